From an optimization exercise on the open Yosys and OpenROAD flow, aimed at small area, a short achievable clock period and few clock cycles; shortcuts taken in it are not production practice. RTL that was checked went through simulation tests only; none was proved equivalent to the original. Runs are listed by start time; runs that overlapped did not see each other's results, and the first one shown may already differ from the original design. Some runs may be left out. An edit can pass the tests and still lose a function that they never use. The RTL of runs 7 to 9 was laid out without a check of its function.

File: design/flow/run.sh
#!/bin/bash
# synth_recipe.tcl (not shown) runs the flow's synth.tcl, then flattens the netlist and writes it again
# the make line also repeats each setting of config.mk as NAME=value (left out here)
make -C /OpenROAD-flow-scripts/flow DESIGN_CONFIG=/design/flow/config.mk WORK_HOME=/design/flow/orfs CLKGATE_MAP_FILE= SYNTH_SCRIPT=/design/flow/synth_recipe.tcl finish
File: design/flow/config.mk
export PLATFORM = sky130hd
export DESIGN_NAME = LinearRegressor
export DESIGN_NICKNAME = LinearRegressor
export VERILOG_FILES = /design/flow/design.v
export SDC_FILE = /design/flow/constraint.sdc
export NUM_CORES = 8
export LEC_CHECK = 0
export CAP_MARGIN = 20
export CORE_MARGIN = 2
export CORE_UTILIZATION = 45
export PLACE_DENSITY = 0.6
export SLEW_MARGIN = 20
File: design/flow/constraint.sdc
create_clock -name core_clock -period 360.0 [get_ports {clk}]
set_input_delay 72.0000 -clock core_clock [delete_from_list [all_inputs] [get_ports {clk}]]
set_output_delay 72.0000 -clock core_clock [all_outputs]
set_load 0.01 [all_outputs]
File: design/flow/design.v
module Controller(input clk, rst, Start, Cout1, Cout2, output reg [15:0] m, output reg Ready, en_x2, en_xx, en_xy, en_x, en_y, en_x_y, en_b0, en_b1, en_err, ld_1, ld_2, cnt1, cnt2);
	reg [3:0] nstate, pstate;
	parameter [3:0] idle = 0, read = 1, cal = 2, mult1 = 3, div1 = 4, sub1 = 5, div2 = 6, mult2 = 7, sub2 = 8, div3 = 9, err_init = 10, err = 11, final_err = 12, finish = 13;
	always @(pstate, Start, Cout1, Cout2) begin
		nstate = 0;
		m = 16'b0; Ready = 1'b0; en_x2 = 1'b0; en_xx = 1'b0; en_xy = 1'b0; en_x = 1'b0; en_y = 1'b0; en_x_y = 1'b0; en_b0 = 1'b0; en_b1 = 1'b0; en_err = 1'b0; ld_1 = 1'b0; ld_2 = 1'b0; cnt1 = 1'b0; cnt2 = 1'b0;
		case(pstate)
			idle: begin nstate = Start ? read : idle; Ready = 1'b1; end
			read: begin nstate = cal; ld_1 = 1'b1; ld_2 = 1'b1; end
			cal: begin nstate = Cout1 ? mult1 : cal; cnt1 = 1'b1; en_x = 1'b1; en_y = 1'b1; en_xy = 1'b1; en_xx = 1'b1; m[10] = 1'b1; m[8] = 1'd1; m[4] = 1'b1; m[2] = 1'b1; end
			mult1: begin nstate = div1; cnt2 = 1'b1; en_x2 = 1'b1; en_x_y = 1'b1; m[3] = 1'b1; m[7] = 1'b1; m[9] = 1'b1; ld_1 = 1'b1; end
			div1: begin nstate = sub1; cnt2 = 1'b1; en_x2 = 1'b1; en_x_y = 1'b1; m[15] = 1'b1; m[5] = 1'b1; end
			sub1: begin nstate = div2; cnt2 = 1'b1; en_xx = 1'b1; en_xy = 1'b1; m[13] = 1'b1; m[12] = 1'b1; end
			div2: begin nstate = mult2; cnt2 =1'b1; en_b1 = 1'b1; m[14] = 1'b1; end
			mult2: begin nstate = sub2; cnt2 = 1'b1; en_b0 = 1'b1; m[1] = 1'b1; m[3] = 1'b1; m[6] = 1'b1; m[11] = 1'b1; end
			sub2: begin nstate = div3; cnt2 = 1'b1; en_b0 = 1'b1; end
			div3: begin nstate = err_init; cnt2 = 1'b1; en_b0 = 1'b1; m[11] = 1'b1; ld_1 = 1'b1; end
			err_init: begin nstate = Cout2 ? err : err_init; cnt2 = 1'b1; end
			err: begin nstate = Cout1 ? final_err : err; cnt1 = 1'b1; en_err = 1'b1; end
			final_err: begin nstate = idle; en_err = 1'b1; end
			default: nstate = idle;
		endcase
	end
	always @(posedge clk, posedge rst) begin
		if(rst)
			pstate <= idle;
		else
			pstate <= nstate;
	end
endmodule		 
module DataLoader(input clk, rst, cnt1, cnt2, ld_1, ld_2, input [19:0] x_in, y_in, output [7:0] addr, output [19:0] xi, yi, output Cout1, Cout2);
	reg [7:0] PO1;
	reg [2:0] PO2;
	always @(posedge clk, posedge rst) begin
		if (rst)
			PO1 <= 8'b0;
		else begin
			if(ld_1)
				PO1 <= 8'd106;
			else if (cnt1) PO1 <= PO1 + 1;
		end
	end
	assign Cout1 = (cnt1) ? &{PO1, 1'b1} : 1'b0;
	always @(posedge clk, posedge rst) begin
		if (rst)
			PO2 <= 3'b0;
		else begin
			if(ld_2)
				PO2 <= 3'b0;
			else if (cnt2) PO2 <= PO2 + 1;
		end	
	end
	assign Cout2 = (cnt2) ? &{PO2, 1'b1} : 1'b0;
	assign addr = PO1 - 8'b01101010;
	assign xi = x_in;
	assign yi = y_in;
endmodule
module CoCalculator(input clk, rst, clr, en_x, en_y, en_xx, en_xy, en_x2, en_x_y, en_b0, en_b1, input [19:0] xi, yi, input [15:0] m, output [83:0] b0, output [55:0] b1);
	reg [27:0] reg_x;
	reg [27:0] reg_y;
	reg [55:0] reg_xx;
	reg [55:0] reg_x2;
	reg [55:0] reg_x_y;
	reg [55:0] reg_xy;
	reg [55:0] reg_b1;
	reg [83:0] reg_b0;
	always @(posedge clk, posedge rst) begin
		if(rst) begin
			reg_x <= 28'b0;
			reg_y <= 28'b0;
			reg_xx <= 56'b0;
			reg_x2 <= 56'b0;
			reg_x_y <= 56'b0;
			reg_xy <= 56'b0;
			reg_b1 <= 56'b0;
			reg_b0 <= 84'b0;
		end
		else if(clr) begin
			reg_x <= 28'b0;
			reg_y <= 28'b0;
			reg_xx <= 56'b0;
			reg_xy <= 56'b0;
		end
		else begin
			if(en_x)
				reg_x <= reg_x + {8'b0,xi};
			if(en_y)
				reg_y <= reg_y + {8'b0,yi};
			if(en_xx) begin
				if(m[10]) begin
					if(m[4])
						reg_xx <= reg_xx + (xi * xi);
					else 
						reg_xx <= reg_xx + (reg_x * reg_x);
				end
				else
					reg_xx <= reg_xx - reg_x2;
			end
			if(en_xy) begin
				if(m[8]) begin
					if(m[2] && m[3] == 1'b0)
						reg_xy <= reg_xy + (xi * yi);
				end
				else
					reg_xy <= reg_xy - reg_x_y;
			end
			if(en_x2) begin
				if(m[9])
					reg_x2 <= reg_x * reg_x;
				else
					reg_x2 <= reg_x2 / 8'b10010110;
			end
			if(en_x_y) begin
				if(m[7])
					reg_x_y <= reg_x * reg_y;
				else
					reg_x_y <= reg_x_y / 8'b10010110;
			end
			if(en_b1)
				reg_b1 <= (reg_xy << 10) / reg_xx;
			if(en_b0) begin
				if(m[11]) begin
					if(m[6])
						reg_b0 <= reg_b1 * reg_x;
					else
						reg_b0 <= reg_b0 / 8'b10010110;
				end
				else
					reg_b0 <= reg_y - (reg_b0 >> 10);
			end
		end
	end
	assign b0 = reg_b0;
	assign b1 = reg_b1;
endmodule
module ErrorChecker(input clk, rst, en_err, cnt1, input [19:0] xi, yi, input [19:0] b0, b1, output [19:0] err, output reg err_valid);
	reg [83:0] reg_err;
	always @(posedge clk, posedge rst) begin
		if(rst) begin
			reg_err <= 84'b0;
			err_valid <= 1'b0;
		end
		else begin
			err_valid <= en_err & cnt1;
			if(en_err)
				reg_err <= yi - b0 - ((b1 * xi) >> 10);
		end
	end
	assign err = reg_err[19:0];
endmodule
module LinearRegressor(input clk, rst, start, input [19:0] x_in, y_in, output [7:0] addr, output [19:0] Vect_E, output err_valid, output ready);
	wire [19:0] Xi, Yi, B0, B1;
	wire [15:0] M;
	wire En_x2, En_xx, En_xy, En_x, En_y, En_x_y, En_b0, En_b1, En_err, Ld_1, Ld_2, cnt_1, cnt_2, Co1, Co2;
	Controller CTRL(.clk(clk), .rst(rst), .Start(start), .Cout1(Co1), .Cout2(Co2), .m(M), .Ready(ready), .en_x2(En_x2), .en_xx(En_xx), .en_xy(En_xy), .en_x(En_x), .en_y(En_y), .en_x_y(En_x_y), .en_b0(En_b0), .en_b1(En_b1), .en_err(En_err), .ld_1(Ld_1), .ld_2(Ld_2), .cnt1(cnt_1), .cnt2(cnt_2));
	DataLoader DL(.clk(clk), .rst(rst), .cnt1(cnt_1), .cnt2(cnt_2), .ld_1(Ld_1), .ld_2(Ld_2), .x_in(x_in), .y_in(y_in), .addr(addr), .xi(Xi), .yi(Yi), .Cout1(Co1), .Cout2(Co2));
	CoCalculator CC(.clk(clk), .rst(rst), .clr(Ld_2), .en_x2(En_x2), .en_xx(En_xx), .en_xy(En_xy), .en_x(En_x), .en_y(En_y), .en_x_y(En_x_y), .en_b0(En_b0), .en_b1(En_b1), .xi(Xi), .yi(Yi), .m(M), .b0(B0), .b1(B1));
	ErrorChecker ECH(.clk(clk), .rst(rst), .en_err(En_err), .cnt1(cnt_1), .xi(Xi), .yi(Yi), .b1(B1), .b0(B0), .err(Vect_E), .err_valid(err_valid));
endmodule
==> results.txt, run 1 <==
status=timing/DRC/antenna clean; final setup violation count=0; Max-Cap Viols=0; most numerous cell in the Yosys netlist=nand2_1; syn avg cell area=7.924 um^2; Worst Hold Depth=2; clk latency of the worst-skew pair=between 800 and 900 ps; area delta synth->final=3.543%; Rows=about 290; CP delay by family, top=compound AO/OA/AOI/OAI gates; design area=between 200000 and 300000 um^2; largest net degree at the start of global routing=100; drt first pass iters=7; chip height=789.0 um; fraction of registers with async set/reset=between 90% and 100%; Initial Utilization=45.14%; Post-CTS Hold Buffers=0; Synth Net Count=around 41000; WHS Endpoint=ECH.reg_err[13]$_DFFE_PP0N_; Tcrit/Tclk final=about 93%; Clock Path Buffers=4; library cells used by synthesis=approximately 230; total track usage=between 20 and 30%; Min-Delay Startpoint=ECH.reg_err[13]$_DFFE_PP0N_; gpl congestion=about 0.93; share of the synthesized area in the top cell type=25.83%; dominant cells by area after synthesis=fa_1 26%, ha_1 13%, nand2_1 6.5%, inv_1 6.0%, o21a_1 4.0%; Die Span X=a little under 800 um; wire per inst=about 22 um; Crit Path Category=flip-flop to flip-flop; post-synth top area cell=fa_1; Fmax=~3.0 MHz; Critical Path Stages=slightly below 700; clock transition at the registers of the reported paths=around 60 ps; num ports=73; CTS buffer count=79; fin nets=just over 40000; DR DRC count=0; buffer and inverter count on the worst path=37; max incr delay on CP=between 500 and 600 ps; WP data required=~360000 ps; Cell Area, Synth=between 200000 and 300000 um^2; vias per inst=5.925; initial antenna violation count=72; clock sinks=between 400 and 500; global-route wire length before repair=~1400000 um; Max H-tree Level=3; crit path to=CC.reg_b1[0]$_DFFE_PP0P_; initial drt markers=between 15000 and 20000; vias=roughly 250k; Tmin final=335820 ps; Final Hold Vio Count=0; critical-path maximum fanout=65; worst path arrival time=336500 ps; CTS root buf=clkbuf_16; port bufs=72; Post-synth EDFFs=0; Critical Path Most Common Cell=o21a_1; Gate Count Post-Synth=35000; Yosys warning total=6; startpoint type of the worst setup path=flip-flop; Post-DRT Antenna Nets=0; vias in the first global route=243800; relative slew slack=between 15 and 20%; Main synth FF type=dfrtp_1; DP HPWL=about 730000 um; FF+latch count, synth=approximately 450; layout cell share with drive strength beyond 1=under 10%; Final Max Slew Viols=0; sequential area share after synthesis=between 4 and 5%; DIE AREA=approximately 620000 um^2; Routed Wire Length=slightly above 900000 um; CP Capture Type=flip-flop; CTS tree=done; Crit. Startpoint=CC.reg_xx[55]$_DFFE_PP0P_; GRT overflow=0; clk_skew=around 65 ps; placed cell area=around 280000 um^2; core area=614400 um^2; most frequent cells after synthesis=4822 x nand2_1, 4427 x inv_1, 3578 x fa_1; worst hold path class=flip-flop to flip-flop; crit path max-delay cell type=dfrtp_1
==> metrics by stage <==
step	hold WS, ps	setup slack (ps)	TNS (ps)	util [%]	instances
3_5_place_dp	474.5	13900	0	46.07	41810
2_1_floorplan	471.4	34200	0	-	35000
4_1_cts	488.3	12710	0	46.50	41950
6_report	479.0	24180	0	46.74	42100
3_3_place_gp	465.9	18900	0	46.07	41810
5_1_grt	520.6	-381.6	-381.6	46.73	42090
==> sequential cells by signal, summed over array words and instances, names as in the netlist <==
| signal | count |
|---|---|
| CC.reg_b0 | 84 |
| CC.reg_b1 | 56 |
| CC.reg_x2 | 56 |
| CC.reg_x_y | 56 |
| CC.reg_xx | 56 |
| CC.reg_xy | 46 |
| CC.reg_x | 28 |
| CC.reg_y | 28 |
| ECH.reg_err | 20 |
| DL.PO1 | 8 |
| CTRL.pstate | 4 |
| DL.PO2 | 3 |
| ECH.err_valid | 1 |
==> repair_timing <==
item / 4_1_cts / 5_1_grt
endpoints found under the setup margin: 0 / 3
resized for setup: 0 / 142
buffers inserted: 0 / 45
==> kinds of logic after synthesis <==
| logic type | count (synthesis) | synth area share, % |
|---|---|---|
| AND/OR/NAND/NOR | 11560 | 19.69 |
| AO/OA/AOI/OAI | 8171 | 21.02 |
| adder cells (fa/ha/maj) | 6506 | 38.96 |
| buffers and inverters | 6319 | 9.431 |
| XOR/XNOR | 1489 | 4.855 |
| multiplexers | 509 | 2.018 |
| flip-flops | 446 | 4.024 |
==> placed cells by master (no fill, tap or decap), types with 120 or more instances in the layout <==
cell      count
buf_4       451
mux2i_1     271
xor2_1      324
nor3_1     1640
o31ai_1    1077
o21bai_1    236
o21a_1     1494
and3_1      124
nor4_1      120
or3_1       168
and2_1     1043
a31oi_1     171
a211oi_1    169
nand2b_1    276
ha_1       2843
o211ai_1    128
nor2b_1     176
a21oi_1    1491
nand2_1    4813
nand3_1     364
fa_1       3578
nand4_1     201
a21o_1      434
nor2_1     1765
mux2_2      171
dfrtp_1     388
o21ai_0    1122
inv_1      4400
xnor2_1    1106
or2_2       218
==> routing by layer <==
layer	vias to the layer above	share of wire [%]	routed length [um]	track usage [%]
met5	-	0.016	147	0
met4	22	4.5	41590	11.05
met3	1441	7.3	67230	4.710
met2	7707	45	414700	46.69
met1	123500	43	401700	39.39
li1	116800	-	-	-
==> area by class of cell <==
type | instances | area (um^2)
diodes | 89 | 222.7
clock buffers | 99 | 2152
clock inverters | 40 | 488.0
fillers | 60580 | 327200
inverters | 4496 | 16960
multi-input cells | 28250 | 241100
flip-flops and latches | 446 | 11300
well taps | 8120 | 10160
repair buffers | 567 | 4792
Testbench counts, summed over its fixed seeds: cycles 24,872.
Power of run 1 is not shown: the default activity estimate is doubtful for this run.
## Run 2: large edit since run 1, in outline
design/flow/design.v: 159 -> 4240 lines; modules unchanged: 0
  lr_sq: new, 955 lines, not shown
  lr_mxy: new, 1791 lines, shown in part
  lr_q1: new, 275 lines, not shown
  lr_q2: new, 347 lines, not shown
  lr_dstage: new, 200 lines, not shown
  lr_tw: new, 43 lines
  lr_tu: new, 67 lines
  lr_ta: new, 123 lines
  lr_add28: new, 116 lines
  lr_add20: new, 84 lines
  lr_add10: new, 44 lines
  lr_add9: new, 40 lines
  LinearRegressor: edited, 9 -> 126 lines
  lr_tstep: new, 16 lines
  lr_b0: new, 13 lines
  removed: Controller, DataLoader, CoCalculator, ErrorChecker
==> module lr_mxy as of run 2, first 131 of 1791 lines <==
module lr_mxy(input [19:0] u, w, input [47:0] ra, input [19:0] rb, output [47:0] z);
  wire n_1;
  wire n_2;
  wire n_3;
  wire n_4;
  wire n_5;
  wire n_6;
  wire n_7;
  wire n_8;
  wire n_9;
  wire n_10;
  wire n_11;
  wire n_12;
  wire n_13;
  wire n_14;
  wire n_15;
  wire n_16;
  wire n_17;
  wire n_18;
  wire n_19;
  wire n_20;
  wire n_21;
  wire n_22;
  wire n_23;
  wire n_24;
  wire n_25;
  wire n_26;
  wire n_27;
  wire n_28;
  wire n_29;
  wire n_30;
  wire n_31;
  wire n_32;
  wire n_33;
  wire n_34;
  wire n_35;
  wire n_36;
  wire n_37;
  wire n_38;
  wire n_39;
  wire n_40;
  wire n_41;
  wire n_42;
  wire n_43;
  wire n_44;
  wire n_45;
  wire n_46;
  wire n_47;
  wire n_48;
  wire n_49;
  wire n_50;
  wire n_51;
  wire n_52;
  wire n_53;
  wire n_54;
  wire n_55;
  wire n_56;
  wire n_57;
  wire n_58;
  wire n_59;
  wire n_60;
  wire n_61;
  wire n_62;
  wire n_63;
  wire n_64;
  wire n_65;
  wire n_66;
  wire n_67;
  wire n_68;
  wire n_69;
  wire n_70;
  wire n_71;
  wire n_72;
  wire n_73;
  wire n_74;
  wire n_75;
  wire n_76;
  wire n_77;
  wire n_78;
  wire n_79;
  wire n_80;
  wire n_81;
  wire n_82;
  wire n_83;
  wire n_84;
  wire n_85;
  wire n_86;
  wire n_87;
  wire n_88;
  wire n_89;
  wire n_90;
  wire n_91;
  wire n_92;
  wire n_93;
  wire n_94;
  wire n_95;
  wire n_96;
  wire n_97;
  wire n_98;
  wire n_99;
  wire n_100;
  wire n_101;
  wire n_102;
  wire n_103;
  wire n_104;
  wire n_105;
  wire n_106;
  wire n_107;
  wire n_108;
  wire n_109;
  wire n_110;
  wire n_111;
  wire n_112;
  wire n_113;
  wire n_114;
  wire n_115;
  wire n_116;
  wire n_117;
  wire n_118;
  wire n_119;
  wire n_120;
  wire n_121;
  wire n_122;
  wire n_123;
  wire n_124;
  wire n_125;
  wire n_126;
  wire n_127;
  wire n_128;
  wire n_129;
  wire n_130;
==> module lr_tw as of run 2 <==
module lr_tw(input q, input [9:0] L, Sl, output [11:0] W);
  wire n_1;
  wire n_2;
  wire n_3;
  wire n_4;
  wire n_5;
  wire n_6;
  wire n_7;
  wire n_8;
  wire n_9;
  wire n_10;
  wire n_11;
  wire n_12;
  wire n_13;
  wire n_14;
  wire n_15;
  wire n_16;
  wire n_17;
  wire n_18;
  wire n_19;
  wire n_20;
  assign n_1 = L[0] ^ (q & Sl[1]);
  assign n_2 = L[0] & (q & Sl[1]);
  assign n_3 = L[1] ^ (q & Sl[2]) ^ n_2;
  assign n_4 = (L[1] & (q & Sl[2])) | (L[1] & n_2) | ((q & Sl[2]) & n_2);
  assign n_5 = L[2] ^ (q & Sl[3]) ^ n_4;
  assign n_6 = (L[2] & (q & Sl[3])) | (L[2] & n_4) | ((q & Sl[3]) & n_4);
  assign n_7 = L[3] ^ (q & Sl[4]) ^ n_6;
  assign n_8 = (L[3] & (q & Sl[4])) | (L[3] & n_6) | ((q & Sl[4]) & n_6);
  assign n_9 = L[4] ^ (q & Sl[5]) ^ n_8;
  assign n_10 = (L[4] & (q & Sl[5])) | (L[4] & n_8) | ((q & Sl[5]) & n_8);
  assign n_11 = L[5] ^ (q & Sl[6]) ^ n_10;
  assign n_12 = (L[5] & (q & Sl[6])) | (L[5] & n_10) | ((q & Sl[6]) & n_10);
  assign n_13 = L[6] ^ (q & Sl[7]) ^ n_12;
  assign n_14 = (L[6] & (q & Sl[7])) | (L[6] & n_12) | ((q & Sl[7]) & n_12);
  assign n_15 = L[7] ^ (q & Sl[8]) ^ n_14;
  assign n_16 = (L[7] & (q & Sl[8])) | (L[7] & n_14) | ((q & Sl[8]) & n_14);
  assign n_17 = L[8] ^ (q & Sl[9]) ^ n_16;
  assign n_18 = (L[8] & (q & Sl[9])) | (L[8] & n_16) | ((q & Sl[9]) & n_16);
  assign n_19 = L[9] ^ n_18;
  assign n_20 = L[9] & n_18;
  assign W = {n_20, n_19, n_17, n_15, n_13, n_11, n_9, n_7, n_5, n_3, n_1, (q & Sl[0])};
endmodule
==> module lr_tu as of run 2 <==
module lr_tu(input q, input [7:0] B, h, input [1:0] f, output [9:0] U);
  wire n_1;
  wire n_2;
  wire n_3;
  wire n_4;
  wire n_5;
  wire n_6;
  wire n_7;
  wire n_8;
  wire n_9;
  wire n_10;
  wire n_11;
  wire n_12;
  wire n_13;
  wire n_14;
  wire n_15;
  wire n_16;
  wire n_17;
  wire n_18;
  wire n_19;
  wire n_20;
  wire n_21;
  wire n_22;
  wire n_23;
  wire n_24;
  wire n_25;
  wire n_26;
  wire n_27;
  wire n_28;
  wire n_29;
  wire n_30;
  wire n_31;
  wire n_32;
  assign n_1 = B[0] ^ (q & h[1]) ^ f[1];
  assign n_2 = (B[0] & (q & h[1])) | (B[0] & f[1]) | ((q & h[1]) & f[1]);
  assign n_3 = n_2 ^ B[1] ^ (q & h[2]);
  assign n_4 = (n_2 & B[1]) | (n_2 & (q & h[2])) | (B[1] & (q & h[2]));
  assign n_5 = n_4 ^ B[2] ^ (q & h[3]);
  assign n_6 = (n_4 & B[2]) | (n_4 & (q & h[3])) | (B[2] & (q & h[3]));
  assign n_7 = n_6 ^ B[3] ^ (q & h[4]);
  assign n_8 = (n_6 & B[3]) | (n_6 & (q & h[4])) | (B[3] & (q & h[4]));
  assign n_9 = n_8 ^ B[4] ^ (q & h[5]);
  assign n_10 = (n_8 & B[4]) | (n_8 & (q & h[5])) | (B[4] & (q & h[5]));
  assign n_11 = n_10 ^ B[5] ^ (q & h[6]);
  assign n_12 = (n_10 & B[5]) | (n_10 & (q & h[6])) | (B[5] & (q & h[6]));
  assign n_13 = n_12 ^ B[6] ^ (q & h[7]);
  assign n_14 = (n_12 & B[6]) | (n_12 & (q & h[7])) | (B[6] & (q & h[7]));
  assign n_15 = (q & h[0]) ^ f[0];
  assign n_16 = (q & h[0]) & f[0];
  assign n_17 = n_1 ^ n_16;
  assign n_18 = n_1 & n_16;
  assign n_19 = n_3 ^ n_18;
  assign n_20 = n_3 & n_18;
  assign n_21 = n_5 ^ n_20;
  assign n_22 = n_5 & n_20;
  assign n_23 = n_7 ^ n_22;
  assign n_24 = n_7 & n_22;
  assign n_25 = n_9 ^ n_24;
  assign n_26 = n_9 & n_24;
  assign n_27 = n_11 ^ n_26;
  assign n_28 = n_11 & n_26;
  assign n_29 = n_13 ^ n_28;
  assign n_30 = n_13 & n_28;
  assign n_31 = n_14 ^ B[7] ^ n_30;
  assign n_32 = (n_14 & B[7]) | (n_14 & n_30) | (B[7] & n_30);
  assign U = {n_32, n_31, n_29, n_27, n_25, n_23, n_21, n_19, n_17, n_15};
endmodule
==> module lr_ta as of run 2 <==
module lr_ta(input q, input [19:0] A, input [9:0] g, input [1:0] e, output [20:0] An);
  wire n_1;
  wire n_2;
  wire n_3;
  wire n_4;
  wire n_5;
  wire n_6;
  wire n_7;
  wire n_8;
  wire n_9;
  wire n_10;
  wire n_11;
  wire n_12;
  wire n_13;
  wire n_14;
  wire n_15;
  wire n_16;
  wire n_17;
  wire n_18;
  wire n_19;
  wire n_20;
  wire n_21;
  wire n_22;
  wire n_23;
  wire n_24;
  wire n_25;
  wire n_26;
  wire n_27;
  wire n_28;
  wire n_29;
  wire n_30;
  wire n_31;
  wire n_32;
  wire n_33;
  wire n_34;
  wire n_35;
  wire n_36;
  wire n_37;
  wire n_38;
  wire n_39;
  wire n_40;
  wire n_41;
  wire n_42;
  wire n_43;
  wire n_44;
  wire n_45;
  wire n_46;
  wire n_47;
  wire n_48;
  wire n_49;
  wire n_50;
  wire n_51;
  wire n_52;
  wire n_53;
  wire n_54;
  wire n_55;
  wire n_56;
  wire n_57;
  wire n_58;
  wire n_59;
  wire n_60;
  assign n_1 = A[0] ^ (q & g[1]) ^ e[1];
  assign n_2 = (A[0] & (q & g[1])) | (A[0] & e[1]) | ((q & g[1]) & e[1]);
  assign n_3 = n_2 ^ A[1] ^ (q & g[2]);
  assign n_4 = (n_2 & A[1]) | (n_2 & (q & g[2])) | (A[1] & (q & g[2]));
  assign n_5 = n_4 ^ A[2] ^ (q & g[3]);
  assign n_6 = (n_4 & A[2]) | (n_4 & (q & g[3])) | (A[2] & (q & g[3]));
  assign n_7 = n_6 ^ A[3] ^ (q & g[4]);
  assign n_8 = (n_6 & A[3]) | (n_6 & (q & g[4])) | (A[3] & (q & g[4]));
  assign n_9 = n_8 ^ A[4] ^ (q & g[5]);
  assign n_10 = (n_8 & A[4]) | (n_8 & (q & g[5])) | (A[4] & (q & g[5]));
  assign n_11 = n_10 ^ A[5] ^ (q & g[6]);
  assign n_12 = (n_10 & A[5]) | (n_10 & (q & g[6])) | (A[5] & (q & g[6]));
  assign n_13 = n_12 ^ A[6] ^ (q & g[7]);
  assign n_14 = (n_12 & A[6]) | (n_12 & (q & g[7])) | (A[6] & (q & g[7]));
  assign n_15 = n_14 ^ A[7] ^ (q & g[8]);
  assign n_16 = (n_14 & A[7]) | (n_14 & (q & g[8])) | (A[7] & (q & g[8]));
  assign n_17 = n_16 ^ A[8] ^ (q & g[9]);
  assign n_18 = (n_16 & A[8]) | (n_16 & (q & g[9])) | (A[8] & (q & g[9]));
  assign n_19 = (q & g[0]) ^ e[0];
  assign n_20 = (q & g[0]) & e[0];
  assign n_21 = n_1 ^ n_20;
  assign n_22 = n_1 & n_20;
  assign n_23 = n_3 ^ n_22;
  assign n_24 = n_3 & n_22;
  assign n_25 = n_5 ^ n_24;
  assign n_26 = n_5 & n_24;
  assign n_27 = n_7 ^ n_26;
  assign n_28 = n_7 & n_26;
  assign n_29 = n_9 ^ n_28;
  assign n_30 = n_9 & n_28;
  assign n_31 = n_11 ^ n_30;
  assign n_32 = n_11 & n_30;
  assign n_33 = n_13 ^ n_32;
  assign n_34 = n_13 & n_32;
  assign n_35 = n_15 ^ n_34;
  assign n_36 = n_15 & n_34;
  assign n_37 = n_17 ^ n_36;
  assign n_38 = n_17 & n_36;
  assign n_39 = n_18 ^ A[9] ^ n_38;
  assign n_40 = (n_18 & A[9]) | (n_18 & n_38) | (A[9] & n_38);
  assign n_41 = A[10] ^ n_40;
  assign n_42 = A[10] & n_40;
  assign n_43 = A[11] ^ n_42;
  assign n_44 = A[11] & n_42;
  assign n_45 = A[12] ^ n_44;
  assign n_46 = A[12] & n_44;
  assign n_47 = A[13] ^ n_46;
  assign n_48 = A[13] & n_46;
  assign n_49 = A[14] ^ n_48;
  assign n_50 = A[14] & n_48;
  assign n_51 = A[15] ^ n_50;
  assign n_52 = A[15] & n_50;
  assign n_53 = A[16] ^ n_52;
  assign n_54 = A[16] & n_52;
  assign n_55 = A[17] ^ n_54;
  assign n_56 = A[17] & n_54;
  assign n_57 = A[18] ^ n_56;
  assign n_58 = A[18] & n_56;
  assign n_59 = A[19] ^ n_58;
  assign n_60 = A[19] & n_58;
  assign An = {n_59, n_57, n_55, n_53, n_51, n_49, n_47, n_45, n_43, n_41, n_39, n_37, n_35, n_33, n_31, n_29, n_27, n_25, n_23, n_21, n_19};
endmodule
==> module lr_add28 as of run 2 <==
module lr_add28(input [27:0] a, b, input ci, output [27:0] s, output co);
  wire n_1;
  wire n_2;
  wire n_3;
  wire n_4;
  wire n_5;
  wire n_6;
  wire n_7;
  wire n_8;
  wire n_9;
  wire n_10;
  wire n_11;
  wire n_12;
  wire n_13;
  wire n_14;
  wire n_15;
  wire n_16;
  wire n_17;
  wire n_18;
  wire n_19;
  wire n_20;
  wire n_21;
  wire n_22;
  wire n_23;
  wire n_24;
  wire n_25;
  wire n_26;
  wire n_27;
  wire n_28;
  wire n_29;
  wire n_30;
  wire n_31;
  wire n_32;
  wire n_33;
  wire n_34;
  wire n_35;
  wire n_36;
  wire n_37;
  wire n_38;
  wire n_39;
  wire n_40;
  wire n_41;
  wire n_42;
  wire n_43;
  wire n_44;
  wire n_45;
  wire n_46;
  wire n_47;
  wire n_48;
  wire n_49;
  wire n_50;
  wire n_51;
  wire n_52;
  wire n_53;
  wire n_54;
  wire n_55;
  wire n_56;
  assign n_1 = a[0] ^ b[0] ^ ci;
  assign n_2 = (a[0] & b[0]) | (a[0] & ci) | (b[0] & ci);
  assign n_3 = n_2 ^ a[1] ^ b[1];
  assign n_4 = (n_2 & a[1]) | (n_2 & b[1]) | (a[1] & b[1]);
  assign n_5 = n_4 ^ a[2] ^ b[2];
  assign n_6 = (n_4 & a[2]) | (n_4 & b[2]) | (a[2] & b[2]);
  assign n_7 = n_6 ^ a[3] ^ b[3];
  assign n_8 = (n_6 & a[3]) | (n_6 & b[3]) | (a[3] & b[3]);
  assign n_9 = n_8 ^ a[4] ^ b[4];
  assign n_10 = (n_8 & a[4]) | (n_8 & b[4]) | (a[4] & b[4]);
  assign n_11 = n_10 ^ a[5] ^ b[5];
  assign n_12 = (n_10 & a[5]) | (n_10 & b[5]) | (a[5] & b[5]);
  assign n_13 = n_12 ^ a[6] ^ b[6];
  assign n_14 = (n_12 & a[6]) | (n_12 & b[6]) | (a[6] & b[6]);
  assign n_15 = n_14 ^ a[7] ^ b[7];
  assign n_16 = (n_14 & a[7]) | (n_14 & b[7]) | (a[7] & b[7]);
  assign n_17 = n_16 ^ a[8] ^ b[8];
  assign n_18 = (n_16 & a[8]) | (n_16 & b[8]) | (a[8] & b[8]);
  assign n_19 = n_18 ^ a[9] ^ b[9];
  assign n_20 = (n_18 & a[9]) | (n_18 & b[9]) | (a[9] & b[9]);
  assign n_21 = n_20 ^ a[10] ^ b[10];
  assign n_22 = (n_20 & a[10]) | (n_20 & b[10]) | (a[10] & b[10]);
  assign n_23 = n_22 ^ a[11] ^ b[11];
  assign n_24 = (n_22 & a[11]) | (n_22 & b[11]) | (a[11] & b[11]);
  assign n_25 = n_24 ^ a[12] ^ b[12];
  assign n_26 = (n_24 & a[12]) | (n_24 & b[12]) | (a[12] & b[12]);
  assign n_27 = n_26 ^ a[13] ^ b[13];
  assign n_28 = (n_26 & a[13]) | (n_26 & b[13]) | (a[13] & b[13]);
  assign n_29 = n_28 ^ a[14] ^ b[14];
  assign n_30 = (n_28 & a[14]) | (n_28 & b[14]) | (a[14] & b[14]);
  assign n_31 = n_30 ^ a[15] ^ b[15];
  assign n_32 = (n_30 & a[15]) | (n_30 & b[15]) | (a[15] & b[15]);
  assign n_33 = n_32 ^ a[16] ^ b[16];
  assign n_34 = (n_32 & a[16]) | (n_32 & b[16]) | (a[16] & b[16]);
  assign n_35 = n_34 ^ a[17] ^ b[17];
  assign n_36 = (n_34 & a[17]) | (n_34 & b[17]) | (a[17] & b[17]);
  assign n_37 = n_36 ^ a[18] ^ b[18];
  assign n_38 = (n_36 & a[18]) | (n_36 & b[18]) | (a[18] & b[18]);
  assign n_39 = n_38 ^ a[19] ^ b[19];
  assign n_40 = (n_38 & a[19]) | (n_38 & b[19]) | (a[19] & b[19]);
  assign n_41 = n_40 ^ a[20] ^ b[20];
  assign n_42 = (n_40 & a[20]) | (n_40 & b[20]) | (a[20] & b[20]);
  assign n_43 = n_42 ^ a[21] ^ b[21];
  assign n_44 = (n_42 & a[21]) | (n_42 & b[21]) | (a[21] & b[21]);
  assign n_45 = n_44 ^ a[22] ^ b[22];
  assign n_46 = (n_44 & a[22]) | (n_44 & b[22]) | (a[22] & b[22]);
  assign n_47 = n_46 ^ a[23] ^ b[23];
  assign n_48 = (n_46 & a[23]) | (n_46 & b[23]) | (a[23] & b[23]);
  assign n_49 = n_48 ^ a[24] ^ b[24];
  assign n_50 = (n_48 & a[24]) | (n_48 & b[24]) | (a[24] & b[24]);
  assign n_51 = n_50 ^ a[25] ^ b[25];
  assign n_52 = (n_50 & a[25]) | (n_50 & b[25]) | (a[25] & b[25]);
  assign n_53 = n_52 ^ a[26] ^ b[26];
  assign n_54 = (n_52 & a[26]) | (n_52 & b[26]) | (a[26] & b[26]);
  assign n_55 = n_54 ^ a[27] ^ b[27];
  assign n_56 = (n_54 & a[27]) | (n_54 & b[27]) | (a[27] & b[27]);
  assign s = {n_55, n_53, n_51, n_49, n_47, n_45, n_43, n_41, n_39, n_37, n_35, n_33, n_31, n_29, n_27, n_25, n_23, n_21, n_19, n_17, n_15, n_13, n_11, n_9, n_7, n_5, n_3, n_1};
  assign co = n_56;
endmodule
==> module lr_add20 as of run 2 <==
module lr_add20(input [19:0] a, b, input ci, output [19:0] s, output co);
  wire n_1;
  wire n_2;
  wire n_3;
  wire n_4;
  wire n_5;
  wire n_6;
  wire n_7;
  wire n_8;
  wire n_9;
  wire n_10;
  wire n_11;
  wire n_12;
  wire n_13;
  wire n_14;
  wire n_15;
  wire n_16;
  wire n_17;
  wire n_18;
  wire n_19;
  wire n_20;
  wire n_21;
  wire n_22;
  wire n_23;
  wire n_24;
  wire n_25;
  wire n_26;
  wire n_27;
  wire n_28;
  wire n_29;
  wire n_30;
  wire n_31;
  wire n_32;
  wire n_33;
  wire n_34;
  wire n_35;
  wire n_36;
  wire n_37;
  wire n_38;
  wire n_39;
  wire n_40;
  assign n_1 = a[0] ^ b[0] ^ ci;
  assign n_2 = (a[0] & b[0]) | (a[0] & ci) | (b[0] & ci);
  assign n_3 = n_2 ^ a[1] ^ b[1];
  assign n_4 = (n_2 & a[1]) | (n_2 & b[1]) | (a[1] & b[1]);
  assign n_5 = n_4 ^ a[2] ^ b[2];
  assign n_6 = (n_4 & a[2]) | (n_4 & b[2]) | (a[2] & b[2]);
  assign n_7 = n_6 ^ a[3] ^ b[3];
  assign n_8 = (n_6 & a[3]) | (n_6 & b[3]) | (a[3] & b[3]);
  assign n_9 = n_8 ^ a[4] ^ b[4];
  assign n_10 = (n_8 & a[4]) | (n_8 & b[4]) | (a[4] & b[4]);
  assign n_11 = n_10 ^ a[5] ^ b[5];
  assign n_12 = (n_10 & a[5]) | (n_10 & b[5]) | (a[5] & b[5]);
  assign n_13 = n_12 ^ a[6] ^ b[6];
  assign n_14 = (n_12 & a[6]) | (n_12 & b[6]) | (a[6] & b[6]);
  assign n_15 = n_14 ^ a[7] ^ b[7];
  assign n_16 = (n_14 & a[7]) | (n_14 & b[7]) | (a[7] & b[7]);
  assign n_17 = n_16 ^ a[8] ^ b[8];
  assign n_18 = (n_16 & a[8]) | (n_16 & b[8]) | (a[8] & b[8]);
  assign n_19 = n_18 ^ a[9] ^ b[9];
  assign n_20 = (n_18 & a[9]) | (n_18 & b[9]) | (a[9] & b[9]);
  assign n_21 = n_20 ^ a[10] ^ b[10];
  assign n_22 = (n_20 & a[10]) | (n_20 & b[10]) | (a[10] & b[10]);
  assign n_23 = n_22 ^ a[11] ^ b[11];
  assign n_24 = (n_22 & a[11]) | (n_22 & b[11]) | (a[11] & b[11]);
  assign n_25 = n_24 ^ a[12] ^ b[12];
  assign n_26 = (n_24 & a[12]) | (n_24 & b[12]) | (a[12] & b[12]);
  assign n_27 = n_26 ^ a[13] ^ b[13];
  assign n_28 = (n_26 & a[13]) | (n_26 & b[13]) | (a[13] & b[13]);
  assign n_29 = n_28 ^ a[14] ^ b[14];
  assign n_30 = (n_28 & a[14]) | (n_28 & b[14]) | (a[14] & b[14]);
  assign n_31 = n_30 ^ a[15] ^ b[15];
  assign n_32 = (n_30 & a[15]) | (n_30 & b[15]) | (a[15] & b[15]);
  assign n_33 = n_32 ^ a[16] ^ b[16];
  assign n_34 = (n_32 & a[16]) | (n_32 & b[16]) | (a[16] & b[16]);
  assign n_35 = n_34 ^ a[17] ^ b[17];
  assign n_36 = (n_34 & a[17]) | (n_34 & b[17]) | (a[17] & b[17]);
  assign n_37 = n_36 ^ a[18] ^ b[18];
  assign n_38 = (n_36 & a[18]) | (n_36 & b[18]) | (a[18] & b[18]);
  assign n_39 = n_38 ^ a[19] ^ b[19];
  assign n_40 = (n_38 & a[19]) | (n_38 & b[19]) | (a[19] & b[19]);
  assign s = {n_39, n_37, n_35, n_33, n_31, n_29, n_27, n_25, n_23, n_21, n_19, n_17, n_15, n_13, n_11, n_9, n_7, n_5, n_3, n_1};
  assign co = n_40;
endmodule
==> module lr_add10 as of run 2 <==
module lr_add10(input [9:0] a, b, input ci, output [9:0] s, output co);
  wire n_1;
  wire n_2;
  wire n_3;
  wire n_4;
  wire n_5;
  wire n_6;
  wire n_7;
  wire n_8;
  wire n_9;
  wire n_10;
  wire n_11;
  wire n_12;
  wire n_13;
  wire n_14;
  wire n_15;
  wire n_16;
  wire n_17;
  wire n_18;
  wire n_19;
  wire n_20;
  assign n_1 = a[0] ^ b[0] ^ ci;
  assign n_2 = (a[0] & b[0]) | (a[0] & ci) | (b[0] & ci);
  assign n_3 = n_2 ^ a[1] ^ b[1];
  assign n_4 = (n_2 & a[1]) | (n_2 & b[1]) | (a[1] & b[1]);
  assign n_5 = n_4 ^ a[2] ^ b[2];
  assign n_6 = (n_4 & a[2]) | (n_4 & b[2]) | (a[2] & b[2]);
  assign n_7 = n_6 ^ a[3] ^ b[3];
  assign n_8 = (n_6 & a[3]) | (n_6 & b[3]) | (a[3] & b[3]);
  assign n_9 = n_8 ^ a[4] ^ b[4];
  assign n_10 = (n_8 & a[4]) | (n_8 & b[4]) | (a[4] & b[4]);
  assign n_11 = n_10 ^ a[5] ^ b[5];
  assign n_12 = (n_10 & a[5]) | (n_10 & b[5]) | (a[5] & b[5]);
  assign n_13 = n_12 ^ a[6] ^ b[6];
  assign n_14 = (n_12 & a[6]) | (n_12 & b[6]) | (a[6] & b[6]);
  assign n_15 = n_14 ^ a[7] ^ b[7];
  assign n_16 = (n_14 & a[7]) | (n_14 & b[7]) | (a[7] & b[7]);
  assign n_17 = n_16 ^ a[8] ^ b[8];
  assign n_18 = (n_16 & a[8]) | (n_16 & b[8]) | (a[8] & b[8]);
  assign n_19 = n_18 ^ a[9] ^ b[9];
  assign n_20 = (n_18 & a[9]) | (n_18 & b[9]) | (a[9] & b[9]);
  assign s = {n_19, n_17, n_15, n_13, n_11, n_9, n_7, n_5, n_3, n_1};
  assign co = n_20;
endmodule
==> module lr_add9 as of run 2 <==
module lr_add9(input [8:0] a, b, input ci, output [8:0] s, output co);
  wire n_1;
  wire n_2;
  wire n_3;
  wire n_4;
  wire n_5;
  wire n_6;
  wire n_7;
  wire n_8;
  wire n_9;
  wire n_10;
  wire n_11;
  wire n_12;
  wire n_13;
  wire n_14;
  wire n_15;
  wire n_16;
  wire n_17;
  wire n_18;
  assign n_1 = a[0] ^ b[0] ^ ci;
  assign n_2 = (a[0] & b[0]) | (a[0] & ci) | (b[0] & ci);
  assign n_3 = n_2 ^ a[1] ^ b[1];
  assign n_4 = (n_2 & a[1]) | (n_2 & b[1]) | (a[1] & b[1]);
  assign n_5 = n_4 ^ a[2] ^ b[2];
  assign n_6 = (n_4 & a[2]) | (n_4 & b[2]) | (a[2] & b[2]);
  assign n_7 = n_6 ^ a[3] ^ b[3];
  assign n_8 = (n_6 & a[3]) | (n_6 & b[3]) | (a[3] & b[3]);
  assign n_9 = n_8 ^ a[4] ^ b[4];
  assign n_10 = (n_8 & a[4]) | (n_8 & b[4]) | (a[4] & b[4]);
  assign n_11 = n_10 ^ a[5] ^ b[5];
  assign n_12 = (n_10 & a[5]) | (n_10 & b[5]) | (a[5] & b[5]);
  assign n_13 = n_12 ^ a[6] ^ b[6];
  assign n_14 = (n_12 & a[6]) | (n_12 & b[6]) | (a[6] & b[6]);
  assign n_15 = n_14 ^ a[7] ^ b[7];
  assign n_16 = (n_14 & a[7]) | (n_14 & b[7]) | (a[7] & b[7]);
  assign n_17 = n_16 ^ a[8] ^ b[8];
  assign n_18 = (n_16 & a[8]) | (n_16 & b[8]) | (a[8] & b[8]);
  assign s = {n_17, n_15, n_13, n_11, n_9, n_7, n_5, n_3, n_1};
  assign co = n_18;
endmodule
==> module LinearRegressor as of run 2 <==
module LinearRegressor(input clk, rst, start, input [19:0] x_in, y_in, output [7:0] addr, output [19:0] Vect_E, output err_valid, output ready);
	reg p_idle, p_sum, p_joint, p_div, p_res;
	reg [7:0] cnt;
	reg ev;
	wire c150 = (cnt == 8'd150);
	wire c27 = (cnt == 8'd27);
	wire last_sum = p_sum & c150;
	wire last_joint = p_joint & c27;
	wire last_div = p_div & c27;
	wire last_res = p_res & c150;
	wire first = p_sum & (cnt == 8'd1);
	wire keep = ~first;
	wire jlow = cnt < 8'd4;             
	wire dlive = cnt < 8'd23;           
	always @(posedge clk, posedge rst) begin
		if (rst) begin
			p_idle <= 1'b1; p_sum <= 1'b0; p_joint <= 1'b0; p_div <= 1'b0; p_res <= 1'b0;
			cnt <= 8'd0; ev <= 1'b0;
		end else begin
			p_idle <= (p_idle & ~start) | last_res;
			p_sum <= (p_idle & start) | (p_sum & ~c150);
			p_joint <= last_sum | (p_joint & ~c27);
			p_div <= last_joint | (p_div & ~c27);
			p_res <= last_div | (p_res & ~c150);
			cnt <= (p_idle | last_sum | last_joint | last_div | last_res) ? 8'd0 : cnt + 8'd1;
			ev <= p_res & (cnt != 8'd0);
		end
	end
	assign addr = cnt;
	assign ready = p_idle;
	assign err_valid = ev;
	reg [19:0] xr, yr;
	reg [27:0] SX, SY;
	reg [47:0] SXX, SXY;
	reg [47:0] Q1;                      
	reg [45:0] QN;                      
	reg [7:0] rb, rd, R1h, R2h, h;
	reg [19:0] A;
	reg [7:0] B;
	reg [9:0] L;
	reg ovf;
	reg [19:0] VE;
	assign Vect_E = VE;
	wire load = ~(p_joint | p_div);
	wire s = SX[27];
	wire t = SY[27];
	wire [8:0] ra9 = {rb, s};
	wire qa = ra9 >= 9'd150;
	wire [7:0] rb_n = qa ? ra9 - 9'd150 : ra9[7:0];
	wire [8:0] rc9 = {rd, t};
	wire qc = rc9 >= 9'd150;
	wire [7:0] rd_n = qc ? rc9 - 9'd150 : rc9[7:0];
	wire [10:0] U1 = {1'b0, R1h, 2'b00} + (s ? {1'b0, rb, 2'b01} : 11'd0);
	wire u1a = U1 >= 11'd600;
	wire [10:0] U1a = u1a ? U1 - 11'd600 : U1;
	wire u1b = U1a >= 11'd300;
	wire [10:0] U1b = u1b ? U1a - 11'd300 : U1a;
	wire u1c = U1b >= 11'd150;
	wire [10:0] U1c = u1c ? U1b - 11'd150 : U1b;
	wire [2:0] e1 = {u1a, u1b, u1c};
	wire [47:0] q1_n;
	lr_q1 HQ1(.q({Q1[45:0], ~SXX[47:46]}), .xa(s ? xr : 20'd0), .e(e1), .s(q1_n));
	wire [10:0] U2 = {1'b0, R2h, 2'b00} + (s ? {2'b0, rd, 1'b0} : 11'd0) + (t ? {2'b0, rb, 1'b0} : 11'd0) + {10'd0, s & t};
	wire u2a = U2 >= 11'd600;
	wire [10:0] U2a = u2a ? U2 - 11'd600 : U2;
	wire u2b = U2a >= 11'd300;
	wire [10:0] U2b = u2b ? U2a - 11'd300 : U2a;
	wire u2c = U2b >= 11'd150;
	wire [10:0] U2c = u2c ? U2b - 11'd150 : U2b;
	wire [2:0] e2 = {u2a, u2b, u2c};
	wire [45:0] q2_n;
	lr_q2 HQ2(.q({QN[43:0], ~SXY[47:46]}), .ya(s ? yr : 20'd0), .xb(t ? xr : 20'd0), .e(e2), .s(q2_n));
	wire n1 = ~QN[45] & dlive & p_div;
	wire n2 = ~QN[44] & dlive & p_div;
	wire [47:0] d1, d2;
	wire co1, co2;
	lr_dstage DS1(.rn({SXX, n1}), .nv(Q1), .d(d1), .co(co1));
	wire q1 = co1 & p_div;
	wire [47:0] r1 = q1 ? d1 : {SXX[46:0], n1};
	lr_dstage DS2(.rn({r1, n2}), .nv(Q1), .d(d2), .co(co2));
	wire q2 = co2 & p_div;
	wire [47:0] r2 = q2 ? d2 : {r1[46:0], n2};
	wire [9:0] Sl = SX[9:0];
	wire [9:0] g = xr[19:10];
	wire [9:0] L1, L2;
	wire [7:0] B1, B2;
	wire [19:0] A1, A2;
	wire o1, o2;
	lr_tstep TS1(.q(q1), .A(A), .B(B), .L(L), .Sl(Sl), .h(h), .g(g), .An(A1), .Bn(B1), .Ln(L1), .ov(o1));
	lr_tstep TS2(.q(q2), .A(A1), .B(B1), .L(L1), .Sl(Sl), .h(h), .g(g), .An(A2), .Bn(B2), .Ln(L2), .ov(o2));
	wire [19:0] c = {yr[7:0], yr[19:8]};    
	wire [19:0] b0;
	lr_b0 FB0(.c(c), .d(rd), .A(A), .B(B), .ovf(ovf), .b0(b0));
	wire [47:0] sq_o;
	lr_sq SQ(.x(xr), .acc(SXX & {48{keep}}), .s(sq_o));
	wire [47:0] mx_o;
	wire [47:0] ra = p_res ? {18'd0, ~yr, 10'd0} : (SXY & {48{keep}});
	lr_mxy MXY(.u(xr), .w(p_res ? QN[19:0] : yr), .ra(ra), .rb(p_res ? Q1[19:0] : 20'd0), .z(mx_o));
	wire [27:0] sx_o, sy_o;
	wire sx_c, sy_c;
	lr_add28 ASX(.a(SX & {28{keep}}), .b({8'd0, xr & {20{p_sum}}}), .ci(1'b0), .s(sx_o), .co(sx_c));
	lr_add28 ASY(.a(SY & {28{keep}}), .b({8'd0, yr}), .ci(1'b0), .s(sy_o), .co(sy_c));
	always @(posedge clk) begin
		xr[19:10] <= load ? x_in[19:10] : (p_joint ? xr[18:9] : xr[19:10]);
		xr[9:0] <= load ? x_in[9:0] : {xr[8:0], qa};
		yr <= load ? y_in : {yr[18:0], p_joint ? qc : yr[19]};
		SX <= p_joint ? {SX[26:0], SX[27]} : sx_o;
		SY <= p_joint ? {SY[26:0], SY[27]} : sy_o;
		SXX <= (p_sum | (p_joint & jlow)) ? sq_o : r2;
		SXY <= (p_joint & ~jlow) ? {SXY[45:0], 2'b00} : mx_o;
		rb <= p_joint ? rb_n : 8'd0;
		rd <= p_sum ? 8'd0 : (p_joint ? rd_n : rd);
		R1h <= p_joint ? U1c[7:0] : 8'd0;
		R2h <= p_joint ? U2c[7:0] : 8'd0;
		if (p_joint && cnt == 8'd17) h <= rb_n;
		if (p_joint) Q1 <= q1_n;
		else if (p_res && cnt == 8'd0) Q1[19:0] <= b0;
		if (p_joint) QN <= q2_n;
		else if (p_div) QN <= {QN[43:0], q1, q2};
		A <= p_div ? A2 : 20'd0;
		B <= p_div ? B2 : 8'd0;
		L <= p_div ? L2 : 10'd0;
		ovf <= p_div & (ovf | o1 | o2);
		VE <= ~mx_o[29:10];
	end
endmodule
==> module lr_tstep as of run 2 <==
module lr_tstep(input q, input [19:0] A, input [7:0] B, input [9:0] L, Sl, input [7:0] h, input [9:0] g, output [19:0] An, output [7:0] Bn, output [9:0] Ln, output ov);
	wire [11:0] W;
	lr_tw TW(.q(q), .L(L), .Sl(Sl), .W(W));
	assign Ln = W[9:0];
	wire [9:0] U;
	lr_tu TU(.q(q), .B(B), .h(h), .f(W[11:10]), .U(U));
	wire ua = U >= 10'd300;
	wire [9:0] Ua = ua ? U - 10'd300 : U;
	wire ub = Ua >= 10'd150;
	wire [9:0] Ub = ub ? Ua - 10'd150 : Ua;
	assign Bn = Ub[7:0];
	wire [20:0] As;
	lr_ta TA(.q(q), .A(A), .g(g), .e({ua, ub}), .An(As));
	assign An = As[19:0];
	assign ov = A[19] | As[20];
endmodule
==> module lr_b0 as of run 2 <==
module lr_b0(input [19:0] c, input [7:0] d, input [19:0] A, input [7:0] B, input ovf, output [19:0] b0);
	localparam [19:0] K = 20'h1b4e8;     
	wire [19:0] D;
	wire nb;
	lr_add20 AD(.a(c), .b(~A), .ci(1'b1), .s(D), .co(nb));
	wire bgt = B > d;
	wire wrap = ovf | ~nb | ((D == 20'd0) & bgt);
	wire zneg = {1'b0, B} > {1'b0, d} + 9'd16;
	wire zbig = {1'b0, d} >= {1'b0, B} + 9'd134;
	wire [19:0] corr = wrap ? (zneg ? K - 20'd1 : (zbig ? K + 20'd1 : K)) : (bgt ? 20'hFFFFF : 20'd0);
	wire bc;
	lr_add20 AB(.a(D), .b(corr), .ci(1'b0), .s(b0), .co(bc));
endmodule
==> run 2 against run 1 <==
Net effect:
- critical path depth is 691 lower
- core utilization is 2.4 points higher
- cell count is 85% lower
- highest routed layer unchanged
- die area is 82% lower
- worst hold slack worse by 32 ps
- wire length is 86% lower
- first-iteration DRC count is 92% lower
- via count is 87% lower
- area after synthesis is 82% lower
==> results.txt, run 2 <==
Tmin final=approximately 74000 ps; GRT overflow=0; r2r setup slk=~300000 ps; fin nets=6226; commonest non-fill, non-tap cell in the layout=inv_1; initial drt markers=between 1500 and 2000; DP HPWL=95170 um; Final Max Slew Viols=0; wire per inst=20.11 um; startpoint type of the worst setup path=flip-flop; vias per inst=slightly above 5; RSZ-0062 raised after global routing=no; Synth Net Count=~6300; clock transition at the registers of the reported paths=60 ps; M1 WL=~57000 um; library cells used by synthesis=97; DR DRC count=0; met2 wire length=59830 um; clk latency of the worst-skew pair=around 690 ps; CP delay by family, top=buffers and inverters; most numerous cell in the Yosys netlist=inv_1; total track usage=between 20% and 30%; Max-Cap Viols=0; core area=107400 um^2; share of the synthesized area in the top cell type=approximately 37%; setup TNS=0 ps; dominant cells by area after synthesis=fa_1 37%, dfxtp_1 11%, ha_1 7.4%, inv_1 7.2%, edfxtp_1 6.9%; Final Hold Vio Count=0; largest net degree at the start of global routing=76; Crit. Startpoint=cnt[7]$_DFF_PP0_; num ports=73; FF-to-FF Start=cnt[0]$_DFF_PP0_; DIE AREA=approximately 110000 um^2; Initial Utilization=45.44%; vias in the first global route=~36000; Main synth FF type=dfxtp_1; met3 wire len=approximately 7600 um; most frequent cells in the layout=934 x inv_1, 911 x fa_1, 647 x nand2_1; Post-CTS Hold Buffers=0; status=timing/DRC/antenna clean; Post-synth EDFFs=between 100 and 150; Clock Path Buffers=3; FF+latch count, synth=just under 400; WP data required=around 290000 ps; fraction of registers with async set/reset=between 3 and 4%; initial antenna violation count=3; Rows=120; # Post-CTS Setup Buffers=0; Cell Area, Synth=48780 um^2; crit path to=addr[7]; Die Span X=333.3 um; Fmax=around 14 MHz; Gate Count Post-Synth=just over 5000; global-route wire length before repair=208700 um; Worst R2R End=ovf$_DFF_P_; port bufs=72; Max H-tree Level=2; clock sinks=~400; Yosys warning total=1; max incr delay on CP=approximately 740 ps; Top Registers=Q1 (48), SXX (48), SXY (48); worst hold path class=flip-flop to flip-flop; critical-path maximum fanout=5; relative slew slack=between 30% and 40%; layout cell share with drive strength beyond 1=7.397%; CP Capture Type=output port; Post-DRT Antenna Nets=0; drt first pass iters=5; Routed Wire Length=129400 um; chip height=about 330 um; syn avg cell area=approximately 9.7 um^2; CTS root buf=clkbuf_16; buffer and inverter count on the worst path=1; DR top layer=met5; area delta synth->final=8.133%; Critical Path Stages=1; post-synth top area cell=fa_1; crit path cell chain=clkdlybuf4s50_1; Slew @ Worst Pin=between 1000 and 1500 ps; vias=between 30000 and 40000; gpl congestion=0.8787; most frequent cells after synthesis=936 x inv_1, 911 x fa_1, 648 x nand2_1; clk_skew=55.61 ps; sequential area share after synthesis=between 10% and 20%; worst r2r path cells=approximately 160; CTS tree=done; PostCTS Resize Cnt=0; Crit Path Category=flip-flop to output port; Tcrit/Tclk final=a little over 20%; final setup violation count=0; worst path arrival time=around 1800 ps; crit path max-delay cell type=clkdlybuf4s50_1; CTS buffer count=between 50 and 60
[run 2: changes by cell type after synthesis, sizes merged, moves of 1140 or more]
cell,change
nor3,-1677
fa,-2667
nand2,-4205
ha,-2556
o21a,-1501
inv,-3505
clkbuf,-1282
a21oi,-1489
o21ai,-1140
nor2,-1699
[run 2: per-stage QoR]
| stage | util, % | worst slack [ps] | hold WS (ps) | cell area, um^2 | instances |
|---|---|---|---|---|---|
| final | 49.14 | 286180 | 447.1 | 52750 | 6433 |
| after global routing | 49.14 | 286050 | 460.6 | 52750 | 6432 |
| after CTS | 49.13 | 286090 | 455.4 | 52740 | 6432 |
| after detailed placement | 47.51 | 286800 | 440.7 | 51010 | 6334 |
| after global placement | 47.51 | 286810 | 431.0 | 51010 | 6334 |
| after floorplan | - | 287460 | 420.1 | 48780 | 5028 |
[run 2: kinds of logic (layout without fill, tap and decap cells)]
| logic type | Yosys count | in the layout | synth area share [%] |
|---|---|---|---|
| muxes | 197 | 197 | 4.424 |
| xor gates and xnor gates | 80 | 80 | 1.482 |
| adders and majority gates | 1198 | 1198 | 44.75 |
| other | 0 | 1 | 0 |
| AOI/OAI and AO/OA | 429 | 429 | 5.699 |
| DFF | 398 | 398 | 18.78 |
| and+or+nand+nor | 1529 | 1529 | 15.60 |
| buffers and inverters | 1197 | 1198 | 9.272 |
[run 2: layout make-up]
cell class / count / area (um^2)
diodes: 1 / 2.502
repair buffers: 161 / 1389
well taps: 1403 / 1755
clock buffers: 59 / 1338
flip-flops and latches: 398 / 9179
inverters: 939 / 3530
multi-input cells: 3433 / 35160
fillers: 10020 / 54600
clock inverters: 39 / 400.4
[run 2: how the worst min path moves through the flow]
stage	from	end	slack [ps]	cells after the start
final	SX[17]$_DFF_P_	SX[18]$_DFF_P_	450	2
after global routing	SX[17]$_DFF_P_	SX[18]$_DFF_P_	460	2
after CTS	SX[26]$_DFF_P_	SX[27]$_DFF_P_	460	2
after detailed placement	SX[26]$_DFF_P_	SX[27]$_DFF_P_	440	2
after global placement	SY[1]$_DFF_P_	SY[2]$_DFF_P_	430	2
after floorplan	SX[26]$_DFF_P_	SX[27]$_DFF_P_	420	2
[run 2: layer usage]
| metal | vias to the layer above | global-route usage (%) |
|---|---|---|
| met5 | - | 0 |
| met4 | 2 | 8.915 |
| met3 | 236 | 3.797 |
| met2 | 816 | 39.56 |
| met1 | 17120 | 33.05 |
| li1 | 15280 | - |
[run 2: tightest hold or removal path, cell delays in order, from the launching register on]
cell and delay, ps:
dfxtp_1 330, nand2_1 50, o21ai_0 50
Testbench counts for the RTL of run 2, summed over its fixed seeds: cycles 28,712.
Power of run 2 is not shown: the default activity estimate is doubtful for this run.
## Run 3: large edit since run 2, in outline
design/flow/design.v: 4240 -> 4070 lines; modules unchanged: 7
  lr_sq: edited, 955 -> 947 lines
  lr_mxy: edited, 1791 -> 1683 lines, shown in part
  lr_q1: edited, 275 -> 267 lines
  lr_dstage: edited, 200 -> 192 lines
  lr_tm: new, 75 lines
  LinearRegressor: edited, 126 -> 125 lines
  lr_tstep: edited, 16 -> 14 lines
  removed: lr_tw, lr_tu
==> module lr_sq, changes in run 3 <==
@@ -1,3 +1,3 @@
-module lr_sq(input [19:0] x, input [47:0] acc, output [47:0] s);
+module lr_sq(input [19:0] x, input [45:0] acc, output [45:0] s);
   wire n_1;
   wire n_2;
@@ -472,8 +472,4 @@
   wire n_471;
   wire n_472;
-  wire n_473;
-  wire n_474;
-  wire n_475;
-  wire n_476;
   assign n_1 = acc[2] ^ (x[0] & x[1]) ^ x[1];
   assign n_2 = (acc[2] & (x[0] & x[1])) | (acc[2] & x[1]) | ((x[0] & x[1]) & x[1]);
@@ -948,8 +944,4 @@
   assign n_471 = acc[45] ^ n_470;
   assign n_472 = acc[45] & n_470;
-  assign n_473 = acc[46] ^ n_472;
-  assign n_474 = acc[46] & n_472;
-  assign n_475 = acc[47] ^ n_474;
-  assign n_476 = acc[47] & n_474;
-  assign s = {n_475, n_473, n_471, n_469, n_467, n_465, n_463, n_461, n_459, n_457, n_455, n_453, n_451, n_449, n_447, n_445, n_443, n_441, n_439, n_437, n_435, n_433, n_431, n_429, n_427, n_425, n_423, n_421, n_419, n_417, n_415, n_413, n_411, n_409, n_407, n_405, n_403, n_401, n_399, n_397, n_395, n_393, n_391, n_389, n_387, n_385, n_383, n_381};
+  assign s = {n_471, n_469, n_467, n_465, n_463, n_461, n_459, n_457, n_455, n_453, n_451, n_449, n_447, n_445, n_443, n_441, n_439, n_437, n_435, n_433, n_431, n_429, n_427, n_425, n_423, n_421, n_419, n_417, n_415, n_413, n_411, n_409, n_407, n_405, n_403, n_401, n_399, n_397, n_395, n_393, n_391, n_389, n_387, n_385, n_383, n_381};
 endmodule
==> module lr_mxy as of run 3, first 131 of 1683 lines <==
module lr_mxy(input [19:0] u, w, input [45:0] ra, input [19:0] rb, output [45:0] z);
  wire n_1;
  wire n_2;
  wire n_3;
  wire n_4;
  wire n_5;
  wire n_6;
  wire n_7;
  wire n_8;
  wire n_9;
  wire n_10;
  wire n_11;
  wire n_12;
  wire n_13;
  wire n_14;
  wire n_15;
  wire n_16;
  wire n_17;
  wire n_18;
  wire n_19;
  wire n_20;
  wire n_21;
  wire n_22;
  wire n_23;
  wire n_24;
  wire n_25;
  wire n_26;
  wire n_27;
  wire n_28;
  wire n_29;
  wire n_30;
  wire n_31;
  wire n_32;
  wire n_33;
  wire n_34;
  wire n_35;
  wire n_36;
  wire n_37;
  wire n_38;
  wire n_39;
  wire n_40;
  wire n_41;
  wire n_42;
  wire n_43;
  wire n_44;
  wire n_45;
  wire n_46;
  wire n_47;
  wire n_48;
  wire n_49;
  wire n_50;
  wire n_51;
  wire n_52;
  wire n_53;
  wire n_54;
  wire n_55;
  wire n_56;
  wire n_57;
  wire n_58;
  wire n_59;
  wire n_60;
  wire n_61;
  wire n_62;
  wire n_63;
  wire n_64;
  wire n_65;
  wire n_66;
  wire n_67;
  wire n_68;
  wire n_69;
  wire n_70;
  wire n_71;
  wire n_72;
  wire n_73;
  wire n_74;
  wire n_75;
  wire n_76;
  wire n_77;
  wire n_78;
  wire n_79;
  wire n_80;
  wire n_81;
  wire n_82;
  wire n_83;
  wire n_84;
  wire n_85;
  wire n_86;
  wire n_87;
  wire n_88;
  wire n_89;
  wire n_90;
  wire n_91;
  wire n_92;
  wire n_93;
  wire n_94;
  wire n_95;
  wire n_96;
  wire n_97;
  wire n_98;
  wire n_99;
  wire n_100;
  wire n_101;
  wire n_102;
  wire n_103;
  wire n_104;
  wire n_105;
  wire n_106;
  wire n_107;
  wire n_108;
  wire n_109;
  wire n_110;
  wire n_111;
  wire n_112;
  wire n_113;
  wire n_114;
  wire n_115;
  wire n_116;
  wire n_117;
  wire n_118;
  wire n_119;
  wire n_120;
  wire n_121;
  wire n_122;
  wire n_123;
  wire n_124;
  wire n_125;
  wire n_126;
  wire n_127;
  wire n_128;
  wire n_129;
  wire n_130;
==> module lr_q1, changes in run 3 <==
@@ -1,3 +1,3 @@
-module lr_q1(input [47:0] q, input [19:0] xa, input [2:0] e, output [47:0] s);
+module lr_q1(input [45:0] q, input [19:0] xa, input [2:0] e, output [45:0] s);
   wire n_1;
   wire n_2;
@@ -132,8 +132,4 @@
   wire n_131;
   wire n_132;
-  wire n_133;
-  wire n_134;
-  wire n_135;
-  wire n_136;
   assign n_1 = q[2] ^ xa[0] ^ e[2];
   assign n_2 = (q[2] & xa[0]) | (q[2] & e[2]) | (xa[0] & e[2]);
@@ -268,8 +264,4 @@
   assign n_131 = q[45] ^ n_130;
   assign n_132 = q[45] & n_130;
-  assign n_133 = q[46] ^ n_132;
-  assign n_134 = q[46] & n_132;
-  assign n_135 = q[47] ^ n_134;
-  assign n_136 = q[47] & n_134;
-  assign s = {n_135, n_133, n_131, n_129, n_127, n_125, n_123, n_121, n_119, n_117, n_115, n_113, n_111, n_109, n_107, n_105, n_103, n_101, n_99, n_97, n_95, n_93, n_91, n_89, n_87, n_85, n_83, n_81, n_79, n_77, n_75, n_73, n_71, n_69, n_67, n_65, n_63, n_61, n_59, n_57, n_55, n_53, n_51, n_49, n_47, n_45, n_43, n_41};
+  assign s = {n_131, n_129, n_127, n_125, n_123, n_121, n_119, n_117, n_115, n_113, n_111, n_109, n_107, n_105, n_103, n_101, n_99, n_97, n_95, n_93, n_91, n_89, n_87, n_85, n_83, n_81, n_79, n_77, n_75, n_73, n_71, n_69, n_67, n_65, n_63, n_61, n_59, n_57, n_55, n_53, n_51, n_49, n_47, n_45, n_43, n_41};
 endmodule
==> module lr_dstage, changes in run 3 <==
@@ -1,3 +1,3 @@
-module lr_dstage(input [48:0] rn, input [47:0] nv, output [47:0] d, output co);
+module lr_dstage(input [46:0] rn, input [45:0] nv, output [45:0] d, output co);
   wire n_1;
   wire n_2;
@@ -94,8 +94,4 @@
   wire n_93;
   wire n_94;
-  wire n_95;
-  wire n_96;
-  wire n_97;
-  wire n_98;
   assign n_1 = rn[0] ^ nv[0] ^ 1'b1;
   assign n_2 = (rn[0] & nv[0]) | (rn[0] & 1'b1) | (nv[0] & 1'b1);
@@ -190,11 +186,7 @@
   assign n_91 = n_90 ^ rn[45] ^ nv[45];
   assign n_92 = (n_90 & rn[45]) | (n_90 & nv[45]) | (rn[45] & nv[45]);
-  assign n_93 = n_92 ^ rn[46] ^ nv[46];
-  assign n_94 = (n_92 & rn[46]) | (n_92 & nv[46]) | (rn[46] & nv[46]);
-  assign n_95 = n_94 ^ rn[47] ^ nv[47];
-  assign n_96 = (n_94 & rn[47]) | (n_94 & nv[47]) | (rn[47] & nv[47]);
-  assign n_97 = n_96 ^ rn[48] ^ 1'b1;
-  assign n_98 = (n_96 & rn[48]) | (n_96 & 1'b1) | (rn[48] & 1'b1);
-  assign d = {n_95, n_93, n_91, n_89, n_87, n_85, n_83, n_81, n_79, n_77, n_75, n_73, n_71, n_69, n_67, n_65, n_63, n_61, n_59, n_57, n_55, n_53, n_51, n_49, n_47, n_45, n_43, n_41, n_39, n_37, n_35, n_33, n_31, n_29, n_27, n_25, n_23, n_21, n_19, n_17, n_15, n_13, n_11, n_9, n_7, n_5, n_3, n_1};
-  assign co = n_98;
+  assign n_93 = n_92 ^ rn[46] ^ 1'b1;
+  assign n_94 = (n_92 & rn[46]) | (n_92 & 1'b1) | (rn[46] & 1'b1);
+  assign d = {n_91, n_89, n_87, n_85, n_83, n_81, n_79, n_77, n_75, n_73, n_71, n_69, n_67, n_65, n_63, n_61, n_59, n_57, n_55, n_53, n_51, n_49, n_47, n_45, n_43, n_41, n_39, n_37, n_35, n_33, n_31, n_29, n_27, n_25, n_23, n_21, n_19, n_17, n_15, n_13, n_11, n_9, n_7, n_5, n_3, n_1};
+  assign co = n_94;
 endmodule
==> module lr_tm as of run 3 <==
module lr_tm(input q, input [17:0] M, m, output [18:0] S);
  wire n_1;
  wire n_2;
  wire n_3;
  wire n_4;
  wire n_5;
  wire n_6;
  wire n_7;
  wire n_8;
  wire n_9;
  wire n_10;
  wire n_11;
  wire n_12;
  wire n_13;
  wire n_14;
  wire n_15;
  wire n_16;
  wire n_17;
  wire n_18;
  wire n_19;
  wire n_20;
  wire n_21;
  wire n_22;
  wire n_23;
  wire n_24;
  wire n_25;
  wire n_26;
  wire n_27;
  wire n_28;
  wire n_29;
  wire n_30;
  wire n_31;
  wire n_32;
  wire n_33;
  wire n_34;
  wire n_35;
  wire n_36;
  assign n_1 = M[0] ^ (q & m[1]);
  assign n_2 = M[0] & (q & m[1]);
  assign n_3 = M[1] ^ (q & m[2]) ^ n_2;
  assign n_4 = (M[1] & (q & m[2])) | (M[1] & n_2) | ((q & m[2]) & n_2);
  assign n_5 = M[2] ^ (q & m[3]) ^ n_4;
  assign n_6 = (M[2] & (q & m[3])) | (M[2] & n_4) | ((q & m[3]) & n_4);
  assign n_7 = M[3] ^ (q & m[4]) ^ n_6;
  assign n_8 = (M[3] & (q & m[4])) | (M[3] & n_6) | ((q & m[4]) & n_6);
  assign n_9 = M[4] ^ (q & m[5]) ^ n_8;
  assign n_10 = (M[4] & (q & m[5])) | (M[4] & n_8) | ((q & m[5]) & n_8);
  assign n_11 = M[5] ^ (q & m[6]) ^ n_10;
  assign n_12 = (M[5] & (q & m[6])) | (M[5] & n_10) | ((q & m[6]) & n_10);
  assign n_13 = M[6] ^ (q & m[7]) ^ n_12;
  assign n_14 = (M[6] & (q & m[7])) | (M[6] & n_12) | ((q & m[7]) & n_12);
  assign n_15 = M[7] ^ (q & m[8]) ^ n_14;
  assign n_16 = (M[7] & (q & m[8])) | (M[7] & n_14) | ((q & m[8]) & n_14);
  assign n_17 = M[8] ^ (q & m[9]) ^ n_16;
  assign n_18 = (M[8] & (q & m[9])) | (M[8] & n_16) | ((q & m[9]) & n_16);
  assign n_19 = M[9] ^ (q & m[10]) ^ n_18;
  assign n_20 = (M[9] & (q & m[10])) | (M[9] & n_18) | ((q & m[10]) & n_18);
  assign n_21 = M[10] ^ (q & m[11]) ^ n_20;
  assign n_22 = (M[10] & (q & m[11])) | (M[10] & n_20) | ((q & m[11]) & n_20);
  assign n_23 = M[11] ^ (q & m[12]) ^ n_22;
  assign n_24 = (M[11] & (q & m[12])) | (M[11] & n_22) | ((q & m[12]) & n_22);
  assign n_25 = M[12] ^ (q & m[13]) ^ n_24;
  assign n_26 = (M[12] & (q & m[13])) | (M[12] & n_24) | ((q & m[13]) & n_24);
  assign n_27 = M[13] ^ (q & m[14]) ^ n_26;
  assign n_28 = (M[13] & (q & m[14])) | (M[13] & n_26) | ((q & m[14]) & n_26);
  assign n_29 = M[14] ^ (q & m[15]) ^ n_28;
  assign n_30 = (M[14] & (q & m[15])) | (M[14] & n_28) | ((q & m[15]) & n_28);
  assign n_31 = M[15] ^ (q & m[16]) ^ n_30;
  assign n_32 = (M[15] & (q & m[16])) | (M[15] & n_30) | ((q & m[16]) & n_30);
  assign n_33 = M[16] ^ (q & m[17]) ^ n_32;
  assign n_34 = (M[16] & (q & m[17])) | (M[16] & n_32) | ((q & m[17]) & n_32);
  assign n_35 = M[17] ^ n_34;
  assign n_36 = M[17] & n_34;
  assign S = {n_35, n_33, n_31, n_29, n_27, n_25, n_23, n_21, n_19, n_17, n_15, n_13, n_11, n_9, n_7, n_5, n_3, n_1, (q & m[0])};
endmodule
==> module LinearRegressor as of run 3 <==
module LinearRegressor(input clk, rst, start, input [19:0] x_in, y_in, output [7:0] addr, output [19:0] Vect_E, output err_valid, output ready);
	reg p_idle, p_sum, p_joint, p_div, p_res;
	reg [7:0] cnt;
	reg ev;
	wire c150 = (cnt == 8'd150);
	wire c27 = (cnt == 8'd27);
	wire last_sum = p_sum & c150;
	wire last_joint = p_joint & c27;
	wire last_div = p_div & c27;
	wire last_res = p_res & c150;
	wire first = p_sum & (cnt == 8'd1);
	wire keep = ~first;
	wire jlow = cnt < 8'd5;             
	wire dlive = cnt < 8'd23;           
	always @(posedge clk, posedge rst) begin
		if (rst) begin
			p_idle <= 1'b1; p_sum <= 1'b0; p_joint <= 1'b0; p_div <= 1'b0; p_res <= 1'b0;
			cnt <= 8'd0; ev <= 1'b0;
		end else begin
			p_idle <= (p_idle & ~start) | last_res;
			p_sum <= (p_idle & start) | (p_sum & ~c150);
			p_joint <= last_sum | (p_joint & ~c27);
			p_div <= last_joint | (p_div & ~c27);
			p_res <= last_div | (p_res & ~c150);
			cnt <= (p_idle | last_sum | last_joint | last_div | last_res) ? 8'd0 : (sk0 ? 8'd12 : cnt + 8'd1);
			ev <= p_res & (cnt != 8'd0);
		end
	end
	assign addr = cnt;
	assign ready = p_idle;
	assign err_valid = ev;
	reg [19:0] xr, yr;
	reg [27:0] SX, SY;
	reg [45:0] SXX, SXY;                
	reg [45:0] Q1;                      
	reg [45:0] QN;                      
	reg [7:0] rb, rd, R1h, R2h, h;
	reg [19:0] A;
	reg [17:0] M;                       
	reg skip;                           
	reg ovf;
	assign Vect_E = ~SXY[29:10];
	wire load = ~(p_joint | p_div);
	wire s = SX[27];
	wire t = SY[27];
	wire [8:0] ra9 = {rb, s};
	wire qa = ra9 >= 9'd150;
	wire [7:0] rb_n = qa ? ra9 - 9'd150 : ra9[7:0];
	wire [8:0] rc9 = {rd, t};
	wire qc = rc9 >= 9'd150;
	wire [7:0] rd_n = qc ? rc9 - 9'd150 : rc9[7:0];
	wire [10:0] U1 = {1'b0, R1h, 2'b00} + (s ? {1'b0, rb, 2'b01} : 11'd0);
	wire u1a = U1 >= 11'd600;
	wire [10:0] U1a = u1a ? U1 - 11'd600 : U1;
	wire u1b = U1a >= 11'd300;
	wire [10:0] U1b = u1b ? U1a - 11'd300 : U1a;
	wire u1c = U1b >= 11'd150;
	wire [10:0] U1c = u1c ? U1b - 11'd150 : U1b;
	wire [2:0] e1 = {u1a, u1b, u1c};
	wire [45:0] q1_n;
	lr_q1 HQ1(.q({Q1[43:0], ~SXX[45:44]}), .xa(s ? xr : 20'd0), .e(e1), .s(q1_n));
	wire [10:0] U2 = {1'b0, R2h, 2'b00} + (s ? {2'b0, rd, 1'b0} : 11'd0) + (t ? {2'b0, rb, 1'b0} : 11'd0) + {10'd0, s & t};
	wire u2a = U2 >= 11'd600;
	wire [10:0] U2a = u2a ? U2 - 11'd600 : U2;
	wire u2b = U2a >= 11'd300;
	wire [10:0] U2b = u2b ? U2a - 11'd300 : U2a;
	wire u2c = U2b >= 11'd150;
	wire [10:0] U2c = u2c ? U2b - 11'd150 : U2b;
	wire [2:0] e2 = {u2a, u2b, u2c};
	wire [45:0] q2_n;
	lr_q2 HQ2(.q({QN[43:0], ~SXY[45:44]}), .ya(s ? yr : 20'd0), .xb(t ? xr : 20'd0), .e(e2), .s(q2_n));
	wire big = ~&Q1[45:24];
	wire sk0 = p_div & (cnt == 8'd0) & big;
	wire n1 = (skip ? ~QN[23] : ~QN[45]) & dlive & p_div;
	wire n2 = (skip ? ~QN[22] : ~QN[44]) & dlive & p_div;
	wire [45:0] d1, d2;
	wire co1, co2;
	lr_dstage DS1(.rn({SXX, n1}), .nv(Q1), .d(d1), .co(co1));
	wire q1 = co1 & p_div & ~sk0;
	wire [45:0] r1 = q1 ? d1 : {SXX[44:0], n1};
	lr_dstage DS2(.rn({r1, n2}), .nv(Q1), .d(d2), .co(co2));
	wire q2 = co2 & p_div & ~sk0;
	wire [45:0] r2 = q2 ? d2 : {r1[44:0], n2};
	wire [17:0] m = {h, SX[9:0]};        
	wire [9:0] g = xr[19:10];            
	wire [17:0] M1, M2;
	wire [19:0] A1, A2;
	wire o1, o2;
	lr_tstep TS1(.q(q1), .A(A), .M(M), .m(m), .g(g), .An(A1), .Mn(M1), .ov(o1));
	lr_tstep TS2(.q(q2), .A(A1), .M(M1), .m(m), .g(g), .An(A2), .Mn(M2), .ov(o2));
	wire [19:0] c = yr;
	wire [19:0] b0;
	lr_b0 FB0(.c(c), .d(rd), .A(A), .B(M[17:10]), .ovf(ovf), .b0(b0));
	wire [45:0] sq_o;
	lr_sq SQ(.x(xr), .acc(SXX & {46{keep}}), .s(sq_o));
	wire [45:0] mx_o;
	wire [45:0] ra = p_res ? {16'd0, ~yr, 10'd0} : (SXY & {46{keep}});
	lr_mxy MXY(.u(xr), .w(p_res ? QN[19:0] : yr), .ra(ra), .rb(p_res ? Q1[19:0] : 20'd0), .z(mx_o));
	wire [27:0] sx_o, sy_o;
	wire sx_c, sy_c;
	lr_add28 ASX(.a(SX & {28{keep}}), .b({8'd0, xr & {20{p_sum}}}), .ci(1'b0), .s(sx_o), .co(sx_c));
	lr_add28 ASY(.a(SY & {28{keep}}), .b({8'd0, yr}), .ci(1'b0), .s(sy_o), .co(sy_c));
	always @(posedge clk) begin
		xr[19:10] <= load ? x_in[19:10] : (p_joint ? xr[18:9] : xr[19:10]);
		xr[9:0] <= load ? x_in[9:0] : {xr[8:0], qa};
		if (!p_div) yr <= load ? y_in : {yr[18:0], qc};
		SX <= p_joint ? {SX[26:0], SX[27]} : sx_o;
		SY <= p_joint ? {SY[26:0], SY[27]} : sy_o;
		SXX <= (p_sum | (p_joint & jlow)) ? sq_o : (sk0 ? {22'd0, ~QN[45:22]} : r2);
		SXY <= (p_joint & ~jlow) ? {SXY[43:0], 2'b00} : mx_o;
		rb <= p_joint ? rb_n : 8'd0;
		rd <= p_sum ? 8'd0 : (p_joint ? rd_n : rd);
		R1h <= p_joint ? U1c[7:0] : 8'd0;
		R2h <= p_joint ? U2c[7:0] : 8'd0;
		if (p_joint && cnt == 8'd17) h <= rb_n;
		if (p_joint) Q1 <= q1_n;
		else if (p_res && cnt == 8'd0) Q1[19:0] <= b0;
		if (p_joint) QN <= q2_n;
		else if (p_div) QN <= {QN[43:0], q1, q2};
		A <= p_div ? A2 : 20'd0;
		M <= p_div ? M2 : 18'd0;
		skip <= p_div & (skip | sk0);
		ovf <= p_div & (ovf | o1 | o2);
	end
endmodule
==> module lr_tstep as of run 3 <==
module lr_tstep(input q, input [19:0] A, input [17:0] M, m, input [9:0] g, output [19:0] An, output [17:0] Mn, output ov);
	wire [18:0] S;
	lr_tm TM(.q(q), .M(M), .m(m), .S(S));
	wire [8:0] U = S[18:10];
	wire ua = U >= 9'd300;
	wire [8:0] Ua = ua ? U - 9'd300 : U;
	wire ub = Ua >= 9'd150;
	wire [8:0] Ub = ub ? Ua - 9'd150 : Ua;
	assign Mn = {Ub[7:0], S[9:0]};
	wire [20:0] As;
	lr_ta TA(.q(q), .A(A), .g(g), .e({ua, ub}), .An(As));
	assign An = As[19:0];
	assign ov = A[19] | As[20];
endmodule
--- a/design/flow/config.mk
+++ b/design/flow/config.mk
@@ -6,4 +6,5 @@
 export NUM_CORES = 8
 export LEC_CHECK = 0
+export ABC_AREA = 1
 export CAP_MARGIN = 20
 export CORE_MARGIN = 2
==> run 3 against run 2 <==
Net effect:
- still clean
- via count grew 5.9%
- core utilization down 0.054 points
- cell area decreased by 5.5%
- non-clock buffer count is 11 higher
==> results.txt, run 3 <==
Die Span X=~320 um; adder-cell share of the synthesized area=between 40% and 50%; dominant cells by area after synthesis=fa_1 33%, dfxtp_1 10%, nand2_1 9.9%, inv_1 9.7%, edfxtp_1 8.5%; largest net degree at the start of global routing=just over 200; port bufs=a little over 70; worst hold path class=flip-flop to flip-flop; Crit Path Category=flip-flop to output port; DIE AREA=roughly 100000 um^2; initial antenna violation count=5; Main synth FF type=dfxtp_1; main combinational cell family by area after synthesis=adder cells; most frequent cells in the layout=1214 x nand2_1, 1188 x inv_1, 751 x fa_1; syn avg cell area=~8.4 um^2; Clock Path Buffers=3; initial drt markers=roughly 3000; vias=35410; r2r setup slk=about 300000 ps; relative slew slack=about 27%; post-synthesis compound-gate area fraction=8.354%; post-synth top area cell=fa_1; clock sinks=roughly 370; worst r2r path cells=between 150 and 200; crit path to=ready; crit path cell chain=clkdlybuf4s50_1; crit path max-delay cell type=dfstp_2; area delta synth->final=8.520%; Post-CTS Hold Buffers=0; Max-Cap Viols=0; post-synthesis mux area share=0%; wire per inst=roughly 20 um; Initial Utilization=between 40% and 50%; gpl congestion=between 0.9 and 1; Routed Wire Length=about 130000 um; GRT overflow=0; global-route wire length before repair=around 210000 um; fraction of registers with async set/reset=3.753%; fin nets=~6500; Fmax=between 10 and 15 MHz; buffer and inverter count on the worst path=1; most numerous cell in the Yosys netlist=nand2_1; startpoint type of the worst setup path=flip-flop; Critical Path Stages=1; vias in the first global route=roughly 36000; layout cell share with drive strength beyond 1=roughly 5.9%; DP HPWL=slightly below 100000 um; WP data required=around 290000 ps; most frequent cells after synthesis=1215 x nand2_1, 1192 x inv_1, 751 x fa_1; CTS buffer count=50; Yosys warning total=1; RSZ-0062 raised after global routing=no; DR DRC count=0; PostCTS Resize Cnt=0; Cell Area, Synth=roughly 46000 um^2; sequential area share after synthesis=~19%; core area=between 100000 and 150000 um^2; num ports=73; vias per inst=5.183; Max H-tree Level=2; Final Max Slew Viols=0; Synth Net Count=approximately 6500; status=timing/DRC/antenna clean; final setup violation count=0; CTS tree=done; Rows=between 100 and 150; setup TNS=0 ps; Final Hold Vio Count=0; # Post-CTS Setup Buffers=0; Post-synth EDFFs=130; FF-to-FF Start=cnt[5]$_DFF_PP0_; Worst R2R End=ovf$_DFF_P_; Slew @ Worst Pin=approximately 1100 ps; library cells used by synthesis=63; Synth Area in XOR/XNOR=under 10%; CTS root buf=clkbuf_16; FF+latch count, synth=around 370; clk latency of the worst-skew pair=660 ps; max incr delay on CP=roughly 540 ps; clock transition at the registers of the reported paths=60 ps; Post-DRT Antenna Nets=0; clk_skew=~35 ps; commonest non-fill, non-tap cell in the layout=nand2_1; Gate Count Post-Synth=5474; Tmin final=between 70000 and 80000 ps; worst path arrival time=around 1700 ps; CP Capture Type=output port; critical-path maximum fanout=3; chip height=between 300 and 400 um; Post-Synth Simple-Gate Area=between 10 and 15%; Tcrit/Tclk final=between 20 and 25%; Crit. Startpoint=p_idle$_DFF_PP1_; drt first pass iters=7; share of the synthesized area in the top cell type=between 30% and 40%; total track usage=26.55%; CP delay by family, top=flip-flops
-- run 3: worst reg2reg max path: cells and delay by family, from the launching register on --
family                   cells  cell delay [ps]
adder cells (fa/ha/maj)    128            48130
AO/OA/AOI/OAI                4              770
flip-flops                   1              400
buffers and inverters       13              800
AND/OR/NAND/NOR             11             1740
-- run 3: per-stage QoR --
stage	std cells	hold WS, ps	area, um^2	setup slack [ps]	utilization, %
CTS	6832	445.4	49860	286260	49.07
detailed placement	6738	439.4	48150	286950	47.39
finish	6833	444.5	49870	286310	49.08
floorplan	5474	409.5	45950	287460	-
global placement	6738	434.8	48150	286950	47.39
global route	6832	475.1	49860	286250	49.08
-- run 3: cell families (layout without fill, tap and decap cells) --
logic type,after synthesis,count (layout)
adder cells (fa/ha/maj),1020,1020
other,0,1
AND/OR/NAND/NOR,1668,1668
flip-flops,373,373
AO/OA/AOI/OAI,658,658
XOR/XNOR,267,267
buffers and inverters,1488,1478
-- run 3: worst min path at each step --
| stage | from | to | slack [ps] | cells past startpoint |
|---|---|---|---|---|
| floorplan | SX[27]$_DFF_P_ | h[0]$_DFFE_PP_ | 410 | 0 |
| global placement | SXY[34]$_DFF_P_ | SXY[36]$_DFF_P_ | 430 | 2 |
| detailed placement | SXY[42]$_DFF_P_ | SXY[44]$_DFF_P_ | 440 | 2 |
| CTS | SXY[41]$_DFF_P_ | SXY[43]$_DFF_P_ | 450 | 2 |
| global route | SXY[42]$_DFF_P_ | SXY[44]$_DFF_P_ | 480 | 2 |
| finish | SXY[39]$_DFF_P_ | SXY[41]$_DFF_P_ | 440 | 2 |
-- run 3: final cells by class --
| cell class | count | area, um^2 |
|---|---|---|
| well taps | 1368 | 1712 |
| diodes | 1 | 2.502 |
| fillers | 9914 | 51730 |
| inverters | 1212 | 4554 |
| flip-flops and latches | 373 | 8846 |
| clock inverters | 28 | 264.0 |
| clock buffers | 66 | 1445 |
| repair buffers | 172 | 1484 |
| multi-input cells | 3613 | 31560 |
-- run 3: metal layers --
layer | track usage [%] | vias up | wire (um)
met5 | 0 | - | 12
met4 | 8.014 | 2 | 3971
met3 | 4.177 | 197 | 10220
met2 | 42.43 | 1171 | 61080
met1 | 37.24 | 17530 | 58980
li1 | - | 16510 | -
Testbench counts for the RTL of run 3, summed over its fixed seeds: cycles 27,843.
Power of run 3 is left out: the tool's default activity adds up to more than one toggle a clock period on the data nets, which glitch-free logic cannot reach.
==> run 4: changes to the inputs <==
--- a/design/flow/design.v
+++ b/design/flow/design.v
@@ -3941,5 +3941,5 @@
 			p_div <= last_joint | (p_div & ~c27);
 			p_res <= last_div | (p_res & ~c150);
-			cnt <= (p_idle | last_sum | last_joint | last_div | last_res) ? 8'd0 : (sk0 ? 8'd12 : cnt + 8'd1);
+			cnt <= (p_idle | last_joint | last_div | last_res) ? 8'd0 : (last_sum ? {5'd0, k0} : (sk0 ? 8'd12 : cnt + 8'd1));
 			ev <= p_res & (cnt != 8'd0);
 		end
@@ -3954,12 +3954,13 @@
 	reg [45:0] QN;                      
 	reg [7:0] rb, rd, R1h, R2h, h;
-	reg [19:0] A;
-	reg [17:0] M;                       
+	wire [19:0] A = SXY[19:0];
+	wire [17:0] M = SXY[37:20];          
 	reg skip;                           
 	reg ovf;
 	assign Vect_E = ~SXY[29:10];
 	wire load = ~(p_joint | p_div);
-	wire s = SX[27];
-	wire t = SY[27];
+	wire [4:0] bi = 5'd27 - cnt[4:0];      
+	wire s = SX[bi];
+	wire t = SY[bi];
 	wire [8:0] ra9 = {rb, s};
 	wire qa = ra9 >= 9'd150;
@@ -4018,13 +4019,16 @@
 	wire sx_c, sy_c;
 	lr_add28 ASX(.a(SX & {28{keep}}), .b({8'd0, xr & {20{p_sum}}}), .ci(1'b0), .s(sx_o), .co(sx_c));
-	lr_add28 ASY(.a(SY & {28{keep}}), .b({8'd0, yr}), .ci(1'b0), .s(sy_o), .co(sy_c));
+	lr_add28 ASY(.a(SY & {28{keep}}), .b({8'd0, yr & {20{p_sum}}}), .ci(1'b0), .s(sy_o), .co(sy_c));
+	wire [4:0] lz = sx_o[27:23] | sy_o[27:23];
+	wire [2:0] k0 = lz[4] ? 3'd0 : lz[3] ? 3'd1 : lz[2] ? 3'd2 : lz[1] ? 3'd3 : lz[0] ? 3'd4 : 3'd5;
 	always @(posedge clk) begin
 		xr[19:10] <= load ? x_in[19:10] : (p_joint ? xr[18:9] : xr[19:10]);
 		xr[9:0] <= load ? x_in[9:0] : {xr[8:0], qa};
 		if (!p_div) yr <= load ? y_in : {yr[18:0], qc};
-		SX <= p_joint ? {SX[26:0], SX[27]} : sx_o;
-		SY <= p_joint ? {SY[26:0], SY[27]} : sy_o;
+		SX <= sx_o;
+		SY <= sy_o;
 		SXX <= (p_sum | (p_joint & jlow)) ? sq_o : (sk0 ? {22'd0, ~QN[45:22]} : r2);
-		SXY <= (p_joint & ~jlow) ? {SXY[43:0], 2'b00} : mx_o;
+		SXY[45:38] <= (p_joint & ~jlow) ? SXY[43:36] : mx_o[45:38];
+		SXY[37:0] <= p_div ? {M2, A2} : ((p_joint & ~jlow) ? {SXY[35:0], 2'b00} : mx_o[37:0]);
 		rb <= p_joint ? rb_n : 8'd0;
 		rd <= p_sum ? 8'd0 : (p_joint ? rd_n : rd);
@@ -4036,6 +4040,4 @@
 		if (p_joint) QN <= q2_n;
 		else if (p_div) QN <= {QN[43:0], q1, q2};
-		A <= p_div ? A2 : 20'd0;
-		M <= p_div ? M2 : 18'd0;
 		skip <= p_div & (skip | sk0);
 		ovf <= p_div & (ovf | o1 | o2);
==> run 4 against run 3 <==
Net effect:
- still clean
- synthesized cell count down 1.9%
- area after synthesis down 2.1%
- register-to-register slack worse by 1600 ps
- first-iteration DRC count up 1.5%
- wire length up 8.9%
- sequential share of layout area down 1.1 points
- cell area down 2.6%
- global-route usage up 2.6 points
- count of clock-buffer cells in the layout down 14
- critical endpoint is now addr[0]
- largest cell class unchanged
==> results.txt, run 4 <==
post-synth top area cell=fa_1; CP Capture Type=output port; Crit Path Category=flip-flop to output port; most numerous cell in the Yosys netlist=inv_1; fin nets=6400; worst hold path class=flip-flop to flip-flop; buffer and inverter count on the worst path=1; most frequent cells after synthesis=1131 x inv_1, 1033 x nand2_1, 751 x fa_1; Post-synth EDFFs=130; Yosys warning total=1; Final Hold Vio Count=0; Fmax=about 13 MHz; global-route wire length before repair=225000 um; DR DRC count=0; Slew @ Worst Pin=1087 ps; crit path max-delay cell type=dfrtp_1; CTS root buf=clkbuf_16; num ports=73; critical-path maximum fanout=32; worst path arrival time=between 2000 and 2500 ps; chip height=320.2 um; GRT overflow=0; sequential area share after synthesis=between 15 and 20%; clk latency of the worst-skew pair=around 600 ps; dominant cells by area after synthesis=fa_1 33%, inv_1 9.4%, edfxtp_1 8.7%, nand2_1 8.6%, dfxtp_1 8.5%; vias=approximately 36000; Initial Utilization=45.57%; Main synth FF type=dfxtp_1; drt first pass iters=7; final setup violation count=0; relative slew slack=between 20% and 30%; vias in the first global route=approximately 37000; clock transition at the registers of the reported paths=60 ps; PostCTS Resize Cnt=0; fraction of registers with async set/reset=under 10%; DP HPWL=109500 um; CP delay by family, top=flip-flops; DIE AREA=approximately 100000 um^2; Clock Path Buffers=3; Final Max Slew Viols=0; share of the synthesized area in the top cell type=between 30% and 40%; WP data required=288000 ps; Max-Cap Viols=0; Routed Wire Length=around 150000 um; clk_skew=21.78 ps; gpl congestion=between 0.9 and 1; startpoint type of the worst setup path=flip-flop; Non-Filler Instances=6654; status=timing/DRC/antenna clean; vias per inst=approximately 5.4; Gate Count Post-Synth=approximately 5400; Synth Net Count=roughly 6400; Tcrit/Tclk final=around a fifth; Cell Area, Synth=44990 um^2; max incr delay on CP=roughly 1000 ps; commonest non-fill, non-tap cell in the layout=inv_1; Post-CTS Hold Buffers=0; CTS buffer count=42; Post-DRT Antenna Nets=0; library cells used by synthesis=64; FF+latch count, synth=~340; total track usage=29.11%; area delta synth->final=7.957%; most frequent cells in the layout=1129 x inv_1, 1032 x nand2_1, 751 x fa_1; largest net degree at the start of global routing=79; crit path cell chain=clkdlybuf4s50_1; placed cell count=6575; setup TNS=0 ps; # Post-CTS Setup Buffers=0; core area=~99000 um^2; initial antenna violation count=3; syn avg cell area=approximately 8.4 um^2; Tmin final=about 74000 ps; Rows=about 120; RSZ-0062 raised after global routing=no; Max H-tree Level=2; layout cell share with drive strength beyond 1=5.499%; initial drt markers=between 3000 and 4000; port bufs=between 70 and 80; Die Span X=between 300 and 400 um; CTS tree=done; wire per inst=21.97 um; clock sinks=335
[run 4: cell count changes in the layout (fill, tap and decap cells not counted), moves of 14 or more]
cell and change:
nand2_2 -25, dfxtp_1 -37, inv_1 -59, a21oi_1 +28, nand3_1 +62, nand2_1 -182, buf_4 +14, nor2_1 +92
o311ai_0 -21, o211ai_1 +14, o21ai_1 +15
[run 4: final timing paths]
check                                     to  depth (start not counted)  slack [ps]              from
setup / recovery                     addr[0]                          1      285670  cnt[0]$_DFF_PP0_
hold / removal               SXY[43]$_DFF_P_                          2         460   SXY[41]$_DFF_P_
setup reg to reg             SXY[19]$_DFF_P_                        158      306490  cnt[0]$_DFF_PP0_
hold reg to reg              SXY[43]$_DFF_P_                          2         460   SXY[41]$_DFF_P_
max in group asynchronous  p_joint$_DFF_PP0_                          2      287760               rst
min in group asynchronous   cnt[5]$_DFF_PP0_                          2       71780               rst
[run 4: cell type report]
type	count	area, um^2
Tap cell	1287	1610
Clock buffer	52	1109
Inverter	1170	4394
Antenna cell	2	5.005
Multi-Input combinational cell	3598	31510
Timing Repair Buffer	186	1597
Sequential cell	335	8085
Clock inverter	24	256.5
Fill cell	9508	50140
[run 4: per-layer routing]
metal,GRT usage [%],share of wire [%],vias up,routed length [um]
met5,0,0,-,0
met4,11.62,4.8,0,6986
met3,5.872,8.7,350,12660
met2,47.38,46,1448,67320
met1,38.12,41,17750,59220
li1,-,-,16330,-
[run 4: stage by stage]
stage	utilization [%]	setup WS, ps	hold WS [ps]	area [um^2]
6_report	49.20	285670	462.6	48570
3_5_place_dp	47.78	286270	453.0	47160
2_1_floorplan	-	287460	426.2	44990
3_3_place_gp	47.78	286290	445.0	47160
5_1_grt	49.20	285580	482.3	48560
4_1_cts	49.16	285640	465.2	48530
[run 4: kinds of logic after synthesis]
logic type                 Yosys count  share of synthesized area (%)
AOI/OAI and AO/OA                  696                          8.836
xor gates and xnor gates           273                          5.332
adders and majority gates         1024                          41.01
buffers and inverters             1437                          12.15
DFF                                335                          17.96
muxes                                1                        0.02503
and+or+nand+nor                   1604                          14.69
Testbench counts for the RTL of run 4, summed over its fixed seeds: cycles 27,506.
Power of run 4 is left out for the same reason.
==> run 5: changes to the inputs <==
--- a/design/flow/config.mk
+++ b/design/flow/config.mk
@@ -7,7 +7,8 @@
 export LEC_CHECK = 0
 export ABC_AREA = 1
-export CAP_MARGIN = 20
+export CAP_MARGIN = 5
 export CORE_MARGIN = 2
 export CORE_UTILIZATION = 45
+export CTS_BUF_LIST = sky130_fd_sc_hd__clkbuf_4
 export PLACE_DENSITY = 0.6
-export SLEW_MARGIN = 20
+export SLEW_MARGIN = 5
==> run 5 against run 4 <==
Net effect:
- count of clock-buffer cells in the layout is 82 higher
- worst hold slack worse by 3.5 ps
- cell area is 0.19% lower
- synthesized cell count stayed put
- clock skew is 87 ps higher
- die area stayed put
- largest cell class unchanged
==> results.txt, run 5 <==
Gate Count Post-Synth=5370; gpl congestion=around 0.98; Post-DRT Antenna Nets=0; drt first pass iters=7; sequential area share after synthesis=roughly 18%; worst hold path class=flip-flop to flip-flop; clk_skew=108.9 ps; buffer and inverter count on the worst path=1; WP data required=between 200000 and 300000 ps; startpoint type of the worst setup path=flip-flop; area delta synth->final=7.757%; critical-path maximum fanout=32; Cell Area, Synth=between 40000 and 50000 um^2; Routed Wire Length=roughly 150000 um; setup TNS=0 ps; port bufs=72; PostCTS Resize Cnt=0; status=timing/DRC/antenna clean; chip height=about 320 um; Post-Synth Simple-Gate Area=between 10 and 15%; Initial Utilization=between 40% and 50%; most frequent cells after synthesis=1131 x inv_1, 1033 x nand2_1, 751 x fa_1; most frequent cells in the layout=1129 x inv_1, 1032 x nand2_1, 751 x fa_1; worst r2r path cells=approximately 160; total track usage=between 20% and 30%; global-route wire length before repair=around 230000 um; wire per inst=between 20 and 25 um; FF-to-FF Start=cnt[0]$_DFF_PP0_; Tcrit/Tclk final=slightly above 20%; CP delay by family, top=flip-flops; Fmax=13.40 MHz; Post-CTS Hold Buffers=0; Synth Area in XOR/XNOR=5.332%; vias in the first global route=37630; Fillers=~9600; DR DRC count=0; Worst R2R End=SXY[19]$_DFF_P_; Worst Hold Depth=2; post-synthesis mux area share=less than 1%; crit path max-delay cell type=dfrtp_1; WHS Endpoint=SXY[43]$_DFF_P_; Max H-tree Level=3; Main synth FF type=dfxtp_1; Yosys warning total=1; Final Max Slew Viols=0; relative slew slack=approximately 16%; Crit Path Category=flip-flop to output port; post-synthesis compound-gate area fraction=8.836%; Min-Delay Startpoint=SXY[41]$_DFF_P_; dominant cells by area after synthesis=fa_1 33%, inv_1 9.4%, edfxtp_1 8.7%, nand2_1 8.6%, dfxtp_1 8.5%; GRT overflow=0; CTS tree=done; Final Hold Vio Count=0; Rows=between 100 and 150; num ports=73; initial antenna violation count=7; Clock Path Buffers=3; crit path cell chain=clkdlybuf4s50_1; placed cell area=between 40000 and 50000 um^2; Tmin final=around 75000 ps; syn avg cell area=around 8.4 um^2; share of the synthesized area in the top cell type=roughly a third; max incr delay on CP=roughly 1000 ps; FF+latch count, synth=between 300 and 400; worst path arrival time=around 2600 ps; CTS buffer count=98; post-synth top area cell=fa_1; final setup violation count=0; clk latency of the worst-skew pair=around 950 ps; multi-input gate area in the final layout=~31000 um^2; most numerous cell in the Yosys netlist=inv_1; layout cell share with drive strength beyond 1=6.909%; FF+latch area=a little over 8000 um^2; fraction of registers with async set/reset=4.179%; core area=around 100000 um^2; Max-Cap Viols=0; CP Capture Type=output port; DIE AREA=102500 um^2; fin nets=about 6500; vias per inst=around 5.4; CTS root buf=clkbuf_4; library cells used by synthesis=64; Die Span X=roughly 320 um; main combinational cell family by area after synthesis=adder cells; largest net degree at the start of global routing=a little under 80; adder-cell share of the synthesized area=41.01%; Slew @ Worst Pin=1258 ps; DP HPWL=between 100000 and 150000 um; clock transition at the registers of the reported paths=about 70 ps; Synth Net Count=6437; r2r setup slk=306520 ps; # Post-CTS Setup Buffers=0; Post-synth EDFFs=between 100 and 150; initial drt markers=between 2000 and 3000; Crit. Startpoint=cnt[0]$_DFF_PP0_; commonest non-fill, non-tap cell in the layout=inv_1; vias=approximately 36000; design area=48480 um^2; RSZ-0062 raised after global routing=no; clock sinks=335
-- run 5: kinds of logic (layout without fill, tap and decap cells) --
logic type               after synthesis  count (layout)
AND/OR/NAND/NOR                     1604            1604
buffers and inverters               1437            1538
adder cells (fa/ha/maj)             1024            1024
AO/OA/AOI/OAI                        696             696
flip-flops                           335             335
XOR/XNOR                             273             273
multiplexers                           1               1
other                                  0               7
-- run 5: worst max path at each step --
stage / end / slack (ps) / depth (start not counted)
after global placement: addr[0] / 286290 / 1
after CTS: addr[0] / 285300 / 1
after floorplan: ready / 287460 / 0
after detailed placement: addr[0] / 286270 / 1
final: addr[0] / 285360 / 1
after global routing: addr[0] / 285250 / 1
-- run 5: metrics by stage --
| stage | utilization [%] | cells | hold WS, ps | worst slack [ps] |
|---|---|---|---|---|
| CTS | 49.09 | 6758 | 463.0 | 285300 |
| finish | 49.11 | 6765 | 459.1 | 285360 |
| global placement | 47.78 | 6575 | 445.0 | 286290 |
| global route | 49.10 | 6761 | 488.4 | 285250 |
| detailed placement | 47.78 | 6575 | 449.1 | 286270 |
| floorplan | - | 5370 | 426.2 | 287460 |
-- run 5: area by class of cell --
| cell class | instances | share of cell area, % |
|---|---|---|
| multi-input cells | 3598 | 64.98 |
| flip-flops and latches | 335 | 16.68 |
| inverters | 1170 | 9.065 |
| well taps | 1287 | 3.322 |
| repair buffers | 185 | 3.237 |
| clock buffers | 134 | 2.075 |
| clock inverters | 49 | 0.6066 |
| diodes | 7 | 0.03614 |
-- run 5: layer usage --
layer / GRT usage [%] / vias up / share of wire [%] / wire, um
li1: - / 16530 / - / -
met1: 37.48 / 17780 / 40 / 58360
met2: 47.04 / 1547 / 45 / 66510
met3: 7.078 / 438 / 9.4 / 13770
met4: 13.09 / 6 / 5.4 / 7920
met5: 0 / - / 0.026 / 38
Power of run 5 is left out for the same reason.
==> run 6: changes to the inputs <==
==> design/flow/flow/run.sh (new file) <==
#!/bin/bash
# Layout flow: the standard synthesis, then flow/invopt.py re-chooses the inverters
# around the full adders (flip-flops, ports and cell names kept), then the standard
# layout from that netlist.  Each tool's output goes to its own log in this folder.
set -euo pipefail
R=orfs/results/${FLOW_PLATFORM}/LinearRegressor/base
bash standard.sh synth > synth.log 2>&1
cp "$R/1_2_yosys.v" "$R/1_2_yosys.std.v"
python3 flow/invopt.py "$R/1_2_yosys.std.v" "$R/1_2_yosys.v" 300 > invopt.log 2>&1
bash standard.sh > layout.log 2>&1
==> design/flow/flow/invopt.py (new file) <==
#!/usr/bin/env python3
"""Inverter clean-up on the synthesized netlist.

Yosys maps full adders onto fixed fa cells after ABC has chosen signal polarities, so the
netlist carries many inverters between adders.  This pass removes every inverter and puts
back as few as it can, choosing for each full adder whether it works on inverted signals
(FA(~a,~b,~c) = (~s,~co)) and for some gates whether to use their inverting or
non-inverting form (nand2 <-> and2, ...).  Flip-flops, ports and all other cells are kept
as they are, with the same names.
usage: invopt.py in.v out.v"""
import re, sys, collections

src = open(sys.argv[1]).read()
m = re.search(r'module\s+(\w+)\s*\((.*?)\);(.*)endmodule', src, re.S)
mod_name, portlist, body = m.group(1), m.group(2), m.group(3)
item_re = re.compile(r'(\s*(?:input|output|wire|inout)\b[^;]*;)|(\s*(sky130_fd_sc_hd__\w+)\s+(\\\S+|\S+)\s*\((.*?)\);)', re.S)
pin_re = re.compile(r'\.(\w+)\(\s*(\\\S+\s|[^()\s]+)\s*\)')
decls, cells = [], []
for im in item_re.finditer(body):
    if im.group(1):
        decls.append(im.group(1).strip())
    else:
        cells.append([im.group(3), im.group(4), {p: n.strip() for p, n in pin_re.findall(im.group(5))}])
assert item_re.sub('', body).strip() == ''

ports = set()
for d in decls:
    dm = re.match(r'(input|output|inout)\s*(\[(\d+):(\d+)\])?\s*(\S+)\s*;', d)
    if dm:
        if dm.group(2):
            a, b = int(dm.group(3)), int(dm.group(4))
            ports.update(f"{dm.group(5)}[{i}]" for i in range(min(a, b), max(a, b) + 1))
        else:
            ports.add(dm.group(5))

P = 'sky130_fd_sc_hd__'
INV_AREA = 3.7536
# inverting form (output Y) <-> non-inverting form (output X), with areas
SIB = {}
for a, b, aa, ba in [
        ('nand2_1', 'and2_1', 3.7536, 6.256), ('nor2_1', 'or2_1', 3.7536, 6.256),
        ('nand3_1', 'and3_1', 5.0048, 6.256), ('nor3_1', 'or3_1', 5.0048, 6.256),
        ('nand4_1', 'and4_1', 6.256, 8.7584), ('nor4_1', 'or4_1', 6.256, 7.5072),
        ('a21oi_1', 'a21o_1', 5.0048, 7.5072), ('o21ai_0', 'o21a_1', 5.0048, 7.5072),
        ('o21ai_1', 'o21a_1', 5.0048, 7.5072), ('a22oi_1', 'a22o_1', 7.5072, 8.7584),
        ('o22ai_1', 'o22a_1', 6.256, 8.7584), ('a211oi_1', 'a211o_1', 7.5072, 8.7584),
        ('o211ai_1', 'o211a_1', 7.5072, 10.0096), ('a31oi_1', 'a31o_1', 6.256, 8.7584),
        ('o31ai_1', 'o31a_1', 7.5072, 8.7584), ('nand2b_1', 'and2b_1', 6.256, 7.5072),
        ('nor2b_1', 'or2b_1', 6.256, 7.5072), ('a32oi_1', 'a32o_1', 8.7584, 10.0096),
        ('o32ai_1', 'o32a_1', 8.7584, 10.0096), ('a221oi_1', 'a221o_1', 8.7584, 10.0096),
        ('o221ai_1', 'o221a_1', 8.7584, 11.2608), ('a2bb2oi_1', 'a2bb2o_1', 8.7584, 10.0096),
        ('o2bb2ai_1', 'o2bb2a_1', 8.7584, 10.0096), ('a21boi_0', 'a21bo_1', 7.5072, 10.0096),
        ('o21bai_1', 'o21ba_1', 7.5072, 10.0096), ('a311oi_1', 'a311o_1', 8.7584, 10.0096),
        ('o311ai_0', 'o311a_1', 8.7584, 10.0096), ('a41oi_1', 'a41o_1', 8.7584, 10.0096),
        ('o41ai_1', 'o41a_1', 8.7584, 11.2608), ('nand3b_1', 'and3b_1', 7.5072, 8.7584),
        ('nor3b_1', 'or3b_1', 7.5072, 8.7584)]:
    SIB[P + a] = (P + b, 'Y', 'X', ba - aa)
    SIB[P + b] = (P + a, 'X', 'Y', aa - ba)
SIB[P + 'xor2_1'] = (P + 'xnor2_1', 'X', 'Y', 0.0)
SIB[P + 'xnor2_1'] = (P + 'xor2_1', 'Y', 'X', 0.0)

OUT = {'X', 'Y', 'Q', 'Q_N', 'COUT', 'SUM', 'HI', 'LO'}
def is_inv(t): return re.match(P + r'(inv|clkinv|clkinvlp)_\d+$', t) is not None
def is_fa(t): return t == P + 'fa_1'

drv = {}
for ci, (t, n, p) in enumerate(cells):
    for pin, net in p.items():
        if pin in OUT: drv[net] = ci

def root(net):
    par = 0
    while net in drv and is_inv(cells[drv[net]][0]):
        net = cells[drv[net]][2]['A']; par ^= 1
    return net, par

keep_inv = {ci for ci, c in enumerate(cells) if is_inv(c[0]) and c[2]['Y'] in ports}
cons = collections.defaultdict(list)   # root -> [(ci, pin, parity)]
for ci, (t, n, p) in enumerate(cells):
    if is_inv(t) and ci not in keep_inv: continue
    for pin, net in p.items():
        if pin in OUT: continue
        r, par = root(net)
        cons[r].append((ci, pin, par))

var = {}          # ci -> 0/1  (FA flip, or gate swap)
frozen = set()
for ci, (t, n, p) in enumerate(cells):
    if is_fa(t) or (t in SIB and ci not in keep_inv):
        var[ci] = 0
        if any(net in ports for pin, net in p.items() if pin in OUT): frozen.add(ci)
def avail(r):
    d = drv.get(r)
    return var.get(d, 0) if d is not None else 0
def need(r):
    a = avail(r)
    for ci, pin, par in cons[r]:
        f = var[ci] if is_fa(cells[ci][0]) else 0
        if par ^ f != a: return 1
    return 0
def affected(ci):
    t, n, p = cells[ci]
    rs = {net for pin, net in p.items() if pin in OUT}
    if is_fa(t): rs |= {root(p[x])[0] for x in ('A', 'B', 'CIN')}
    return rs
def local_cost(ci, rs):
    c = sum(need(r) for r in rs) * INV_AREA
    if cells[ci][0] in SIB and var[ci]: c += SIB[cells[ci][0]][3]
    return c
import random
rng = random.Random(1)
order = [ci for ci in var if ci not in frozen]
aff = {ci: affected(ci) for ci in order}
def total():
    return sum(need(r) for r in cons) * INV_AREA + sum(SIB[cells[ci][0]][3] for ci in var if var[ci] and cells[ci][0] in SIB)
def descend():
    for it in range(100):
        improved = False
        rng.shuffle(order)
        for ci in order:
            rs = aff[ci]
            before = local_cost(ci, rs)
            var[ci] ^= 1
            if local_cost(ci, rs) < before - 1e-9: improved = True
            else: var[ci] ^= 1
        if not improved: break
descend()
best = dict(var); bestc = total()
for restart in range(int(sys.argv[3]) if len(sys.argv) > 3 else 20):
    # perturb: flip a random 5% of the variables, then descend again
    for ci in rng.sample(order, max(1, len(order) // 20)): var[ci] ^= 1
    descend()
    c = total()
    if c < bestc - 1e-9: best = dict(var); bestc = c
    else: var.update(best)
var.update(best)

# rebuild
newcells, newwires, invnet = [], [], {}
def phys(r, want):
    if want == avail(r): return r
    if r not in invnet:
        nm = f"_invopt_{len(invnet)}_"
        invnet[r] = nm
        newwires.append(nm)
        newcells.append([P + 'inv_1', nm + 'i', {'A': r, 'Y': nm}])
    return invnet[r]
nflip = nswap = 0
for ci, (t, n, p) in enumerate(cells):
    if is_inv(t) and ci not in keep_inv: continue
    f = var.get(ci, 0)
    q = {}
    for pin, net in p.items():
        if pin in OUT: q[pin] = net
        else:
            r, par = root(net)
            q[pin] = phys(r, par ^ (f if is_fa(t) else 0))
    if f and t in SIB:
        nt, o_old, o_new, _ = SIB[t]
        q[o_new] = q.pop(o_old); t = nt; nswap += 1
    elif f: nflip += 1
    newcells.append([t, n, q])
def fmt(x): return x + ' ' if x.startswith('\\') else x
out = [f"/* inverters re-chosen by invopt.py */", f"module {mod_name}({portlist});"]
out += ["  " + d for d in decls] + [f"  wire {w};" for w in newwires]
for t, n, p in newcells:
    out.append(f"  {t} {fmt(n)} (" + ", ".join(f".{k}({fmt(v)})" for k, v in p.items()) + ");")
out.append("endmodule")
open(sys.argv[2], 'w').write("\n".join(out) + "\n")
ninv = sum(1 for c in cells if is_inv(c[0]))
print(f"invopt: inverters {ninv} -> {len(invnet) + len(keep_inv)}; "
      f"full adders flipped {nflip}, gates swapped {nswap}", file=sys.stderr)
==> design/flow/standard.sh (new file) <==
#!/bin/bash
# synth_recipe.tcl (not shown) runs the flow's synth.tcl, then flattens the netlist and writes it again
# the make line also repeats each setting of config.mk as NAME=value (left out here)
make -C /OpenROAD-flow-scripts/flow DESIGN_CONFIG=/design/flow/config.mk WORK_HOME=/design/flow/orfs CLKGATE_MAP_FILE= SYNTH_SCRIPT=/design/flow/synth_recipe.tcl "${@:-finish}"
--- a/design/flow/config.mk
+++ b/design/flow/config.mk
@@ -7,8 +7,7 @@
 export LEC_CHECK = 0
 export ABC_AREA = 1
-export CAP_MARGIN = 5
+export CAP_MARGIN = 20
 export CORE_MARGIN = 2
 export CORE_UTILIZATION = 45
-export CTS_BUF_LIST = sky130_fd_sc_hd__clkbuf_4
 export PLACE_DENSITY = 0.6
-export SLEW_MARGIN = 5
+export SLEW_MARGIN = 20
removed: design/flow/run.sh
==> run 6 against run 5 <==
Net effect:
- cell area fell by 3.5%
- die area fell by 4.2%
- maximum frequency rose by 0.94%
- sequential cell count did not move
- worst hold slack got worse by 10 ps
- worst setup slack improved by 700 ps
- cell count fell by 11%
- via count fell by 5.5%
- register-to-register slack improved by 3600 ps
- synthesized cell count fell by 12%
- global-route usage rose by 1.1 points
- non-clock buffer count fell by 5
- critical endpoint is now addr[2]
- critical path type unchanged
==> results.txt, run 6 <==
vias in the first global route=about 35000; num ports=73; largest net degree at the start of global routing=around 100; Synth Net Count=roughly 5800; Tcrit/Tclk final=20.54%; crit path to=addr[2]; vias per inst=approximately 5.7; CP delay by family, top=buffers and inverters; drt first pass iters=6; DP HPWL=110900 um; clock sinks=roughly 340; setup TNS=0 ps; gpl congestion=0.9719; CTS tree=done; Max H-tree Level=2; port bufs=72; Slew @ Worst Pin=~1100 ps; Final Hold Vio Count=0; FF-to-FF Start=cnt[0]$_DFF_PP0_; Yosys warning total=1; RSZ-0062 raised after global routing=no; fin nets=5755; Max-Cap Viols=0; syn avg cell area=between 9 and 10 um^2; Routed Wire Length=~150000 um; DR DRC count=0; layout cell share with drive strength beyond 1=under 10%; startpoint type of the worst setup path=flip-flop; initial drt markers=3795; total track usage=between 30 and 40%; DIE AREA=~100000 um^2; vias=roughly 34000; core area=approximately 95000 um^2; Worst R2R End=SXY[19]$_DFF_P_; most frequent cells in the layout=872 x nand2_1, 751 x fa_1, 518 x inv_1; critical-path maximum fanout=10; clk_skew=a little over 30 ps; Post-DRT Antenna Nets=0; crit path cell chain=clkdlybuf4s50_1; Finished Core Util=49.31%; initial antenna violation count=15; CTS root buf=clkbuf_16; Crit Path Category=flip-flop to output port; global-route wire length before repair=~220000 um; relative slew slack=a little under a quarter; Cell Area, Synth=43080 um^2; CP Capture Type=output port; clk latency of the worst-skew pair=approximately 640 ps; Tmin final=73950 ps; Fmax=~14 MHz; WP data required=~290000 ps; Post-CTS Hold Buffers=0; worst hold path class=flip-flop to flip-flop; Critical Path Stages=1; r2r setup slk=between 300000 and 400000 ps; Clock Path Buffers=3; Crit. Startpoint=cnt[2]$_DFF_PP0_; Rows=around 110; CTS buffer count=45; Gate Count Post-Synth=roughly 4700; final setup violation count=0; GRT overflow=0; Initial Utilization=between 40 and 50%; commonest non-fill, non-tap cell in the layout=nand2_1; Final Max Slew Viols=0; Die Span X=between 300 and 400 um; # Post-CTS Setup Buffers=0; max incr delay on CP=roughly 660 ps; status=timing/DRC/antenna clean; wire per inst=24.49 um; worst r2r path cells=154; buffer and inverter count on the worst path=1; worst path arrival time=1950 ps; PostCTS Resize Cnt=0; area delta synth->final=8.606%; crit path max-delay cell type=clkdlybuf4s50_1; chip height=between 300 and 400 um; clock transition at the registers of the reported paths=60 ps
[run 6: through the flow]
stage	instance area (um^2)	hold WS (ps)	setup WS, ps	instances
after floorplan	43080	426.2	287460	4728
after CTS	46730	450.7	286040	5987
final	46780	448.9	286050	5991
after detailed placement	45170	439.1	286730	5904
after global routing	46780	472.9	286020	5989
after global placement	45170	442.6	286730	5904
[run 6: tightest hold or removal path: stages, from the launching register on]
cell and delay, ps:
dfxtp_1 300, nand2_1 60, nand2_1 40
[run 6: worst min path at each step]
stage,start,end,depth (start not counted)
final,SXY[42]$_DFF_P_,SXY[44]$_DFF_P_,2
after global routing,SXY[42]$_DFF_P_,SXY[44]$_DFF_P_,2
after CTS,SXY[42]$_DFF_P_,SXY[44]$_DFF_P_,2
after detailed placement,SXY[42]$_DFF_P_,SXY[44]$_DFF_P_,2
after global placement,SXY[42]$_DFF_P_,SXY[44]$_DFF_P_,2
after floorplan,SXY[39]$_DFF_P_,SXY[41]$_DFF_P_,2
[run 6: final cells by class]
cell class	instances	area [um^2]
Inverter	528	1982
Clock buffer	61	1267
Fill cell	8927	48080
Multi-Input combinational cell	3598	32020
Tap cell	1265	1583
Timing Repair Buffer	180	1551
Sequential cell	335	8085
Clock inverter	22	294.0
Antenna cell	2	5.005
[run 6: routing by layer]
metal	share of wire, %	track usage [%]	vias to the layer above	wire, um
li1	-	-	15050	-
met1	41	42.60	17110	60190
met2	42	44.71	1798	62330
met3	12	9.295	339	18020
met4	4.2	10.44	8	6153
met5	0.037	0	-	54
Power of run 6 is left out for the same reason.
==> run 7: changes to the inputs <==
--- a/design/flow/design.v
+++ b/design/flow/design.v
@@ -3917,8 +3917,62 @@
   assign co = n_18;
 endmodule
+module lr_add8(input [7:0] a, b, input ci, output [7:0] s, output co);
+  wire n_1;
+  wire n_2;
+  wire n_3;
+  wire n_4;
+  wire n_5;
+  wire n_6;
+  wire n_7;
+  wire n_8;
+  wire n_9;
+  wire n_10;
+  wire n_11;
+  wire n_12;
+  wire n_13;
+  wire n_14;
+  wire n_15;
+  wire n_16;
+  assign n_1 = a[0] ^ b[0] ^ ci;
+  assign n_2 = (a[0] & b[0]) | (a[0] & ci) | (b[0] & ci);
+  assign n_3 = n_2 ^ a[1] ^ b[1];
+  assign n_4 = (n_2 & a[1]) | (n_2 & b[1]) | (a[1] & b[1]);
+  assign n_5 = n_4 ^ a[2] ^ b[2];
+  assign n_6 = (n_4 & a[2]) | (n_4 & b[2]) | (a[2] & b[2]);
+  assign n_7 = n_6 ^ a[3] ^ b[3];
+  assign n_8 = (n_6 & a[3]) | (n_6 & b[3]) | (a[3] & b[3]);
+  assign n_9 = n_8 ^ a[4] ^ b[4];
+  assign n_10 = (n_8 & a[4]) | (n_8 & b[4]) | (a[4] & b[4]);
+  assign n_11 = n_10 ^ a[5] ^ b[5];
+  assign n_12 = (n_10 & a[5]) | (n_10 & b[5]) | (a[5] & b[5]);
+  assign n_13 = n_12 ^ a[6] ^ b[6];
+  assign n_14 = (n_12 & a[6]) | (n_12 & b[6]) | (a[6] & b[6]);
+  assign n_15 = n_14 ^ a[7] ^ b[7];
+  assign n_16 = (n_14 & a[7]) | (n_14 & b[7]) | (a[7] & b[7]);
+  assign s = {n_15, n_13, n_11, n_9, n_7, n_5, n_3, n_1};
+  assign co = n_16;
+endmodule
 module LinearRegressor(input clk, rst, start, input [19:0] x_in, y_in, output [7:0] addr, output [19:0] Vect_E, output err_valid, output ready);
+	function [7:0] radd8; input [7:0] a, b; integer i; reg c;
+		begin c = 1'b0; for (i = 0; i < 8; i = i + 1) begin radd8[i] = a[i] ^ b[i] ^ c; c = (a[i] & b[i]) | (a[i] & c) | (b[i] & c); end end
+	endfunction
+	function [10:0] radd11; input [10:0] a, b; input ci; integer i; reg c;
+		begin c = ci; for (i = 0; i < 11; i = i + 1) begin radd11[i] = a[i] ^ b[i] ^ c; c = (a[i] & b[i]) | (a[i] & c) | (b[i] & c); end end
+	endfunction
+	function [10:0] red150; input [10:0] U; reg [2:0] e; reg [7:0] c;
+		begin
+			e = (U >= 11'd1050) ? 3'd7 : (U >= 11'd900) ? 3'd6 : (U >= 11'd750) ? 3'd5 : (U >= 11'd600) ? 3'd4 :
+			    (U >= 11'd450) ? 3'd3 : (U >= 11'd300) ? 3'd2 : (U >= 11'd150) ? 3'd1 : 3'd0;
+			case (e)    
+				3'd0: c = 8'd0; 3'd1: c = 8'd106; 3'd2: c = 8'd212; 3'd3: c = 8'd62;
+				3'd4: c = 8'd168; 3'd5: c = 8'd18; 3'd6: c = 8'd124; default: c = 8'd230;
+			endcase
+			red150 = {e, radd8(U[7:0], c)};
+		end
+	endfunction
 	reg p_idle, p_sum, p_joint, p_div, p_res;
 	reg [7:0] cnt;
 	reg ev;
+	reg [7:0] ar;                      
 	wire c150 = (cnt == 8'd150);
 	wire c27 = (cnt == 8'd27);
@@ -3931,8 +3985,9 @@
 	wire jlow = cnt < 8'd5;             
 	wire dlive = cnt < 8'd23;           
+	wire [7:0] cnt_n;
 	always @(posedge clk, posedge rst) begin
 		if (rst) begin
 			p_idle <= 1'b1; p_sum <= 1'b0; p_joint <= 1'b0; p_div <= 1'b0; p_res <= 1'b0;
-			cnt <= 8'd0; ev <= 1'b0;
+			cnt <= 8'd0; ar <= 8'd0; ev <= 1'b0;
 		end else begin
 			p_idle <= (p_idle & ~start) | last_res;
@@ -3941,9 +3996,11 @@
 			p_div <= last_joint | (p_div & ~c27);
 			p_res <= last_div | (p_res & ~c150);
-			cnt <= (p_idle | last_joint | last_div | last_res) ? 8'd0 : (last_sum ? {5'd0, k0} : (sk0 ? 8'd12 : cnt + 8'd1));
+			cnt <= cnt_n;
+			ar <= cnt_n;
 			ev <= p_res & (cnt != 8'd0);
 		end
 	end
-	assign addr = cnt;
+	assign cnt_n = (p_idle | last_joint | last_div | last_res) ? 8'd0 : (last_sum ? {5'd0, k0} : (sk0 ? 8'd12 : radd8(cnt, 8'd1)));
+	assign addr = ar;
 	assign ready = p_idle;
 	assign err_valid = ev;
@@ -3965,26 +4022,16 @@
 	wire [8:0] ra9 = {rb, s};
 	wire qa = ra9 >= 9'd150;
-	wire [7:0] rb_n = qa ? ra9 - 9'd150 : ra9[7:0];
+	wire [7:0] rb_n = radd8(ra9[7:0], qa ? 8'd106 : 8'd0);       
 	wire [8:0] rc9 = {rd, t};
 	wire qc = rc9 >= 9'd150;
-	wire [7:0] rd_n = qc ? rc9 - 9'd150 : rc9[7:0];
-	wire [10:0] U1 = {1'b0, R1h, 2'b00} + (s ? {1'b0, rb, 2'b01} : 11'd0);
-	wire u1a = U1 >= 11'd600;
-	wire [10:0] U1a = u1a ? U1 - 11'd600 : U1;
-	wire u1b = U1a >= 11'd300;
-	wire [10:0] U1b = u1b ? U1a - 11'd300 : U1a;
-	wire u1c = U1b >= 11'd150;
-	wire [10:0] U1c = u1c ? U1b - 11'd150 : U1b;
-	wire [2:0] e1 = {u1a, u1b, u1c};
+	wire [7:0] rd_n = radd8(rc9[7:0], qc ? 8'd106 : 8'd0);
+	wire [10:0] U1 = radd11({1'b0, R1h, 2'b00}, s ? {1'b0, rb, 2'b01} : 11'd0, 1'b0);
+	wire [10:0] V1 = red150(U1);
+	wire [2:0] e1 = V1[10:8];
 	wire [45:0] q1_n;
 	lr_q1 HQ1(.q({Q1[43:0], ~SXX[45:44]}), .xa(s ? xr : 20'd0), .e(e1), .s(q1_n));
-	wire [10:0] U2 = {1'b0, R2h, 2'b00} + (s ? {2'b0, rd, 1'b0} : 11'd0) + (t ? {2'b0, rb, 1'b0} : 11'd0) + {10'd0, s & t};
-	wire u2a = U2 >= 11'd600;
-	wire [10:0] U2a = u2a ? U2 - 11'd600 : U2;
-	wire u2b = U2a >= 11'd300;
-	wire [10:0] U2b = u2b ? U2a - 11'd300 : U2a;
-	wire u2c = U2b >= 11'd150;
-	wire [10:0] U2c = u2c ? U2b - 11'd150 : U2b;
-	wire [2:0] e2 = {u2a, u2b, u2c};
+	wire [10:0] U2 = radd11(radd11({1'b0, R2h, 2'b00}, s ? {2'b0, rd, 1'b0} : 11'd0, s & t), t ? {2'b0, rb, 1'b0} : 11'd0, 1'b0);
+	wire [10:0] V2 = red150(U2);
+	wire [2:0] e2 = V2[10:8];
 	wire [45:0] q2_n;
 	lr_q2 HQ2(.q({QN[43:0], ~SXY[45:44]}), .ya(s ? yr : 20'd0), .xb(t ? xr : 20'd0), .e(e2), .s(q2_n));
@@ -4033,6 +4080,6 @@
 		rb <= p_joint ? rb_n : 8'd0;
 		rd <= p_sum ? 8'd0 : (p_joint ? rd_n : rd);
-		R1h <= p_joint ? U1c[7:0] : 8'd0;
-		R2h <= p_joint ? U2c[7:0] : 8'd0;
+		R1h <= p_joint ? V1[7:0] : 8'd0;
+		R2h <= p_joint ? V2[7:0] : 8'd0;
 		if (p_joint && cnt == 8'd17) h <= rb_n;
 		if (p_joint) Q1 <= q1_n;
@@ -4047,10 +4094,12 @@
 	wire [18:0] S;
 	lr_tm TM(.q(q), .M(M), .m(m), .S(S));
-	wire [8:0] U = S[18:10];
+	wire [8:0] U = S[18:10];            
 	wire ua = U >= 9'd300;
-	wire [8:0] Ua = ua ? U - 9'd300 : U;
-	wire ub = Ua >= 9'd150;
-	wire [8:0] Ub = ub ? Ua - 9'd150 : Ua;
-	assign Mn = {Ub[7:0], S[9:0]};
+	wire ub = ~ua & (U >= 9'd150);
+	wire [7:0] c = ua ? 8'd212 : (ub ? 8'd106 : 8'd0);    
+	wire [7:0] bs;
+	wire bc;
+	lr_add8 AB(.a(U[7:0]), .b(c), .ci(1'b0), .s(bs), .co(bc));
+	assign Mn = {bs, S[9:0]};
 	wire [20:0] As;
 	lr_ta TA(.q(q), .A(A), .g(g), .e({ua, ub}), .An(As));
@@ -4063,8 +4112,12 @@
 	wire nb;
 	lr_add20 AD(.a(c), .b(~A), .ci(1'b1), .s(D), .co(nb));
-	wire bgt = B > d;
+	wire [8:0] z;
+	wire zc;
+	lr_add9 AZ(.a({1'b0, d}), .b({1'b1, ~B}), .ci(1'b1), .s(z), .co(zc));    
+	wire [8:0] z16 = z + 9'd16;
+	wire bgt = z[8];                     
+	wire zneg = z16[8];                  
+	wire zbig = ~z16[8] & (z16[7:0] >= 8'd150);
 	wire wrap = ovf | ~nb | ((D == 20'd0) & bgt);
-	wire zneg = {1'b0, B} > {1'b0, d} + 9'd16;
-	wire zbig = {1'b0, d} >= {1'b0, B} + 9'd134;
 	wire [19:0] corr = wrap ? (zneg ? K - 20'd1 : (zbig ? K + 20'd1 : K)) : (bgt ? 20'hFFFFF : 20'd0);
 	wire bc;
==> run 7 against run 6 <==
Net effect:
- clock skew rose by 3.8 ps
- core utilization is 0.53 points lower
- synthesized cell count is 6.2% lower
- wire length is 5.5% lower
- register-to-register slack worse by 1200 ps
- sequential share of layout area is 0.53 points higher
- cell area down 3.0%
- sequential cell count unchanged
- worst hold slack gained 8.7 ps
- critical path depth unchanged
- first-iteration DRC count fell by 29%
- critical endpoint is now addr[0]
- largest cell class unchanged
- highest routed layer unchanged
==> results.txt, run 7 <==
fin nets=~5500; initial antenna violation count=5; final setup violation count=0; # Post-CTS Setup Buffers=0; CTS buffer count=45; port bufs=72; vias in the first global route=33220; RSZ-0062 raised after global routing=no; Slew @ Worst Pin=1116 ps; vias per inst=5.635; CP delay by family, top=flip-flops; Clock Path Buffers=3; FF+latch area=around 8100 um^2; Final Hold Vio Count=0; PostCTS Resize Cnt=0; layout cell share with drive strength beyond 1=between 5 and 6%; DIE AREA=about 96000 um^2; CTS tree=done; status=timing/DRC/antenna clean; commonest non-fill, non-tap cell in the layout=nand2_1; Post-DRT Antenna Nets=0; total track usage=between 20% and 30%; crit path cell chain=clkdlybuf4s50_1; clk latency of the worst-skew pair=about 620 ps; Tmin final=74280 ps; worst hold path class=flip-flop to flip-flop; clk_skew=between 30 and 40 ps; clock sinks=roughly 340; Gate Count Post-Synth=roughly 4400; Die Span X=310 um; Max-Cap Viols=0; Initial Utilization=45.28%; drt first pass iters=6; CTS root buf=clkbuf_16; multi-input gate area in the final layout=approximately 30000 um^2; startpoint type of the worst setup path=flip-flop; Rows=roughly 110; num ports=between 70 and 80; critical-path maximum fanout=31; Yosys warning total=1; worst path arrival time=~2300 ps; Cell Area, Synth=around 42000 um^2; area delta synth->final=7.723%; WP data required=approximately 290000 ps; largest net degree at the start of global routing=89; clock transition at the registers of the reported paths=around 60 ps; Synth Net Count=roughly 5500; Tcrit/Tclk final=20.63%; chip height=between 300 and 400 um; DP HPWL=around 100000 um; Fmax=approximately 13 MHz; buffer and inverter count on the worst path=1; CP Capture Type=output port; crit path max-delay cell type=dfrtp_1; GRT overflow=0; global-route wire length before repair=211200 um; most frequent cells in the layout=862 x nand2_1, 795 x fa_1, 508 x inv_1; wire per inst=24.46 um; syn avg cell area=about 9.5 um^2; relative slew slack=approximately 26%; Post-CTS Hold Buffers=0; Final Max Slew Viols=0; initial drt markers=2712; vias=about 32000; Max H-tree Level=2; max incr delay on CP=980 ps; Crit Path Category=flip-flop to output port; core area=about 93000 um^2; WHS=457.6 ps; DR DRC count=0; setup TNS=0 ps; gpl congestion=0.9795; Fillers=between 8000 and 9000; Routed Wire Length=between 100000 and 150000 um
## run 7: path summary, 6_finish.rpt
path	start	to	slack (ps)	depth (start not counted)
max	ar[0]$_DFF_PP0_	addr[0]	285720	1
min	SXY[41]$_DFF_P_	SXY[43]$_DFF_P_	460	2
max reg2reg	ar[0]$_DFF_PP0_	SXY[19]$_DFF_P_	308960	156
min reg2reg	SXY[41]$_DFF_P_	SXY[43]$_DFF_P_	460	2
max in group asynchronous	rst	p_joint$_DFF_PP0_	287830	2
min in group asynchronous	rst	ar[4]$_DFF_PP0_	71740	2
## run 7: routing by layer
metal	up-vias	GRT usage, %	wire length [um]
met3	349	6.545	12440
met1	16220	38.74	54870
li1	13920	-	-
met5	-	0	20
met2	1448	47.42	63630
met4	4	14.11	7720
## run 7: per-stage QoR
stage / instance area [um^2] / cells / setup slack [ps] / utilization, %
after floorplan: 42140 / 4437 / 287460 / -
after global placement: 43900 / 5584 / 286340 / 47.18
after detailed placement: 43900 / 5584 / 286320 / 47.18
after CTS: 45380 / 5667 / 285660 / 48.77
after global routing: 45380 / 5667 / 285600 / 48.77
final: 45390 / 5670 / 285720 / 48.78
## run 7: final cells by class
| cell class | instances | area share [%] |
|---|---|---|
| Timing Repair Buffer | 161 | 3.060 |
| Clock buffer | 63 | 2.858 |
| Sequential cell | 335 | 17.81 |
| Clock inverter | 20 | 0.4135 |
| Antenna cell | 3 | 0.01654 |
| Multi-Input combinational cell | 3320 | 68.13 |
| Tap cell | 1254 | 3.457 |
| Inverter | 514 | 4.253 |
Power of run 7 is left out for the same reason.
==> run 8: changes to the inputs <==
--- a/design/flow/design.v
+++ b/design/flow/design.v
@@ -3974,5 +3974,4 @@
 	reg [7:0] cnt;
 	reg ev;
-	reg [7:0] ar;                      
 	wire c150 = (cnt == 8'd150);
 	wire c27 = (cnt == 8'd27);
@@ -3989,5 +3988,5 @@
 		if (rst) begin
 			p_idle <= 1'b1; p_sum <= 1'b0; p_joint <= 1'b0; p_div <= 1'b0; p_res <= 1'b0;
-			cnt <= 8'd0; ar <= 8'd0; ev <= 1'b0;
+			cnt <= 8'd0; ev <= 1'b0;
 		end else begin
 			p_idle <= (p_idle & ~start) | last_res;
@@ -3997,10 +3996,9 @@
 			p_res <= last_div | (p_res & ~c150);
 			cnt <= cnt_n;
-			ar <= cnt_n;
 			ev <= p_res & (cnt != 8'd0);
 		end
 	end
-	assign cnt_n = (p_idle | last_joint | last_div | last_res) ? 8'd0 : (last_sum ? {5'd0, k0} : (sk0 ? 8'd12 : radd8(cnt, 8'd1)));
-	assign addr = ar;
+	assign cnt_n = (p_idle | (last_joint & ~big) | last_div | last_res) ? 8'd0 : (last_sum ? {5'd0, k0} : ((last_joint & big) ? 8'd12 : radd8(cnt, 8'd1)));
+	assign addr = cnt;
 	assign ready = p_idle;
 	assign err_valid = ev;
@@ -4036,15 +4034,14 @@
 	wire [45:0] q2_n;
 	lr_q2 HQ2(.q({QN[43:0], ~SXY[45:44]}), .ya(s ? yr : 20'd0), .xb(t ? xr : 20'd0), .e(e2), .s(q2_n));
-	wire big = ~&Q1[45:24];
-	wire sk0 = p_div & (cnt == 8'd0) & big;
-	wire n1 = (skip ? ~QN[23] : ~QN[45]) & dlive & p_div;
-	wire n2 = (skip ? ~QN[22] : ~QN[44]) & dlive & p_div;
+	wire big = ~&q1_n[45:24];
+	wire n1 = (skip ? ~QN[21] : ~QN[45]) & dlive & p_div;
+	wire n2 = (skip ? ~QN[20] : ~QN[44]) & dlive & p_div;
 	wire [45:0] d1, d2;
 	wire co1, co2;
 	lr_dstage DS1(.rn({SXX, n1}), .nv(Q1), .d(d1), .co(co1));
-	wire q1 = co1 & p_div & ~sk0;
+	wire q1 = co1 & p_div;
 	wire [45:0] r1 = q1 ? d1 : {SXX[44:0], n1};
 	lr_dstage DS2(.rn({r1, n2}), .nv(Q1), .d(d2), .co(co2));
-	wire q2 = co2 & p_div & ~sk0;
+	wire q2 = co2 & p_div;
 	wire [45:0] r2 = q2 ? d2 : {r1[44:0], n2};
 	wire [17:0] m = {h, SX[9:0]};        
@@ -4075,5 +4072,5 @@
 		SX <= sx_o;
 		SY <= sy_o;
-		SXX <= (p_sum | (p_joint & jlow)) ? sq_o : (sk0 ? {22'd0, ~QN[45:22]} : r2);
+		SXX <= (p_sum | (p_joint & jlow)) ? sq_o : ((last_joint & big) ? {22'd0, ~q2_n[45:22]} : r2);
 		SXY[45:38] <= (p_joint & ~jlow) ? SXY[43:36] : mx_o[45:38];
 		SXY[37:0] <= p_div ? {M2, A2} : ((p_joint & ~jlow) ? {SXY[35:0], 2'b00} : mx_o[37:0]);
@@ -4087,5 +4084,5 @@
 		if (p_joint) QN <= q2_n;
 		else if (p_div) QN <= {QN[43:0], q1, q2};
-		skip <= p_div & (skip | sk0);
+		skip <= (last_joint & big) | (p_div & skip);
 		ovf <= p_div & (ovf | o1 | o2);
 	end
==> run 8 against run 7 <==
Net effect:
- global-route usage is 0.11 points lower
- maximum frequency grew 0.33%
- synthesized cell count down 2.0%
- register-to-register slack gained 2800 ps
- area after synthesis barely moved
- core utilization grew 0.30 points
- die area hardly changed
- count of clock-buffer cells in the layout decreased by 4
- largest cell class unchanged
==> results.txt, run 8 <==
Slew @ Worst Pin=~1100 ps; Routed Wire Length=about 140000 um; DR DRC count=0; area delta synth->final=8.287%; Initial Utilization=~45%; Post-CTS Hold Buffers=0; WHS=462.9 ps; r2r setup slk=311770 ps; PostCTS Resize Cnt=0; WP data required=~290000 ps; Tcrit/Tclk final=roughly 21%; CP Capture Type=output port; clk latency of the worst-skew pair=slightly above 600 ps; clk_skew=just under 40 ps; relative slew slack=28.86%; drt first pass iters=8; vias per inst=between 5 and 6; clock sinks=335; DIE AREA=about 96000 um^2; commonest non-fill, non-tap cell in the layout=fa_1; gpl congestion=around 1.0; worst r2r path cells=roughly 150; num ports=between 70 and 80; Min-Delay Startpoint=SXY[43]$_DFF_P_; WHS Endpoint=SXY[45]$_DFF_P_; most frequent cells in the layout=795 x fa_1, 700 x nand2_1, 503 x inv_1; Max-Cap Viols=0; Worst R2R End=SXY[19]$_DFF_P_; critical-path maximum fanout=17; design area=~46000 um^2; Fmax=approximately 14 MHz; Gate Count Post-Synth=about 4400; clock transition at the registers of the reported paths=~60 ps; Rows=about 110; core area=about 93000 um^2; largest net degree at the start of global routing=slightly above 80; setup TNS=0 ps; max incr delay on CP=770 ps; Post-DRT Antenna Nets=0; initial drt markers=around 2800; Max H-tree Level=2; buffer and inverter count on the worst path=1; worst path arrival time=~2000 ps; wire per inst=roughly 25 um; layout cell share with drive strength beyond 1=6.267%; placed cell area=~44000 um^2; chip height=310.1 um; total track usage=slightly below 30%; FF-to-FF Start=cnt[1]$_DFF_PP0_; final setup violation count=0; GRT overflow=0; Yosys warning total=1; Die Span X=a little over 300 um; Clock Path Buffers=3; crit path cell chain=clkdlybuf4s50_1; CTS buffer count=44; DP HPWL=between 100000 and 150000 um; vias in the first global route=approximately 33000; port bufs=72; Final Max Slew Viols=0; Worst Hold Depth=2; initial antenna violation count=6; Tmin final=74040 ps; RSZ-0062 raised after global routing=no; CTS root buf=clkbuf_16; vias=31690; status=timing/DRC/antenna clean; worst hold path class=flip-flop to flip-flop; syn avg cell area=between 9 and 10 um^2; Fillers=8760; # Post-CTS Setup Buffers=0; Cell Area, Synth=roughly 42000 um^2; crit path max-delay cell type=dfrtp_1; startpoint type of the worst setup path=flip-flop; fin nets=roughly 5400; Crit Path Category=flip-flop to output port; global-route wire length before repair=210200 um; Synth Net Count=roughly 5400; CP delay by family, top=flip-flops; CTS tree=done; Final Hold Vio Count=0
[run 8: through the flow]
| stage | std cells | worst slack [ps] | utilization, % |
|---|---|---|---|
| after global placement | 5512 | 286620 | 47.41 |
| final | 5599 | 285960 | 49.08 |
| after CTS | 5594 | 285950 | 49.05 |
| after floorplan | 4350 | 287460 | - |
| after global routing | 5594 | 285920 | 49.06 |
| after detailed placement | 5512 | 286610 | 47.41 |
[run 8: worst max-delay path by stage]
| stage | startpoint | to | slack (ps) | cells after the start |
|---|---|---|---|---|
| 2_1_floorplan | p_idle$_DFF_PP1_ | ready | 287460 | 0 |
| 3_3_place_gp | cnt[1]$_DFF_PP0_ | addr[1] | 286620 | 1 |
| 3_5_place_dp | cnt[1]$_DFF_PP0_ | addr[1] | 286610 | 1 |
| 4_1_cts | cnt[1]$_DFF_PP0_ | addr[1] | 285950 | 1 |
| 5_1_grt | cnt[1]$_DFF_PP0_ | addr[1] | 285920 | 1 |
| 6_report | cnt[1]$_DFF_PP0_ | addr[1] | 285960 | 1 |
[run 8: metal layers]
layer | up-vias | part of all wire [%] | track usage [%]
met4 | 6 | 5.5 | 13.31
met2 | 1512 | 45 | 46.69
met1 | 16000 | 39 | 38.56
li1 | 13750 | - | -
met5 | - | 0.028 | 0
met3 | 420 | 10 | 7.758
[run 8: worst register-to-register path: cells and delay by family, from the launching register on]
| family | cells | cell delay, ps |
|---|---|---|
| fa+ha+maj | 124 | 42200 |
| buf+inv | 12 | 2420 |
| simple gates | 9 | 1800 |
| flops | 1 | 770 |
| compound gates | 5 | 610 |
| xor+xnor | 2 | 270 |
[run 8: cell type report]
class	instances	area, um^2	area share, %
antenna	5	12.51	0.02740
clock buffer	59	1292	2.830
clock inverter	23	240.2	0.5261
inverter	508	1908	4.178
multi-input combinational	3244	31090	68.09
sequential	335	8087	17.71
tap	1254	1569	3.436
timing repair buffer	171	1464	3.206
Power of run 8 is left out for the same reason.
==> run 9: changes to the inputs <==
==> design/flow/flow/run.sh (replaced) <==
#!/bin/bash
# Layout flow: the standard synthesis, then flow/invopt.py re-chooses the inverters
# around the full adders (flip-flops, ports and cell names kept), then the standard
# layout from that netlist, with the port buffers of flow/ports.env.  Each tool's output
# goes to its own log in this folder.
set -euo pipefail
R=orfs/results/${FLOW_PLATFORM}/LinearRegressor/base
bash standard.sh synth > synth.log 2>&1
cp "$R/1_2_yosys.v" "$R/1_2_yosys.std.v"
python3 flow/invopt.py "$R/1_2_yosys.std.v" "$R/1_2_yosys.v" 300 > invopt.log 2>&1
if [[ -f flow/ports.env ]]; then source flow/ports.env; fi
bash standard.sh > layout.log 2>&1
==> design/flow/flow/ports.env (new file) <==
export BUFFER_PORTS_ARGS="-buffer_cell sky130_fd_sc_hd__buf_2"
==> run 9 against run 8 <==
Net effect:
- cell count about the same
- via count decreased by 0.26%
- non-clock buffer count increased by 2
==> results.txt, run 9 <==
status=timing/DRC/antenna clean; most frequent cells in the layout=795 x fa_1, 700 x nand2_1, 503 x inv_1; Crit. Startpoint=cnt[1]$_DFF_PP0_; Final Hold Vio Count=0; Critical Path Stages=1; Max H-tree Level=2; vias per inst=between 5 and 6; Max-Cap Viols=0; Final Max Slew Viols=0; PostCTS Resize Cnt=0; clk latency of the worst-skew pair=around 610 ps; Routed Wire Length=138500 um; Gate Count Post-Synth=roughly 4400; clk_skew=21.55 ps; clock transition at the registers of the reported paths=around 60 ps; clock sinks=between 300 and 400; Rows=~110; core area=93050 um^2; fin nets=between 5000 and 6000; DP HPWL=just over 100000 um; vias=roughly 32000; DIE AREA=96180 um^2; Cell Area, Synth=between 40000 and 50000 um^2; vias in the first global route=between 30000 and 40000; drt first pass iters=5; layout cell share with drive strength beyond 1=under 10%; chip height=approximately 310 um; crit path max-delay cell type=dfrtp_1; area delta synth->final=7.189%; Synth Net Count=approximately 5400; Worst Hold Depth=2; initial antenna violation count=8; global-route wire length before repair=roughly 210000 um; crit path cell chain=buf_2; worst hold path class=flip-flop to flip-flop; buffer and inverter count on the worst path=1; largest net degree at the start of global routing=just over 80; port bufs=72; RSZ-0062 raised after global routing=no; DR DRC count=0; GRT overflow=0; Tcrit/Tclk final=between 20 and 25%; setup TNS=0 ps; wire per inst=roughly 25 um; Post-DRT Antenna Nets=0; worst path arrival time=approximately 1600 ps; critical-path maximum fanout=17; Fmax=around 14 MHz; worst r2r path cells=approximately 160; Clock Path Buffers=3; crit path to=addr[1]; num ports=between 70 and 80; gpl congestion=0.9970; Initial Utilization=a little under half; relative slew slack=roughly 27%; startpoint type of the worst setup path=flip-flop; Fillers=a little under 9000; Slew @ Worst Pin=approximately 1100 ps; Yosys warning total=1; CP delay by family, top=flip-flops; WP data required=288000 ps; # Post-CTS Setup Buffers=0; total track usage=between 20% and 30%; CP Capture Type=output port; CTS buffer count=43; Tmin final=73610 ps; final setup violation count=0; FF-to-FF Start=cnt[1]$_DFF_PP0_; syn avg cell area=slightly below 10 um^2; Post-CTS Hold Buffers=0; Crit Path Category=flip-flop to output port; Min-Delay Startpoint=SXY[43]$_DFF_P_; initial drt markers=approximately 2800; Worst R2R End=SXY[19]$_DFF_P_; r2r setup slk=around 310000 ps; max incr delay on CP=750 ps; commonest non-fill, non-tap cell in the layout=fa_1; CTS tree=done; Die Span X=310.1 um; CTS root buf=clkbuf_16
-- run 9: final cells by class --
type                            instances  area, um^2  share of cell area, %
Antenna cell                            7       17.52                0.03875
Inverter                              508        1908                  4.221
Timing Repair Buffer                  173        1119                  2.475
Tap cell                             1254        1569                  3.471
Sequential cell                       335        8085                  17.89
Multi-Input combinational cell       3244       31090                  68.79
Clock inverter                         22       207.7                 0.4595
Clock buffer                           58        1204                  2.663
-- run 9: stage by stage --
stage	hold slack (ps)	instance area (um^2)	util, %	setup slack, ps	cells
global route	494.5	45190	48.56	286360	5595
CTS	470.8	45180	48.55	286370	5594
floorplan	426.2	42170	-	287460	4350
global placement	448.9	43770	47.04	287030	5514
detailed placement	457.7	43770	47.04	287020	5514
finish	464.9	45200	48.58	286390	5601
-- run 9: tightest hold or removal path, cell delays in order, from the launching register on --
cell and delay [ps]:
dfxtp_1 320, nand2_1 50, o21ai_0 60
-- run 9: worst min-delay path by stage --
stage and to:
5_1_grt SXY[43]$_DFF_P_, 2_1_floorplan SXY[41]$_DFF_P_, 4_1_cts SXY[41]$_DFF_P_, 3_3_place_gp SXY[45]$_DFF_P_, 3_5_place_dp SXY[45]$_DFF_P_, 6_report SXY[45]$_DFF_P_
-- run 9: routing by layer --
metal  GRT usage [%]  up-vias  part of all wire (%)
met1           38.93    15990                    39
met2           46.95     1466                    45
met5               0        -                 0.017
met4           13.96        4                   5.8
li1                -    13770                     -
met3           7.390      382                    10
Power of run 9 is left out for the same reason.
==> run 10: changes to the inputs <==
--- a/design/flow/design.v
+++ b/design/flow/design.v
@@ -3510,5 +3510,5 @@
   assign S = {n_35, n_33, n_31, n_29, n_27, n_25, n_23, n_21, n_19, n_17, n_15, n_13, n_11, n_9, n_7, n_5, n_3, n_1, (q & m[0])};
 endmodule
-module lr_ta(input q, input [19:0] A, input [9:0] g, input [1:0] e, output [20:0] An);
+module lr_ta(input q, inj, input [20:0] A, input [9:0] g, input [1:0] e, output [21:0] An);
   wire n_1;
   wire n_2;
@@ -3571,44 +3571,46 @@
   wire n_59;
   wire n_60;
-  assign n_1 = A[0] ^ (q & g[1]) ^ e[1];
-  assign n_2 = (A[0] & (q & g[1])) | (A[0] & e[1]) | ((q & g[1]) & e[1]);
-  assign n_3 = n_2 ^ A[1] ^ (q & g[2]);
-  assign n_4 = (n_2 & A[1]) | (n_2 & (q & g[2])) | (A[1] & (q & g[2]));
-  assign n_5 = n_4 ^ A[2] ^ (q & g[3]);
-  assign n_6 = (n_4 & A[2]) | (n_4 & (q & g[3])) | (A[2] & (q & g[3]));
-  assign n_7 = n_6 ^ A[3] ^ (q & g[4]);
-  assign n_8 = (n_6 & A[3]) | (n_6 & (q & g[4])) | (A[3] & (q & g[4]));
-  assign n_9 = n_8 ^ A[4] ^ (q & g[5]);
-  assign n_10 = (n_8 & A[4]) | (n_8 & (q & g[5])) | (A[4] & (q & g[5]));
-  assign n_11 = n_10 ^ A[5] ^ (q & g[6]);
-  assign n_12 = (n_10 & A[5]) | (n_10 & (q & g[6])) | (A[5] & (q & g[6]));
-  assign n_13 = n_12 ^ A[6] ^ (q & g[7]);
-  assign n_14 = (n_12 & A[6]) | (n_12 & (q & g[7])) | (A[6] & (q & g[7]));
-  assign n_15 = n_14 ^ A[7] ^ (q & g[8]);
-  assign n_16 = (n_14 & A[7]) | (n_14 & (q & g[8])) | (A[7] & (q & g[8]));
-  assign n_17 = n_16 ^ A[8] ^ (q & g[9]);
-  assign n_18 = (n_16 & A[8]) | (n_16 & (q & g[9])) | (A[8] & (q & g[9]));
-  assign n_19 = (q & g[0]) ^ e[0];
-  assign n_20 = (q & g[0]) & e[0];
-  assign n_21 = n_1 ^ n_20;
-  assign n_22 = n_1 & n_20;
-  assign n_23 = n_3 ^ n_22;
-  assign n_24 = n_3 & n_22;
-  assign n_25 = n_5 ^ n_24;
-  assign n_26 = n_5 & n_24;
-  assign n_27 = n_7 ^ n_26;
-  assign n_28 = n_7 & n_26;
-  assign n_29 = n_9 ^ n_28;
-  assign n_30 = n_9 & n_28;
-  assign n_31 = n_11 ^ n_30;
-  assign n_32 = n_11 & n_30;
-  assign n_33 = n_13 ^ n_32;
-  assign n_34 = n_13 & n_32;
-  assign n_35 = n_15 ^ n_34;
-  assign n_36 = n_15 & n_34;
-  assign n_37 = n_17 ^ n_36;
-  assign n_38 = n_17 & n_36;
-  assign n_39 = n_18 ^ A[9] ^ n_38;
-  assign n_40 = (n_18 & A[9]) | (n_18 & n_38) | (A[9] & n_38);
+  wire n_61;
+  wire n_62;
+  assign n_1 = inj ^ (q & g[0]) ^ e[0];
+  assign n_2 = (inj & (q & g[0])) | (inj & e[0]) | ((q & g[0]) & e[0]);
+  assign n_3 = A[0] ^ (q & g[1]) ^ e[1];
+  assign n_4 = (A[0] & (q & g[1])) | (A[0] & e[1]) | ((q & g[1]) & e[1]);
+  assign n_5 = n_4 ^ A[1] ^ (q & g[2]);
+  assign n_6 = (n_4 & A[1]) | (n_4 & (q & g[2])) | (A[1] & (q & g[2]));
+  assign n_7 = n_6 ^ A[2] ^ (q & g[3]);
+  assign n_8 = (n_6 & A[2]) | (n_6 & (q & g[3])) | (A[2] & (q & g[3]));
+  assign n_9 = n_8 ^ A[3] ^ (q & g[4]);
+  assign n_10 = (n_8 & A[3]) | (n_8 & (q & g[4])) | (A[3] & (q & g[4]));
+  assign n_11 = n_10 ^ A[4] ^ (q & g[5]);
+  assign n_12 = (n_10 & A[4]) | (n_10 & (q & g[5])) | (A[4] & (q & g[5]));
+  assign n_13 = n_12 ^ A[5] ^ (q & g[6]);
+  assign n_14 = (n_12 & A[5]) | (n_12 & (q & g[6])) | (A[5] & (q & g[6]));
+  assign n_15 = n_14 ^ A[6] ^ (q & g[7]);
+  assign n_16 = (n_14 & A[6]) | (n_14 & (q & g[7])) | (A[6] & (q & g[7]));
+  assign n_17 = n_16 ^ A[7] ^ (q & g[8]);
+  assign n_18 = (n_16 & A[7]) | (n_16 & (q & g[8])) | (A[7] & (q & g[8]));
+  assign n_19 = n_18 ^ A[8] ^ (q & g[9]);
+  assign n_20 = (n_18 & A[8]) | (n_18 & (q & g[9])) | (A[8] & (q & g[9]));
+  assign n_21 = n_2 ^ n_3;
+  assign n_22 = n_2 & n_3;
+  assign n_23 = n_5 ^ n_22;
+  assign n_24 = n_5 & n_22;
+  assign n_25 = n_7 ^ n_24;
+  assign n_26 = n_7 & n_24;
+  assign n_27 = n_9 ^ n_26;
+  assign n_28 = n_9 & n_26;
+  assign n_29 = n_11 ^ n_28;
+  assign n_30 = n_11 & n_28;
+  assign n_31 = n_13 ^ n_30;
+  assign n_32 = n_13 & n_30;
+  assign n_33 = n_15 ^ n_32;
+  assign n_34 = n_15 & n_32;
+  assign n_35 = n_17 ^ n_34;
+  assign n_36 = n_17 & n_34;
+  assign n_37 = n_19 ^ n_36;
+  assign n_38 = n_19 & n_36;
+  assign n_39 = n_20 ^ A[9] ^ n_38;
+  assign n_40 = (n_20 & A[9]) | (n_20 & n_38) | (A[9] & n_38);
   assign n_41 = A[10] ^ n_40;
   assign n_42 = A[10] & n_40;
@@ -3631,5 +3633,7 @@
   assign n_59 = A[19] ^ n_58;
   assign n_60 = A[19] & n_58;
-  assign An = {n_59, n_57, n_55, n_53, n_51, n_49, n_47, n_45, n_43, n_41, n_39, n_37, n_35, n_33, n_31, n_29, n_27, n_25, n_23, n_21, n_19};
+  assign n_61 = A[20] ^ n_60;
+  assign n_62 = A[20] & n_60;
+  assign An = {n_61, n_59, n_57, n_55, n_53, n_51, n_49, n_47, n_45, n_43, n_41, n_39, n_37, n_35, n_33, n_31, n_29, n_27, n_25, n_23, n_21, n_1};
 endmodule
 module lr_add28(input [27:0] a, b, input ci, output [27:0] s, output co);
@@ -3957,4 +3961,7 @@
 		begin c = 1'b0; for (i = 0; i < 8; i = i + 1) begin radd8[i] = a[i] ^ b[i] ^ c; c = (a[i] & b[i]) | (a[i] & c) | (b[i] & c); end end
 	endfunction
+	function [3:0] radd4; input [3:0] a, b; integer i; reg c;
+		begin c = 1'b0; for (i = 0; i < 4; i = i + 1) begin radd4[i] = a[i] ^ b[i] ^ c; c = (a[i] & b[i]) | (a[i] & c) | (b[i] & c); end end
+	endfunction
 	function [10:0] radd11; input [10:0] a, b; input ci; integer i; reg c;
 		begin c = ci; for (i = 0; i < 11; i = i + 1) begin radd11[i] = a[i] ^ b[i] ^ c; c = (a[i] & b[i]) | (a[i] & c) | (b[i] & c); end end
@@ -4009,6 +4016,6 @@
 	reg [45:0] QN;                      
 	reg [7:0] rb, rd, R1h, R2h, h;
-	wire [19:0] A = SXY[19:0];
-	wire [17:0] M = SXY[37:20];          
+	wire [20:0] A = SXY[20:0];           
+	wire [17:0] M = SXY[38:21];          
 	reg skip;                           
 	reg ovf;
@@ -4048,11 +4055,14 @@
 	wire [9:0] g = xr[19:10];            
 	wire [17:0] M1, M2;
-	wire [19:0] A1, A2;
+	wire [20:0] A1, A2;
 	wire o1, o2;
-	lr_tstep TS1(.q(q1), .A(A), .M(M), .m(m), .g(g), .An(A1), .Mn(M1), .ov(o1));
-	lr_tstep TS2(.q(q2), .A(A1), .M(M1), .m(m), .g(g), .An(A2), .Mn(M2), .ov(o2));
-	wire [19:0] c = yr;
+	wire late = cnt >= 8'd18;
+	wire [3:0] ci = radd4(cnt[3:0], 4'd14);           
+	wire inj1 = late & ~yr[5'd19 - {ci, 1'b0}];
+	wire inj2 = late & ~yr[5'd18 - {ci, 1'b0}];
+	lr_tstep TS1(.q(q1), .inj(inj1), .A(A), .M(M), .m(m), .g(g), .An(A1), .Mn(M1), .ov(o1));
+	lr_tstep TS2(.q(q2), .inj(inj2), .A(A1), .M(M1), .m(m), .g(g), .An(A2), .Mn(M2), .ov(o2));
 	wire [19:0] b0;
-	lr_b0 FB0(.c(c), .d(rd), .A(A), .B(M[17:10]), .ovf(ovf), .b0(b0));
+	lr_b0 FB0(.F(A), .d(rd), .B(M[17:10]), .ovf(ovf), .b0(b0));
 	wire [45:0] sq_o;
 	lr_sq SQ(.x(xr), .acc(SXX & {46{keep}}), .s(sq_o));
@@ -4073,6 +4083,6 @@
 		SY <= sy_o;
 		SXX <= (p_sum | (p_joint & jlow)) ? sq_o : ((last_joint & big) ? {22'd0, ~q2_n[45:22]} : r2);
-		SXY[45:38] <= (p_joint & ~jlow) ? SXY[43:36] : mx_o[45:38];
-		SXY[37:0] <= p_div ? {M2, A2} : ((p_joint & ~jlow) ? {SXY[35:0], 2'b00} : mx_o[37:0]);
+		SXY[45:39] <= (p_joint & ~jlow) ? SXY[43:37] : mx_o[45:39];
+		SXY[38:0] <= p_div ? {M2, A2} : ((p_joint & ~jlow) ? {SXY[36:0], 2'b00} : mx_o[38:0]);
 		rb <= p_joint ? rb_n : 8'd0;
 		rd <= p_sum ? 8'd0 : (p_joint ? rd_n : rd);
@@ -4082,11 +4092,12 @@
 		if (p_joint) Q1 <= q1_n;
 		else if (p_res && cnt == 8'd0) Q1[19:0] <= b0;
-		if (p_joint) QN <= q2_n;
-		else if (p_div) QN <= {QN[43:0], q1, q2};
+		QN[45:20] <= p_joint ? q2_n[45:20] : QN[43:18];
+		if (p_joint) QN[19:0] <= q2_n[19:0];
+		else if (p_div) QN[19:0] <= {QN[17:0], q1, q2};
 		skip <= (last_joint & big) | (p_div & skip);
 		ovf <= p_div & (ovf | o1 | o2);
 	end
 endmodule
-module lr_tstep(input q, input [19:0] A, input [17:0] M, m, input [9:0] g, output [19:0] An, output [17:0] Mn, output ov);
+module lr_tstep(input q, inj, input [20:0] A, input [17:0] M, m, input [9:0] g, output [20:0] An, output [17:0] Mn, output ov);
 	wire [18:0] S;
 	lr_tm TM(.q(q), .M(M), .m(m), .S(S));
@@ -4099,14 +4110,11 @@
 	lr_add8 AB(.a(U[7:0]), .b(c), .ci(1'b0), .s(bs), .co(bc));
 	assign Mn = {bs, S[9:0]};
-	wire [20:0] As;
-	lr_ta TA(.q(q), .A(A), .g(g), .e({ua, ub}), .An(As));
-	assign An = As[19:0];
-	assign ov = A[19] | As[20];
+	wire [21:0] As;
+	lr_ta TA(.q(q), .inj(inj), .A(A), .g(g), .e({ua, ub}), .An(As));
+	assign An = As[20:0];
+	assign ov = A[20] | As[21];
 endmodule
-module lr_b0(input [19:0] c, input [7:0] d, input [19:0] A, input [7:0] B, input ovf, output [19:0] b0);
+module lr_b0(input [20:0] F, input [7:0] d, input [7:0] B, input ovf, output [19:0] b0);
 	localparam [19:0] K = 20'h1b4e8;     
-	wire [19:0] D;
-	wire nb;
-	lr_add20 AD(.a(c), .b(~A), .ci(1'b1), .s(D), .co(nb));
 	wire [8:0] z;
 	wire zc;
@@ -4116,7 +4124,7 @@
 	wire zneg = z16[8];                  
 	wire zbig = ~z16[8] & (z16[7:0] >= 8'd150);
-	wire wrap = ovf | ~nb | ((D == 20'd0) & bgt);
+	wire wrap = ovf | F[20] | ((&F[19:0]) & bgt);
 	wire [19:0] corr = wrap ? (zneg ? K - 20'd1 : (zbig ? K + 20'd1 : K)) : (bgt ? 20'hFFFFF : 20'd0);
 	wire bc;
-	lr_add20 AB(.a(D), .b(corr), .ci(1'b0), .s(b0), .co(bc));
+	lr_add20 AB(.a(~F[19:0]), .b(corr), .ci(1'b0), .s(b0), .co(bc));
 endmodule
--- a/design/flow/config.mk
+++ b/design/flow/config.mk
@@ -10,4 +10,6 @@
 export CORE_MARGIN = 2
 export CORE_UTILIZATION = 45
+export CTS_CLUSTER_DIAMETER = 100
+export CTS_CLUSTER_SIZE = 20
 export PLACE_DENSITY = 0.6
 export SLEW_MARGIN = 20
==> run 10 against run 9 <==
Net effect:
- critical path type unchanged
- worst hold slack worse by 17 ps
- largest cell class unchanged
- cell area down 2.9%
- highest routed layer unchanged
- maximum frequency up 0.12%
- core utilization down 0.62 points
- sequential share of layout area down 0.061 points
- via count down 0.60%
- wire length down 1.8%
==> results.txt, run 10 <==
relative slew slack=28.00%; Max H-tree Level=1; WP data required=about 290000 ps; WHS Endpoint=QN[35]$_DFF_P_; vias=between 30000 and 40000; initial antenna violation count=6; drt first pass iters=5; CP Capture Type=output port; Fmax=13.60 MHz; RSZ-0062 raised after global routing=no; num ports=73; Crit Path Category=flip-flop to output port; global-route wire length before repair=between 200000 and 250000 um; commonest non-fill, non-tap cell in the layout=nand2_1; vias per inst=5.665; core area=91520 um^2; fin nets=about 5400; placed cell area=between 40000 and 50000 um^2; status=timing/DRC/antenna clean; Clock Path Buffers=3; Worst R2R End=ovf$_DFF_P_; syn avg cell area=9.413 um^2; Gate Count Post-Synth=approximately 4400; Yosys warning total=1; clk_skew=51.35 ps; Final Hold Vio Count=0; CTS buffer count=26; CTS tree=done; most frequent cells in the layout=804 x nand2_1, 778 x fa_1, 496 x inv_1; Tcrit/Tclk final=between 20% and 30%; critical-path maximum fanout=10; GRT overflow=0; Routed Wire Length=between 100000 and 150000 um; Non-Filler Instances=~5500; initial drt markers=roughly 3000; setup TNS=0 ps; DIE AREA=between 90000 and 100000 um^2; clock transition at the registers of the reported paths=90 ps; worst r2r path cells=between 150 and 200; # Post-CTS Setup Buffers=0; PostCTS Resize Cnt=0; placed cell count=roughly 5500; Rows=approximately 110; Final Max Slew Viols=0; area delta synth->final=5.682%; Finished Core Util=about 48%; Post-DRT Antenna Nets=0; startpoint type of the worst setup path=flip-flop; port bufs=72; total track usage=approximately 29%; largest net degree at the start of global routing=81; max incr delay on CP=660 ps; crit path cell chain=buf_2; Worst Hold Depth=2; Initial Utilization=approximately 45%; Die Span X=between 300 and 400 um; wire per inst=approximately 25 um; chip height=between 300 and 400 um; Tmin final=between 70000 and 80000 ps; gpl congestion=around 0.97; crit path max-delay cell type=dfrtp_1; vias in the first global route=about 33000; Post-CTS Hold Buffers=0; worst hold path class=flip-flop to flip-flop; DP HPWL=101600 um; FF-to-FF Start=cnt[0]$_DFF_PP0_; Cell Area, Synth=around 42000 um^2; clk latency of the worst-skew pair=640 ps; buffer and inverter count on the worst path=1; Critical Path Stages=1; CP delay by family, top=flip-flops; Slew @ Worst Pin=~1100 ps; Max-Cap Viols=0; layout cell share with drive strength beyond 1=approximately 6.6%; CTS root buf=clkbuf_16; final setup violation count=0; Synth Net Count=approximately 5500; r2r setup slk=310220 ps; worst path arrival time=around 1500 ps; clock sinks=between 300 and 400; design area=about 44000 um^2; DR DRC count=0; Min-Delay Startpoint=QN[33]$_DFF_P_
run 10: changes by cell type in the layout (fill, tap and decap cells not counted), moves of 17 or more:
cell / change
clkbuf_16: -17
edfxtp_1: -26
fa_1: -17
nor2_1: +30
o22ai_2: -22
nand2_1: +104
o22ai_1: +23
dfxtp_1: +27
mux2i_1: -18
and2_1: -45
run 10: worst max-delay path by stage:
stage | from | to
6_report | cnt[2]$_DFF_PP0_ | addr[2]
5_1_grt | cnt[2]$_DFF_PP0_ | addr[2]
4_1_cts | cnt[2]$_DFF_PP0_ | addr[2]
3_5_place_dp | cnt[2]$_DFF_PP0_ | addr[2]
3_3_place_gp | cnt[2]$_DFF_PP0_ | addr[2]
2_1_floorplan | p_idle$_DFF_PP1_ | ready
run 10: area by class of cell:
cell class	count	area, um^2
fill	8746	47630
multi-input combinational	3309	30740
sequential	335	7824
inverter	501	1881
tap	1186	1484
timing repair buffer	166	1066
clock buffer	32	694.4
clock inverter	16	195.2
antenna	1	2.502
run 10: through the flow:
step	hold WS (ps)	worst slack (ps)
CTS	443.4	286430
global placement	431.5	287140
global route	465.6	286410
detailed placement	436.4	287130
finish	448.1	286480
floorplan	422.8	287460
run 10: metal layers:
metal	wire (um)	up-vias	GRT usage (%)	part of all wire, %
li1	-	13850	-	-
met1	53500	15800	38.57	39
met2	62380	1426	47.68	46
met4	7742	4	13.52	5.7
met3	12380	341	5.333	9.1
met5	23	-	0	0.017
Testbench counts for the RTL of run 10, summed over its fixed seeds: cycles 27,427.
Power of run 10 is left out for the same reason.
==> run 11: changes to the inputs <==
--- a/design/flow/config.mk
+++ b/design/flow/config.mk
@@ -10,6 +10,6 @@
 export CORE_MARGIN = 2
 export CORE_UTILIZATION = 45
-export CTS_CLUSTER_DIAMETER = 100
-export CTS_CLUSTER_SIZE = 20
+export CTS_CLUSTER_DIAMETER = 150
+export CTS_CLUSTER_SIZE = 16
 export PLACE_DENSITY = 0.6
 export SLEW_MARGIN = 20
==> run 11 against run 10 <==
Net effect:
- critical path depth did not move
- sequential share of layout area rose by 0.066 points
- still clean
- cell count barely moved
==> results.txt, run 11 <==
clock transition at the registers of the reported paths=about 80 ps; Max H-tree Level=1; Finished Core Util=a little under half; max incr delay on CP=680 ps; Gate Count Post-Synth=between 4000 and 5000; Tmin final=roughly 74000 ps; layout cell share with drive strength beyond 1=about 6.2%; crit path to=addr[2]; worst r2r path cells=roughly 160; PostCTS Resize Cnt=0; GRT overflow=0; crit path cell chain=buf_2; gpl congestion=slightly below 1; Tcrit/Tclk final=between 20% and 30%; Fillers=around 8700; Worst R2R End=ovf$_DFF_P_; drt first pass iters=6; DP HPWL=approximately 100000 um; design area=~44000 um^2; ant diodes=0; Yosys warning total=1; Crit Path Category=flip-flop to output port; FF-to-FF Start=cnt[0]$_DFF_PP0_; relative slew slack=roughly 29%; worst path arrival time=1530 ps; DR DRC count=0; vias per inst=5.690; placed cell area=42990 um^2; Clock Path Buffers=3; vias=31540; Final Hold Vio Count=0; Die Span X=307.8 um; num ports=73; initial drt markers=about 3000; area delta synth->final=5.290%; Rows=approximately 110; Final Max Slew Viols=0; wire per inst=about 25 um; # Post-CTS Setup Buffers=0; CTS tree=done; worst hold path class=flip-flop to flip-flop; commonest non-fill, non-tap cell in the layout=nand2_1; DIE AREA=approximately 95000 um^2; CTS buffer count=25; buffer and inverter count on the worst path=1; core area=between 90000 and 100000 um^2; critical-path maximum fanout=10; most frequent cells in the layout=804 x nand2_1, 778 x fa_1, 496 x inv_1; startpoint type of the worst setup path=flip-flop; Fmax=13.60 MHz; global-route wire length before repair=approximately 210000 um; syn avg cell area=9.413 um^2; Crit. Startpoint=cnt[2]$_DFF_PP0_; largest net degree at the start of global routing=81; Synth Net Count=roughly 5500; port bufs=72; final setup violation count=0; clk latency of the worst-skew pair=about 620 ps; clock sinks=between 300 and 400; initial antenna violation count=8; setup TNS=0 ps; CP delay by family, top=flip-flops; r2r setup slk=between 300000 and 400000 ps; clk_skew=39.95 ps; Critical Path Stages=1; WP data required=288000 ps; total track usage=~29%; crit path max-delay cell type=dfrtp_1; vias in the first global route=about 33000; Max-Cap Viols=0; Initial Utilization=between 40% and 50%; fin nets=between 5000 and 6000; Post-CTS Hold Buffers=0; Routed Wire Length=approximately 140000 um; chip height=307.8 um; status=timing/DRC/antenna clean; CP Capture Type=output port; RSZ-0062 raised after global routing=no; Slew @ Worst Pin=about 1100 ps; WHS=~450 ps; CTS root buf=clkbuf_16; Cell Area, Synth=around 42000 um^2; Post-DRT Antenna Nets=0
==> run 11: cell type report <==
cell class | count | area, um^2 | share of cell area (%)
Inverter | 501 | 1881 | 4.301
Tap cell | 1186 | 1484 | 3.394
Clock buffer | 42 | 689.4 | 1.577
Timing Repair Buffer | 166 | 1066 | 2.438
Sequential cell | 335 | 7824 | 17.89
Multi-Input combinational cell | 3309 | 30740 | 70.31
Clock inverter | 3 | 40.04 | 0.09156
==> run 11: how the worst min path moves through the flow <==
| stage | from | to | slack [ps] | cells after the start |
|---|---|---|---|---|
| 3_5_place_dp | SXY[41]$_DFF_P_ | SXY[43]$_DFF_P_ | 440 | 2 |
| 2_1_floorplan | QN[22]$_DFF_P_ | QN[24]$_DFF_P_ | 420 | 2 |
| 4_1_cts | SXY[41]$_DFF_P_ | SXY[43]$_DFF_P_ | 450 | 2 |
| 6_report | SXY[41]$_DFF_P_ | SXY[43]$_DFF_P_ | 450 | 2 |
| 5_1_grt | QN[36]$_DFF_P_ | QN[38]$_DFF_P_ | 480 | 2 |
| 3_3_place_gp | QN[34]$_DFF_P_ | QN[36]$_DFF_P_ | 430 | 2 |
==> run 11: metal layers <==
| metal | routed length [um] | vias up | track usage, % |
|---|---|---|---|
| li1 | - | 13830 | - |
| met4 | 7675 | 6 | 13.31 |
| met2 | 62760 | 1436 | 47.75 |
| met3 | 12140 | 323 | 5.643 |
| met1 | 53740 | 15940 | 38.44 |
| met5 | 41 | - | 0 |
==> run 11: through the flow <==
stage          std cells  worst slack (ps)
2_1_floorplan       4412            287460
3_3_place_gp        5497            287140
3_5_place_dp        5497            287130
4_1_cts             5542            286460
5_1_grt             5542            286440
6_report            5542            286470
Power of run 11 is left out for the same reason.
==> run 12: changes to the inputs <==
--- a/design/flow/config.mk
+++ b/design/flow/config.mk
@@ -7,5 +7,5 @@
 export LEC_CHECK = 0
 export ABC_AREA = 1
-export CAP_MARGIN = 20
+export CAP_MARGIN = 0
 export CORE_MARGIN = 2
 export CORE_UTILIZATION = 45
@@ -13,3 +13,3 @@
 export CTS_CLUSTER_SIZE = 16
 export PLACE_DENSITY = 0.6
-export SLEW_MARGIN = 20
+export SLEW_MARGIN = 0
==> run 12 against run 11 <==
Net effect:
- maximum frequency barely moved
- die area is the same
- register-to-register slack barely moved
- largest cell class unchanged
- critical endpoint unchanged
- still clean
==> results.txt, run 12 <==
Routed Wire Length=about 140000 um; DP HPWL=101600 um; worst hold path class=flip-flop to flip-flop; DIE AREA=94740 um^2; PostCTS Resize Cnt=0; Tcrit/Tclk final=just over 20%; CP Capture Type=output port; GRT overflow=0; CTS root buf=clkbuf_16; met3 wire len=around 12000 um; Synth Net Count=5478; crit path max-delay cell type=dfrtp_1; met2 wire length=around 63000 um; Worst R2R End=ovf$_DFF_P_; clock sinks=approximately 340; worst path arrival time=~1600 ps; chip height=307.8 um; multi-input gate area in the final layout=30740 um^2; core area=91520 um^2; clk_skew=slightly below 40 ps; max incr delay on CP=about 700 ps; Gate Count Post-Synth=about 4400; num ports=73; drt first pass iters=6; initial drt markers=between 3000 and 4000; DR DRC count=0; largest net degree at the start of global routing=81; DR top layer=met5; Die Span X=roughly 310 um; Clock Path Buffers=3; Min-Delay Startpoint=SXY[41]$_DFF_P_; Rows=approximately 110; Cell Area, Synth=between 40000 and 50000 um^2; setup TNS=0 ps; final setup violation count=0; CP delay by family, top=flip-flops; CTS buffer count=25; gpl congestion=roughly 0.97; total track usage=29.49%; area delta synth->final=5.272%; clk latency of the worst-skew pair=about 620 ps; WHS Endpoint=SXY[43]$_DFF_P_; Initial Utilization=45.38%; Fillers=between 8000 and 9000; Post-CTS Hold Buffers=0; FF-to-FF Start=cnt[0]$_DFF_PP0_; Slew @ Worst Pin=about 1200 ps; Yosys warning total=1; vias=approximately 31000; startpoint type of the worst setup path=flip-flop; initial antenna violation count=8; # Post-CTS Setup Buffers=0; fin nets=5404; RSZ-0062 raised after global routing=no; ant diodes=0; CTS tree=done; Worst Hold Depth=2; worst r2r path cells=157; most frequent cells in the layout=804 x nand2_1, 778 x fa_1, 496 x inv_1; Max H-tree Level=1; WP data required=288000 ps; vias in the first global route=about 33000; vias per inst=around 5.7; global-route wire length before repair=207900 um; FF+latch area=7824 um^2; layout cell share with drive strength beyond 1=6.244%; M1 WL=~54000 um; Tmin final=73550 ps; port bufs=72; crit path cell chain=buf_2; Fmax=13.60 MHz; clock transition at the registers of the reported paths=80 ps; critical-path maximum fanout=10; commonest non-fill, non-tap cell in the layout=nand2_1; wire per inst=between 20 and 25 um; Crit Path Category=flip-flop to output port; relative slew slack=21.21%; Final Max Slew Viols=0; r2r setup slk=310210 ps; syn avg cell area=9.413 um^2; status=timing/DRC/antenna clean; Final Hold Vio Count=0; Max-Cap Viols=0; buffer and inverter count on the worst path=1; Post-DRT Antenna Nets=0
run 12: per-layer routing:
layer  vias to the layer above  global-route usage, %
met2                      1408                  47.75
met3                       311                  5.643
li1                      13820                      -
met1                     15930                  38.44
met5                         -                      0
met4                         6                  13.31
run 12: per-stage QoR:
step / cell area (um^2) / utilization, % / hold WS [ps] / worst slack (ps) / std cells
after global routing: 43720 / 47.77 / 478.5 / 286440 / 5542
after CTS: 43720 / 47.77 / 450.4 / 286460 / 5542
after floorplan: 41530 / - / 422.8 / 287460 / 4412
after global placement: 42990 / 46.97 / 431.5 / 287140 / 5497
final: 43720 / 47.77 / 448.6 / 286450 / 5542
after detailed placement: 42990 / 46.97 / 436.4 / 287130 / 5497
run 12: layout make-up:
type / instances / share of cell area (%)
inverter: 501 / 4.301
tap: 1186 / 3.394
clock inverter: 3 / 0.09158
timing repair buffer: 166 / 2.438
clock buffer: 42 / 1.577
multi-input combinational: 3309 / 70.30
sequential: 335 / 17.89
run 12: worst max path at each step:
stage	startpoint	endpoint	slack [ps]	cells past startpoint
finish	cnt[2]$_DFF_PP0_	addr[2]	286450	1
global route	cnt[2]$_DFF_PP0_	addr[2]	286440	1
CTS	cnt[2]$_DFF_PP0_	addr[2]	286460	1
detailed placement	cnt[2]$_DFF_PP0_	addr[2]	287130	1
global placement	cnt[2]$_DFF_PP0_	addr[2]	287140	1
floorplan	p_idle$_DFF_PP1_	ready	287460	0
Power of run 12 is left out for the same reason.
==> run 13: changes to the inputs <==
--- a/design/flow/design.v
+++ b/design/flow/design.v
@@ -946,5 +946,5 @@
   assign s = {n_471, n_469, n_467, n_465, n_463, n_461, n_459, n_457, n_455, n_453, n_451, n_449, n_447, n_445, n_443, n_441, n_439, n_437, n_435, n_433, n_431, n_429, n_427, n_425, n_423, n_421, n_419, n_417, n_415, n_413, n_411, n_409, n_407, n_405, n_403, n_401, n_399, n_397, n_395, n_393, n_391, n_389, n_387, n_385, n_383, n_381};
 endmodule
-module lr_mxy(input [19:0] u, w, input [45:0] ra, input [19:0] rb, output [45:0] z);
+module lr_mxy(input [19:0] u, w, input [45:0] ra, output [45:0] z);
   wire n_1;
   wire n_2;
@@ -1747,44 +1747,4 @@
   wire n_799;
   wire n_800;
-  wire n_801;
-  wire n_802;
-  wire n_803;
-  wire n_804;
-  wire n_805;
-  wire n_806;
-  wire n_807;
-  wire n_808;
-  wire n_809;
-  wire n_810;
-  wire n_811;
-  wire n_812;
-  wire n_813;
-  wire n_814;
-  wire n_815;
-  wire n_816;
-  wire n_817;
-  wire n_818;
-  wire n_819;
-  wire n_820;
-  wire n_821;
-  wire n_822;
-  wire n_823;
-  wire n_824;
-  wire n_825;
-  wire n_826;
-  wire n_827;
-  wire n_828;
-  wire n_829;
-  wire n_830;
-  wire n_831;
-  wire n_832;
-  wire n_833;
-  wire n_834;
-  wire n_835;
-  wire n_836;
-  wire n_837;
-  wire n_838;
-  wire n_839;
-  wire n_840;
   assign n_1 = w[0] ^ 1'b0;
   assign n_2 = (w[1] & ~w[0] & ~1'b0) | (~w[1] & w[0] & 1'b0);
@@ -2051,581 +2011,541 @@
   assign n_263 = n_57 ^ n_79 ^ n_101;
   assign n_264 = (n_57 & n_79) | (n_57 & n_101) | (n_79 & n_101);
-  assign n_265 = ra[10] ^ rb[0] ^ n_14;
-  assign n_266 = (ra[10] & rb[0]) | (ra[10] & n_14) | (rb[0] & n_14);
-  assign n_267 = n_36 ^ n_58 ^ n_80;
-  assign n_268 = (n_36 & n_58) | (n_36 & n_80) | (n_58 & n_80);
-  assign n_269 = n_102 ^ n_124 ^ n_123;
-  assign n_270 = (n_102 & n_124) | (n_102 & n_123) | (n_124 & n_123);
-  assign n_271 = ra[11] ^ rb[1] ^ n_15;
-  assign n_272 = (ra[11] & rb[1]) | (ra[11] & n_15) | (rb[1] & n_15);
-  assign n_273 = n_37 ^ n_59 ^ n_81;
-  assign n_274 = (n_37 & n_59) | (n_37 & n_81) | (n_59 & n_81);
-  assign n_275 = ra[12] ^ rb[2] ^ n_16;
-  assign n_276 = (ra[12] & rb[2]) | (ra[12] & n_16) | (rb[2] & n_16);
-  assign n_277 = n_38 ^ n_60 ^ n_82;
-  assign n_278 = (n_38 & n_60) | (n_38 & n_82) | (n_60 & n_82);
-  assign n_279 = n_104 ^ n_126 ^ n_148;
-  assign n_280 = (n_104 & n_126) | (n_104 & n_148) | (n_126 & n_148);
-  assign n_281 = ra[13] ^ rb[3] ^ n_17;
-  assign n_282 = (ra[13] & rb[3]) | (ra[13] & n_17) | (rb[3] & n_17);
-  assign n_283 = n_39 ^ n_61 ^ n_83;
-  assign n_284 = (n_39 & n_61) | (n_39 & n_83) | (n_61 & n_83);
-  assign n_285 = n_105 ^ n_127 ^ n_149;
-  assign n_286 = (n_105 & n_127) | (n_105 & n_149) | (n_127 & n_149);
-  assign n_287 = ra[14] ^ rb[4] ^ n_18;
-  assign n_288 = (ra[14] & rb[4]) | (ra[14] & n_18) | (rb[4] & n_18);
-  assign n_289 = n_40 ^ n_62 ^ n_84;
-  assign n_290 = (n_40 & n_62) | (n_40 & n_84) | (n_62 & n_84);
-  assign n_291 = n_106 ^ n_128 ^ n_150;
-  assign n_292 = (n_106 & n_128) | (n_106 & n_150) | (n_128 & n_150);
-  assign n_293 = ra[15] ^ rb[5] ^ n_19;
-  assign n_294 = (ra[15] & rb[5]) | (ra[15] & n_19) | (rb[5] & n_19);
-  assign n_295 = n_41 ^ n_63 ^ n_85;
-  assign n_296 = (n_41 & n_63) | (n_41 & n_85) | (n_63 & n_85);
-  assign n_297 = n_107 ^ n_129 ^ n_151;
-  assign n_298 = (n_107 & n_129) | (n_107 & n_151) | (n_129 & n_151);
-  assign n_299 = ra[16] ^ rb[6] ^ n_20;
-  assign n_300 = (ra[16] & rb[6]) | (ra[16] & n_20) | (rb[6] & n_20);
-  assign n_301 = n_42 ^ n_64 ^ n_86;
-  assign n_302 = (n_42 & n_64) | (n_42 & n_86) | (n_64 & n_86);
-  assign n_303 = n_108 ^ n_130 ^ n_152;
-  assign n_304 = (n_108 & n_130) | (n_108 & n_152) | (n_130 & n_152);
-  assign n_305 = n_174 ^ n_196 ^ n_195;
-  assign n_306 = (n_174 & n_196) | (n_174 & n_195) | (n_196 & n_195);
-  assign n_307 = ra[17] ^ rb[7] ^ n_21;
-  assign n_308 = (ra[17] & rb[7]) | (ra[17] & n_21) | (rb[7] & n_21);
-  assign n_309 = n_43 ^ n_65 ^ n_87;
-  assign n_310 = (n_43 & n_65) | (n_43 & n_87) | (n_65 & n_87);
-  assign n_311 = n_109 ^ n_131 ^ n_153;
-  assign n_312 = (n_109 & n_131) | (n_109 & n_153) | (n_131 & n_153);
-  assign n_313 = ra[18] ^ rb[8] ^ n_22;
-  assign n_314 = (ra[18] & rb[8]) | (ra[18] & n_22) | (rb[8] & n_22);
-  assign n_315 = n_44 ^ n_66 ^ n_88;
-  assign n_316 = (n_44 & n_66) | (n_44 & n_88) | (n_66 & n_88);
-  assign n_317 = n_110 ^ n_132 ^ n_154;
-  assign n_318 = (n_110 & n_132) | (n_110 & n_154) | (n_132 & n_154);
-  assign n_319 = n_176 ^ n_198 ^ n_220;
-  assign n_320 = (n_176 & n_198) | (n_176 & n_220) | (n_198 & n_220);
-  assign n_321 = ra[19] ^ rb[9] ^ n_23;
-  assign n_322 = (ra[19] & rb[9]) | (ra[19] & n_23) | (rb[9] & n_23);
-  assign n_323 = n_45 ^ n_67 ^ n_89;
-  assign n_324 = (n_45 & n_67) | (n_45 & n_89) | (n_67 & n_89);
-  assign n_325 = n_111 ^ n_133 ^ n_155;
-  assign n_326 = (n_111 & n_133) | (n_111 & n_155) | (n_133 & n_155);
-  assign n_327 = n_177 ^ n_199 ^ n_221;
-  assign n_328 = (n_177 & n_199) | (n_177 & n_221) | (n_199 & n_221);
-  assign n_329 = ra[20] ^ rb[10] ^ n_24;
-  assign n_330 = (ra[20] & rb[10]) | (ra[20] & n_24) | (rb[10] & n_24);
-  assign n_331 = n_46 ^ n_68 ^ n_90;
-  assign n_332 = (n_46 & n_68) | (n_46 & n_90) | (n_68 & n_90);
-  assign n_333 = n_112 ^ n_134 ^ n_156;
-  assign n_334 = (n_112 & n_134) | (n_112 & n_156) | (n_134 & n_156);
-  assign n_335 = n_178 ^ n_200 ^ n_222;
-  assign n_336 = (n_178 & n_200) | (n_178 & n_222) | (n_200 & n_222);
-  assign n_337 = ra[21] ^ rb[11] ^ ~n_3;
-  assign n_338 = (ra[21] & rb[11]) | (ra[21] & ~n_3) | (rb[11] & ~n_3);
-  assign n_339 = n_47 ^ n_69 ^ n_91;
-  assign n_340 = (n_47 & n_69) | (n_47 & n_91) | (n_69 & n_91);
-  assign n_341 = n_113 ^ n_135 ^ n_157;
-  assign n_342 = (n_113 & n_135) | (n_113 & n_157) | (n_135 & n_157);
-  assign n_343 = n_179 ^ n_201 ^ n_223;
-  assign n_344 = (n_179 & n_201) | (n_179 & n_223) | (n_201 & n_223);
-  assign n_345 = ra[22] ^ rb[12] ^ n_48;
-  assign n_346 = (ra[22] & rb[12]) | (ra[22] & n_48) | (rb[12] & n_48);
-  assign n_347 = n_70 ^ n_92 ^ n_114;
-  assign n_348 = (n_70 & n_92) | (n_70 & n_114) | (n_92 & n_114);
-  assign n_349 = n_136 ^ n_158 ^ n_180;
-  assign n_350 = (n_136 & n_158) | (n_136 & n_180) | (n_158 & n_180);
-  assign n_351 = n_202 ^ n_224 ^ (w[19] & u[2]);
-  assign n_352 = (n_202 & n_224) | (n_202 & (w[19] & u[2])) | (n_224 & (w[19] & u[2]));
-  assign n_353 = ra[23] ^ rb[13] ^ ~n_27;
-  assign n_354 = (ra[23] & rb[13]) | (ra[23] & ~n_27) | (rb[13] & ~n_27);
-  assign n_355 = n_71 ^ n_93 ^ n_115;
-  assign n_356 = (n_71 & n_93) | (n_71 & n_115) | (n_93 & n_115);
-  assign n_357 = n_137 ^ n_159 ^ n_181;
-  assign n_358 = (n_137 & n_159) | (n_137 & n_181) | (n_159 & n_181);
-  assign n_359 = n_203 ^ n_225 ^ (w[19] & u[3]);
-  assign n_360 = (n_203 & n_225) | (n_203 & (w[19] & u[3])) | (n_225 & (w[19] & u[3]));
-  assign n_361 = ra[24] ^ rb[14] ^ n_72;
-  assign n_362 = (ra[24] & rb[14]) | (ra[24] & n_72) | (rb[14] & n_72);
-  assign n_363 = n_94 ^ n_116 ^ n_138;
-  assign n_364 = (n_94 & n_116) | (n_94 & n_138) | (n_116 & n_138);
-  assign n_365 = n_160 ^ n_182 ^ n_204;
-  assign n_366 = (n_160 & n_182) | (n_160 & n_204) | (n_182 & n_204);
-  assign n_367 = n_226 ^ (w[19] & u[4]) ^ 1'b1;
-  assign n_368 = (n_226 & (w[19] & u[4])) | (n_226 & 1'b1) | ((w[19] & u[4]) & 1'b1);
-  assign n_369 = ra[25] ^ rb[15] ^ ~n_51;
-  assign n_370 = (ra[25] & rb[15]) | (ra[25] & ~n_51) | (rb[15] & ~n_51);
-  assign n_371 = n_95 ^ n_117 ^ n_139;
-  assign n_372 = (n_95 & n_117) | (n_95 & n_139) | (n_117 & n_139);
-  assign n_373 = n_161 ^ n_183 ^ n_205;
-  assign n_374 = (n_161 & n_183) | (n_161 & n_205) | (n_183 & n_205);
-  assign n_375 = ra[26] ^ rb[16] ^ n_96;
-  assign n_376 = (ra[26] & rb[16]) | (ra[26] & n_96) | (rb[16] & n_96);
-  assign n_377 = n_118 ^ n_140 ^ n_162;
-  assign n_378 = (n_118 & n_140) | (n_118 & n_162) | (n_140 & n_162);
-  assign n_379 = n_184 ^ n_206 ^ n_228;
-  assign n_380 = (n_184 & n_206) | (n_184 & n_228) | (n_206 & n_228);
-  assign n_381 = ra[27] ^ rb[17] ^ ~n_75;
-  assign n_382 = (ra[27] & rb[17]) | (ra[27] & ~n_75) | (rb[17] & ~n_75);
-  assign n_383 = n_119 ^ n_141 ^ n_163;
-  assign n_384 = (n_119 & n_141) | (n_119 & n_163) | (n_141 & n_163);
-  assign n_385 = n_185 ^ n_207 ^ n_229;
-  assign n_386 = (n_185 & n_207) | (n_185 & n_229) | (n_207 & n_229);
-  assign n_387 = ra[28] ^ rb[18] ^ n_120;
-  assign n_388 = (ra[28] & rb[18]) | (ra[28] & n_120) | (rb[18] & n_120);
-  assign n_389 = n_142 ^ n_164 ^ n_186;
-  assign n_390 = (n_142 & n_164) | (n_142 & n_186) | (n_164 & n_186);
-  assign n_391 = n_208 ^ n_230 ^ (w[19] & u[8]);
-  assign n_392 = (n_208 & n_230) | (n_208 & (w[19] & u[8])) | (n_230 & (w[19] & u[8]));
-  assign n_393 = ra[29] ^ rb[19] ^ ~n_99;
-  assign n_394 = (ra[29] & rb[19]) | (ra[29] & ~n_99) | (rb[19] & ~n_99);
-  assign n_395 = n_143 ^ n_165 ^ n_187;
-  assign n_396 = (n_143 & n_165) | (n_143 & n_187) | (n_165 & n_187);
-  assign n_397 = n_209 ^ n_231 ^ (w[19] & u[9]);
-  assign n_398 = (n_209 & n_231) | (n_209 & (w[19] & u[9])) | (n_231 & (w[19] & u[9]));
-  assign n_399 = ra[30] ^ n_144 ^ n_166;
-  assign n_400 = (ra[30] & n_144) | (ra[30] & n_166) | (n_144 & n_166);
-  assign n_401 = n_188 ^ n_210 ^ n_232;
-  assign n_402 = (n_188 & n_210) | (n_188 & n_232) | (n_210 & n_232);
-  assign n_403 = ra[31] ^ ~n_123 ^ n_167;
-  assign n_404 = (ra[31] & ~n_123) | (ra[31] & n_167) | (~n_123 & n_167);
-  assign n_405 = n_189 ^ n_211 ^ n_233;
-  assign n_406 = (n_189 & n_211) | (n_189 & n_233) | (n_211 & n_233);
-  assign n_407 = ra[32] ^ n_168 ^ n_190;
-  assign n_408 = (ra[32] & n_168) | (ra[32] & n_190) | (n_168 & n_190);
-  assign n_409 = n_212 ^ n_234 ^ (w[19] & u[12]);
-  assign n_410 = (n_212 & n_234) | (n_212 & (w[19] & u[12])) | (n_234 & (w[19] & u[12]));
-  assign n_411 = ra[33] ^ ~n_147 ^ n_191;
-  assign n_412 = (ra[33] & ~n_147) | (ra[33] & n_191) | (~n_147 & n_191);
-  assign n_413 = n_213 ^ n_235 ^ (w[19] & u[13]);
-  assign n_414 = (n_213 & n_235) | (n_213 & (w[19] & u[13])) | (n_235 & (w[19] & u[13]));
-  assign n_415 = ra[34] ^ n_192 ^ n_214;
-  assign n_416 = (ra[34] & n_192) | (ra[34] & n_214) | (n_192 & n_214);
-  assign n_417 = n_236 ^ (w[19] & u[14]) ^ 1'b1;
-  assign n_418 = (n_236 & (w[19] & u[14])) | (n_236 & 1'b1) | ((w[19] & u[14]) & 1'b1);
-  assign n_419 = ra[35] ^ ~n_171 ^ n_215;
-  assign n_420 = (ra[35] & ~n_171) | (ra[35] & n_215) | (~n_171 & n_215);
-  assign n_421 = ra[36] ^ n_216 ^ n_238;
-  assign n_422 = (ra[36] & n_216) | (ra[36] & n_238) | (n_216 & n_238);
-  assign n_423 = ra[37] ^ ~n_195 ^ n_239;
-  assign n_424 = (ra[37] & ~n_195) | (ra[37] & n_239) | (~n_195 & n_239);
-  assign n_425 = ra[38] ^ n_240 ^ (w[19] & u[18]);
-  assign n_426 = (ra[38] & n_240) | (ra[38] & (w[19] & u[18])) | (n_240 & (w[19] & u[18]));
-  assign n_427 = ra[39] ^ ~n_219 ^ (w[19] & u[19]);
-  assign n_428 = (ra[39] & ~n_219) | (ra[39] & (w[19] & u[19])) | (~n_219 & (w[19] & u[19]));
-  assign n_429 = n_242 ^ ra[1] ^ n_5;
-  assign n_430 = (n_242 & ra[1]) | (n_242 & n_5) | (ra[1] & n_5);
-  assign n_431 = n_246 ^ n_247 ^ n_52;
-  assign n_432 = (n_246 & n_247) | (n_246 & n_52) | (n_247 & n_52);
-  assign n_433 = n_248 ^ n_249 ^ n_53;
-  assign n_434 = (n_248 & n_249) | (n_248 & n_53) | (n_249 & n_53);
-  assign n_435 = n_250 ^ n_251 ^ n_253;
-  assign n_436 = (n_250 & n_251) | (n_250 & n_253) | (n_251 & n_253);
-  assign n_437 = n_252 ^ n_254 ^ n_255;
-  assign n_438 = (n_252 & n_254) | (n_252 & n_255) | (n_254 & n_255);
-  assign n_439 = n_256 ^ n_257 ^ n_259;
-  assign n_440 = (n_256 & n_257) | (n_256 & n_259) | (n_257 & n_259);
-  assign n_441 = n_258 ^ n_260 ^ n_261;
-  assign n_442 = (n_258 & n_260) | (n_258 & n_261) | (n_260 & n_261);
-  assign n_443 = n_262 ^ n_264 ^ n_265;
-  assign n_444 = (n_262 & n_264) | (n_262 & n_265) | (n_264 & n_265);
-  assign n_445 = n_266 ^ n_268 ^ n_270;
-  assign n_446 = (n_266 & n_268) | (n_266 & n_270) | (n_268 & n_270);
-  assign n_447 = n_271 ^ n_273 ^ n_103;
-  assign n_448 = (n_271 & n_273) | (n_271 & n_103) | (n_273 & n_103);
-  assign n_449 = n_272 ^ n_274 ^ n_275;
-  assign n_450 = (n_272 & n_274) | (n_272 & n_275) | (n_274 & n_275);
-  assign n_451 = n_277 ^ n_279 ^ n_147;
-  assign n_452 = (n_277 & n_279) | (n_277 & n_147) | (n_279 & n_147);
-  assign n_453 = n_276 ^ n_278 ^ n_280;
-  assign n_454 = (n_276 & n_278) | (n_276 & n_280) | (n_278 & n_280);
-  assign n_455 = n_281 ^ n_283 ^ n_285;
-  assign n_456 = (n_281 & n_283) | (n_281 & n_285) | (n_283 & n_285);
-  assign n_457 = n_282 ^ n_284 ^ n_286;
-  assign n_458 = (n_282 & n_284) | (n_282 & n_286) | (n_284 & n_286);
-  assign n_459 = n_287 ^ n_289 ^ n_291;
-  assign n_460 = (n_287 & n_289) | (n_287 & n_291) | (n_289 & n_291);
-  assign n_461 = n_288 ^ n_290 ^ n_292;
-  assign n_462 = (n_288 & n_290) | (n_288 & n_292) | (n_290 & n_292);
-  assign n_463 = n_293 ^ n_295 ^ n_297;
-  assign n_464 = (n_293 & n_295) | (n_293 & n_297) | (n_295 & n_297);
-  assign n_465 = n_294 ^ n_296 ^ n_298;
-  assign n_466 = (n_294 & n_296) | (n_294 & n_298) | (n_296 & n_298);
-  assign n_467 = n_299 ^ n_301 ^ n_303;
-  assign n_468 = (n_299 & n_301) | (n_299 & n_303) | (n_301 & n_303);
-  assign n_469 = n_300 ^ n_302 ^ n_304;
-  assign n_470 = (n_300 & n_302) | (n_300 & n_304) | (n_302 & n_304);
-  assign n_471 = n_306 ^ n_307 ^ n_309;
-  assign n_472 = (n_306 & n_307) | (n_306 & n_309) | (n_307 & n_309);
-  assign n_473 = n_311 ^ n_175 ^ n_197;
-  assign n_474 = (n_311 & n_175) | (n_311 & n_197) | (n_175 & n_197);
-  assign n_475 = n_308 ^ n_310 ^ n_312;
-  assign n_476 = (n_308 & n_310) | (n_308 & n_312) | (n_310 & n_312);
-  assign n_477 = n_313 ^ n_315 ^ n_317;
-  assign n_478 = (n_313 & n_315) | (n_313 & n_317) | (n_315 & n_317);
-  assign n_479 = n_314 ^ n_316 ^ n_318;
-  assign n_480 = (n_314 & n_316) | (n_314 & n_318) | (n_316 & n_318);
-  assign n_481 = n_320 ^ n_321 ^ n_323;
-  assign n_482 = (n_320 & n_321) | (n_320 & n_323) | (n_321 & n_323);
-  assign n_483 = n_322 ^ n_324 ^ n_326;
-  assign n_484 = (n_322 & n_324) | (n_322 & n_326) | (n_324 & n_326);
-  assign n_485 = n_328 ^ n_329 ^ n_331;
-  assign n_486 = (n_328 & n_329) | (n_328 & n_331) | (n_329 & n_331);
-  assign n_487 = n_333 ^ n_335 ^ (w[19] & u[0]);
-  assign n_488 = (n_333 & n_335) | (n_333 & (w[19] & u[0])) | (n_335 & (w[19] & u[0]));
-  assign n_489 = n_330 ^ n_332 ^ n_334;
-  assign n_490 = (n_330 & n_332) | (n_330 & n_334) | (n_332 & n_334);
-  assign n_491 = n_336 ^ n_337 ^ n_339;
-  assign n_492 = (n_336 & n_337) | (n_336 & n_339) | (n_337 & n_339);
-  assign n_493 = n_341 ^ n_343 ^ (w[19] & u[1]);
-  assign n_494 = (n_341 & n_343) | (n_341 & (w[19] & u[1])) | (n_343 & (w[19] & u[1]));
-  assign n_495 = n_338 ^ n_340 ^ n_342;
-  assign n_496 = (n_338 & n_340) | (n_338 & n_342) | (n_340 & n_342);
-  assign n_497 = n_344 ^ n_345 ^ n_347;
-  assign n_498 = (n_344 & n_345) | (n_344 & n_347) | (n_345 & n_347);
-  assign n_499 = n_349 ^ n_351 ^ 1'b1;
-  assign n_500 = (n_349 & n_351) | (n_349 & 1'b1) | (n_351 & 1'b1);
-  assign n_501 = n_346 ^ n_348 ^ n_350;
-  assign n_502 = (n_346 & n_348) | (n_346 & n_350) | (n_348 & n_350);
-  assign n_503 = n_352 ^ n_353 ^ n_355;
-  assign n_504 = (n_352 & n_353) | (n_352 & n_355) | (n_353 & n_355);
-  assign n_505 = n_354 ^ n_356 ^ n_358;
-  assign n_506 = (n_354 & n_356) | (n_354 & n_358) | (n_356 & n_358);
-  assign n_507 = n_360 ^ n_361 ^ n_363;
-  assign n_508 = (n_360 & n_361) | (n_360 & n_363) | (n_361 & n_363);
-  assign n_509 = n_362 ^ n_364 ^ n_366;
-  assign n_510 = (n_362 & n_364) | (n_362 & n_366) | (n_364 & n_366);
-  assign n_511 = n_368 ^ n_369 ^ n_371;
-  assign n_512 = (n_368 & n_369) | (n_368 & n_371) | (n_369 & n_371);
-  assign n_513 = n_373 ^ n_227 ^ (w[19] & u[5]);
-  assign n_514 = (n_373 & n_227) | (n_373 & (w[19] & u[5])) | (n_227 & (w[19] & u[5]));
-  assign n_515 = n_370 ^ n_372 ^ n_374;
-  assign n_516 = (n_370 & n_372) | (n_370 & n_374) | (n_372 & n_374);
-  assign n_517 = n_375 ^ n_377 ^ n_379;
-  assign n_518 = (n_375 & n_377) | (n_375 & n_379) | (n_377 & n_379);
-  assign n_519 = n_376 ^ n_378 ^ n_380;
-  assign n_520 = (n_376 & n_378) | (n_376 & n_380) | (n_378 & n_380);
-  assign n_521 = n_381 ^ n_383 ^ n_385;
-  assign n_522 = (n_381 & n_383) | (n_381 & n_385) | (n_383 & n_385);
-  assign n_523 = n_382 ^ n_384 ^ n_386;
-  assign n_524 = (n_382 & n_384) | (n_382 & n_386) | (n_384 & n_386);
-  assign n_525 = n_387 ^ n_389 ^ n_391;
-  assign n_526 = (n_387 & n_389) | (n_387 & n_391) | (n_389 & n_391);
-  assign n_527 = n_388 ^ n_390 ^ n_392;
-  assign n_528 = (n_388 & n_390) | (n_388 & n_392) | (n_390 & n_392);
-  assign n_529 = n_393 ^ n_395 ^ n_397;
-  assign n_530 = (n_393 & n_395) | (n_393 & n_397) | (n_395 & n_397);
-  assign n_531 = n_394 ^ n_396 ^ n_398;
-  assign n_532 = (n_394 & n_396) | (n_394 & n_398) | (n_396 & n_398);
-  assign n_533 = n_399 ^ n_401 ^ (w[19] & u[10]);
-  assign n_534 = (n_399 & n_401) | (n_399 & (w[19] & u[10])) | (n_401 & (w[19] & u[10]));
-  assign n_535 = n_400 ^ n_402 ^ n_403;
-  assign n_536 = (n_400 & n_402) | (n_400 & n_403) | (n_402 & n_403);
-  assign n_537 = n_404 ^ n_406 ^ n_407;
-  assign n_538 = (n_404 & n_406) | (n_404 & n_407) | (n_406 & n_407);
-  assign n_539 = n_408 ^ n_410 ^ n_411;
-  assign n_540 = (n_408 & n_410) | (n_408 & n_411) | (n_410 & n_411);
-  assign n_541 = n_412 ^ n_414 ^ n_415;
-  assign n_542 = (n_412 & n_414) | (n_412 & n_415) | (n_414 & n_415);
-  assign n_543 = n_416 ^ n_418 ^ n_419;
-  assign n_544 = (n_416 & n_418) | (n_416 & n_419) | (n_418 & n_419);
-  assign n_545 = n_420 ^ n_421 ^ (w[19] & u[16]);
-  assign n_546 = (n_420 & n_421) | (n_420 & (w[19] & u[16])) | (n_421 & (w[19] & u[16]));
-  assign n_547 = n_422 ^ n_423 ^ (w[19] & u[17]);
-  assign n_548 = (n_422 & n_423) | (n_422 & (w[19] & u[17])) | (n_423 & (w[19] & u[17]));
-  assign n_549 = n_424 ^ n_425 ^ 1'b1;
-  assign n_550 = (n_424 & n_425) | (n_424 & 1'b1) | (n_425 & 1'b1);
-  assign n_551 = n_428 ^ ra[40] ^ 1'b1;
-  assign n_552 = (n_428 & ra[40]) | (n_428 & 1'b1) | (ra[40] & 1'b1);
-  assign n_553 = n_430 ^ n_243 ^ n_27;
-  assign n_554 = (n_430 & n_243) | (n_430 & n_27) | (n_243 & n_27);
-  assign n_555 = n_436 ^ n_437 ^ n_55;
-  assign n_556 = (n_436 & n_437) | (n_436 & n_55) | (n_437 & n_55);
-  assign n_557 = n_438 ^ n_439 ^ n_99;
-  assign n_558 = (n_438 & n_439) | (n_438 & n_99) | (n_439 & n_99);
-  assign n_559 = n_440 ^ n_441 ^ n_263;
-  assign n_560 = (n_440 & n_441) | (n_440 & n_263) | (n_441 & n_263);
-  assign n_561 = n_442 ^ n_443 ^ n_267;
-  assign n_562 = (n_442 & n_443) | (n_442 & n_267) | (n_443 & n_267);
-  assign n_563 = n_444 ^ n_445 ^ n_447;
-  assign n_564 = (n_444 & n_445) | (n_444 & n_447) | (n_445 & n_447);
-  assign n_565 = n_446 ^ n_448 ^ n_449;
-  assign n_566 = (n_446 & n_448) | (n_446 & n_449) | (n_448 & n_449);
-  assign n_567 = n_450 ^ n_452 ^ n_453;
-  assign n_568 = (n_450 & n_452) | (n_450 & n_453) | (n_452 & n_453);
-  assign n_569 = n_454 ^ n_456 ^ n_457;
-  assign n_570 = (n_454 & n_456) | (n_454 & n_457) | (n_456 & n_457);
-  assign n_571 = n_459 ^ n_172 ^ n_171;
-  assign n_572 = (n_459 & n_172) | (n_459 & n_171) | (n_172 & n_171);
-  assign n_573 = n_458 ^ n_460 ^ n_461;
-  assign n_574 = (n_458 & n_460) | (n_458 & n_461) | (n_460 & n_461);
-  assign n_575 = n_462 ^ n_464 ^ n_465;
-  assign n_576 = (n_462 & n_464) | (n_462 & n_465) | (n_464 & n_465);
-  assign n_577 = n_466 ^ n_468 ^ n_469;
-  assign n_578 = (n_466 & n_468) | (n_466 & n_469) | (n_468 & n_469);
-  assign n_579 = n_470 ^ n_472 ^ n_474;
-  assign n_580 = (n_470 & n_472) | (n_470 & n_474) | (n_472 & n_474);
-  assign n_581 = n_475 ^ n_477 ^ n_319;
-  assign n_582 = (n_475 & n_477) | (n_475 & n_319) | (n_477 & n_319);
-  assign n_583 = n_476 ^ n_478 ^ n_479;
-  assign n_584 = (n_476 & n_478) | (n_476 & n_479) | (n_478 & n_479);
-  assign n_585 = n_481 ^ n_325 ^ n_327;
-  assign n_586 = (n_481 & n_325) | (n_481 & n_327) | (n_325 & n_327);
-  assign n_587 = n_480 ^ n_482 ^ n_483;
-  assign n_588 = (n_480 & n_482) | (n_480 & n_483) | (n_482 & n_483);
-  assign n_589 = n_484 ^ n_486 ^ n_488;
-  assign n_590 = (n_484 & n_486) | (n_484 & n_488) | (n_486 & n_488);
-  assign n_591 = n_489 ^ n_491 ^ n_493;
-  assign n_592 = (n_489 & n_491) | (n_489 & n_493) | (n_491 & n_493);
-  assign n_593 = n_490 ^ n_492 ^ n_494;
-  assign n_594 = (n_490 & n_492) | (n_490 & n_494) | (n_492 & n_494);
-  assign n_595 = n_495 ^ n_497 ^ n_499;
-  assign n_596 = (n_495 & n_497) | (n_495 & n_499) | (n_497 & n_499);
-  assign n_597 = n_496 ^ n_498 ^ n_500;
-  assign n_598 = (n_496 & n_498) | (n_496 & n_500) | (n_498 & n_500);
-  assign n_599 = n_501 ^ n_503 ^ n_357;
-  assign n_600 = (n_501 & n_503) | (n_501 & n_357) | (n_503 & n_357);
-  assign n_601 = n_502 ^ n_504 ^ n_505;
-  assign n_602 = (n_502 & n_504) | (n_502 & n_505) | (n_504 & n_505);
-  assign n_603 = n_507 ^ n_365 ^ n_367;
-  assign n_604 = (n_507 & n_365) | (n_507 & n_367) | (n_365 & n_367);
-  assign n_605 = n_506 ^ n_508 ^ n_509;
-  assign n_606 = (n_506 & n_508) | (n_506 & n_509) | (n_508 & n_509);
-  assign n_607 = n_510 ^ n_512 ^ n_514;
-  assign n_608 = (n_510 & n_512) | (n_510 & n_514) | (n_512 & n_514);
-  assign n_609 = n_515 ^ n_517 ^ (w[19] & u[6]);
-  assign n_610 = (n_515 & n_517) | (n_515 & (w[19] & u[6])) | (n_517 & (w[19] & u[6]));
-  assign n_611 = n_516 ^ n_518 ^ n_519;
-  assign n_612 = (n_516 & n_518) | (n_516 & n_519) | (n_518 & n_519);
-  assign n_613 = n_520 ^ n_522 ^ n_523;
-  assign n_614 = (n_520 & n_522) | (n_520 & n_523) | (n_522 & n_523);
-  assign n_615 = n_524 ^ n_526 ^ n_527;
-  assign n_616 = (n_524 & n_526) | (n_524 & n_527) | (n_526 & n_527);
-  assign n_617 = n_528 ^ n_530 ^ n_531;
-  assign n_618 = (n_528 & n_530) | (n_528 & n_531) | (n_530 & n_531);
-  assign n_619 = n_532 ^ n_534 ^ n_535;
-  assign n_620 = (n_532 & n_534) | (n_532 & n_535) | (n_534 & n_535);
-  assign n_621 = n_536 ^ n_537 ^ n_409;
-  assign n_622 = (n_536 & n_537) | (n_536 & n_409) | (n_537 & n_409);
-  assign n_623 = n_538 ^ n_539 ^ n_413;
-  assign n_624 = (n_538 & n_539) | (n_538 & n_413) | (n_539 & n_413);
-  assign n_625 = n_540 ^ n_541 ^ n_417;
-  assign n_626 = (n_540 & n_541) | (n_540 & n_417) | (n_541 & n_417);
-  assign n_627 = n_542 ^ n_543 ^ n_237;
-  assign n_628 = (n_542 & n_543) | (n_542 & n_237) | (n_543 & n_237);
-  assign n_629 = n_544 ^ n_545 ^ 1'b1;
-  assign n_630 = (n_544 & n_545) | (n_544 & 1'b1) | (n_545 & 1'b1);
-  assign n_631 = n_550 ^ n_426 ^ n_427;
-  assign n_632 = (n_550 & n_426) | (n_550 & n_427) | (n_426 & n_427);
-  assign n_633 = n_552 ^ ra[41] ^ 1'b1;
-  assign n_634 = (n_552 & ra[41]) | (n_552 & 1'b1) | (ra[41] & 1'b1);
-  assign n_635 = n_554 ^ n_244 ^ n_245;
-  assign n_636 = (n_554 & n_244) | (n_554 & n_245) | (n_244 & n_245);
-  assign n_637 = n_560 ^ n_561 ^ n_269;
-  assign n_638 = (n_560 & n_561) | (n_560 & n_269) | (n_561 & n_269);
-  assign n_639 = n_562 ^ n_563 ^ n_125;
-  assign n_640 = (n_562 & n_563) | (n_562 & n_125) | (n_563 & n_125);
-  assign n_641 = n_564 ^ n_565 ^ n_451;
-  assign n_642 = (n_564 & n_565) | (n_564 & n_451) | (n_565 & n_451);
-  assign n_643 = n_566 ^ n_567 ^ n_455;
-  assign n_644 = (n_566 & n_567) | (n_566 & n_455) | (n_567 & n_455);
-  assign n_645 = n_568 ^ n_569 ^ n_571;
-  assign n_646 = (n_568 & n_569) | (n_568 & n_571) | (n_569 & n_571);
-  assign n_647 = n_570 ^ n_572 ^ n_573;
-  assign n_648 = (n_570 & n_572) | (n_570 & n_573) | (n_572 & n_573);
-  assign n_649 = n_574 ^ n_575 ^ n_467;
-  assign n_650 = (n_574 & n_575) | (n_574 & n_467) | (n_575 & n_467);
-  assign n_651 = n_576 ^ n_577 ^ n_471;
-  assign n_652 = (n_576 & n_577) | (n_576 & n_471) | (n_577 & n_471);
-  assign n_653 = n_578 ^ n_579 ^ n_581;
-  assign n_654 = (n_578 & n_579) | (n_578 & n_581) | (n_579 & n_581);
-  assign n_655 = n_580 ^ n_582 ^ n_583;
-  assign n_656 = (n_580 & n_582) | (n_580 & n_583) | (n_582 & n_583);
-  assign n_657 = n_584 ^ n_586 ^ n_587;
-  assign n_658 = (n_584 & n_586) | (n_584 & n_587) | (n_586 & n_587);
-  assign n_659 = n_588 ^ n_589 ^ n_591;
-  assign n_660 = (n_588 & n_589) | (n_588 & n_591) | (n_589 & n_591);
-  assign n_661 = n_590 ^ n_592 ^ n_593;
-  assign n_662 = (n_590 & n_592) | (n_590 & n_593) | (n_592 & n_593);
-  assign n_663 = n_594 ^ n_596 ^ n_597;
-  assign n_664 = (n_594 & n_596) | (n_594 & n_597) | (n_596 & n_597);
-  assign n_665 = n_598 ^ n_600 ^ n_601;
-  assign n_666 = (n_598 & n_600) | (n_598 & n_601) | (n_600 & n_601);
-  assign n_667 = n_602 ^ n_604 ^ n_605;
-  assign n_668 = (n_602 & n_604) | (n_602 & n_605) | (n_604 & n_605);
-  assign n_669 = n_606 ^ n_607 ^ n_609;
-  assign n_670 = (n_606 & n_607) | (n_606 & n_609) | (n_607 & n_609);
-  assign n_671 = n_608 ^ n_610 ^ n_611;
-  assign n_672 = (n_608 & n_610) | (n_608 & n_611) | (n_610 & n_611);
-  assign n_673 = n_612 ^ n_613 ^ n_525;
-  assign n_674 = (n_612 & n_613) | (n_612 & n_525) | (n_613 & n_525);
-  assign n_675 = n_614 ^ n_615 ^ n_529;
-  assign n_676 = (n_614 & n_615) | (n_614 & n_529) | (n_615 & n_529);
-  assign n_677 = n_616 ^ n_617 ^ n_533;
-  assign n_678 = (n_616 & n_617) | (n_616 & n_533) | (n_617 & n_533);
-  assign n_679 = n_618 ^ n_619 ^ n_405;
-  assign n_680 = (n_618 & n_619) | (n_618 & n_405) | (n_619 & n_405);
-  assign n_681 = n_620 ^ n_621 ^ 1'b1;
-  assign n_682 = (n_620 & n_621) | (n_620 & 1'b1) | (n_621 & 1'b1);
-  assign n_683 = n_626 ^ n_627 ^ (w[19] & u[15]);
-  assign n_684 = (n_626 & n_627) | (n_626 & (w[19] & u[15])) | (n_627 & (w[19] & u[15]));
-  assign n_685 = n_630 ^ n_546 ^ n_547;
-  assign n_686 = (n_630 & n_546) | (n_630 & n_547) | (n_546 & n_547);
-  assign n_687 = n_634 ^ ra[42] ^ 1'b1;
-  assign n_688 = (n_634 & ra[42]) | (n_634 & 1'b1) | (ra[42] & 1'b1);
-  assign n_689 = n_636 ^ n_431 ^ n_51;
-  assign n_690 = (n_636 & n_431) | (n_636 & n_51) | (n_431 & n_51);
-  assign n_691 = n_646 ^ n_647 ^ n_463;
-  assign n_692 = (n_646 & n_647) | (n_646 & n_463) | (n_647 & n_463);
-  assign n_693 = n_648 ^ n_649 ^ n_305;
-  assign n_694 = (n_648 & n_649) | (n_648 & n_305) | (n_649 & n_305);
-  assign n_695 = n_650 ^ n_651 ^ n_473;
-  assign n_696 = (n_650 & n_651) | (n_650 & n_473) | (n_651 & n_473);
-  assign n_697 = n_652 ^ n_653 ^ n_219;
-  assign n_698 = (n_652 & n_653) | (n_652 & n_219) | (n_653 & n_219);
-  assign n_699 = n_654 ^ n_655 ^ n_585;
-  assign n_700 = (n_654 & n_655) | (n_654 & n_585) | (n_655 & n_585);
-  assign n_701 = n_656 ^ n_657 ^ n_485;
-  assign n_702 = (n_656 & n_657) | (n_656 & n_485) | (n_657 & n_485);
-  assign n_703 = n_658 ^ n_659 ^ 1'b1;
-  assign n_704 = (n_658 & n_659) | (n_658 & 1'b1) | (n_659 & 1'b1);
-  assign n_705 = n_660 ^ n_661 ^ n_595;
-  assign n_706 = (n_660 & n_661) | (n_660 & n_595) | (n_661 & n_595);
-  assign n_707 = n_662 ^ n_663 ^ n_599;
-  assign n_708 = (n_662 & n_663) | (n_662 & n_599) | (n_663 & n_599);
-  assign n_709 = n_664 ^ n_665 ^ n_603;
-  assign n_710 = (n_664 & n_665) | (n_664 & n_603) | (n_665 & n_603);
-  assign n_711 = n_666 ^ n_667 ^ n_511;
-  assign n_712 = (n_666 & n_667) | (n_666 & n_511) | (n_667 & n_511);
-  assign n_713 = n_668 ^ n_669 ^ 1'b1;
-  assign n_714 = (n_668 & n_669) | (n_668 & 1'b1) | (n_669 & 1'b1);
-  assign n_715 = n_670 ^ n_671 ^ n_521;
-  assign n_716 = (n_670 & n_671) | (n_670 & n_521) | (n_671 & n_521);
-  assign n_717 = n_672 ^ n_673 ^ 1'b1;
-  assign n_718 = (n_672 & n_673) | (n_672 & 1'b1) | (n_673 & 1'b1);
-  assign n_719 = n_676 ^ n_677 ^ 1'b1;
-  assign n_720 = (n_676 & n_677) | (n_676 & 1'b1) | (n_677 & 1'b1);
-  assign n_721 = n_678 ^ n_679 ^ (w[19] & u[11]);
-  assign n_722 = (n_678 & n_679) | (n_678 & (w[19] & u[11])) | (n_679 & (w[19] & u[11]));
-  assign n_723 = n_682 ^ n_622 ^ n_623;
-  assign n_724 = (n_682 & n_622) | (n_682 & n_623) | (n_622 & n_623);
-  assign n_725 = n_684 ^ n_628 ^ n_629;
-  assign n_726 = (n_684 & n_628) | (n_684 & n_629) | (n_628 & n_629);
-  assign n_727 = n_686 ^ n_548 ^ n_549;
-  assign n_728 = (n_686 & n_548) | (n_686 & n_549) | (n_548 & n_549);
-  assign n_729 = n_688 ^ ra[43] ^ 1'b1;
-  assign n_730 = (n_688 & ra[43]) | (n_688 & 1'b1) | (ra[43] & 1'b1);
-  assign n_731 = n_690 ^ n_432 ^ n_433;
-  assign n_732 = (n_690 & n_432) | (n_690 & n_433) | (n_432 & n_433);
-  assign n_733 = n_700 ^ n_701 ^ n_487;
-  assign n_734 = (n_700 & n_701) | (n_700 & n_487) | (n_701 & n_487);
-  assign n_735 = n_706 ^ n_707 ^ n_359;
-  assign n_736 = (n_706 & n_707) | (n_706 & n_359) | (n_707 & n_359);
-  assign n_737 = n_710 ^ n_711 ^ n_513;
-  assign n_738 = (n_710 & n_711) | (n_710 & n_513) | (n_711 & n_513);
-  assign n_739 = n_714 ^ n_715 ^ (w[19] & u[7]);
-  assign n_740 = (n_714 & n_715) | (n_714 & (w[19] & u[7])) | (n_715 & (w[19] & u[7]));
-  assign n_741 = n_718 ^ n_674 ^ n_675;
-  assign n_742 = (n_718 & n_674) | (n_718 & n_675) | (n_674 & n_675);
-  assign n_743 = n_722 ^ n_680 ^ n_681;
-  assign n_744 = (n_722 & n_680) | (n_722 & n_681) | (n_680 & n_681);
-  assign n_745 = n_724 ^ n_624 ^ n_625;
-  assign n_746 = (n_724 & n_624) | (n_724 & n_625) | (n_624 & n_625);
-  assign n_747 = n_730 ^ ra[44] ^ 1'b1;
-  assign n_748 = (n_730 & ra[44]) | (n_730 & 1'b1) | (ra[44] & 1'b1);
-  assign n_749 = n_732 ^ n_434 ^ n_435;
-  assign n_750 = (n_732 & n_434) | (n_732 & n_435) | (n_434 & n_435);
-  assign n_751 = n_734 ^ n_702 ^ n_703;
-  assign n_752 = (n_734 & n_702) | (n_734 & n_703) | (n_702 & n_703);
-  assign n_753 = n_736 ^ n_708 ^ n_709;
-  assign n_754 = (n_736 & n_708) | (n_736 & n_709) | (n_708 & n_709);
-  assign n_755 = n_738 ^ n_712 ^ n_713;
-  assign n_756 = (n_738 & n_712) | (n_738 & n_713) | (n_712 & n_713);
-  assign n_757 = n_740 ^ n_716 ^ n_717;
-  assign n_758 = (n_740 & n_716) | (n_740 & n_717) | (n_716 & n_717);
-  assign n_759 = n_748 ^ ra[45] ^ 1'b1;
-  assign n_760 = (n_748 & ra[45]) | (n_748 & 1'b1) | (ra[45] & 1'b1);
-  assign n_761 = n_750 ^ n_555 ^ n_77;
-  assign n_762 = (n_750 & n_555) | (n_750 & n_77) | (n_555 & n_77);
-  assign n_763 = n_752 ^ n_704 ^ n_705;
-  assign n_764 = (n_752 & n_704) | (n_752 & n_705) | (n_704 & n_705);
-  assign n_765 = n_762 ^ n_556 ^ n_557;
-  assign n_766 = (n_762 & n_556) | (n_762 & n_557) | (n_556 & n_557);
-  assign n_767 = n_766 ^ n_558 ^ n_559;
-  assign n_768 = (n_766 & n_558) | (n_766 & n_559) | (n_558 & n_559);
-  assign n_769 = n_768 ^ n_637;
-  assign n_770 = n_768 & n_637;
-  assign n_771 = n_638 ^ n_639 ^ n_770;
-  assign n_772 = (n_638 & n_639) | (n_638 & n_770) | (n_639 & n_770);
-  assign n_773 = n_640 ^ n_641 ^ n_772;
-  assign n_774 = (n_640 & n_641) | (n_640 & n_772) | (n_641 & n_772);
-  assign n_775 = n_642 ^ n_643 ^ n_774;
-  assign n_776 = (n_642 & n_643) | (n_642 & n_774) | (n_643 & n_774);
-  assign n_777 = n_644 ^ n_645 ^ n_776;
-  assign n_778 = (n_644 & n_645) | (n_644 & n_776) | (n_645 & n_776);
-  assign n_779 = n_691 ^ n_173 ^ n_778;
-  assign n_780 = (n_691 & n_173) | (n_691 & n_778) | (n_173 & n_778);
-  assign n_781 = n_692 ^ n_693 ^ n_780;
-  assign n_782 = (n_692 & n_693) | (n_692 & n_780) | (n_693 & n_780);
-  assign n_783 = n_694 ^ n_695 ^ n_782;
-  assign n_784 = (n_694 & n_695) | (n_694 & n_782) | (n_695 & n_782);
-  assign n_785 = n_696 ^ n_697 ^ n_784;
-  assign n_786 = (n_696 & n_697) | (n_696 & n_784) | (n_697 & n_784);
-  assign n_787 = n_698 ^ n_699 ^ n_786;
-  assign n_788 = (n_698 & n_699) | (n_698 & n_786) | (n_699 & n_786);
-  assign n_789 = n_733 ^ n_788;
-  assign n_790 = n_733 & n_788;
-  assign n_791 = n_751 ^ n_790;
-  assign n_792 = n_751 & n_790;
-  assign n_793 = n_763 ^ n_792;
-  assign n_794 = n_763 & n_792;
-  assign n_795 = n_764 ^ n_735 ^ n_794;
-  assign n_796 = (n_764 & n_735) | (n_764 & n_794) | (n_735 & n_794);
-  assign n_797 = n_753 ^ n_796;
-  assign n_798 = n_753 & n_796;
-  assign n_799 = n_754 ^ n_737 ^ n_798;
-  assign n_800 = (n_754 & n_737) | (n_754 & n_798) | (n_737 & n_798);
-  assign n_801 = n_755 ^ n_800;
-  assign n_802 = n_755 & n_800;
-  assign n_803 = n_756 ^ n_739 ^ n_802;
-  assign n_804 = (n_756 & n_739) | (n_756 & n_802) | (n_739 & n_802);
-  assign n_805 = n_757 ^ n_804;
-  assign n_806 = n_757 & n_804;
-  assign n_807 = n_758 ^ n_741 ^ n_806;
-  assign n_808 = (n_758 & n_741) | (n_758 & n_806) | (n_741 & n_806);
-  assign n_809 = n_742 ^ n_719 ^ n_808;
-  assign n_810 = (n_742 & n_719) | (n_742 & n_808) | (n_719 & n_808);
-  assign n_811 = n_720 ^ n_721 ^ n_810;
-  assign n_812 = (n_720 & n_721) | (n_720 & n_810) | (n_721 & n_810);
-  assign n_813 = n_743 ^ n_812;
-  assign n_814 = n_743 & n_812;
-  assign n_815 = n_744 ^ n_723 ^ n_814;
-  assign n_816 = (n_744 & n_723) | (n_744 & n_814) | (n_723 & n_814);
-  assign n_817 = n_745 ^ n_816;
-  assign n_818 = n_745 & n_816;
-  assign n_819 = n_746 ^ n_683 ^ n_818;
-  assign n_820 = (n_746 & n_683) | (n_746 & n_818) | (n_683 & n_818);
-  assign n_821 = n_725 ^ n_820;
-  assign n_822 = n_725 & n_820;
-  assign n_823 = n_726 ^ n_685 ^ n_822;
-  assign n_824 = (n_726 & n_685) | (n_726 & n_822) | (n_685 & n_822);
-  assign n_825 = n_727 ^ n_824;
-  assign n_826 = n_727 & n_824;
-  assign n_827 = n_728 ^ n_631 ^ n_826;
-  assign n_828 = (n_728 & n_631) | (n_728 & n_826) | (n_631 & n_826);
-  assign n_829 = n_632 ^ n_551 ^ n_828;
-  assign n_830 = (n_632 & n_551) | (n_632 & n_828) | (n_551 & n_828);
-  assign n_831 = n_633 ^ n_830;
-  assign n_832 = n_633 & n_830;
-  assign n_833 = n_687 ^ n_832;
-  assign n_834 = n_687 & n_832;
-  assign n_835 = n_729 ^ n_834;
-  assign n_836 = n_729 & n_834;
-  assign n_837 = n_747 ^ n_836;
-  assign n_838 = n_747 & n_836;
-  assign n_839 = n_759 ^ n_838;
-  assign n_840 = n_759 & n_838;
-  assign z = {n_839, n_837, n_835, n_833, n_831, n_829, n_827, n_825, n_823, n_821, n_819, n_817, n_815, n_813, n_811, n_809, n_807, n_805, n_803, n_801, n_799, n_797, n_795, n_793, n_791, n_789, n_787, n_785, n_783, n_781, n_779, n_777, n_775, n_773, n_771, n_769, n_767, n_765, n_761, n_749, n_731, n_689, n_635, n_553, n_429, n_241};
+  assign n_265 = ra[10] ^ n_14 ^ n_36;
+  assign n_266 = (ra[10] & n_14) | (ra[10] & n_36) | (n_14 & n_36);
+  assign n_267 = n_58 ^ n_80 ^ n_102;
+  assign n_268 = (n_58 & n_80) | (n_58 & n_102) | (n_80 & n_102);
+  assign n_269 = ra[11] ^ n_15 ^ n_37;
+  assign n_270 = (ra[11] & n_15) | (ra[11] & n_37) | (n_15 & n_37);
+  assign n_271 = n_59 ^ n_81 ^ n_103;
+  assign n_272 = (n_59 & n_81) | (n_59 & n_103) | (n_81 & n_103);
+  assign n_273 = ra[12] ^ n_16 ^ n_38;
+  assign n_274 = (ra[12] & n_16) | (ra[12] & n_38) | (n_16 & n_38);
+  assign n_275 = n_60 ^ n_82 ^ n_104;
+  assign n_276 = (n_60 & n_82) | (n_60 & n_104) | (n_82 & n_104);
+  assign n_277 = n_126 ^ n_148 ^ n_147;
+  assign n_278 = (n_126 & n_148) | (n_126 & n_147) | (n_148 & n_147);
+  assign n_279 = ra[13] ^ n_17 ^ n_39;
+  assign n_280 = (ra[13] & n_17) | (ra[13] & n_39) | (n_17 & n_39);
+  assign n_281 = n_61 ^ n_83 ^ n_105;
+  assign n_282 = (n_61 & n_83) | (n_61 & n_105) | (n_83 & n_105);
+  assign n_283 = ra[14] ^ n_18 ^ n_40;
+  assign n_284 = (ra[14] & n_18) | (ra[14] & n_40) | (n_18 & n_40);
+  assign n_285 = n_62 ^ n_84 ^ n_106;
+  assign n_286 = (n_62 & n_84) | (n_62 & n_106) | (n_84 & n_106);
+  assign n_287 = n_128 ^ n_150 ^ n_172;
+  assign n_288 = (n_128 & n_150) | (n_128 & n_172) | (n_150 & n_172);
+  assign n_289 = ra[15] ^ n_19 ^ n_41;
+  assign n_290 = (ra[15] & n_19) | (ra[15] & n_41) | (n_19 & n_41);
+  assign n_291 = n_63 ^ n_85 ^ n_107;
+  assign n_292 = (n_63 & n_85) | (n_63 & n_107) | (n_85 & n_107);
+  assign n_293 = n_129 ^ n_151 ^ n_173;
+  assign n_294 = (n_129 & n_151) | (n_129 & n_173) | (n_151 & n_173);
+  assign n_295 = ra[16] ^ n_20 ^ n_42;
+  assign n_296 = (ra[16] & n_20) | (ra[16] & n_42) | (n_20 & n_42);
+  assign n_297 = n_64 ^ n_86 ^ n_108;
+  assign n_298 = (n_64 & n_86) | (n_64 & n_108) | (n_86 & n_108);
+  assign n_299 = n_130 ^ n_152 ^ n_174;
+  assign n_300 = (n_130 & n_152) | (n_130 & n_174) | (n_152 & n_174);
+  assign n_301 = ra[17] ^ n_21 ^ n_43;
+  assign n_302 = (ra[17] & n_21) | (ra[17] & n_43) | (n_21 & n_43);
+  assign n_303 = n_65 ^ n_87 ^ n_109;
+  assign n_304 = (n_65 & n_87) | (n_65 & n_109) | (n_87 & n_109);
+  assign n_305 = n_131 ^ n_153 ^ n_175;
+  assign n_306 = (n_131 & n_153) | (n_131 & n_175) | (n_153 & n_175);
+  assign n_307 = ra[18] ^ n_22 ^ n_44;
+  assign n_308 = (ra[18] & n_22) | (ra[18] & n_44) | (n_22 & n_44);
+  assign n_309 = n_66 ^ n_88 ^ n_110;
+  assign n_310 = (n_66 & n_88) | (n_66 & n_110) | (n_88 & n_110);
+  assign n_311 = n_132 ^ n_154 ^ n_176;
+  assign n_312 = (n_132 & n_154) | (n_132 & n_176) | (n_154 & n_176);
+  assign n_313 = n_198 ^ n_220 ^ n_219;
+  assign n_314 = (n_198 & n_220) | (n_198 & n_219) | (n_220 & n_219);
+  assign n_315 = ra[19] ^ n_23 ^ n_45;
+  assign n_316 = (ra[19] & n_23) | (ra[19] & n_45) | (n_23 & n_45);
+  assign n_317 = n_67 ^ n_89 ^ n_111;
+  assign n_318 = (n_67 & n_89) | (n_67 & n_111) | (n_89 & n_111);
+  assign n_319 = n_133 ^ n_155 ^ n_177;
+  assign n_320 = (n_133 & n_155) | (n_133 & n_177) | (n_155 & n_177);
+  assign n_321 = ra[20] ^ n_24 ^ n_46;
+  assign n_322 = (ra[20] & n_24) | (ra[20] & n_46) | (n_24 & n_46);
+  assign n_323 = n_68 ^ n_90 ^ n_112;
+  assign n_324 = (n_68 & n_90) | (n_68 & n_112) | (n_90 & n_112);
+  assign n_325 = n_134 ^ n_156 ^ n_178;
+  assign n_326 = (n_134 & n_156) | (n_134 & n_178) | (n_156 & n_178);
+  assign n_327 = n_200 ^ n_222 ^ (w[19] & u[0]);
+  assign n_328 = (n_200 & n_222) | (n_200 & (w[19] & u[0])) | (n_222 & (w[19] & u[0]));
+  assign n_329 = ra[21] ^ ~n_3 ^ n_47;
+  assign n_330 = (ra[21] & ~n_3) | (ra[21] & n_47) | (~n_3 & n_47);
+  assign n_331 = n_69 ^ n_91 ^ n_113;
+  assign n_332 = (n_69 & n_91) | (n_69 & n_113) | (n_91 & n_113);
+  assign n_333 = n_135 ^ n_157 ^ n_179;
+  assign n_334 = (n_135 & n_157) | (n_135 & n_179) | (n_157 & n_179);
+  assign n_335 = n_201 ^ n_223 ^ (w[19] & u[1]);
+  assign n_336 = (n_201 & n_223) | (n_201 & (w[19] & u[1])) | (n_223 & (w[19] & u[1]));
+  assign n_337 = ra[22] ^ n_48 ^ n_70;
+  assign n_338 = (ra[22] & n_48) | (ra[22] & n_70) | (n_48 & n_70);
+  assign n_339 = n_92 ^ n_114 ^ n_136;
+  assign n_340 = (n_92 & n_114) | (n_92 & n_136) | (n_114 & n_136);
+  assign n_341 = n_158 ^ n_180 ^ n_202;
+  assign n_342 = (n_158 & n_180) | (n_158 & n_202) | (n_180 & n_202);
+  assign n_343 = n_224 ^ (w[19] & u[2]) ^ 1'b1;
+  assign n_344 = (n_224 & (w[19] & u[2])) | (n_224 & 1'b1) | ((w[19] & u[2]) & 1'b1);
+  assign n_345 = ra[23] ^ ~n_27 ^ n_71;
+  assign n_346 = (ra[23] & ~n_27) | (ra[23] & n_71) | (~n_27 & n_71);
+  assign n_347 = n_93 ^ n_115 ^ n_137;
+  assign n_348 = (n_93 & n_115) | (n_93 & n_137) | (n_115 & n_137);
+  assign n_349 = n_159 ^ n_181 ^ n_203;
+  assign n_350 = (n_159 & n_181) | (n_159 & n_203) | (n_181 & n_203);
+  assign n_351 = ra[24] ^ n_72 ^ n_94;
+  assign n_352 = (ra[24] & n_72) | (ra[24] & n_94) | (n_72 & n_94);
+  assign n_353 = n_116 ^ n_138 ^ n_160;
+  assign n_354 = (n_116 & n_138) | (n_116 & n_160) | (n_138 & n_160);
+  assign n_355 = n_182 ^ n_204 ^ n_226;
+  assign n_356 = (n_182 & n_204) | (n_182 & n_226) | (n_204 & n_226);
+  assign n_357 = ra[25] ^ ~n_51 ^ n_95;
+  assign n_358 = (ra[25] & ~n_51) | (ra[25] & n_95) | (~n_51 & n_95);
+  assign n_359 = n_117 ^ n_139 ^ n_161;
+  assign n_360 = (n_117 & n_139) | (n_117 & n_161) | (n_139 & n_161);
+  assign n_361 = n_183 ^ n_205 ^ n_227;
+  assign n_362 = (n_183 & n_205) | (n_183 & n_227) | (n_205 & n_227);
+  assign n_363 = ra[26] ^ n_96 ^ n_118;
+  assign n_364 = (ra[26] & n_96) | (ra[26] & n_118) | (n_96 & n_118);
+  assign n_365 = n_140 ^ n_162 ^ n_184;
+  assign n_366 = (n_140 & n_162) | (n_140 & n_184) | (n_162 & n_184);
+  assign n_367 = n_206 ^ n_228 ^ (w[19] & u[6]);
+  assign n_368 = (n_206 & n_228) | (n_206 & (w[19] & u[6])) | (n_228 & (w[19] & u[6]));
+  assign n_369 = ra[27] ^ ~n_75 ^ n_119;
+  assign n_370 = (ra[27] & ~n_75) | (ra[27] & n_119) | (~n_75 & n_119);
+  assign n_371 = n_141 ^ n_163 ^ n_185;
+  assign n_372 = (n_141 & n_163) | (n_141 & n_185) | (n_163 & n_185);
+  assign n_373 = n_207 ^ n_229 ^ (w[19] & u[7]);
+  assign n_374 = (n_207 & n_229) | (n_207 & (w[19] & u[7])) | (n_229 & (w[19] & u[7]));
+  assign n_375 = ra[28] ^ n_120 ^ n_142;
+  assign n_376 = (ra[28] & n_120) | (ra[28] & n_142) | (n_120 & n_142);
+  assign n_377 = n_164 ^ n_186 ^ n_208;
+  assign n_378 = (n_164 & n_186) | (n_164 & n_208) | (n_186 & n_208);
+  assign n_379 = n_230 ^ (w[19] & u[8]) ^ 1'b1;
+  assign n_380 = (n_230 & (w[19] & u[8])) | (n_230 & 1'b1) | ((w[19] & u[8]) & 1'b1);
+  assign n_381 = ra[29] ^ ~n_99 ^ n_143;
+  assign n_382 = (ra[29] & ~n_99) | (ra[29] & n_143) | (~n_99 & n_143);
+  assign n_383 = n_165 ^ n_187 ^ n_209;
+  assign n_384 = (n_165 & n_187) | (n_165 & n_209) | (n_187 & n_209);
+  assign n_385 = ra[30] ^ n_144 ^ n_166;
+  assign n_386 = (ra[30] & n_144) | (ra[30] & n_166) | (n_144 & n_166);
+  assign n_387 = n_188 ^ n_210 ^ n_232;
+  assign n_388 = (n_188 & n_210) | (n_188 & n_232) | (n_210 & n_232);
+  assign n_389 = ra[31] ^ ~n_123 ^ n_167;
+  assign n_390 = (ra[31] & ~n_123) | (ra[31] & n_167) | (~n_123 & n_167);
+  assign n_391 = n_189 ^ n_211 ^ n_233;
+  assign n_392 = (n_189 & n_211) | (n_189 & n_233) | (n_211 & n_233);
+  assign n_393 = ra[32] ^ n_168 ^ n_190;
+  assign n_394 = (ra[32] & n_168) | (ra[32] & n_190) | (n_168 & n_190);
+  assign n_395 = n_212 ^ n_234 ^ (w[19] & u[12]);
+  assign n_396 = (n_212 & n_234) | (n_212 & (w[19] & u[12])) | (n_234 & (w[19] & u[12]));
+  assign n_397 = ra[33] ^ ~n_147 ^ n_191;
+  assign n_398 = (ra[33] & ~n_147) | (ra[33] & n_191) | (~n_147 & n_191);
+  assign n_399 = n_213 ^ n_235 ^ (w[19] & u[13]);
+  assign n_400 = (n_213 & n_235) | (n_213 & (w[19] & u[13])) | (n_235 & (w[19] & u[13]));
+  assign n_401 = ra[34] ^ n_192 ^ n_214;
+  assign n_402 = (ra[34] & n_192) | (ra[34] & n_214) | (n_192 & n_214);
+  assign n_403 = n_236 ^ (w[19] & u[14]) ^ 1'b1;
+  assign n_404 = (n_236 & (w[19] & u[14])) | (n_236 & 1'b1) | ((w[19] & u[14]) & 1'b1);
+  assign n_405 = ra[35] ^ ~n_171 ^ n_215;
+  assign n_406 = (ra[35] & ~n_171) | (ra[35] & n_215) | (~n_171 & n_215);
+  assign n_407 = ra[36] ^ n_216 ^ n_238;
+  assign n_408 = (ra[36] & n_216) | (ra[36] & n_238) | (n_216 & n_238);
+  assign n_409 = ra[37] ^ ~n_195 ^ n_239;
+  assign n_410 = (ra[37] & ~n_195) | (ra[37] & n_239) | (~n_195 & n_239);
+  assign n_411 = ra[38] ^ n_240 ^ (w[19] & u[18]);
+  assign n_412 = (ra[38] & n_240) | (ra[38] & (w[19] & u[18])) | (n_240 & (w[19] & u[18]));
+  assign n_413 = ra[39] ^ ~n_219 ^ (w[19] & u[19]);
+  assign n_414 = (ra[39] & ~n_219) | (ra[39] & (w[19] & u[19])) | (~n_219 & (w[19] & u[19]));
+  assign n_415 = n_242 ^ ra[1] ^ n_5;
+  assign n_416 = (n_242 & ra[1]) | (n_242 & n_5) | (ra[1] & n_5);
+  assign n_417 = n_246 ^ n_247 ^ n_52;
+  assign n_418 = (n_246 & n_247) | (n_246 & n_52) | (n_247 & n_52);
+  assign n_419 = n_248 ^ n_249 ^ n_53;
+  assign n_420 = (n_248 & n_249) | (n_248 & n_53) | (n_249 & n_53);
+  assign n_421 = n_250 ^ n_251 ^ n_253;
+  assign n_422 = (n_250 & n_251) | (n_250 & n_253) | (n_251 & n_253);
+  assign n_423 = n_252 ^ n_254 ^ n_255;
+  assign n_424 = (n_252 & n_254) | (n_252 & n_255) | (n_254 & n_255);
+  assign n_425 = n_256 ^ n_257 ^ n_259;
+  assign n_426 = (n_256 & n_257) | (n_256 & n_259) | (n_257 & n_259);
+  assign n_427 = n_258 ^ n_260 ^ n_261;
+  assign n_428 = (n_258 & n_260) | (n_258 & n_261) | (n_260 & n_261);
+  assign n_429 = n_262 ^ n_264 ^ n_265;
+  assign n_430 = (n_262 & n_264) | (n_262 & n_265) | (n_264 & n_265);
+  assign n_431 = n_267 ^ n_124 ^ n_123;
+  assign n_432 = (n_267 & n_124) | (n_267 & n_123) | (n_124 & n_123);
+  assign n_433 = n_266 ^ n_268 ^ n_269;
+  assign n_434 = (n_266 & n_268) | (n_266 & n_269) | (n_268 & n_269);
+  assign n_435 = n_270 ^ n_272 ^ n_273;
+  assign n_436 = (n_270 & n_272) | (n_270 & n_273) | (n_272 & n_273);
+  assign n_437 = n_274 ^ n_276 ^ n_278;
+  assign n_438 = (n_274 & n_276) | (n_274 & n_278) | (n_276 & n_278);
+  assign n_439 = n_279 ^ n_281 ^ n_127;
+  assign n_440 = (n_279 & n_281) | (n_279 & n_127) | (n_281 & n_127);
+  assign n_441 = n_280 ^ n_282 ^ n_283;
+  assign n_442 = (n_280 & n_282) | (n_280 & n_283) | (n_282 & n_283);
+  assign n_443 = n_285 ^ n_287 ^ n_171;
+  assign n_444 = (n_285 & n_287) | (n_285 & n_171) | (n_287 & n_171);
+  assign n_445 = n_284 ^ n_286 ^ n_288;
+  assign n_446 = (n_284 & n_286) | (n_284 & n_288) | (n_286 & n_288);
+  assign n_447 = n_289 ^ n_291 ^ n_293;
+  assign n_448 = (n_289 & n_291) | (n_289 & n_293) | (n_291 & n_293);
+  assign n_449 = n_290 ^ n_292 ^ n_294;
+  assign n_450 = (n_290 & n_292) | (n_290 & n_294) | (n_292 & n_294);
+  assign n_451 = n_295 ^ n_297 ^ n_299;
+  assign n_452 = (n_295 & n_297) | (n_295 & n_299) | (n_297 & n_299);
+  assign n_453 = n_296 ^ n_298 ^ n_300;
+  assign n_454 = (n_296 & n_298) | (n_296 & n_300) | (n_298 & n_300);
+  assign n_455 = n_301 ^ n_303 ^ n_305;
+  assign n_456 = (n_301 & n_303) | (n_301 & n_305) | (n_303 & n_305);
+  assign n_457 = n_302 ^ n_304 ^ n_306;
+  assign n_458 = (n_302 & n_304) | (n_302 & n_306) | (n_304 & n_306);
+  assign n_459 = n_307 ^ n_309 ^ n_311;
+  assign n_460 = (n_307 & n_309) | (n_307 & n_311) | (n_309 & n_311);
+  assign n_461 = n_308 ^ n_310 ^ n_312;
+  assign n_462 = (n_308 & n_310) | (n_308 & n_312) | (n_310 & n_312);
+  assign n_463 = n_314 ^ n_315 ^ n_317;
+  assign n_464 = (n_314 & n_315) | (n_314 & n_317) | (n_315 & n_317);
+  assign n_465 = n_319 ^ n_199 ^ n_221;
+  assign n_466 = (n_319 & n_199) | (n_319 & n_221) | (n_199 & n_221);
+  assign n_467 = n_316 ^ n_318 ^ n_320;
+  assign n_468 = (n_316 & n_318) | (n_316 & n_320) | (n_318 & n_320);
+  assign n_469 = n_321 ^ n_323 ^ n_325;
+  assign n_470 = (n_321 & n_323) | (n_321 & n_325) | (n_323 & n_325);
+  assign n_471 = n_322 ^ n_324 ^ n_326;
+  assign n_472 = (n_322 & n_324) | (n_322 & n_326) | (n_324 & n_326);
+  assign n_473 = n_328 ^ n_329 ^ n_331;
+  assign n_474 = (n_328 & n_329) | (n_328 & n_331) | (n_329 & n_331);
+  assign n_475 = n_333 ^ n_335 ^ 1'b1;
+  assign n_476 = (n_333 & n_335) | (n_333 & 1'b1) | (n_335 & 1'b1);
+  assign n_477 = n_330 ^ n_332 ^ n_334;
+  assign n_478 = (n_330 & n_332) | (n_330 & n_334) | (n_332 & n_334);
+  assign n_479 = n_336 ^ n_337 ^ n_339;
+  assign n_480 = (n_336 & n_337) | (n_336 & n_339) | (n_337 & n_339);
+  assign n_481 = n_338 ^ n_340 ^ n_342;
+  assign n_482 = (n_338 & n_340) | (n_338 & n_342) | (n_340 & n_342);
+  assign n_483 = n_344 ^ n_345 ^ n_347;
+  assign n_484 = (n_344 & n_345) | (n_344 & n_347) | (n_345 & n_347);
+  assign n_485 = n_349 ^ n_225 ^ (w[19] & u[3]);
+  assign n_486 = (n_349 & n_225) | (n_349 & (w[19] & u[3])) | (n_225 & (w[19] & u[3]));
+  assign n_487 = n_346 ^ n_348 ^ n_350;
+  assign n_488 = (n_346 & n_348) | (n_346 & n_350) | (n_348 & n_350);
+  assign n_489 = n_351 ^ n_353 ^ n_355;
+  assign n_490 = (n_351 & n_353) | (n_351 & n_355) | (n_353 & n_355);
+  assign n_491 = n_352 ^ n_354 ^ n_356;
+  assign n_492 = (n_352 & n_354) | (n_352 & n_356) | (n_354 & n_356);
+  assign n_493 = n_357 ^ n_359 ^ n_361;
+  assign n_494 = (n_357 & n_359) | (n_357 & n_361) | (n_359 & n_361);
+  assign n_495 = n_358 ^ n_360 ^ n_362;
+  assign n_496 = (n_358 & n_360) | (n_358 & n_362) | (n_360 & n_362);
+  assign n_497 = n_363 ^ n_365 ^ n_367;
+  assign n_498 = (n_363 & n_365) | (n_363 & n_367) | (n_365 & n_367);
+  assign n_499 = n_364 ^ n_366 ^ n_368;
+  assign n_500 = (n_364 & n_366) | (n_364 & n_368) | (n_366 & n_368);
+  assign n_501 = n_369 ^ n_371 ^ n_373;
+  assign n_502 = (n_369 & n_371) | (n_369 & n_373) | (n_371 & n_373);
+  assign n_503 = n_370 ^ n_372 ^ n_374;
+  assign n_504 = (n_370 & n_372) | (n_370 & n_374) | (n_372 & n_374);
+  assign n_505 = n_375 ^ n_377 ^ n_379;
+  assign n_506 = (n_375 & n_377) | (n_375 & n_379) | (n_377 & n_379);
+  assign n_507 = n_376 ^ n_378 ^ n_380;
+  assign n_508 = (n_376 & n_378) | (n_376 & n_380) | (n_378 & n_380);
+  assign n_509 = n_381 ^ n_383 ^ n_231;
+  assign n_510 = (n_381 & n_383) | (n_381 & n_231) | (n_383 & n_231);
+  assign n_511 = n_382 ^ n_384 ^ n_385;
+  assign n_512 = (n_382 & n_384) | (n_382 & n_385) | (n_384 & n_385);
+  assign n_513 = n_387 ^ (w[19] & u[10]) ^ 1'b1;
+  assign n_514 = (n_387 & (w[19] & u[10])) | (n_387 & 1'b1) | ((w[19] & u[10]) & 1'b1);
+  assign n_515 = n_386 ^ n_388 ^ n_389;
+  assign n_516 = (n_386 & n_388) | (n_386 & n_389) | (n_388 & n_389);
+  assign n_517 = n_390 ^ n_392 ^ n_393;
+  assign n_518 = (n_390 & n_392) | (n_390 & n_393) | (n_392 & n_393);
+  assign n_519 = n_394 ^ n_396 ^ n_397;
+  assign n_520 = (n_394 & n_396) | (n_394 & n_397) | (n_396 & n_397);
+  assign n_521 = n_398 ^ n_400 ^ n_401;
+  assign n_522 = (n_398 & n_400) | (n_398 & n_401) | (n_400 & n_401);
+  assign n_523 = n_402 ^ n_404 ^ n_405;
+  assign n_524 = (n_402 & n_404) | (n_402 & n_405) | (n_404 & n_405);
+  assign n_525 = n_406 ^ n_407 ^ (w[19] & u[16]);
+  assign n_526 = (n_406 & n_407) | (n_406 & (w[19] & u[16])) | (n_407 & (w[19] & u[16]));
+  assign n_527 = n_408 ^ n_409 ^ (w[19] & u[17]);
+  assign n_528 = (n_408 & n_409) | (n_408 & (w[19] & u[17])) | (n_409 & (w[19] & u[17]));
+  assign n_529 = n_410 ^ n_411 ^ 1'b1;
+  assign n_530 = (n_410 & n_411) | (n_410 & 1'b1) | (n_411 & 1'b1);
+  assign n_531 = n_414 ^ ra[40] ^ 1'b1;
+  assign n_532 = (n_414 & ra[40]) | (n_414 & 1'b1) | (ra[40] & 1'b1);
+  assign n_533 = n_416 ^ n_243 ^ n_27;
+  assign n_534 = (n_416 & n_243) | (n_416 & n_27) | (n_243 & n_27);
+  assign n_535 = n_422 ^ n_423 ^ n_55;
+  assign n_536 = (n_422 & n_423) | (n_422 & n_55) | (n_423 & n_55);
+  assign n_537 = n_424 ^ n_425 ^ n_99;
+  assign n_538 = (n_424 & n_425) | (n_424 & n_99) | (n_425 & n_99);
+  assign n_539 = n_426 ^ n_427 ^ n_263;
+  assign n_540 = (n_426 & n_427) | (n_426 & n_263) | (n_427 & n_263);
+  assign n_541 = n_428 ^ n_429 ^ n_431;
+  assign n_542 = (n_428 & n_429) | (n_428 & n_431) | (n_429 & n_431);
+  assign n_543 = n_430 ^ n_432 ^ n_433;
+  assign n_544 = (n_430 & n_432) | (n_430 & n_433) | (n_432 & n_433);
+  assign n_545 = n_434 ^ n_435 ^ n_275;
+  assign n_546 = (n_434 & n_435) | (n_434 & n_275) | (n_435 & n_275);
+  assign n_547 = n_436 ^ n_437 ^ n_439;
+  assign n_548 = (n_436 & n_437) | (n_436 & n_439) | (n_437 & n_439);
+  assign n_549 = n_438 ^ n_440 ^ n_441;
+  assign n_550 = (n_438 & n_440) | (n_438 & n_441) | (n_440 & n_441);
+  assign n_551 = n_442 ^ n_444 ^ n_445;
+  assign n_552 = (n_442 & n_444) | (n_442 & n_445) | (n_444 & n_445);
+  assign n_553 = n_446 ^ n_448 ^ n_449;
+  assign n_554 = (n_446 & n_448) | (n_446 & n_449) | (n_448 & n_449);
+  assign n_555 = n_451 ^ n_196 ^ n_195;
+  assign n_556 = (n_451 & n_196) | (n_451 & n_195) | (n_196 & n_195);
+  assign n_557 = n_450 ^ n_452 ^ n_453;
+  assign n_558 = (n_450 & n_452) | (n_450 & n_453) | (n_452 & n_453);
+  assign n_559 = n_454 ^ n_456 ^ n_457;
+  assign n_560 = (n_454 & n_456) | (n_454 & n_457) | (n_456 & n_457);
+  assign n_561 = n_458 ^ n_460 ^ n_461;
+  assign n_562 = (n_458 & n_460) | (n_458 & n_461) | (n_460 & n_461);
+  assign n_563 = n_462 ^ n_464 ^ n_466;
+  assign n_564 = (n_462 & n_464) | (n_462 & n_466) | (n_464 & n_466);
+  assign n_565 = n_467 ^ n_469 ^ n_327;
+  assign n_566 = (n_467 & n_469) | (n_467 & n_327) | (n_469 & n_327);
+  assign n_567 = n_468 ^ n_470 ^ n_471;
+  assign n_568 = (n_468 & n_470) | (n_468 & n_471) | (n_470 & n_471);
+  assign n_569 = n_472 ^ n_474 ^ n_476;
+  assign n_570 = (n_472 & n_474) | (n_472 & n_476) | (n_474 & n_476);
+  assign n_571 = n_477 ^ n_479 ^ n_341;
+  assign n_572 = (n_477 & n_479) | (n_477 & n_341) | (n_479 & n_341);
+  assign n_573 = n_478 ^ n_480 ^ n_481;
+  assign n_574 = (n_478 & n_480) | (n_478 & n_481) | (n_480 & n_481);
+  assign n_575 = n_482 ^ n_484 ^ n_486;
+  assign n_576 = (n_482 & n_484) | (n_482 & n_486) | (n_484 & n_486);
+  assign n_577 = n_487 ^ n_489 ^ (w[19] & u[4]);
+  assign n_578 = (n_487 & n_489) | (n_487 & (w[19] & u[4])) | (n_489 & (w[19] & u[4]));
+  assign n_579 = n_488 ^ n_490 ^ n_491;
+  assign n_580 = (n_488 & n_490) | (n_488 & n_491) | (n_490 & n_491);
+  assign n_581 = n_492 ^ n_494 ^ n_495;
+  assign n_582 = (n_492 & n_494) | (n_492 & n_495) | (n_494 & n_495);
+  assign n_583 = n_496 ^ n_498 ^ n_499;
+  assign n_584 = (n_496 & n_498) | (n_496 & n_499) | (n_498 & n_499);
+  assign n_585 = n_500 ^ n_502 ^ n_503;
+  assign n_586 = (n_500 & n_502) | (n_500 & n_503) | (n_502 & n_503);
+  assign n_587 = n_504 ^ n_506 ^ n_507;
+  assign n_588 = (n_504 & n_506) | (n_504 & n_507) | (n_506 & n_507);
+  assign n_589 = n_508 ^ n_510 ^ n_511;
+  assign n_590 = (n_508 & n_510) | (n_508 & n_511) | (n_510 & n_511);
+  assign n_591 = n_512 ^ n_514 ^ n_515;
+  assign n_592 = (n_512 & n_514) | (n_512 & n_515) | (n_514 & n_515);
+  assign n_593 = n_516 ^ n_517 ^ n_395;
+  assign n_594 = (n_516 & n_517) | (n_516 & n_395) | (n_517 & n_395);
+  assign n_595 = n_518 ^ n_519 ^ n_399;
+  assign n_596 = (n_518 & n_519) | (n_518 & n_399) | (n_519 & n_399);
+  assign n_597 = n_520 ^ n_521 ^ n_403;
+  assign n_598 = (n_520 & n_521) | (n_520 & n_403) | (n_521 & n_403);
+  assign n_599 = n_522 ^ n_523 ^ n_237;
+  assign n_600 = (n_522 & n_523) | (n_522 & n_237) | (n_523 & n_237);
+  assign n_601 = n_524 ^ n_525 ^ 1'b1;
+  assign n_602 = (n_524 & n_525) | (n_524 & 1'b1) | (n_525 & 1'b1);
+  assign n_603 = n_530 ^ n_412 ^ n_413;
+  assign n_604 = (n_530 & n_412) | (n_530 & n_413) | (n_412 & n_413);
+  assign n_605 = n_532 ^ ra[41] ^ 1'b1;
+  assign n_606 = (n_532 & ra[41]) | (n_532 & 1'b1) | (ra[41] & 1'b1);
+  assign n_607 = n_534 ^ n_244 ^ n_245;
+  assign n_608 = (n_534 & n_244) | (n_534 & n_245) | (n_244 & n_245);
+  assign n_609 = n_542 ^ n_543 ^ n_271;
+  assign n_610 = (n_542 & n_543) | (n_542 & n_271) | (n_543 & n_271);
+  assign n_611 = n_544 ^ n_545 ^ n_277;
+  assign n_612 = (n_544 & n_545) | (n_544 & n_277) | (n_545 & n_277);
+  assign n_613 = n_546 ^ n_547 ^ n_149;
+  assign n_614 = (n_546 & n_547) | (n_546 & n_149) | (n_547 & n_149);
+  assign n_615 = n_548 ^ n_549 ^ n_443;
+  assign n_616 = (n_548 & n_549) | (n_548 & n_443) | (n_549 & n_443);
+  assign n_617 = n_550 ^ n_551 ^ n_447;
+  assign n_618 = (n_550 & n_551) | (n_550 & n_447) | (n_551 & n_447);
+  assign n_619 = n_552 ^ n_553 ^ n_555;
+  assign n_620 = (n_552 & n_553) | (n_552 & n_555) | (n_553 & n_555);
+  assign n_621 = n_554 ^ n_556 ^ n_557;
+  assign n_622 = (n_554 & n_556) | (n_554 & n_557) | (n_556 & n_557);
+  assign n_623 = n_558 ^ n_559 ^ n_459;
+  assign n_624 = (n_558 & n_559) | (n_558 & n_459) | (n_559 & n_459);
+  assign n_625 = n_560 ^ n_561 ^ n_463;
+  assign n_626 = (n_560 & n_561) | (n_560 & n_463) | (n_561 & n_463);
+  assign n_627 = n_562 ^ n_563 ^ n_565;
+  assign n_628 = (n_562 & n_563) | (n_562 & n_565) | (n_563 & n_565);
+  assign n_629 = n_564 ^ n_566 ^ n_567;
+  assign n_630 = (n_564 & n_566) | (n_564 & n_567) | (n_566 & n_567);
+  assign n_631 = n_568 ^ n_569 ^ n_571;
+  assign n_632 = (n_568 & n_569) | (n_568 & n_571) | (n_569 & n_571);
+  assign n_633 = n_570 ^ n_572 ^ n_573;
+  assign n_634 = (n_570 & n_572) | (n_570 & n_573) | (n_572 & n_573);
+  assign n_635 = n_574 ^ n_575 ^ n_577;
+  assign n_636 = (n_574 & n_575) | (n_574 & n_577) | (n_575 & n_577);
+  assign n_637 = n_576 ^ n_578 ^ n_579;
+  assign n_638 = (n_576 & n_578) | (n_576 & n_579) | (n_578 & n_579);
+  assign n_639 = n_580 ^ n_581 ^ n_497;
+  assign n_640 = (n_580 & n_581) | (n_580 & n_497) | (n_581 & n_497);
+  assign n_641 = n_582 ^ n_583 ^ n_501;
+  assign n_642 = (n_582 & n_583) | (n_582 & n_501) | (n_583 & n_501);
+  assign n_643 = n_584 ^ n_585 ^ n_505;
+  assign n_644 = (n_584 & n_585) | (n_584 & n_505) | (n_585 & n_505);
+  assign n_645 = n_586 ^ n_587 ^ n_509;
+  assign n_646 = (n_586 & n_587) | (n_586 & n_509) | (n_587 & n_509);
+  assign n_647 = n_588 ^ n_589 ^ n_513;
+  assign n_648 = (n_588 & n_589) | (n_588 & n_513) | (n_589 & n_513);
+  assign n_649 = n_590 ^ n_591 ^ n_391;
+  assign n_650 = (n_590 & n_591) | (n_590 & n_391) | (n_591 & n_391);
+  assign n_651 = n_592 ^ n_593 ^ 1'b1;
+  assign n_652 = (n_592 & n_593) | (n_592 & 1'b1) | (n_593 & 1'b1);
+  assign n_653 = n_598 ^ n_599 ^ (w[19] & u[15]);
+  assign n_654 = (n_598 & n_599) | (n_598 & (w[19] & u[15])) | (n_599 & (w[19] & u[15]));
+  assign n_655 = n_602 ^ n_526 ^ n_527;
+  assign n_656 = (n_602 & n_526) | (n_602 & n_527) | (n_526 & n_527);
+  assign n_657 = n_606 ^ ra[42] ^ 1'b1;
+  assign n_658 = (n_606 & ra[42]) | (n_606 & 1'b1) | (ra[42] & 1'b1);
+  assign n_659 = n_608 ^ n_417 ^ n_51;
+  assign n_660 = (n_608 & n_417) | (n_608 & n_51) | (n_417 & n_51);
+  assign n_661 = n_620 ^ n_621 ^ n_455;
+  assign n_662 = (n_620 & n_621) | (n_620 & n_455) | (n_621 & n_455);
+  assign n_663 = n_622 ^ n_623 ^ n_313;
+  assign n_664 = (n_622 & n_623) | (n_622 & n_313) | (n_623 & n_313);
+  assign n_665 = n_624 ^ n_625 ^ n_465;
+  assign n_666 = (n_624 & n_625) | (n_624 & n_465) | (n_625 & n_465);
+  assign n_667 = n_628 ^ n_629 ^ n_473;
+  assign n_668 = (n_628 & n_629) | (n_628 & n_473) | (n_629 & n_473);
+  assign n_669 = n_630 ^ n_631 ^ n_343;
+  assign n_670 = (n_630 & n_631) | (n_630 & n_343) | (n_631 & n_343);
+  assign n_671 = n_632 ^ n_633 ^ n_483;
+  assign n_672 = (n_632 & n_633) | (n_632 & n_483) | (n_633 & n_483);
+  assign n_673 = n_634 ^ n_635 ^ 1'b1;
+  assign n_674 = (n_634 & n_635) | (n_634 & 1'b1) | (n_635 & 1'b1);
+  assign n_675 = n_636 ^ n_637 ^ n_493;
+  assign n_676 = (n_636 & n_637) | (n_636 & n_493) | (n_637 & n_493);
+  assign n_677 = n_638 ^ n_639 ^ 1'b1;
+  assign n_678 = (n_638 & n_639) | (n_638 & 1'b1) | (n_639 & 1'b1);
+  assign n_679 = n_644 ^ n_645 ^ (w[19] & u[9]);
+  assign n_680 = (n_644 & n_645) | (n_644 & (w[19] & u[9])) | (n_645 & (w[19] & u[9]));
+  assign n_681 = n_648 ^ n_649 ^ (w[19] & u[11]);
+  assign n_682 = (n_648 & n_649) | (n_648 & (w[19] & u[11])) | (n_649 & (w[19] & u[11]));
+  assign n_683 = n_652 ^ n_594 ^ n_595;
+  assign n_684 = (n_652 & n_594) | (n_652 & n_595) | (n_594 & n_595);
+  assign n_685 = n_654 ^ n_600 ^ n_601;
+  assign n_686 = (n_654 & n_600) | (n_654 & n_601) | (n_600 & n_601);
+  assign n_687 = n_656 ^ n_528 ^ n_529;
+  assign n_688 = (n_656 & n_528) | (n_656 & n_529) | (n_528 & n_529);
+  assign n_689 = n_658 ^ ra[43] ^ 1'b1;
+  assign n_690 = (n_658 & ra[43]) | (n_658 & 1'b1) | (ra[43] & 1'b1);
+  assign n_691 = n_660 ^ n_418 ^ n_419;
+  assign n_692 = (n_660 & n_418) | (n_660 & n_419) | (n_418 & n_419);
+  assign n_693 = n_666 ^ n_626 ^ n_627;
+  assign n_694 = (n_666 & n_626) | (n_666 & n_627) | (n_626 & n_627);
+  assign n_695 = n_670 ^ n_671 ^ n_485;
+  assign n_696 = (n_670 & n_671) | (n_670 & n_485) | (n_671 & n_485);
+  assign n_697 = n_674 ^ n_675 ^ (w[19] & u[5]);
+  assign n_698 = (n_674 & n_675) | (n_674 & (w[19] & u[5])) | (n_675 & (w[19] & u[5]));
+  assign n_699 = n_678 ^ n_640 ^ n_641;
+  assign n_700 = (n_678 & n_640) | (n_678 & n_641) | (n_640 & n_641);
+  assign n_701 = n_680 ^ n_646 ^ n_647;
+  assign n_702 = (n_680 & n_646) | (n_680 & n_647) | (n_646 & n_647);
+  assign n_703 = n_682 ^ n_650 ^ n_651;
+  assign n_704 = (n_682 & n_650) | (n_682 & n_651) | (n_650 & n_651);
+  assign n_705 = n_684 ^ n_596 ^ n_597;
+  assign n_706 = (n_684 & n_596) | (n_684 & n_597) | (n_596 & n_597);
+  assign n_707 = n_690 ^ ra[44] ^ 1'b1;
+  assign n_708 = (n_690 & ra[44]) | (n_690 & 1'b1) | (ra[44] & 1'b1);
+  assign n_709 = n_692 ^ n_420 ^ n_421;
+  assign n_710 = (n_692 & n_420) | (n_692 & n_421) | (n_420 & n_421);
+  assign n_711 = n_694 ^ n_667 ^ n_475;
+  assign n_712 = (n_694 & n_667) | (n_694 & n_475) | (n_667 & n_475);
+  assign n_713 = n_696 ^ n_672 ^ n_673;
+  assign n_714 = (n_696 & n_672) | (n_696 & n_673) | (n_672 & n_673);
+  assign n_715 = n_698 ^ n_676 ^ n_677;
+  assign n_716 = (n_698 & n_676) | (n_698 & n_677) | (n_676 & n_677);
+  assign n_717 = n_700 ^ n_642 ^ n_643;
+  assign n_718 = (n_700 & n_642) | (n_700 & n_643) | (n_642 & n_643);
+  assign n_719 = n_708 ^ ra[45] ^ 1'b1;
+  assign n_720 = (n_708 & ra[45]) | (n_708 & 1'b1) | (ra[45] & 1'b1);
+  assign n_721 = n_710 ^ n_535 ^ n_77;
+  assign n_722 = (n_710 & n_535) | (n_710 & n_77) | (n_535 & n_77);
+  assign n_723 = n_712 ^ n_668 ^ n_669;
+  assign n_724 = (n_712 & n_668) | (n_712 & n_669) | (n_668 & n_669);
+  assign n_725 = n_722 ^ n_536 ^ n_537;
+  assign n_726 = (n_722 & n_536) | (n_722 & n_537) | (n_536 & n_537);
+  assign n_727 = n_726 ^ n_538 ^ n_539;
+  assign n_728 = (n_726 & n_538) | (n_726 & n_539) | (n_538 & n_539);
+  assign n_729 = n_728 ^ n_540 ^ n_541;
+  assign n_730 = (n_728 & n_540) | (n_728 & n_541) | (n_540 & n_541);
+  assign n_731 = n_730 ^ n_609 ^ n_125;
+  assign n_732 = (n_730 & n_609) | (n_730 & n_125) | (n_609 & n_125);
+  assign n_733 = n_732 ^ n_610 ^ n_611;
+  assign n_734 = (n_732 & n_610) | (n_732 & n_611) | (n_610 & n_611);
+  assign n_735 = n_734 ^ n_612 ^ n_613;
+  assign n_736 = (n_734 & n_612) | (n_734 & n_613) | (n_612 & n_613);
+  assign n_737 = n_736 ^ n_614 ^ n_615;
+  assign n_738 = (n_736 & n_614) | (n_736 & n_615) | (n_614 & n_615);
+  assign n_739 = n_738 ^ n_616 ^ n_617;
+  assign n_740 = (n_738 & n_616) | (n_738 & n_617) | (n_616 & n_617);
+  assign n_741 = n_740 ^ n_618 ^ n_619;
+  assign n_742 = (n_740 & n_618) | (n_740 & n_619) | (n_618 & n_619);
+  assign n_743 = n_742 ^ n_661 ^ n_197;
+  assign n_744 = (n_742 & n_661) | (n_742 & n_197) | (n_661 & n_197);
+  assign n_745 = n_744 ^ n_662 ^ n_663;
+  assign n_746 = (n_744 & n_662) | (n_744 & n_663) | (n_662 & n_663);
+  assign n_747 = n_746 ^ n_664 ^ n_665;
+  assign n_748 = (n_746 & n_664) | (n_746 & n_665) | (n_664 & n_665);
+  assign n_749 = n_748 ^ n_693;
+  assign n_750 = n_748 & n_693;
+  assign n_751 = n_711 ^ n_750;
+  assign n_752 = n_711 & n_750;
+  assign n_753 = n_723 ^ n_752;
+  assign n_754 = n_723 & n_752;
+  assign n_755 = n_724 ^ n_695 ^ n_754;
+  assign n_756 = (n_724 & n_695) | (n_724 & n_754) | (n_695 & n_754);
+  assign n_757 = n_713 ^ n_756;
+  assign n_758 = n_713 & n_756;
+  assign n_759 = n_714 ^ n_697 ^ n_758;
+  assign n_760 = (n_714 & n_697) | (n_714 & n_758) | (n_697 & n_758);
+  assign n_761 = n_715 ^ n_760;
+  assign n_762 = n_715 & n_760;
+  assign n_763 = n_716 ^ n_699 ^ n_762;
+  assign n_764 = (n_716 & n_699) | (n_716 & n_762) | (n_699 & n_762);
+  assign n_765 = n_717 ^ n_764;
+  assign n_766 = n_717 & n_764;
+  assign n_767 = n_718 ^ n_679 ^ n_766;
+  assign n_768 = (n_718 & n_679) | (n_718 & n_766) | (n_679 & n_766);
+  assign n_769 = n_701 ^ n_768;
+  assign n_770 = n_701 & n_768;
+  assign n_771 = n_702 ^ n_681 ^ n_770;
+  assign n_772 = (n_702 & n_681) | (n_702 & n_770) | (n_681 & n_770);
+  assign n_773 = n_703 ^ n_772;
+  assign n_774 = n_703 & n_772;
+  assign n_775 = n_704 ^ n_683 ^ n_774;
+  assign n_776 = (n_704 & n_683) | (n_704 & n_774) | (n_683 & n_774);
+  assign n_777 = n_705 ^ n_776;
+  assign n_778 = n_705 & n_776;
+  assign n_779 = n_706 ^ n_653 ^ n_778;
+  assign n_780 = (n_706 & n_653) | (n_706 & n_778) | (n_653 & n_778);
+  assign n_781 = n_685 ^ n_780;
+  assign n_782 = n_685 & n_780;
+  assign n_783 = n_686 ^ n_655 ^ n_782;
+  assign n_784 = (n_686 & n_655) | (n_686 & n_782) | (n_655 & n_782);
+  assign n_785 = n_687 ^ n_784;
+  assign n_786 = n_687 & n_784;
+  assign n_787 = n_688 ^ n_603 ^ n_786;
+  assign n_788 = (n_688 & n_603) | (n_688 & n_786) | (n_603 & n_786);
+  assign n_789 = n_604 ^ n_531 ^ n_788;
+  assign n_790 = (n_604 & n_531) | (n_604 & n_788) | (n_531 & n_788);
+  assign n_791 = n_605 ^ n_790;
+  assign n_792 = n_605 & n_790;
+  assign n_793 = n_657 ^ n_792;
+  assign n_794 = n_657 & n_792;
+  assign n_795 = n_689 ^ n_794;
+  assign n_796 = n_689 & n_794;
+  assign n_797 = n_707 ^ n_796;
+  assign n_798 = n_707 & n_796;
+  assign n_799 = n_719 ^ n_798;
+  assign n_800 = n_719 & n_798;
+  assign z = {n_799, n_797, n_795, n_793, n_791, n_789, n_787, n_785, n_783, n_781, n_779, n_777, n_775, n_773, n_771, n_769, n_767, n_765, n_763, n_761, n_759, n_757, n_755, n_753, n_751, n_749, n_747, n_745, n_743, n_741, n_739, n_737, n_735, n_733, n_731, n_729, n_727, n_725, n_721, n_709, n_691, n_659, n_607, n_533, n_415, n_241};
 endmodule
 module lr_q1(input [45:0] q, input [19:0] xa, input [2:0] e, output [45:0] s);
@@ -4063,15 +3983,15 @@
 	lr_tstep TS1(.q(q1), .inj(inj1), .A(A), .M(M), .m(m), .g(g), .An(A1), .Mn(M1), .ov(o1));
 	lr_tstep TS2(.q(q2), .inj(inj2), .A(A1), .M(M1), .m(m), .g(g), .An(A2), .Mn(M2), .ov(o2));
-	wire [19:0] b0;
-	lr_b0 FB0(.F(A), .d(rd), .B(M[17:10]), .ovf(ovf), .b0(b0));
+	wire [19:0] nb0;                     
+	lr_b0 FB0(.F(A), .d(rd), .B(M[17:10]), .ovf(ovf), .nb0(nb0));
 	wire [45:0] sq_o;
 	lr_sq SQ(.x(xr), .acc(SXX & {46{keep}}), .s(sq_o));
 	wire [45:0] mx_o;
-	wire [45:0] ra = p_res ? {16'd0, ~yr, 10'd0} : (SXY & {46{keep}});
-	lr_mxy MXY(.u(xr), .w(p_res ? QN[19:0] : yr), .ra(ra), .rb(p_res ? Q1[19:0] : 20'd0), .z(mx_o));
+	wire [45:0] ra = p_res ? {16'd0, ~sy_o[19:0], 10'd0} : (SXY & {46{keep}});
+	lr_mxy MXY(.u(xr), .w(p_res ? QN[19:0] : yr), .ra(ra), .z(mx_o));
 	wire [27:0] sx_o, sy_o;
 	wire sx_c, sy_c;
 	lr_add28 ASX(.a(SX & {28{keep}}), .b({8'd0, xr & {20{p_sum}}}), .ci(1'b0), .s(sx_o), .co(sx_c));
-	lr_add28 ASY(.a(SY & {28{keep}}), .b({8'd0, yr & {20{p_sum}}}), .ci(1'b0), .s(sy_o), .co(sy_c));
+	lr_add28 ASY(.a(SY & {28{keep}}), .b({8'd0, yr}), .ci(1'b0), .s(sy_o), .co(sy_c));
 	wire [4:0] lz = sx_o[27:23] | sy_o[27:23];
 	wire [2:0] k0 = lz[4] ? 3'd0 : lz[3] ? 3'd1 : lz[2] ? 3'd2 : lz[1] ? 3'd3 : lz[0] ? 3'd4 : 3'd5;
@@ -4081,5 +4001,6 @@
 		if (!p_div) yr <= load ? y_in : {yr[18:0], qc};
 		SX <= sx_o;
-		SY <= sy_o;
+		if (p_sum) SY <= sy_o;
+		else if (p_res && cnt == 8'd0) SY[19:0] <= nb0;
 		SXX <= (p_sum | (p_joint & jlow)) ? sq_o : ((last_joint & big) ? {22'd0, ~q2_n[45:22]} : r2);
 		SXY[45:39] <= (p_joint & ~jlow) ? SXY[43:37] : mx_o[45:39];
@@ -4091,5 +4012,4 @@
 		if (p_joint && cnt == 8'd17) h <= rb_n;
 		if (p_joint) Q1 <= q1_n;
-		else if (p_res && cnt == 8'd0) Q1[19:0] <= b0;
 		QN[45:20] <= p_joint ? q2_n[45:20] : QN[43:18];
 		if (p_joint) QN[19:0] <= q2_n[19:0];
@@ -4115,5 +4035,5 @@
 	assign ov = A[20] | As[21];
 endmodule
-module lr_b0(input [20:0] F, input [7:0] d, input [7:0] B, input ovf, output [19:0] b0);
+module lr_b0(input [20:0] F, input [7:0] d, input [7:0] B, input ovf, output [19:0] nb0);
 	localparam [19:0] K = 20'h1b4e8;     
 	wire [8:0] z;
@@ -4125,6 +4045,6 @@
 	wire zbig = ~z16[8] & (z16[7:0] >= 8'd150);
 	wire wrap = ovf | F[20] | ((&F[19:0]) & bgt);
-	wire [19:0] corr = wrap ? (zneg ? K - 20'd1 : (zbig ? K + 20'd1 : K)) : (bgt ? 20'hFFFFF : 20'd0);
+	wire [19:0] ncorr = wrap ? (zneg ? 20'd1 - K : (zbig ? 20'hFFFFF - K : 20'd0 - K)) : (bgt ? 20'd1 : 20'd0);
 	wire bc;
-	lr_add20 AB(.a(~F[19:0]), .b(corr), .ci(1'b0), .s(b0), .co(bc));
+	lr_add20 AB(.a(F[19:0]), .b(ncorr), .ci(1'b1), .s(nb0), .co(bc));
 endmodule
--- a/design/flow/flow/run.sh
+++ b/design/flow/flow/run.sh
@@ -8,5 +8,5 @@
 bash standard.sh synth > synth.log 2>&1
 cp "$R/1_2_yosys.v" "$R/1_2_yosys.std.v"
-python3 flow/invopt.py "$R/1_2_yosys.std.v" "$R/1_2_yosys.v" 300 > invopt.log 2>&1
+python3 flow/invopt.py "$R/1_2_yosys.std.v" "$R/1_2_yosys.v" 3000000 > invopt.log 2>&1
 if [[ -f flow/ports.env ]]; then source flow/ports.env; fi
 bash standard.sh > layout.log 2>&1
--- a/design/flow/flow/invopt.py
+++ b/design/flow/flow/invopt.py
@@ -108,5 +108,5 @@
     if cells[ci][0] in SIB and var[ci]: c += SIB[cells[ci][0]][3]
     return c
-import random
+import random, math
 rng = random.Random(1)
 order = [ci for ci in var if ci not in frozen]
@@ -114,4 +114,11 @@
 def total():
     return sum(need(r) for r in cons) * INV_AREA + sum(SIB[cells[ci][0]][3] for ci in var if var[ci] and cells[ci][0] in SIB)
+def delta(ci):
+    rs = aff[ci]
+    before = local_cost(ci, rs)
+    var[ci] ^= 1
+    after = local_cost(ci, rs)
+    var[ci] ^= 1
+    return after - before
 def descend():
     for it in range(100):
@@ -119,21 +126,21 @@
         rng.shuffle(order)
         for ci in order:
-            rs = aff[ci]
-            before = local_cost(ci, rs)
-            var[ci] ^= 1
-            if local_cost(ci, rs) < before - 1e-9: improved = True
-            else: var[ci] ^= 1
+            if delta(ci) < -1e-9: var[ci] ^= 1; improved = True
         if not improved: break
 descend()
-best = dict(var); bestc = total()
-for restart in range(int(sys.argv[3]) if len(sys.argv) > 3 else 20):
-    # perturb: flip a random 5% of the variables, then descend again
-    for ci in rng.sample(order, max(1, len(order) // 20)): var[ci] ^= 1
-    descend()
-    c = total()
-    if c < bestc - 1e-9: best = dict(var); bestc = c
-    else: var.update(best)
+moves = int(sys.argv[3]) if len(sys.argv) > 3 else 300000
+cur = total(); best = dict(var); bestc = cur
+T0, T1 = 3.0, 0.1
+n = len(order)
+for k in range(moves):
+    T = T0 * (T1 / T0) ** (k / moves)
+    ci = order[rng.randrange(n)]
+    d = delta(ci)
+    if d <= 0 or rng.random() < math.exp(-d / T):
+        var[ci] ^= 1; cur += d
+        if cur < bestc - 1e-9 and (k & 255) == 0 or cur < bestc - 3:
+            bestc = cur; best = dict(var)
 var.update(best)
-
+descend()
 # rebuild
 newcells, newwires, invnet = [], [], {}
--- a/design/flow/config.mk
+++ b/design/flow/config.mk
@@ -7,5 +7,5 @@
 export LEC_CHECK = 0
 export ABC_AREA = 1
-export CAP_MARGIN = 0
+export CAP_MARGIN = 20
 export CORE_MARGIN = 2
 export CORE_UTILIZATION = 45
@@ -13,3 +13,3 @@
 export CTS_CLUSTER_SIZE = 16
 export PLACE_DENSITY = 0.6
-export SLEW_MARGIN = 0
+export SLEW_MARGIN = 20
==> run 13 against run 12 <==
Net effect:
- maximum frequency is essentially flat
- via count shrank 1.4%
- clock skew shrank 4.4 ps
- critical path type unchanged
==> results.txt, run 13 <==
status=timing/DRC/antenna clean; initial antenna violation count=7; Fmax=roughly 14 MHz; port bufs=72; fin nets=5299; Cell Area, Synth=between 40000 and 50000 um^2; DP HPWL=98310 um; Synth Net Count=around 5400; r2r setup slk=between 300000 and 400000 ps; Setup Slack @ Placement=~290000 ps; CP Capture Type=output port; CTS root buf=clkbuf_16; most frequent cells in the layout=771 x nand2_1, 749 x fa_1, 499 x inv_1; layout cell share with drive strength beyond 1=6.762%; final setup violation count=0; PostCTS Resize Cnt=0; Worst R2R End=SXY[20]$_DFF_P_; CTS buffer count=26; Post-DRT Antenna Nets=0; syn avg cell area=roughly 9.5 um^2; critical-path maximum fanout=45; DR DRC count=0; vias=between 30000 and 40000; commonest non-fill, non-tap cell in the layout=nand2_1; Final Max Slew Viols=0; Final Hold Vio Count=0; worst setup margin=286410 ps; chip height=305.9 um; Rows=110; worst hold path class=flip-flop to flip-flop; WHS Endpoint=QN[35]$_DFF_P_; Min-Delay Startpoint=QN[33]$_DFF_P_; # Post-CTS Setup Buffers=0; largest net degree at the start of global routing=slightly above 80; core area=approximately 90000 um^2; WP data required=~290000 ps; CTS tree=done; Tcrit/Tclk final=about a fifth; design area=43310 um^2; worst r2r path cells=160; clk latency of the worst-skew pair=between 600 and 700 ps; vias per inst=5.693; RSZ-0062 raised after global routing=no; global-route wire length before repair=203500 um; Die Span X=approximately 310 um; FF+latch area=about 8100 um^2; vias in the first global route=around 32000; GRT overflow=0; Fillers=between 8000 and 9000; DIE AREA=between 90000 and 100000 um^2; Post-CTS Hold Buffers=0; wire per inst=about 24 um; Worst Hold Depth=2; num ports=73; placed cell area=42530 um^2; worst path arrival time=approximately 1600 ps; drt first pass iters=6; Max H-tree Level=1; clock transition at the registers of the reported paths=80 ps; gpl congestion=roughly 0.97; Tmin final=roughly 74000 ps; Max-Cap Viols=0; multi-input gate area in the final layout=between 20000 and 30000 um^2; relative slew slack=30.97%; clk_skew=~35 ps; FF-to-FF Start=cnt[0]$_DFF_PP0_; area delta synth->final=5.594%; Initial Utilization=a little under half; Clock Path Buffers=3; Gate Count Post-Synth=around 4300; initial drt markers=around 3600; total track usage=about 29%; startpoint type of the worst setup path=flip-flop; Yosys warning total=1; setup TNS=0 ps; Crit Path Category=flip-flop to output port; Slew @ Worst Pin=~1000 ps; Routed Wire Length=132800 um; clock sinks=335
## run 13: worst max path at each step
stage                   end  cells past startpoint  slack [ps]              from
floorplan             ready                      0      287460  p_idle$_DFF_PP1_
global placement    addr[0]                      2      287060  cnt[0]$_DFF_PP0_
detailed placement  addr[0]                      2      287060  cnt[0]$_DFF_PP0_
CTS                 addr[0]                      2      286390  cnt[0]$_DFF_PP0_
global route        addr[0]                      2      286360  cnt[0]$_DFF_PP0_
finish              addr[0]                      2      286410  cnt[0]$_DFF_PP0_
## run 13: per-layer routing
layer	vias up	share of wire [%]	track usage, %
met3	223	12	7.652
met5	-	0.051	0
li1	13650	-	-
met2	1596	42	42.39
met1	15560	42	42.23
met4	10	3.5	8.489
## run 13: layout make-up
type	instances	area share, %
tap	1176	3.397
clock buffer	43	1.649
clock inverter	5	0.1329
inverter	508	4.402
sequential	335	18.71
multi-input combinational	3214	69.19
timing repair buffer	169	2.513
antenna	1	0.005778
## run 13: through the flow
step / utilization (%) / hold slack (ps) / instances
floorplan: - / 422.8 / 4315
global placement: 47.18 / 436.0 / 5402
finish: 48.05 / 417.7 / 5451
global route: 48.04 / 446.1 / 5450
CTS: 48.03 / 420.0 / 5450
detailed placement: 47.18 / 437.6 / 5402
## run 13: worst max-delay path, stage by stage (launching register included)
cell,delay (ps)
dfrtp_1,330
buf_4,420
buf_2,230
Testbench counts for the RTL of run 13, summed over its fixed seeds: cycles 27,427.
Power of run 13 is left out for the same reason.
==> run 14: changes to the inputs <==
--- a/design/flow/config.mk
+++ b/design/flow/config.mk
@@ -12,4 +12,5 @@
 export CTS_CLUSTER_DIAMETER = 150
 export CTS_CLUSTER_SIZE = 16
+export GPL_TIMING_DRIVEN = 0
 export PLACE_DENSITY = 0.6
 export SLEW_MARGIN = 20
==> run 14 against run 13 <==
Net effect:
- still clean on timing, DRC and antenna
- area after synthesis did not move
- non-clock buffer count increased by 168
- worst setup slack improved by 58 ps
- critical endpoint is now addr[2]
- register-to-register slack got worse by 1600 ps
- critical path depth fell by 1
- via count up 5.5%
- count of clock-buffer cells in the layout up 1
- maximum frequency is essentially flat
- global-route usage grew 5.6 points
==> results.txt, run 14 <==
Slew @ Worst Pin=1301 ps; DP HPWL=130800 um; RSZ-0062 raised after global routing=no; chip height=around 310 um; vias=between 30000 and 40000; fin nets=roughly 5500; Final Max Slew Viols=0; relative slew slack=a little over an eighth; area delta synth->final=6.571%; CTS buffer count=24; gpl congestion=1.038; largest net degree at the start of global routing=32; Initial Utilization=around 46%; Cell Area, Synth=about 41000 um^2; startpoint type of the worst setup path=flip-flop; num ports=between 70 and 80; clk_skew=48.74 ps; FF-to-FF Start=cnt[2]$_DFF_PP0_; multi-input gate area in the final layout=29940 um^2; design area=~44000 um^2; Die Span X=between 300 and 400 um; initial drt markers=~4000; status=timing/DRC/antenna clean; Synth Net Count=~5400; Crit Path Category=flip-flop to output port; CP delay by family, top=flip-flops; Final Hold Vio Count=0; Rows=110; crit path max-delay cell type=dfrtp_1; buffer and inverter count on the worst path=1; clk latency of the worst-skew pair=610 ps; Fillers=~8700; PostCTS Resize Cnt=0; FF+latch area=8100 um^2; core area=between 90000 and 100000 um^2; Crit. Startpoint=cnt[2]$_DFF_PP0_; Max H-tree Level=1; commonest non-fill, non-tap cell in the layout=nand2_1; DIE AREA=approximately 94000 um^2; worst hold path class=flip-flop to flip-flop; vias in the first global route=32790; global-route wire length before repair=231700 um; DR DRC count=0; syn avg cell area=9.506 um^2; worst path arrival time=between 1500 and 2000 ps; Clock Path Buffers=3; placed cell area=between 40000 and 50000 um^2; Post-CTS Hold Buffers=0; Max-Cap Viols=0; initial antenna violation count=9; port bufs=72; Tcrit/Tclk final=a little over 20%; total track usage=roughly a third; clock transition at the registers of the reported paths=around 80 ps; max incr delay on CP=about 700 ps; GRT overflow=0; setup TNS=0 ps; Tmin final=approximately 74000 ps; Fmax=around 14 MHz; Post-DRT Antenna Nets=0; layout cell share with drive strength beyond 1=5.791%; drt first pass iters=6; clock sinks=335; most frequent cells in the layout=772 x nand2_1, 749 x fa_1, 508 x inv_1; CTS root buf=clkbuf_16; crit path cell chain=buf_2; # Post-CTS Setup Buffers=0; vias per inst=approximately 5.8; Min-Delay Startpoint=QN[37]$_DFF_P_; WP data required=~290000 ps; Routed Wire Length=roughly 160000 um; CTS tree=done; Gate Count Post-Synth=~4300; wire per inst=28.57 um; CP Capture Type=output port; critical-path maximum fanout=11; Yosys warning total=1; final setup violation count=0
## run 14: changes by cell type in the layout (fill, tap and decap cells not counted), moves of 3 or more
| cell | delta |
|---|---|
| buf_2 | +51 |
| inv_2 | -7 |
| buf_1 | +27 |
| clkbuf_1 | +154 |
| inv_1 | +9 |
| nor2_1 | +3 |
| clkbuf_2 | +17 |
| buf_8 | +3 |
| buf_6 | +6 |
| diode_2 | +8 |
| buf_4 | -90 |
## run 14: metrics by stage
| step | setup WS, ps | cells | util (%) | hold slack (ps) |
|---|---|---|---|---|
| finish | 286470 | 5623 | 48.49 | 451.6 |
| CTS | 286480 | 5613 | 48.45 | 454.3 |
| global placement | 287120 | 5563 | 47.53 | 437.8 |
| detailed placement | 287120 | 5569 | 47.67 | 439.1 |
| global route | 286460 | 5614 | 48.47 | 477.4 |
| floorplan | 287460 | 4315 | - | 422.8 |
## run 14: area by class of cell
cell class	instances	area share [%]
Clock buffer	44	1.594
Timing Repair Buffer	79	1.056
Inverter	508	4.362
Multi-Input combinational cell	3214	68.49
Antenna cell	9	0.05152
Tap cell	1176	3.366
Sequential cell	335	18.53
Buffer	258	2.553
## run 14: layer usage
metal  wire [um]  GRT usage (%)
met4        6649          11.75
met3       23300          13.12
met5          27              0
met1       67120          50.10
met2       63550          47.05
## run 14: path summary, 6_finish.rpt
check / end / slack, ps / cells after the start
min in group asynchronous: ev$_DFF_PP0_ / 71520 / 2
worst max register to register: SXY[20]$_DFF_P_ / 304750 / 161
worst min register to register: QN[39]$_DFF_P_ / 450 / 2
worst min-delay path: QN[39]$_DFF_P_ / 450 / 2
max in group asynchronous: p_joint$_DFF_PP0_ / 287970 / 2
worst max-delay path: addr[2] / 286470 / 1
Power of run 14 is left out for the same reason.
==> run 15: changes to the inputs <==
--- a/design/flow/config.mk
+++ b/design/flow/config.mk
@@ -9,8 +9,7 @@
 export CAP_MARGIN = 20
 export CORE_MARGIN = 2
-export CORE_UTILIZATION = 45
+export CORE_UTILIZATION = 65
 export CTS_CLUSTER_DIAMETER = 150
 export CTS_CLUSTER_SIZE = 16
-export GPL_TIMING_DRIVEN = 0
-export PLACE_DENSITY = 0.6
+export PLACE_DENSITY = 0.8
 export SLEW_MARGIN = 20
==> run 15 against run 14 <==
Net effect:
- cell area is 2.0% lower
- register-to-register slack better by 860 ps
- global-route usage is 5.9 points higher
- critical path type unchanged
- worst hold slack worse by 4.4 ps
- via count is 1.5% lower
- count of clock-buffer cells in the layout is 1 lower
- sequential share of layout area is 0.39 points higher
- still clean
==> results.txt, run 15 <==
status=timing/DRC/antenna clean; FF+latch area=approximately 8000 um^2; CP delay by family, top=flip-flops; crit path max-delay cell type=dfrtp_1; r2r setup slk=about 310000 ps; vias per inst=approximately 6.3; clock transition at the registers of the reported paths=~80 ps; fin nets=5293; wire per inst=24.80 um; port bufs=72; CTS tree=done; CTS buffer count=25; PostCTS Resize Cnt=0; Fmax=13.61 MHz; worst r2r path cells=160; Cell Area, Synth=a little over 40000 um^2; Crit Path Category=flip-flop to output port; core area=about 63000 um^2; Post-DRT Antenna Nets=0; Fillers=between 4000 and 5000; Max H-tree Level=1; clock sinks=around 340; Die Span X=255.2 um; num ports=between 70 and 80; largest net degree at the start of global routing=around 80; Post-CTS Hold Buffers=0; Clock Path Buffers=3; RSZ-0062 raised after global routing=no; clk_skew=38.34 ps; GRT overflow=0; gpl congestion=just over 1; DP HPWL=93770 um; commonest non-fill, non-tap cell in the layout=nand2_1; Rows=92; Gate Count Post-Synth=4315; Yosys warning total=1; final setup violation count=0; initial antenna violation count=4; Crit. Startpoint=cnt[2]$_DFF_PP0_; area delta synth->final=4.457%; Tcrit/Tclk final=between 20% and 30%; critical-path maximum fanout=11; worst hold path class=flip-flop to flip-flop; DIE AREA=around 65000 um^2; Routed Wire Length=~130000 um; layout cell share with drive strength beyond 1=6.585%; Initial Utilization=about two thirds; Tmin final=about 73000 ps; crit path cell chain=buf_2; vias=32260; vias in the first global route=33370; syn avg cell area=around 9.5 um^2; # Post-CTS Setup Buffers=0; global-route wire length before repair=195600 um; Max-Cap Viols=0; relative slew slack=approximately a quarter; Worst Hold Depth=2; DR DRC count=0; most frequent cells in the layout=771 x nand2_1, 749 x fa_1, 499 x inv_1; drt first pass iters=8; crit path to=addr[2]; WP data required=between 200000 and 300000 ps; multi-input gate area in the final layout=approximately 30000 um^2; Slew @ Worst Pin=between 1000 and 1500 ps; Critical Path Stages=1; setup TNS=0 ps; CP Capture Type=output port; clk latency of the worst-skew pair=roughly 630 ps; total track usage=between 40% and 50%; startpoint type of the worst setup path=flip-flop; initial drt markers=around 3900; worst path arrival time=between 1000 and 1500 ps; Final Max Slew Viols=0; Final Hold Vio Count=0; max incr delay on CP=between 600 and 700 ps; chip height=approximately 260 um; CTS root buf=clkbuf_16; Synth Net Count=5360; buffer and inverter count on the worst path=1; Worst R2R End=SXY[20]$_DFF_P_; FF-to-FF Start=cnt[0]$_DFF_PP0_
run 15: per-layer routing:
layer	global-route usage, %	vias up	wire (um)
li1	-	13630	-
met2	59.41	2388	53990
met3	14.74	440	20130
met1	54.35	15800	45790
met4	17.61	6	6821
met5	1.429	-	150
run 15: worst min-delay path by stage:
| stage | startpoint | endpoint | slack (ps) |
|---|---|---|---|
| finish | QN[29]$_DFF_P_ | QN[31]$_DFF_P_ | 450 |
| detailed placement | QN[32]$_DFF_P_ | QN[34]$_DFF_P_ | 430 |
| global route | QN[29]$_DFF_P_ | QN[31]$_DFF_P_ | 470 |
| global placement | QN[33]$_DFF_P_ | QN[35]$_DFF_P_ | 430 |
| floorplan | QN[22]$_DFF_P_ | QN[24]$_DFF_P_ | 420 |
| CTS | QN[32]$_DFF_P_ | QN[34]$_DFF_P_ | 450 |
run 15: layout make-up:
type	instances	area share, %
Antenna cell	3	0.01752
Clock buffer	43	1.618
Clock inverter	3	0.09637
Inverter	508	4.450
Multi-Input combinational cell	3214	69.98
Sequential cell	335	18.92
Tap cell	846	2.471
Timing Repair Buffer	164	2.453
run 15: metrics by stage:
step           instances  instance area (um^2)  hold slack [ps]  utilization, %  setup slack [ps]
3_3_place_gp        5067                 42100            432.7           67.10            287240
4_1_cts             5113                 42830            450.3           68.27            286560
3_5_place_dp        5067                 42100            432.6           67.10            287200
5_1_grt             5114                 42840            470.0           68.29            286500
2_1_floorplan       4315                 41020            422.8               -            287460
6_report            5116                 42850            447.3           68.30            286540
Power of run 15 is left out for the same reason.
==> run 16: changes to the inputs <==
--- a/design/flow/config.mk
+++ b/design/flow/config.mk
@@ -9,7 +9,7 @@
 export CAP_MARGIN = 20
 export CORE_MARGIN = 2
-export CORE_UTILIZATION = 65
+export CORE_UTILIZATION = 72
 export CTS_CLUSTER_DIAMETER = 150
 export CTS_CLUSTER_SIZE = 16
-export PLACE_DENSITY = 0.8
+export PLACE_DENSITY = 0.86
 export SLEW_MARGIN = 20
==> run 16 against run 15 <==
Net effect:
- first-iteration DRC count grew 20%
- register-to-register slack gained 220 ps
- clock skew shrank 3.4 ps
- critical path type unchanged
- highest routed layer unchanged
- critical endpoint is now addr[0]
==> results.txt, run 16 <==
status=timing/DRC/antenna clean; gpl congestion=around 1.1; PostCTS Resize Cnt=0; Final Hold Vio Count=0; relative slew slack=~20%; area delta synth->final=4.194%; num ports=73; most frequent cells in the layout=771 x nand2_1, 749 x fa_1, 500 x inv_1; syn avg cell area=around 9.5 um^2; design area=between 40000 and 50000 um^2; total track usage=approximately 45%; vias per inst=approximately 6.6; clock sinks=between 300 and 400; Initial Utilization=about 73%; DR DRC count=0; clock transition at the registers of the reported paths=around 90 ps; DIE AREA=58890 um^2; port bufs=72; largest net degree at the start of global routing=82; Final Max Slew Viols=0; fin nets=5296; wire per inst=about 26 um; drt first pass iters=7; WP data required=288000 ps; worst r2r path cells=approximately 160; chip height=roughly 240 um; critical-path maximum fanout=45; initial antenna violation count=8; # Post-CTS Setup Buffers=0; Routed Wire Length=129100 um; Gate Count Post-Synth=about 4300; Clock Path Buffers=3; clk_skew=approximately 35 ps; setup TNS=0 ps; CTS tree=done; final setup violation count=0; Rows=between 80 and 90; DP HPWL=a little over 90000 um; clk latency of the worst-skew pair=620 ps; Tmin final=between 70000 and 80000 ps; GRT overflow=0; WHS=approximately 460 ps; Post-DRT Antenna Nets=0; Synth Net Count=between 5000 and 6000; initial drt markers=about 4600; Tcrit/Tclk final=approximately 20%; core area=between 50000 and 60000 um^2; RSZ-0062 raised after global routing=no; commonest non-fill, non-tap cell in the layout=nand2_1; Setup Slack @ Placement=between 200000 and 300000 ps; placed cell area=between 40000 and 50000 um^2; r2r setup slk=approximately 300000 ps; FF-to-FF Start=cnt[0]$_DFF_PP0_; Cell Area, Synth=slightly above 40000 um^2; worst path arrival time=between 1500 and 2000 ps; CTS root buf=clkbuf_16; worst setup margin=286440 ps; Max-Cap Viols=0; worst hold path class=flip-flop to flip-flop; Fillers=between 3000 and 4000; vias in the first global route=about 35000; crit path to=addr[0]; global-route wire length before repair=~200000 um; Slew @ Worst Pin=~1200 ps; Worst R2R End=SXY[20]$_DFF_P_; vias=about 33000; CP Capture Type=output port; layout cell share with drive strength beyond 1=~6.6%; Crit. Startpoint=cnt[0]$_DFF_PP0_; CTS buffer count=25; Post-CTS Hold Buffers=0; startpoint type of the worst setup path=flip-flop; Fmax=13.59 MHz; Max H-tree Level=1; Die Span X=242.7 um; Yosys warning total=1; Crit Path Category=flip-flop to output port
## run 16: worst min-delay path by stage
| stage | from | end | cells after the start |
|---|---|---|---|
| after floorplan | QN[22]$_DFF_P_ | QN[24]$_DFF_P_ | 2 |
| after global placement | SXY[41]$_DFF_P_ | SXY[43]$_DFF_P_ | 2 |
| after detailed placement | QN[23]$_DFF_P_ | QN[25]$_DFF_P_ | 2 |
| after CTS | QN[39]$_DFF_P_ | QN[41]$_DFF_P_ | 2 |
| after global routing | QN[30]$_DFF_P_ | QN[32]$_DFF_P_ | 2 |
| final | SXY[41]$_DFF_P_ | SXY[43]$_DFF_P_ | 2 |
## run 16: worst max-delay path, cell delays in order, from the launching register on
cell and delay, ps:
dfrtp_1 340, buf_4 400, buf_2 220
## run 16: per-stage QoR
step,util (%),instances
5_1_grt,75.76,5025
4_1_cts,75.76,5025
6_report,75.80,5034
3_3_place_gp,74.46,4980
3_5_place_dp,74.46,4980
2_1_floorplan,-,4315
## run 16: layer usage
metal  vias up  routed length (um)  global-route usage (%)
met3       651               21960                   17.22
met4        10                8206                   23.26
met1     15950               44190                   58.98
met2      2752               54720                   65.20
li1      13660                   -                       -
met5         -                  70                       0
## run 16: cell type report
type	instances	area (um^2)	share of cell area [%]
flip-flops and latches	335	8104	18.96
repair buffers	167	1074	2.512
clock buffers	42	689.4	1.613
clock inverters	3	41.29	0.09661
inverters	508	1907	4.462
diodes	9	22.52	0.05270
well taps	756	945.9	2.213
multi-input cells	3214	29960	70.09
Power of run 16 is left out for the same reason.
==> run 17: changes to the inputs <==
--- a/design/flow/config.mk
+++ b/design/flow/config.mk
@@ -9,7 +9,7 @@
 export CAP_MARGIN = 20
 export CORE_MARGIN = 2
-export CORE_UTILIZATION = 72
+export CORE_UTILIZATION = 55
 export CTS_CLUSTER_DIAMETER = 150
 export CTS_CLUSTER_SIZE = 16
-export PLACE_DENSITY = 0.86
+export PLACE_DENSITY = 0.7
 export SLEW_MARGIN = 20
==> run 17 against run 16 <==
Net effect:
- sequential cell count stayed put
- via count is 4.1% lower
- wire length is 1.2% lower
- worst setup slack better by 120 ps
- maximum frequency is 0.17% higher
- non-clock buffer count is 1 higher
- register-to-register slack better by 370 ps
- critical endpoint is now addr[2]
- largest cell class unchanged
- highest routed layer unchanged
==> results.txt, run 17 <==
relative slew slack=33.63%; clock transition at the registers of the reported paths=~90 ps; CP Capture Type=output port; Worst R2R End=SXY[20]$_DFF_P_; layout cell share with drive strength beyond 1=around 6.7%; CTS root buf=clkbuf_16; gpl congestion=0.9890; Crit Path Category=flip-flop to output port; DR DRC count=0; Clock Path Buffers=3; Tmin final=about 73000 ps; setup TNS=0 ps; wire per inst=24.33 um; clk_skew=around 28 ps; crit path cell chain=buf_2; Routed Wire Length=127600 um; clock sinks=335; startpoint type of the worst setup path=flip-flop; syn avg cell area=9.506 um^2; vias per inst=~6.0; Crit. Startpoint=cnt[2]$_DFF_PP0_; most frequent cells in the layout=771 x nand2_1, 749 x fa_1, 502 x inv_1; port bufs=just over 70; Final Hold Vio Count=0; crit path max-delay cell type=dfrtp_1; Tcrit/Tclk final=between 20% and 30%; buffer and inverter count on the worst path=1; clk latency of the worst-skew pair=about 620 ps; Worst Hold Depth=2; worst hold path class=flip-flop to flip-flop; worst path arrival time=roughly 1400 ps; WP data required=approximately 290000 ps; commonest non-fill, non-tap cell in the layout=nand2_1; Synth Net Count=between 5000 and 6000; initial antenna violation count=6; final setup violation count=0; largest net degree at the start of global routing=between 80 and 90; Cell Area, Synth=between 40000 and 50000 um^2; num ports=73; Max H-tree Level=1; Gate Count Post-Synth=roughly 4300; Die Span X=277.1 um; Post-DRT Antenna Nets=0; placed cell count=between 5000 and 6000; Rows=100; fin nets=about 5300; WHS Endpoint=QN[34]$_DFF_P_; core area=~74000 um^2; max incr delay on CP=610 ps; status=timing/DRC/antenna clean; Final Max Slew Viols=0; Slew @ Worst Pin=slightly below 1000 ps; Fmax=between 10 and 15 MHz; DP HPWL=~93000 um; CTS tree=done; worst r2r path cells=160; Initial Utilization=55.28%; vias=approximately 32000; vias in the first global route=32700; CTS buffer count=25; area delta synth->final=4.881%; Post-CTS Hold Buffers=0; chip height=approximately 280 um; Non-Filler Instances=approximately 5200; critical-path maximum fanout=11; # Post-CTS Setup Buffers=0; CP delay by family, top=flip-flops; RSZ-0062 raised after global routing=no; FF-to-FF Start=cnt[0]$_DFF_PP0_; GRT overflow=0; Max-Cap Viols=0; drt first pass iters=6; global-route wire length before repair=198200 um; Min-Delay Startpoint=QN[32]$_DFF_P_; DIE AREA=~77000 um^2; initial drt markers=approximately 3500; Finished Core Util=a little under 60%; PostCTS Resize Cnt=0; r2r setup slk=around 310000 ps; Yosys warning total=1; total track usage=around a third
run 17: per-stage QoR:
step | instance area, um^2 | hold WS (ps) | worst slack [ps]
final | 43020 | 445.0 | 286560
after floorplan | 41020 | 422.8 | 287460
after detailed placement | 42260 | 435.7 | 287220
after global routing | 43010 | 456.3 | 286530
after global placement | 42260 | 435.9 | 287220
after CTS | 43000 | 441.6 | 286550
run 17: worst max-delay path by stage:
stage                          to  cells after the start  slack [ps]
after global placement    addr[2]                      1      287220
final                     addr[2]                      1      286560
after floorplan             ready                      0      287460
after global routing      addr[2]                      1      286530
after detailed placement  addr[2]                      1      287220
after CTS                 addr[2]                      1      286550
run 17: layer usage:
layer | GRT usage [%] | wire [um]
met1 | 47.30 | 50060
met2 | 49.97 | 54270
met3 | 10.26 | 17000
met4 | 13.78 | 6200
met5 | 0 | 39
run 17: cell type report:
| class | count | area [um^2] |
|---|---|---|
| flip-flops and latches | 335 | 8105 |
| repair buffers | 168 | 1081 |
| diodes | 4 | 10.01 |
| multi-input cells | 3214 | 29970 |
| well taps | 969 | 1212 |
| clock buffers | 42 | 689.4 |
| inverters | 508 | 1907 |
| clock inverters | 4 | 42.54 |
| fillers | 6450 | 31180 |
Power of run 17 is left out for the same reason.
==> run 18: changes to the inputs <==
==> design/flow/flow/run.sh (replaced) <==
#!/bin/bash
# Layout flow: the standard synthesis; then, on its netlist, two rounds of
#   flow/invopt.py  - choose the polarity of each full adder (and inverting or plain form of
#                     some gates) so that as few inverters as possible are needed
#   flow/resyn.py   - map the plain logic gates again with an area-oriented ABC script
# (flip-flops, full/half adders, tie cells and ports keep their cells and names); then
# the standard layout from that netlist, with the port buffers of flow/ports.env.
# Each tool's output goes to its own log in this folder.
set -euo pipefail
R=orfs/results/${FLOW_PLATFORM}/LinearRegressor/base
PD=${FLOW_HOME}/platforms/${FLOW_PLATFORM}
LIB=${PD}/lib/sky130_fd_sc_hd__tt_025C_1v80.lib
DONT_USE=$(sed -n '/^export DONT_USE_CELLS/,/^$/p' "${PD}/config.mk" | grep -oE 'sky130_fd_sc_hd__[A-Za-z0-9_]+' | tr '\n' ' ')
bash standard.sh synth > synth.log 2>&1
mkdir -p netopt
cp "$R/1_2_yosys.v" netopt/0_std.v
python3 flow/invopt.py netopt/0_std.v netopt/1_inv.v 3000000 > invopt1.log 2>&1
python3 flow/resyn.py netopt/1_inv.v netopt/2_resyn.v netopt/w2 "$LIB" $DONT_USE > resyn1.log 2>&1
python3 flow/invopt.py netopt/2_resyn.v netopt/3_inv.v 3000000 > invopt2.log 2>&1
python3 flow/resyn.py netopt/3_inv.v netopt/4_resyn.v netopt/w4 "$LIB" $DONT_USE > resyn2.log 2>&1
cp netopt/4_resyn.v "$R/1_2_yosys.v"
if [[ -f flow/ports.env ]]; then source flow/ports.env; fi
bash standard.sh > layout.log 2>&1
--- a/design/flow/flow/invopt.py
+++ b/design/flow/flow/invopt.py
@@ -8,5 +8,5 @@
 non-inverting form (nand2 <-> and2, ...).  Flip-flops, ports and all other cells are kept
 as they are, with the same names.
-usage: invopt.py in.v out.v"""
+usage: invopt.py in.v out.v [annealing moves]"""
 import re, sys, collections
 
@@ -16,4 +16,23 @@
 item_re = re.compile(r'(\s*(?:input|output|wire|inout)\b[^;]*;)|(\s*(sky130_fd_sc_hd__\w+)\s+(\\\S+|\S+)\s*\((.*?)\);)', re.S)
 pin_re = re.compile(r'\.(\w+)\(\s*(\\\S+\s|[^()\s]+)\s*\)')
+# "assign port = {nets};" aliases (left by a resynthesis): rename the nets to the port bits
+alias = {}
+def bits_of(expr):
+    expr = expr.strip()
+    if expr.startswith('{'):
+        out = []
+        for part in re.findall(r'\\\S+\s|[^\s{},]+', expr[1:-1]):
+            out.extend(bits_of(part))
+        return out
+    m2 = re.match(r'(\S+)\[(\d+):(\d+)\]$', expr)
+    if m2:
+        a, b = int(m2.group(2)), int(m2.group(3))
+        return [f"{m2.group(1)}[{i}]" for i in (range(a, b - 1, -1) if a >= b else range(a, b + 1))]
+    return [expr]
+for am in re.finditer(r'\s*assign\s+(.*?)\s*=\s*(.*?);', body, re.S):
+    lhs, rhs = bits_of(am.group(1)), bits_of(am.group(2))
+    assert len(lhs) == len(rhs), am.group(0)
+    for l, r in zip(lhs, rhs): alias[r] = l
+body = re.sub(r'\s*assign\s+.*?;', '', body, flags=re.S)
 decls, cells = [], []
 for im in item_re.finditer(body):
@@ -21,5 +40,5 @@
         decls.append(im.group(1).strip())
     else:
-        cells.append([im.group(3), im.group(4), {p: n.strip() for p, n in pin_re.findall(im.group(5))}])
+        cells.append([im.group(3), im.group(4), {p: alias.get(n.strip(), n.strip()) for p, n in pin_re.findall(im.group(5))}])
 assert item_re.sub('', body).strip() == ''
 
@@ -34,5 +53,7 @@
             ports.add(dm.group(5))
 
-P = 'sky130_fd_sc_hd__'
+P = "sky130_fd_sc_hd__"
+import zlib
+PFX = "iv%05d_" % (zlib.crc32(src.encode()) % 100000)
 INV_AREA = 3.7536
 # inverting form (output Y) <-> non-inverting form (output X), with areas
@@ -148,5 +169,5 @@
     if want == avail(r): return r
     if r not in invnet:
-        nm = f"_invopt_{len(invnet)}_"
+        nm = f"_{PFX}{len(invnet)}_"
         invnet[r] = nm
         newwires.append(nm)
==> design/flow/flow/resyn.py (new file) <==
#!/usr/bin/env python3
"""Re-maps the plain logic gates of a synthesized netlist with an area-oriented ABC script.
Flip-flops, full and half adders, tie cells and ports stay as they are (same cells, same
instance names); only the other gates are turned back into logic and mapped again.
usage: resyn.py in.v out.v workdir liberty [dont_use cells...]"""
import os, re, subprocess, sys

src, dst, work, lib = sys.argv[1:5]
dont_use = sys.argv[5:]
os.makedirs(work, exist_ok=True)
yosys = os.environ.get("YOSYS_EXE") or "yosys"

def run(script, log):
    path = os.path.join(work, log + ".ys")
    open(path, "w").write(script)
    with open(os.path.join(work, log + ".log"), "w") as f:
        subprocess.run([yosys, "-q", "-s", path], stdout=f, stderr=subprocess.STDOUT, check=True)

# functional models of every library cell
models = os.path.join(work, "cells.v")
run(f"read_liberty -ignore_miss_func {lib}\nproc\nopt_clean\nwrite_verilog -noattr {models}\n", "models")
text = open(models).read()
keep = re.compile(r"sky130_fd_sc_hd__(fa_|ha_|conb|df|edf|sdf|dl|lpflow|probe|tap|fill|decap|diode|ebuf|einv)")
comb, bb = [], []
for full, name, ports, body in re.findall(r"(module (sky130_fd_sc_hd__\w+)\((.*?)\);(.*?)endmodule)", text, re.S):
    if keep.match(name) or "reg " in body or "always" in body:
        decl = "\n".join(l for l in body.split("\n") if re.match(r"\s*(input|output)\b", l))
        bb.append(f"(* blackbox *)\nmodule {name}({ports});\n{decl}\nendmodule\n")
    else:
        comb.append(full)
open(os.path.join(work, "bb.v"), "w").write("\n".join(bb))
open(os.path.join(work, "comb.v"), "w").write("\n".join(comb))
open(os.path.join(work, "area.abc"), "w").write("strash\ndc2\ndch -f\nmap -a\ntopo\n")
du = " ".join(f"-dont_use {c}" for c in dont_use)
top = re.search(r"module\s+(\w+)", open(src).read()).group(1)
run(f"""read_verilog -lib {work}/bb.v
read_verilog {work}/comb.v
read_verilog {src}
hierarchy -top {top}
flatten
rename -hide w:*.*
opt_clean -purge
techmap
opt -fast
abc -liberty {lib} {du} -script {work}/area.abc
opt_clean -purge
stat -liberty {lib}
write_verilog -noattr {dst}
""", "resyn")
==> run 18 against run 17 <==
Net effect:
- count of clock-buffer cells in the layout unchanged
- synthesized cell count down 11%
- wire length down 0.25%
- die area down 6.4%
- core utilization up 2.2 points
- critical path type unchanged
- critical path depth unchanged
- sequential share of layout area up 0.73 points
- global-route usage up 2.8 points
- cell count down 5.2%
- area after synthesis down 6.5%
==> results.txt, run 18 <==
status=timing/DRC/antenna clean; Yosys warning total=1; worst path arrival time=1530 ps; M1 GR Usage=between 40% and 50%; initial drt markers=roughly 3500; max incr delay on CP=roughly 700 ps; fin nets=around 5100; Clock Path Buffers=3; buffer and inverter count on the worst path=1; Initial Utilization=between 50 and 60%; Cell Area, Synth=38360 um^2; commonest non-fill, non-tap cell in the layout=fa_1; Routed Wire Length=127200 um; gpl congestion=slightly below 1; clock transition at the registers of the reported paths=~90 ps; Crit. Startpoint=cnt[2]$_DFF_PP0_; clock sinks=roughly 340; clk latency of the worst-skew pair=610 ps; Synth Net Count=4871; CTS buffer count=25; Critical Path Stages=1; crit path cell chain=buf_2; final setup violation count=0; GRT Max-Usage Layer=met2; most frequent cells in the layout=749 x fa_1, 733 x nand2_1, 413 x clkinv_1; vias per inst=6.198; worst hold path class=flip-flop to flip-flop; Post-DRT Antenna Nets=0; vias=about 30000; WP data required=288000 ps; Worst Hold Depth=2; area delta synth->final=7.952%; CP Capture Type=output port; Crit Path Category=flip-flop to output port; Fmax=about 14 MHz; PostCTS Resize Cnt=0; syn avg cell area=10.03 um^2; Die Span X=between 200 and 300 um; DR DRC count=0; Rows=96; DP HPWL=approximately 95000 um; drt first pass iters=8; crit path max-delay cell type=dfrtp_1; total track usage=between 30% and 40%; met3 Usage GRT=between 10% and 20%; port bufs=72; Max H-tree Level=1; largest net degree at the start of global routing=80; clk_skew=37.52 ps; CTS root buf=clkbuf_16; num ports=73; GRT overflow=0; Max-Cap Viols=0; Tmin final=roughly 74000 ps; CP delay by family, top=flip-flops; Post-CTS Hold Buffers=0; # Post-CTS Setup Buffers=0; CTS tree=done; wire per inst=between 20 and 30 um; Gate Count Post-Synth=3826; Min-Delay Startpoint=QN[41]$_DFF_P_; layout cell share with drive strength beyond 1=under 10%; core area=68830 um^2; Fillers=5891; startpoint type of the worst setup path=flip-flop; Final Max Slew Viols=0; Tcrit/Tclk final=20.43%; Final Hold Vio Count=0; relative slew slack=~30%; RSZ-0062 raised after global routing=no; setup TNS=0 ps; chip height=~270 um; vias in the first global route=32160; met2 Track Usage GR=a little over half; worst r2r path cells=~160; DIE AREA=71870 um^2; Slew @ Worst Pin=~1100 ps; critical-path maximum fanout=13; global-route wire length before repair=slightly below 200000 um; initial antenna violation count=2
[run 18: path summary, 6_finish.rpt]
| path | endpoint | slack [ps] |
|---|---|---|
| setup / recovery | addr[2] | 286470 |
| hold / removal | QN[43]$_DFF_P_ | 450 |
| setup reg to reg | SXY[20]$_DFF_P_ | 303930 |
| hold reg to reg | QN[43]$_DFF_P_ | 450 |
| max in group asynchronous | p_idle$_DFF_PP1_ | 288340 |
| min in group asynchronous | cnt[6]$_DFF_PP0_ | 71360 |
[run 18: routing by layer]
layer / vias to the layer above / routed length, um
met1: 15210 / 46490
met4: 6 / 7937
met3: 482 / 18400
met5: - / 44
met2: 2004 / 54370
li1: 13120 / -
[run 18: tightest hold or removal path: stages (launching register included)]
cell and delay [ps]:
dfxtp_1 330, nand2_1 70, nand2_1 40
[run 18: per-stage QoR]
| step | cells | area (um^2) | worst slack (ps) | util [%] | hold WS, ps |
|---|---|---|---|---|---|
| final | 4973 | 41410 | 286470 | 60.17 | 450.8 |
| after global routing | 4971 | 41410 | 286430 | 60.16 | 470.3 |
| after detailed placement | 4925 | 40690 | 287110 | 59.11 | 440.7 |
| after floorplan | 3826 | 38360 | 287460 | - | 419.1 |
| after CTS | 4971 | 41410 | 286450 | 60.16 | 454.9 |
| after global placement | 4925 | 40690 | 287150 | 59.11 | 436.0 |
[run 18: area by class of cell]
cell class	instances	area, um^2	share of cell area [%]
Antenna cell	2	5.005	0.01209
Clock buffer	42	689.4	1.665
Clock inverter	4	31.28	0.07554
Inverter	416	1562	3.771
Multi-Input combinational cell	3075	28780	69.49
Sequential cell	335	8103	19.57
Tap cell	931	1165	2.813
Timing Repair Buffer	168	1081	2.611
Power of run 18 is left out for the same reason.
==> run 19: changes to the inputs <==
--- a/design/flow/flow/run.sh
+++ b/design/flow/flow/run.sh
@@ -4,4 +4,5 @@
 #                     some gates) so that as few inverters as possible are needed
 #   flow/resyn.py   - map the plain logic gates again with an area-oriented ABC script
+#                     (map -a in the first round, amap in the second)
 # (flip-flops, full/half adders, tie cells and ports keep their cells and names); then
 # the standard layout from that netlist, with the port buffers of flow/ports.env.
@@ -16,7 +17,7 @@
 cp "$R/1_2_yosys.v" netopt/0_std.v
 python3 flow/invopt.py netopt/0_std.v netopt/1_inv.v 3000000 > invopt1.log 2>&1
-python3 flow/resyn.py netopt/1_inv.v netopt/2_resyn.v netopt/w2 "$LIB" $DONT_USE > resyn1.log 2>&1
+python3 flow/resyn.py netopt/1_inv.v netopt/2_resyn.v netopt/w2 "$LIB" map $DONT_USE > resyn1.log 2>&1
 python3 flow/invopt.py netopt/2_resyn.v netopt/3_inv.v 3000000 > invopt2.log 2>&1
-python3 flow/resyn.py netopt/3_inv.v netopt/4_resyn.v netopt/w4 "$LIB" $DONT_USE > resyn2.log 2>&1
+python3 flow/resyn.py netopt/3_inv.v netopt/4_resyn.v netopt/w4 "$LIB" amap $DONT_USE > resyn2.log 2>&1
 cp netopt/4_resyn.v "$R/1_2_yosys.v"
 if [[ -f flow/ports.env ]]; then source flow/ports.env; fi
--- a/design/flow/flow/resyn.py
+++ b/design/flow/flow/resyn.py
@@ -3,9 +3,10 @@
 Flip-flops, full and half adders, tie cells and ports stay as they are (same cells, same
 instance names); only the other gates are turned back into logic and mapped again.
-usage: resyn.py in.v out.v workdir liberty [dont_use cells...]"""
+usage: resyn.py in.v out.v workdir liberty script dont_use_cells...
+script: "map" (strash; dc2; dch; map -a) or "amap" (the same with amap, twice)"""
 import os, re, subprocess, sys
 
-src, dst, work, lib = sys.argv[1:5]
-dont_use = sys.argv[5:]
+src, dst, work, lib, mode = sys.argv[1:6]
+dont_use = sys.argv[6:]
 os.makedirs(work, exist_ok=True)
 yosys = os.environ.get("YOSYS_EXE") or "yosys"
@@ -31,5 +32,7 @@
 open(os.path.join(work, "bb.v"), "w").write("\n".join(bb))
 open(os.path.join(work, "comb.v"), "w").write("\n".join(comb))
-open(os.path.join(work, "area.abc"), "w").write("strash\ndc2\ndch -f\nmap -a\ntopo\n")
+scripts = {"map": "strash\ndc2\ndch -f\nmap -a\ntopo\n",
+           "amap": "strash\ndc2\ndch -f\namap\nstrash\ndch -f\namap\ntopo\n"}
+open(os.path.join(work, "area.abc"), "w").write(scripts[mode])
 du = " ".join(f"-dont_use {c}" for c in dont_use)
 top = re.search(r"module\s+(\w+)", open(src).read()).group(1)
==> run 19 against run 18 <==
Net effect:
- area after synthesis decreased by 0.90%
- die area fell by 0.89%
- cell area is 0.78% lower
- critical path depth unchanged
- largest cell class unchanged
- still clean on timing, DRC and antenna
- worst hold slack lost 7.5 ps
- first-iteration DRC count grew 1.8%
- core utilization shrank 0.16 points
- sequential share of layout area is 0.15 points higher
- worst setup slack lost 64 ps
- count of clock-buffer cells in the layout increased by 1
- critical endpoint is now addr[1]
- synthesized cell count decreased by 3.4%
==> results.txt, run 19 <==
Initial Utilization=between 50% and 60%; initial antenna violation count=4; commonest non-fill, non-tap cell in the layout=fa_1; final setup violation count=0; Yosys warning total=1; vias=31030; core area=68470 um^2; gpl congestion=0.9523; ant diodes=0; # Post-CTS Setup Buffers=0; initial drt markers=3518; num ports=73; global-route wire length before repair=195700 um; Fillers=a little under 6000; status=timing/DRC/antenna clean; WHS=443.2 ps; CTS buffer count=25; Crit Path Category=flip-flop to output port; Final Hold Vio Count=0; total track usage=between 30% and 40%; Gate Count Post-Synth=around 3700; clock sinks=around 340; area delta synth->final=8.080%; fin nets=around 4900; Crit. Startpoint=cnt[1]$_DFF_PP0_; Final Max Slew Viols=0; WP data required=288000 ps; clk_skew=roughly 27 ps; PostCTS Resize Cnt=0; setup TNS=0 ps; critical-path maximum fanout=21; design area=between 40000 and 50000 um^2; clk latency of the worst-skew pair=between 600 and 700 ps; Synth Net Count=roughly 4700; Post-CTS Hold Buffers=0; Min-Delay Startpoint=SXY[41]$_DFF_P_; FF-to-FF Start=cnt[1]$_DFF_PP0_; CP delay by family, top=flip-flops; chip height=between 200 and 300 um; Die Span X=266.9 um; drt first pass iters=9; CTS root buf=clkbuf_16; GRT overflow=0; worst path arrival time=between 1500 and 2000 ps; GRT Max-Usage Layer=met2; syn avg cell area=between 10 and 15 um^2; largest net degree at the start of global routing=between 80 and 90; relative slew slack=22.85%; Routed Wire Length=127400 um; layout cell share with drive strength beyond 1=approximately 5.7%; met2 Track Usage GR=a little over half; Fmax=roughly 14 MHz; wire per inst=26.52 um; buffer and inverter count on the worst path=1; port bufs=between 70 and 80; met3 Usage GRT=between 10% and 20%; startpoint type of the worst setup path=flip-flop; Max-Cap Viols=0; placed cell area=a little over 40000 um^2; vias in the first global route=roughly 32000; CTS tree=done; DIE AREA=roughly 71000 um^2; Post-DRT Antenna Nets=0; Slew @ Worst Pin=about 1200 ps; worst setup margin=~290000 ps; max incr delay on CP=roughly 760 ps; Cell Area, Synth=~38000 um^2; Clock Path Buffers=3; M1 GR Usage=about 50%; Setup Slack @ Placement=287030 ps; DR DRC count=0; Rows=96; vias per inst=6.462; crit path max-delay cell type=dfrtp_1; CP Capture Type=output port; Tmin final=73600 ps; most frequent cells in the layout=749 x fa_1, 470 x nand2_1, 411 x nor2_1; Max H-tree Level=1; Tcrit/Tclk final=20.44%; DP HPWL=94320 um; clock transition at the registers of the reported paths=80 ps; crit path cell chain=buf_2; worst hold path class=flip-flop to flip-flop; RSZ-0062 raised after global routing=no
-- run 19: final cells by class --
type,instances,area [um^2],area share [%]
tap,882,1104,2.686
inverter,363,1364,3.319
multi-input combinational,2999,28630,69.68
sequential,335,8103,19.72
clock inverter,3,37.54,0.09136
timing repair buffer,177,1149,2.796
clock buffer,43,703.2,1.711
-- run 19: worst paths after layout --
kind,end,slack [ps],cells after the start
max,addr[1],286400,1
min,SXY[43]$_DFF_P_,440,2
max reg2reg,SXY[20]$_DFF_P_,303580,162
min reg2reg,SXY[43]$_DFF_P_,440,2
max in group asynchronous,p_joint$_DFF_PP0_,288300,2
min in group asynchronous,p_res$_DFF_PP0_,71370,2
-- run 19: through the flow --
| stage | util, % | std cells |
|---|---|---|
| finish | 60.01 | 4802 |
| global route | 60.01 | 4802 |
| floorplan | - | 3697 |
| CTS | 60.00 | 4802 |
| detailed placement | 58.92 | 4756 |
| global placement | 58.92 | 4756 |
-- run 19: per-layer routing --
layer	vias up	wire length (um)
met4	10	7720
met1	15260	48030
met3	463	16920
met2	1946	54500
met5	-	185
li1	13350	-
Power of run 19 is left out for the same reason.
==> run 20: changes to the inputs <==
--- a/design/flow/flow/run.sh
+++ b/design/flow/flow/run.sh
@@ -3,7 +3,8 @@
 #   flow/invopt.py  - choose the polarity of each full adder (and inverting or plain form of
 #                     some gates) so that as few inverters as possible are needed
-#   flow/resyn.py   - map the plain logic gates again with an area-oriented ABC script
+#   flow/resyn.py   - map the logic gates (half adders included) again with an
+#                     area-oriented ABC script
 #                     (map -a in the first round, amap in the second)
-# (flip-flops, full/half adders, tie cells and ports keep their cells and names); then
+# (flip-flops, full adders, tie cells and ports keep their cells and names); then
 # the standard layout from that netlist, with the port buffers of flow/ports.env.
 # Each tool's output goes to its own log in this folder.
--- a/design/flow/flow/resyn.py
+++ b/design/flow/flow/resyn.py
@@ -1,6 +1,6 @@
 #!/usr/bin/env python3
-"""Re-maps the plain logic gates of a synthesized netlist with an area-oriented ABC script.
-Flip-flops, full and half adders, tie cells and ports stay as they are (same cells, same
-instance names); only the other gates are turned back into logic and mapped again.
+"""Re-maps the logic gates of a synthesized netlist with an area-oriented ABC script.
+Flip-flops, full adders, tie cells and ports stay as they are (same cells, same instance
+names); the other gates, half adders included, are turned back into logic and mapped again.
 usage: resyn.py in.v out.v workdir liberty script dont_use_cells...
 script: "map" (strash; dc2; dch; map -a) or "amap" (the same with amap, twice)"""
@@ -22,5 +22,5 @@
 run(f"read_liberty -ignore_miss_func {lib}\nproc\nopt_clean\nwrite_verilog -noattr {models}\n", "models")
 text = open(models).read()
-keep = re.compile(r"sky130_fd_sc_hd__(fa_|ha_|conb|df|edf|sdf|dl|lpflow|probe|tap|fill|decap|diode|ebuf|einv)")
+keep = re.compile(r"sky130_fd_sc_hd__(fa_|conb|df|edf|sdf|dl|lpflow|probe|tap|fill|decap|diode|ebuf|einv)")
 comb, bb = [], []
 for full, name, ports, body in re.findall(r"(module (sky130_fd_sc_hd__\w+)\((.*?)\);(.*?)endmodule)", text, re.S):
==> run 20 against run 19 <==
Net effect:
- still clean on timing, DRC and antenna
- count of clock-buffer cells in the layout increased by 1
- non-clock buffer count decreased by 4
- core utilization decreased by 0.15 points
- critical path depth unchanged
- synthesized cell count increased by 6.9%
- global-route usage decreased by 0.48 points
- sequential share of layout area increased by 0.51 points
- cell count increased by 5.0%
- sequential cell count unchanged
- worst setup slack improved by 110 ps
- area after synthesis decreased by 2.6%
- via count increased by 3.7%
- critical endpoint is now addr[0]
- largest cell class unchanged
==> results.txt, run 20 <==
Routed Wire Length=approximately 120000 um; clock transition at the registers of the reported paths=approximately 80 ps; GRT overflow=0; Fmax=between 10 and 15 MHz; num ports=73; startpoint type of the worst setup path=flip-flop; Final Max Slew Viols=0; commonest non-fill, non-tap cell in the layout=fa_1; CP Capture Type=output port; Max H-tree Level=1; DR DRC count=0; global-route wire length before repair=around 190000 um; Post-CTS Hold Buffers=0; clk latency of the worst-skew pair=slightly below 600 ps; critical-path maximum fanout=15; placed cell count=4998; Post-DRT Antenna Nets=0; Rows=95; layout cell share with drive strength beyond 1=under 10%; final setup violation count=0; total track usage=a little over a third; vias=~32000; PostCTS Resize Cnt=0; syn avg cell area=about 9.4 um^2; fin nets=~5000; Cell Area, Synth=about 37000 um^2; Tcrit/Tclk final=about a fifth; chip height=between 200 and 300 um; CTS tree=done; clock sinks=about 340; Gate Count Post-Synth=3953; drt first pass iters=6; gpl congestion=between 0.9 and 1; DIE AREA=69380 um^2; wire per inst=24.44 um; vias in the first global route=~33000; status=timing/DRC/antenna clean; CTS buffer count=24; worst path arrival time=1490 ps; max incr delay on CP=about 670 ps; setup TNS=0 ps; CTS root buf=clkbuf_16; DP HPWL=around 89000 um; Slew @ Worst Pin=1166 ps; Clock Path Buffers=3; RSZ-0062 raised after global routing=no; Synth Net Count=about 4700; relative slew slack=between 20% and 30%; Crit Path Category=flip-flop to output port; Yosys warning total=1; crit path max-delay cell type=dfrtp_1; largest net degree at the start of global routing=80; Initial Utilization=between 50% and 60%; most frequent cells in the layout=749 x fa_1, 640 x nand2_1, 542 x nor2_1; Max-Cap Viols=0; core area=66920 um^2; area delta synth->final=8.246%; worst hold path class=flip-flop to flip-flop; crit path cell chain=buf_2; Final Hold Vio Count=0; WP data required=288000 ps; initial antenna violation count=2; Tmin final=between 70000 and 80000 ps; Die Span X=roughly 260 um; port bufs=slightly above 70; vias per inst=around 6.4; clk_skew=roughly 26 ps; initial drt markers=between 3000 and 4000; WHS=~460 ps; buffer and inverter count on the worst path=1; # Post-CTS Setup Buffers=0; Non-Filler Instances=5044; CP delay by family, top=flip-flops
-- run 20: final timing paths --
kind	from	to	slack, ps	cells past startpoint
max	cnt[0]$_DFF_PP0_	addr[0]	286510	1
max in group asynchronous	rst	p_idle$_DFF_PP1_	288310	2
min in group asynchronous	rst	cnt[6]$_DFF_PP0_	71370	2
min reg2reg	SXY[42]$_DFF_P_	SXY[44]$_DFF_P_	460	2
max reg2reg	cnt[0]$_DFF_PP0_	SXY[20]$_DFF_P_	304180	160
min	SXY[42]$_DFF_P_	SXY[44]$_DFF_P_	460	2
-- run 20: layer usage --
layer  share of wire, %  track usage, %  wire [um]  vias to the layer above
li1                   -               -          -                    14150
met1                 39           50.32      47650                    15710
met2                 44           55.14      54340                     1934
met3                 12           7.932      14330                      373
met4                5.6           18.10       6906                        2
met5              0.011               0         13                        -
-- run 20: metrics by stage --
stage / util, % / worst slack (ps) / cell area (um^2)
floorplan: - / 287430 / 37010
global placement: 58.78 / 287200 / 39330
detailed placement: 58.78 / 287170 / 39330
CTS: 59.82 / 286540 / 40030
global route: 59.86 / 286500 / 40060
finish: 59.86 / 286510 / 40060
-- run 20: layout make-up --
cell class,instances,area (um^2)
fillers,5857,26860
inverters,395,1483
repair buffers,173,1151
multi-input cells,3223,27530
flip-flops and latches,335,8103
well taps,873,1092
diodes,1,2.502
clock buffers,44,696.9
-- run 20: tightest hold or removal path: cells and delay by family (launching register included) --
family / cells / cell delay, ps
and+or+nand+nor: 1 / 40
AOI/OAI and AO/OA: 1 / 60
DFF: 1 / 330
Power of run 20 is left out for the same reason.
==> run 21: changes to the inputs <==
--- a/design/flow/config.mk
+++ b/design/flow/config.mk
@@ -10,6 +10,7 @@
 export CORE_MARGIN = 2
 export CORE_UTILIZATION = 55
-export CTS_CLUSTER_DIAMETER = 150
-export CTS_CLUSTER_SIZE = 16
+export CTS_BUF_LIST = sky130_fd_sc_hd__clkbuf_8
+export CTS_CLUSTER_DIAMETER = 100
+export CTS_CLUSTER_SIZE = 12
 export PLACE_DENSITY = 0.7
 export SLEW_MARGIN = 20
==> run 21 against run 20 <==
Net effect:
- still clean on timing, DRC and antenna
- worst setup slack got worse by 100 ps
- via count rose by 0.26%
- area after synthesis did not move
- critical path type unchanged
- critical endpoint unchanged
- largest cell class unchanged
==> results.txt, run 21 <==
port bufs=a little over 70; clk_skew=between 50 and 60 ps; Slew @ Worst Pin=around 1200 ps; Die Span X=between 200 and 300 um; clock transition at the registers of the reported paths=approximately 90 ps; buffer and inverter count on the worst path=1; DIE AREA=around 69000 um^2; Final Max Slew Viols=0; Max-Cap Viols=0; Post-CTS Hold Buffers=0; Tmin final=about 74000 ps; FF-to-FF Start=cnt[0]$_DFF_PP0_; Crit Path Category=flip-flop to output port; Yosys warning total=1; design area=39980 um^2; final setup violation count=0; worst setup margin=between 200000 and 300000 ps; Cell Area, Synth=roughly 37000 um^2; CTS buffer count=34; area delta synth->final=8.033%; wire per inst=24.34 um; clk latency of the worst-skew pair=680 ps; CP delay by family, top=flip-flops; Clock Path Buffers=3; Min-Delay Startpoint=SXY[41]$_DFF_P_; CTS tree=done; placed cell area=~39000 um^2; Critical Path Stages=1; Worst R2R End=SXY[20]$_DFF_P_; WHS Endpoint=SXY[43]$_DFF_P_; DR DRC count=0; vias in the first global route=approximately 33000; global-route wire length before repair=a little under 200000 um; RSZ-0062 raised after global routing=no; CTS root buf=clkbuf_8; largest net degree at the start of global routing=80; Post-DRT Antenna Nets=0; worst path arrival time=about 1600 ps; initial antenna violation count=4; max incr delay on CP=between 600 and 700 ps; crit path max-delay cell type=dfrtp_1; worst r2r path cells=160; chip height=263.4 um; GRT overflow=0; Gate Count Post-Synth=between 3000 and 4000; CP Capture Type=output port; Max H-tree Level=2; Tcrit/Tclk final=between 20% and 30%; crit path cell chain=buf_2; relative slew slack=19.73%; fin nets=between 4000 and 5000; most frequent cells in the layout=749 x fa_1, 640 x nand2_1, 542 x nor2_1; status=timing/DRC/antenna clean; core area=66920 um^2; clock sinks=between 300 and 400; total track usage=36.62%; worst hold path class=flip-flop to flip-flop; Rows=95; gpl congestion=~0.96; commonest non-fill, non-tap cell in the layout=fa_1; Synth Net Count=~4700; r2r setup slk=just over 300000 ps; vias=about 32000; Final Hold Vio Count=0; Setup Slack @ Placement=around 290000 ps; setup TNS=0 ps; DP HPWL=89350 um; WP data required=288000 ps; startpoint type of the worst setup path=flip-flop; PostCTS Resize Cnt=0; layout cell share with drive strength beyond 1=under 10%; initial drt markers=roughly 3900; # Post-CTS Setup Buffers=0; critical-path maximum fanout=15; vias per inst=about 6.4; syn avg cell area=between 9 and 10 um^2; Worst Hold Depth=2; drt first pass iters=6; Initial Utilization=55.30%; Fmax=roughly 14 MHz; num ports=between 70 and 80; Routed Wire Length=123200 um
[run 21: worst max path at each step]
stage,endpoint,slack (ps),start
2_1_floorplan,Vect_E[7],287430,SXY[17]$_DFF_P_
3_3_place_gp,addr[0],287200,cnt[0]$_DFF_PP0_
3_5_place_dp,addr[0],287170,cnt[0]$_DFF_PP0_
4_1_cts,addr[0],286440,cnt[0]$_DFF_PP0_
5_1_grt,addr[0],286380,cnt[0]$_DFF_PP0_
6_report,addr[0],286410,cnt[0]$_DFF_PP0_
[run 21: final cells by class]
type / instances / area [um^2]
Clock inverter: 25 / 145.1
Tap cell: 873 / 1092
Multi-Input combinational cell: 3223 / 27530
Sequential cell: 335 / 8103
Inverter: 395 / 1483
Timing Repair Buffer: 172 / 1124
Fill cell: 5869 / 26940
Clock buffer: 36 / 495.5
Antenna cell: 3 / 7.507
[run 21: metal layers]
metal / GRT usage (%) / vias to the layer above / share of wire, %
met5: 0 / - / 0.022
met4: 18.76 / 4 / 5.6
met3: 8.568 / 373 / 12
met2: 55.08 / 1862 / 44
met1: 50.03 / 15860 / 39
li1: - / 14150 / -
[run 21: tightest hold or removal path: stages (launching register included)]
cell,delay [ps]
dfxtp_1,310
clkinv_1,50
o22ai_1,60
[run 21: per-stage QoR]
stage	util, %	hold WS, ps	std cells
after floorplan	-	425.7	3953
after global placement	58.78	442.1	4998
after detailed placement	58.78	445.6	4998
after CTS	59.73	460.9	5059
after global routing	59.74	488.0	5060
final	59.74	462.0	5062
Power of run 21 is left out for the same reason.
==> run 22: changes to the inputs <==
--- a/design/flow/config.mk
+++ b/design/flow/config.mk
@@ -9,8 +9,7 @@
 export CAP_MARGIN = 20
 export CORE_MARGIN = 2
-export CORE_UTILIZATION = 55
-export CTS_BUF_LIST = sky130_fd_sc_hd__clkbuf_8
-export CTS_CLUSTER_DIAMETER = 100
-export CTS_CLUSTER_SIZE = 12
-export PLACE_DENSITY = 0.7
+export CORE_UTILIZATION = 65
+export CTS_CLUSTER_DIAMETER = 150
+export CTS_CLUSTER_SIZE = 16
+export PLACE_DENSITY = 0.8
 export SLEW_MARGIN = 20
==> run 22 against run 21 <==
Net effect:
- worst hold slack worse by 1.4 ps
- critical path depth unchanged
- non-clock buffer count up 4
- register-to-register slack got worse by 30 ps
- sequential cell count did not move
- synthesized cell count is the same
- global-route usage up 5.7 points
- first-iteration DRC count grew 3.8%
- highest routed layer unchanged
==> results.txt, run 22 <==
syn avg cell area=between 9 and 10 um^2; Crit Path Category=flip-flop to output port; # Post-CTS Setup Buffers=0; layout cell share with drive strength beyond 1=between 5 and 6%; clock transition at the registers of the reported paths=about 80 ps; Max H-tree Level=1; DIE AREA=approximately 59000 um^2; PostCTS Resize Cnt=0; RSZ-0062 raised after global routing=no; Gate Count Post-Synth=about 4000; Cell Area, Synth=approximately 37000 um^2; max incr delay on CP=around 700 ps; CTS buffer count=24; initial drt markers=~4000; Die Span X=approximately 240 um; status=timing/DRC/antenna clean; DR DRC count=0; WHS Endpoint=SXY[44]$_DFF_P_; Post-CTS Hold Buffers=0; largest net degree at the start of global routing=80; gpl congestion=around 1; ant diodes=0; Fmax=approximately 14 MHz; Worst R2R End=SXY[20]$_DFF_P_; startpoint type of the worst setup path=flip-flop; drt first pass iters=8; Synth Net Count=approximately 4700; Tmin final=73560 ps; Fillers=roughly 4400; buffer and inverter count on the worst path=1; Setup Slack @ Placement=~290000 ps; vias per inst=roughly 6.6; vias in the first global route=~33000; total track usage=a little over two fifths; worst hold path class=flip-flop to flip-flop; CTS root buf=clkbuf_16; Worst Hold Depth=2; WP data required=between 200000 and 300000 ps; Clock Path Buffers=3; setup TNS=0 ps; num ports=73; Initial Utilization=~66%; Post-DRT Antenna Nets=0; CTS tree=done; r2r setup slk=between 300000 and 400000 ps; area delta synth->final=7.823%; DP HPWL=around 88000 um; crit path cell chain=buf_2; Rows=87; worst r2r path cells=159; worst path arrival time=1560 ps; Max-Cap Viols=0; GRT overflow=0; Final Max Slew Viols=0; multi-input gate area in the final layout=around 28000 um^2; commonest non-fill, non-tap cell in the layout=fa_1; global-route wire length before repair=between 150000 and 200000 um; initial antenna violation count=3; port bufs=72; Slew @ Worst Pin=~1200 ps; clk_skew=34.85 ps; critical-path maximum fanout=15; clk latency of the worst-skew pair=~620 ps; fin nets=a little under 5000; Tcrit/Tclk final=20.43%; Min-Delay Startpoint=SXY[42]$_DFF_P_; CP Capture Type=output port; FF+latch area=8103 um^2; chip height=~240 um; FF-to-FF Start=cnt[0]$_DFF_PP0_; wire per inst=approximately 25 um; Routed Wire Length=121500 um; clock sinks=between 300 and 400; Final Hold Vio Count=0; CP delay by family, top=flip-flops; vias=~33000; core area=roughly 56000 um^2; Yosys warning total=1; most frequent cells in the layout=749 x fa_1, 640 x nand2_1, 543 x nor2_1; relative slew slack=approximately 19%; final setup violation count=0; worst setup margin=roughly 290000 ps; crit path max-delay cell type=dfrtp_1
[run 22: cell types whose count changed in the layout (fill, tap and decap cells not counted), sizes merged]
| cell | delta |
|---|---|
| diode | -3 |
| clkinv | -1 |
| inv | -21 |
| bufinv | -1 |
| clkinvlp | -1 |
| buf | +4 |
| clkbuf | +7 |
[run 22: through the flow]
stage	cell area [um^2]	cells	utilization [%]	hold WS, ps
final	39900	4929	70.77	460.6
after global routing	39900	4929	70.77	489.4
after CTS	39900	4929	70.77	463.2
after detailed placement	39200	4885	69.52	444.4
after global placement	39200	4885	69.52	442.8
after floorplan	37010	3953	-	425.7
[run 22: layout make-up]
class	count	share of cell area (%)
Clock buffer	43	1.684
Clock inverter	1	0.07525
Inverter	395	3.716
Multi-Input combinational cell	3223	68.99
Sequential cell	335	20.31
Tap cell	756	2.370
Timing Repair Buffer	176	2.860
[run 22: worst max path at each step]
| stage | depth (start not counted) | slack [ps] | start | endpoint |
|---|---|---|---|---|
| after floorplan | 1 | 287430 | SXY[17]$_DFF_P_ | Vect_E[7] |
| after global placement | 1 | 287150 | cnt[0]$_DFF_PP0_ | addr[0] |
| after detailed placement | 1 | 287130 | cnt[0]$_DFF_PP0_ | addr[0] |
| after CTS | 1 | 286480 | cnt[0]$_DFF_PP0_ | addr[0] |
| after global routing | 1 | 286420 | cnt[0]$_DFF_PP0_ | addr[0] |
| final | 1 | 286450 | cnt[0]$_DFF_PP0_ | addr[0] |
[run 22: worst register-to-register path: cells and delay by family (launching register included)]
| kind | cells | cell delay [ps] |
|---|---|---|
| flip-flops | 1 | 710 |
| buffers and inverters | 15 | 2480 |
| AO/OA/AOI/OAI | 10 | 2430 |
| AND/OR/NAND/NOR | 19 | 3540 |
| adder cells (fa/ha/maj) | 115 | 46500 |
[run 22: per-layer routing]
layer	share of wire, %	track usage, %
met3	14	12.79
met4	7.1	23.57
met2	43	62.23
met5	0.021	0
met1	36	56.63
Power of run 22 is left out for the same reason.
==> run 23: changes to the inputs <==
--- a/design/flow/flow/run.sh
+++ b/design/flow/flow/run.sh
@@ -7,4 +7,6 @@
 #                     (map -a in the first round, amap in the second)
 # (flip-flops, full adders, tie cells and ports keep their cells and names); then
+# flow/outbuf.py gives each flip-flop that drives an output port a buffer for its other
+# loads (GPL_TIMING_DRIVEN 0 keeps global placement from removing these buffers); then
 # the standard layout from that netlist, with the port buffers of flow/ports.env.
 # Each tool's output goes to its own log in this folder.
@@ -21,5 +23,6 @@
 python3 flow/invopt.py netopt/2_resyn.v netopt/3_inv.v 3000000 > invopt2.log 2>&1
 python3 flow/resyn.py netopt/3_inv.v netopt/4_resyn.v netopt/w4 "$LIB" amap $DONT_USE > resyn2.log 2>&1
-cp netopt/4_resyn.v "$R/1_2_yosys.v"
+python3 flow/outbuf.py netopt/4_resyn.v netopt/5_outbuf.v > outbuf.log 2>&1
+cp netopt/5_outbuf.v "$R/1_2_yosys.v"
 if [[ -f flow/ports.env ]]; then source flow/ports.env; fi
 bash standard.sh > layout.log 2>&1
==> design/flow/flow/outbuf.py (new file) <==
#!/usr/bin/env python3
"""Gives each flip-flop that drives an output port (directly or through one inverter) a
buffer for its other loads, so that the flip-flop output only drives the port path.
usage: outbuf.py in.v out.v [buffer cell]"""
import re, sys, collections

src = open(sys.argv[1]).read()
buf = sys.argv[3] if len(sys.argv) > 3 else "sky130_fd_sc_hd__buf_2"
m = re.search(r'module\s+(\w+)\s*\((.*?)\);(.*)endmodule', src, re.S)
name, portlist, body = m.group(1), m.group(2), m.group(3)
item_re = re.compile(r'(\s*(?:input|output|wire|inout)\b[^;]*;)|(\s*(sky130_fd_sc_hd__\w+)\s+(\\\S+|\S+)\s*\((.*?)\);)', re.S)
pin_re = re.compile(r'\.(\w+)\(\s*(\\\S+\s|[^()\s]+)\s*\)')
decls, cells = [], []
for im in item_re.finditer(body):
    if im.group(1): decls.append(im.group(1).strip())
    else: cells.append([im.group(3), im.group(4), {p: n.strip() for p, n in pin_re.findall(im.group(5))}])
assert item_re.sub('', body).strip() == '', "unexpected netlist content"
outs = set()
for d in decls:
    dm = re.match(r'output\s*(\[(\d+):(\d+)\])?\s*(\S+)\s*;', d)
    if dm:
        if dm.group(1):
            a, b = int(dm.group(2)), int(dm.group(3))
            outs.update(f"{dm.group(4)}[{i}]" for i in range(min(a, b), max(a, b) + 1))
        else: outs.add(dm.group(4))
OUT = {'X', 'Y', 'Q', 'Q_N', 'COUT', 'SUM', 'HI', 'LO'}
drv, loads = {}, collections.defaultdict(list)
for ci, (t, n, p) in enumerate(cells):
    for pin, net in p.items():
        if pin in OUT: drv[net] = ci
        else: loads[net].append((ci, pin))
def is_ff(t): return re.match(r'sky130_fd_sc_hd__(df|edf)', t) is not None
def is_inv(t): return re.match(r'sky130_fd_sc_hd__(inv|clkinv)_\d+$', t) is not None
new = []
for o in sorted(outs):
    keep_load = None
    net = o
    if net in drv and is_inv(cells[drv[net]][0]):
        keep_load = (drv[net], 'A')
        net = cells[drv[net]][2]['A']
    if net not in drv or not is_ff(cells[drv[net]][0]): continue
    others = [l for l in loads[net] if l != keep_load]
    if not others or (net == o and False): continue
    if net == o:
        pass   # the flip-flop drives the port net itself; its other loads move to the buffer
    iso = f"_obuf{len(new)}_"
    for ci, pin in others: cells[ci][2][pin] = iso
    new.append((iso, net))
def fmt(x): return x + ' ' if x.startswith('\\') else x
out = [f"module {name}({portlist});"] + ["  " + d for d in decls]
out += [f"  wire {iso};" for iso, _ in new]
for t, n, p in cells:
    out.append(f"  {t} {fmt(n)} (" + ", ".join(f".{k}({fmt(v)})" for k, v in p.items()) + ");")
for iso, net in new:
    out.append(f"  {buf} {iso}b (.A({fmt(net)}), .X({iso}));")
out.append("endmodule")
open(sys.argv[2], "w").write("\n".join(out) + "\n")
print(f"outbuf: {len(new)} buffers", file=sys.stderr)
--- a/design/flow/config.mk
+++ b/design/flow/config.mk
@@ -9,7 +9,8 @@
 export CAP_MARGIN = 20
 export CORE_MARGIN = 2
-export CORE_UTILIZATION = 65
+export CORE_UTILIZATION = 55
 export CTS_CLUSTER_DIAMETER = 150
 export CTS_CLUSTER_SIZE = 16
-export PLACE_DENSITY = 0.8
+export GPL_TIMING_DRIVEN = 0
+export PLACE_DENSITY = 0.7
 export SLEW_MARGIN = 20
==> run 23 against run 22 <==
Net effect:
- still clean
- maximum frequency grew 0.16%
- first-iteration DRC count shrank 2.9%
- core utilization shrank 10 points
- critical endpoint is now Vect_E[13]
- largest cell class unchanged
==> results.txt, run 23 <==
Max-Cap Viols=0; ant diodes=0; GRT overflow=0; Yosys warning total=1; Post-DRT Antenna Nets=0; drt first pass iters=6; crit path max-delay cell type=dfxtp_1; Final Max Slew Viols=0; Die Span X=roughly 260 um; total track usage=35.68%; Fillers=a little under 6000; Synth Net Count=4765; gpl congestion=roughly 0.93; worst r2r path cells=roughly 160; Routed Wire Length=121000 um; clock sinks=~340; r2r setup slk=302910 ps; DIE AREA=69560 um^2; core area=between 60000 and 70000 um^2; clk latency of the worst-skew pair=600 ps; Slew @ Worst Pin=approximately 1300 ps; Max H-tree Level=1; Worst Hold Depth=2; largest net degree at the start of global routing=79; fin nets=approximately 4900; RSZ-0062 raised after global routing=no; CTS tree=done; Worst R2R End=SXY[20]$_DFF_P_; max incr delay on CP=roughly 340 ps; critical-path maximum fanout=4; FF-to-FF Start=cnt[0]$_DFF_PP0_; Gate Count Post-Synth=approximately 4000; vias per inst=between 6 and 7; Initial Utilization=a little under three fifths; chip height=263.8 um; port bufs=just over 70; CTS root buf=clkbuf_16; initial antenna violation count=0; Post-CTS Hold Buffers=0; crit path cell chain=clkinv_1 -> buf_2; clock transition at the registers of the reported paths=100 ps; clk_skew=32.43 ps; Rows=95; Tcrit/Tclk final=approximately a fifth; CTS buffer count=24; layout cell share with drive strength beyond 1=under 10%; relative slew slack=between 10% and 20%; vias=approximately 32000; most frequent cells in the layout=749 x fa_1, 639 x nand2_1, 539 x nor2_1; status=timing/DRC/antenna clean; buffer and inverter count on the worst path=2; startpoint type of the worst setup path=flip-flop; initial drt markers=between 3000 and 4000; Min-Delay Startpoint=QN[33]$_DFF_P_; WHS Endpoint=QN[35]$_DFF_P_; DP HPWL=just under 90000 um; Crit Path Category=flip-flop to output port; commonest non-fill, non-tap cell in the layout=fa_1; worst path arrival time=~1400 ps; WP data required=roughly 290000 ps; Final Hold Vio Count=0; final setup violation count=0; syn avg cell area=~9.3 um^2; Crit. Startpoint=SXY[23]$_DFF_P_; Clock Path Buffers=3; CP delay by family, top=buffers and inverters; setup TNS=0 ps; Cell Area, Synth=approximately 37000 um^2; area delta synth->final=9.373%; PostCTS Resize Cnt=0; global-route wire length before repair=between 150000 and 200000 um; num ports=73; # Post-CTS Setup Buffers=0; DR DRC count=0; Fmax=around 14 MHz; worst hold path class=flip-flop to flip-flop; Tmin final=~73000 ps; vias in the first global route=roughly 33000; wire per inst=between 20 and 25 um; CP Capture Type=output port
## run 23: worst max path at each step
stage	end	slack [ps]	depth (start not counted)
CTS	Vect_E[13]	286580	2
global placement	xr[17]$_DFFE_PP_	287140	3
detailed placement	Vect_E[13]	287240	2
finish	Vect_E[13]	286570	2
floorplan	ready	287470	0
global route	Vect_E[3]	286540	2
## run 23: worst register-to-register path, delay by kind of cell, from the launching register on
kind	cells	cell delay [ps]
adder cells (fa/ha/maj)	116	46780
buffers and inverters	19	3360
AO/OA/AOI/OAI	10	2560
flip-flops	1	350
AND/OR/NAND/NOR	19	3930
## run 23: metrics by stage
step | util, % | setup slack (ps) | hold slack (ps) | instance area, um^2 | instances
after detailed placement | 59.34 | 287240 | 443.7 | 39780 | 4974
after CTS | 60.37 | 286580 | 460.9 | 40470 | 5018
final | 60.54 | 286570 | 457.9 | 40590 | 5023
after floorplan | - | 287470 | 425.7 | 37110 | 3973
after global placement | 57.52 | 287140 | 440.5 | 38560 | 4918
after global routing | 60.54 | 286540 | 490.1 | 40590 | 5023
## run 23: area by class of cell
cell class	instances	area [um^2]	area share, %
multi-input cells	3223	27700	68.24
flip-flops and latches	335	8118	20.00
inverters	395	1523	3.752
repair buffers	133	1370	3.376
well taps	873	1092	2.691
clock buffers	43	671.9	1.655
plain buffers	20	100.1	0.2466
clock inverters	1	16.27	0.04008
## run 23: layer usage
| layer | up-vias | share of wire (%) | wire length, um | global-route usage, % |
|---|---|---|---|---|
| li1 | 14100 | - | - | - |
| met1 | 15730 | 40 | 48020 | 50.29 |
| met2 | 1902 | 43 | 52460 | 53.21 |
| met3 | 312 | 11 | 13840 | 7.411 |
| met4 | 0 | 5.5 | 6671 | 17.05 |
| met5 | - | 0 | 0 | 0 |
Power of run 23 is left out for the same reason.

[separate check: timing with driven ports]
No port has a modelled driver above. Below, the same layouts with a new extraction and two added sets of constraints.
Step 1: set_driving_cell puts a clkbuf_16 on clk and a buf_2 on each other input, an assumption about the parent block.
Step 2 moves the port delays by t, midway between the first and last clock arrival at a register: inputs arrive t later, outputs are due t later. That takes back most of the time a late clock gives input paths.
Slacks: ideal ports / drivers / drivers and shift; pairs: ideal ports / drivers.
run | t (ns) | setup slack, ns | worst setup path after step 2 | slew at the worst register clock pin (ns) | worst data-port slew with drivers (ns)
run 1 | 0.968 | 24.176 / 24.176 / 24.176 | register to register | 0.09 / 0.09 | 0.61
run 2 | 0.734 | 286.183 / 286.110 / 286.844 | register to output | 0.08 / 0.08 | 0.04
run 3 | 0.706 | 286.307 / 286.243 / 286.949 | register to output | 0.07 / 0.07 | 0.05
run 4 | 0.647 | 285.669 / 285.601 / 286.248 | register to output | 0.07 / 0.07 | 0.04
run 5 | 0.963 | 285.357 / 285.292 / 286.255 | register to output | 0.08 / 0.08 | 0.04
run 6 | 0.688 | 286.053 / 285.990 / 286.677 | register to output | 0.07 / 0.07 | 0.07
run 7 | 0.672 | 285.717 / 285.651 / 286.323 | register to output | 0.07 / 0.07 | 0.05
run 8 | 0.663 | 285.963 / 285.894 / 286.556 | register to output | 0.07 / 0.07 | 0.04
run 9 | 0.669 | 286.391 / 286.325 / 286.993 | register to output | 0.07 / 0.07 | 0.03
run 10 | 0.681 | 286.478 / 286.409 / 287.090 | register to output | 0.10 / 0.10 | 0.04
run 11 | 0.668 | 286.470 / 286.402 / 287.070 | register to output | 0.11 / 0.11 | 0.04
run 12 | 0.667 | 286.454 / 286.386 / 287.052 | register to output | 0.11 / 0.11 | 0.03
run 13 | 0.678 | 286.409 / 286.344 / 287.022 | register to output | 0.10 / 0.10 | 0.06
run 14 | 0.654 | 286.467 / 286.398 / 287.052 | register to output | 0.10 / 0.10 | 0.04
run 15 | 0.671 | 286.536 / 286.475 / 287.147 | register to output | 0.10 / 0.10 | 0.04
run 16 | 0.661 | 286.437 / 286.376 / 287.038 | register to output | 0.09 / 0.09 | 0.05
run 17 | 0.672 | 286.560 / 286.498 / 287.170 | register to output | 0.10 / 0.10 | 0.06
run 18 | 0.663 | 286.466 / 286.399 / 287.062 | register to output | 0.10 / 0.10 | 0.04
run 19 | 0.667 | 286.402 / 286.332 / 287.000 | register to output | 0.09 / 0.09 | 0.04
run 20 | 0.639 | 286.513 / 286.448 / 287.088 | register to output | 0.09 / 0.09 | 0.03
run 21 | 0.722 | 286.409 / 286.344 / 287.066 | register to output | 0.10 / 0.10 | 0.03
run 22 | 0.667 | 286.445 / 286.378 / 287.046 | register to output | 0.09 / 0.09 | 0.03
run 23 | 0.657 | 286.565 / 286.495 / 287.151 | register to output | 0.10 / 0.10 | 0.04
After both steps setup and hold are still met in every run listed.
